This is an optimization exercise on Yosys and OpenROAD, whose aim is small area and a short achievable clock period, not a production implementation. At most, simulation tests tie the RTL to the original design; equivalence was not proved. Order is by start time. A run may have started before the one above it ended, and the first run may already hold edits. Not every run is shown, and edits may drop behaviour that the tests do not exercise. Function not checked in runs 1, 11, 15 and 16: the RTL went through the layout flow alone. No driver is modelled on the clock port, so clocking that relies on it looks cheaper here than on a real chip. No activity file was given, so power comes from the tool's default toggle rates.

`flow/config.mk`:
```
export PLATFORM = sky130hd
export DESIGN_NAME = sram_controller
export DESIGN_NICKNAME = sram_controller
export VERILOG_FILES = /design/flow/design.v
export SDC_FILE = /design/flow/constraint.sdc
export NUM_CORES = 4
export LEC_CHECK = 0
export CAP_MARGIN = 20
export CORE_MARGIN = 2
export CORE_UTILIZATION = 40
export PLACE_DENSITY = 0.6
export SLEW_MARGIN = 20
```
`flow/constraint.sdc`:
```
create_clock -name core_clock -period 10.0 [get_ports {hclk}]
set_input_delay 2.0000 -clock core_clock [delete_from_list [all_inputs] [get_ports {hclk}]]
set_output_delay 2.0000 -clock core_clock [all_outputs]
set_load 0.01 [all_outputs]
```
`flow/design.v`:
```
`default_nettype none
module sram_controller_pmu_sync (
    input  logic clk_pmu,               
    input  logic clk_ctrl,              
    input  logic reset_n,
    input  logic pwr_save_req,           
    input  logic pwr_restore_req,        
    output logic pwr_save_req_sync,      
    output logic pwr_restore_req_sync     
);
    (* ASYNC_REG = "TRUE" *)
    logic pwr_save_req_meta;
    (* ASYNC_REG = "TRUE" *)
    logic pwr_save_req_sync1;
    (* ASYNC_REG = "TRUE" *)
    logic pwr_save_req_sync2;
    always_ff @(posedge clk_ctrl or negedge reset_n) begin
        if (!reset_n) begin
            pwr_save_req_meta  <= 1'b0;
            pwr_save_req_sync1 <= 1'b0;
            pwr_save_req_sync2 <= 1'b0;
        end else begin
            pwr_save_req_meta  <= pwr_save_req;       
            pwr_save_req_sync1 <= pwr_save_req_meta;  
            pwr_save_req_sync2 <= pwr_save_req_sync1;  
        end
    end
    assign pwr_save_req_sync = pwr_save_req_sync2;
    (* ASYNC_REG = "TRUE" *)
    logic pwr_restore_req_meta;
    (* ASYNC_REG = "TRUE" *)
    logic pwr_restore_req_sync1;
    (* ASYNC_REG = "TRUE" *)
    logic pwr_restore_req_sync2;
    always_ff @(posedge clk_ctrl or negedge reset_n) begin
        if (!reset_n) begin
            pwr_restore_req_meta  <= 1'b0;
            pwr_restore_req_sync1 <= 1'b0;
            pwr_restore_req_sync2 <= 1'b0;
        end else begin
            pwr_restore_req_meta  <= pwr_restore_req;
            pwr_restore_req_sync1 <= pwr_restore_req_meta;
            pwr_restore_req_sync2 <= pwr_restore_req_sync1;
        end
    end
    assign pwr_restore_req_sync = pwr_restore_req_sync2;
endmodule
`default_nettype wire
`default_nettype none
module sram_controller_wakeup_timer (
    input  logic        clk,
    input  logic        reset_n,
    input  logic        enable,            
    output logic        timer_done,        
    output logic [1:0]  timer_count        
);
    logic [1:0] count;
    logic       done;
    logic       safety_lock;   
    always_ff @(posedge clk or negedge reset_n) begin
        if (!reset_n) begin
            count       <= 2'b00;
            done        <= 1'b0;
            safety_lock <= 1'b0;
        end else if (enable) begin
            if (count == 2'b11) begin
                count       <= 2'b11;   
                safety_lock <= 1'b1;    
                done        <= 1'b1;     
            end else begin
                count       <= count + 1'b1;
                done        <= 1'b0;
                safety_lock <= 1'b0;
            end
        end else begin
            count       <= 2'b00;        
            done        <= 1'b0;
            safety_lock <= 1'b0;
        end
    end
    assign timer_done  = done && safety_lock;
    assign timer_count = count;
endmodule
`default_nettype wire
`default_nettype none
module sram_controller_fsm (
    input  logic        clk,
    input  logic        reset_n,
    input  logic        pwr_save_req_sync,       
    input  logic        pwr_restore_req_sync,    
    input  logic        timer_done,              
    output logic [1:0]  fsm_state,                
    output logic        isolation_en,            
    output logic        power_gate_en,           
    output logic        hready_gate,             
    output logic        timer_enable             
);
    typedef enum logic [1:0] {
        ACTIVE = 2'b00,
        SLEEP  = 2'b01,
        WAKEUP = 2'b10
    } fsm_state_t;
    fsm_state_t current_state, next_state;
    always_ff @(posedge clk or negedge reset_n) begin
        if (!reset_n) begin
            current_state <= ACTIVE;   
        end else begin
            current_state <= next_state;
        end
    end
    always_comb begin
        next_state = current_state;   
        case (current_state)
            ACTIVE: begin
                if (pwr_save_req_sync) begin
                    next_state = SLEEP;
                end else begin
                    next_state = ACTIVE;
                end
            end
            SLEEP: begin
                if (pwr_restore_req_sync) begin
                    next_state = WAKEUP;
                end else begin
                    next_state = SLEEP;
                end
            end
            WAKEUP: begin
                if (timer_done) begin
                    next_state = ACTIVE;
                end else begin
                    next_state = WAKEUP;   
                end
            end
            default: begin
                next_state = ACTIVE;
            end
        endcase
    end
    always_comb begin
        isolation_en = 1'b0;
        power_gate_en = 1'b0;
        hready_gate = 1'b1;   
        timer_enable = 1'b0;
        case (current_state)
            ACTIVE: begin
                isolation_en = 1'b0;       
                power_gate_en = 1'b0;      
                hready_gate = 1'b1;        
                timer_enable = 1'b0;       
            end
            SLEEP: begin
                isolation_en = 1'b1;       
                power_gate_en = 1'b1;     
                hready_gate = 1'b0;       
                timer_enable = 1'b0;      
            end
            WAKEUP: begin
                isolation_en = 1'b1;       
                power_gate_en = 1'b0;     
                hready_gate = 1'b0;       
                timer_enable = 1'b1;      
            end
            default: begin
                isolation_en = 1'b1;       
                power_gate_en = 1'b0;     
                hready_gate = 1'b0;       
                timer_enable = 1'b0;
            end
        endcase
    end
    assign fsm_state = current_state;
endmodule
`default_nettype wire
`default_nettype none
module sram_controller_parity (
    input  logic        clk,
    input  logic        reset_n,
    input  logic [31:0] wdata,               
    input  logic        write_enable,        
    input  logic [7:0]  waddr,               
    input  logic [31:0] rdata,               
    input  logic        read_enable,         
    input  logic [7:0]  raddr,               
    output logic        parity_out,          
    input  logic        parity_in,           
    output logic        parity_error         
);
    logic parity_gen;
    assign parity_gen = ^wdata;   
    assign parity_out = !parity_gen;   
    logic parity_check;
    logic parity_mismatch;
    assign parity_check = ^rdata;   
    assign parity_mismatch = (parity_check ^ parity_in) != 1'b1;
    always_ff @(posedge clk or negedge reset_n) begin
        if (!reset_n) begin
            parity_error <= 1'b0;
        end else begin
            if (read_enable) begin
                parity_error <= parity_mismatch;
            end else begin
                parity_error <= 1'b0;
            end
        end
    end
endmodule
`default_nettype wire
`default_nettype none
module sram_controller_parity_storage (
    input  logic        clk,
    input  logic        reset_n,
    input  logic        write_enable,
    input  logic [7:0]  write_addr,
    input  logic        write_parity,
    input  logic [7:0]  read_addr,
    output logic        read_parity
);
    logic [7:0] parity_mem [0:31];   
    always_ff @(posedge clk or negedge reset_n) begin
        if (!reset_n) begin
            for (int i = 0; i < 32; i++) begin
                parity_mem[i] <= 8'h0;
            end
        end else if (write_enable) begin
            parity_mem[write_addr[7:3]][write_addr[2:0]] <= write_parity;
        end
    end
    assign read_parity = parity_mem[read_addr[7:3]][read_addr[2:0]];
endmodule
`default_nettype wire
`default_nettype none
module sram_controller_ahb_lite (
    input  logic        hclk,               
    input  logic        hreset_n,           
    input  logic        hsel,               
    input  logic [7:0]  haddr,              
    input  logic        hwrite,             
    input  logic [1:0]  htrans,             
    input  logic [2:0]  hsize,              
    input  logic [31:0] hwdata,             
    output logic [31:0] hrdata,             
    output logic        hready,             
    output logic        hresp,              
    input  logic        hready_gate,        
    input  logic [1:0]  fsm_state,          
    output logic        sram_clk0,          
    output logic        sram_csb0,          
    output logic        sram_web0,          
    output logic [7:0]  sram_addr0,         
    output logic [31:0] sram_din0,          
    output logic [3:0]  sram_wmask0,        
    input  logic [31:0] sram_dout0,         
    output logic        parity_error        
);
    logic valid_transfer;                   
    logic read_enable;                      
    logic write_enable;                     
    logic [31:0] hrdata_reg;                
    logic [31:0] hrdata_falling;           
    logic parity_out;                       
    logic parity_in;                        
    logic parity_write_en;                  
    logic parity_read_en;                   
    assign sram_addr0 = haddr[7:0];
    assign valid_transfer = hsel && htrans[1];   
    assign read_enable  = valid_transfer && !hwrite;
    assign write_enable = valid_transfer && hwrite;
    assign sram_csb0 = !valid_transfer;    
    assign sram_web0 = !write_enable;      
    assign sram_clk0 = hclk;
    assign sram_din0 = hwdata;
    always_comb begin
        case (hsize)
            3'b000: begin   
                case (haddr[1:0])
                    2'b00: sram_wmask0 = 4'b0001;   
                    2'b01: sram_wmask0 = 4'b0010;   
                    2'b10: sram_wmask0 = 4'b0100;   
                    2'b11: sram_wmask0 = 4'b1000;   
                endcase
            end
            3'b001: begin   
                sram_wmask0 = haddr[1] ? 4'b1100 : 4'b0011;   
            end
            default: begin   
                sram_wmask0 = 4'b1111;   
            end
        endcase
    end
    always_ff @(negedge hclk or negedge hreset_n) begin
        if (!hreset_n) begin
            hrdata_falling <= 32'h0;
        end else begin
            if (read_enable) begin
                hrdata_falling <= sram_dout0;   
            end
        end
    end
    always_ff @(posedge hclk or negedge hreset_n) begin
        if (!hreset_n) begin
            hrdata_reg <= 32'h0;
        end else begin
            hrdata_reg <= hrdata_falling;
        end
    end
    assign hrdata = hrdata_reg;
    always_comb begin
        if (!hready_gate) begin
            hready = 1'b0;
        end else if (valid_transfer) begin
            hready = 1'b1;
        end else begin
            hready = 1'b1;
        end
    end
    assign hresp = 1'b0;   
    assign parity_write_en = write_enable;
    assign parity_read_en = read_enable;
    sram_controller_parity i_parity (
        .clk(hclk),
        .reset_n(hreset_n),
        .wdata(hwdata),                     
        .write_enable(parity_write_en),
        .waddr(haddr),
        .rdata(sram_dout0),                  
        .read_enable(parity_read_en),
        .raddr(haddr),
        .parity_out(parity_out),            
        .parity_in(parity_in),              
        .parity_error(parity_error)         
    );
    sram_controller_parity_storage i_parity_storage (
        .clk(hclk),
        .reset_n(hreset_n),
        .write_enable(parity_write_en),
        .write_addr(haddr),
        .write_parity(parity_out),
        .read_addr(haddr),
        .read_parity(parity_in)
    );
endmodule
`default_nettype wire
`default_nettype none
module sram_controller (
    input  logic        hclk,               
    input  logic        hreset_n,           
    input  logic        hsel,               
    input  logic [7:0]  haddr,              
    input  logic        hwrite,             
    input  logic [1:0]  htrans,             
    input  logic [2:0]  hsize,              
    input  logic [31:0] hwdata,             
    output logic [31:0] hrdata,             
    output logic        hready,             
    output logic        hresp,              
    input  logic        pwr_save_req,       
    input  logic        pwr_restore_req,    
    output logic        sram_csb0,          
    output logic        sram_web0,          
    output logic [7:0]  sram_addr0,         
    output logic [31:0] sram_din0,          
    output logic [3:0]  sram_wmask0,        
    input  logic [31:0] sram_dout0,         
    output logic        parity_error,       
    output logic [1:0]  fsm_state           
);
    logic clk_ctrl;                         
    logic reset_n;                          
    logic pwr_save_req_sync;                
    logic pwr_restore_req_sync;             
    logic [1:0] fsm_state_int;              
    logic isolation_en;                     
    logic power_gate_en;                    
    logic hready_gate;                      
    logic timer_enable;                     
    logic timer_done;                       
    logic [1:0] timer_count;                
    logic parity_error_int;                 
    logic sram_clk0_unused;                 
    assign reset_n = hreset_n;
    assign clk_ctrl = hclk;
    sram_controller_pmu_sync i_pmu_sync (
        .clk_pmu(1'b0),
        .clk_ctrl(clk_ctrl),
        .reset_n(reset_n),
        .pwr_save_req(pwr_save_req),
        .pwr_restore_req(pwr_restore_req),
        .pwr_save_req_sync(pwr_save_req_sync),
        .pwr_restore_req_sync(pwr_restore_req_sync)
    );
    sram_controller_wakeup_timer i_wakeup_timer (
        .clk(clk_ctrl),
        .reset_n(reset_n),
        .enable(timer_enable),
        .timer_done(timer_done),
        .timer_count(timer_count)
    );
    sram_controller_fsm i_fsm (
        .clk(clk_ctrl),
        .reset_n(reset_n),
        .pwr_save_req_sync(pwr_save_req_sync),
        .pwr_restore_req_sync(pwr_restore_req_sync),
        .timer_done(timer_done),
        .fsm_state(fsm_state_int),
        .isolation_en(isolation_en),
        .power_gate_en(power_gate_en),
        .hready_gate(hready_gate),
        .timer_enable(timer_enable)
    );
    sram_controller_ahb_lite i_ahb_lite (
        .hclk(hclk),
        .hreset_n(hreset_n),
        .hsel(hsel),
        .haddr(haddr),
        .hwrite(hwrite),
        .htrans(htrans),
        .hsize(hsize),
        .hwdata(hwdata),
        .hrdata(hrdata),
        .hready(hready),
        .hresp(hresp),
        .hready_gate(hready_gate),
        .fsm_state(fsm_state_int),
        .sram_clk0(sram_clk0_unused),
        .sram_csb0(sram_csb0),
        .sram_web0(sram_web0),
        .sram_addr0(sram_addr0),
        .sram_din0(sram_din0),
        .sram_wmask0(sram_wmask0),
        .sram_dout0(sram_dout0),
        .parity_error(parity_error_int)
    );
    assign parity_error = parity_error_int;
    assign fsm_state = fsm_state_int;
endmodule
`default_nettype wire
```
`flow/run.sh`:
```
#!/bin/bash
# synth_recipe.tcl (not shown) runs the flow's synth.tcl, then flattens the netlist and writes it again
# the make line also repeats each setting of config.mk as NAME=value (left out here)
make -C /OpenROAD-flow-scripts/flow DESIGN_CONFIG=/design/flow/config.mk WORK_HOME=/design/flow/orfs CLKGATE_MAP_FILE= SYNTH_SCRIPT=/design/flow/synth_recipe.tcl finish
```
==> results of run 1 <==
## final cells by class
cell class,count,area (um^2)
Clock inverter,12,143
Sequential cell,332,8310
Inverter,11,41.3
Tap cell,518,648
Clock buffer,55,1100
Multi-Input combinational cell,997,6420
Fill cell,3537,20100
Timing Repair Buffer,190,1860
## worst max path at each step
stage	to	from	slack [ns]
floorplan	i_ahb_lite.hrdata_falling[10]$_DFFE_NN0P_	hsel	1.68
global placement	i_ahb_lite.hrdata_falling[11]$_DFFE_NN0P_	hsel	1.24
detailed placement	i_ahb_lite.hrdata_falling[14]$_DFFE_NN0P_	hsel	1.24
CTS	i_ahb_lite.hrdata_falling[14]$_DFFE_NN0P_	hsel	1.78
global route	i_ahb_lite.hrdata_falling[21]$_DFFE_NN0P_	hsel	1.68
finish	i_ahb_lite.hrdata_falling[14]$_DFFE_NN0P_	hsel	1.78
## power groups by stage
stage	combinational (mW)	sequential, mW	clock [mW]
6_report	0.802	1.49	1.39
5_1_grt	0.857	1.51	1.46
4_1_cts	0.800	1.50	1.40
3_5_place_dp	0.797	1.52	0
3_3_place_gp	0.792	1.52	0
2_1_floorplan	0.457	1.52	0
## placed cells by master, fill, tap and decap left out, types with 21 or more instances in the layout
master and count:
nor2_1 31, and3_1 25, nand3_1 21, o21ai_0 392, dfrtp_1 300, a22oi_1 50, xnor2_1 55, clkbuf_16 37
nand2_1 60, buf_4 25, o31ai_1 129, mux2_2 38, clkdlybuf4s50_1 162, dfrtn_1 32
## cells by family (layout without fill, tap and decap cells)
| family | after synthesis | in the layout | share of synthesized area (%) |
|---|---|---|---|
| and+or+nand+nor | 234 | 234 | 8.27 |
| other | 1 | 1 | 0.0239 |
| AOI/OAI and AO/OA | 639 | 639 | 24.7 |
| xor gates and xnor gates | 64 | 64 | 3.58 |
| DFF | 332 | 332 | 53.0 |
| buffers and inverters | 191 | 268 | 6.16 |
| muxes | 54 | 54 | 3.87 |
| adders and majority gates | 5 | 5 | 0.399 |
## metal layers
layer / GRT usage [%] / part of all wire (%) / vias to the layer above
met2: 38.4 / 45 / 625
met1: 35.2 / 42 / 6258
met5: 0 / 0 / -
met4: 8.51 / 3.6 / 0
met3: 5.76 / 9.4 / 114
li1: - / - / 5693
## stage by stage
| stage | hold WS (ns) | cells | utilization, % | power [mW] | instance area [um^2] |
|---|---|---|---|---|---|
| finish | 0.347 | 2115 | 47.9 | 3.68 | 18500 |
| global route | 0.353 | 2115 | 47.9 | 3.82 | 18500 |
| CTS | 0.350 | 2115 | 47.9 | 3.70 | 18500 |
| detailed placement | 0.337 | 2048 | 44.7 | 2.32 | 17300 |
| global placement | 0.332 | 2048 | 44.7 | 2.31 | 17300 |
| floorplan | 0.331 | 1520 | - | 1.98 | 15700 |
==> qor.txt, run 1 <==
Status: timing/DRC/antenna clean
Layout area overhead: 18.2%
R2R depth: 0
#FFs+latches synth: 332
Root Buffer: clkbuf_16
Core ar.: 0.0386 mm^2
Hold Buf Count CTS: 0
Fin. max-slew vios: 0
Worst path cell trace: clkdlybuf4s50_1 -> nand2_1 -> or2_2 -> mux2_2
Post-CTS sizing: 0
Cell area after synthesis: 0.0157 mm^2
Combinational group share of total power: 21.8%
Slew HR: 23.3%
Internal power: 2.50 mW
WL/cell: 24.3 um
Synth async-reset ratio: 100%
Synth top area cells: dfrtp_1, o21ai_0, o31ai_1
Worst hold start: i_pmu_sync.pwr_restore_req_meta$_DFF_PN0_
I/O Pins: 166
Effective utilization at floorplan: 40.5%
Synth warnings: 7
Post-Synthesis Cells: 1520
CTS sink count: 332
Largest register FFs: 256
Critical path class: input port to flip-flop
Net Sw Frac: 32.3%
Hold Path Class: flip-flop to flip-flop
Sequential power share: 40.6%
Vias: 12690
Max-Cap Viols: 0
Synth unique cells: 70
R2r startpoint: i_ahb_lite.hrdata_falling[14]$_DFFE_NN0P_
# rows: 72
Skew-Pair Late Insertion Delay: 0.53 ns
Pre-CTS WS: 1.24 ns
Fin worst setup slack: 1.78 ns
Slowest cell on crit path: or2_2
Die Wd: 202 um
HPWL Detailed: 33100 um
Family with the most delay on the worst path: simple AND/OR/NAND/NOR gates
R2R setup slack: 4.50 ns
Clock transition at path regs: 0.05 ns
Post-synth EDFFs: 0
Critical Path End Type: flip-flop
CP max stage delay: 0.65 ns
Crit path buf inv count: 1
Endpoint of the worst hold path: i_pmu_sync.pwr_restore_req_sync1$_DFF_PN0_
Commonest cells in the synthesized netlist: o21ai_0, dfrtp_1, o31ai_1, clkbuf_1, nand2_1
Worst R2R End: i_ahb_lite.hrdata_reg[14]$_DFF_PN0_
Die height: 202 um
Worst VDD drop: 0.312 mV
Initial antenna violation count: 0
CTS buffer count: 37
Total GRT Usage: 25.1%
Post-Route WL: 51400 um
Final Skew: 0.0204 ns
Most frequent cell after synthesis: o21ai_0
Drt drc: 0
Antenna diode count: 0
Tightest Pin Transition: 1.12 ns
Antenna Nets Post-Route: 0
Req. time, crit path: 5.38 ns
Vias/cell: 6.00
I/O Buffers: 163
Psw: 1.19 mW
Final setup viols: 0
CP Max Fanout: 34
RSZ-0062 raised after global routing: false
Pleak: 7.55 nW
Most used DFF post-synth: dfrtp_1
CTS max path bufs: 3
Iter 0 DRT Violations: 1427
Clk network pwr share: 37.6%
Largest net degree at the start of global routing: 163
Power per cell area: 199 mW/mm^2
GP Congestion: 0.935
Grt ovf: 0
Hold Crit Depth: 0
Synth top area share: 47.9%
Mapped Avg Cell Area: 10.3 um^2
Final Hold Vio Count: 0
# nets final: 1657
Share of layout cells above drive strength 1: 9.71%
Clock H-tree levels: 2
Total die area: 0.0408 mm^2
Vias in the first global route: 12133
WP data arrival: 3.60 ns
Setup repair bufs after CTS: 0
Sequential share of the synthesized area: 53.0%
First-pass GRT wire length: 77800 um
Cell count along the critical path: 4
Drt first pass iters: 6
Startpoint types: input port
Total negative setup slack: 0 ns
Area leader, netlist: dfrtp_1
CTS tree: done
==> inputs of run 2 (changes only) <==
==> flow/design.v (replaced) <==
`default_nettype none
module sram_controller_pmu_sync (
    input  logic clk,
    input  logic reset_n,
    input  logic pwr_save_req,
    input  logic pwr_restore_req,
    output logic pwr_save_req_sync,
    output logic pwr_restore_req_sync
);
    logic [2:0] save_q;
    logic [2:0] restore_q;
    always_ff @(posedge clk or negedge reset_n) begin
        if (!reset_n) begin
            save_q    <= 3'b000;
            restore_q <= 3'b000;
        end else begin
            save_q    <= {save_q[1:0], pwr_save_req};
            restore_q <= {restore_q[1:0], pwr_restore_req};
        end
    end
    assign pwr_save_req_sync    = save_q[2];
    assign pwr_restore_req_sync = restore_q[2];
endmodule
`default_nettype wire
`default_nettype none
module sram_controller_wakeup_timer (
    input  logic clk,
    input  logic reset_n,
    input  logic enable,
    output logic timer_done
);
    logic [2:0] count;
    always_ff @(posedge clk or negedge reset_n) begin
        if (!reset_n) begin
            count <= 3'd0;
        end else if (enable) begin
            count <= count + 3'd1;
        end else begin
            count <= 3'd0;
        end
    end
    assign timer_done = count[2];
endmodule
`default_nettype wire
`default_nettype none
module sram_controller_fsm (
    input  logic       clk,
    input  logic       reset_n,
    input  logic       pwr_save_req_sync,
    input  logic       pwr_restore_req_sync,
    output logic [1:0] fsm_state,
    output logic       hready
);
    logic [1:0] state;
    logic       timer_done;
    sram_controller_wakeup_timer i_wakeup_timer (
        .clk(clk),
        .reset_n(reset_n),
        .enable(state[1]),
        .timer_done(timer_done)
    );
    always_ff @(posedge clk or negedge reset_n) begin
        if (!reset_n) begin
            state <= 2'b00;
        end else begin
            case (state)
                2'b00:   state <= {1'b0, pwr_save_req_sync};
                2'b01:   state <= pwr_restore_req_sync ? 2'b10 : 2'b01;
                2'b10:   state <= timer_done ? 2'b00 : 2'b10;
                default: state <= 2'b00;
            endcase
        end
    end
    assign fsm_state = state;
    assign hready    = ~(state[1] | state[0]);
endmodule
`default_nettype wire
`default_nettype none
module sram_controller_parity (
    input  logic        clk,
    input  logic        reset_n,
    input  logic [31:0] rdata,
    input  logic        read_enable,
    input  logic        parity_in,
    output logic        parity_error
);
    always_ff @(posedge clk or negedge reset_n) begin
        if (!reset_n) begin
            parity_error <= 1'b0;
        end else begin
            parity_error <= read_enable & ~(^rdata ^ parity_in);
        end
    end
endmodule
`default_nettype wire
`default_nettype none
module sram_controller_parity_storage (
    input  logic       clk,
    input  logic       reset_n,
    input  logic       write_enable,
    input  logic [7:0] addr,
    input  logic       write_parity,
    output logic       read_parity
);
    logic [255:0] bits;
    logic [15:0]  row_sel;
    logic [15:0]  col_sel;
    logic         wdata;
    always_comb begin
        for (int i = 0; i < 16; i++) begin
            row_sel[i] = ~reset_n | (write_enable & (addr[7:4] == i[3:0]));
            col_sel[i] = ~reset_n | (addr[3:0] == i[3:0]);
        end
    end
    assign wdata = write_parity & reset_n;
    always_ff @(posedge clk) begin
        for (int k = 0; k < 256; k++) begin
            if (row_sel[k / 16] & col_sel[k % 16]) begin
                bits[k] <= wdata;
            end
        end
    end
    assign read_parity = bits[addr];
endmodule
`default_nettype wire
`default_nettype none
module sram_controller_ahb_lite (
    input  logic        hclk,
    input  logic        hreset_n,
    input  logic        hsel,
    input  logic [7:0]  haddr,
    input  logic        hwrite,
    input  logic [1:0]  htrans,
    input  logic [2:0]  hsize,
    input  logic [31:0] hwdata,
    output logic [31:0] hrdata,
    output logic        hresp,
    output logic        sram_csb0,
    output logic        sram_web0,
    output logic [7:0]  sram_addr0,
    output logic [31:0] sram_din0,
    output logic [3:0]  sram_wmask0,
    input  logic [31:0] sram_dout0,
    output logic        parity_error
);
    logic valid;
    logic read_enable;
    logic write_enable;
    logic parity_in;
    assign valid        = hsel & htrans[1];
    assign read_enable  = valid & ~hwrite;
    assign write_enable = valid & hwrite;
    assign sram_csb0  = ~valid;
    assign sram_web0  = ~write_enable;
    assign sram_addr0 = haddr;
    assign sram_din0  = hwdata;
    assign hresp      = 1'b0;
    always_comb begin
        case (hsize)
            3'b000:  sram_wmask0 = 4'b0001 << haddr[1:0];
            3'b001:  sram_wmask0 = haddr[1] ? 4'b1100 : 4'b0011;
            default: sram_wmask0 = 4'b1111;
        endcase
    end
    always_ff @(posedge hclk or negedge hreset_n) begin
        if (!hreset_n) begin
            hrdata <= 32'h0;
        end else if (read_enable) begin
            hrdata <= sram_dout0;
        end
    end
    sram_controller_parity_storage i_parity_storage (
        .clk(hclk),
        .reset_n(hreset_n),
        .write_enable(write_enable),
        .addr(haddr),
        .write_parity(~^hwdata),
        .read_parity(parity_in)
    );
    sram_controller_parity i_parity (
        .clk(hclk),
        .reset_n(hreset_n),
        .rdata(sram_dout0),
        .read_enable(read_enable),
        .parity_in(parity_in),
        .parity_error(parity_error)
    );
endmodule
`default_nettype wire
`default_nettype none
module sram_controller (
    input  logic        hclk,
    input  logic        hreset_n,
    input  logic        hsel,
    input  logic [7:0]  haddr,
    input  logic        hwrite,
    input  logic [1:0]  htrans,
    input  logic [2:0]  hsize,
    input  logic [31:0] hwdata,
    output logic [31:0] hrdata,
    output logic        hready,
    output logic        hresp,
    input  logic        pwr_save_req,
    input  logic        pwr_restore_req,
    output logic        sram_csb0,
    output logic        sram_web0,
    output logic [7:0]  sram_addr0,
    output logic [31:0] sram_din0,
    output logic [3:0]  sram_wmask0,
    input  logic [31:0] sram_dout0,
    output logic        parity_error,
    output logic [1:0]  fsm_state
);
    logic pwr_save_req_sync;
    logic pwr_restore_req_sync;
    sram_controller_pmu_sync i_pmu_sync (
        .clk(hclk),
        .reset_n(hreset_n),
        .pwr_save_req(pwr_save_req),
        .pwr_restore_req(pwr_restore_req),
        .pwr_save_req_sync(pwr_save_req_sync),
        .pwr_restore_req_sync(pwr_restore_req_sync)
    );
    sram_controller_fsm i_fsm (
        .clk(hclk),
        .reset_n(hreset_n),
        .pwr_save_req_sync(pwr_save_req_sync),
        .pwr_restore_req_sync(pwr_restore_req_sync),
        .fsm_state(fsm_state),
        .hready(hready)
    );
    sram_controller_ahb_lite i_ahb_lite (
        .hclk(hclk),
        .hreset_n(hreset_n),
        .hsel(hsel),
        .haddr(haddr),
        .hwrite(hwrite),
        .htrans(htrans),
        .hsize(hsize),
        .hwdata(hwdata),
        .hrdata(hrdata),
        .hresp(hresp),
        .sram_csb0(sram_csb0),
        .sram_web0(sram_web0),
        .sram_addr0(sram_addr0),
        .sram_din0(sram_din0),
        .sram_wmask0(sram_wmask0),
        .sram_dout0(sram_dout0),
        .parity_error(parity_error)
    );
endmodule
`default_nettype wire
==> qor.txt, run 2 <==
Synth async-reset ratio: 14.7% (was 100%)
Worst path cell trace: clkdlybuf4s50_1 -> clkdlybuf4s50_1 (was clkdlybuf4s50_1 -> nand2_1 -> or2_2 -> mux2_2)
Most frequent cells in the layout: nor2_1, edfxtp_1, clkdlybuf4s50_1, xnor2_1, dfrtp_1 (was o21ai_0, dfrtp_1, clkdlybuf4s50_1, o31ai_1, nand2_1)
Effective utilization at floorplan: 40.4% (was 40.5%)
Clock H-tree levels: 2 (unchanged)
Worst R2R End: i_ahb_lite.i_parity.parity_error$_DFF_PN0_ (was i_ahb_lite.hrdata_reg[14]$_DFF_PN0_)
Sequential share of the synthesized area: 63.3% (was 53.0%)
Vias in the first global route: 8688 (was 12133)
#FFs+latches synth: 300 (was 332)
Fin util: 49.0% (was 47.9%)
Max-Cap Viols: 0 (unchanged)
Startpoint types: input port (unchanged)
Pleak: 5.81 nW (was 7.55 nW)
Critical Path End Type: primary output (was flip-flop)
Tightest Pin Transition: 1.11 ns (was 1.12 ns)
Die Wd: 190 um (was 202 um)
Core ar.: 0.0344 mm^2 (was 0.0386 mm^2)
Clock transition at path regs: 0.06 ns (was 0.05 ns)
Post-CTS sizing: 0 (unchanged)
I/O Buffers: 163 (unchanged)
Largest net degree at the start of global routing: 257 (was 163)
Biggest register: i_ahb_lite.i_parity_storage.bits
WL/cell: 20.3 um (was 24.3 um)
Critical path class: input port to primary output (was input port to flip-flop)
Commonest non-fill, non-tap cell in the layout: nor2_1 (was o21ai_0)
Mapped Avg Cell Area: 13.2 um^2 (was 10.3 um^2)
Most frequent cell after synthesis: nor2_1 (was o21ai_0)
Multi-input logic area: 0.00451 mm^2 (was 0.00642 mm^2)
Synth warnings: 6 (was 7)
R2R depth: 7 (was 0)
Most frequent CP cell: clkdlybuf4s50_1
Share of layout cells above drive strength 1: 14.9% (was 9.71%)
Total die area: 0.0362 mm^2 (was 0.0408 mm^2)
Most used DFF post-synth: edfxtp_1 (was dfrtp_1)
Tmin final: 5.72 ns
Worst VDD drop: 0.248 mV (was 0.312 mV)
Largest register FFs: 256 (unchanged)
Worst hold start: i_pmu_sync.save_q[0]$_DFF_PN0_ (was i_pmu_sync.pwr_restore_req_meta$_DFF_PN0_)
Req. time, crit path: 8.00 ns (was 5.38 ns)
Fin worst setup slack: 4.28 ns (was 1.78 ns)
R2R setup slack: 7.52 ns (was 4.50 ns)
Grt ovf: 0 (unchanged)
CP Max Fanout: 18 (was 34)
I/O Pins: 166 (unchanged)
Crit path buf inv count: 2 (was 1)
Final Hold Vio Count: 0 (unchanged)
Endpoint of the worst hold path: i_pmu_sync.save_q[1]$_DFF_PN0_ (was i_pmu_sync.pwr_restore_req_sync1$_DFF_PN0_)
Status: timing/DRC/antenna clean (unchanged)
Fin. max-slew vios: 0 (unchanged)
Vias: 8712 (was 12690)
Final critical-path share of the clock period: 57.2%
Hold Crit Depth: 0 (unchanged)
Power per cell area: 246 mW/mm^2 (was 199 mW/mm^2)
Hold Path Class: flip-flop to flip-flop (unchanged)
# rows: 68 (was 72)
Post-Synthesis Cells: 1055 (was 1520)
Hold Buf Count CTS: 0 (unchanged)
Synth top area share: 55.4% (was 47.9%)
Synth unique cells: 43 (was 70)
RSZ-0062 raised after global routing: false (unchanged)
Cell area after synthesis: 0.0139 mm^2 (was 0.0157 mm^2)
Pre-CTS WS: 4.29 ns (was 1.24 ns)
Drt drc: 0 (unchanged)
Slew HR: 26.0% (was 23.3%)
Setup repair bufs after CTS: 0 (unchanged)
Family with the most delay on the worst path: buffers and inverters (was simple AND/OR/NAND/NOR gates)
CTS tree: done (unchanged)
CP max stage delay: 1.03 ns (was 0.65 ns)
WP data arrival: 3.72 ns (was 3.60 ns)
Root Buffer: clkbuf_16 (unchanged)
CTS sink count: 300 (was 332)
HPWL Detailed: 20400 um (was 33100 um)
Final setup viols: 0 (unchanged)
Final Skew: 0.0123 ns (was 0.0204 ns)
Total GRT Usage: 18.4% (was 25.1%)
First-pass GRT wire length: 50400 um (was 77800 um)
Placed Cells: 1587 (was 2048)
Sequential cell area: 0.00879 mm^2 (was 0.00831 mm^2)
# nets final: 1253 (was 1657)
Skew-Pair Late Insertion Delay: 0.51 ns (was 0.53 ns)
Vias/cell: 5.28 (was 6.00)
Die height: 190 um (was 202 um)
Synth top area cells: edfxtp_1, dfrtp_1, nor2_1 (was dfrtp_1, o21ai_0, o31ai_1)
Post-Route WL: 33400 um (was 51400 um)
Antenna Nets Post-Route: 0 (unchanged)
Antenna diode count: 0 (unchanged)
Tot Pwr: 4.14 mW (was 3.68 mW)
Initial antenna violation count: 0 (unchanged)
Fill cells: 3049 (was 3537)
R2r startpoint: i_ahb_lite.i_parity_storage.bits[86]$_DFFE_PP_ (was i_ahb_lite.hrdata_falling[14]$_DFFE_NN0P_)
FMAX: 175 MHz
Total negative setup slack: 0 ns (unchanged)
Area leader, netlist: edfxtp_1 (was dfrtp_1)
CTS max path bufs: 3 (unchanged)
GP Congestion: 0.749 (was 0.935)
Post-synth EDFFs: 256 (was 0)
Slowest cell on crit path: clkdlybuf4s50_1 (was or2_2)
Drt first pass iters: 5 (was 6)
Cell Count, Final, Fillers Out: 1649 (was 2115)
Layout area overhead: 21.2% (was 18.2%)
Commonest cells in the synthesized netlist: nor2_1, edfxtp_1, xnor2_1, buf_4, clkbuf_1 (was o21ai_0, dfrtp_1, o31ai_1, clkbuf_1, nand2_1)
CTS buffer count: 35 (was 37)
Iter 0 DRT Violations: 685 (was 1427)
-- run 2: cells by family after synthesis --
group | share of synthesized area [%]
other cells | 0.0270
fa+ha+maj | 0.0901
mux | 13.1
simple gates | 11.4
compound gates | 3.17
flops | 63.3
xor+xnor | 3.97
buf+inv | 4.96
-- run 2: area by class of cell --
cell class / instances / area share, %
tap: 455 / 3.38
clock inverter: 20 / 0.989
clock buffer: 42 / 5.49
timing repair buffer: 193 / 11.1
multi-input combinational: 635 / 26.8
inverter: 4 / 0.0892
sequential: 300 / 52.2
-- run 2: how the worst max path moves through the flow --
stage | startpoint | end | slack [ns] | cells after the start
2_1_floorplan | hwdata[31] | i_ahb_lite.i_parity_storage.bits[0]$_DFFE_PP_ | 2.74 | 6
5_1_grt | haddr[7] | sram_addr0[7] | 4.28 | 2
6_report | haddr[7] | sram_addr0[7] | 4.28 | 2
3_3_place_gp | haddr[7] | sram_addr0[7] | 4.31 | 2
4_1_cts | haddr[7] | sram_addr0[7] | 4.30 | 2
3_5_place_dp | haddr[7] | sram_addr0[7] | 4.29 | 2
-- run 2: stage by stage --
stage          area, um^2  hold slack [ns]
3_5_place_dp        15700            0.340
5_1_grt             16800            0.359
6_report            16800            0.346
3_3_place_gp        15700            0.332
2_1_floorplan       13900            0.331
4_1_cts             16800            0.352
-- run 2: where the power goes --
part	total, mW	switching [mW]	leakage [nW]	internal, mW
Clock	1.21	0.498	0.542	0.714
Sequential	2.09	0.0914	2.78	2.00
Combinational	0.837	0.501	2.49	0.335
Total	4.14	1.09	5.81	3.05
-- run 2: layer usage --
metal	global-route usage, %	wire length [um]
met5	0	0
met4	6.08	998
met3	2.85	1880
met2	31.2	16700
met1	24.1	13800
==> inputs of run 3 (changes only) <==
--- a/flow/config.mk
+++ b/flow/config.mk
@@ -9,4 +9,5 @@
 export CORE_MARGIN = 2
-export CORE_UTILIZATION = 40
-export PLACE_DENSITY = 0.6
+export CORE_UTILIZATION = 60
+export CTS_BUF_LIST = sky130_fd_sc_hd__clkbuf_2 sky130_fd_sc_hd__clkbuf_4
+export PLACE_DENSITY = 0.7
 export SLEW_MARGIN = 20
==> qor.txt, run 3 <==
Status: timing/DRC/antenna clean (unchanged)
Total die area: 0.0244 mm^2 (was 0.0362 mm^2)
Post-synth EDFFs: 256 (unchanged)
Cell area after synthesis: 0.0139 mm^2 (unchanged)
Startpoint types: input port (unchanged)
Slowest cell on crit path: clkdlybuf4s50_1 (unchanged)
Psw: 1.06 mW (was 1.09 mW)
Layout area overhead: 18.9% (was 21.2%)
CTS tree: done (unchanged)
Area leader, netlist: edfxtp_1 (unchanged)
Sequential power share: 52.6% (was 50.5%)
Fin. max-slew vios: 0 (unchanged)
Synth warnings: 6 (unchanged)
Combinational group share of total power: 20.8% (was 20.2%)
I/O Buffers: 163 (unchanged)
Mapped Avg Cell Area: 13.2 um^2 (unchanged)
Die Wd: 156 um (was 190 um)
FMAX: 175 MHz (about the same)
Pleak: 5.87 nW (was 5.81 nW)
Root Buffer: clkbuf_4 (was clkbuf_16)
Synth async-reset ratio: 14.7% (unchanged)
Vias: 9136 (was 8712)
RSZ-0062 raised after global routing: false (unchanged)
Clock H-tree levels: 3 (was 2)
Largest net degree at the start of global routing: 217 (was 257)
Fin util: 72.7% (was 49.0%)
CP max stage delay: 1.02 ns (was 1.03 ns)
HPWL Detailed: 19900 um (was 20400 um)
Commonest cells in the synthesized netlist: nor2_1, edfxtp_1, xnor2_1, buf_4, clkbuf_1 (unchanged)
Power per cell area: 241 mW/mm^2 (was 246 mW/mm^2)
Vias/cell: 5.89 (was 5.28)
Vias in the first global route: 9023 (was 8688)
Worst VDD drop: 0.295 mV (was 0.248 mV)
Most used DFF post-synth: edfxtp_1 (unchanged)
Setup repair bufs after CTS: 0 (unchanged)
Tmin final: 5.71 ns (was 5.72 ns)
Critical Path End Type: primary output (unchanged)
Multi-input logic area: 0.00447 mm^2 (was 0.00451 mm^2)
Sequential share of the synthesized area: 63.3% (unchanged)
Final Hold Vio Count: 0 (unchanged)
Clock transition at path regs: 0.06 ns (about the same)
Synth top area share: 55.4% (unchanged)
Crit path buf inv count: 2 (unchanged)
CTS buffer count: 77 (was 35)
Final Skew: 0.0436 ns (was 0.0123 ns)
Most frequent CP cell: clkdlybuf4s50_1 (unchanged)
Most frequent cell after synthesis: nor2_1 (unchanged)
Total negative setup slack: 0 ns (unchanged)
Effective utilization at floorplan: 61.1% (was 40.4%)
Req. time, crit path: 8.00 ns (about the same)
Drt first pass iters: 5 (unchanged)
Clk network pwr share: 26.6% (was 29.3%)
Hold Path Class: flip-flop to flip-flop (unchanged)
CTS sink count: 300 (unchanged)
CP Max Fanout: 18 (unchanged)
Internal power: 2.91 mW (was 3.05 mW)
Placed Cells: 1420 (was 1587)
Sequential cell area: 0.00879 mm^2 (unchanged)
Antenna Nets Post-Route: 0 (unchanged)
Worst path cell trace: clkdlybuf4s50_1 -> clkdlybuf4s50_1 (unchanged)
Pre-CTS WS: 4.31 ns (was 4.29 ns)
Total GRT Usage: 26.6% (was 18.4%)
Biggest register: i_ahb_lite.i_parity_storage.bits (unchanged)
Post-Synthesis Cells: 1055 (unchanged)
Max-Cap Viols: 0 (unchanged)
WL/cell: 20.4 um (was 20.3 um)
Synth unique cells: 43 (unchanged)
#FFs+latches synth: 300 (unchanged)
Net Sw Frac: 26.7% (was 26.4%)
Slew HR: 25.6% (was 26.0%)
Hold Buf Count CTS: 0 (unchanged)
Commonest non-fill, non-tap cell in the layout: nor2_1 (unchanged)
CTS max path bufs: 3 (unchanged)
GP Congestion: 0.831 (was 0.749)
Iter 0 DRT Violations: 837 (was 685)
Drt drc: 0 (unchanged)
Cell Count, Final, Fillers Out: 1551 (was 1649)
Initial antenna violation count: 1 (was 0)
I/O Pins: 166 (unchanged)
WP data arrival: 3.71 ns (was 3.72 ns)
Critical path class: input port to primary output (unchanged)
Largest register FFs: 256 (unchanged)
Post-Route WL: 31700 um (was 33400 um)
Family with the most delay on the worst path: buffers and inverters (unchanged)
Most frequent cells in the layout: nor2_1, edfxtp_1, clkdlybuf4s50_1, clkbuf_4, xnor2_1 (was nor2_1, edfxtp_1, clkdlybuf4s50_1, xnor2_1, dfrtp_1)
Die height: 156 um (was 190 um)
# nets final: 1298 (was 1253)
Tot Pwr: 3.98 mW (was 4.14 mW)
Skew-Pair Late Insertion Delay: 0.71 ns (was 0.51 ns)
Synth top area cells: edfxtp_1, dfrtp_1, nor2_1 (unchanged)
Final setup viols: 0 (unchanged)
First-pass GRT wire length: 48700 um (was 50400 um)
Tightest Pin Transition: 1.12 ns (was 1.11 ns)
# rows: 55 (was 68)
Core ar.: 0.0227 mm^2 (was 0.0344 mm^2)
Fin worst setup slack: 4.29 ns (was 4.28 ns)
Share of layout cells above drive strength 1: 19.6% (was 14.9%)
Post-CTS sizing: 0 (unchanged)
Grt ovf: 0 (unchanged)
Final critical-path share of the clock period: 57.1% (was 57.2%)
Fill cells: 1590 (was 3049)
-- run 3: final cells by class --
class,instances,area share (%)
Clock buffer,117,5.32
Timing Repair Buffer,196,11.4
Sequential cell,300,53.3
Inverter,4,0.0910
Multi-Input combinational cell,635,27.1
Clock inverter,13,0.675
Tap cell,285,2.16
Antenna cell,1,0.0152
-- run 3: kinds of logic after synthesis --
kind of cell / count (synthesis) / synth area share, %
AND/OR/NAND/NOR: 383 / 11.4
multiplexers: 118 / 13.1
other: 1 / 0.0270
XOR/XNOR: 63 / 3.97
AO/OA/AOI/OAI: 69 / 3.17
adder cells (fa/ha/maj): 1 / 0.0901
buffers and inverters: 120 / 4.96
flip-flops: 300 / 63.3
-- run 3: per-stage QoR --
step	cell area (um^2)	hold WS, ns
CTS	16500	0.349
detailed placement	15500	0.339
global route	16500	0.353
finish	16500	0.348
global placement	15500	0.335
floorplan	13900	0.331
-- run 3: worst paths after layout --
| kind | start | endpoint | slack [ns] | depth (start not counted) |
|---|---|---|---|---|
| worst max-delay path | haddr[7] | sram_addr0[7] | 4.29 | 2 |
| worst min-delay path | i_pmu_sync.restore_q[0]$_DFF_PN0_ | i_pmu_sync.restore_q[1]$_DFF_PN0_ | 0.35 | 0 |
| worst max register to register | i_ahb_lite.i_parity_storage.bits[86]$_DFFE_PP_ | i_ahb_lite.i_parity.parity_error$_DFF_PN0_ | 7.54 | 7 |
| worst min register to register | i_pmu_sync.restore_q[0]$_DFF_PN0_ | i_pmu_sync.restore_q[1]$_DFF_PN0_ | 0.35 | 0 |
| max in group asynchronous | hreset_n | i_ahb_lite.hrdata[14]$_DFFE_PN0P_ | 8.19 | 2 |
| min in group asynchronous | hreset_n | i_fsm.i_wakeup_timer.count[0]$_DFF_PN0_ | 1.39 | 2 |
-- run 3: metal layers --
metal  vias to the layer above  track usage (%)  share of wire (%)
met3                        72             6.17                9.1
met5                         -                0                  0
li1                       4112                -                  -
met4                         0             10.9                2.5
met2                       455             42.1                 48
met1                      4497             36.3                 41
-- run 3: power by group through the flow --
| stage | logic, mW | registers [mW] | clock network, mW |
|---|---|---|---|
| floorplan | 0.507 | 2.13 | 0 |
| global placement | 0.820 | 2.09 | 0 |
| detailed placement | 0.827 | 2.11 | 0 |
| CTS | 0.830 | 2.09 | 1.08 |
| global route | 0.906 | 2.12 | 1.15 |
| finish | 0.827 | 2.09 | 1.06 |
==> inputs of run 4 (changes only) <==
--- a/flow/config.mk
+++ b/flow/config.mk
@@ -9,5 +9,6 @@
 export CORE_MARGIN = 2
-export CORE_UTILIZATION = 60
-export CTS_BUF_LIST = sky130_fd_sc_hd__clkbuf_2 sky130_fd_sc_hd__clkbuf_4
-export PLACE_DENSITY = 0.7
+export CORE_UTILIZATION = 40
+export CTS_BUF_LIST = sky130_fd_sc_hd__clkbuf_4
+export PLACE_DENSITY = 0.6
+export SETUP_SLACK_MARGIN = 5
 export SLEW_MARGIN = 20
==> qor.txt, run 4 <==
Post-Synthesis Cells: 1055 (unchanged)
Internal power: 2.93 mW (was 2.91 mW)
Post-route cell area: 0.0168 mm^2 (was 0.0165 mm^2)
Cell Count, Final, Fillers Out: 1731 (was 1551)
Worst VDD drop: 0.196 mV (was 0.295 mV)
Combinational group share of total power: 20.6% (was 20.8%)
Endpoint of the worst hold path: i_pmu_sync.restore_q[1]$_DFF_PN0_ (unchanged)
CP max stage delay: 0.60 ns (was 1.02 ns)
CTS tree: done (unchanged)
CP Max Fanout: 12 (was 18)
Hold Crit Depth: 0 (unchanged)
Root Buffer: clkbuf_4 (unchanged)
R2R setup slack: 7.49 ns (was 7.54 ns)
Largest net degree at the start of global routing: 130 (was 217)
Layout area overhead: 21.1% (was 18.9%)
Most used DFF post-synth: edfxtp_1 (unchanged)
Final Hold Vio Count: 0 (unchanged)
Clk network pwr share: 27.3% (was 26.6%)
First-pass GRT wire length: 50800 um (was 48700 um)
Vias in the first global route: 9183 (was 9023)
Final Skew: 0.0374 ns (was 0.0436 ns)
Tmin final: 4.97 ns (was 5.71 ns)
Synth warnings: 6 (unchanged)
Total die area: 0.0362 mm^2 (was 0.0244 mm^2)
Placed Cells: 1591 (was 1420)
Final setup viols: 0 (unchanged)
Critical Path End Type: primary output (unchanged)
Commonest non-fill, non-tap cell in the layout: nor2_1 (unchanged)
Vias: 9014 (was 9136)
Crit path buf inv count: 2 (unchanged)
Iter 0 DRT Violations: 603 (was 837)
Worst R2R End: i_ahb_lite.i_parity.parity_error$_DFF_PN0_ (unchanged)
Post-synth EDFFs: 256 (unchanged)
Drt drc: 0 (unchanged)
Drt first pass iters: 5 (unchanged)
Post-Route WL: 33300 um (was 31700 um)
Sequential cell area: 0.00879 mm^2 (unchanged)
CTS sink count: 300 (unchanged)
Vias/cell: 5.21 (was 5.89)
Die Wd: 190 um (was 156 um)
Clock H-tree levels: 3 (unchanged)
Most Used Layer, Global Route: met2 (unchanged)
Pleak: 6.01 nW (was 5.87 nW)
Hold Path Class: flip-flop to flip-flop (unchanged)
Sequential share of the synthesized area: 63.3% (unchanged)
Die height: 190 um (was 156 um)
Hold Buf Count CTS: 0 (unchanged)
WP data arrival: 2.97 ns (was 3.71 ns)
Total GRT Usage: 18.6% (was 26.6%)
R2r startpoint: i_ahb_lite.i_parity_storage.bits[222]$_DFFE_PP_ (was i_ahb_lite.i_parity_storage.bits[86]$_DFFE_PP_)
Met2 Use GR: 30.2% (was 42.1%)
Most frequent cell after synthesis: nor2_1 (unchanged)
GP Congestion: 0.772 (was 0.831)
M1 GR Usage: 24.1% (was 36.3%)
Synth top area share: 55.4% (unchanged)
Area leader, netlist: edfxtp_1 (unchanged)
Met3 track demand over resource: 4.45% (was 6.17%)
I/O Buffers: 163 (unchanged)
Status: timing/DRC/antenna clean (unchanged)
FMAX: 201 MHz (was 175 MHz)
Placed Area: 0.0157 mm^2 (was 0.0155 mm^2)
Slew HR: 28.6% (was 25.6%)
Share of layout cells above drive strength 1: 21.6% (was 19.6%)
Tightest Pin Transition: 1.07 ns (was 1.12 ns)
Synth unique cells: 43 (unchanged)
RSZ-0062 raised after global routing: false (unchanged)
Final critical-path share of the clock period: 49.7% (was 57.1%)
Initial antenna violation count: 1 (unchanged)
Max-Cap Viols: 0 (unchanged)
Largest register FFs: 256 (unchanged)
Commonest cells in the synthesized netlist: nor2_1, edfxtp_1, xnor2_1, buf_4, clkbuf_1 (unchanged)
Biggest register: i_ahb_lite.i_parity_storage.bits (unchanged)
Total negative setup slack: 0 ns (unchanged)
Psw: 1.07 mW (was 1.06 mW)
Mapped Avg Cell Area: 13.2 um^2 (unchanged)
Most frequent cells in the layout: nor2_1, edfxtp_1, clkbuf_4, clkdlybuf4s50_1, xnor2_1 (was nor2_1, edfxtp_1, clkdlybuf4s50_1, clkbuf_4, xnor2_1)
WL/cell: 19.2 um (was 20.4 um)
Fin. max-slew vios: 0 (unchanged)
Cell area after synthesis: 0.0139 mm^2 (unchanged)
Synth async-reset ratio: 14.7% (unchanged)
HPWL Detailed: 20300 um (was 19900 um)
Clock transition at path regs: 0.06 ns (about the same)
Multi-input logic area: 0.00453 mm^2 (was 0.00447 mm^2)
Worst hold start: i_pmu_sync.restore_q[0]$_DFF_PN0_ (unchanged)
Critical path class: input port to primary output (unchanged)
I/O Pins: 166 (unchanged)
Slowest cell on crit path: clkdlybuf4s50_1 (unchanged)
Req. time, crit path: 8.00 ns (about the same)
#FFs+latches synth: 300 (unchanged)
# nets final: 1305 (was 1298)
CTS buffer count: 80 (was 77)
CTS max path bufs: 3 (unchanged)
Family with the most delay on the worst path: buffers and inverters (unchanged)
Effective utilization at floorplan: 40.4% (was 61.1%)
Fill cells: 3098 (was 1590)
Grt ovf: 0 (unchanged)
# rows: 68 (was 55)
R2R depth: 6 (was 7)
Antenna Nets Post-Route: 0 (unchanged)
Sequential power share: 52.1% (was 52.6%)
Net Sw Frac: 26.8% (was 26.7%)
Startpoint types: input port (unchanged)
Synth top area cells: edfxtp_1, dfrtp_1, nor2_1 (unchanged)
Core ar.: 0.0344 mm^2 (was 0.0227 mm^2)
Worst path cell trace: clkdlybuf4s15_2 -> clkdlybuf4s50_1 (was clkdlybuf4s50_1 -> clkdlybuf4s50_1)
Skew-Pair Late Insertion Delay: 0.73 ns (was 0.71 ns)
Power per cell area: 238 mW/mm^2 (was 241 mW/mm^2)
-- run 4: cell counts after synthesis --
Identical to the previous run, type by type.
-- run 4: layer usage --
layer / routed length [um] / up-vias
met1: 13700 / 4453
met4: 778 / 0
met3: 2420 / 73
met5: 0 / -
met2: 16400 / 345
li1: - / 4143
-- run 4: worst reg2reg max path, cell delays in order, from the launching register on --
cell      delay [ns]
edfxtp_1        0.36
mux4_2          0.48
mux4_2          0.51
nor2b_1         0.15
a211oi_1        0.41
o211ai_1        0.23
a31o_1          0.26
-- run 4: cells by family (layout without fill, tap and decap cells) --
group                      after synthesis  after routing  synth area share [%]
xor gates and xnor gates                63             63                  3.97
DFF                                    300            300                  63.3
buffers and inverters                  120            340                  4.96
adders and majority gates                1              1                0.0901
and+or+nand+nor                        383            383                  11.4
AOI/OAI and AO/OA                       69             69                  3.17
other                                    1              2                0.0270
muxes                                  118            118                  13.1
-- run 4: worst max path at each step --
stage,from,end,slack (ns),cells after the start
CTS,haddr[7],sram_addr0[7],4.85,2
global route,haddr[4],sram_addr0[4],5.00,2
global placement,haddr[7],sram_addr0[7],4.24,2
floorplan,hwdata[31],i_ahb_lite.i_parity_storage.bits[0]$_DFFE_PP_,4.57,6
finish,haddr[4],sram_addr0[4],5.03,2
detailed placement,haddr[7],sram_addr0[7],4.24,2
-- run 4: area by class of cell --
| class | count | area share [%] |
|---|---|---|
| Timing Repair Buffer | 200 | 11.3 |
| Sequential cell | 300 | 52.2 |
| Clock buffer | 122 | 5.44 |
| Tap cell | 455 | 3.38 |
| Antenna cell | 1 | 0.0149 |
| Clock inverter | 14 | 0.647 |
| Inverter | 4 | 0.0893 |
| Multi-Input combinational cell | 635 | 26.9 |
-- run 4: power by group through the flow --
stage	combinational (mW)	clock [mW]	sequential, mW
2_1_floorplan	0.514	0	2.11
3_3_place_gp	0.820	0	2.10
3_5_place_dp	0.832	0	2.12
4_1_cts	0.833	1.13	2.09
5_1_grt	0.906	1.20	2.12
6_report	0.826	1.09	2.08
-- run 4: per-stage QoR --
| step | total power [mW] | hold WS, ns | utilization, % | setup WS [ns] |
|---|---|---|---|---|
| after floorplan | 2.62 | 0.331 | - | 4.57 |
| after global placement | 2.92 | 0.332 | 45.8 | 4.24 |
| after detailed placement | 2.95 | 0.335 | 45.8 | 4.24 |
| after CTS | 4.06 | 0.350 | 48.9 | 4.85 |
| after global routing | 4.23 | 0.364 | 48.9 | 5.00 |
| final | 4.00 | 0.348 | 48.9 | 5.03 |
-- run 4: what timing repair did --
item	4_1_cts	5_1_grt
resized for setup	71	13
cloned	1	0
endpoints found under the setup margin	45	6
buffers inserted	2	0
pin swaps	1	0
==> inputs of run 5 (changes only) <==
==> flow/flow/run.sh (new file) <==
#!/bin/bash
# Own layout flow: the standard ORFS flow (standard.sh: unchanged synthesis,
# floorplan, power grid and tap cells, placement, routing), with hooks that
# change how the port-to-port paths are built:
#  - io_fast.tcl (before the placement resizer): port buffers get fixed cells,
#    and each input buffer drives only the pins that lead to an output port;
#    its loads that only reach registers are moved behind a buffer of their own;
#  - post_cts.tcl: sizes up cells towards a larger setup margin, no buffering;
#  - the clock tree uses larger sink clusters and no dummy loads.
# The make run's full output goes to standard_flow.log in the work folder;
# ORFS's own per-step logs are under orfs/logs/.
set -euo pipefail
cd "$(dirname "${BASH_SOURCE[0]}")/.."
F=$PWD/flow

export IO_FAST_IN_CELL=sky130_fd_sc_hd__buf_2
export IO_FAST_OUT_CELL=sky130_fd_sc_hd__buf_4
export IO_FAST_ISO_CELL=sky130_fd_sc_hd__buf_4
export IO_FAST_SETUP_MARGIN=5.85
export PRE_RESIZE_TCL=$F/io_fast.tcl
export POST_CTS_TCL=$F/post_cts.tcl
export CTS_ARGS="-sink_clustering_enable -repair_clock_nets -buf_list {sky130_fd_sc_hd__clkbuf_16} -sink_clustering_size 25 -sink_clustering_max_diameter 80 -dont_use_dummy_load"

bash standard.sh > standard_flow.log 2>&1
==> flow/flow/io_fast.tcl (new file) <==
# Port-to-port paths: after buffer_ports, let each input buffer drive only the
# pins that lead combinationally to an output port, and move its other loads
# (those that only reach registers) behind a buffer of their own. Port buffers
# are then sized for speed.

proc io_fast_reaches_output { pin } {
  set paths [find_timing_paths -through $pin -to [all_outputs] -group_path_count 1]
  return [expr { [llength $paths] > 0 }]
}

proc io_fast { } {
  set in_cell  $::env(IO_FAST_IN_CELL)
  set out_cell $::env(IO_FAST_OUT_CELL)
  set iso_cell $::env(IO_FAST_ISO_CELL)
  set clk_port [get_full_name [get_property [lindex [all_clocks] 0] sources]]
  set n_iso 0
  foreach port [get_ports -filter "direction==output"] {
    set net [get_nets [get_full_name $port]]
    set drv [get_pins -of_objects $net -filter "direction==output"]
    if { [llength $drv] != 1 } { continue }
    set inst [get_cells -of_objects $drv]
    if { [string match "*__buf_*" [get_property $inst ref_name]] ||
         [string match "*__clkdlybuf*" [get_property $inst ref_name]] ||
         [string match "*__clkbuf_*" [get_property $inst ref_name]] } {
      replace_cell $inst $out_cell
    }
  }
  foreach port [get_ports -filter "direction==input"] {
    set pname [get_full_name $port]
    if { $pname eq $clk_port } { continue }
    set loads [get_pins -of_objects [get_nets $pname] -filter "direction==input"]
    if { [llength $loads] != 1 } { continue }
    set inbuf [get_cells -of_objects $loads]
    set ref [get_property $inbuf ref_name]
    if { ![string match "*buf*" $ref] } { continue }
    replace_cell $inbuf $in_cell
    set xnet [get_nets -of_objects [get_pins -of_objects $inbuf -filter "direction==output"]]
    set keep {}
    set move {}
    foreach s [get_pins -of_objects $xnet -filter "direction==input"] {
      if { [io_fast_reaches_output $s] } {
        lappend keep $s
      } else {
        lappend move $s
      }
    }
    if { [llength $keep] > 0 && [llength $move] > 1 } {
      insert_buffer -buffer_cell $iso_cell -net $xnet -load_pins $move
      incr n_iso
    }
  }
  puts "io_fast: isolated the register loads of $n_iso input ports"
}

io_fast
==> flow/flow/post_cts.tcl (new file) <==
# After clock tree synthesis: size up the cells on the port-to-port paths
# (no new buffers) towards a larger setup margin, then legalise.
log_cmd repair_timing -setup -setup_margin $::env(IO_FAST_SETUP_MARGIN) \
  -sequence "sizeup,swap" -skip_buffering -skip_gate_cloning -skip_last_gasp \
  -skip_pin_swap -verbose
detailed_placement
check_placement -verbose
report_worst_slack -max
==> flow/standard.sh (new file) <==
#!/bin/bash
# synth_recipe.tcl (not shown) runs the flow's synth.tcl, then flattens the netlist and writes it again
# the make line also repeats each setting of config.mk as NAME=value (left out here)
make -C /OpenROAD-flow-scripts/flow DESIGN_CONFIG=/design/flow/config.mk WORK_HOME=/design/flow/orfs CLKGATE_MAP_FILE= SYNTH_SCRIPT=/design/flow/synth_recipe.tcl "${@:-finish}"
--- a/flow/config.mk
+++ b/flow/config.mk
@@ -10,5 +10,4 @@
 export CORE_UTILIZATION = 40
-export CTS_BUF_LIST = sky130_fd_sc_hd__clkbuf_4
+export GPL_TIMING_DRIVEN = 0
 export PLACE_DENSITY = 0.6
-export SETUP_SLACK_MARGIN = 5
 export SLEW_MARGIN = 20
removed: flow/run.sh
==> qor.txt, run 5 <==
I/O Buffers: 160 (was 163)
CP Capture Point: sram_wmask0[3] (was sram_addr0[4])
Fin. max-slew vios: 0 (unchanged)
Area leader, netlist: edfxtp_1 (unchanged)
# rows: 68 (unchanged)
Tmin final: 5.30 ns (was 4.97 ns)
Antenna diode count: 0 (was 1)
Commonest non-fill, non-tap cell in the layout: nor2_1 (unchanged)
Post-route cell area: 0.0168 mm^2 (about the same)
Critical Path End Type: primary output (unchanged)
R2R depth: 7 (was 6)
Layout area overhead: 21.2% (was 21.1%)
CP Max Fanout: 10 (was 12)
Synth async-reset ratio: 14.7% (unchanged)
Synth unique cells: 43 (unchanged)
R2r startpoint: i_ahb_lite.i_parity_storage.bits[214]$_DFFE_PP_ (was i_ahb_lite.i_parity_storage.bits[222]$_DFFE_PP_)
Share of layout cells above drive strength 1: 29.4% (was 21.6%)
CTS sink count: 300 (unchanged)
Largest register FFs: 256 (unchanged)
Total die area: 0.0362 mm^2 (unchanged)
Commonest cells in the synthesized netlist: nor2_1, edfxtp_1, xnor2_1, buf_4, clkbuf_1 (unchanged)
Post-synth EDFFs: 256 (unchanged)
Final Hold Vio Count: 0 (unchanged)
Final Skew: 0.0266 ns (was 0.0374 ns)
Core ar.: 0.0344 mm^2 (unchanged)
# nets final: 1329 (was 1305)
Vias in the first global route: 8993 (was 9183)
Post-Route WL: 35000 um (was 33300 um)
Biggest register: i_ahb_lite.i_parity_storage.bits (unchanged)
Skew-Pair Late Insertion Delay: 0.51 ns (was 0.73 ns)
Grt ovf: 0 (unchanged)
Drt drc: 0 (unchanged)
Mapped Avg Cell Area: 13.2 um^2 (unchanged)
WP data arrival: 3.30 ns (was 2.97 ns)
Vias: 8895 (was 9014)
Most used DFF post-synth: edfxtp_1 (unchanged)
HPWL Detailed: 24400 um (was 20300 um)
Iter 0 DRT Violations: 720 (was 603)
Status: timing/DRC/antenna clean (unchanged)
Worst R2R End: i_ahb_lite.i_parity.parity_error$_DFF_PN0_ (unchanged)
GP Congestion: 0.833 (was 0.772)
Vias/cell: 5.24 (was 5.21)
Hold Path Class: flip-flop to flip-flop (unchanged)
Max-Cap Viols: 0 (unchanged)
Placed Area: 0.0156 mm^2 (was 0.0157 mm^2)
Final setup viols: 0 (unchanged)
CTS tree: done (unchanged)
Final critical-path share of the clock period: 53.0% (was 49.7%)
Cell area after synthesis: 0.0139 mm^2 (unchanged)
Synth top area cells: edfxtp_1, dfrtp_1, nor2_1 (unchanged)
Setup crit start: haddr[0] (was haddr[4])
Die Wd: 190 um (unchanged)
Worst VDD drop: 0.117 mV (was 0.196 mV)
Final hold slack: 0.353 ns (was 0.348 ns)
First-pass GRT wire length: 52700 um (was 50800 um)
Most frequent cells in the layout: nor2_1, edfxtp_1, buf_6, xnor2_1, buf_4 (was nor2_1, edfxtp_1, clkbuf_4, clkdlybuf4s50_1, xnor2_1)
RSZ-0062 raised after global routing: false (unchanged)
I/O Pins: 166 (unchanged)
Power per cell area: 221 mW/mm^2 (was 238 mW/mm^2)
Drt first pass iters: 5 (unchanged)
Slew HR: 22.7% (was 28.6%)
WL/cell: 20.6 um (was 19.2 um)
#FFs+latches synth: 300 (unchanged)
Effective utilization at floorplan: 40.4% (unchanged)
Die height: 190 um (unchanged)
Initial antenna violation count: 0 (was 1)
Post-Synthesis Cells: 1055 (unchanged)
Tightest Pin Transition: 1.15 ns (was 1.07 ns)
Critical path class: input port to primary output (unchanged)
Synth top area share: 55.4% (unchanged)
Synth warnings: 6 (unchanged)
Most frequent cell after synthesis: nor2_1 (unchanged)
Pleak: 6.10 nW (was 6.01 nW)
Total GRT Usage: 19.4% (was 18.6%)
FMAX: 189 MHz (was 201 MHz)
Antenna Nets Post-Route: 0 (unchanged)
Startpoint types: input port (unchanged)
R2R setup slack: 7.50 ns (was 7.49 ns)
Clock transition at path regs: 0.08 ns (was 0.06 ns)
Req. time, crit path: 8.00 ns (about the same)
Largest net degree at the start of global routing: 46 (was 130)
Sequential share of the synthesized area: 63.3% (unchanged)
## run 5: cell counts after synthesis
Identical to the previous run, type by type.
## run 5: how the worst min path moves through the flow
| stage | to | start | slack, ns | cells past startpoint |
|---|---|---|---|---|
| 2_1_floorplan | i_pmu_sync.restore_q[1]$_DFF_PN0_ | i_pmu_sync.restore_q[0]$_DFF_PN0_ | 0.33 | 0 |
| 3_3_place_gp | i_pmu_sync.save_q[1]$_DFF_PN0_ | i_pmu_sync.save_q[0]$_DFF_PN0_ | 0.33 | 0 |
| 3_5_place_dp | i_pmu_sync.restore_q[1]$_DFF_PN0_ | i_pmu_sync.restore_q[0]$_DFF_PN0_ | 0.34 | 0 |
| 5_1_grt | i_pmu_sync.save_q[1]$_DFF_PN0_ | i_pmu_sync.save_q[0]$_DFF_PN0_ | 0.37 | 0 |
| 6_report | i_pmu_sync.save_q[2]$_DFF_PN0_ | i_pmu_sync.save_q[1]$_DFF_PN0_ | 0.35 | 0 |
## run 5: logic make-up (layout without fill, tap and decap cells)
family                     after synthesis  after routing  share of synthesized area [%]
muxes                                  118            118                           13.1
adders and majority gates                1              1                         0.0901
AOI/OAI and AO/OA                       69             69                           3.17
and+or+nand+nor                        383            383                           11.4
other                                    1              1                         0.0270
buffers and inverters                  120            308                           4.96
DFF                                    300            300                           63.3
xor gates and xnor gates                63             63                           3.97
## run 5: layer usage
layer | track usage, % | share of wire (%) | vias to the layer above
met5 | 0 | 0 | -
met4 | 6.05 | 3.1 | 0
met3 | 2.89 | 6.4 | 62
met2 | 33.3 | 50 | 271
met1 | 25.4 | 40 | 4464
li1 | - | - | 4098
## run 5: layout make-up, clock buffers not listed
cell class / instances / area [um^2]
fillers: 3129 / 17500
inverters: 4 / 15.0
well taps: 455 / 569
multi-input cells: 635 / 4520
flip-flops and latches: 300 / 8790
repair buffers: 171 / 1620
plain buffers: 116 / 891
## run 5: worst max-delay path: stages
cell and delay, ns:
buf_12 0.11, buf_12 0.15, buf_16 0.17, buf_12 0.16, buf_12 0.16, buf_8 0.14
nor2_1 0.16, o21ai_1 0.08, buf_4 0.15
## run 5: per-stage QoR
step | worst slack [ns] | TNS [ns] | power [mW] | cells | util (%)
after floorplan | 2.74 | 0 | 2.64 | 1055 | -
after global placement | -2.32 | -592.75 | 3.01 | 1670 | 46.7
after detailed placement | 4.18 | 0 | 3.03 | 1681 | 45.5
after global routing | 4.61 | 0 | 3.89 | 1698 | 49.0
final | 4.70 | 0 | 3.72 | 1698 | 49.0
## run 5: report_power, final
part           total, mW  leakage [nW]  internal (mW)  switching (mW)
Combinational      0.954          3.12          0.410           0.543
Clock              0.692         0.209          0.305           0.387
Sequential          2.07          2.78           1.98          0.0916
==> inputs of run 6 (changes only) <==
--- a/flow/flow/run.sh
+++ b/flow/flow/run.sh
@@ -4,6 +4,9 @@
 # change how the port-to-port paths are built:
-#  - io_fast.tcl (before the placement resizer): port buffers get fixed cells,
-#    and each input buffer drives only the pins that lead to an output port;
-#    its loads that only reach registers are moved behind a buffer of their own;
-#  - post_cts.tcl: sizes up cells towards a larger setup margin, no buffering;
+#  - synthesis buffers are removed at floorplan (REMOVE_ABC_BUFFERS) and the
+#    ports are buffered with buf_2;
+#  - io_fast.tcl (before the placement resizer): each input buffer drives only
+#    the pins that lead to an output port; its loads that only reach registers
+#    are moved behind a buffer of their own;
+#  - post_cts.tcl: one extra timing repair of the paths to the outputs against
+#    a tighter output delay (the SDC's is restored right after);
 #  - the clock tree uses larger sink clusters and no dummy loads.
@@ -15,6 +18,8 @@
 
+export REMOVE_ABC_BUFFERS=1
+export BUFFER_PORTS_ARGS="-buffer_cell sky130_fd_sc_hd__buf_2"
 export IO_FAST_IN_CELL=sky130_fd_sc_hd__buf_2
-export IO_FAST_OUT_CELL=sky130_fd_sc_hd__buf_4
+export IO_FAST_OUT_CELL=sky130_fd_sc_hd__buf_2
 export IO_FAST_ISO_CELL=sky130_fd_sc_hd__buf_4
-export IO_FAST_SETUP_MARGIN=5.85
+export IO_FAST_OUT_DELAY=7.6
 export PRE_RESIZE_TCL=$F/io_fast.tcl
==> flow/flow/post_cts.tcl (replaced) <==
# After clock tree synthesis: repair the paths to the output ports against a
# tighter output delay (IO_FAST_OUT_DELAY instead of the SDC's), so that the
# port-to-port paths are made fast, then restore the SDC's output delay and
# legalise. Only this repair sees the tighter delay; nothing of it is written.
set io_clk [lindex [all_clocks] 0]
set io_sdc_out [expr {$::env(FLOW_PERIOD_NS) * 0.2}]
set_output_delay $::env(IO_FAST_OUT_DELAY) -clock $io_clk [all_outputs]
log_cmd repair_timing -setup -setup_margin 0 -skip_last_gasp -verbose
set_output_delay $io_sdc_out -clock $io_clk [all_outputs]
detailed_placement
check_placement -verbose
estimate_parasitics -placement
report_worst_slack -max
report_checks -to [all_outputs] -group_path_count 5 -format end
==> qor.txt, run 6 <==
Status: timing/DRC/antenna clean (unchanged)
Most frequent cells in the layout: nor2_1, edfxtp_1, buf_2, xnor2_1, dfrtp_1 (was nor2_1, edfxtp_1, buf_6, xnor2_1, buf_4)
Critical path class: input port to flip-flop (was input port to primary output)
Net Sw Frac: 27.1% (was 27.5%)
Layout area overhead: 13.5% (was 21.2%)
Max-Cap Viols: 0 (unchanged)
Critical Path End Type: flip-flop (was primary output)
Worst R2R End: i_ahb_lite.i_parity.parity_error$_DFF_PN0_ (unchanged)
CP Capture Point: i_ahb_lite.i_parity.parity_error$_DFF_PN0_ (was sram_wmask0[3])
Synth top area share: 55.4% (unchanged)
Startpoint types: input port (unchanged)
Fin worst setup slack: 5.31 ns (was 4.70 ns)
Area leader, netlist: edfxtp_1 (unchanged)
Vias in the first global route: 8523 (was 8993)
Final Skew: 0.0355 ns (was 0.0266 ns)
Die Wd: 190 um (unchanged)
Most frequent cell after synthesis: nor2_1 (unchanged)
Synth unique cells: 43 (unchanged)
Mapped Avg Cell Area: 13.2 um^2 (unchanged)
Family with the most delay on the worst path: simple AND/OR/NAND/NOR gates (was buffers and inverters)
FMAX: 213 MHz (was 189 MHz)
CP Max Fanout: 38 (was 10)
First-pass GRT wire length: 48700 um (was 52700 um)
Sequential power share: 56.9% (was 55.7%)
Clock transition at path regs: 0.09 ns (was 0.08 ns)
CTS sink count: 300 (unchanged)
Antenna diode count: 0 (unchanged)
Vias: 8617 (was 8895)
Cell area after synthesis: 0.0139 mm^2 (unchanged)
Cell count along the critical path: 11 (was 9)
Post-Synthesis Cells: 1055 (unchanged)
HPWL Detailed: 20500 um (was 24400 um)
Internal power: 2.65 mW (was 2.70 mW)
#FFs+latches synth: 300 (unchanged)
Drt drc: 0 (unchanged)
Combinational group share of total power: 25.0% (was 25.7%)
Post-Route WL: 31700 um (was 35000 um)
Fin. max-slew vios: 0 (unchanged)
Effective utilization at floorplan: 40.4% (unchanged)
Iter 0 DRT Violations: 703 (was 720)
GP Congestion: 0.787 (was 0.833)
Crit path buf inv count: 3 (was 7)
Fill cells: 3125 (was 3129)
Final setup viols: 0 (unchanged)
Drt first pass iters: 5 (unchanged)
Hold Path Class: flip-flop to flip-flop (unchanged)
Pleak: 5.58 nW (was 6.10 nW)
Core ar.: 0.0344 mm^2 (unchanged)
Psw: 986 uW (was 1.02 mW)
Biggest register: i_ahb_lite.i_parity_storage.bits (unchanged)
Vias/cell: 5.37 (was 5.24)
Grt ovf: 0 (unchanged)
CP max stage delay: 0.87 ns (was 0.17 ns)
Fin util: 45.9% (was 49.0%)
Hold Crit Depth: 0 (unchanged)
Initial antenna violation count: 0 (unchanged)
R2R setup slack: 7.63 ns (was 7.50 ns)
Synth async-reset ratio: 14.7% (unchanged)
Largest net degree at the start of global routing: 67 (was 46)
I/O Pins: 166 (unchanged)
Sequential share of the synthesized area: 63.3% (unchanged)
# rows: 68 (unchanged)
Tightest Pin Transition: 1.13 ns (was 1.15 ns)
RSZ-0062 raised after global routing: false (unchanged)
Tot Pwr: 3.64 mW (was 3.72 mW)
Total GRT Usage: 17.5% (was 19.4%)
Worst VDD drop: 0.143 mV (was 0.117 mV)
Most used DFF post-synth: edfxtp_1 (unchanged)
Worst path cell trace: buf_12 -> buf_4 -> buf_4 -> and2_1 -> nand2_1 -> nand3_1 -> a41oi_1 -> o21ai_0 -> o211ai_1 -> a21oi_1 -> a31o_1 (was buf_12 -> buf_12 -> buf_16 -> buf_12 -> buf_12 -> buf_8 -> nor2_1 -> o21ai_1 -> buf_4)
Skew-Pair Late Insertion Delay: 0.51 ns (about the same)
Antenna Nets Post-Route: 0 (unchanged)
Die height: 190 um (unchanged)
WP data arrival: 5.12 ns (was 3.30 ns)
Slowest cell on crit path: and2_1 (was buf_16)
Pre-CTS WS: 4.81 ns (was 4.18 ns)
Power per cell area: 231 mW/mm^2 (was 221 mW/mm^2)
Multi-input logic area: 0.00468 mm^2 (was 0.00452 mm^2)
Most frequent CP cell: buf_4 (was buf_12)
Synth warnings: 6 (unchanged)
Commonest non-fill, non-tap cell in the layout: nor2_1 (unchanged)
Slew HR: 24.8% (was 22.7%)
Post-synth EDFFs: 256 (unchanged)
Synth top area cells: edfxtp_1, dfrtp_1, nor2_1 (unchanged)
R2r startpoint: i_ahb_lite.i_parity_storage.bits[84]$_DFFE_PP_ (was i_ahb_lite.i_parity_storage.bits[214]$_DFFE_PP_)
WL/cell: 19.8 um (was 20.6 um)
R2R depth: 6 (was 7)
CTS tree: done (unchanged)
Final Hold Vio Count: 0 (unchanged)
# nets final: 1235 (was 1329)
Sequential cell area: 0.00879 mm^2 (unchanged)
Share of layout cells above drive strength 1: 28.4% (was 29.4%)
Final critical-path share of the clock period: 46.9% (was 53.0%)
I/O Buffers: 163 (was 160)
Clk network pwr share: 18.1% (was 18.6%)
Setup crit start: haddr[1] (was haddr[0])
Total die area: 0.0362 mm^2 (unchanged)
Worst hold start: i_pmu_sync.save_q[0]$_DFF_PN0_ (was i_pmu_sync.save_q[1]$_DFF_PN0_)
Commonest cells in the synthesized netlist: nor2_1, edfxtp_1, xnor2_1, buf_4, clkbuf_1 (unchanged)
Req. time, crit path: 10.42 ns (was 8.00 ns)
Tmin final: 4.69 ns (was 5.30 ns)
Final hold slack: 0.356 ns (was 0.353 ns)
Largest register FFs: 256 (unchanged)
## run 6: worst min path at each step
stage,to
3_5_place_dp,i_pmu_sync.save_q[1]$_DFF_PN0_
2_1_floorplan,i_pmu_sync.restore_q[1]$_DFF_PN0_
5_1_grt,i_pmu_sync.restore_q[2]$_DFF_PN0_
3_3_place_gp,i_pmu_sync.restore_q[1]$_DFF_PN0_
6_report,i_pmu_sync.save_q[1]$_DFF_PN0_
## run 6: final cells by class, clock buffers not listed
class                   instances  area share, %
inverters                       4          0.127
well taps                     455           3.61
multi-input cells             635           29.7
flip-flops and latches        300           55.8
repair buffers                194           8.28
## run 6: cell families after synthesis
logic type	count (synthesis)	share of synthesized area (%)
adder cells (fa/ha/maj)	1	0.0901
AO/OA/AOI/OAI	69	3.17
XOR/XNOR	63	3.97
AND/OR/NAND/NOR	383	11.4
buffers and inverters	120	4.96
multiplexers	118	13.1
other	1	0.0270
flip-flops	300	63.3
## run 6: per-stage QoR
step	cells	TNS (ns)	area [um^2]
floorplan	939	-5.66	13200
global placement	1557	-1435.34	14600
detailed placement	1585	0	15300
global route	1604	0	15800
finish	1604	0	15800
## run 6: power by group through the flow
stage | Clock (mW) | Sequential [mW] | Combinational (mW)
floorplan | 0 | 2.18 | 0.462
global placement | 0 | 2.06 | 0.650
detailed placement | 0 | 2.10 | 0.914
global route | 0.720 | 2.11 | 0.991
finish | 0.658 | 2.07 | 0.908
## run 6: per-layer routing
| layer | vias up | global-route usage, % | share of wire [%] |
|---|---|---|---|
| met5 | - | 0 | 0 |
| met3 | 52 | 2.01 | 5.3 |
| li1 | 3911 | - | - |
| met4 | 0 | 4.77 | 2.4 |
| met1 | 4374 | 22.9 | 41 |
| met2 | 280 | 30.9 | 51 |
## run 6: worst reg2reg max path, cell delays in order (launching register included)
cell and delay, ns:
edfxtp_1 0.38, mux4_2 0.47, mux4_2 0.49, nor2b_1 0.15
a211oi_1 0.27, o211ai_1 0.24, a31o_1 0.27
==> inputs of run 7 (changes only) <==
--- a/flow/flow/run.sh
+++ b/flow/flow/run.sh
@@ -3,3 +3,3 @@
 # floorplan, power grid and tap cells, placement, routing), with hooks that
-# change how the port-to-port paths are built:
+# change how the paths from the input ports are built:
 #  - synthesis buffers are removed at floorplan (REMOVE_ABC_BUFFERS) and the
@@ -9,4 +9,4 @@
 #    are moved behind a buffer of their own;
-#  - post_cts.tcl: one extra timing repair of the paths to the outputs against
-#    a tighter output delay (the SDC's is restored right after);
+#  - tighten.tcl (CTS and global route stages): the stage's timing repair runs
+#    against a tighter input delay (the SDC's is restored right after);
 #  - the clock tree uses larger sink clusters and no dummy loads.
@@ -23,5 +23,6 @@
 export IO_FAST_ISO_CELL=sky130_fd_sc_hd__buf_4
-export IO_FAST_OUT_DELAY=7.6
+export IO_FAST_IN_DELAY=${IO_FAST_IN_DELAY:-7.6}
 export PRE_RESIZE_TCL=$F/io_fast.tcl
-export POST_CTS_TCL=$F/post_cts.tcl
+export PRE_CTS_TCL=$F/tighten.tcl
+export PRE_GLOBAL_ROUTE_TCL=$F/tighten.tcl
 export CTS_ARGS="-sink_clustering_enable -repair_clock_nets -buf_list {sky130_fd_sc_hd__clkbuf_16} -sink_clustering_size 25 -sink_clustering_max_diameter 80 -dont_use_dummy_load"
==> flow/flow/tighten.tcl (new file) <==
# Wraps ORFS's repair_timing_helper so that the stage's own timing repair runs
# against a tighter input delay (IO_FAST_IN_DELAY, max only, instead of the
# SDC's), which makes the repair speed up every path from an input port, to
# registers and to output ports alike. The SDC's input delay is restored
# right after the repair, so nothing of it is written to the stage's SDC.
proc io_fast_inputs { } {
  set clk_src [get_full_name [get_property [lindex [all_clocks] 0] sources]]
  set ins {}
  foreach p [all_inputs] {
    if { [get_full_name $p] ne $clk_src } { lappend ins $p }
  }
  return $ins
}

if { [info commands io_fast_orig_repair_timing_helper] eq "" } {
  rename repair_timing_helper io_fast_orig_repair_timing_helper
  proc repair_timing_helper { args } {
    set clk [lindex [all_clocks] 0]
    set ins [io_fast_inputs]
    set_input_delay -max $::env(IO_FAST_IN_DELAY) -clock $clk $ins
    io_fast_orig_repair_timing_helper {*}$args
    set_input_delay -max [expr { $::env(FLOW_PERIOD_NS) * 0.2 }] -clock $clk $ins
    report_worst_slack -max
  }
}
removed: flow/flow/post_cts.tcl
==> qor.txt, run 7 <==
R2R depth: 6 (unchanged)
Critical Path End Type: primary output (was flip-flop)
Fill cells: 3118 (was 3125)
Vias in the first global route: 8537 (was 8523)
CP max stage delay: 0.15 ns (was 0.87 ns)
CP Capture Point: sram_wmask0[3] (was i_ahb_lite.i_parity.parity_error$_DFF_PN0_)
Largest net degree at the start of global routing: 46 (was 67)
Mapped Avg Cell Area: 13.2 um^2 (unchanged)
Drt first pass iters: 5 (unchanged)
WP data arrival: 2.50 ns (was 5.12 ns)
CTS tree: done (unchanged)
Req. time, crit path: 8.00 ns (was 10.42 ns)
# rows: 68 (unchanged)
RSZ-0062 raised after global routing: true (was false)
Biggest register: i_ahb_lite.i_parity_storage.bits (unchanged)
Most frequent cells in the layout: nor2_1, edfxtp_1, buf_2, xnor2_1, dfrtp_1 (unchanged)
Status: timing/DRC/antenna clean (unchanged)
Hold Path Class: flip-flop to flip-flop (unchanged)
Total negative setup slack: 0 ns (unchanged)
Die Wd: 190 um (unchanged)
CTS sink count: 300 (unchanged)
CTS buffer count: 16
Total GRT Usage: 17.6% (was 17.5%)
Largest register FFs: 256 (unchanged)
Synth warnings: 6 (unchanged)
Most used DFF post-synth: edfxtp_1 (unchanged)
Antenna Nets Post-Route: 0 (unchanged)
Power per cell area: 230 mW/mm^2 (was 231 mW/mm^2)
Metal3 WL: 1580 um (was 1670 um)
Cell area after synthesis: 0.0139 mm^2 (unchanged)
Share of layout cells above drive strength 1: 28.7% (was 28.4%)
Final critical-path share of the clock period: 45.0% (was 46.9%)
Sequential share of the synthesized area: 63.3% (unchanged)
Tmin final: 4.50 ns (was 4.69 ns)
Post-route cell area: 0.0158 mm^2 (about the same)
Fin. max-slew vios: 0 (unchanged)
Layout area overhead: 14.1% (was 13.5%)
Drt drc: 0 (unchanged)
Commonest non-fill, non-tap cell in the layout: nor2_1 (unchanged)
Met2 wire length: 16400 um (was 16200 um)
Final Hold Vio Count: 0 (unchanged)
Pleak: 5.62 nW (was 5.58 nW)
Length of routed wiring on met1: 13200 um (was 13100 um)
I/O Buffers: 163 (unchanged)
Setup crit start: haddr[1] (unchanged)
#FFs+latches synth: 300 (unchanged)
Final hold slack: 0.356 ns (about the same)
Most frequent cell after synthesis: nor2_1 (unchanged)
Pre-CTS WS: 4.81 ns (unchanged)
Highest routed layer: met4 (unchanged)
Iter 0 DRT Violations: 739 (was 703)
Slew HR: 26.1% (was 24.8%)
Post-synth EDFFs: 256 (unchanged)
Cell Count, Final, Fillers Out: 1606 (was 1604)
Synth top area share: 55.4% (unchanged)
Fin util: 46.1% (was 45.9%)
Synth top area cells: edfxtp_1, dfrtp_1, nor2_1 (unchanged)
Core ar.: 0.0344 mm^2 (unchanged)
R2R setup slack: 7.63 ns (about the same)
Area leader, netlist: edfxtp_1 (unchanged)
Synth async-reset ratio: 14.7% (unchanged)
Post-Route WL: 31900 um (was 31700 um)
Max-Cap Viols: 0 (unchanged)
Vias: 8618 (was 8617)
Startpoint types: input port (unchanged)
WL/cell: 19.8 um (about the same)
Fin worst setup slack: 5.50 ns (was 5.31 ns)
Tightest Pin Transition: 1.11 ns (was 1.13 ns)
Antenna diode count: 0 (unchanged)
Grt ovf: 0 (unchanged)
CP Max Fanout: 5 (was 38)
R2r startpoint: i_ahb_lite.i_parity_storage.bits[84]$_DFFE_PP_ (unchanged)
Worst R2R End: i_ahb_lite.i_parity.parity_error$_DFF_PN0_ (unchanged)
I/O Pins: 166 (unchanged)
Placed Area: 0.0153 mm^2 (unchanged)
Critical path class: input port to primary output (was input port to flip-flop)
FMAX: 222 MHz (was 213 MHz)
Post-Synthesis Cells: 1055 (unchanged)
Vias/cell: 5.37 (about the same)
Synth unique cells: 43 (unchanged)
Slowest cell on crit path: buf_2 (was and2_1)
Worst VDD drop: 0.144 mV (was 0.143 mV)
Die height: 190 um (unchanged)
Initial antenna violation count: 0 (unchanged)
# nets final: 1237 (was 1235)
Commonest cells in the synthesized netlist: nor2_1, edfxtp_1, xnor2_1, buf_4, clkbuf_1 (unchanged)
Final Skew: 0.0402 ns (was 0.0355 ns)
Clock transition at path regs: 0.09 ns (about the same)
Placed Cells: 1585 (unchanged)
Skew-Pair Late Insertion Delay: 0.52 ns (was 0.51 ns)
HPWL Detailed: 20500 um (unchanged)
GP Congestion: 0.787 (unchanged)
Effective utilization at floorplan: 40.4% (unchanged)
Hold Buf Count CTS: 0
Worst path cell trace: buf_12 -> clkinvlp_4 -> o21ai_2 -> buf_2 (was buf_12 -> buf_4 -> buf_4 -> and2_1 -> nand2_1 -> nand3_1 -> a41oi_1 -> o21ai_0 -> o211ai_1 -> a21oi_1 -> a31o_1)
Final setup viols: 0 (unchanged)
Total die area: 0.0362 mm^2 (unchanged)
Tot Pwr: 3.64 mW (about the same)
First-pass GRT wire length: 48900 um (was 48700 um)
[run 7: worst min path at each step]
stage / from / end / slack, ns / depth (start not counted)
global route: i_pmu_sync.restore_q[1]$_DFF_PN0_ / i_pmu_sync.restore_q[2]$_DFF_PN0_ / 0.36 / 0
detailed placement: i_pmu_sync.save_q[0]$_DFF_PN0_ / i_pmu_sync.save_q[1]$_DFF_PN0_ / 0.34 / 0
global placement: i_pmu_sync.restore_q[0]$_DFF_PN0_ / i_pmu_sync.restore_q[1]$_DFF_PN0_ / 0.33 / 0
finish: i_pmu_sync.save_q[0]$_DFF_PN0_ / i_pmu_sync.save_q[1]$_DFF_PN0_ / 0.36 / 0
floorplan: i_pmu_sync.restore_q[0]$_DFF_PN0_ / i_pmu_sync.restore_q[1]$_DFF_PN0_ / 0.33 / 0
CTS: i_pmu_sync.save_q[0]$_DFF_PN0_ / i_pmu_sync.save_q[1]$_DFF_PN0_ / 0.36 / 0
[run 7: final cells by class, clock buffers not listed]
type / count / area [um^2] / area share [%]
Multi-Input combinational cell: 635 / 4690 / 29.6
Inverter: 4 / 18.8 / 0.118
Tap cell: 455 / 569 / 3.59
Timing Repair Buffer: 196 / 1370 / 8.65
Sequential cell: 300 / 8790 / 55.5
[run 7: cell families (layout without fill, tap and decap cells)]
group / after synthesis / in the layout / synth area share, %
flops: 300 / 300 / 63.3
compound gates: 69 / 69 / 3.17
mux: 118 / 118 / 13.1
xor+xnor: 63 / 63 / 3.97
other cells: 1 / 1 / 0.0270
buf+inv: 120 / 216 / 4.96
fa+ha+maj: 1 / 1 / 0.0901
simple gates: 383 / 383 / 11.4
[run 7: report_power, final]
group	switching, mW	internal [mW]
combinational	0.530	0.385
sequential	0.0895	1.98
clock	0.370	0.288
[run 7: metal layers]
layer / vias to the layer above / track usage, %
met1: 4397 / 23.0
met2: 257 / 31.3
met5: - / 0
met4: 0 / 4.41
li1: 3922 / -
met3: 42 / 1.95
[run 7: worst max-delay path: cells and delay by family]
family / cells / cell delay [ns]
compound gates: 1 / 0.13
buf+inv: 3 / 0.37
[run 7: timing repair]
item                       4_1_cts  5_1_grt
cloned                           1        0
pin swaps                        2        2
setup endpoints to repair      242        5
gates resized for setup         22        3
setup buffers                    1        2
==> inputs of run 8 (changes only) <==
--- a/flow/flow/run.sh
+++ b/flow/flow/run.sh
@@ -5,3 +5,3 @@
 #  - synthesis buffers are removed at floorplan (REMOVE_ABC_BUFFERS) and the
-#    ports are buffered with buf_2;
+#    ports are buffered with buf_1;
 #  - io_fast.tcl (before the placement resizer): each input buffer drives only
@@ -19,5 +19,5 @@
 export REMOVE_ABC_BUFFERS=1
-export BUFFER_PORTS_ARGS="-buffer_cell sky130_fd_sc_hd__buf_2"
-export IO_FAST_IN_CELL=sky130_fd_sc_hd__buf_2
-export IO_FAST_OUT_CELL=sky130_fd_sc_hd__buf_2
+export BUFFER_PORTS_ARGS="-buffer_cell sky130_fd_sc_hd__buf_1"
+export IO_FAST_IN_CELL=sky130_fd_sc_hd__buf_1
+export IO_FAST_OUT_CELL=sky130_fd_sc_hd__buf_1
 export IO_FAST_ISO_CELL=sky130_fd_sc_hd__buf_4
@@ -27,3 +27,3 @@
 export PRE_GLOBAL_ROUTE_TCL=$F/tighten.tcl
-export CTS_ARGS="-sink_clustering_enable -repair_clock_nets -buf_list {sky130_fd_sc_hd__clkbuf_16} -sink_clustering_size 25 -sink_clustering_max_diameter 80 -dont_use_dummy_load"
+export CTS_ARGS="-sink_clustering_enable -repair_clock_nets -buf_list {sky130_fd_sc_hd__clkbuf_8} -sink_clustering_size 16 -sink_clustering_max_diameter 50 -dont_use_dummy_load"
 
==> qor.txt, run 8 <==
Status: timing/DRC/antenna clean (unchanged)
Tmin final: 4.54 ns (was 4.50 ns)
Req. time, crit path: 8.00 ns (about the same)
Die Wd: 190 um (unchanged)
Pleak: 5.21 nW (was 5.62 nW)
Fin. max-slew vios: 0 (unchanged)
CTS buffer count: 27 (was 16)
CTS tree: done (unchanged)
Final hold slack: 0.354 ns (was 0.356 ns)
Fill cells: 3146 (was 3118)
Biggest register: i_ahb_lite.i_parity_storage.bits (unchanged)
GP Congestion: 0.793 (was 0.787)
Layout area overhead: 12.5% (was 14.1%)
Sequential share of the synthesized area: 63.3% (unchanged)
Critical path class: input port to primary output (unchanged)
Largest register FFs: 256 (unchanged)
Post-synth EDFFs: 256 (unchanged)
#FFs+latches synth: 300 (unchanged)
Synth top area cells: edfxtp_1, dfrtp_1, nor2_1 (unchanged)
Final Skew: 0.0248 ns (was 0.0402 ns)
Die height: 190 um (unchanged)
Fin util: 45.4% (was 46.1%)
Tightest Pin Transition: 1.12 ns (was 1.11 ns)
Synth async-reset ratio: 14.7% (unchanged)
First-pass GRT wire length: 48800 um (was 48900 um)
FMAX: 220 MHz (was 222 MHz)
# nets final: 1257 (was 1237)
Placed Area: 0.0150 mm^2 (was 0.0153 mm^2)
Area leader, netlist: edfxtp_1 (unchanged)
Mapped Avg Cell Area: 13.2 um^2 (unchanged)
Grt ovf: 0 (unchanged)
Vias/cell: 5.30 (was 5.37)
R2R depth: 7 (was 6)
Worst VDD drop: 0.137 mV (was 0.144 mV)
Antenna Nets Post-Route: 0 (unchanged)
# rows: 68 (unchanged)
WL/cell: 19.4 um (was 19.8 um)
Largest net degree at the start of global routing: 45 (was 46)
Slew HR: 25.5% (was 26.1%)
Commonest non-fill, non-tap cell in the layout: nor2_1 (unchanged)
Setup crit start: haddr[1] (unchanged)
Final setup viols: 0 (unchanged)
Core ar.: 0.0344 mm^2 (unchanged)
Cell area after synthesis: 0.0139 mm^2 (unchanged)
Skew-Pair Late Insertion Delay: 0.57 ns (was 0.52 ns)
Hold Path Class: flip-flop to flip-flop (unchanged)
Post-Route WL: 31600 um (was 31900 um)
RSZ-0062 raised after global routing: true (unchanged)
Share of layout cells above drive strength 1: 17.3% (was 28.7%)
Worst hold start: i_pmu_sync.restore_q[1]$_DFF_PN0_ (was i_pmu_sync.save_q[0]$_DFF_PN0_)
Most frequent cells in the layout: nor2_1, edfxtp_1, buf_1, xnor2_1, dfrtp_1 (was nor2_1, edfxtp_1, buf_2, xnor2_1, dfrtp_1)
HPWL Detailed: 20300 um (was 20500 um)
Iter 0 DRT Violations: 605 (was 739)
I/O Pins: 166 (unchanged)
Effective utilization at floorplan: 40.4% (unchanged)
Hold Crit Depth: 0 (unchanged)
Clock transition at path regs: 0.09 ns (about the same)
Cell Count, Final, Fillers Out: 1626 (was 1606)
CTS sink count: 300 (unchanged)
Post-Synthesis Cells: 1055 (unchanged)
Antenna diode count: 0 (unchanged)
Final critical-path share of the clock period: 45.4% (was 45.0%)
Endpoint of the worst hold path: i_pmu_sync.restore_q[2]$_DFF_PN0_ (was i_pmu_sync.save_q[1]$_DFF_PN0_)
Synth unique cells: 43 (unchanged)
CP Max Fanout: 5 (unchanged)
Drt drc: 0 (unchanged)
Commonest cells in the synthesized netlist: nor2_1, edfxtp_1, xnor2_1, buf_4, clkbuf_1 (unchanged)
Max-Cap Viols: 0 (unchanged)
Synth top area share: 55.4% (unchanged)
Multi-input logic area: 0.00468 mm^2 (was 0.00469 mm^2)
Most used DFF post-synth: edfxtp_1 (unchanged)
Sequential cell area: 0.00879 mm^2 (unchanged)
Initial antenna violation count: 0 (unchanged)
Drt first pass iters: 5 (unchanged)
Total negative setup slack: 0 ns (unchanged)
R2R setup slack: 7.60 ns (was 7.63 ns)
Worst R2R End: i_ahb_lite.i_parity.parity_error$_DFF_PN0_ (unchanged)
Fin worst setup slack: 5.46 ns (was 5.50 ns)
Vias: 8616 (was 8618)
WP data arrival: 2.54 ns (was 2.50 ns)
Pre-CTS WS: 4.62 ns (was 4.81 ns)
Final Hold Vio Count: 0 (unchanged)
Most frequent cell after synthesis: nor2_1 (unchanged)
Placed Cells: 1583 (was 1585)
I/O Buffers: 163 (unchanged)
Startpoint types: input port (unchanged)
Total die area: 0.0362 mm^2 (unchanged)
Synth warnings: 6 (unchanged)
R2r startpoint: i_ahb_lite.i_parity_storage.bits[84]$_DFFE_PP_ (unchanged)
Vias in the first global route: 8665 (was 8537)
Total GRT Usage: 17.4% (was 17.6%)
Power per cell area: 228 mW/mm^2 (was 230 mW/mm^2)
Tot Pwr: 3.57 mW (was 3.64 mW)
Critical Path End Type: primary output (unchanged)
Post-route cell area: 0.0156 mm^2 (was 0.0158 mm^2)
## run 8: cell families after synthesis
logic type               Yosys count  share of synthesized area (%)
AO/OA/AOI/OAI                     69                           3.17
buffers and inverters            120                           4.96
AND/OR/NAND/NOR                  383                           11.4
XOR/XNOR                          63                           3.97
multiplexers                     118                           13.1
other                              1                         0.0270
flip-flops                       300                           63.3
adder cells (fa/ha/maj)            1                         0.0901
## run 8: cell type report, clock buffers not listed
class	instances	share of cell area (%)
multi-input cells	635	30.0
inverters	4	0.120
flip-flops and latches	300	56.3
repair buffers	205	7.63
well taps	455	3.64
## run 8: worst max path at each step
stage / endpoint / slack (ns) / depth (start not counted)
after floorplan: i_ahb_lite.i_parity_storage.bits[0]$_DFFE_PP_ / -0.02 / 6
after global placement: i_ahb_lite.i_parity_storage.bits[34]$_DFFE_PP_ / -7.19 / 3
after detailed placement: i_ahb_lite.i_parity.parity_error$_DFF_PN0_ / 4.62 / 9
after CTS: sram_wmask0[2] / 5.50 / 4
after global routing: sram_wmask0[2] / 5.46 / 4
final: sram_wmask0[2] / 5.46 / 4
## run 8: where the power goes
part | internal [mW] | switching (mW) | total (mW) | leakage (nW)
Clock | 0.240 | 0.377 | 0.617 | 0.194
Sequential | 1.98 | 0.0924 | 2.07 | 2.78
Combinational | 0.351 | 0.522 | 0.873 | 2.24
## run 8: critical path, cell delays in order
cell        delay [ns]
buf_12            0.10
clkinvlp_4        0.14
o21ai_1           0.15
buf_2             0.14
## run 8: metal layers
metal | share of wire (%) | up-vias | global-route usage [%]
met3 | 4.4 | 60 | 1.71
li1 | - | 3951 | -
met5 | 0 | - | 0
met4 | 2.3 | 0 | 4.80
met2 | 51 | 256 | 30.9
met1 | 42 | 4349 | 22.8
## run 8: what timing repair did
item,4_1_cts,5_1_grt
setup endpoints to repair,8,13
hold buffers,0,0
pin swaps,4,2
cloned,1,0
buffers inserted,14,1
resized for setup,30,6
==> inputs of run 9 (changes only) <==
--- a/flow/flow/run.sh
+++ b/flow/flow/run.sh
@@ -23,3 +23,3 @@
 export IO_FAST_ISO_CELL=sky130_fd_sc_hd__buf_4
-export IO_FAST_IN_DELAY=${IO_FAST_IN_DELAY:-7.6}
+export IO_FAST_IN_DELAY=${IO_FAST_IN_DELAY:-7.85}
 export PRE_RESIZE_TCL=$F/io_fast.tcl
==> qor.txt, run 9 <==
Critical path class: input port to primary output (unchanged)
Clk network pwr share: 17.0% (was 17.3%)
Slew HR: 18.8% (was 25.5%)
Clock transition at path regs: 0.10 ns (was 0.09 ns)
Worst R2R End: i_ahb_lite.i_parity.parity_error$_DFF_PN0_ (unchanged)
Most frequent cell after synthesis: nor2_1 (unchanged)
RSZ-0062 raised after global routing: true (unchanged)
Antenna diode count: 0 (unchanged)
Post-synth EDFFs: 256 (unchanged)
Largest net degree at the start of global routing: 45 (unchanged)
Grt ovf: 0 (unchanged)
FMAX: 219 MHz (was 220 MHz)
CTS tree: done (unchanged)
GP Congestion: 0.793 (unchanged)
Tot Pwr: 3.65 mW (was 3.57 mW)
Psw: 1.03 mW (was 992 uW)
Post-Route WL: 34500 um (was 31600 um)
Initial antenna violation count: 0 (unchanged)
Skew-Pair Late Insertion Delay: 0.57 ns (about the same)
Status: timing/DRC/antenna clean (unchanged)
Synth unique cells: 43 (unchanged)
Worst hold start: i_pmu_sync.restore_q[1]$_DFF_PN0_ (unchanged)
Power per cell area: 216 mW/mm^2 (was 228 mW/mm^2)
Post-Synthesis Cells: 1055 (unchanged)
Drt first pass iters: 5 (unchanged)
R2R depth: 7 (unchanged)
CP Max Fanout: 5 (unchanged)
Max-Cap Viols: 0 (unchanged)
Tmin final: 4.57 ns (was 4.54 ns)
Post-synthesis xor/xnor area fraction: 3.97% (unchanged)
Vias in the first global route: 9024 (was 8665)
Internal power: 2.63 mW (was 2.57 mW)
Worst VDD drop: 0.153 mV (was 0.137 mV)
Area leader, netlist: edfxtp_1 (unchanged)
Synth top area cells: edfxtp_1, dfrtp_1, nor2_1 (unchanged)
Req. time, crit path: 8.00 ns (about the same)
Most used DFF post-synth: edfxtp_1 (unchanged)
CTS sink count: 300 (unchanged)
Simple-gate portion of the synthesized area: 11.4% (unchanged)
Sequential power share: 56.8% (was 58.2%)
Mux contribution to synthesized area: 13.1% (unchanged)
Core ar.: 0.0344 mm^2 (unchanged)
Drt drc: 0 (unchanged)
Sequential share of the synthesized area: 63.3% (unchanged)
R2R setup slack: 7.61 ns (was 7.60 ns)
Iter 0 DRT Violations: 642 (was 605)
Total negative setup slack: 0 ns (unchanged)
CTS buffer count: 27 (unchanged)
R2r startpoint: i_ahb_lite.i_parity_storage.bits[149]$_DFFE_PP_ (was i_ahb_lite.i_parity_storage.bits[84]$_DFFE_PP_)
I/O Pins: 166 (unchanged)
Fin util: 49.1% (was 45.4%)
WP data arrival: 2.57 ns (was 2.54 ns)
HPWL Detailed: 20300 um (unchanged)
Fin. max-slew vios: 0 (unchanged)
Multi-input logic area: 0.00477 mm^2 (was 0.00468 mm^2)
Critical Path End Type: primary output (unchanged)
Hold Crit Depth: 0 (unchanged)
WL/cell: 20.3 um (was 19.4 um)
Total die area: 0.0362 mm^2 (unchanged)
Compound-Gate Fraction of Synth Area: 3.17% (unchanged)
Antenna Nets Post-Route: 0 (unchanged)
Hold Path Class: flip-flop to flip-flop (unchanged)
Total GRT Usage: 18.1% (was 17.4%)
Largest family of logic cells by synthesized area: multiplexers (unchanged)
Post-route cell area: 0.0169 mm^2 (was 0.0156 mm^2)
Biggest register: i_ahb_lite.i_parity_storage.bits (unchanged)
Final Hold Vio Count: 0 (unchanged)
Largest register FFs: 256 (unchanged)
Sequential cell area: 0.00879 mm^2 (unchanged)
Final critical-path share of the clock period: 45.7% (was 45.4%)
Share of layout cells above drive strength 1: 29.0% (was 17.3%)
Die height: 190 um (unchanged)
First-pass GRT wire length: 50800 um (was 48800 um)
Placed Area: 0.0150 mm^2 (unchanged)
Vias: 9051 (was 8616)
# nets final: 1326 (was 1257)
Pleak: 5.94 nW (was 5.21 nW)
Final setup viols: 0 (unchanged)
Net Sw Frac: 28.1% (was 27.8%)
Setup crit start: haddr[1] (unchanged)
Layout area overhead: 21.6% (was 12.5%)
Post-Synth Adder-Cell Area: 0.0901% (unchanged)
Mapped Avg Cell Area: 13.2 um^2 (unchanged)
Most frequent cells in the layout: nor2_1, edfxtp_1, buf_4, buf_1, buf_6 (was nor2_1, edfxtp_1, buf_1, xnor2_1, dfrtp_1)
Synth top area share: 55.4% (unchanged)
Synth warnings: 6 (unchanged)
Commonest cells in the synthesized netlist: nor2_1, edfxtp_1, xnor2_1, buf_4, clkbuf_1 (unchanged)
Hold Buf Count CTS: 0 (unchanged)
Synth async-reset ratio: 14.7% (unchanged)
Cell area after synthesis: 0.0139 mm^2 (unchanged)
Combinational group share of total power: 26.2% (was 24.5%)
Tightest Pin Transition: 1.22 ns (was 1.12 ns)
#FFs+latches synth: 300 (unchanged)
Commonest non-fill, non-tap cell in the layout: nor2_1 (unchanged)
# rows: 68 (unchanged)
Endpoint of the worst hold path: i_pmu_sync.restore_q[2]$_DFF_PN0_ (unchanged)
Die Wd: 190 um (unchanged)
Final Skew: 0.0248 ns (about the same)
Vias/cell: 5.34 (was 5.30)
Startpoint types: input port (unchanged)
Effective utilization at floorplan: 40.4% (unchanged)
I/O Buffers: 163 (unchanged)
Fill cells: 2996 (was 3146)
-- run 9: cell counts after synthesis --
No cell type changed its count.
-- run 9: power by group through the flow --
stage / Sequential [mW] / Combinational (mW) / Clock [mW]
6_report: 2.08 / 0.957 / 0.621
5_1_grt: 2.11 / 1.04 / 0.675
4_1_cts: 2.08 / 0.917 / 0.639
3_5_place_dp: 2.11 / 0.872 / 0
3_3_place_gp: 2.07 / 0.648 / 0
2_1_floorplan: 2.18 / 0.462 / 0
-- run 9: worst max path at each step --
stage	end	cells past startpoint
final	sram_wmask0[2]	4
after global routing	sram_wmask0[2]	4
after CTS	sram_wmask0[2]	4
after detailed placement	i_ahb_lite.i_parity.parity_error$_DFF_PN0_	9
after global placement	i_ahb_lite.i_parity_storage.bits[34]$_DFFE_PP_	3
after floorplan	i_ahb_lite.i_parity_storage.bits[0]$_DFFE_PP_	6
-- run 9: per-stage QoR --
step                      setup slack (ns)  hold WS (ns)  std cells
after floorplan                    -0.0221         0.331        939
after global placement               -7.19         0.333       1557
after detailed placement              4.62         0.336       1583
after CTS                             5.51         0.355       1666
after global routing                  5.43         0.367       1695
final                                 5.43         0.353       1695
-- run 9: cell families after synthesis --
family | count (synthesis)
XOR/XNOR | 63
AO/OA/AOI/OAI | 69
buffers and inverters | 120
adder cells (fa/ha/maj) | 1
multiplexers | 118
AND/OR/NAND/NOR | 383
flip-flops | 300
other | 1
-- run 9: worst max-delay path, stage by stage --
cell	delay, ns
buf_12	0.10
clkinvlp_4	0.14
o21ai_2	0.16
buf_2	0.16
-- run 9: timing repair --
item,in CTS,in global routing
endpoints found under the setup margin,56,143
resized for setup,172,80
gates cloned,1,4
setup buffers,55,26
pin swaps,5,14
-- run 9: layer usage --
metal	GRT usage, %	up-vias	wire [um]	part of all wire (%)
li1	-	4091	-	-
met1	23.5	4597	14000	40
met2	32.1	298	17800	52
met3	2.23	65	1830	5.3
met4	4.89	0	863	2.5
met5	0	-	0	0
-- run 9: final cells by class, clock buffers not listed --
| cell class | count | area share (%) |
|---|---|---|
| inverter | 4 | 0.111 |
| multi-input combinational | 637 | 28.3 |
| sequential | 300 | 52.1 |
| tap | 455 | 3.37 |
| timing repair buffer | 272 | 14.0 |
==> inputs of run 10 (changes only) <==
--- a/flow/design.v
+++ b/flow/design.v
@@ -107,14 +107,16 @@
     logic [15:0]  col_sel;
-    logic         wdata;
     always_comb begin
         for (int i = 0; i < 16; i++) begin
-            row_sel[i] = ~reset_n | (write_enable & (addr[7:4] == i[3:0]));
-            col_sel[i] = ~reset_n | (addr[3:0] == i[3:0]);
-        end
-    end
-    assign wdata = write_parity & reset_n;
-    always_ff @(posedge clk) begin
-        for (int k = 0; k < 256; k++) begin
-            if (row_sel[k / 16] & col_sel[k % 16]) begin
-                bits[k] <= wdata;
+            row_sel[i] = write_enable & (addr[7:4] == i[3:0]);
+            col_sel[i] = (addr[3:0] == i[3:0]);
+        end
+    end
+    always_ff @(posedge clk or negedge reset_n) begin
+        if (!reset_n) begin
+            bits <= 256'b0;
+        end else begin
+            for (int k = 0; k < 256; k++) begin
+                if (row_sel[k / 16] & col_sel[k % 16]) begin
+                    bits[k] <= write_parity;
+                end
             end
--- a/flow/flow/run.sh
+++ b/flow/flow/run.sh
@@ -5,3 +5,3 @@
 #  - synthesis buffers are removed at floorplan (REMOVE_ABC_BUFFERS) and the
-#    ports are buffered with buf_1;
+#    ports are buffered with buf_2;
 #  - io_fast.tcl (before the placement resizer): each input buffer drives only
@@ -19,7 +19,7 @@
 export REMOVE_ABC_BUFFERS=1
-export BUFFER_PORTS_ARGS="-buffer_cell sky130_fd_sc_hd__buf_1"
-export IO_FAST_IN_CELL=sky130_fd_sc_hd__buf_1
-export IO_FAST_OUT_CELL=sky130_fd_sc_hd__buf_1
+export BUFFER_PORTS_ARGS="-buffer_cell sky130_fd_sc_hd__buf_2"
+export IO_FAST_IN_CELL=sky130_fd_sc_hd__buf_2
+export IO_FAST_OUT_CELL=sky130_fd_sc_hd__buf_2
 export IO_FAST_ISO_CELL=sky130_fd_sc_hd__buf_4
-export IO_FAST_IN_DELAY=${IO_FAST_IN_DELAY:-7.85}
+export IO_FAST_IN_DELAY=${IO_FAST_IN_DELAY:-7.6}
 export PRE_RESIZE_TCL=$F/io_fast.tcl
@@ -27,3 +27,3 @@
 export PRE_GLOBAL_ROUTE_TCL=$F/tighten.tcl
-export CTS_ARGS="-sink_clustering_enable -repair_clock_nets -buf_list {sky130_fd_sc_hd__clkbuf_8} -sink_clustering_size 16 -sink_clustering_max_diameter 50 -dont_use_dummy_load"
+export CTS_ARGS="-sink_clustering_enable -repair_clock_nets -buf_list {sky130_fd_sc_hd__clkbuf_16} -sink_clustering_size 25 -sink_clustering_max_diameter 80 -dont_use_dummy_load"
 
==> qor.txt, run 10 <==
Clock transition at path regs: 0.07 ns (was 0.10 ns)
Power per cell area: 189 mW/mm^2 (was 216 mW/mm^2)
Antenna Nets Post-Route: 0 (unchanged)
Cell Count, Final, Fillers Out: 2075 (was 1695)
# nets final: 1649 (was 1326)
Most frequent cell after synthesis: nand2_1 (was nor2_1)
WL/cell: 18.2 um (was 20.3 um)
Compound-Gate Fraction of Synth Area: 16.6% (was 3.17%)
Hold Path Class: flip-flop to flip-flop (unchanged)
Grt ovf: 0 (unchanged)
Endpoint of the worst hold path: i_pmu_sync.save_q[2]$_DFF_PN0_ (was i_pmu_sync.restore_q[2]$_DFF_PN0_)
Placed Area: 0.0162 mm^2 (was 0.0150 mm^2)
Total die area: 0.0392 mm^2 (was 0.0362 mm^2)
Vias/cell: 5.45 (was 5.34)
Commonest non-fill, non-tap cell in the layout: nand2_1 (was nor2_1)
Most frequent cells in the layout: nand2_1, dfrtp_1, o21ai_0, buf_2, o31ai_1 (was nor2_1, edfxtp_1, buf_4, buf_1, buf_6)
Largest family of logic cells by synthesized area: compound AO/OA/AOI/OAI gates (was multiplexers)
GP Congestion: 0.811 (was 0.793)
Hold Buf Count CTS: 0 (unchanged)
Die height: 198 um (was 190 um)
Final setup viols: 0 (unchanged)
R2R setup slack: 7.68 ns (was 7.61 ns)
RSZ-0062 raised after global routing: true (unchanged)
Synth top area cells: dfrtp_1, o21ai_0, nand2_1 (was edfxtp_1, dfrtp_1, nor2_1)
Critical path class: input port to primary output (unchanged)
Vias in the first global route: 10846 (was 9024)
Initial antenna violation count: 1 (was 0)
Final Hold Vio Count: 0 (unchanged)
Post-Route WL: 37800 um (was 34500 um)
Effective utilization at floorplan: 40.2% (was 40.4%)
Iter 0 DRT Violations: 791 (was 642)
Mapped Avg Cell Area: 10.0 um^2 (was 13.2 um^2)
Vias: 11313 (was 9051)
Most used DFF post-synth: dfrtp_1 (was edfxtp_1)
Hold Crit Depth: 0 (unchanged)
I/O Buffers: 163 (unchanged)
Max-Cap Viols: 0 (unchanged)
Mux contribution to synthesized area: 11.9% (was 13.1%)
Final Skew: 0.0203 ns (was 0.0248 ns)
Status: timing/DRC/antenna clean (unchanged)
Worst VDD drop: 0.130 mV (was 0.153 mV)
Biggest register: i_ahb_lite.i_parity_storage.bits (unchanged)
First-pass GRT wire length: 60300 um (was 50800 um)
Tot Pwr: 3.16 mW (was 3.65 mW)
Req. time, crit path: 8.00 ns (about the same)
Tmin final: 4.54 ns (was 4.57 ns)
CP Max Fanout: 4 (was 5)
Post-Synthesis Cells: 1500 (was 1055)
Worst hold start: i_pmu_sync.save_q[1]$_DFF_PN0_ (was i_pmu_sync.restore_q[1]$_DFF_PN0_)
HPWL Detailed: 25200 um (was 20300 um)
Cell area after synthesis: 0.0151 mm^2 (was 0.0139 mm^2)
Startpoint types: input port (unchanged)
I/O Pins: 166 (unchanged)
WP data arrival: 2.54 ns (was 2.57 ns)
Die Wd: 198 um (was 190 um)
Post-synthesis xor/xnor area fraction: 3.67% (was 3.97%)
Skew-Pair Late Insertion Delay: 0.52 ns (was 0.57 ns)
Share of layout cells above drive strength 1: 20.5% (was 29.0%)
Drt first pass iters: 5 (unchanged)
Fin. max-slew vios: 0 (unchanged)
Largest net degree at the start of global routing: 78 (was 45)
CTS buffer count: 16 (was 27)
Simple-gate portion of the synthesized area: 12.0% (was 11.4%)
Post-synth EDFFs: 0 (was 256)
Synth warnings: 6 (unchanged)
Synth unique cells: 37 (was 43)
Met2 Use GR: 32.6% (was 32.1%)
R2r startpoint: i_ahb_lite.i_parity_storage.bits[215]$_DFFE_PN0P_ (was i_ahb_lite.i_parity_storage.bits[149]$_DFFE_PP_)
Area leader, netlist: dfrtp_1 (was edfxtp_1)
Commonest cells in the synthesized netlist: nand2_1, dfrtp_1, o21ai_0, o31ai_1, clkbuf_1 (was nor2_1, edfxtp_1, xnor2_1, buf_4, clkbuf_1)
Placed Cells: 2054 (was 1583)
Pre-CTS WS: 4.76 ns (was 4.62 ns)
Critical Path End Type: primary output (unchanged)
Sequential share of the synthesized area: 49.9% (was 63.3%)
Post-route cell area: 0.0167 mm^2 (was 0.0169 mm^2)
Post-Synth Adder-Cell Area: 0.0831% (was 0.0901%)
Met3 track demand over resource: 2.38% (was 2.23%)
Slew HR: 26.7% (was 18.8%)
Worst R2R End: i_ahb_lite.i_parity.parity_error$_DFF_PN0_ (unchanged)
Tightest Pin Transition: 1.10 ns (was 1.22 ns)
CTS tree: done (unchanged)
Largest register FFs: 256 (unchanged)
Most Used Layer, Global Route: met2 (unchanged)
Layout area overhead: 11.2% (was 21.6%)
#FFs+latches synth: 300 (unchanged)
Synth top area share: 49.9% (was 55.4%)
Final critical-path share of the clock period: 45.4% (was 45.7%)
R2R depth: 6 (was 7)
Drt drc: 0 (unchanged)
Pleak: 7.03 nW (was 5.94 nW)
Total GRT Usage: 19.4% (was 18.1%)
FMAX: 220 MHz (was 219 MHz)
M1 GR Usage: 27.4% (was 23.5%)
CTS sink count: 300 (unchanged)
Core ar.: 0.0374 mm^2 (was 0.0344 mm^2)
Fin worst setup slack: 5.46 ns (was 5.43 ns)
Synth async-reset ratio: 100% (was 14.7%)
# rows: 71 (was 68)
Total negative setup slack: 0 ns (unchanged)
[run 10: cell count changes in the layout (fill, tap and decap cells not counted), moves of 27 or more]
cell | previous run | this run
buf_1 | 78 | 0
buf_2 | 12 | 159
buf_4 | 82 | 12
buf_6 | 63 | 20
clkbuf_8 | 27 | 0
dfrtp_1 | 44 | 300
edfxtp_1 | 256 | 0
nand2_1 | 37 | 317
nor2_1 | 260 | 26
o21ai_0 | 4 | 262
o31ai_1 | 1 | 129
[run 10: routing by layer]
layer / part of all wire, % / wire, um / vias up
li1: - / - / 5423
met1: 46 / 17300 / 5460
met2: 47 / 17600 / 389
met3: 6.2 / 2350 / 41
met4: 1.4 / 543 / 0
met5: 0 / 0 / -
[run 10: per-stage QoR]
stage | util [%] | hold slack [ns]
finish | 44.7 | 0.352
global route | 44.7 | 0.370
CTS | 44.6 | 0.355
detailed placement | 43.3 | 0.337
global placement | 41.9 | 0.334
floorplan | - | 0.331
[run 10: kinds of logic (layout without fill, tap and decap cells)]
kind of cell | Yosys count | after routing
compound gates | 422 | 422
xor+xnor | 63 | 63
fa+ha+maj | 1 | 1
buf+inv | 159 | 222
flops | 300 | 300
mux | 118 | 118
other cells | 1 | 2
simple gates | 436 | 436
[run 10: worst max path at each step]
stage                          from                                                end  cells past startpoint
after floorplan           hwdata[7]  i_ahb_lite.i_parity_storage.bits[128]$_DFFE_PN0P_                      6
after global placement    hwdata[3]  i_ahb_lite.i_parity_storage.bits[236]$_DFFE_PN0P_                      7
after detailed placement   haddr[0]         i_ahb_lite.i_parity.parity_error$_DFF_PN0_                     10
after CTS                  haddr[1]                                     sram_wmask0[3]                      4
after global routing       haddr[1]                                     sram_wmask0[3]                      4
final                      haddr[0]                                     sram_wmask0[0]                      4
[run 10: cell type report, clock buffers not listed]
type | instances | area [um^2]
Tap cell | 511 | 639
Multi-Input combinational cell | 1041 | 6780
Sequential cell | 300 | 7510
Fill cell | 3540 | 20700
Inverter | 3 | 15.0
Timing Repair Buffer | 203 | 1390
Antenna cell | 1 | 2.50
[run 10: worst max-delay path, cell delays in order]
cell,delay [ns]
buf_12,0.12
nor2b_1,0.13
o21ai_0,0.13
buf_2,0.15
[run 10: what timing repair did]
item                                    4_1_cts  5_1_grt
cloned                                        1        0
pin swaps                                     2        3
endpoints found under the setup margin        8        6
resized for setup                            17        3
endpoints found under the hold margin         0        0
buffers inserted                              1        2
[run 10: report_power, final]
part,internal [mW],switching (mW)
sequential,1.30,0.0442
combinational,0.408,0.735
clock,0.288,0.385
==> inputs of run 11 (changes only) <==
--- a/flow/design.v
+++ b/flow/design.v
@@ -96,2 +96,35 @@
 `default_nettype none
+module sram_controller_parity_bit (
+    input  logic clk,
+    input  logic row,
+    input  logic col_set,
+    input  logic col_clr,
+    output logic q
+);
+    always_ff @(posedge clk) begin
+        q <= (q & ~(row & col_clr)) | (row & col_set);
+    end
+endmodule
+module sram_controller_parity_sel4 (
+    input  logic [3:0] bits,
+    input  logic [3:0] sel,
+    output logic       out
+);
+    assign out = |(bits & sel);
+endmodule
+module sram_controller_parity_sel16 (
+    input  logic [15:0] bits,
+    input  logic [15:0] sel,
+    output logic        out
+);
+    logic [3:0] part;
+    for (genvar g = 0; g < 4; g++) begin : g_part
+        sram_controller_parity_sel4 u_sel (
+            .bits(bits[g * 4 +: 4]),
+            .sel(sel[g * 4 +: 4]),
+            .out(part[g])
+        );
+    end
+    assign out = |part;
+endmodule
 module sram_controller_parity_storage (
@@ -106,21 +139,37 @@
     logic [15:0]  row_sel;
-    logic [15:0]  col_sel;
+    logic [15:0]  col_set;
+    logic [15:0]  col_clr;
+    logic [15:0]  row_hit;
+    logic [15:0]  col_hit;
+    logic [15:0]  row_val;
     always_comb begin
         for (int i = 0; i < 16; i++) begin
-            row_sel[i] = write_enable & (addr[7:4] == i[3:0]);
-            col_sel[i] = (addr[3:0] == i[3:0]);
-        end
-    end
-    always_ff @(posedge clk or negedge reset_n) begin
-        if (!reset_n) begin
-            bits <= 256'b0;
-        end else begin
-            for (int k = 0; k < 256; k++) begin
-                if (row_sel[k / 16] & col_sel[k % 16]) begin
-                    bits[k] <= write_parity;
-                end
-            end
-        end
-    end
-    assign read_parity = bits[addr];
+            row_hit[i] = (addr[7:4] == i[3:0]);
+            col_hit[i] = (addr[3:0] == i[3:0]);
+            row_sel[i] = ~reset_n | (write_enable & (addr[7:4] == i[3:0]));
+            col_set[i] = reset_n & write_parity & (addr[3:0] == i[3:0]);
+            col_clr[i] = ~reset_n | (~write_parity & (addr[3:0] == i[3:0]));
+        end
+    end
+    for (genvar k = 0; k < 256; k++) begin : g_bit
+        sram_controller_parity_bit u_bit (
+            .clk(clk),
+            .row(row_sel[k / 16]),
+            .col_set(col_set[k % 16]),
+            .col_clr(col_clr[k % 16]),
+            .q(bits[k])
+        );
+    end
+    for (genvar i = 0; i < 16; i++) begin : g_row
+        sram_controller_parity_sel16 u_row (
+            .bits(bits[i * 16 +: 16]),
+            .sel(col_hit),
+            .out(row_val[i])
+        );
+    end
+    sram_controller_parity_sel16 u_col (
+        .bits(row_val),
+        .sel(row_hit),
+        .out(read_parity)
+    );
 endmodule
--- a/flow/flow/run.sh
+++ b/flow/flow/run.sh
@@ -5,3 +5,3 @@
 #  - synthesis buffers are removed at floorplan (REMOVE_ABC_BUFFERS) and the
-#    ports are buffered with buf_2;
+#    ports are buffered with buf_1;
 #  - io_fast.tcl (before the placement resizer): each input buffer drives only
@@ -19,5 +19,5 @@
 export REMOVE_ABC_BUFFERS=1
-export BUFFER_PORTS_ARGS="-buffer_cell sky130_fd_sc_hd__buf_2"
-export IO_FAST_IN_CELL=sky130_fd_sc_hd__buf_2
-export IO_FAST_OUT_CELL=sky130_fd_sc_hd__buf_2
+export BUFFER_PORTS_ARGS="-buffer_cell sky130_fd_sc_hd__buf_1"
+export IO_FAST_IN_CELL=sky130_fd_sc_hd__buf_1
+export IO_FAST_OUT_CELL=sky130_fd_sc_hd__buf_1
 export IO_FAST_ISO_CELL=sky130_fd_sc_hd__buf_4
@@ -27,3 +27,3 @@
 export PRE_GLOBAL_ROUTE_TCL=$F/tighten.tcl
-export CTS_ARGS="-sink_clustering_enable -repair_clock_nets -buf_list {sky130_fd_sc_hd__clkbuf_16} -sink_clustering_size 25 -sink_clustering_max_diameter 80 -dont_use_dummy_load"
+export CTS_ARGS="-sink_clustering_enable -repair_clock_nets -buf_list {sky130_fd_sc_hd__clkbuf_8} -sink_clustering_size 16 -sink_clustering_max_diameter 50 -dont_use_dummy_load"
 
--- a/flow/config.mk
+++ b/flow/config.mk
@@ -13 +13,3 @@
 export SLEW_MARGIN = 20
+export SYNTH_HIERARCHICAL = 1
+export SYNTH_MINIMUM_KEEP_SIZE = 0
==> qor.txt, run 11 <==
Most frequent cell after synthesis: nand2_1 (unchanged)
Area leader, netlist: dfxtp_1 (was dfrtp_1)
Status: timing/DRC/antenna clean (unchanged)
Commonest non-fill, non-tap cell in the layout: nand2_1 (unchanged)
Critical path class: input port to flip-flop (was input port to primary output)
Synth warnings: 13 (was 6)
Most used DFF post-synth: dfxtp_1 (was dfrtp_1)
Multi-input logic area: 0.00711 mm^2 (was 0.00678 mm^2)
Commonest cells in the synthesized netlist: nand2_1, a22o_1, dfxtp_1, a22oi_1, xnor2_1 (was nand2_1, dfrtp_1, o21ai_0, o31ai_1, clkbuf_1)
Skew-Pair Late Insertion Delay: 0.58 ns (was 0.52 ns)
FMAX: 204 MHz (was 220 MHz)
R2R depth: 11 (was 6)
I/O Buffers: 163 (unchanged)
Tmin final: 4.91 ns (was 4.54 ns)
Cell area after synthesis: 0.0128 mm^2 (was 0.0151 mm^2)
Tightest Pin Transition: 0.932 ns (was 1.10 ns)
Combinational group share of total power: 23.0% (was 36.2%)
Placed Cells: 1864 (was 2054)
Final critical-path share of the clock period: 49.1% (was 45.4%)
Core ar.: 0.0316 mm^2 (was 0.0374 mm^2)
Synth unique cells: 38 (was 37)
Largest net degree at the start of global routing: 33 (was 78)
Met2 Use GR: 37.9% (was 32.6%)
Most frequent cells in the layout: nand2_1, a22o_1, dfxtp_1, buf_1, a22oi_1 (was nand2_1, dfrtp_1, o21ai_0, buf_2, o31ai_1)
Synth top area cells: dfxtp_1, a22o_1, nand2_1 (was dfrtp_1, o21ai_0, nand2_1)
Power per cell area: 171 mW/mm^2 (was 189 mW/mm^2)
Fill cells: 2823 (was 3540)
Cell Count, Final, Fillers Out: 1941 (was 2075)
Most Used Layer, Global Route: met2 (unchanged)
Internal power: 1.89 mW (was 2.00 mW)
Psw: 847 uW (was 1.16 mW)
Final Skew: 0.0396 ns (was 0.0203 ns)
Critical Path End Type: flip-flop (was primary output)
GP Congestion: 0.836 (was 0.811)
Worst VDD drop: 0.132 mV (was 0.130 mV)
Sequential share of the synthesized area: 48.6% (was 49.9%)
Synth top area share: 40.0% (was 49.9%)
#FFs+latches synth: 300 (unchanged)
Iter 0 DRT Violations: 1084 (was 791)
Req. time, crit path: 10.47 ns (was 8.00 ns)
Die height: 183 um (was 198 um)
Post-Route WL: 40900 um (was 37800 um)
Net Sw Frac: 30.9% (was 36.8%)
WL/cell: 21.1 um (was 18.2 um)
Final setup viols: 0 (unchanged)
Drt first pass iters: 5 (unchanged)
R2r startpoint: i_ahb_lite.i_parity_storage.g_bit[208].u_bit.q$_DFF_P_ (was i_ahb_lite.i_parity_storage.bits[215]$_DFFE_PN0P_)
Vias/cell: 5.85 (was 5.45)
Vias in the first global route: 10522 (was 10846)
Total die area: 0.0335 mm^2 (was 0.0392 mm^2)
Post-Synthesis Cells: 1316 (was 1500)
CTS buffer count: 29 (was 16)
Post-synth EDFFs: 0 (unchanged)
Final Hold Vio Count: 0 (unchanged)
Antenna Nets Post-Route: 0 (unchanged)
Met3 track demand over resource: 3.12% (was 2.38%)
Max-Cap Viols: 0 (unchanged)
Clock transition at path regs: 0.08 ns (was 0.07 ns)
CTS tree: done (unchanged)
CTS sink count: 300 (unchanged)
WP data arrival: 5.38 ns (was 2.54 ns)
HPWL Detailed: 26700 um (was 25200 um)
Setup crit start: haddr[2] (was haddr[0])
RSZ-0062 raised after global routing: true (unchanged)
Total GRT Usage: 23.5% (was 19.4%)
Startpoint types: input port (unchanged)
Drt drc: 0 (unchanged)
Sequential cell area: 0.00623 mm^2 (was 0.00751 mm^2)
Die Wd: 183 um (was 198 um)
Clk network pwr share: 23.8% (was 21.3%)
Synth async-reset ratio: 14.7% (was 100%)
Share of layout cells above drive strength 1: 20.9% (was 20.5%)
Effective utilization at floorplan: 40.6% (was 40.2%)
I/O Pins: 166 (unchanged)
Hold Path Class: flip-flop to flip-flop (unchanged)
Biggest register: i_ahb_lite.i_parity_storage.g_bit.u_bit.q (was i_ahb_lite.i_parity_storage.bits)
Worst hold start: i_pmu_sync.restore_q[0]$_DFF_PN0_ (was i_pmu_sync.save_q[1]$_DFF_PN0_)
First-pass GRT wire length: 61200 um (was 60300 um)
Initial antenna violation count: 1 (unchanged)
M1 GR Usage: 32.3% (was 27.4%)
Sequential power share: 53.2% (was 42.5%)
Mapped Avg Cell Area: 9.74 um^2 (was 10.0 um^2)
Antenna diode count: 0 (was 1)
# nets final: 1625 (was 1649)
Pleak: 6.37 nW (was 7.03 nW)
Total negative setup slack: 0 ns (unchanged)
Largest register FFs: 256 (unchanged)
Slew HR: 37.8% (was 26.7%)
Fin. max-slew vios: 0 (unchanged)
Grt ovf: 0 (unchanged)
Vias: 11352 (was 11313)
Layout area overhead: 25.3% (was 11.2%)
# rows: 65 (was 71)
Hold Crit Depth: 0 (unchanged)
CP Max Fanout: 6 (was 4)
run 11: power groups by stage:
| stage | clock network [mW] | logic [mW] | registers [mW] |
|---|---|---|---|
| 2_1_floorplan | 0 | 0.345 | 1.47 |
| 5_1_grt | 0.721 | 0.682 | 1.48 |
| 6_report | 0.652 | 0.630 | 1.46 |
| 4_1_cts | 0.670 | 0.607 | 1.45 |
| 3_5_place_dp | 0 | 0.575 | 1.47 |
| 3_3_place_gp | 0 | 0.527 | 1.47 |
run 11: worst max-delay path, stage by stage:
cell      delay, ns
buf_6          0.11
buf_6          0.21
nand2b_4       0.23
buf_4          0.14
nor2_2         0.07
buf_4          0.14
a22oi_2        0.19
nand2_1        0.14
or4_1          0.46
a22oi_1        0.20
nand2_1        0.08
or4_4          0.53
xnor2_2        0.16
xnor2_1        0.18
xnor2_1        0.15
xnor3_1        0.24
mux2i_1        0.13
run 11: worst paths after layout:
kind / end / slack [ns]
min in group asynchronous: i_ahb_lite.hrdata[11]$_DFFE_PN0P_ / 1.35
worst max register to register: i_ahb_lite.i_parity.parity_error$_DFF_PN0_ / 6.83
max in group asynchronous: i_pmu_sync.save_q[0]$_DFF_PN0_ / 8.07
worst max-delay path: i_ahb_lite.i_parity.parity_error$_DFF_PN0_ / 5.09
worst min register to register: i_pmu_sync.restore_q[1]$_DFF_PN0_ / 0.31
worst min-delay path: i_pmu_sync.restore_q[1]$_DFF_PN0_ / 0.31
run 11: per-stage QoR:
step / utilization, % / power, mW / setup WS, ns / cell area (um^2) / hold WS [ns]
after CTS: 49.8 / 2.73 / 5.25 / 15700 / 0.313
after global routing: 50.9 / 2.88 / 5.01 / 16100 / 0.319
after global placement: 42.9 / 1.99 / 0.365 / 13500 / 0.332
after detailed placement: 46.0 / 2.05 / 3.38 / 14500 / 0.335
final: 50.9 / 2.74 / 5.09 / 16100 / 0.314
after floorplan: - / 1.81 / 4.85 / 12400 / 0.331
run 11: routing by layer:
layer | wire length, um | part of all wire (%)
met5 | 0 | 0
met4 | 1550 | 3.8
met3 | 3440 | 8.4
met2 | 18200 | 44
met1 | 17700 | 43
run 11: cell families after synthesis:
group           count (synthesis)  share of synthesized area [%]
compound gates                430                           27.0
xor+xnor                       61                           4.38
fa+ha+maj                       1                         0.0976
buf+inv                        59                           3.08
flops                         300                           48.6
mux                            33                           2.89
other cells                     1                         0.0293
simple gates                  431                           14.0
run 11: area by class of cell, clock buffers not listed:
cell class / count / share of cell area, %
multi-input combinational: 960 / 44.3
sequential: 300 / 38.8
timing repair buffer: 248 / 11.3
tap: 402 / 3.13
inverter: 2 / 0.0467
run 11: what timing repair did:
action / in CTS / in global routing
setup endpoints to repair: 180 / 34
hold buffers: 0 / 0
pin swaps: 27 / 30
resized for setup: 131 / 51
buffers inserted: 26 / 18
cloned: 4 / 1
run 11: per-module statistics from Yosys (local to each module, per instance), excerpt:
module,cells inside,area (um^2),copies in the design,flops+latches
sram_controller_ahb_lite,152,1820,1,32
sram_controller_parity_storage,119,588,1,0
sram_controller_parity,33,327,1,1
sram_controller_pmu_sync,6,150,1,6
sram_controller_wakeup_timer,8,115,1,3
sram_controller_fsm,9,92.6,1,2
sram_controller_parity_bit,3,32.5,256,1
sram_controller_parity_sel4,3,18.8,68,0
sram_controller_parity_sel16,1,7.51,17,0
==> inputs of run 12 (changes only) <==
--- a/flow/design.v
+++ b/flow/design.v
@@ -78,2 +78,8 @@
 `default_nettype none
+module sram_controller_parity_xor32 (
+    input  logic [31:0] data,
+    output logic        parity
+);
+    assign parity = ^data;
+endmodule
 module sram_controller_parity (
@@ -86,2 +92,7 @@
 );
+    logic rdata_parity;
+    sram_controller_parity_xor32 i_rdata_parity (
+        .data(rdata),
+        .parity(rdata_parity)
+    );
     always_ff @(posedge clk or negedge reset_n) begin
@@ -90,3 +101,3 @@
         end else begin
-            parity_error <= read_enable & ~(^rdata ^ parity_in);
+            parity_error <= read_enable & ~(rdata_parity ^ parity_in);
         end
@@ -107,5 +118,5 @@
 endmodule
-module sram_controller_parity_sel4 (
-    input  logic [3:0] bits,
-    input  logic [3:0] sel,
+module sram_controller_parity_sel8 (
+    input  logic [7:0] bits,
+    input  logic [7:0] sel,
     output logic       out
@@ -119,7 +130,7 @@
 );
-    logic [3:0] part;
-    for (genvar g = 0; g < 4; g++) begin : g_part
-        sram_controller_parity_sel4 u_sel (
-            .bits(bits[g * 4 +: 4]),
-            .sel(sel[g * 4 +: 4]),
+    logic [1:0] part;
+    for (genvar g = 0; g < 2; g++) begin : g_part
+        sram_controller_parity_sel8 u_sel (
+            .bits(bits[g * 8 +: 8]),
+            .sel(sel[g * 8 +: 8]),
             .out(part[g])
--- a/flow/flow/run.sh
+++ b/flow/flow/run.sh
@@ -23,3 +23,3 @@
 export IO_FAST_ISO_CELL=sky130_fd_sc_hd__buf_4
-export IO_FAST_IN_DELAY=${IO_FAST_IN_DELAY:-7.6}
+export IO_FAST_IN_DELAY=${IO_FAST_IN_DELAY:-7.4}
 export PRE_RESIZE_TCL=$F/io_fast.tcl
==> qor.txt, run 12 <==
Post-Route WL: 37800 um (was 40900 um)
Fin. max-slew vios: 0 (unchanged)
Worst path cell trace: buf_2 -> nor2b_1 -> o21ai_0 -> buf_1 (was buf_6 -> buf_6 -> nand2b_4 -> buf_4 -> nor2_2 -> buf_4 -> a22oi_2 -> nand2_1 -> or4_1 -> a22oi_1 -> nand2_1 -> or4_4 -> xnor2_2 -> xnor2_1 -> xnor2_1 -> xnor3_1 -> mux2i_1)
Synth unique cells: 36 (was 38)
Skew-Pair Late Insertion Delay: 0.53 ns (was 0.58 ns)
Share of layout cells above drive strength 1: 12.5% (was 20.9%)
Startpoint types: input port (unchanged)
I/O Buffers: 163 (unchanged)
Total die area: 0.0333 mm^2 (was 0.0335 mm^2)
Die Wd: 182 um (was 183 um)
Worst VDD drop: 0.0970 mV (was 0.132 mV)
CP max stage delay: 0.16 ns (was 0.53 ns)
Total GRT Usage: 22.5% (was 23.5%)
CTS sink count: 300 (unchanged)
Largest register FFs: 256 (unchanged)
Drt first pass iters: 6 (was 5)
Antenna Nets Post-Route: 0 (unchanged)
I/O Pins: 166 (unchanged)
Sequential share of the synthesized area: 48.9% (was 48.6%)
Post-Synthesis Cells: 1283 (was 1316)
Core ar.: 0.0315 mm^2 (was 0.0316 mm^2)
Tmin final: 4.57 ns (was 4.91 ns)
GP Congestion: 0.837 (was 0.836)
Cell area after synthesis: 0.0127 mm^2 (was 0.0128 mm^2)
Met2 Use GR: 36.1% (was 37.9%)
Max-Cap Viols: 0 (unchanged)
Grt ovf: 0 (unchanged)
Layout area overhead: 16.8% (was 25.3%)
Most frequent cell after synthesis: nand2_1 (unchanged)
FMAX: 219 MHz (was 204 MHz)
Slowest cell on crit path: buf_1 (was or4_4)
Synth warnings: 13 (unchanged)
Power per cell area: 184 mW/mm^2 (was 171 mW/mm^2)
Req. time, crit path: 8.00 ns (was 10.47 ns)
Slew HR: 36.4% (was 37.8%)
Largest net degree at the start of global routing: 33 (unchanged)
Commonest non-fill, non-tap cell in the layout: nand2_1 (unchanged)
Vias: 10722 (was 11352)
CTS tree: done (unchanged)
Effective utilization at floorplan: 40.5% (was 40.6%)
Final hold slack: 0.355 ns (was 0.314 ns)
Initial antenna violation count: 1 (unchanged)
#FFs+latches synth: 300 (unchanged)
Synth top area share: 40.2% (was 40.0%)
Final setup viols: 0 (unchanged)
Vias in the first global route: 10230 (was 10522)
Final Hold Vio Count: 0 (unchanged)
WL/cell: 20.3 um (was 21.1 um)
Cell Count, Final, Fillers Out: 1868 (was 1941)
Final critical-path share of the clock period: 45.7% (was 49.1%)
RSZ-0062 raised after global routing: true (unchanged)
# rows: 65 (unchanged)
First-pass GRT wire length: 58900 um (was 61200 um)
Final Skew: 0.0338 ns (was 0.0396 ns)
Hold Path Class: flip-flop to flip-flop (unchanged)
Area leader, netlist: dfxtp_1 (unchanged)
M1 GR Usage: 31.2% (was 32.3%)
Synth top area cells: dfxtp_1, a22o_1, dfrtp_1 (was dfxtp_1, a22o_1, nand2_1)
Total negative setup slack: 0 ns (unchanged)
CP Max Fanout: 4 (was 6)
Commonest cells in the synthesized netlist: nand2_1, a22o_1, dfxtp_1, a22oi_1, xnor2_1 (unchanged)
Vias/cell: 5.74 (was 5.85)
CTS buffer count: 34 (was 29)
Setup repair bufs after CTS: 0 (was 26)
Placed Cells: 1833 (was 1864)
Status: timing/DRC/antenna clean (unchanged)
Synth async-reset ratio: 14.7% (unchanged)
Post-synth EDFFs: 0 (unchanged)
Critical path class: input port to primary output (was input port to flip-flop)
Drt drc: 0 (unchanged)
Met3 track demand over resource: 3.11% (was 3.12%)
Mapped Avg Cell Area: 9.93 um^2 (was 9.74 um^2)
Die height: 182 um (was 183 um)
Antenna diode count: 0 (unchanged)
Biggest register: i_ahb_lite.i_parity_storage.g_bit.u_bit.q (unchanged)
Tightest Pin Transition: 0.953 ns (was 0.932 ns)
# nets final: 1552 (was 1625)
Critical Path End Type: primary output (was flip-flop)
Most used DFF post-synth: dfxtp_1 (unchanged)
Pleak: 5.66 nW (was 6.37 nW)
Iter 0 DRT Violations: 936 (was 1084)
Most Used Layer, Global Route: met2 (unchanged)
Clock transition at path regs: 0.09 ns (was 0.08 ns)
Most frequent cells in the layout: nand2_1, a22o_1, dfxtp_1, buf_1, a22oi_1 (unchanged)
HPWL Detailed: 25900 um (was 26700 um)
WP data arrival: 2.57 ns (was 5.38 ns)
[run 12: changes by cell type in the layout (fill, tap and decap cells not counted), sizes merged, moves of 4 or more]
cell,previous run,this run
nand2,331,262
buf,246,204
nand4,1,35
or2,2,19
or4,17,0
clkbuf,31,36
xnor2,52,56
[run 12: logic make-up (layout without fill, tap and decap cells)]
kind of cell	Yosys count	after routing	share of synthesized area, %
DFF	300	300	48.9
AOI/OAI and AO/OA	430	430	27.1
and+or+nand+nor	396	396	13.5
muxes	32	32	2.83
buffers and inverters	59	242	3.10
xor gates and xnor gates	64	64	4.40
adders and majority gates	1	1	0.0982
other	1	1	0.0294
[run 12: metrics by stage]
stage                     instance area [um^2]  power [mW]  setup slack [ns]  util [%]
final                                    14900        2.74              5.43      47.3
after global routing                     14900        2.88              5.34      47.3
after CTS                                14900        2.76              5.41      47.2
after detailed placement                 14400        2.05              4.77      45.7
after global placement                   13500        1.99             0.829      42.8
after floorplan                          12400        1.82              5.21         -
[run 12: final cells by class, clock buffers not listed]
cell class,count,area (um^2)
Tap cell,402,503
Timing Repair Buffer,206,1220
Fill cell,2921,16600
Inverter,2,7.51
Multi-Input combinational cell,924,6460
Sequential cell,300,6230
[run 12: what timing repair did]
item                                    in CTS  in global routing
pin swaps                                    0                  0
hold buffers                                 0                  0
resized for setup                            3                  4
endpoints found under the setup margin       4                 59
[run 12: layer usage]
metal  vias to the layer above  part of all wire (%)
met5                         -                     0
met3                        76                   5.8
li1                       5141                     -
met2                       341                    46
met1                      5164                    45
met4                         0                   2.9
[run 12: where the power goes]
part | switching (mW) | internal (mW) | total [mW]
registers | 0.0888 | 1.36 | 1.45
logic | 0.331 | 0.248 | 0.579
clock network | 0.407 | 0.304 | 0.712
total | 0.827 | 1.91 | 2.74
[run 12: worst paths after layout]
path	to	startpoint	slack, ns	cells after the start
min in group asynchronous	i_pmu_sync.save_q[2]$_DFF_PN0_	hreset_n	1.36	1
max	sram_wmask0[0]	haddr[0]	5.43	4
max in group asynchronous	i_ahb_lite.hrdata[19]$_DFFE_PN0P_	hreset_n	8.12	2
min reg2reg	i_pmu_sync.restore_q[1]$_DFF_PN0_	i_pmu_sync.restore_q[0]$_DFF_PN0_	0.35	0
max reg2reg	i_ahb_lite.i_parity.parity_error$_DFF_PN0_	i_ahb_lite.i_parity_storage.g_bit[216].u_bit.q$_DFF_P_	7.79	8
min	i_pmu_sync.restore_q[1]$_DFF_PN0_	i_pmu_sync.restore_q[0]$_DFF_PN0_	0.35	0
[run 12: critical path: cells and delay by family]
family | cells | cell delay [ns]
AO/OA/AOI/OAI | 1 | 0.14
buffers and inverters | 2 | 0.29
AND/OR/NAND/NOR | 1 | 0.14
[run 12: per-module statistics from Yosys (local to each module, per instance), excerpt]
module	times used	flip-flops and latches
sram_controller_parity_storage	1	0
sram_controller_parity	1	1
sram_controller_fsm	1	2
sram_controller_parity_sel8	34	0
sram_controller_wakeup_timer	1	3
sram_controller_ahb_lite	1	32
sram_controller_pmu_sync	1	6
sram_controller_parity_bit	256	1
sram_controller_parity_sel16	17	0
==> inputs of run 13 (changes only) <==
--- a/flow/flow/run.sh
+++ b/flow/flow/run.sh
@@ -23,3 +23,3 @@
 export IO_FAST_ISO_CELL=sky130_fd_sc_hd__buf_4
-export IO_FAST_IN_DELAY=${IO_FAST_IN_DELAY:-7.4}
+export IO_FAST_IN_DELAY=${IO_FAST_IN_DELAY:-7.6}
 export PRE_RESIZE_TCL=$F/io_fast.tcl
==> qor.txt, run 13 <==
Pleak: 5.71 nW (was 5.66 nW)
Total die area: 0.0333 mm^2 (unchanged)
Fin. max-slew vios: 0 (unchanged)
Layout area overhead: 17.8% (was 16.8%)
Placed Area: 0.0144 mm^2 (unchanged)
Post-synth EDFFs: 0 (unchanged)
Skew-Pair Late Insertion Delay: 0.53 ns (about the same)
Effective utilization at floorplan: 40.5% (unchanged)
Commonest cells in the synthesized netlist: nand2_1, a22o_1, dfxtp_1, a22oi_1, xnor2_1 (unchanged)
Grt ovf: 0 (unchanged)
CTS sink count: 300 (unchanged)
Critical path class: input port to primary output (unchanged)
CP Capture Point: sram_wmask0[0] (unchanged)
First-pass GRT wire length: 59100 um (was 58900 um)
Largest register FFs: 256 (unchanged)
Total GRT Usage: 22.5% (about the same)
Post-synthesis xor/xnor area fraction: 4.40% (unchanged)
Synth top area share: 40.2% (unchanged)
Tightest Pin Transition: 0.956 ns (was 0.953 ns)
Worst R2R End: i_ahb_lite.i_parity.parity_error$_DFF_PN0_ (unchanged)
Pre-CTS WS: 4.77 ns (unchanged)
Startpoint types: input port (unchanged)
Hold Path Class: flip-flop to flip-flop (unchanged)
Placed Cells: 1833 (unchanged)
Area leader, netlist: dfxtp_1 (unchanged)
Worst VDD drop: 0.0972 mV (was 0.0970 mV)
Most frequent cells in the layout: nand2_1, a22o_1, dfxtp_1, buf_1, a22oi_1 (unchanged)
Vias: 10720 (was 10722)
Final critical-path share of the clock period: 44.9% (was 45.7%)
Vias in the first global route: 10259 (was 10230)
Final Hold Vio Count: 0 (unchanged)
CP Max Fanout: 4 (unchanged)
Most frequent cell after synthesis: nand2_1 (unchanged)
Share of layout cells above drive strength 1: 13.5% (was 12.5%)
Post-Route WL: 37900 um (was 37800 um)
# nets final: 1552 (unchanged)
Simple-gate portion of the synthesized area: 13.5% (unchanged)
Iter 0 DRT Violations: 904 (was 936)
Total negative setup slack: 0 ns (unchanged)
Compound-Gate Fraction of Synth Area: 27.1% (unchanged)
Core ar.: 0.0315 mm^2 (unchanged)
Most used DFF post-synth: dfxtp_1 (unchanged)
Vias/cell: 5.74 (about the same)
Fin worst setup slack: 5.51 ns (was 5.43 ns)
Biggest register: i_ahb_lite.i_parity_storage.g_bit.u_bit.q (unchanged)
FMAX: 223 MHz (was 219 MHz)
Hold Buf Count CTS: 0 (unchanged)
WL/cell: 20.3 um (about the same)
RSZ-0062 raised after global routing: true (unchanged)
#FFs+latches synth: 300 (unchanged)
Largest family of logic cells by synthesized area: compound AO/OA/AOI/OAI gates (unchanged)
Post-Synth Adder-Cell Area: 0.0982% (unchanged)
Initial antenna violation count: 1 (unchanged)
WP data arrival: 2.49 ns (was 2.57 ns)
Power per cell area: 183 mW/mm^2 (was 184 mW/mm^2)
Synth unique cells: 36 (unchanged)
Tmin final: 4.49 ns (was 4.57 ns)
Max-Cap Viols: 0 (unchanged)
GP Congestion: 0.837 (unchanged)
Slew HR: 36.2% (was 36.4%)
Drt first pass iters: 5 (was 6)
Final setup viols: 0 (unchanged)
Req. time, crit path: 8.00 ns (about the same)
Cell area after synthesis: 0.0127 mm^2 (unchanged)
Sequential share of the synthesized area: 48.9% (unchanged)
Cell Count, Final, Fillers Out: 1868 (unchanged)
CTS buffer count: 34 (unchanged)
Commonest non-fill, non-tap cell in the layout: nand2_1 (unchanged)
Antenna Nets Post-Route: 0 (unchanged)
Post-route cell area: 0.0150 mm^2 (was 0.0149 mm^2)
CTS tree: done (unchanged)
Setup crit start: haddr[0] (unchanged)
Largest net degree at the start of global routing: 33 (unchanged)
Synth warnings: 13 (unchanged)
R2R setup slack: 7.74 ns (was 7.79 ns)
R2r startpoint: i_ahb_lite.i_parity_storage.g_bit[216].u_bit.q$_DFF_P_ (unchanged)
Final hold slack: 0.355 ns (unchanged)
I/O Pins: 166 (unchanged)
Post-Synthesis Cells: 1283 (unchanged)
Drt drc: 0 (unchanged)
Die height: 182 um (unchanged)
Status: timing/DRC/antenna clean (unchanged)
Critical Path End Type: primary output (unchanged)
Mapped Avg Cell Area: 9.93 um^2 (unchanged)
I/O Buffers: 163 (unchanged)
Antenna diode count: 0 (unchanged)
Final Skew: 0.0357 ns (was 0.0338 ns)
Synth async-reset ratio: 14.7% (unchanged)
HPWL Detailed: 25900 um (unchanged)
# rows: 65 (unchanged)
Clock transition at path regs: 0.09 ns (about the same)
Synth top area cells: dfxtp_1, a22o_1, dfrtp_1 (unchanged)
Die Wd: 182 um (unchanged)
Mux contribution to synthesized area: 2.83% (unchanged)
R2R depth: 8 (unchanged)
==> run 13: changes by cell type in the layout (fill, tap and decap cells not counted), moves of 2 or more <==
cell / previous run / this run
nor2_1: 16 / 14
nor2_4: 1 / 7
o21ai_4: 16 / 20
o21ai_1: 1 / 4
o21ai_0: 3 / 0
buf_2: 3 / 7
clkbuf_2: 2 / 4
buf_1: 158 / 150
o21ai_2: 16 / 12
nand2_2: 0 / 2
nor2_2: 27 / 23
nand2_1: 262 / 260
==> run 13: logic make-up (layout without fill, tap and decap cells) <==
family,after synthesis,after routing
simple gates,396,396
mux,32,32
compound gates,430,430
flops,300,300
other cells,1,1
fa+ha+maj,1,1
xor+xnor,64,64
buf+inv,59,242
==> run 13: final cells by class, clock buffers not listed <==
cell class	count	area [um^2]
inverter	2	7.51
multi-input combinational	924	6550
timing repair buffer	206	1250
fill	2907	16500
tap	402	503
sequential	300	6230
==> run 13: modules after synthesis (local to each module, per instance), a selection <==
module	flops+latches	copies in the design	area, um^2	cells inside
sram_controller_parity_sel16	0	17	6.26	1
sram_controller_parity_bit	1	256	32.5	3
sram_controller_parity_sel8	0	34	36.3	5
sram_controller_fsm	2	1	92.6	9
sram_controller_pmu_sync	6	1	150	6
sram_controller_parity_storage	0	1	588	119
sram_controller_wakeup_timer	3	1	115	8
sram_controller_parity	1	1	40.0	3
sram_controller_ahb_lite	32	1	1820	152
sram_controller_parity_xor32	0	1	272	31
==> run 13: timing repair <==
action | 4_1_cts | 5_1_grt
pin swaps | 1 | 2
gates resized for setup | 27 | 19
endpoints found under the setup margin | 64 | 233
setup buffers | 0 | 0
gates cloned | 0 | 0
==> run 13: worst min-delay path by stage <==
stage | start | end | depth (start not counted)
floorplan | i_pmu_sync.restore_q[0]$_DFF_PN0_ | i_pmu_sync.restore_q[1]$_DFF_PN0_ | 0
global placement | i_pmu_sync.restore_q[0]$_DFF_PN0_ | i_pmu_sync.restore_q[1]$_DFF_PN0_ | 0
detailed placement | i_pmu_sync.restore_q[0]$_DFF_PN0_ | i_pmu_sync.restore_q[1]$_DFF_PN0_ | 0
CTS | i_pmu_sync.restore_q[0]$_DFF_PN0_ | i_pmu_sync.restore_q[1]$_DFF_PN0_ | 0
global route | i_pmu_sync.restore_q[0]$_DFF_PN0_ | i_pmu_sync.restore_q[1]$_DFF_PN0_ | 0
finish | i_pmu_sync.restore_q[0]$_DFF_PN0_ | i_pmu_sync.restore_q[1]$_DFF_PN0_ | 0
==> run 13: per-stage QoR <==
step / total power, mW / util (%)
floorplan: 1.82 / -
finish: 2.75 / 47.7
global placement: 1.99 / 42.8
detailed placement: 2.05 / 45.7
CTS: 2.76 / 47.4
global route: 2.90 / 47.7
==> run 13: layer usage <==
| layer | global-route usage (%) | vias to the layer above | routed length [um] |
|---|---|---|---|
| li1 | - | 5142 | - |
| met1 | 31.3 | 5171 | 16900 |
| met2 | 36.2 | 340 | 17700 |
| met3 | 3.09 | 67 | 2300 |
| met4 | 7.23 | 0 | 983 |
| met5 | 0 | - | 0 |
==> run 13: report_power, final <==
part	internal [mW]	switching, mW
clock	0.304	0.406
combinational	0.255	0.339
sequential	1.36	0.0887
==> run 13: critical path, cell delays in order <==
cell	delay, ns
buf_8	0.10
nor2b_4	0.12
o21ai_1	0.12
buf_2	0.14
==> inputs of run 14 (changes only) <==
--- a/flow/flow/run.sh
+++ b/flow/flow/run.sh
@@ -27,3 +27,3 @@
 export PRE_GLOBAL_ROUTE_TCL=$F/tighten.tcl
-export CTS_ARGS="-sink_clustering_enable -repair_clock_nets -buf_list {sky130_fd_sc_hd__clkbuf_8} -sink_clustering_size 16 -sink_clustering_max_diameter 50 -dont_use_dummy_load"
+export CTS_ARGS="-sink_clustering_enable -repair_clock_nets -buf_list {sky130_fd_sc_hd__clkbuf_16} -sink_clustering_size 25 -sink_clustering_max_diameter 60 -dont_use_dummy_load"
 
--- a/flow/config.mk
+++ b/flow/config.mk
@@ -9,5 +9,5 @@
 export CORE_MARGIN = 2
-export CORE_UTILIZATION = 40
+export CORE_UTILIZATION = 60
 export GPL_TIMING_DRIVEN = 0
-export PLACE_DENSITY = 0.6
+export PLACE_DENSITY = 0.7
 export SLEW_MARGIN = 20
==> qor.txt, run 14 <==
Layout area overhead: 17.1% (was 17.8%)
Endpoint of the worst hold path: i_pmu_sync.restore_q[2]$_DFF_PN0_ (was i_pmu_sync.restore_q[1]$_DFF_PN0_)
Fin util: 71.2% (was 47.7%)
Tightest Pin Transition: 0.890 ns (was 0.956 ns)
Family with the most delay on the worst path: buffers and inverters (unchanged)
# rows: 53 (was 65)
Synth top area share: 40.2% (unchanged)
Effective utilization at floorplan: 60.8% (was 40.5%)
Largest family of logic cells by synthesized area: compound AO/OA/AOI/OAI gates (unchanged)
WP data arrival: 2.49 ns (about the same)
Placed Area: 0.0142 mm^2 (was 0.0144 mm^2)
Status: timing/DRC/antenna clean (unchanged)
Power per cell area: 190 mW/mm^2 (was 183 mW/mm^2)
R2R setup slack: 7.87 ns (was 7.74 ns)
Met2 Use GR: 53.7% (was 36.2%)
First-pass GRT wire length: 56700 um (was 59100 um)
Biggest register: i_ahb_lite.i_parity_storage.g_bit.u_bit.q (unchanged)
Initial antenna violation count: 0 (was 1)
Post-Route WL: 37700 um (was 37900 um)
Slowest cell on crit path: buf_2 (unchanged)
Total GRT Usage: 32.6% (was 22.5%)
I/O Pins: 166 (unchanged)
Most frequent cells in the layout: nand2_1, a22o_1, dfxtp_1, buf_1, a22oi_1 (unchanged)
Post-Synth Adder-Cell Area: 0.0982% (unchanged)
Die Wd: 150 um (was 182 um)
Simple-gate portion of the synthesized area: 13.5% (unchanged)
Total negative setup slack: 0 ns (unchanged)
Drt first pass iters: 6 (was 5)
Crit path buf inv count: 2 (unchanged)
Worst VDD drop: 0.132 mV (was 0.0972 mV)
M1 GR Usage: 43.2% (was 31.3%)
Cell Count, Final, Fillers Out: 1726 (was 1868)
Critical Path End Type: primary output (unchanged)
#FFs+latches synth: 300 (unchanged)
Skew-Pair Late Insertion Delay: 0.51 ns (was 0.53 ns)
# nets final: 1537 (was 1552)
Mapped Avg Cell Area: 9.93 um^2 (unchanged)
Critical path class: input port to primary output (unchanged)
Final critical-path share of the clock period: 44.9% (about the same)
Most frequent cell after synthesis: nand2_1 (unchanged)
Synth async-reset ratio: 14.7% (unchanged)
Worst hold start: i_pmu_sync.restore_q[1]$_DFF_PN0_ (was i_pmu_sync.restore_q[0]$_DFF_PN0_)
Startpoint types: input port (unchanged)
Fin. max-slew vios: 0 (unchanged)
Post-synthesis xor/xnor area fraction: 4.40% (unchanged)
Cell count along the critical path: 4 (unchanged)
Total die area: 0.0224 mm^2 (was 0.0333 mm^2)
Vias in the first global route: 10043 (was 10259)
CTS tree: done (unchanged)
Iter 0 DRT Violations: 1177 (was 904)
Antenna Nets Post-Route: 0 (unchanged)
RSZ-0062 raised after global routing: true (unchanged)
Commonest non-fill, non-tap cell in the layout: nand2_1 (unchanged)
Final Hold Vio Count: 0 (unchanged)
Final Skew: 0.0234 ns (was 0.0357 ns)
Sequential share of the synthesized area: 48.9% (unchanged)
Area leader, netlist: dfxtp_1 (unchanged)
Synth top area cells: dfxtp_1, a22o_1, dfrtp_1 (unchanged)
Cell area after synthesis: 0.0127 mm^2 (unchanged)
Post-synth EDFFs: 0 (unchanged)
R2R depth: 8 (unchanged)
Worst path cell trace: buf_8 -> nor2b_4 -> o21ai_1 -> buf_2 (unchanged)
Commonest cells in the synthesized netlist: nand2_1, a22o_1, dfxtp_1, a22oi_1, xnor2_1 (unchanged)
Vias: 10971 (was 10720)
R2r startpoint: i_ahb_lite.i_parity_storage.g_bit[139].u_bit.q$_DFF_P_ (was i_ahb_lite.i_parity_storage.g_bit[216].u_bit.q$_DFF_P_)
Largest register FFs: 256 (unchanged)
Largest net degree at the start of global routing: 29 (was 33)
Slew HR: 40.6% (was 36.2%)
Req. time, crit path: 8.00 ns (about the same)
Mux contribution to synthesized area: 2.83% (unchanged)
I/O Buffers: 163 (unchanged)
Drt drc: 0 (unchanged)
Worst R2R End: i_ahb_lite.i_parity.parity_error$_DFF_PN0_ (unchanged)
Synth unique cells: 36 (unchanged)
CTS buffer count: 22 (was 34)
CP max stage delay: 0.15 ns (was 0.14 ns)
Compound-Gate Fraction of Synth Area: 27.1% (unchanged)
Pleak: 5.72 nW (was 5.71 nW)
Die height: 150 um (was 182 um)
HPWL Detailed: 25700 um (was 25900 um)
CP Max Fanout: 4 (unchanged)
Met3 track demand over resource: 3.99% (was 3.09%)
Synth warnings: 13 (unchanged)
GP Congestion: 0.937 (was 0.837)
Max-Cap Viols: 0 (unchanged)
Clock transition at path regs: 0.09 ns (about the same)
FMAX: 223 MHz (about the same)
Grt ovf: 0 (unchanged)
Core ar.: 0.0210 mm^2 (was 0.0315 mm^2)
Antenna diode count: 0 (unchanged)
Placed Cells: 1702 (was 1833)
Most used DFF post-synth: dfxtp_1 (unchanged)
Hold Path Class: flip-flop to flip-flop (unchanged)
Tot Pwr: 2.83 mW (was 2.75 mW)
Hold Crit Depth: 0 (unchanged)
Most Used Layer, Global Route: met2 (unchanged)
WL/cell: 21.8 um (was 20.3 um)
CTS sink count: 300 (unchanged)
Tmin final: 4.49 ns (about the same)
Post-route cell area: 0.0149 mm^2 (was 0.0150 mm^2)
Vias/cell: 6.36 (was 5.74)
Post-Synthesis Cells: 1283 (unchanged)
Final setup viols: 0 (unchanged)
Share of layout cells above drive strength 1: 12.5% (was 13.5%)
==> run 14: cell families (layout without fill, tap and decap cells) <==
kind of cell,after synthesis,after routing
muxes,32,32
buffers and inverters,59,227
AOI/OAI and AO/OA,430,430
adders and majority gates,1,1
DFF,300,300
and+or+nand+nor,396,396
other,1,1
xor gates and xnor gates,64,64
==> run 14: area by class of cell, clock buffers not listed <==
| cell class | count | area [um^2] |
|---|---|---|
| multi-input combinational | 924 | 6560 |
| inverter | 2 | 7.51 |
| fill | 1558 | 6040 |
| sequential | 300 | 6230 |
| tap | 275 | 344 |
| timing repair buffer | 203 | 1230 |
==> run 14: repair_timing <==
action                     4_1_cts  5_1_grt
setup endpoints to repair      230       57
setup buffers                    0        1
resized for setup               36       15
pin swaps                        2        3
hold buffers                     0        0
==> run 14: worst max path at each step <==
stage,slack (ns),end,start
6_report,5.51,sram_wmask0[2],haddr[0]
5_1_grt,5.48,sram_wmask0[1],hsize[1]
4_1_cts,5.51,i_ahb_lite.i_parity_storage.g_bit[48].u_bit.q$_DFF_P_,hwdata[12]
3_5_place_dp,4.87,i_ahb_lite.i_parity_storage.g_bit[149].u_bit.q$_DFF_P_,hwdata[12]
3_3_place_gp,0.62,i_ahb_lite.i_parity_storage.g_bit[18].u_bit.q$_DFF_P_,hreset_n
2_1_floorplan,5.21,i_ahb_lite.i_parity_storage.g_bit[0].u_bit.q$_DFF_P_,hsel
==> run 14: metrics by stage <==
stage | setup WS, ns | hold WS (ns)
after floorplan | 5.21 | 0.331
final | 5.51 | 0.354
after detailed placement | 4.87 | 0.335
after global placement | 0.622 | 0.333
after global routing | 5.48 | 0.368
after CTS | 5.51 | 0.355
==> run 14: worst register-to-register path, stage by stage, from the launching register on <==
cell	delay, ns
dfxtp_1	0.31
a22oi_1	0.29
nand4_1	0.25
or2_1	0.29
a22oi_1	0.21
nand4_1	0.13
or2_1	0.29
xnor2_1	0.13
and2_1	0.15
==> run 14: per-layer routing <==
metal | routed length (um) | part of all wire [%]
met5 | 0 | 0
met4 | 2000 | 5.3
met3 | 2530 | 6.7
met2 | 17800 | 47
met1 | 15400 | 41
==> run 14: power by group <==
part,switching (mW),internal [mW],total [mW],leakage [nW]
logic,0.344,0.254,0.597,2.85
clock network,0.397,0.389,0.786,0.271
registers,0.0893,1.36,1.45,2.60
==> run 14: Yosys stat by module (local to each module, per instance), excerpt <==
| module | flops+latches | cells | cell area [um^2] |
|---|---|---|---|
| sram_controller_parity_storage | 0 | 119 | 588 |
| sram_controller_fsm | 2 | 9 | 92.6 |
| sram_controller_wakeup_timer | 3 | 8 | 115 |
| sram_controller_parity | 1 | 3 | 40.0 |
| sram_controller_parity_sel8 | 0 | 5 | 36.3 |
| sram_controller_ahb_lite | 32 | 152 | 1820 |
| sram_controller_pmu_sync | 6 | 6 | 150 |
| sram_controller_parity_sel16 | 0 | 1 | 6.26 |
==> inputs of run 15 (changes only) <==
--- a/flow/design.v
+++ b/flow/design.v
@@ -26,18 +26,6 @@
 module sram_controller_wakeup_timer (
-    input  logic clk,
-    input  logic reset_n,
-    input  logic enable,
-    output logic timer_done
+    input  logic [2:0] count,
+    output logic [2:0] count_next
 );
-    logic [2:0] count;
-    always_ff @(posedge clk or negedge reset_n) begin
-        if (!reset_n) begin
-            count <= 3'd0;
-        end else if (enable) begin
-            count <= count + 3'd1;
-        end else begin
-            count <= 3'd0;
-        end
-    end
-    assign timer_done = count[2];
+    assign count_next = (count[2] & count[1]) ? 3'b000 : count + 3'd1;
 endmodule
@@ -53,9 +41,7 @@
 );
-    logic [1:0] state;
-    logic       timer_done;
+    logic [2:0] state;
+    logic [2:0] wakeup_next;
     sram_controller_wakeup_timer i_wakeup_timer (
-        .clk(clk),
-        .reset_n(reset_n),
-        .enable(state[1]),
-        .timer_done(timer_done)
+        .count(state),
+        .count_next(wakeup_next)
     );
@@ -63,9 +49,8 @@
         if (!reset_n) begin
-            state <= 2'b00;
+            state <= 3'b000;
         end else begin
             case (state)
-                2'b00:   state <= {1'b0, pwr_save_req_sync};
-                2'b01:   state <= pwr_restore_req_sync ? 2'b10 : 2'b01;
-                2'b10:   state <= timer_done ? 2'b00 : 2'b10;
-                default: state <= 2'b00;
+                3'b000:  state <= {2'b00, pwr_save_req_sync};
+                3'b001:  state <= pwr_restore_req_sync ? 3'b010 : 3'b001;
+                default: state <= wakeup_next;
             endcase
@@ -73,4 +58,4 @@
     end
-    assign fsm_state = state;
-    assign hready    = ~(state[1] | state[0]);
+    assign fsm_state = {state[2] | state[1], ~state[2] & ~state[1] & state[0]};
+    assign hready    = ~(state[2] | state[1] | state[0]);
 endmodule
--- a/flow/flow/run.sh
+++ b/flow/flow/run.sh
@@ -27,3 +27,3 @@
 export PRE_GLOBAL_ROUTE_TCL=$F/tighten.tcl
-export CTS_ARGS="-sink_clustering_enable -repair_clock_nets -buf_list {sky130_fd_sc_hd__clkbuf_16} -sink_clustering_size 25 -sink_clustering_max_diameter 60 -dont_use_dummy_load"
+export CTS_ARGS="-sink_clustering_enable -repair_clock_nets -buf_list {sky130_fd_sc_hd__clkbuf_4} -sink_clustering_size 12 -sink_clustering_max_diameter 30 -dont_use_dummy_load"
 
--- a/flow/config.mk
+++ b/flow/config.mk
@@ -9,5 +9,5 @@
 export CORE_MARGIN = 2
-export CORE_UTILIZATION = 60
+export CORE_UTILIZATION = 40
 export GPL_TIMING_DRIVEN = 0
-export PLACE_DENSITY = 0.7
+export PLACE_DENSITY = 0.6
 export SLEW_MARGIN = 20
==> qor.txt, run 15 <==
Die Wd: 182 um (was 150 um)
Effective utilization at floorplan: 40.4% (was 60.8%)
Commonest cells in the synthesized netlist: nand2_1, a22o_1, dfxtp_1, a22oi_1, xnor2_1 (unchanged)
Power per cell area: 185 mW/mm^2 (was 190 mW/mm^2)
Total die area: 0.0332 mm^2 (was 0.0224 mm^2)
Final hold slack: 0.349 ns (was 0.354 ns)
RSZ-0062 raised after global routing: true (unchanged)
Crit path buf inv count: 2 (unchanged)
I/O Pins: 166 (unchanged)
Fin. max-slew vios: 0 (unchanged)
Family with the most delay on the worst path: buffers and inverters (unchanged)
HPWL Detailed: 25800 um (was 25700 um)
Worst VDD drop: 0.0988 mV (was 0.132 mV)
Status: timing/DRC/antenna clean (unchanged)
I/O Buffers: 163 (unchanged)
CP Max Fanout: 4 (unchanged)
Final critical-path share of the clock period: 44.7% (was 44.9%)
Tightest Pin Transition: 0.930 ns (was 0.890 ns)
Hold Buf Count CTS: 0 (unchanged)
#FFs+latches synth: 298 (was 300)
Synth unique cells: 41 (was 36)
Most used DFF post-synth: dfxtp_1 (unchanged)
Skew-Pair Late Insertion Delay: 0.69 ns (was 0.51 ns)
Pleak: 5.70 nW (was 5.72 nW)
Mapped Avg Cell Area: 9.89 um^2 (was 9.93 um^2)
Critical Path End Type: primary output (unchanged)
Die height: 182 um (was 150 um)
Tmin final: 4.47 ns (was 4.49 ns)
Fin worst setup slack: 5.53 ns (was 5.51 ns)
Critical path class: input port to primary output (unchanged)
GP Congestion: 0.813 (was 0.937)
WL/cell: 19.8 um (was 21.8 um)
Antenna Nets Post-Route: 0 (unchanged)
Sequential share of the synthesized area: 48.5% (was 48.9%)
Startpoint types: input port (unchanged)
Most frequent cell after synthesis: nand2_1 (unchanged)
Most frequent cells in the layout: nand2_1, a22o_1, dfxtp_1, buf_1, a22oi_1 (unchanged)
Vias/cell: 5.71 (was 6.36)
Total negative setup slack: 0 ns (unchanged)
Post-Synthesis Cells: 1286 (was 1283)
CTS sink count: 298 (was 300)
FMAX: 224 MHz (was 223 MHz)
WP data arrival: 2.47 ns (was 2.49 ns)
CP max stage delay: 0.14 ns (was 0.15 ns)
Commonest non-fill, non-tap cell in the layout: nand2_1 (unchanged)
Fill cells: 2944 (was 1558)
Drt drc: 0 (unchanged)
Slew HR: 38.0% (was 40.6%)
Iter 0 DRT Violations: 820 (was 1177)
Drt first pass iters: 5 (was 6)
Vias in the first global route: 10562 (was 10043)
Vias: 10863 (was 10971)
Total GRT Usage: 22.6% (was 32.6%)
Cell area after synthesis: 0.0127 mm^2 (about the same)
Core ar.: 0.0315 mm^2 (was 0.0210 mm^2)
Worst path cell trace: buf_8 -> nor2b_4 -> o21ai_1 -> buf_2 (unchanged)
Layout area overhead: 17.0% (was 17.1%)
Initial antenna violation count: 2 (was 0)
Req. time, crit path: 8.00 ns (about the same)
# nets final: 1584 (was 1537)
CTS tree: done (unchanged)
CTS buffer count: 66 (was 22)
Largest net degree at the start of global routing: 30 (was 29)
Post-synth EDFFs: 0 (unchanged)
Slowest cell on crit path: buf_2 (unchanged)
Hold Path Class: flip-flop to flip-flop (unchanged)
First-pass GRT wire length: 58400 um (was 56700 um)
Synth top area share: 40.3% (was 40.2%)
Max-Cap Viols: 0 (unchanged)
Share of layout cells above drive strength 1: 15.0% (was 12.5%)
Grt ovf: 0 (unchanged)
# rows: 65 (was 53)
Synth warnings: 12 (was 13)
Biggest register: i_ahb_lite.i_parity_storage.g_bit.u_bit.q (unchanged)
Largest register FFs: 256 (unchanged)
Final Hold Vio Count: 0 (unchanged)
Pre-CTS WS: 4.80 ns (was 4.87 ns)
Synth async-reset ratio: 14.1% (was 14.7%)
Area leader, netlist: dfxtp_1 (unchanged)
Final Skew: 0.0645 ns (was 0.0234 ns)
Clock transition at path regs: 0.06 ns (was 0.09 ns)
Synth top area cells: dfxtp_1, a22o_1, dfrtp_1 (unchanged)
Final setup viols: 0 (unchanged)
Post-Route WL: 37600 um (was 37700 um)
-- run 15: cell count changes in the layout (fill, tap and decap cells not counted), sizes merged, moves of 2 or more --
cell,previous run,this run
buf,199,202
clkbuf,26,67
dfrtp,44,42
o21ai,36,38
-- run 15: area by class of cell, clock buffers not listed --
class	instances	area, um^2	share of cell area [%]
inverter	3	11.3	0.0757
sequential	298	6180	41.5
multi-input combinational	928	6500	43.7
tap	402	503	3.38
antenna	1	2.50	0.0168
timing repair buffer	203	1190	8.00
-- run 15: cell families after synthesis --
logic type               count (synthesis)  synth area share [%]
AO/OA/AOI/OAI                          434                  27.4
multiplexers                            33                  2.91
AND/OR/NAND/NOR                        396                  13.6
adder cells (fa/ha/maj)                  1                0.0983
flip-flops                             298                  48.5
other                                    1                0.0295
XOR/XNOR                                63                  4.34
buffers and inverters                   60                  3.14
-- run 15: layer usage --
metal	track usage, %	share of wire [%]
met5	0	0
met1	29.1	44
met4	11.6	4.4
met3	3.77	4.8
met2	36.5	47
-- run 15: repair_timing --
item	in CTS	in global routing
endpoints found under the setup margin	6	6
pin swaps	1	1
resized for setup	19	4
setup buffers	1	0
-- run 15: final timing paths --
check | from | endpoint | slack, ns | cells past startpoint
min | i_pmu_sync.restore_q[1]$_DFF_PN0_ | i_pmu_sync.restore_q[2]$_DFF_PN0_ | 0.35 | 0
max | haddr[0] | sram_wmask0[0] | 5.53 | 4
max reg2reg | i_ahb_lite.i_parity_storage.g_bit[216].u_bit.q$_DFF_P_ | i_ahb_lite.i_parity.parity_error$_DFF_PN0_ | 7.81 | 8
max in group asynchronous | hreset_n | i_ahb_lite.hrdata[5]$_DFFE_PN0P_ | 8.35 | 2
min reg2reg | i_pmu_sync.restore_q[1]$_DFF_PN0_ | i_pmu_sync.restore_q[2]$_DFF_PN0_ | 0.35 | 0
min in group asynchronous | hreset_n | i_pmu_sync.restore_q[1]$_DFF_PN0_ | 1.18 | 1
-- run 15: modules after synthesis, one instance, submodules excluded, excerpt --
module,cells,copies in the design,flip-flops and latches,area [um^2]
sram_controller_fsm,15,1,3,148
sram_controller_parity_sel16,1,17,0,6.26
sram_controller_parity,3,1,1,40.0
sram_controller_parity_sel8,5,34,0,36.3
sram_controller_wakeup_timer,5,1,0,41.3
sram_controller_parity_bit,3,256,1,32.5
sram_controller_ahb_lite,152,1,32,1820
sram_controller_parity_storage,119,1,0,588
sram_controller_pmu_sync,6,1,6,150
sram_controller_parity_xor32,31,1,0,272
-- run 15: where the power goes --
| part | switching [mW] | internal [mW] | leakage, nW |
|---|---|---|---|
| clock network | 0.423 | 0.301 | 0.304 |
| registers | 0.0887 | 1.35 | 2.57 |
| logic | 0.337 | 0.258 | 2.82 |
-- run 15: stage by stage --
stage	power, mW	util, %	std cells	cell area (um^2)
2_1_floorplan	1.83	-	1229	12300
3_3_place_gp	2.01	42.7	1794	13400
3_5_place_dp	2.05	45.5	1833	14300
4_1_cts	2.79	47.2	1900	14800
5_1_grt	2.92	47.3	1901	14900
6_report	2.76	47.3	1901	14900
==> inputs of run 16 (changes only) <==
--- a/flow/flow/run.sh
+++ b/flow/flow/run.sh
@@ -27,3 +27,3 @@
 export PRE_GLOBAL_ROUTE_TCL=$F/tighten.tcl
-export CTS_ARGS="-sink_clustering_enable -repair_clock_nets -buf_list {sky130_fd_sc_hd__clkbuf_4} -sink_clustering_size 12 -sink_clustering_max_diameter 30 -dont_use_dummy_load"
+export CTS_ARGS="-sink_clustering_enable -repair_clock_nets -buf_list {sky130_fd_sc_hd__clkbuf_8} -sink_clustering_size 24 -sink_clustering_max_diameter 40 -dont_use_dummy_load"
 
==> qor.txt, run 16 <==
GP Congestion: 0.813 (unchanged)
Initial antenna violation count: 1 (was 2)
Sequential share of the synthesized area: 48.5% (unchanged)
Final Skew: 0.0427 ns (was 0.0645 ns)
Max-Cap Viols: 0 (unchanged)
Fin util: 47.6% (was 47.3%)
Worst VDD drop: 0.0978 mV (was 0.0988 mV)
Mapped Avg Cell Area: 9.89 um^2 (unchanged)
Hold Path Class: flip-flop to flip-flop (unchanged)
FMAX: 224 MHz (about the same)
Final Hold Vio Count: 0 (unchanged)
WP data arrival: 2.47 ns (about the same)
Final hold slack: 0.347 ns (was 0.349 ns)
Startpoint types: input port (unchanged)
Drt drc: 0 (unchanged)
Final setup viols: 0 (unchanged)
CTS tree: done (unchanged)
First-pass GRT wire length: 58200 um (was 58400 um)
Post-synth EDFFs: 0 (unchanged)
RSZ-0062 raised after global routing: true (unchanged)
Pre-CTS WS: 4.80 ns (unchanged)
Status: timing/DRC/antenna clean (unchanged)
WL/cell: 20.0 um (was 19.8 um)
Post-Synthesis Cells: 1286 (unchanged)
Share of layout cells above drive strength 1: 13.6% (was 15.0%)
Skew-Pair Late Insertion Delay: 0.54 ns (was 0.69 ns)
Fin. max-slew vios: 0 (unchanged)
Biggest register: i_ahb_lite.i_parity_storage.g_bit.u_bit.q (unchanged)
# nets final: 1558 (was 1584)
Power per cell area: 188 mW/mm^2 (was 185 mW/mm^2)
Cell area after synthesis: 0.0127 mm^2 (unchanged)
Critical path class: input port to primary output (unchanged)
Synth top area share: 40.3% (unchanged)
# rows: 65 (unchanged)
HPWL Detailed: 25800 um (unchanged)
CTS sink count: 298 (unchanged)
Antenna Nets Post-Route: 0 (unchanged)
Clock transition at path regs: 0.06 ns (about the same)
Synth top area cells: dfxtp_1, a22o_1, dfrtp_1 (unchanged)
Vias: 10697 (was 10863)
Slew HR: 37.0% (was 38.0%)
CTS buffer count: 40 (was 66)
Hold Buf Count CTS: 0 (unchanged)
Layout area overhead: 17.7% (was 17.0%)
I/O Pins: 166 (unchanged)
#FFs+latches synth: 298 (unchanged)
Final critical-path share of the clock period: 44.7% (about the same)
Most frequent cells in the layout: nand2_1, a22o_1, dfxtp_1, buf_1, a22oi_1 (unchanged)
Pleak: 5.68 nW (was 5.70 nW)
Core ar.: 0.0315 mm^2 (unchanged)
Synth unique cells: 41 (unchanged)
Total GRT Usage: 22.3% (was 22.6%)
Vias/cell: 5.71 (about the same)
Total negative setup slack: 0 ns (unchanged)
Fin worst setup slack: 5.53 ns (about the same)
Grt ovf: 0 (unchanged)
Critical Path End Type: primary output (unchanged)
Commonest non-fill, non-tap cell in the layout: nand2_1 (unchanged)
Req. time, crit path: 8.00 ns (about the same)
Most used DFF post-synth: dfxtp_1 (unchanged)
Antenna diode count: 0 (was 1)
Synth warnings: 12 (unchanged)
Die Wd: 182 um (unchanged)
Most frequent cell after synthesis: nand2_1 (unchanged)
Drt first pass iters: 5 (unchanged)
Post-Route WL: 37500 um (was 37600 um)
Commonest cells in the synthesized netlist: nand2_1, a22o_1, dfxtp_1, a22oi_1, xnor2_1 (unchanged)
Largest register FFs: 256 (unchanged)
I/O Buffers: 163 (unchanged)
Iter 0 DRT Violations: 739 (was 820)
Vias in the first global route: 10355 (was 10562)
Area leader, netlist: dfxtp_1 (unchanged)
Die height: 182 um (unchanged)
Tightest Pin Transition: 0.944 ns (was 0.930 ns)
Largest net degree at the start of global routing: 30 (unchanged)
Tmin final: 4.47 ns (about the same)
Synth async-reset ratio: 14.1% (unchanged)
CP Max Fanout: 4 (unchanged)
Total die area: 0.0332 mm^2 (unchanged)
Effective utilization at floorplan: 40.4% (unchanged)
run 16: what timing repair did:
item | CTS | global route
setup buffers | 1 | 0
gates resized for setup | 33 | 10
hold endpoints to repair | 0 | 0
pin swaps | 2 | 3
endpoints found under the setup margin | 66 | 131
run 16: modules after synthesis, one instance, submodules excluded, a selection:
module                          area, um^2  copies in the design  cells  flip-flops and latches
sram_controller_ahb_lite              1820                     1    152                      32
sram_controller_fsm                    148                     1     15                       3
sram_controller_parity                40.0                     1      3                       1
sram_controller_parity_bit            32.5                   256      3                       1
sram_controller_parity_sel16          6.26                    17      1                       0
sram_controller_parity_sel8           36.3                    34      5                       0
sram_controller_parity_storage         588                     1    119                       0
sram_controller_parity_xor32           272                     1     31                       0
sram_controller_pmu_sync               150                     1      6                       6
sram_controller_wakeup_timer          41.3                     1      5                       0
run 16: cells by family after synthesis:
family | count (synthesis) | share of synthesized area (%)
compound gates | 434 | 27.4
xor+xnor | 63 | 4.34
fa+ha+maj | 1 | 0.0983
buf+inv | 60 | 3.14
flops | 298 | 48.5
mux | 33 | 2.91
other cells | 1 | 0.0295
simple gates | 396 | 13.6
run 16: final timing paths:
path                                                         endpoint  slack [ns]  depth (start not counted)                                                   start
max reg2reg                i_ahb_lite.i_parity.parity_error$_DFF_PN0_        7.74                          8  i_ahb_lite.i_parity_storage.g_bit[104].u_bit.q$_DFF_P_
min reg2reg                         i_pmu_sync.restore_q[2]$_DFF_PN0_        0.35                          0                       i_pmu_sync.restore_q[1]$_DFF_PN0_
min                                 i_pmu_sync.restore_q[2]$_DFF_PN0_        0.35                          0                       i_pmu_sync.restore_q[1]$_DFF_PN0_
min in group asynchronous                    i_fsm.state[1]$_DFF_PN0_        1.31                          1                                                hreset_n
max                                                    sram_wmask0[0]        5.53                          4                                                haddr[0]
max in group asynchronous           i_ahb_lite.hrdata[24]$_DFFE_PN0P_        8.20                          2                                                hreset_n
run 16: where the power goes:
group / internal [mW] / switching (mW) / total [mW]
Clock: 0.354 / 0.415 / 0.769
Combinational: 0.258 / 0.340 / 0.599
Sequential: 1.35 / 0.0886 / 1.44
Total: 1.96 / 0.844 / 2.81
run 16: cell type report, clock buffers not listed:
cell class              instances  area [um^2]
fillers                      2911        16500
inverters                       3         11.3
multi-input cells             928         6550
flip-flops and latches        298         6180
well taps                     402          503
repair buffers                203         1190
run 16: worst max-delay path, cell delays in order:
cell and delay [ns]:
buf_8 0.10, nor2b_4 0.12, o21ai_1 0.11, buf_2 0.14
run 16: metrics by stage:
step | cells | instance area (um^2) | total power [mW]
after floorplan | 1229 | 12300 | 1.83
after global placement | 1794 | 13400 | 2.01
after detailed placement | 1833 | 14300 | 2.05
after CTS | 1874 | 14900 | 2.83
after global routing | 1874 | 15000 | 2.96
final | 1874 | 15000 | 2.81
run 16: routing by layer:
layer	part of all wire, %	global-route usage, %	up-vias
met1	43	29.3	5161
li1	-	-	5165
met2	48	37.1	297
met5	0	0	-
met4	3.6	8.61	0
met3	5.4	3.47	74
==> inputs of run 17 (changes only) <==
--- a/flow/design.v
+++ b/flow/design.v
@@ -173,2 +173,18 @@
 `default_nettype none
+module sram_controller_hrdata_bit (
+    input  logic clk,
+    input  logic reset_n,
+    input  logic load,
+    input  logic hold,
+    input  logic d,
+    output logic q
+);
+    always_ff @(posedge clk or negedge reset_n) begin
+        if (!reset_n) begin
+            q <= 1'b0;
+        end else begin
+            q <= (load & d) | (hold & q);
+        end
+    end
+endmodule
 module sram_controller_ahb_lite (
@@ -211,8 +227,11 @@
     end
-    always_ff @(posedge hclk or negedge hreset_n) begin
-        if (!hreset_n) begin
-            hrdata <= 32'h0;
-        end else if (read_enable) begin
-            hrdata <= sram_dout0;
-        end
+    for (genvar i = 0; i < 32; i++) begin : g_hrdata
+        sram_controller_hrdata_bit u_bit (
+            .clk(hclk),
+            .reset_n(hreset_n),
+            .load(read_enable),
+            .hold(~read_enable),
+            .d(sram_dout0[i]),
+            .q(hrdata[i])
+        );
     end
--- a/flow/flow/run.sh
+++ b/flow/flow/run.sh
@@ -11,3 +11,3 @@
 #    against a tighter input delay (the SDC's is restored right after);
-#  - the clock tree uses larger sink clusters and no dummy loads.
+#  - the clock tree uses its own buffer list and sink clustering, and no dummy loads.
 # The make run's full output goes to standard_flow.log in the work folder;
@@ -27,3 +27,3 @@
 export PRE_GLOBAL_ROUTE_TCL=$F/tighten.tcl
-export CTS_ARGS="-sink_clustering_enable -repair_clock_nets -buf_list {sky130_fd_sc_hd__clkbuf_8} -sink_clustering_size 24 -sink_clustering_max_diameter 40 -dont_use_dummy_load"
+export CTS_ARGS="-sink_clustering_enable -repair_clock_nets -buf_list {sky130_fd_sc_hd__clkbuf_16} -sink_clustering_size 30 -sink_clustering_max_diameter 90 -dont_use_dummy_load"
 
==> qor.txt, run 17 <==
Status: timing/DRC/antenna clean (unchanged)
Most frequent cells in the layout: a22o_1, nand2_1, dfxtp_1, buf_1, a22oi_1 (was nand2_1, a22o_1, dfxtp_1, buf_1, a22oi_1)
Grt ovf: 0 (unchanged)
Mapped Avg Cell Area: 9.84 um^2 (was 9.89 um^2)
Pleak: 5.68 nW (about the same)
Setup crit start: haddr[0] (unchanged)
Power per cell area: 180 mW/mm^2 (was 188 mW/mm^2)
Tightest Pin Transition: 1.05 ns (was 0.944 ns)
Total negative setup slack: 0 ns (unchanged)
Post-route cell area: 0.0148 mm^2 (was 0.0150 mm^2)
Commonest cells in the synthesized netlist: a22o_1, nand2_1, dfxtp_1, a22oi_1, xnor2_1 (was nand2_1, a22o_1, dfxtp_1, a22oi_1, xnor2_1)
Antenna diode count: 0 (unchanged)
Cell area after synthesis: 0.0126 mm^2 (was 0.0127 mm^2)
Area leader, netlist: dfxtp_1 (unchanged)
Layout area overhead: 17.3% (was 17.7%)
Total die area: 0.0330 mm^2 (was 0.0332 mm^2)
Post-Route WL: 38000 um (was 37500 um)
Core ar.: 0.0313 mm^2 (was 0.0315 mm^2)
RSZ-0062 raised after global routing: true (unchanged)
Synth warnings: 13 (was 12)
Worst hold start: i_pmu_sync.save_q[1]$_DFF_PN0_ (was i_pmu_sync.restore_q[1]$_DFF_PN0_)
Vias in the first global route: 9877 (was 10355)
HPWL Detailed: 26000 um (was 25800 um)
Initial antenna violation count: 0 (was 1)
Fill cells: 2881 (was 2911)
# nets final: 1538 (was 1558)
I/O Pins: 166 (unchanged)
Most frequent cell after synthesis: a22o_1 (was nand2_1)
Die Wd: 182 um (about the same)
CP max stage delay: 0.14 ns (about the same)
Commonest non-fill, non-tap cell in the layout: a22o_1 (was nand2_1)
CTS buffer count: 14 (was 40)
Largest register FFs: 256 (unchanged)
Metal3 WL: 1840 um (was 2020 um)
Crit path buf inv count: 2 (unchanged)
Sequential share of the synthesized area: 48.9% (was 48.5%)
Post-Synthesis Cells: 1284 (was 1286)
First-pass GRT wire length: 58300 um (was 58200 um)
Largest net degree at the start of global routing: 34 (was 30)
Clock transition at path regs: 0.10 ns (was 0.06 ns)
Worst path cell trace: buf_8 -> nor2b_4 -> o21ai_1 -> buf_2 (unchanged)
R2r startpoint: i_ahb_lite.i_parity_storage.g_bit[168].u_bit.q$_DFF_P_ (was i_ahb_lite.i_parity_storage.g_bit[104].u_bit.q$_DFF_P_)
Effective utilization at floorplan: 40.3% (was 40.4%)
Antenna Nets Post-Route: 0 (unchanged)
CTS sink count: 298 (unchanged)
Skew-Pair Late Insertion Delay: 0.52 ns (was 0.54 ns)
Slowest cell on crit path: buf_2 (unchanged)
Pre-CTS WS: 4.87 ns (was 4.80 ns)
Final setup viols: 0 (unchanged)
Placed Area: 0.0142 mm^2 (was 0.0143 mm^2)
Biggest register: i_ahb_lite.i_parity_storage.g_bit.u_bit.q (unchanged)
Tmin final: 4.48 ns (was 4.47 ns)
# rows: 65 (unchanged)
Critical path class: input port to primary output (unchanged)
Final Skew: 0.0384 ns (was 0.0427 ns)
Synth async-reset ratio: 14.1% (unchanged)
WP data arrival: 2.48 ns (was 2.47 ns)
Synth unique cells: 40 (was 41)
Synth top area share: 40.6% (was 40.3%)
Family with the most delay on the worst path: buffers and inverters (unchanged)
I/O Buffers: 163 (unchanged)
Highest routed layer: met4 (unchanged)
Final critical-path share of the clock period: 44.8% (was 44.7%)
Share of layout cells above drive strength 1: 10.1% (was 13.6%)
Worst VDD drop: 0.121 mV (was 0.0978 mV)
Post-synth EDFFs: 0 (unchanged)
Length of routed wiring on met1: 16700 um (was 16200 um)
Hold Buf Count CTS: 0 (unchanged)
Req. time, crit path: 8.00 ns (about the same)
FMAX: 223 MHz (was 224 MHz)
Drt first pass iters: 5 (unchanged)
WL/cell: 20.5 um (was 20.0 um)
Critical Path End Type: primary output (unchanged)
Final Hold Vio Count: 0 (unchanged)
Fin worst setup slack: 5.52 ns (was 5.53 ns)
Slew HR: 29.9% (was 37.0%)
Met2 wire length: 18100 um (was 17900 um)
Hold Path Class: flip-flop to flip-flop (unchanged)
CP Max Fanout: 4 (unchanged)
Drt drc: 0 (unchanged)
Most used DFF post-synth: dfxtp_1 (unchanged)
Synth top area cells: dfxtp_1, a22o_1, dfrtp_1 (unchanged)
Max-Cap Viols: 0 (unchanged)
Vias/cell: 5.79 (was 5.71)
Iter 0 DRT Violations: 904 (was 739)
#FFs+latches synth: 298 (unchanged)
Total GRT Usage: 22.4% (was 22.3%)
Die height: 182 um (about the same)
Vias: 10727 (was 10697)
Fin. max-slew vios: 0 (unchanged)
Startpoint types: input port (unchanged)
GP Congestion: 0.866 (was 0.813)
CTS tree: done (unchanged)
==> run 17: kinds of logic after synthesis <==
kind of cell / Yosys count / share of synthesized area [%]
DFF: 298 / 48.9
adders and majority gates: 1 / 0.0990
muxes: 1 / 0.0793
and+or+nand+nor: 396 / 13.7
buffers and inverters: 58 / 3.07
xor gates and xnor gates: 63 / 4.37
other: 1 / 0.0297
AOI/OAI and AO/OA: 466 / 29.8
==> run 17: worst register-to-register path, cell delays in order (launching register included) <==
cell	delay, ns
dfxtp_1	0.33
a22oi_1	0.28
nand4_1	0.28
or2_1	0.32
a22oi_1	0.19
nand4_1	0.16
or2_1	0.28
xnor2_1	0.12
and2_1	0.14
==> run 17: cell type report, clock buffers not listed <==
cell class / count / area, um^2 / share of cell area (%)
inverter: 4 / 15.0 / 0.101
multi-input combinational: 928 / 6520 / 44.0
sequential: 298 / 6180 / 41.7
tap: 402 / 503 / 3.39
timing repair buffer: 208 / 1250 / 8.44
==> run 17: metrics by stage <==
stage / hold WS [ns] / cells / power [mW] / utilization, %
CTS: 0.359 / 1850 / 2.67 / 46.8
finish: 0.356 / 1854 / 2.67 / 47.3
detailed placement: 0.335 / 1836 / 2.04 / 45.5
global placement: 0.334 / 1795 / 1.99 / 42.7
global route: 0.361 / 1854 / 2.80 / 47.3
floorplan: 0.331 / 1230 / 1.81 / -
==> run 17: modules after synthesis, one instance, submodules excluded, a selection <==
| module | area, um^2 | flops+latches |
|---|---|---|
| sram_controller_ahb_lite | 643 | 0 |
| sram_controller_fsm | 148 | 3 |
| sram_controller_hrdata_bit | 33.8 | 1 |
| sram_controller_parity_bit | 32.5 | 1 |
| sram_controller_parity_sel16 | 6.26 | 0 |
| sram_controller_parity_sel8 | 36.3 | 0 |
| sram_controller_parity_xor32 | 272 | 0 |
| sram_controller_pmu_sync | 150 | 6 |
==> run 17: layer usage <==
metal / up-vias / global-route usage (%)
li1: 5157 / -
met1: 5219 / 30.5
met2: 286 / 37.0
met3: 65 / 2.63
met4: 0 / 7.45
met5: - / 0
==> run 17: final timing paths <==
path	endpoint	slack (ns)	depth (start not counted)
max	sram_wmask0[0]	5.52	4
min	i_pmu_sync.save_q[2]$_DFF_PN0_	0.36	0
max reg2reg	i_ahb_lite.i_parity.parity_error$_DFF_PN0_	7.78	8
min reg2reg	i_pmu_sync.save_q[2]$_DFF_PN0_	0.36	0
max in group asynchronous	i_ahb_lite.i_parity.parity_error$_DFF_PN0_	7.87	3
min in group asynchronous	i_ahb_lite.g_hrdata[4].u_bit.q$_DFF_PN0_	1.41	1
==> run 17: report_power, final <==
part / leakage (nW) / switching [mW] / total, mW / internal, mW
Sequential: 2.59 / 0.0883 / 1.43 / 1.35
Clock: 0.173 / 0.372 / 0.627 / 0.254
Combinational: 2.91 / 0.347 / 0.609 / 0.262
Total: 5.68 / 0.807 / 2.67 / 1.86
==> run 17: timing repair <==
item / 4_1_cts / 5_1_grt
pin swaps: 2 / 4
setup endpoints to repair: 70 / 256
resized for setup: 27 / 21
buffers inserted: 0 / 4
cloned: 0 / 0
==> inputs of run 18 (changes only) <==
--- a/flow/flow/run.sh
+++ b/flow/flow/run.sh
@@ -27,3 +27,3 @@
 export PRE_GLOBAL_ROUTE_TCL=$F/tighten.tcl
-export CTS_ARGS="-sink_clustering_enable -repair_clock_nets -buf_list {sky130_fd_sc_hd__clkbuf_16} -sink_clustering_size 30 -sink_clustering_max_diameter 90 -dont_use_dummy_load"
+export CTS_ARGS="-sink_clustering_enable -repair_clock_nets -buf_list {sky130_fd_sc_hd__clkbuf_4} -sink_clustering_size 12 -sink_clustering_max_diameter 30 -dont_use_dummy_load"
 
==> qor.txt, run 18 <==
Commonest cells in the synthesized netlist: a22o_1, nand2_1, dfxtp_1, a22oi_1, xnor2_1 (unchanged)
Total GRT Usage: 23.0% (was 22.4%)
#FFs+latches synth: 298 (unchanged)
Placed Area: 0.0142 mm^2 (unchanged)
Tot Pwr: 2.72 mW (was 2.67 mW)
CP Max Fanout: 2 (was 4)
Largest net degree at the start of global routing: 34 (unchanged)
Compound-Gate Fraction of Synth Area: 29.8% (unchanged)
Setup crit start: hsize[0] (was haddr[0])
Pre-CTS WS: 4.87 ns (unchanged)
CTS buffer count: 60 (was 14)
I/O Pins: 166 (unchanged)
CP Capture Point: sram_wmask0[3] (was sram_wmask0[0])
Mux contribution to synthesized area: 0.0792% (unchanged)
Post-synth EDFFs: 0 (unchanged)
WP data arrival: 2.47 ns (was 2.48 ns)
Startpoint types: input port (unchanged)
Slew HR: 30.4% (was 29.9%)
Fin. max-slew vios: 0 (unchanged)
Total negative setup slack: 0 ns (unchanged)
Final hold slack: 0.350 ns (was 0.356 ns)
Core ar.: 0.0313 mm^2 (unchanged)
Commonest non-fill, non-tap cell in the layout: a22o_1 (unchanged)
Status: timing/DRC/antenna clean (unchanged)
First-pass GRT wire length: 59600 um (was 58300 um)
Skew-Pair Late Insertion Delay: 0.75 ns (was 0.52 ns)
Post-Route WL: 38600 um (was 38000 um)
Cell count along the critical path: 4 (unchanged)
Synth warnings: 13 (unchanged)
I/O Buffers: 163 (unchanged)
Worst VDD drop: 0.0914 mV (was 0.121 mV)
Most used DFF post-synth: dfxtp_1 (unchanged)
RSZ-0062 raised after global routing: true (unchanged)
Total die area: 0.0330 mm^2 (unchanged)
Post-Synthesis Cells: 1284 (unchanged)
Area leader, netlist: dfxtp_1 (unchanged)
Final setup viols: 0 (unchanged)
Grt ovf: 0 (unchanged)
Drt drc: 0 (unchanged)
Clock transition at path regs: 0.07 ns (was 0.10 ns)
Cell area after synthesis: 0.0126 mm^2 (unchanged)
Power per cell area: 183 mW/mm^2 (was 180 mW/mm^2)
Cell Count, Final, Fillers Out: 1899 (was 1854)
Vias in the first global route: 10312 (was 9877)
Crit path buf inv count: 2 (unchanged)
Fin util: 47.3% (about the same)
# nets final: 1582 (was 1538)
Most frequent CP cell: buf_2
Placed Cells: 1836 (unchanged)
Iter 0 DRT Violations: 903 (was 904)
Die height: 182 um (unchanged)
Worst R2R End: i_ahb_lite.i_parity.parity_error$_DFF_PN0_ (unchanged)
R2R depth: 8 (unchanged)
Die Wd: 182 um (unchanged)
Initial antenna violation count: 1 (was 0)
Synth top area cells: dfxtp_1, a22o_1, dfrtp_1 (unchanged)
Final Hold Vio Count: 0 (unchanged)
Synth unique cells: 40 (unchanged)
Final critical-path share of the clock period: 44.7% (was 44.8%)
GP Congestion: 0.866 (unchanged)
Sequential share of the synthesized area: 48.9% (unchanged)
WL/cell: 20.3 um (was 20.5 um)
R2r startpoint: i_ahb_lite.i_parity_storage.g_bit[168].u_bit.q$_DFF_P_ (unchanged)
Hold Path Class: flip-flop to flip-flop (unchanged)
Tmin final: 4.47 ns (was 4.48 ns)
Drt first pass iters: 5 (unchanged)
Post-Synth Adder-Cell Area: 0.0991% (unchanged)
Simple-gate portion of the synthesized area: 13.7% (unchanged)
Max-Cap Viols: 0 (unchanged)
Antenna Nets Post-Route: 0 (unchanged)
Mapped Avg Cell Area: 9.84 um^2 (unchanged)
Post-synthesis xor/xnor area fraction: 4.37% (unchanged)
Synth async-reset ratio: 14.1% (unchanged)
Critical Path End Type: primary output (unchanged)
Worst path cell trace: buf_2 -> nor2_1 -> o21ai_1 -> buf_2 (was buf_8 -> nor2b_4 -> o21ai_1 -> buf_2)
Vias: 10958 (was 10727)
Final Skew: 0.0506 ns (was 0.0384 ns)
FMAX: 224 MHz (was 223 MHz)
Pleak: 5.74 nW (was 5.68 nW)
Most frequent cell after synthesis: a22o_1 (unchanged)
Fin worst setup slack: 5.53 ns (was 5.52 ns)
HPWL Detailed: 26000 um (unchanged)
Most frequent cells in the layout: a22o_1, nand2_1, dfxtp_1, buf_1, a22oi_1 (unchanged)
R2R setup slack: 7.79 ns (was 7.78 ns)
CTS tree: done (unchanged)
Layout area overhead: 17.2% (was 17.3%)
Share of layout cells above drive strength 1: 12.6% (was 10.1%)
CTS sink count: 298 (unchanged)
CP max stage delay: 0.14 ns (about the same)
Biggest register: i_ahb_lite.i_parity_storage.g_bit.u_bit.q (unchanged)
Post-route cell area: 0.0148 mm^2 (about the same)
Req. time, crit path: 8.00 ns (about the same)
Vias/cell: 5.77 (was 5.79)
Largest register FFs: 256 (unchanged)
Effective utilization at floorplan: 40.3% (unchanged)
Synth top area share: 40.6% (unchanged)
Tightest Pin Transition: 1.04 ns (was 1.05 ns)
Slowest cell on crit path: nor2_1 (was buf_2)
Family with the most delay on the worst path: buffers and inverters (unchanged)
Critical path class: input port to primary output (unchanged)
# rows: 65 (unchanged)
Largest family of logic cells by synthesized area: compound AO/OA/AOI/OAI gates (unchanged)
## run 18: cell types whose count changed in the layout (fill, tap and decap cells not counted), sizes merged
| cell | previous run | this run |
|---|---|---|
| buf | 207 | 205 |
| clkbuf | 15 | 61 |
| diode | 0 | 1 |
## run 18: area by class of cell, clock buffers not listed
type	count	area (um^2)
Sequential cell	298	6180
Antenna cell	1	2.50
Fill cell	2928	16500
Multi-Input combinational cell	928	6450
Timing Repair Buffer	206	1210
Tap cell	402	503
Inverter	4	15.0
## run 18: per-layer routing
layer / GRT usage, % / up-vias / routed length [um]
li1: - / 5262 / -
met1: 30.5 / 5259 / 16900
met2: 36.6 / 342 / 18000
met3: 4.23 / 95 / 2040
met4: 10.6 / 0 / 1580
met5: 0 / - / 0
## run 18: cells by family after synthesis
group           count (synthesis)
compound gates                466
xor+xnor                       63
fa+ha+maj                       1
buf+inv                        58
flops                         298
mux                             1
other cells                     1
simple gates                  396
## run 18: repair_timing
item / CTS / global route
pin swaps: 3 / 2
resized for setup: 17 / 12
setup endpoints to repair: 5 / 11
buffers inserted: 1 / 1
hold buffers: 0 / 0
## run 18: worst min path at each step
stage / cells past startpoint / end / slack, ns / startpoint
detailed placement: 0 / i_pmu_sync.save_q[2]$_DFF_PN0_ / 0.33 / i_pmu_sync.save_q[1]$_DFF_PN0_
floorplan: 0 / i_pmu_sync.restore_q[1]$_DFF_PN0_ / 0.33 / i_pmu_sync.restore_q[0]$_DFF_PN0_
global placement: 0 / i_pmu_sync.save_q[2]$_DFF_PN0_ / 0.33 / i_pmu_sync.save_q[1]$_DFF_PN0_
finish: 0 / i_pmu_sync.restore_q[2]$_DFF_PN0_ / 0.35 / i_pmu_sync.restore_q[1]$_DFF_PN0_
CTS: 0 / i_pmu_sync.restore_q[2]$_DFF_PN0_ / 0.36 / i_pmu_sync.restore_q[1]$_DFF_PN0_
global route: 0 / i_pmu_sync.save_q[1]$_DFF_PN0_ / 0.36 / i_pmu_sync.save_q[0]$_DFF_PN0_
## run 18: report_power, final
part	total, mW	switching, mW	internal, mW	leakage, nW
Combinational	0.592	0.339	0.253	2.88
Sequential	1.44	0.0884	1.35	2.59
Clock	0.688	0.417	0.271	0.276
## run 18: Yosys stat by module, one instance, submodules excluded, excerpt
module	flip-flops and latches	times used	cells	area (um^2)
sram_controller_parity_bit	1	256	3	32.5
sram_controller_wakeup_timer	0	1	5	41.3
sram_controller_parity_sel16	0	17	1	6.26
sram_controller_parity_xor32	0	1	31	272
sram_controller_hrdata_bit	1	32	2	33.8
sram_controller_fsm	3	1	15	148
sram_controller_parity	1	1	3	40.0
==> inputs of run 19 (changes only) <==
--- a/flow/flow/run.sh
+++ b/flow/flow/run.sh
@@ -10,3 +10,5 @@
 #  - tighten.tcl (CTS and global route stages): the stage's timing repair runs
-#    against a tighter input delay (the SDC's is restored right after);
+#    against a tighter input delay (the SDC's is restored right after),
+#    followed by a power-recovery pass that sizes cells back down where that
+#    tighter delay leaves slack;
 #  - the clock tree uses its own buffer list and sink clustering, and no dummy loads.
@@ -24,2 +26,3 @@
 export IO_FAST_IN_DELAY=${IO_FAST_IN_DELAY:-7.6}
+export IO_FAST_RECOVER=100
 export PRE_RESIZE_TCL=$F/io_fast.tcl
--- a/flow/flow/tighten.tcl
+++ b/flow/flow/tighten.tcl
@@ -5,2 +5,4 @@
 # right after the repair, so nothing of it is written to the stage's SDC.
+# With IO_FAST_RECOVER set, a power-recovery pass (which sizes cells down
+# where there is slack) follows the repair, against the same tighter delay.
 proc io_fast_inputs { } {
@@ -21,2 +23,6 @@
     io_fast_orig_repair_timing_helper {*}$args
+    if { [info exists ::env(IO_FAST_RECOVER)] && $::env(IO_FAST_RECOVER) > 0 } {
+      # Size cells back down where the tighter input delay leaves slack.
+      log_cmd repair_timing -recover_power $::env(IO_FAST_RECOVER) -setup_margin 0 -verbose
+    }
     set_input_delay -max [expr { $::env(FLOW_PERIOD_NS) * 0.2 }] -clock $clk $ins
==> qor.txt, run 19 <==
Status: timing/DRC/antenna clean (unchanged)
Tot Pwr: 2.71 mW (was 2.72 mW)
Share of layout cells above drive strength 1: 12.1% (was 12.6%)
First-pass GRT wire length: 59600 um (about the same)
Commonest non-fill, non-tap cell in the layout: a22o_1 (unchanged)
WP data arrival: 2.47 ns (about the same)
Startpoint types: input port (unchanged)
FMAX: 224 MHz (about the same)
Layout area overhead: 16.8% (was 17.2%)
# rows: 65 (unchanged)
Slew HR: 18.0% (was 30.4%)
Vias in the first global route: 10304 (was 10312)
Pleak: 5.72 nW (was 5.74 nW)
Antenna Nets Post-Route: 0 (unchanged)
Req. time, crit path: 8.00 ns (about the same)
Hold Crit Depth: 0 (unchanged)
Total die area: 0.0330 mm^2 (unchanged)
R2r startpoint: i_ahb_lite.i_parity_storage.g_bit[220].u_bit.q$_DFF_P_ (was i_ahb_lite.i_parity_storage.g_bit[168].u_bit.q$_DFF_P_)
Effective utilization at floorplan: 40.3% (unchanged)
Iter 0 DRT Violations: 850 (was 903)
Total GRT Usage: 23.0% (about the same)
GP Congestion: 0.866 (unchanged)
Synth warnings: 13 (unchanged)
Crit path buf inv count: 2 (unchanged)
Critical Path End Type: primary output (unchanged)
Hold Path Class: flip-flop to flip-flop (unchanged)
Most used DFF post-synth: dfxtp_1 (unchanged)
I/O Buffers: 163 (unchanged)
Hold Buf Count CTS: 0 (unchanged)
Tmin final: 4.47 ns (about the same)
WL/cell: 20.3 um (about the same)
Post-route cell area: 0.0148 mm^2 (about the same)
Worst hold start: i_pmu_sync.restore_q[1]$_DFF_PN0_ (unchanged)
Largest register FFs: 256 (unchanged)
Highest routed layer: met4 (unchanged)
Biggest register: i_ahb_lite.i_parity_storage.g_bit.u_bit.q (unchanged)
Placed Area: 0.0142 mm^2 (unchanged)
Final Skew: 0.0519 ns (was 0.0506 ns)
Worst path cell trace: buf_2 -> nor2_1 -> o21ai_1 -> buf_2 (unchanged)
CP max stage delay: 0.14 ns (about the same)
Drt first pass iters: 5 (unchanged)
Power per cell area: 184 mW/mm^2 (was 183 mW/mm^2)
Most frequent CP cell: buf_2 (unchanged)
Area leader, netlist: dfxtp_1 (unchanged)
Core ar.: 0.0313 mm^2 (unchanged)
CTS sink count: 298 (unchanged)
Synth top area share: 40.6% (unchanged)
Sequential share of the synthesized area: 48.9% (unchanged)
R2R depth: 8 (unchanged)
Mapped Avg Cell Area: 9.84 um^2 (unchanged)
Largest net degree at the start of global routing: 34 (unchanged)
Family with the most delay on the worst path: buffers and inverters (unchanged)
Final setup viols: 0 (unchanged)
Sequential cell area: 0.00618 mm^2 (unchanged)
Slowest cell on crit path: nor2_1 (unchanged)
Grt ovf: 0 (unchanged)
Post-synth EDFFs: 0 (unchanged)
Vias: 10987 (was 10958)
Critical path class: input port to primary output (unchanged)
CP Max Fanout: 2 (unchanged)
Most frequent cells in the layout: a22o_1, nand2_1, dfxtp_1, buf_1, a22oi_1 (unchanged)
Worst VDD drop: 0.0917 mV (was 0.0914 mV)
Synth top area cells: dfxtp_1, a22o_1, dfrtp_1 (unchanged)
Length of routed wiring on met1: 16700 um (was 16900 um)
Final Hold Vio Count: 0 (unchanged)
Post-Synthesis Cells: 1284 (unchanged)
Commonest cells in the synthesized netlist: a22o_1, nand2_1, dfxtp_1, a22oi_1, xnor2_1 (unchanged)
R2R setup slack: 7.77 ns (was 7.79 ns)
Die height: 182 um (unchanged)
Post-Route WL: 38400 um (was 38600 um)
Synth async-reset ratio: 14.1% (unchanged)
#FFs+latches synth: 298 (unchanged)
Endpoint of the worst hold path: i_pmu_sync.restore_q[2]$_DFF_PN0_ (unchanged)
Clock transition at path regs: 0.07 ns (about the same)
Met2 wire length: 18000 um (about the same)
I/O Pins: 166 (unchanged)
# nets final: 1581 (was 1582)
CTS tree: done (unchanged)
Tightest Pin Transition: 1.23 ns (was 1.04 ns)
RSZ-0062 raised after global routing: true (unchanged)
Cell area after synthesis: 0.0126 mm^2 (unchanged)
Max-Cap Viols: 0 (unchanged)
Die Wd: 182 um (unchanged)
Multi-input logic area: 0.00641 mm^2 (was 0.00645 mm^2)
Fill cells: 2933 (was 2928)
Final critical-path share of the clock period: 44.7% (about the same)
CTS buffer count: 60 (unchanged)
Drt drc: 0 (unchanged)
Worst R2R End: i_ahb_lite.i_parity.parity_error$_DFF_PN0_ (unchanged)
Initial antenna violation count: 1 (unchanged)
Total negative setup slack: 0 ns (unchanged)
Vias/cell: 5.79 (was 5.77)
Metal3 WL: 2230 um (was 2040 um)
Fin. max-slew vios: 0 (unchanged)
HPWL Detailed: 26000 um (unchanged)
Synth unique cells: 40 (unchanged)
Most frequent cell after synthesis: a22o_1 (unchanged)
Skew-Pair Late Insertion Delay: 0.75 ns (about the same)
[run 19: cell counts after synthesis]
No cell type changed its count.
[run 19: Yosys stat by module (local to each module, per instance), excerpt]
module                          flops+latches  times used
sram_controller_parity_xor32                0           1
sram_controller_ahb_lite                    0           1
sram_controller_parity_sel16                0          17
sram_controller_parity_bit                  1         256
sram_controller_parity_sel8                 0          34
sram_controller_wakeup_timer                0           1
sram_controller_parity_storage              0           1
[run 19: metrics by stage]
| stage | worst slack, ns | instances | hold slack, ns | util [%] |
|---|---|---|---|---|
| finish | 5.53 | 1898 | 0.350 | 47.1 |
| global route | 5.49 | 1898 | 0.360 | 47.1 |
| CTS | 5.53 | 1897 | 0.355 | 47.0 |
| detailed placement | 4.87 | 1836 | 0.335 | 45.5 |
| global placement | 0.942 | 1795 | 0.334 | 42.7 |
| floorplan | 5.21 | 1230 | 0.331 | - |
[run 19: per-layer routing]
layer / vias to the layer above / GRT usage [%]
met5: - / 0
met4: 0 / 10.4
met3: 91 / 4.23
met2: 346 / 36.7
met1: 5283 / 30.5
li1: 5267 / -
[run 19: cell families after synthesis]
family	count (synthesis)	synth area share (%)
flops	298	48.9
buf+inv	58	3.07
simple gates	396	13.7
mux	1	0.0793
other cells	1	0.0297
compound gates	466	29.8
fa+ha+maj	1	0.0990
xor+xnor	63	4.37
[run 19: area by class of cell, clock buffers not listed]
type / count / area share (%)
multi-input cells: 928 / 43.5
repair buffers: 205 / 8.09
flip-flops and latches: 298 / 41.9
diodes: 1 / 0.0170
inverters: 4 / 0.102
well taps: 402 / 3.41
[run 19: worst reg2reg max path, cell delays in order (launching register included)]
cell	delay (ns)
dfxtp_1	0.32
a22oi_1	0.26
nand4_1	0.28
or2_1	0.30
a22oi_1	0.19
nand4_1	0.18
or2_0	0.29
xnor2_1	0.13
and2_1	0.15
[run 19: power breakdown]
group	total, mW	internal (mW)	switching [mW]
Clock	0.688	0.271	0.417
Sequential	1.44	1.35	0.0879
Combinational	0.591	0.254	0.337
[run 19: how the worst max path moves through the flow]
stage	depth (start not counted)	slack (ns)	to	startpoint
finish	4	5.53	sram_wmask0[3]	hsize[0]
global route	4	5.49	sram_wmask0[0]	haddr[0]
CTS	4	5.53	sram_wmask0[0]	haddr[0]
detailed placement	12	4.87	i_ahb_lite.i_parity.parity_error$_DFF_PN0_	haddr[0]
global placement	3	0.94	i_ahb_lite.i_parity_storage.g_bit[62].u_bit.q$_DFF_P_	hreset_n
floorplan	6	5.21	i_ahb_lite.i_parity_storage.g_bit[0].u_bit.q$_DFF_P_	hsel
[run 19: timing repair]
item                                    4_1_cts  5_1_grt
gates cloned                                  0        0
setup buffers                                 1        0
endpoints found under the setup margin        5       21
hold endpoints to repair                      0        0
pin swaps                                     3        2
gates resized for setup                      17        7
==> inputs of run 20 (changes only) <==
--- a/flow/flow/run.sh
+++ b/flow/flow/run.sh
@@ -10,4 +10,4 @@
 #  - tighten.tcl (CTS and global route stages): the stage's timing repair runs
-#    against a tighter input delay (the SDC's is restored right after),
-#    followed by a power-recovery pass that sizes cells back down where that
+#    against tighter input and output delays (the SDC's are restored right
+#    after), followed by a power-recovery pass that sizes cells back down where that
 #    tighter delay leaves slack;
@@ -27,2 +27,3 @@
 export IO_FAST_RECOVER=100
+export IO_FAST_OUT_DELAY=2.15
 export PRE_RESIZE_TCL=$F/io_fast.tcl
--- a/flow/flow/tighten.tcl
+++ b/flow/flow/tighten.tcl
@@ -3,4 +3,6 @@
 # SDC's), which makes the repair speed up every path from an input port, to
-# registers and to output ports alike. The SDC's input delay is restored
-# right after the repair, so nothing of it is written to the stage's SDC.
+# registers and to output ports alike, and a slightly tighter output delay
+# (IO_FAST_OUT_DELAY), which asks a little more of the port-to-port paths.
+# The SDC's input and output delays are restored right after the repair,
+# so nothing of it is written to the stage's SDC.
 # With IO_FAST_RECOVER set, a power-recovery pass (which sizes cells down
@@ -22,2 +24,3 @@
     set_input_delay -max $::env(IO_FAST_IN_DELAY) -clock $clk $ins
+    set_output_delay -max $::env(IO_FAST_OUT_DELAY) -clock $clk [all_outputs]
     io_fast_orig_repair_timing_helper {*}$args
@@ -28,2 +31,3 @@
     set_input_delay -max [expr { $::env(FLOW_PERIOD_NS) * 0.2 }] -clock $clk $ins
+    set_output_delay -max [expr { $::env(FLOW_PERIOD_NS) * 0.2 }] -clock $clk [all_outputs]
     report_worst_slack -max
==> qor.txt, run 20 <==
Status: timing/DRC/antenna clean (unchanged)
R2R depth: 8 (unchanged)
HPWL Detailed: 26000 um (unchanged)
Layout area overhead: 19.2% (was 16.8%)
Drt drc: 0 (unchanged)
Post-Synthesis Cells: 1284 (unchanged)
Commonest non-fill, non-tap cell in the layout: a22o_1 (unchanged)
Cell Count, Final, Fillers Out: 1899 (was 1898)
Vias/cell: 5.82 (was 5.79)
CP Max Fanout: 2 (unchanged)
I/O Buffers: 163 (unchanged)
First-pass GRT wire length: 59900 um (was 59600 um)
Vias: 11045 (was 10987)
Synth warnings: 13 (unchanged)
Req. time, crit path: 8.00 ns (about the same)
Total negative setup slack: 0 ns (unchanged)
Skew-Pair Late Insertion Delay: 0.75 ns (about the same)
Max-Cap Viols: 0 (unchanged)
Slew HR: 23.7% (was 18.0%)
Power per cell area: 181 mW/mm^2 (was 184 mW/mm^2)
# nets final: 1582 (was 1581)
Hold Path Class: flip-flop to flip-flop (unchanged)
Total die area: 0.0330 mm^2 (unchanged)
Final critical-path share of the clock period: 44.7% (unchanged)
Setup crit start: hsize[0] (unchanged)
Area leader, netlist: dfxtp_1 (unchanged)
Cell area after synthesis: 0.0126 mm^2 (unchanged)
Pre-CTS WS: 4.87 ns (unchanged)
Die height: 182 um (unchanged)
Tmin final: 4.47 ns (unchanged)
Vias in the first global route: 10413 (was 10304)
Share of layout cells above drive strength 1: 17.6% (was 12.1%)
Worst VDD drop: 0.0916 mV (was 0.0917 mV)
Startpoint types: input port (unchanged)
Grt ovf: 0 (unchanged)
WP data arrival: 2.47 ns (about the same)
CTS sink count: 298 (unchanged)
Synth top area cells: dfxtp_1, a22o_1, dfrtp_1 (unchanged)
Post-route cell area: 0.0151 mm^2 (was 0.0148 mm^2)
Die Wd: 182 um (unchanged)
Fin. max-slew vios: 0 (unchanged)
Most frequent cells in the layout: a22o_1, nand2_1, dfxtp_1, a22oi_1, buf_1 (was a22o_1, nand2_1, dfxtp_1, buf_1, a22oi_1)
Placed Cells: 1836 (unchanged)
Iter 0 DRT Violations: 857 (was 850)
Effective utilization at floorplan: 40.3% (unchanged)
Pleak: 5.99 nW (was 5.72 nW)
RSZ-0062 raised after global routing: true (unchanged)
Most used DFF post-synth: dfxtp_1 (unchanged)
Worst R2R End: i_ahb_lite.i_parity.parity_error$_DFF_PN0_ (unchanged)
#FFs+latches synth: 298 (unchanged)
Post-synth EDFFs: 0 (unchanged)
Slowest cell on crit path: buf_2 (was nor2_1)
GP Congestion: 0.866 (unchanged)
Antenna Nets Post-Route: 0 (unchanged)
Commonest cells in the synthesized netlist: a22o_1, nand2_1, dfxtp_1, a22oi_1, xnor2_1 (unchanged)
Placed Area: 0.0142 mm^2 (unchanged)
Tightest Pin Transition: 1.14 ns (was 1.23 ns)
Synth unique cells: 40 (unchanged)
Sequential share of the synthesized area: 48.9% (unchanged)
Worst path cell trace: buf_2 -> nor2_1 -> o21ai_1 -> buf_2 (unchanged)
R2R setup slack: 7.78 ns (was 7.77 ns)
Synth top area share: 40.6% (unchanged)
WL/cell: 20.5 um (was 20.3 um)
Initial antenna violation count: 1 (unchanged)
Fin worst setup slack: 5.53 ns (unchanged)
Clock transition at path regs: 0.07 ns (about the same)
Final Hold Vio Count: 0 (unchanged)
CP max stage delay: 0.14 ns (about the same)
CTS tree: done (unchanged)
FMAX: 224 MHz (about the same)
Core ar.: 0.0313 mm^2 (unchanged)
Biggest register: i_ahb_lite.i_parity_storage.g_bit.u_bit.q (unchanged)
Largest register FFs: 256 (unchanged)
Tot Pwr: 2.73 mW (was 2.71 mW)
Critical path class: input port to primary output (unchanged)
Critical Path End Type: primary output (unchanged)
Most frequent cell after synthesis: a22o_1 (unchanged)
Most frequent CP cell: buf_2 (unchanged)
Final hold slack: 0.350 ns (about the same)
R2r startpoint: i_ahb_lite.i_parity_storage.g_bit[220].u_bit.q$_DFF_P_ (unchanged)
CTS buffer count: 60 (unchanged)
Largest net degree at the start of global routing: 34 (unchanged)
Mapped Avg Cell Area: 9.84 um^2 (unchanged)
# rows: 65 (unchanged)
Total GRT Usage: 23.2% (was 23.0%)
Drt first pass iters: 7 (was 5)
Synth async-reset ratio: 14.1% (unchanged)
Final Skew: 0.0558 ns (was 0.0519 ns)
Post-Route WL: 39000 um (was 38400 um)
I/O Pins: 166 (unchanged)
Fin util: 48.1% (was 47.1%)
Final setup viols: 0 (unchanged)
CP Capture Point: sram_wmask0[1] (was sram_wmask0[3])
[run 20: changes by cell type in the layout (fill, tap and decap cells not counted), sizes merged]
cell,delta
buf,-27
clkbuf,+28
[run 20: Yosys stat by module, one instance, submodules excluded, excerpt]
module                          area [um^2]  flops+latches  times used
sram_controller_wakeup_timer           41.3              0           1
sram_controller_parity_xor32            272              0           1
sram_controller_fsm                     148              3           1
sram_controller_parity                 40.0              1           1
sram_controller_parity_sel16           6.26              0          17
sram_controller_ahb_lite                643              0           1
sram_controller_hrdata_bit             33.8              1          32
sram_controller_pmu_sync                150              6           1
sram_controller_parity_storage          588              0           1
sram_controller_parity_sel8            36.3              0          34
sram_controller_parity_bit             32.5              1         256
[run 20: how the worst min path moves through the flow]
stage	from	to	slack (ns)	depth (start not counted)
detailed placement	i_pmu_sync.save_q[1]$_DFF_PN0_	i_pmu_sync.save_q[2]$_DFF_PN0_	0.33	0
global route	i_pmu_sync.save_q[0]$_DFF_PN0_	i_pmu_sync.save_q[1]$_DFF_PN0_	0.36	0
floorplan	i_pmu_sync.restore_q[0]$_DFF_PN0_	i_pmu_sync.restore_q[1]$_DFF_PN0_	0.33	0
CTS	i_pmu_sync.restore_q[1]$_DFF_PN0_	i_pmu_sync.restore_q[2]$_DFF_PN0_	0.36	0
finish	i_pmu_sync.restore_q[1]$_DFF_PN0_	i_pmu_sync.restore_q[2]$_DFF_PN0_	0.35	0
global placement	i_pmu_sync.save_q[1]$_DFF_PN0_	i_pmu_sync.save_q[2]$_DFF_PN0_	0.33	0
[run 20: critical path: cells and delay by family]
| family | cells | cell delay (ns) |
|---|---|---|
| buf+inv | 2 | 0.26 |
| simple gates | 1 | 0.13 |
| compound gates | 1 | 0.07 |
[run 20: cell type report, clock buffers not listed]
cell class,instances,area [um^2]
Timing Repair Buffer,206,1440
Tap cell,402,503
Multi-Input combinational cell,928,6470
Sequential cell,298,6180
Inverter,4,15.0
Fill cell,2901,16300
Antenna cell,1,2.50
[run 20: timing repair]
item                       in CTS  in global routing
pin swaps                       4                  3
buffers inserted                2                  0
hold buffers                    0                  0
setup endpoints to repair      46                 52
gates resized for setup        90                 54
[run 20: cells by family (layout without fill, tap and decap cells)]
kind of cell / count (synthesis) / count (layout) / synth area share, %
other: 1 / 2 / 0.0297
DFF: 298 / 298 / 48.9
adders and majority gates: 1 / 1 / 0.0990
buffers and inverters: 58 / 270 / 3.07
AOI/OAI and AO/OA: 466 / 466 / 29.8
muxes: 1 / 1 / 0.0793
xor gates and xnor gates: 63 / 63 / 4.37
and+or+nand+nor: 396 / 396 / 13.7
[run 20: report_power, final]
group / switching (mW) / internal [mW] / total [mW]
registers: 0.0881 / 1.35 / 1.44
logic: 0.342 / 0.261 / 0.603
clock network: 0.418 / 0.271 / 0.689
[run 20: layer usage]
metal / global-route usage (%) / share of wire (%) / vias up
met5: 0 / 0 / -
met4: 10.4 / 3.9 / 0
met3: 4.27 / 6.0 / 93
met2: 37.1 / 47 / 362
met1: 30.5 / 43 / 5321
li1: - / - / 5269
==> inputs of run 21 (changes only) <==
--- a/flow/design.v
+++ b/flow/design.v
@@ -103,8 +103,8 @@
 endmodule
-module sram_controller_parity_sel8 (
-    input  logic [7:0] bits,
-    input  logic [7:0] sel,
+module sram_controller_parity_sel4 (
+    input  logic [3:0] bits,
+    input  logic [3:0] sel_n,
     output logic       out
 );
-    assign out = |(bits & sel);
+    assign out = &(bits | sel_n);
 endmodule
@@ -112,10 +112,10 @@
     input  logic [15:0] bits,
-    input  logic [15:0] sel,
+    input  logic [15:0] sel_n,
     output logic        out
 );
-    logic [1:0] part;
-    for (genvar g = 0; g < 2; g++) begin : g_part
-        sram_controller_parity_sel8 u_sel (
-            .bits(bits[g * 8 +: 8]),
-            .sel(sel[g * 8 +: 8]),
+    logic [3:0] part;
+    for (genvar g = 0; g < 4; g++) begin : g_part
+        sram_controller_parity_sel4 u_sel (
+            .bits(bits[g * 4 +: 4]),
+            .sel_n(sel_n[g * 4 +: 4]),
             .out(part[g])
@@ -123,3 +123,3 @@
     end
-    assign out = |part;
+    assign out = &part;
 endmodule
@@ -139,2 +139,4 @@
     logic [15:0]  col_hit;
+    logic [15:0]  row_hit_n;
+    logic [15:0]  col_hit_n;
     logic [15:0]  row_val;
@@ -144,2 +146,4 @@
             col_hit[i] = (addr[3:0] == i[3:0]);
+            row_hit_n[i] = ~row_hit[i];
+            col_hit_n[i] = ~col_hit[i];
             row_sel[i] = ~reset_n | (write_enable & (addr[7:4] == i[3:0]));
@@ -161,3 +165,3 @@
             .bits(bits[i * 16 +: 16]),
-            .sel(col_hit),
+            .sel_n(col_hit_n),
             .out(row_val[i])
@@ -167,3 +171,3 @@
         .bits(row_val),
-        .sel(row_hit),
+        .sel_n(row_hit_n),
         .out(read_parity)
--- a/flow/flow/run.sh
+++ b/flow/flow/run.sh
@@ -10,4 +10,4 @@
 #  - tighten.tcl (CTS and global route stages): the stage's timing repair runs
-#    against tighter input and output delays (the SDC's are restored right
-#    after), followed by a power-recovery pass that sizes cells back down where that
+#    against a tighter input delay (the SDC's is restored right after),
+#    followed by a power-recovery pass that sizes cells back down where that
 #    tighter delay leaves slack;
@@ -27,3 +27,2 @@
 export IO_FAST_RECOVER=100
-export IO_FAST_OUT_DELAY=2.15
 export PRE_RESIZE_TCL=$F/io_fast.tcl
--- a/flow/flow/tighten.tcl
+++ b/flow/flow/tighten.tcl
@@ -3,6 +3,4 @@
 # SDC's), which makes the repair speed up every path from an input port, to
-# registers and to output ports alike, and a slightly tighter output delay
-# (IO_FAST_OUT_DELAY), which asks a little more of the port-to-port paths.
-# The SDC's input and output delays are restored right after the repair,
-# so nothing of it is written to the stage's SDC.
+# registers and to output ports alike. The SDC's input delay is restored
+# right after the repair, so nothing of it is written to the stage's SDC.
 # With IO_FAST_RECOVER set, a power-recovery pass (which sizes cells down
@@ -24,3 +22,2 @@
     set_input_delay -max $::env(IO_FAST_IN_DELAY) -clock $clk $ins
-    set_output_delay -max $::env(IO_FAST_OUT_DELAY) -clock $clk [all_outputs]
     io_fast_orig_repair_timing_helper {*}$args
@@ -31,3 +28,2 @@
     set_input_delay -max [expr { $::env(FLOW_PERIOD_NS) * 0.2 }] -clock $clk $ins
-    set_output_delay -max [expr { $::env(FLOW_PERIOD_NS) * 0.2 }] -clock $clk [all_outputs]
     report_worst_slack -max
==> qor.txt, run 21 <==
# nets final: 1608 (was 1582)
CTS buffer count: 60 (unchanged)
Psw: 882 uW (was 848 uW)
Setup repair bufs after CTS: 0 (was 2)
Synth async-reset ratio: 14.1% (unchanged)
Power per cell area: 189 mW/mm^2 (was 181 mW/mm^2)
# rows: 64 (was 65)
R2R setup slack: 8.20 ns (was 7.78 ns)
Tmin final: 4.51 ns (was 4.47 ns)
Internal power: 1.89 mW (was 1.88 mW)
Post-synth EDFFs: 0 (unchanged)
Grt ovf: 0 (unchanged)
Commonest non-fill, non-tap cell in the layout: a22o_1 (unchanged)
Final Hold Vio Count: 0 (unchanged)
Die Wd: 181 um (was 182 um)
Slew HR: 24.2% (was 23.7%)
Clock transition at path regs: 0.10 ns (was 0.07 ns)
Initial antenna violation count: 4 (was 1)
Antenna Nets Post-Route: 0 (unchanged)
Mapped Avg Cell Area: 9.50 um^2 (was 9.84 um^2)
Sequential power share: 51.8% (was 52.6%)
I/O Buffers: 163 (unchanged)
Critical path class: input port to primary output (unchanged)
Final Skew: 0.0787 ns (was 0.0558 ns)
Req. time, crit path: 8.00 ns (about the same)
Slowest cell on crit path: buf_2 (unchanged)
Max-Cap Viols: 0 (unchanged)
Effective utilization at floorplan: 40.9% (was 40.3%)
Total die area: 0.0329 mm^2 (was 0.0330 mm^2)
CTS sink count: 298 (unchanged)
Fin util: 47.7% (was 48.1%)
Vias in the first global route: 10333 (was 10413)
Synth top area cells: dfxtp_1, a22o_1, dfrtp_1 (unchanged)
#FFs+latches synth: 298 (unchanged)
HPWL Detailed: 27000 um (was 26000 um)
Drt drc: 0 (unchanged)
Most used DFF post-synth: dfxtp_1 (unchanged)
First-pass GRT wire length: 61000 um (was 59900 um)
Startpoint types: input port (unchanged)
Tightest Pin Transition: 1.14 ns (about the same)
Iter 0 DRT Violations: 1059 (was 857)
Total negative setup slack: 0 ns (unchanged)
WL/cell: 20.9 um (was 20.5 um)
Synth warnings: 13 (unchanged)
Layout area overhead: 16.4% (was 19.2%)
Synth top area share: 40.7% (was 40.6%)
GP Congestion: 0.904 (was 0.866)
Clk network pwr share: 24.8% (was 25.3%)
Post-Synthesis Cells: 1324 (was 1284)
Vias/cell: 5.84 (was 5.82)
Combinational group share of total power: 23.5% (was 22.1%)
Area leader, netlist: dfxtp_1 (unchanged)
Synth unique cells: 40 (unchanged)
RSZ-0062 raised after global routing: true (unchanged)
CP max stage delay: 0.14 ns (about the same)
Most frequent cells in the layout: a22o_1, nand2_1, dfxtp_1, buf_1, o22ai_1 (was a22o_1, nand2_1, dfxtp_1, a22oi_1, buf_1)
Largest net degree at the start of global routing: 34 (unchanged)
WP data arrival: 2.51 ns (was 2.47 ns)
Share of layout cells above drive strength 1: 10.2% (was 17.6%)
Largest register FFs: 256 (unchanged)
Fin. max-slew vios: 0 (unchanged)
Vias: 11225 (was 11045)
Final critical-path share of the clock period: 45.1% (was 44.7%)
Worst path cell trace: buf_12 -> nor2b_4 -> o21ai_1 -> buf_2 (was buf_2 -> nor2_1 -> o21ai_1 -> buf_2)
CTS tree: done (unchanged)
Final setup viols: 0 (unchanged)
Family with the most delay on the worst path: buffers and inverters (unchanged)
I/O Pins: 166 (unchanged)
Total GRT Usage: 23.9% (was 23.2%)
Worst VDD drop: 0.149 mV (was 0.0916 mV)
Biggest register: i_ahb_lite.i_parity_storage.g_bit.u_bit.q (unchanged)
Post-Route WL: 40300 um (was 39000 um)
Skew-Pair Late Insertion Delay: 0.73 ns (was 0.75 ns)
Pleak: 5.85 nW (was 5.99 nW)
Critical Path End Type: primary output (unchanged)
Core ar.: 0.0307 mm^2 (was 0.0313 mm^2)
Die height: 181 um (was 182 um)
Sequential share of the synthesized area: 49.1% (was 48.9%)
Status: timing/DRC/antenna clean (unchanged)
CP Max Fanout: 4 (was 2)
Cell area after synthesis: 0.0126 mm^2 (about the same)
FMAX: 221 MHz (was 224 MHz)
Most frequent cell after synthesis: a22o_1 (unchanged)
Commonest cells in the synthesized netlist: a22o_1, nand2_1, dfxtp_1, o22ai_1, nor2_1 (was a22o_1, nand2_1, dfxtp_1, a22oi_1, xnor2_1)
Net Sw Frac: 31.8% (was 31.1%)
Drt first pass iters: 5 (was 7)
Hold Path Class: flip-flop to flip-flop (unchanged)
Crit path buf inv count: 2 (unchanged)
## run 21: cell count changes after synthesis, moves of 12 or more
cell	before	now
o22ai_1	0	136
nor2_1	43	91
nand3_1	2	14
a22oi_1	136	0
or2_1	17	2
nand2_1	262	278
nand4_1	35	3
and4_1	0	17
## run 21: logic make-up after synthesis
family / Yosys count / share of synthesized area [%]
AO/OA/AOI/OAI: 466 / 28.5
AND/OR/NAND/NOR: 436 / 14.7
flip-flops: 298 / 49.1
XOR/XNOR: 63 / 4.38
buffers and inverters: 58 / 3.04
adder cells (fa/ha/maj): 1 / 0.0994
other: 1 / 0.0298
multiplexers: 1 / 0.0795
## run 21: per-module statistics from Yosys, one instance, submodules excluded, excerpt
module | times used | cell area [um^2] | flip-flops and latches
sram_controller_parity_bit | 256 | 32.5 | 1
sram_controller_fsm | 1 | 148 | 3
sram_controller_parity_xor32 | 1 | 272 | 0
sram_controller_hrdata_bit | 32 | 33.8 | 1
sram_controller_parity | 1 | 40.0 | 1
sram_controller_parity_storage | 1 | 627 | 0
sram_controller_ahb_lite | 1 | 643 | 0
sram_controller_parity_sel16 | 17 | 8.76 | 0
sram_controller_parity_sel4 | 68 | 16.3 | 0
sram_controller_pmu_sync | 1 | 150 | 6
sram_controller_wakeup_timer | 1 | 41.3 | 0
## run 21: worst register-to-register path: cells and delay by family, from the launching register on
kind            cells  cell delay, ns
xor+xnor            1            0.09
compound gates      2            0.20
flops               1            0.33
simple gates        5            1.09
## run 21: layout make-up, clock buffers not listed
class / count / area [um^2]
Fill cell: 2917 / 16100
Multi-Input combinational cell: 968 / 6350
Sequential cell: 298 / 6180
Timing Repair Buffer: 192 / 1160
Tap cell: 396 / 495
Inverter: 4 / 15.0
Antenna cell: 4 / 10.0
## run 21: what timing repair did
action | 4_1_cts | 5_1_grt
pin swaps | 2 | 4
endpoints found under the setup margin | 70 | 257
hold buffers | 0 | 0
gates resized for setup | 25 | 13
## run 21: path summary, 6_finish.rpt
path,endpoint,from,depth (start not counted)
hold / removal,i_pmu_sync.restore_q[1]$_DFF_PN0_,i_pmu_sync.restore_q[0]$_DFF_PN0_,0
min in group asynchronous,i_ahb_lite.g_hrdata[10].u_bit.q$_DFF_PN0_,hreset_n,1
hold reg to reg,i_pmu_sync.restore_q[1]$_DFF_PN0_,i_pmu_sync.restore_q[0]$_DFF_PN0_,0
max in group asynchronous,i_ahb_lite.g_hrdata[18].u_bit.q$_DFF_PN0_,hreset_n,3
setup reg to reg,i_ahb_lite.i_parity.parity_error$_DFF_PN0_,i_ahb_lite.i_parity_storage.g_bit[34].u_bit.q$_DFF_P_,8
setup / recovery,sram_wmask0[0],haddr[0],4
## run 21: metal layers
layer	global-route usage [%]	wire [um]
met1	32.1	17300
met2	37.2	18400
met3	4.97	2980
met4	10.1	1590
met5	0	0
## run 21: stage by stage
step	hold WS, ns	cell area [um^2]	total power [mW]	worst slack, ns	instances
after floorplan	0.331	12200	1.84	5.21	1270
after global placement	0.333	13300	2.05	0.721	1829
after detailed placement	0.340	14100	2.10	4.70	1858
after CTS	0.320	14600	2.79	5.50	1918
after global routing	0.314	14600	2.93	5.48	1920
final	0.321	14700	2.77	5.49	1922
## run 21: power groups by stage
stage	Clock (mW)	Combinational, mW	Sequential, mW
final	0.687	0.651	1.44
after global routing	0.763	0.707	1.45
after CTS	0.711	0.640	1.43
after detailed placement	0	0.639	1.46
after global placement	0	0.596	1.45
after floorplan	0	0.393	1.45
==> inputs of run 22 (changes only) <==
--- a/flow/config.mk
+++ b/flow/config.mk
@@ -9,5 +9,5 @@
 export CORE_MARGIN = 2
-export CORE_UTILIZATION = 40
+export CORE_UTILIZATION = 50
 export GPL_TIMING_DRIVEN = 0
-export PLACE_DENSITY = 0.6
+export PLACE_DENSITY = 0.8
 export SLEW_MARGIN = 20
==> qor.txt, run 22 <==
R2R depth: 8 (unchanged)
Iter 0 DRT Violations: 1187 (was 1059)
Pleak: 5.84 nW (was 5.85 nW)
Final Hold Vio Count: 0 (unchanged)
Effective utilization at floorplan: 50.4% (was 40.9%)
Commonest cells in the synthesized netlist: a22o_1, nand2_1, dfxtp_1, o22ai_1, nor2_1 (unchanged)
Area leader, netlist: dfxtp_1 (unchanged)
I/O Buffers: 163 (unchanged)
Psw: 862 uW (was 882 uW)
Hold Path Class: flip-flop to flip-flop (unchanged)
Synth async-reset ratio: 14.1% (unchanged)
Critical Path End Type: primary output (unchanged)
Biggest register: i_ahb_lite.i_parity_storage.g_bit.u_bit.q (unchanged)
Total GRT Usage: 28.4% (was 23.9%)
Total negative setup slack: 0 ns (unchanged)
CTS tree: done (unchanged)
Clk network pwr share: 23.3% (was 24.8%)
Fill cells: 2147 (was 2917)
Synth top area share: 40.7% (unchanged)
Max-Cap Viols: 0 (unchanged)
Antenna Nets Post-Route: 0 (unchanged)
Tmin final: 4.49 ns (was 4.51 ns)
Clock transition at path regs: 0.06 ns (was 0.10 ns)
Skew-Pair Late Insertion Delay: 0.71 ns (was 0.73 ns)
Most frequent cells in the layout: a22o_1, nand2_1, dfxtp_1, buf_1, o22ai_1 (unchanged)
Post-Route WL: 38300 um (was 40300 um)
Status: timing/DRC/antenna clean (unchanged)
Worst VDD drop: 0.149 mV (about the same)
Slew HR: 26.3% (was 24.2%)
Die Wd: 163 um (was 181 um)
HPWL Detailed: 26000 um (was 27000 um)
Vias in the first global route: 10777 (was 10333)
Startpoint types: input port (unchanged)
Final hold slack: 0.351 ns (was 0.321 ns)
# nets final: 1605 (was 1608)
Most used DFF post-synth: dfxtp_1 (unchanged)
Endpoint of the worst hold path: i_pmu_sync.restore_q[2]$_DFF_PN0_ (was i_pmu_sync.restore_q[1]$_DFF_PN0_)
Hold Crit Depth: 0 (unchanged)
FMAX: 223 MHz (was 221 MHz)
GP Congestion: 0.907 (was 0.904)
R2R setup slack: 8.12 ns (was 8.20 ns)
Most frequent cell after synthesis: a22o_1 (unchanged)
Drt drc: 0 (unchanged)
Cell area after synthesis: 0.0126 mm^2 (unchanged)
Final Skew: 0.0685 ns (was 0.0787 ns)
# rows: 58 (was 64)
Sequential share of the synthesized area: 49.1% (unchanged)
Critical path class: input port to primary output (unchanged)
Fin. max-slew vios: 0 (unchanged)
Worst R2R End: i_ahb_lite.i_parity.parity_error$_DFF_PN0_ (unchanged)
Post-synth EDFFs: 0 (unchanged)
RSZ-0062 raised after global routing: true (unchanged)
Vias/cell: 6.30 (was 5.84)
Initial antenna violation count: 3 (was 4)
Req. time, crit path: 8.00 ns (about the same)
Largest register FFs: 256 (unchanged)
Grt ovf: 0 (unchanged)
Internal power: 1.86 mW (was 1.89 mW)
Synth top area cells: dfxtp_1, a22o_1, dfrtp_1 (unchanged)
Tot Pwr: 2.72 mW (was 2.77 mW)
CTS sink count: 298 (unchanged)
Synth warnings: 13 (unchanged)
Vias: 11663 (was 11225)
CP Max Fanout: 3 (was 4)
Drt first pass iters: 5 (unchanged)
Sequential power share: 52.9% (was 51.8%)
CTS buffer count: 53 (was 60)
Synth unique cells: 40 (unchanged)
Total die area: 0.0265 mm^2 (was 0.0329 mm^2)
WL/cell: 20.7 um (was 20.9 um)
Die height: 163 um (was 181 um)
Power per cell area: 188 mW/mm^2 (was 189 mW/mm^2)
Share of layout cells above drive strength 1: 10.0% (was 10.2%)
Tightest Pin Transition: 1.11 ns (was 1.14 ns)
Core ar.: 0.0250 mm^2 (was 0.0307 mm^2)
Combinational group share of total power: 23.8% (was 23.5%)
Layout area overhead: 15.3% (was 16.4%)
#FFs+latches synth: 298 (unchanged)
Hold Buf Count CTS: 0 (unchanged)
First-pass GRT wire length: 58900 um (was 61000 um)
R2r startpoint: i_ahb_lite.i_parity_storage.g_bit[204].u_bit.q$_DFF_P_ (was i_ahb_lite.i_parity_storage.g_bit[34].u_bit.q$_DFF_P_)
Final setup viols: 0 (unchanged)
Mapped Avg Cell Area: 9.50 um^2 (unchanged)
Cell Count, Final, Fillers Out: 1850 (was 1922)
I/O Pins: 166 (unchanged)
Worst hold start: i_pmu_sync.restore_q[1]$_DFF_PN0_ (was i_pmu_sync.restore_q[0]$_DFF_PN0_)
Commonest non-fill, non-tap cell in the layout: a22o_1 (unchanged)
Placed Cells: 1795 (was 1858)
Post-Synthesis Cells: 1324 (unchanged)
Final critical-path share of the clock period: 44.9% (was 45.1%)
Net Sw Frac: 31.7% (was 31.8%)
WP data arrival: 2.49 ns (was 2.51 ns)
Largest net degree at the start of global routing: 34 (unchanged)
==> run 22: cell counts after synthesis <==
Identical to the previous run, type by type.
==> run 22: how the worst max path moves through the flow <==
stage               depth (start not counted)  slack (ns)  startpoint                                                endpoint
CTS                                         9        5.43  hwdata[14]  i_ahb_lite.i_parity_storage.g_bit[140].u_bit.q$_DFF_P_
global placement                            3        1.04    hreset_n  i_ahb_lite.i_parity_storage.g_bit[223].u_bit.q$_DFF_P_
floorplan                                   6        5.21        hsel    i_ahb_lite.i_parity_storage.g_bit[0].u_bit.q$_DFF_P_
detailed placement                          9        4.73  hwdata[14]  i_ahb_lite.i_parity_storage.g_bit[191].u_bit.q$_DFF_P_
finish                                      4        5.51    haddr[0]                                          sram_wmask0[0]
global route                                4        5.51    haddr[0]                                          sram_wmask0[0]
==> run 22: per-module statistics from Yosys, one instance, submodules excluded, excerpt <==
module | times used | cells inside | flip-flops and latches
sram_controller_ahb_lite | 1 | 86 | 0
sram_controller_parity_sel4 | 68 | 3 | 0
sram_controller_fsm | 1 | 15 | 3
sram_controller_parity_storage | 1 | 125 | 0
sram_controller_hrdata_bit | 32 | 2 | 1
sram_controller_pmu_sync | 1 | 6 | 6
sram_controller_wakeup_timer | 1 | 5 | 0
sram_controller_parity_bit | 256 | 3 | 1
sram_controller_parity | 1 | 3 | 1
sram_controller_parity_sel16 | 17 | 1 | 0
sram_controller_parity_xor32 | 1 | 31 | 0
==> run 22: cell families after synthesis <==
family,after synthesis,share of synthesized area [%]
multiplexers,1,0.0795
AO/OA/AOI/OAI,466,28.5
AND/OR/NAND/NOR,436,14.7
flip-flops,298,49.1
other,1,0.0298
buffers and inverters,58,3.04
adder cells (fa/ha/maj),1,0.0994
XOR/XNOR,63,4.38
==> run 22: layout make-up, clock buffers not listed <==
type | instances | area (um^2) | share of cell area, %
diodes | 1 | 2.50 | 0.0172
inverters | 4 | 15.0 | 0.103
multi-input cells | 968 | 6340 | 43.7
flip-flops and latches | 298 | 6180 | 42.6
well taps | 330 | 413 | 2.85
repair buffers | 196 | 1170 | 8.05
==> run 22: critical path, cell delays in order <==
cell	delay, ns
buf_8	0.10
nor2b_4	0.12
o21ai_1	0.12
buf_2	0.14
==> run 22: per-stage QoR <==
step / util, % / cell area [um^2] / setup WS (ns)
2_1_floorplan: - / 12200 / 5.21
3_3_place_gp: 53.0 / 13200 / 1.04
3_5_place_dp: 56.2 / 14000 / 4.73
4_1_cts: 57.9 / 14500 / 5.43
5_1_grt: 58.1 / 14500 / 5.51
6_report: 58.1 / 14500 / 5.51
==> run 22: layer usage <==
layer / vias up / part of all wire, % / wire length, um / global-route usage [%]
li1: 5331 / - / - / -
met1: 5519 / 39 / 15100 / 37.7
met2: 660 / 45 / 17100 / 44.3
met3: 153 / 10 / 3870 / 5.91
met4: 0 / 5.7 / 2200 / 13.8
met5: - / 0 / 0 / 0
==> run 22: timing repair <==
| action | CTS | global route |
|---|---|---|
| setup buffers | 1 | 0 |
| pin swaps | 3 | 2 |
| endpoints found under the hold margin | 0 | 0 |
| endpoints found under the setup margin | 194 | 251 |
| resized for setup | 31 | 19 |
==> run 22: power by group through the flow <==
stage / Sequential, mW / Combinational [mW] / Clock [mW]
floorplan: 1.45 / 0.393 / 0
global placement: 1.45 / 0.577 / 0
detailed placement: 1.46 / 0.627 / 0
CTS: 1.44 / 0.628 / 0.649
global route: 1.46 / 0.697 / 0.704
finish: 1.44 / 0.648 / 0.635
==> inputs of run 23 (changes only) <==
--- a/flow/flow/run.sh
+++ b/flow/flow/run.sh
@@ -25,3 +25,3 @@
 export IO_FAST_ISO_CELL=sky130_fd_sc_hd__buf_4
-export IO_FAST_IN_DELAY=${IO_FAST_IN_DELAY:-7.6}
+export IO_FAST_IN_DELAY=${IO_FAST_IN_DELAY:-7.5}
 export IO_FAST_RECOVER=100
--- a/flow/config.mk
+++ b/flow/config.mk
@@ -9,5 +9,5 @@
 export CORE_MARGIN = 2
-export CORE_UTILIZATION = 50
+export CORE_UTILIZATION = 40
 export GPL_TIMING_DRIVEN = 0
-export PLACE_DENSITY = 0.8
+export PLACE_DENSITY = 0.6
 export SLEW_MARGIN = 20
==> qor.txt, run 23 <==
Post-Route WL: 40300 um (was 38300 um)
RSZ-0062 raised after global routing: true (unchanged)
Commonest cells in the synthesized netlist: a22o_1, nand2_1, dfxtp_1, o22ai_1, nor2_1 (unchanged)
Most used DFF post-synth: dfxtp_1 (unchanged)
Total negative setup slack: 0 ns (unchanged)
Post-Synth Adder-Cell Area: 0.0994% (unchanged)
Final setup viols: 0 (unchanged)
# nets final: 1608 (was 1605)
I/O Buffers: 163 (unchanged)
Hold Crit Depth: 0 (unchanged)
Commonest non-fill, non-tap cell in the layout: a22o_1 (unchanged)
Largest family of logic cells by synthesized area: compound AO/OA/AOI/OAI gates (unchanged)
Fill cells: 2925 (was 2147)
Grt ovf: 0 (unchanged)
Final critical-path share of the clock period: 45.0% (was 44.9%)
Cell area after synthesis: 0.0126 mm^2 (unchanged)
#FFs+latches synth: 298 (unchanged)
Drt drc: 0 (unchanged)
Largest net degree at the start of global routing: 34 (unchanged)
Effective utilization at floorplan: 40.9% (was 50.4%)
Post-synthesis xor/xnor area fraction: 4.38% (unchanged)
Slowest cell on crit path: buf_2 (unchanged)
Sequential share of the synthesized area: 49.1% (unchanged)
Largest register FFs: 256 (unchanged)
Post-Synthesis Cells: 1324 (unchanged)
# rows: 64 (was 58)
Tot Pwr: 2.77 mW (was 2.72 mW)
Worst hold start: i_pmu_sync.restore_q[0]$_DFF_PN0_ (was i_pmu_sync.restore_q[1]$_DFF_PN0_)
Slew HR: 24.3% (was 26.3%)
Synth async-reset ratio: 14.1% (unchanged)
Share of layout cells above drive strength 1: 9.86% (was 10.0%)
Internal power: 1.89 mW (was 1.86 mW)
Power per cell area: 190 mW/mm^2 (was 188 mW/mm^2)
Total die area: 0.0329 mm^2 (was 0.0265 mm^2)
Mapped Avg Cell Area: 9.50 um^2 (unchanged)
GP Congestion: 0.904 (was 0.907)
Simple-gate portion of the synthesized area: 14.7% (unchanged)
Worst path cell trace: buf_12 -> nor2b_4 -> o21ai_1 -> buf_2 (was buf_8 -> nor2b_4 -> o21ai_1 -> buf_2)
Hold Buf Count CTS: 0 (unchanged)
Sequential power share: 51.8% (was 52.9%)
Setup repair bufs after CTS: 0 (was 1)
Pre-CTS WS: 4.70 ns (was 4.73 ns)
Combinational group share of total power: 23.4% (was 23.8%)
Tightest Pin Transition: 1.14 ns (was 1.11 ns)
Core ar.: 0.0307 mm^2 (was 0.0250 mm^2)
Biggest register: i_ahb_lite.i_parity_storage.g_bit.u_bit.q (unchanged)
Endpoint of the worst hold path: i_pmu_sync.restore_q[1]$_DFF_PN0_ (was i_pmu_sync.restore_q[2]$_DFF_PN0_)
Post-synth EDFFs: 0 (unchanged)
CTS buffer count: 60 (was 53)
Initial antenna violation count: 2 (was 3)
Die height: 181 um (was 163 um)
CTS sink count: 298 (unchanged)
Status: timing/DRC/antenna clean (unchanged)
Worst VDD drop: 0.147 mV (was 0.149 mV)
Vias: 11239 (was 11663)
R2R depth: 8 (unchanged)
Critical path class: input port to primary output (unchanged)
Die Wd: 181 um (was 163 um)
WP data arrival: 2.50 ns (was 2.49 ns)
HPWL Detailed: 27000 um (was 26000 um)
Vias/cell: 5.85 (was 6.30)
Synth unique cells: 40 (unchanged)
Clock transition at path regs: 0.10 ns (was 0.06 ns)
Req. time, crit path: 8.00 ns (about the same)
Synth top area cells: dfxtp_1, a22o_1, dfrtp_1 (unchanged)
Hold Path Class: flip-flop to flip-flop (unchanged)
Synth top area share: 40.7% (unchanged)
Iter 0 DRT Violations: 997 (was 1187)
Final Hold Vio Count: 0 (unchanged)
CP Max Fanout: 4 (was 3)
Final Skew: 0.0753 ns (was 0.0685 ns)
Most frequent cell after synthesis: a22o_1 (unchanged)
Skew-Pair Late Insertion Delay: 0.72 ns (was 0.71 ns)
Antenna Nets Post-Route: 0 (unchanged)
Startpoint types: input port (unchanged)
Compound-Gate Fraction of Synth Area: 28.5% (unchanged)
R2r startpoint: i_ahb_lite.i_parity_storage.g_bit[12].u_bit.q$_DFF_P_ (was i_ahb_lite.i_parity_storage.g_bit[204].u_bit.q$_DFF_P_)
Mux contribution to synthesized area: 0.0795% (unchanged)
R2R setup slack: 8.17 ns (was 8.12 ns)
Fin worst setup slack: 5.50 ns (was 5.51 ns)
Net Sw Frac: 31.8% (was 31.7%)
CP max stage delay: 0.14 ns (about the same)
Most frequent cells in the layout: a22o_1, nand2_1, dfxtp_1, buf_1, o22ai_1 (unchanged)
Fin. max-slew vios: 0 (unchanged)
Layout area overhead: 16.2% (was 15.3%)
Clk network pwr share: 24.8% (was 23.3%)
FMAX: 222 MHz (was 223 MHz)
WL/cell: 21.0 um (was 20.7 um)
First-pass GRT wire length: 61100 um (was 58900 um)
CTS tree: done (unchanged)
Vias in the first global route: 10331 (was 10777)
Area leader, netlist: dfxtp_1 (unchanged)
Pleak: 5.84 nW (about the same)
Synth warnings: 13 (unchanged)
Drt first pass iters: 5 (unchanged)
Critical Path End Type: primary output (unchanged)
I/O Pins: 166 (unchanged)
Psw: 882 uW (was 862 uW)
Max-Cap Viols: 0 (unchanged)
Tmin final: 4.50 ns (was 4.49 ns)
Worst R2R End: i_ahb_lite.i_parity.parity_error$_DFF_PN0_ (unchanged)
Total GRT Usage: 23.8% (was 28.4%)
-- run 23: per-layer routing --
layer  GRT usage [%]  routed length (um)  up-vias
met5               0                   0        -
met4            9.33                1240        0
met3            4.69                2880       93
met2            37.5               18700      476
met1            32.3               17500     5323
li1                -                   -     5347
-- run 23: metrics by stage --
step	instances	util (%)	hold slack (ns)	area (um^2)
5_1_grt	1919	47.6	0.314	14600
4_1_cts	1918	47.4	0.320	14600
3_3_place_gp	1829	43.3	0.333	13300
3_5_place_dp	1858	45.9	0.340	14100
6_report	1920	47.6	0.321	14600
2_1_floorplan	1270	-	0.331	12200
-- run 23: power by group through the flow --
| stage | sequential (mW) | combinational, mW | clock (mW) |
|---|---|---|---|
| 6_report | 1.44 | 0.650 | 0.687 |
| 3_3_place_gp | 1.45 | 0.596 | 0 |
| 2_1_floorplan | 1.45 | 0.393 | 0 |
| 3_5_place_dp | 1.46 | 0.639 | 0 |
| 5_1_grt | 1.45 | 0.706 | 0.764 |
| 4_1_cts | 1.43 | 0.639 | 0.711 |
-- run 23: cell type report, clock buffers not listed --
class / instances / area [um^2] / share of cell area (%)
Tap cell: 396 / 495 / 3.39
Antenna cell: 2 / 5.00 / 0.0342
Inverter: 4 / 15.0 / 0.103
Timing Repair Buffer: 192 / 1150 / 7.88
Sequential cell: 298 / 6180 / 42.2
Multi-Input combinational cell: 968 / 6330 / 43.3
-- run 23: per-module statistics from Yosys (local to each module, per instance), excerpt --
| module | cell area, um^2 | copies in the design | flip-flops and latches |
|---|---|---|---|
| sram_controller_parity_storage | 627 | 1 | 0 |
| sram_controller_ahb_lite | 643 | 1 | 0 |
| sram_controller_parity_sel4 | 16.3 | 68 | 0 |
| sram_controller_parity | 40.0 | 1 | 1 |
| sram_controller_parity_sel16 | 8.76 | 17 | 0 |
| sram_controller_wakeup_timer | 41.3 | 1 | 0 |
| sram_controller_parity_bit | 32.5 | 256 | 1 |
| sram_controller_hrdata_bit | 33.8 | 32 | 1 |
| sram_controller_parity_xor32 | 272 | 1 | 0 |
| sram_controller_pmu_sync | 150 | 1 | 6 |
| sram_controller_fsm | 148 | 1 | 3 |
-- run 23: worst max path at each step --
stage	startpoint	to	cells past startpoint
3_3_place_gp	hreset_n	i_ahb_lite.i_parity_storage.g_bit[183].u_bit.q$_DFF_P_	3
3_5_place_dp	hwdata[7]	i_ahb_lite.i_parity_storage.g_bit[148].u_bit.q$_DFF_P_	9
4_1_cts	haddr[0]	sram_wmask0[0]	4
2_1_floorplan	hsel	i_ahb_lite.i_parity_storage.g_bit[0].u_bit.q$_DFF_P_	6
5_1_grt	haddr[0]	sram_wmask0[2]	4
6_report	haddr[0]	sram_wmask0[0]	4
-- run 23: critical path, delay by kind of cell --
kind            cells  cell delay, ns
buf+inv             2            0.26
compound gates      1            0.11
simple gates        1            0.12
-- run 23: logic make-up (layout without fill, tap and decap cells) --
group	after synthesis	in the layout
compound gates	466	466
fa+ha+maj	1	1
buf+inv	58	256
xor+xnor	63	63
flops	298	298
simple gates	436	436
other cells	1	3
mux	1	1
-- run 23: what timing repair did --
item / in CTS / in global routing
pin swaps: 1 / 3
resized for setup: 16 / 10
endpoints found under the setup margin: 18 / 50
hold endpoints to repair: 0 / 0
==> inputs of run 24 (changes only) <==
--- a/flow/flow/run.sh
+++ b/flow/flow/run.sh
@@ -25,3 +25,3 @@
 export IO_FAST_ISO_CELL=sky130_fd_sc_hd__buf_4
-export IO_FAST_IN_DELAY=${IO_FAST_IN_DELAY:-7.5}
+export IO_FAST_IN_DELAY=${IO_FAST_IN_DELAY:-7.6}
 export IO_FAST_RECOVER=100
--- a/flow/config.mk
+++ b/flow/config.mk
@@ -7,3 +7,3 @@
 export LEC_CHECK = 0
-export CAP_MARGIN = 20
+export CAP_MARGIN = 0
 export CORE_MARGIN = 2
@@ -12,3 +12,3 @@
 export PLACE_DENSITY = 0.6
-export SLEW_MARGIN = 20
+export SLEW_MARGIN = 0
 export SYNTH_HIERARCHICAL = 1
==> qor.txt, run 24 <==
Critical path class: input port to primary output (unchanged)
Clock transition at path regs: 0.09 ns (was 0.10 ns)
Synth top area cells: dfxtp_1, a22o_1, dfrtp_1 (unchanged)
Total die area: 0.0329 mm^2 (unchanged)
Worst R2R End: i_ahb_lite.i_parity.parity_error$_DFF_PN0_ (unchanged)
Drt drc: 0 (unchanged)
Largest net degree at the start of global routing: 38 (was 34)
Startpoint types: input port (unchanged)
Total GRT Usage: 23.6% (was 23.8%)
Final Hold Vio Count: 0 (unchanged)
GP Congestion: 0.904 (unchanged)
Fin util: 46.9% (was 47.6%)
R2R depth: 8 (unchanged)
Antenna Nets Post-Route: 0 (unchanged)
Tightest Pin Transition: 1.04 ns (was 1.14 ns)
Drt first pass iters: 5 (unchanged)
R2R setup slack: 8.16 ns (was 8.17 ns)
WP data arrival: 2.50 ns (about the same)
#FFs+latches synth: 298 (unchanged)
Pleak: 5.76 nW (was 5.84 nW)
Post-synth EDFFs: 0 (unchanged)
First-pass GRT wire length: 60800 um (was 61100 um)
Fin. max-slew vios: 0 (unchanged)
Die Wd: 181 um (unchanged)
Sequential share of the synthesized area: 49.1% (unchanged)
Slew HR: 30.2% (was 24.3%)
Hold Crit Depth: 0 (unchanged)
Hold Path Class: flip-flop to flip-flop (unchanged)
WL/cell: 20.9 um (was 21.0 um)
# nets final: 1602 (was 1608)
Most frequent cell after synthesis: a22o_1 (unchanged)
Worst VDD drop: 0.109 mV (was 0.147 mV)
Synth top area share: 40.7% (unchanged)
Core ar.: 0.0307 mm^2 (unchanged)
Pre-CTS WS: 4.64 ns (was 4.70 ns)
Commonest cells in the synthesized netlist: a22o_1, nand2_1, dfxtp_1, o22ai_1, nor2_1 (unchanged)
Skew-Pair Late Insertion Delay: 0.74 ns (was 0.72 ns)
Post-Route WL: 39900 um (was 40300 um)
Fin worst setup slack: 5.50 ns (about the same)
Synth unique cells: 40 (unchanged)
# rows: 64 (unchanged)
Total negative setup slack: 0 ns (unchanged)
Hold Buf Count CTS: 0 (unchanged)
Most frequent cells in the layout: a22o_1, nand2_1, dfxtp_1, buf_1, o22ai_1 (unchanged)
Mapped Avg Cell Area: 9.50 um^2 (unchanged)
CTS tree: done (unchanged)
Vias/cell: 5.85 (about the same)
I/O Pins: 166 (unchanged)
HPWL Detailed: 26000 um (was 27000 um)
CTS sink count: 298 (unchanged)
CTS buffer count: 58 (was 60)
CP Max Fanout: 3 (was 4)
Die height: 181 um (unchanged)
Final critical-path share of the clock period: 45.0% (about the same)
Cell area after synthesis: 0.0126 mm^2 (unchanged)
Area leader, netlist: dfxtp_1 (unchanged)
Req. time, crit path: 8.00 ns (about the same)
Layout area overhead: 14.6% (was 16.2%)
Max-Cap Viols: 0 (unchanged)
Post-Synthesis Cells: 1324 (unchanged)
Largest register FFs: 256 (unchanged)
Commonest non-fill, non-tap cell in the layout: a22o_1 (unchanged)
Endpoint of the worst hold path: i_pmu_sync.save_q[1]$_DFF_PN0_ (was i_pmu_sync.restore_q[1]$_DFF_PN0_)
Status: timing/DRC/antenna clean (unchanged)
Worst hold start: i_pmu_sync.save_q[0]$_DFF_PN0_ (was i_pmu_sync.restore_q[0]$_DFF_PN0_)
Synth async-reset ratio: 14.1% (unchanged)
Tot Pwr: 2.75 mW (was 2.77 mW)
Final hold slack: 0.322 ns (was 0.321 ns)
Fill cells: 2925 (unchanged)
Final setup viols: 0 (unchanged)
Critical Path End Type: primary output (unchanged)
Initial antenna violation count: 1 (was 2)
Share of layout cells above drive strength 1: 9.96% (was 9.86%)
Vias: 11195 (was 11239)
I/O Buffers: 163 (unchanged)
Effective utilization at floorplan: 40.9% (unchanged)
Grt ovf: 0 (unchanged)
Most used DFF post-synth: dfxtp_1 (unchanged)
Biggest register: i_ahb_lite.i_parity_storage.g_bit.u_bit.q (unchanged)
Iter 0 DRT Violations: 1114 (was 997)
Vias in the first global route: 10197 (was 10331)
FMAX: 222 MHz (about the same)
Synth warnings: 13 (unchanged)
R2r startpoint: i_ahb_lite.i_parity_storage.g_bit[34].u_bit.q$_DFF_P_ (was i_ahb_lite.i_parity_storage.g_bit[12].u_bit.q$_DFF_P_)
Final Skew: 0.0574 ns (was 0.0753 ns)
Power per cell area: 190 mW/mm^2 (about the same)
Tmin final: 4.50 ns (about the same)
RSZ-0062 raised after global routing: true (unchanged)
[run 24: cell count changes in the layout (fill, tap and decap cells not counted), moves of 4 or more]
cell      before  now
nand3_2        0    5
clkbuf_2       0    4
o21ai_4       16    9
buf_16        10    4
nand3_1       14    9
o21ai_2       16   20
[run 24: kinds of logic after synthesis]
family | share of synthesized area, %
AND/OR/NAND/NOR | 14.7
adder cells (fa/ha/maj) | 0.0994
XOR/XNOR | 4.38
other | 0.0298
flip-flops | 49.1
AO/OA/AOI/OAI | 28.5
multiplexers | 0.0795
buffers and inverters | 3.04
[run 24: layout make-up, clock buffers not listed]
class	count	area [um^2]	area share, %
flip-flops and latches	298	6180	42.8
multi-input cells	968	6310	43.8
repair buffers	188	985	6.83
inverters	4	15.0	0.104
diodes	1	2.50	0.0174
well taps	396	495	3.44
[run 24: metrics by stage]
stage          cells  cell area (um^2)
6_report        1913             14400
5_1_grt         1913             14400
4_1_cts         1910             14300
3_5_place_dp    1851             13800
3_3_place_gp    1829             13300
2_1_floorplan   1270             12200
[run 24: worst max-delay path by stage]
stage / start / endpoint / slack (ns) / cells after the start
finish: haddr[0] / sram_wmask0[1] / 5.50 / 5
global route: haddr[0] / sram_wmask0[3] / 5.46 / 5
CTS: hwdata[7] / i_ahb_lite.i_parity_storage.g_bit[13].u_bit.q$_DFF_P_ / 5.43 / 9
detailed placement: hwdata[7] / i_ahb_lite.i_parity_storage.g_bit[89].u_bit.q$_DFF_P_ / 4.64 / 9
global placement: hreset_n / i_ahb_lite.i_parity_storage.g_bit[183].u_bit.q$_DFF_P_ / 0.72 / 3
floorplan: hsel / i_ahb_lite.i_parity_storage.g_bit[0].u_bit.q$_DFF_P_ / 5.21 / 6
[run 24: per-module statistics from Yosys (local to each module, per instance), excerpt]
module,area [um^2],times used
sram_controller_ahb_lite,643,1
sram_controller_parity_storage,627,1
sram_controller_parity_xor32,272,1
sram_controller_pmu_sync,150,1
sram_controller_fsm,148,1
sram_controller_wakeup_timer,41.3,1
sram_controller_parity,40.0,1
sram_controller_hrdata_bit,33.8,32
sram_controller_parity_bit,32.5,256
sram_controller_parity_sel4,16.3,68
sram_controller_parity_sel16,8.76,17
[run 24: critical path: stages]
cell and delay, ns:
buf_12 0.11, buf_6 0.11, nor2_4 0.08, o21ai_1 0.07, buf_2 0.14
[run 24: what timing repair did]
action,in CTS,in global routing
resized for setup,41,29
setup buffers,1,1
pin swaps,2,5
endpoints found under the setup margin,250,263
[run 24: power by group]
| group | internal (mW) | switching (mW) | leakage (nW) |
|---|---|---|---|
| clock network | 0.263 | 0.408 | 0.267 |
| logic | 0.266 | 0.373 | 2.91 |
| registers | 1.35 | 0.0888 | 2.59 |
[run 24: layer usage]
metal | up-vias | wire [um] | global-route usage [%]
met3 | 91 | 2890 | 4.15
met1 | 5312 | 17400 | 32.1
met2 | 474 | 18200 | 37.2
li1 | 5318 | - | -
met5 | - | 0 | 0
met4 | 0 | 1500 | 9.66
==> inputs of run 25 (changes only) <==
--- a/flow/flow/run.sh
+++ b/flow/flow/run.sh
@@ -30,3 +30,3 @@
 export PRE_GLOBAL_ROUTE_TCL=$F/tighten.tcl
-export CTS_ARGS="-sink_clustering_enable -repair_clock_nets -buf_list {sky130_fd_sc_hd__clkbuf_4} -sink_clustering_size 12 -sink_clustering_max_diameter 30 -dont_use_dummy_load"
+export CTS_ARGS="-sink_clustering_enable -repair_clock_nets -buf_list {sky130_fd_sc_hd__clkbuf_8} -tree_buf sky130_fd_sc_hd__clkbuf_4 -sink_clustering_size 20 -sink_clustering_max_diameter 40 -dont_use_dummy_load"
 
==> qor.txt, run 25 <==
Most frequent cells in the layout: a22o_1, nand2_1, dfxtp_1, buf_1, o22ai_1 (unchanged)
Post-synth EDFFs: 0 (unchanged)
Largest net degree at the start of global routing: 38 (unchanged)
WL/cell: 21.1 um (was 20.9 um)
Hold Crit Depth: 0 (unchanged)
Total negative setup slack: 0 ns (unchanged)
Share of layout cells above drive strength 1: 8.84% (was 9.96%)
HPWL Detailed: 26000 um (unchanged)
Final setup viols: 0 (unchanged)
Met2 Use GR: 37.1% (was 37.2%)
Power per cell area: 195 mW/mm^2 (was 190 mW/mm^2)
Clock transition at path regs: 0.08 ns (was 0.09 ns)
Worst VDD drop: 0.119 mV (was 0.109 mV)
Synth top area share: 40.7% (unchanged)
#FFs+latches synth: 298 (unchanged)
Die height: 181 um (unchanged)
Core ar.: 0.0307 mm^2 (unchanged)
Sequential share of the synthesized area: 49.1% (unchanged)
Internal power: 1.96 mW (was 1.88 mW)
Iter 0 DRT Violations: 1139 (was 1114)
Fin worst setup slack: 5.40 ns (was 5.50 ns)
Drt first pass iters: 5 (unchanged)
Post-route cell area: 0.0145 mm^2 (was 0.0144 mm^2)
Total die area: 0.0329 mm^2 (unchanged)
Cell area after synthesis: 0.0126 mm^2 (unchanged)
Vias/cell: 5.89 (was 5.85)
M1 GR Usage: 32.2% (was 32.1%)
# nets final: 1580 (was 1602)
I/O Pins: 166 (unchanged)
Initial antenna violation count: 0 (was 1)
Max-Cap Viols: 0 (unchanged)
Synth top area cells: dfxtp_1, a22o_1, dfrtp_1 (unchanged)
Tot Pwr: 2.84 mW (was 2.75 mW)
# rows: 64 (unchanged)
Combinational group share of total power: 22.7% (was 23.3%)
Grt ovf: 0 (unchanged)
CP Max Fanout: 4 (was 3)
Tightest Pin Transition: 1.30 ns (was 1.04 ns)
I/O Buffers: 163 (unchanged)
Final hold slack: 0.320 ns (was 0.322 ns)
Die Wd: 181 um (unchanged)
Synth warnings: 13 (unchanged)
Placed Area: 0.0138 mm^2 (unchanged)
Commonest cells in the synthesized netlist: a22o_1, nand2_1, dfxtp_1, o22ai_1, nor2_1 (unchanged)
Pre-CTS WS: 4.64 ns (unchanged)
Effective utilization at floorplan: 40.9% (unchanged)
Met3 track demand over resource: 3.49% (was 4.15%)
Critical path class: input port to primary output (unchanged)
Mapped Avg Cell Area: 9.50 um^2 (unchanged)
Status: timing/DRC/antenna clean (unchanged)
Vias: 11133 (was 11195)
Antenna diode count: 0 (was 1)
FMAX: 217 MHz (was 222 MHz)
Vias in the first global route: 9978 (was 10197)
Placed Cells: 1851 (unchanged)
Fin util: 47.3% (was 46.9%)
First-pass GRT wire length: 60200 um (was 60800 um)
Final critical-path share of the clock period: 46.0% (was 45.0%)
Fin. max-slew vios: 0 (unchanged)
Biggest register: i_ahb_lite.i_parity_storage.g_bit.u_bit.q (unchanged)
Most Used Layer, Global Route: met2 (unchanged)
Startpoint types: input port (unchanged)
CTS tree: done (unchanged)
Final Skew: 0.0359 ns (was 0.0574 ns)
CTS buffer count: 39 (was 58)
Post-Route WL: 39900 um (about the same)
Critical Path End Type: primary output (unchanged)
Pleak: 5.77 nW (was 5.76 nW)
CTS sink count: 298 (unchanged)
WP data arrival: 2.60 ns (was 2.50 ns)
Largest register FFs: 256 (unchanged)
Hold Path Class: flip-flop to flip-flop (unchanged)
Cell Count, Final, Fillers Out: 1890 (was 1913)
Req. time, crit path: 8.00 ns (about the same)
Most used DFF post-synth: dfxtp_1 (unchanged)
Layout area overhead: 15.6% (was 14.6%)
Slew HR: 12.9% (was 30.2%)
R2R depth: 8 (unchanged)
Final Hold Vio Count: 0 (unchanged)
Antenna Nets Post-Route: 0 (unchanged)
Psw: 884 uW (was 871 uW)
Skew-Pair Late Insertion Delay: 0.54 ns (was 0.74 ns)
Drt drc: 0 (unchanged)
Tmin final: 4.60 ns (was 4.50 ns)
Sequential power share: 50.5% (was 52.3%)
Synth async-reset ratio: 14.1% (unchanged)
Clk network pwr share: 26.8% (was 24.4%)
Setup repair bufs after CTS: 0 (was 1)
Total GRT Usage: 23.4% (was 23.6%)
GP Congestion: 0.904 (unchanged)
RSZ-0062 raised after global routing: true (unchanged)
Most frequent cell after synthesis: a22o_1 (unchanged)
Post-Synthesis Cells: 1324 (unchanged)
Area leader, netlist: dfxtp_1 (unchanged)
Net Sw Frac: 31.1% (was 31.7%)
Synth unique cells: 40 (unchanged)
Commonest non-fill, non-tap cell in the layout: a22o_1 (unchanged)
## run 25: cell counts after synthesis
Identical to the previous run, type by type.
## run 25: power groups by stage
stage | clock network, mW | logic, mW | registers, mW
CTS | 0.778 | 0.629 | 1.44
global placement | 0 | 0.596 | 1.45
floorplan | 0 | 0.393 | 1.45
finish | 0.762 | 0.644 | 1.44
global route | 0.822 | 0.695 | 1.46
detailed placement | 0 | 0.619 | 1.46
## run 25: area by class of cell, clock buffers not listed
type	instances	area (um^2)
Fill cell	2887	16200
Inverter	4	15.0
Multi-Input combinational cell	968	6370
Sequential cell	298	6180
Tap cell	396	495
Timing Repair Buffer	185	948
## run 25: path summary, 6_finish.rpt
kind	startpoint	endpoint	slack, ns
setup reg to reg	i_ahb_lite.i_parity_storage.g_bit[206].u_bit.q$_DFF_P_	i_ahb_lite.i_parity.parity_error$_DFF_PN0_	8.17
setup / recovery	haddr[0]	sram_wmask0[0]	5.40
min in group asynchronous	hreset_n	i_fsm.state[0]$_DFF_PN0_	1.33
max in group asynchronous	hreset_n	i_ahb_lite.g_hrdata[19].u_bit.q$_DFF_PN0_	8.08
hold / removal	i_pmu_sync.save_q[1]$_DFF_PN0_	i_pmu_sync.save_q[2]$_DFF_PN0_	0.32
hold reg to reg	i_pmu_sync.save_q[1]$_DFF_PN0_	i_pmu_sync.save_q[2]$_DFF_PN0_	0.32
## run 25: cell families (layout without fill, tap and decap cells)
family	after synthesis	count (layout)	synth area share (%)
flip-flops	298	298	49.1
AND/OR/NAND/NOR	436	436	14.7
other	1	1	0.0298
AO/OA/AOI/OAI	466	466	28.5
multiplexers	1	1	0.0795
buffers and inverters	58	228	3.04
adder cells (fa/ha/maj)	1	1	0.0994
XOR/XNOR	63	63	4.38
## run 25: Yosys stat by module (local to each module, per instance), a selection
module | copies in the design | area (um^2) | cells | flip-flops and latches
sram_controller_parity_storage | 1 | 627 | 125 | 0
sram_controller_parity_sel4 | 68 | 16.3 | 3 | 0
sram_controller_wakeup_timer | 1 | 41.3 | 5 | 0
sram_controller_pmu_sync | 1 | 150 | 6 | 6
sram_controller_parity_bit | 256 | 32.5 | 3 | 1
sram_controller_fsm | 1 | 148 | 15 | 3
sram_controller_ahb_lite | 1 | 643 | 86 | 0
sram_controller_parity_xor32 | 1 | 272 | 31 | 0
## run 25: worst max-delay path, stage by stage
cell	delay, ns
buf_2	0.20
nor2b_4	0.20
o21ai_1	0.06
buf_2	0.14
## run 25: what timing repair did
action | 4_1_cts | 5_1_grt
resized for setup | 38 | 44
hold buffers | 0 | 0
setup endpoints to repair | 263 | 220
pin swaps | 2 | 4
## run 25: metal layers
layer  part of all wire [%]  up-vias
met2                     46      459
met4                    3.5        0
li1                       -     5264
met1                     43     5317
met5                      0        -
met3                    7.1       93
==> inputs of run 26 (changes only) <==
--- a/flow/flow/run.sh
+++ b/flow/flow/run.sh
@@ -30,3 +30,3 @@
 export PRE_GLOBAL_ROUTE_TCL=$F/tighten.tcl
-export CTS_ARGS="-sink_clustering_enable -repair_clock_nets -buf_list {sky130_fd_sc_hd__clkbuf_8} -tree_buf sky130_fd_sc_hd__clkbuf_4 -sink_clustering_size 20 -sink_clustering_max_diameter 40 -dont_use_dummy_load"
+export CTS_ARGS="-sink_clustering_enable -repair_clock_nets -buf_list {sky130_fd_sc_hd__clkbuf_4} -sink_clustering_size 14 -sink_clustering_max_diameter 34 -dont_use_dummy_load"
 
==> qor.txt, run 26 <==
HPWL Detailed: 26000 um (unchanged)
Fin. max-slew vios: 0 (unchanged)
Tightest Pin Transition: 1.05 ns (was 1.30 ns)
Total GRT Usage: 23.5% (was 23.4%)
Slew HR: 29.7% (was 12.9%)
Iter 0 DRT Violations: 1098 (was 1139)
Synth top area share: 40.7% (unchanged)
GP Congestion: 0.904 (unchanged)
Mapped Avg Cell Area: 9.50 um^2 (unchanged)
Vias: 11151 (was 11133)
Die Wd: 181 um (unchanged)
Area leader, netlist: dfxtp_1 (unchanged)
Power per cell area: 188 mW/mm^2 (was 195 mW/mm^2)
Skew-Pair Late Insertion Delay: 0.67 ns (was 0.54 ns)
Post-Route WL: 40000 um (was 39900 um)
WL/cell: 21.0 um (was 21.1 um)
Grt ovf: 0 (unchanged)
Tmin final: 4.49 ns (was 4.60 ns)
Most frequent cells in the layout: a22o_1, nand2_1, dfxtp_1, buf_1, o22ai_1 (unchanged)
Synth warnings: 13 (unchanged)
Vias in the first global route: 10103 (was 9978)
Core ar.: 0.0307 mm^2 (unchanged)
Critical path class: input port to primary output (unchanged)
Cell area after synthesis: 0.0126 mm^2 (unchanged)
Synth unique cells: 40 (unchanged)
Vias/cell: 5.86 (was 5.89)
Antenna Nets Post-Route: 0 (unchanged)
Largest register FFs: 256 (unchanged)
CP max stage delay: 0.14 ns (was 0.20 ns)
Commonest cells in the synthesized netlist: a22o_1, nand2_1, dfxtp_1, o22ai_1, nor2_1 (unchanged)
# rows: 64 (unchanged)
Die height: 181 um (unchanged)
Initial antenna violation count: 1 (was 0)
Commonest non-fill, non-tap cell in the layout: a22o_1 (unchanged)
Most frequent cell after synthesis: a22o_1 (unchanged)
RSZ-0062 raised after global routing: true (unchanged)
Final hold slack: 0.325 ns (was 0.320 ns)
Synth async-reset ratio: 14.1% (unchanged)
Worst VDD drop: 0.108 mV (was 0.119 mV)
Final Hold Vio Count: 0 (unchanged)
WP data arrival: 2.49 ns (was 2.60 ns)
Drt first pass iters: 8 (was 5)
Simple-gate portion of the synthesized area: 14.7% (unchanged)
Post-synthesis xor/xnor area fraction: 4.38% (unchanged)
R2R depth: 8 (unchanged)
CTS buffer count: 50 (was 39)
Post-synth EDFFs: 0 (unchanged)
Pleak: 5.72 nW (was 5.77 nW)
Final Skew: 0.0567 ns (was 0.0359 ns)
Synth top area cells: dfxtp_1, a22o_1, dfrtp_1 (unchanged)
Hold Path Class: flip-flop to flip-flop (unchanged)
CP Max Fanout: 3 (was 4)
Clock transition at path regs: 0.10 ns (was 0.08 ns)
Post-Synthesis Cells: 1324 (unchanged)
Mux contribution to synthesized area: 0.0795% (unchanged)
Hold Crit Depth: 0 (unchanged)
Max-Cap Viols: 0 (unchanged)
Final critical-path share of the clock period: 44.9% (was 46.0%)
Status: timing/DRC/antenna clean (unchanged)
Effective utilization at floorplan: 40.9% (unchanged)
#FFs+latches synth: 298 (unchanged)
Total negative setup slack: 0 ns (unchanged)
I/O Buffers: 163 (unchanged)
Largest net degree at the start of global routing: 38 (unchanged)
Post-Synth Adder-Cell Area: 0.0994% (unchanged)
Critical Path End Type: primary output (unchanged)
Share of layout cells above drive strength 1: 9.56% (was 8.84%)
CTS sink count: 298 (unchanged)
Crit path buf inv count: 2 (unchanged)
Cell count along the critical path: 4 (unchanged)
Sequential share of the synthesized area: 49.1% (unchanged)
Final setup viols: 0 (unchanged)
Family with the most delay on the worst path: buffers and inverters (unchanged)
First-pass GRT wire length: 60500 um (was 60200 um)
Total die area: 0.0329 mm^2 (unchanged)
FMAX: 223 MHz (was 217 MHz)
Layout area overhead: 14.0% (was 15.6%)
Startpoint types: input port (unchanged)
Hold Buf Count CTS: 0 (unchanged)
Compound-Gate Fraction of Synth Area: 28.5% (unchanged)
# nets final: 1593 (was 1580)
Largest family of logic cells by synthesized area: compound AO/OA/AOI/OAI gates (unchanged)
Drt drc: 0 (unchanged)
Slowest cell on crit path: buf_2 (unchanged)
Worst path cell trace: buf_12 -> nor2b_4 -> o21ai_2 -> buf_2 (was buf_2 -> nor2b_4 -> o21ai_1 -> buf_2)
Most used DFF post-synth: dfxtp_1 (unchanged)
Req. time, crit path: 8.00 ns (about the same)
Biggest register: i_ahb_lite.i_parity_storage.g_bit.u_bit.q (unchanged)
I/O Pins: 166 (unchanged)
CTS tree: done (unchanged)
## run 26: cell counts after synthesis
No cell type changed its count.
## run 26: worst paths after layout
path | startpoint | end | slack, ns
max in group asynchronous | hreset_n | i_ahb_lite.g_hrdata[24].u_bit.q$_DFF_PN0_ | 8.17
hold / removal | i_pmu_sync.save_q[1]$_DFF_PN0_ | i_pmu_sync.save_q[2]$_DFF_PN0_ | 0.33
hold reg to reg | i_pmu_sync.save_q[1]$_DFF_PN0_ | i_pmu_sync.save_q[2]$_DFF_PN0_ | 0.33
min in group asynchronous | hreset_n | i_fsm.state[0]$_DFF_PN0_ | 1.19
setup / recovery | haddr[0] | sram_wmask0[2] | 5.51
setup reg to reg | i_ahb_lite.i_parity_storage.g_bit[206].u_bit.q$_DFF_P_ | i_ahb_lite.i_parity.parity_error$_DFF_PN0_ | 8.16
## run 26: Yosys stat by module, one instance, submodules excluded, a selection
module | flip-flops and latches | copies in the design | cell area (um^2)
sram_controller_parity_sel16 | 0 | 17 | 8.76
sram_controller_wakeup_timer | 0 | 1 | 41.3
sram_controller_fsm | 3 | 1 | 148
sram_controller_ahb_lite | 0 | 1 | 643
sram_controller_parity_xor32 | 0 | 1 | 272
sram_controller_parity | 1 | 1 | 40.0
sram_controller_parity_sel4 | 0 | 68 | 16.3
sram_controller_parity_bit | 1 | 256 | 32.5
## run 26: cell type report, clock buffers not listed
class,instances,area (um^2)
antenna,1,2.50
timing repair buffer,187,981
multi-input combinational,968,6300
fill,2917,16400
inverter,4,15.0
tap,396,495
sequential,298,6180
## run 26: power breakdown
group / total (mW) / internal [mW] / switching, mW
combinational: 0.637 / 0.265 / 0.372
clock: 0.628 / 0.228 / 0.400
sequential: 1.44 / 1.35 / 0.0889
total: 2.70 / 1.84 / 0.861
## run 26: per-stage QoR
stage	std cells	power, mW	util [%]	cell area, um^2	setup WS (ns)
6_report	1904	2.70	46.6	14300	5.51
5_1_grt	1904	2.84	46.6	14300	5.47
4_1_cts	1902	2.71	46.2	14200	5.41
3_5_place_dp	1851	2.08	44.8	13800	4.64
3_3_place_gp	1829	2.05	43.3	13300	0.721
2_1_floorplan	1270	1.84	-	12200	5.21
## run 26: per-layer routing
metal	vias up	wire (um)	track usage, %
li1	5304	-	-
met1	5270	17300	31.9
met2	489	18500	37.6
met3	88	2900	3.99
met4	0	1280	8.78
met5	-	0	0
## run 26: kinds of logic after synthesis
kind of cell,Yosys count
buffers and inverters,58
adder cells (fa/ha/maj),1
XOR/XNOR,63
flip-flops,298
AO/OA/AOI/OAI,466
multiplexers,1
other,1
AND/OR/NAND/NOR,436
## run 26: what timing repair did
| item | in CTS | in global routing |
|---|---|---|
| pin swaps | 2 | 3 |
| gates resized for setup | 36 | 36 |
| setup endpoints to repair | 256 | 253 |
| hold endpoints to repair | 0 | 0 |
| setup buffers | 1 | 0 |
==> inputs of run 27 (changes only) <==
--- a/flow/flow/io_fast.tcl
+++ b/flow/flow/io_fast.tcl
@@ -3,3 +3,3 @@
 # (those that only reach registers) behind a buffer of their own. Port buffers
-# are then sized for speed.
+# are set to the cells the flow names.
 
==> qor.txt, run 27 <==
Status: timing/DRC/antenna clean (unchanged)
Fin worst setup slack: 5.51 ns (unchanged)
Post-Route WL: 40000 um (unchanged)
Drt first pass iters: 8 (unchanged)
Worst VDD drop: 0.108 mV (unchanged)
Die height: 181 um (unchanged)
Synth async-reset ratio: 14.1% (unchanged)
Effective utilization at floorplan: 40.9% (unchanged)
Most frequent cell after synthesis: a22o_1 (unchanged)
I/O Buffers: 163 (unchanged)
Req. time, crit path: 8.00 ns (about the same)
CTS tree: done (unchanged)
Startpoint types: input port (unchanged)
Clock transition at path regs: 0.10 ns (about the same)
Post-Synth Adder-Cell Area: 0.0994% (unchanged)
Die Wd: 181 um (unchanged)
Area leader, netlist: dfxtp_1 (unchanged)
Skew-Pair Late Insertion Delay: 0.67 ns (about the same)
Mapped Avg Cell Area: 9.50 um^2 (unchanged)
Drt drc: 0 (unchanged)
Final setup viols: 0 (unchanged)
Share of layout cells above drive strength 1: 9.56% (unchanged)
#FFs+latches synth: 298 (unchanged)
Slew HR: 29.7% (unchanged)
First-pass GRT wire length: 60500 um (unchanged)
RSZ-0062 raised after global routing: true (unchanged)
WL/cell: 21.0 um (unchanged)
Tightest Pin Transition: 1.05 ns (unchanged)
Iter 0 DRT Violations: 1098 (unchanged)
# nets final: 1593 (unchanged)
CTS sink count: 298 (unchanged)
WP data arrival: 2.49 ns (about the same)
Total die area: 0.0329 mm^2 (unchanged)
CTS buffer count: 50 (unchanged)
Synth top area share: 40.7% (unchanged)
HPWL Detailed: 26000 um (unchanged)
# rows: 64 (unchanged)
Sequential share of the synthesized area: 49.1% (unchanged)
Max-Cap Viols: 0 (unchanged)
FMAX: 223 MHz (unchanged)
Final Hold Vio Count: 0 (unchanged)
Simple-gate portion of the synthesized area: 14.7% (unchanged)
Total negative setup slack: 0 ns (unchanged)
Tot Pwr: 2.70 mW (unchanged)
Vias: 11151 (unchanged)
Most frequent cells in the layout: a22o_1, nand2_1, dfxtp_1, buf_1, o22ai_1 (unchanged)
CP Max Fanout: 3 (unchanged)
Largest register FFs: 256 (unchanged)
Pleak: 5.72 nW (unchanged)
Antenna Nets Post-Route: 0 (unchanged)
Largest net degree at the start of global routing: 38 (unchanged)
Power per cell area: 188 mW/mm^2 (unchanged)
Post-Synthesis Cells: 1324 (unchanged)
Multi-input logic area: 0.00630 mm^2 (unchanged)
Mux contribution to synthesized area: 0.0795% (unchanged)
Initial antenna violation count: 1 (unchanged)
Tmin final: 4.49 ns (unchanged)
Commonest cells in the synthesized netlist: a22o_1, nand2_1, dfxtp_1, o22ai_1, nor2_1 (unchanged)
Hold Buf Count CTS: 0 (unchanged)
Pre-CTS WS: 4.64 ns (unchanged)
Fin. max-slew vios: 0 (unchanged)
Critical path class: input port to primary output (unchanged)
Layout area overhead: 14.0% (unchanged)
Most used DFF post-synth: dfxtp_1 (unchanged)
Final Skew: 0.0567 ns (unchanged)
GP Congestion: 0.904 (unchanged)
Compound-Gate Fraction of Synth Area: 28.5% (unchanged)
Total GRT Usage: 23.5% (unchanged)
Grt ovf: 0 (unchanged)
Hold Path Class: flip-flop to flip-flop (unchanged)
Largest family of logic cells by synthesized area: compound AO/OA/AOI/OAI gates (unchanged)
Synth warnings: 13 (unchanged)
I/O Pins: 166 (unchanged)
Vias/cell: 5.86 (unchanged)
Post-synthesis xor/xnor area fraction: 4.38% (unchanged)
Synth unique cells: 40 (unchanged)
Fin util: 46.6% (unchanged)
Sequential cell area: 0.00618 mm^2 (unchanged)
Post-synth EDFFs: 0 (unchanged)
Critical Path End Type: primary output (unchanged)
Synth top area cells: dfxtp_1, a22o_1, dfrtp_1 (unchanged)
Fill cells: 2917 (unchanged)
Biggest register: i_ahb_lite.i_parity_storage.g_bit.u_bit.q (unchanged)
Final critical-path share of the clock period: 44.9% (unchanged)
Cell area after synthesis: 0.0126 mm^2 (unchanged)
Vias in the first global route: 10103 (unchanged)
Commonest non-fill, non-tap cell in the layout: a22o_1 (unchanged)
Core ar.: 0.0307 mm^2 (unchanged)
-- run 27: cell counts after synthesis --
Identical to the previous run, type by type.
-- run 27: worst paths after layout --
path,slack (ns),end,depth (start not counted),startpoint
setup reg to reg,8.16,i_ahb_lite.i_parity.parity_error$_DFF_PN0_,8,i_ahb_lite.i_parity_storage.g_bit[206].u_bit.q$_DFF_P_
max in group asynchronous,8.17,i_ahb_lite.g_hrdata[24].u_bit.q$_DFF_PN0_,2,hreset_n
setup / recovery,5.51,sram_wmask0[2],4,haddr[0]
hold reg to reg,0.33,i_pmu_sync.save_q[2]$_DFF_PN0_,0,i_pmu_sync.save_q[1]$_DFF_PN0_
hold / removal,0.33,i_pmu_sync.save_q[2]$_DFF_PN0_,0,i_pmu_sync.save_q[1]$_DFF_PN0_
min in group asynchronous,1.19,i_fsm.state[0]$_DFF_PN0_,1,hreset_n
-- run 27: layout make-up, clock buffers not listed --
| class | instances | share of cell area [%] |
|---|---|---|
| antenna | 1 | 0.0174 |
| inverter | 4 | 0.105 |
| multi-input combinational | 968 | 43.9 |
| sequential | 298 | 43.1 |
| tap | 396 | 3.45 |
| timing repair buffer | 187 | 6.84 |
-- run 27: Yosys stat by module, one instance, submodules excluded, a selection --
module | area (um^2) | cells inside | copies in the design
sram_controller_ahb_lite | 643 | 86 | 1
sram_controller_parity_xor32 | 272 | 31 | 1
sram_controller_wakeup_timer | 41.3 | 5 | 1
sram_controller_parity_sel16 | 8.76 | 1 | 17
sram_controller_hrdata_bit | 33.8 | 2 | 32
sram_controller_parity_bit | 32.5 | 3 | 256
sram_controller_pmu_sync | 150 | 6 | 1
sram_controller_parity_storage | 627 | 125 | 1
sram_controller_fsm | 148 | 15 | 1
sram_controller_parity | 40.0 | 3 | 1
sram_controller_parity_sel4 | 16.3 | 3 | 68
-- run 27: layer usage --
layer / wire length, um / vias up / GRT usage (%)
met1: 17300 / 5270 / 31.9
met4: 1280 / 0 / 8.78
met2: 18500 / 489 / 37.6
met3: 2900 / 88 / 3.99
met5: 0 / - / 0
li1: - / 5304 / -
-- run 27: per-stage QoR --
step,std cells,hold WS (ns),instance area (um^2)
3_3_place_gp,1829,0.333,13300
3_5_place_dp,1851,0.335,13800
2_1_floorplan,1270,0.331,12200
5_1_grt,1904,0.348,14300
4_1_cts,1902,0.324,14200
6_report,1904,0.325,14300
-- run 27: cell families after synthesis --
family                     Yosys count
other                                1
AOI/OAI and AO/OA                  466
xor gates and xnor gates            63
and+or+nand+nor                    436
buffers and inverters               58
adders and majority gates            1
DFF                                298
muxes                                1
-- run 27: critical path, stage by stage --
cell and delay (ns):
buf_12 0.11, nor2b_4 0.12, o21ai_2 0.12, buf_2 0.14
-- run 27: what timing repair did --
action / 4_1_cts / 5_1_grt
cloned: 0 / 0
buffers inserted: 1 / 0
resized for setup: 36 / 36
endpoints found under the setup margin: 256 / 253
pin swaps: 2 / 3
-- run 27: power breakdown --
| group | switching [mW] | internal, mW | total, mW |
|---|---|---|---|
| Clock | 0.400 | 0.228 | 0.628 |
| Sequential | 0.0889 | 1.35 | 1.44 |
| Combinational | 0.372 | 0.265 | 0.637 |
| Total | 0.861 | 1.84 | 2.70 |
==> inputs of run 28 (changes only) <==
--- a/flow/flow/run.sh
+++ b/flow/flow/run.sh
@@ -24,3 +24,3 @@
 export IO_FAST_OUT_CELL=sky130_fd_sc_hd__buf_1
-export IO_FAST_ISO_CELL=sky130_fd_sc_hd__buf_4
+export IO_FAST_ISO_CELL=sky130_fd_sc_hd__buf_2
 export IO_FAST_IN_DELAY=${IO_FAST_IN_DELAY:-7.6}
==> qor.txt, run 28 <==
Status: timing/DRC/antenna clean (unchanged)
Share of layout cells above drive strength 1: 9.23% (was 9.56%)
Synth top area cells: dfxtp_1, a22o_1, dfrtp_1 (unchanged)
Power per cell area: 188 mW/mm^2 (about the same)
Largest register FFs: 256 (unchanged)
Vias/cell: 5.84 (was 5.86)
Pleak: 5.70 nW (was 5.72 nW)
M1 GR Usage: 31.6% (was 31.9%)
Final Skew: 0.0607 ns (was 0.0567 ns)
Cell area after synthesis: 0.0126 mm^2 (unchanged)
Sequential share of the synthesized area: 49.1% (unchanged)
Final critical-path share of the clock period: 45.0% (was 44.9%)
Die Wd: 181 um (unchanged)
Hold Path Class: flip-flop to flip-flop (unchanged)
Layout area overhead: 13.6% (was 14.0%)
Most used DFF post-synth: dfxtp_1 (unchanged)
Biggest register: i_ahb_lite.i_parity_storage.g_bit.u_bit.q (unchanged)
Max-Cap Viols: 0 (unchanged)
R2R depth: 8 (unchanged)
First-pass GRT wire length: 60300 um (was 60500 um)
CTS buffer count: 48 (was 50)
Iter 0 DRT Violations: 937 (was 1098)
Post-Route WL: 39900 um (was 40000 um)
Commonest cells in the synthesized netlist: a22o_1, nand2_1, dfxtp_1, o22ai_1, nor2_1 (unchanged)
Most frequent cell after synthesis: a22o_1 (unchanged)
Most frequent cells in the layout: a22o_1, nand2_1, dfxtp_1, buf_1, o22ai_1 (unchanged)
Synth async-reset ratio: 14.1% (unchanged)
Total die area: 0.0329 mm^2 (unchanged)
Post-synthesis xor/xnor area fraction: 4.38% (unchanged)
RSZ-0062 raised after global routing: true (unchanged)
Slew HR: 30.1% (was 29.7%)
Die height: 181 um (unchanged)
WL/cell: 20.9 um (was 21.0 um)
Area leader, netlist: dfxtp_1 (unchanged)
Clock transition at path regs: 0.10 ns (about the same)
#FFs+latches synth: 298 (unchanged)
Post-synth EDFFs: 0 (unchanged)
Largest family of logic cells by synthesized area: compound AO/OA/AOI/OAI gates (unchanged)
Final setup viols: 0 (unchanged)
Drt first pass iters: 5 (was 8)
# nets final: 1592 (was 1593)
Critical Path End Type: primary output (unchanged)
Commonest non-fill, non-tap cell in the layout: a22o_1 (unchanged)
Vias: 11125 (was 11151)
WP data arrival: 2.50 ns (was 2.49 ns)
Hold Crit Depth: 0 (unchanged)
Mapped Avg Cell Area: 9.50 um^2 (unchanged)
Pre-CTS WS: 4.59 ns (was 4.64 ns)
I/O Buffers: 163 (unchanged)
Most Used Layer, Global Route: met2 (unchanged)
Effective utilization at floorplan: 40.9% (unchanged)
FMAX: 222 MHz (was 223 MHz)
Largest net degree at the start of global routing: 38 (unchanged)
Fin. max-slew vios: 0 (unchanged)
Worst VDD drop: 0.0996 mV (was 0.108 mV)
HPWL Detailed: 26000 um (about the same)
Total negative setup slack: 0 ns (unchanged)
Startpoint types: input port (unchanged)
Final hold slack: 0.325 ns (about the same)
Tmin final: 4.50 ns (was 4.49 ns)
Placed Cells: 1851 (unchanged)
Fin worst setup slack: 5.50 ns (was 5.51 ns)
GP Congestion: 0.904 (unchanged)
Req. time, crit path: 8.00 ns (about the same)
I/O Pins: 166 (unchanged)
CP Max Fanout: 3 (unchanged)
Fill cells: 2965 (was 2917)
R2R setup slack: 8.21 ns (was 8.16 ns)
Synth top area share: 40.7% (unchanged)
Critical path class: input port to primary output (unchanged)
Met2 Use GR: 37.8% (was 37.6%)
Tightest Pin Transition: 1.04 ns (was 1.05 ns)
Post-Synth Adder-Cell Area: 0.0994% (unchanged)
Fin util: 46.5% (was 46.6%)
Total GRT Usage: 23.5% (about the same)
Met3 track demand over resource: 3.91% (was 3.99%)
Synth warnings: 13 (unchanged)
Synth unique cells: 40 (unchanged)
Hold Buf Count CTS: 0 (unchanged)
Simple-gate portion of the synthesized area: 14.7% (unchanged)
Vias in the first global route: 10124 (was 10103)
Cell Count, Final, Fillers Out: 1904 (unchanged)
CTS sink count: 298 (unchanged)
Drt drc: 0 (unchanged)
Mux contribution to synthesized area: 0.0795% (unchanged)
Antenna Nets Post-Route: 0 (unchanged)
Compound-Gate Fraction of Synth Area: 28.5% (unchanged)
Skew-Pair Late Insertion Delay: 0.70 ns (was 0.67 ns)
Grt ovf: 0 (unchanged)
# rows: 64 (unchanged)
Initial antenna violation count: 1 (unchanged)
Post-Synthesis Cells: 1324 (unchanged)
CTS tree: done (unchanged)
Final Hold Vio Count: 0 (unchanged)
Core ar.: 0.0307 mm^2 (unchanged)
run 28: Yosys stat by module, one instance, submodules excluded, excerpt:
module / cell area, um^2 / times used / flops+latches
sram_controller_wakeup_timer: 41.3 / 1 / 0
sram_controller_parity_bit: 32.5 / 256 / 1
sram_controller_parity_sel4: 16.3 / 68 / 0
sram_controller_fsm: 148 / 1 / 3
sram_controller_parity_storage: 627 / 1 / 0
sram_controller_hrdata_bit: 33.8 / 32 / 1
sram_controller_parity: 40.0 / 1 / 1
sram_controller_ahb_lite: 643 / 1 / 0
sram_controller_parity_xor32: 272 / 1 / 0
run 28: area by class of cell, clock buffers not listed:
| type | instances | area [um^2] | share of cell area (%) |
|---|---|---|---|
| Antenna cell | 2 | 5.00 | 0.0350 |
| Inverter | 4 | 15.0 | 0.105 |
| Multi-Input combinational cell | 968 | 6290 | 44.0 |
| Sequential cell | 298 | 6180 | 43.2 |
| Tap cell | 396 | 495 | 3.47 |
| Timing Repair Buffer | 188 | 947 | 6.63 |
run 28: path summary, 6_finish.rpt:
check / startpoint / endpoint
hold reg to reg: i_pmu_sync.save_q[1]$_DFF_PN0_ / i_pmu_sync.save_q[2]$_DFF_PN0_
min in group asynchronous: hreset_n / i_fsm.state[0]$_DFF_PN0_
setup reg to reg: i_ahb_lite.i_parity_storage.g_bit[154].u_bit.q$_DFF_P_ / i_ahb_lite.i_parity.parity_error$_DFF_PN0_
setup / recovery: haddr[0] / sram_wmask0[0]
hold / removal: i_pmu_sync.save_q[1]$_DFF_PN0_ / i_pmu_sync.save_q[2]$_DFF_PN0_
max in group asynchronous: hreset_n / i_ahb_lite.g_hrdata[24].u_bit.q$_DFF_PN0_
run 28: routing by layer:
layer | vias to the layer above | part of all wire, %
met4 | 0 | 3.3
met5 | - | 0
li1 | 5302 | -
met1 | 5254 | 43
met2 | 483 | 46
met3 | 86 | 7.4
run 28: where the power goes:
part	switching, mW	internal [mW]
logic	0.372	0.264
registers	0.0888	1.35
clock network	0.403	0.220
run 28: timing repair:
| item | in CTS | in global routing |
|---|---|---|
| setup buffers | 1 | 0 |
| pin swaps | 1 | 0 |
| resized for setup | 33 | 33 |
| endpoints found under the setup margin | 263 | 237 |
run 28: cell families (layout without fill, tap and decap cells):
family	after synthesis	count (layout)
buffers and inverters	58	240
AND/OR/NAND/NOR	436	436
other	1	3
XOR/XNOR	63	63
adder cells (fa/ha/maj)	1	1
multiplexers	1	1
AO/OA/AOI/OAI	466	466
flip-flops	298	298
run 28: per-stage QoR:
step           power [mW]  cell area, um^2
2_1_floorplan        1.84            12200
6_report             2.69            14300
3_3_place_gp         2.05            13300
3_5_place_dp         2.08            13700
4_1_cts              2.70            14200
5_1_grt              2.83            14300
run 28: worst max-delay path: stages:
cell	delay [ns]
buf_12	0.11
nor2b_4	0.12
o21ai_1	0.12
buf_2	0.14
==> inputs of run 29 (changes only) <==
--- a/flow/flow/run.sh
+++ b/flow/flow/run.sh
@@ -24,3 +24,3 @@
 export IO_FAST_OUT_CELL=sky130_fd_sc_hd__buf_1
-export IO_FAST_ISO_CELL=sky130_fd_sc_hd__buf_2
+export IO_FAST_ISO_CELL=sky130_fd_sc_hd__buf_4
 export IO_FAST_IN_DELAY=${IO_FAST_IN_DELAY:-7.6}
--- a/flow/config.mk
+++ b/flow/config.mk
@@ -9,5 +9,5 @@
 export CORE_MARGIN = 2
-export CORE_UTILIZATION = 40
+export CORE_UTILIZATION = 45
 export GPL_TIMING_DRIVEN = 0
-export PLACE_DENSITY = 0.6
+export PLACE_DENSITY = 0.65
 export SLEW_MARGIN = 0
==> qor.txt, run 29 <==
Status: timing/DRC/antenna clean (unchanged)
Die Wd: 171 um (was 181 um)
Most used DFF post-synth: dfxtp_1 (unchanged)
RSZ-0062 raised after global routing: true (unchanged)
GP Congestion: 0.911 (was 0.904)
Req. time, crit path: 8.00 ns (about the same)
Worst hold start: i_pmu_sync.save_q[1]$_DFF_PN0_ (unchanged)
Sequential power share: 53.0% (was 53.3%)
Area leader, netlist: dfxtp_1 (unchanged)
Biggest register: i_ahb_lite.i_parity_storage.g_bit.u_bit.q (unchanged)
Max-Cap Viols: 0 (unchanged)
Drt drc: 0 (unchanged)
Hold Path Class: flip-flop to flip-flop (unchanged)
R2r startpoint: i_ahb_lite.i_parity_storage.g_bit[40].u_bit.q$_DFF_P_ (was i_ahb_lite.i_parity_storage.g_bit[154].u_bit.q$_DFF_P_)
Post-synth EDFFs: 0 (unchanged)
Tot Pwr: 2.71 mW (was 2.69 mW)
I/O Buffers: 163 (unchanged)
Post-Synthesis Cells: 1324 (unchanged)
Drt first pass iters: 7 (was 5)
Total negative setup slack: 0 ns (unchanged)
Sequential cell area: 0.00618 mm^2 (unchanged)
CP Max Fanout: 3 (unchanged)
Critical path class: input port to primary output (unchanged)
Internal power: 1.85 mW (was 1.83 mW)
Initial antenna violation count: 1 (unchanged)
Total die area: 0.0293 mm^2 (was 0.0329 mm^2)
Combinational group share of total power: 23.3% (was 23.6%)
Tmin final: 4.47 ns (was 4.50 ns)
Net Sw Frac: 31.6% (was 32.1%)
Pleak: 5.77 nW (was 5.70 nW)
Clk network pwr share: 23.8% (was 23.1%)
Mapped Avg Cell Area: 9.50 um^2 (unchanged)
Fill cells: 2558 (was 2965)
Most frequent cells in the layout: a22o_1, nand2_1, dfxtp_1, buf_1, o22ai_1 (unchanged)
Cell Count, Final, Fillers Out: 1895 (was 1904)
CTS tree: done (unchanged)
Commonest non-fill, non-tap cell in the layout: a22o_1 (unchanged)
Vias/cell: 5.89 (was 5.84)
HPWL Detailed: 25800 um (was 26000 um)
FMAX: 224 MHz (was 222 MHz)
Slew HR: 30.7% (was 30.1%)
Tightest Pin Transition: 1.04 ns (about the same)
Multi-input logic area: 0.00622 mm^2 (was 0.00629 mm^2)
Post-Route WL: 38800 um (was 39900 um)
# rows: 61 (was 64)
Setup crit start: haddr[0] (unchanged)
Largest register FFs: 256 (unchanged)
Iter 0 DRT Violations: 1034 (was 937)
Power per cell area: 189 mW/mm^2 (was 188 mW/mm^2)
R2R setup slack: 8.12 ns (was 8.21 ns)
WP data arrival: 2.47 ns (was 2.50 ns)
Final Skew: 0.0622 ns (was 0.0607 ns)
Commonest cells in the synthesized netlist: a22o_1, nand2_1, dfxtp_1, o22ai_1, nor2_1 (unchanged)
Synth async-reset ratio: 14.1% (unchanged)
Fin. max-slew vios: 0 (unchanged)
Antenna Nets Post-Route: 0 (unchanged)
I/O Pins: 166 (unchanged)
Synth top area cells: dfxtp_1, a22o_1, dfrtp_1 (unchanged)
Most frequent cell after synthesis: a22o_1 (unchanged)
WL/cell: 20.5 um (was 20.9 um)
First-pass GRT wire length: 59100 um (was 60300 um)
Effective utilization at floorplan: 45.5% (was 40.9%)
Largest net degree at the start of global routing: 44 (was 38)
Vias: 11165 (was 11125)
Sequential share of the synthesized area: 49.1% (unchanged)
Final Hold Vio Count: 0 (unchanged)
Hold Buf Count CTS: 0 (unchanged)
CTS buffer count: 53 (was 48)
Psw: 858 uW (was 863 uW)
Critical Path End Type: primary output (unchanged)
Total GRT Usage: 26.0% (was 23.5%)
Core ar.: 0.0276 mm^2 (was 0.0307 mm^2)
Clock transition at path regs: 0.11 ns (was 0.10 ns)
Startpoint types: input port (unchanged)
#FFs+latches synth: 298 (unchanged)
Synth warnings: 13 (unchanged)
Layout area overhead: 14.0% (was 13.6%)
Cell area after synthesis: 0.0126 mm^2 (unchanged)
Final critical-path share of the clock period: 44.7% (was 45.0%)
Die height: 171 um (was 181 um)
Final setup viols: 0 (unchanged)
Vias in the first global route: 10067 (was 10124)
Fin util: 51.9% (was 46.5%)
CTS sink count: 298 (unchanged)
Synth unique cells: 40 (unchanged)
Synth top area share: 40.7% (unchanged)
Share of layout cells above drive strength 1: 9.76% (was 9.23%)
# nets final: 1602 (was 1592)
Placed Cells: 1839 (was 1851)
Skew-Pair Late Insertion Delay: 0.69 ns (was 0.70 ns)
Grt ovf: 0 (unchanged)
Worst VDD drop: 0.118 mV (was 0.0996 mV)
[run 29: cell counts after synthesis]
Identical to the previous run, type by type.
[run 29: path summary, 6_finish.rpt]
kind,end,cells past startpoint
worst max register to register,i_ahb_lite.i_parity.parity_error$_DFF_PN0_,8
worst min register to register,i_pmu_sync.save_q[2]$_DFF_PN0_,0
min in group asynchronous,i_ahb_lite.g_hrdata[4].u_bit.q$_DFF_PN0_,1
max in group asynchronous,i_ahb_lite.g_hrdata[19].u_bit.q$_DFF_PN0_,2
worst min-delay path,i_pmu_sync.save_q[2]$_DFF_PN0_,0
worst max-delay path,sram_wmask0[2],4
[run 29: timing repair]
action                     CTS  global route
resized for setup           47            25
setup endpoints to repair  222           242
setup buffers                1             0
pin swaps                    3             1
[run 29: kinds of logic after synthesis]
group / count (synthesis) / share of synthesized area [%]
AO/OA/AOI/OAI: 466 / 28.5
AND/OR/NAND/NOR: 436 / 14.7
flip-flops: 298 / 49.1
other: 1 / 0.0298
buffers and inverters: 58 / 3.04
XOR/XNOR: 63 / 4.38
adder cells (fa/ha/maj): 1 / 0.0994
multiplexers: 1 / 0.0795
[run 29: layout make-up, clock buffers not listed]
cell class,count,share of cell area (%)
diodes,1,0.0174
flip-flops and latches,298,43.1
inverters,4,0.105
well taps,378,3.30
repair buffers,193,7.35
multi-input cells,968,43.4
[run 29: modules after synthesis (local to each module, per instance), excerpt]
module,flops+latches,copies in the design,cells inside
sram_controller_parity_sel4,0,68,3
sram_controller_parity_xor32,0,1,31
sram_controller_parity_sel16,0,17,1
sram_controller_parity_storage,0,1,125
sram_controller_fsm,3,1,15
sram_controller_wakeup_timer,0,1,5
sram_controller_hrdata_bit,1,32,2
[run 29: critical path: stages]
cell and delay [ns]:
buf_12 0.11, nor2b_4 0.12, o21ai_1 0.10, buf_2 0.14
[run 29: metrics by stage]
stage,hold slack [ns],setup slack (ns),area (um^2)
5_1_grt,0.379,5.49,14300
6_report,0.362,5.53,14300
3_3_place_gp,0.332,0.898,13300
4_1_cts,0.367,5.42,14300
2_1_floorplan,0.331,5.21,12200
3_5_place_dp,0.341,4.71,13800
[run 29: power by group through the flow]
stage / sequential [mW] / combinational (mW) / clock [mW]
3_5_place_dp: 1.46 / 0.613 / 0
4_1_cts: 1.44 / 0.618 / 0.663
5_1_grt: 1.46 / 0.691 / 0.711
6_report: 1.44 / 0.631 / 0.644
2_1_floorplan: 1.45 / 0.393 / 0
3_3_place_gp: 1.45 / 0.587 / 0
[run 29: metal layers]
| metal | up-vias | routed length [um] | GRT usage, % |
|---|---|---|---|
| met3 | 84 | 3060 | 4.83 |
| met1 | 5292 | 16800 | 36.6 |
| met4 | 0 | 1170 | 8.92 |
| li1 | 5334 | - | - |
| met5 | - | 0 | 0 |
| met2 | 455 | 17800 | 40.3 |
==> inputs of run 30 (changes only) <==
--- a/flow/design.v
+++ b/flow/design.v
@@ -94,2 +94,3 @@
     input  logic clk,
+    input  logic reset_n,
     input  logic row,
@@ -99,4 +100,8 @@
 );
-    always_ff @(posedge clk) begin
-        q <= (q & ~(row & col_clr)) | (row & col_set);
+    always_ff @(posedge clk or negedge reset_n) begin
+        if (!reset_n) begin
+            q <= 1'b0;
+        end else begin
+            q <= (q & ~(row & col_clr)) | (row & col_set);
+        end
     end
@@ -148,5 +153,5 @@
             col_hit_n[i] = ~col_hit[i];
-            row_sel[i] = ~reset_n | (write_enable & (addr[7:4] == i[3:0]));
-            col_set[i] = reset_n & write_parity & (addr[3:0] == i[3:0]);
-            col_clr[i] = ~reset_n | (~write_parity & (addr[3:0] == i[3:0]));
+            row_sel[i] = write_enable & (addr[7:4] == i[3:0]);
+            col_set[i] = write_parity & (addr[3:0] == i[3:0]);
+            col_clr[i] = ~write_parity & (addr[3:0] == i[3:0]);
         end
@@ -156,2 +161,3 @@
             .clk(clk),
+            .reset_n(reset_n),
             .row(row_sel[k / 16]),
--- a/flow/config.mk
+++ b/flow/config.mk
@@ -9,5 +9,5 @@
 export CORE_MARGIN = 2
-export CORE_UTILIZATION = 45
+export CORE_UTILIZATION = 40
 export GPL_TIMING_DRIVEN = 0
-export PLACE_DENSITY = 0.65
+export PLACE_DENSITY = 0.6
 export SLEW_MARGIN = 0
==> qor.txt, run 30 <==
GP Congestion: 0.928 (was 0.911)
Sequential power share: 51.2% (was 53.0%)
Final setup viols: 0 (unchanged)
Fin. max-slew vios: 111 (was 0)
Die Wd: 190 um (was 171 um)
Psw: 839 uW (was 858 uW)
Largest net degree at the start of global routing: 39 (was 44)
Final Hold Vio Count: 0 (unchanged)
RSZ-0062 raised after global routing: true (unchanged)
Pleak: 6.73 nW (was 5.77 nW)
Effective utilization at floorplan: 40.4% (was 45.5%)
Post-synthesis xor/xnor area fraction: 3.98% (was 4.38%)
Most frequent cells in the layout: dfrtp_1, a22o_1, nand2_1, buf_1, o22ai_1 (was a22o_1, nand2_1, dfxtp_1, buf_1, o22ai_1)
Simple-gate portion of the synthesized area: 14.4% (was 14.7%)
I/O Buffers: 163 (unchanged)
WP data arrival: 2.56 ns (was 2.47 ns)
Worst path cell trace: clkbuf_2 -> nor2b_4 -> o21ai_1 -> buf_2 (was buf_12 -> nor2b_4 -> o21ai_1 -> buf_2)
#FFs+latches synth: 298 (unchanged)
Synth async-reset ratio: 100% (was 14.1%)
# rows: 68 (was 61)
Placed Area: 0.0152 mm^2 (was 0.0138 mm^2)
Vias/cell: 5.86 (was 5.89)
Mapped Avg Cell Area: 10.5 um^2 (was 9.50 um^2)
Commonest cells in the synthesized netlist: dfrtp_1, a22o_1, nand2_1, o22ai_1, nor2_1 (was a22o_1, nand2_1, dfxtp_1, o22ai_1, nor2_1)
# nets final: 1619 (was 1602)
Die height: 190 um (was 171 um)
Post-synth EDFFs: 0 (unchanged)
Hold Path Class: flip-flop to flip-flop (unchanged)
Initial antenna violation count: 2 (was 1)
Vias: 11677 (was 11165)
HPWL Detailed: 28400 um (was 25800 um)
Synth unique cells: 39 (was 40)
Critical path class: input port to primary output (unchanged)
I/O Pins: 166 (unchanged)
Clk network pwr share: 28.1% (was 23.8%)
Worst VDD drop: 0.201 mV (was 0.118 mV)
Post-Synth Adder-Cell Area: 0.0903% (was 0.0994%)
First-pass GRT wire length: 66000 um (was 59100 um)
Slew HR: -39.7% (was 30.7%)
Synth top area share: 53.8% (was 40.7%)
Core ar.: 0.0343 mm^2 (was 0.0276 mm^2)
Tightest Pin Transition: 2.10 ns (was 1.04 ns)
Setup repair bufs after CTS: 0 (was 1)
Skew-Pair Late Insertion Delay: 0.72 ns (was 0.69 ns)
Drt drc: 0 (unchanged)
Synth top area cells: dfrtp_1, a22o_1, nand2_1 (was dfxtp_1, a22o_1, dfrtp_1)
Critical Path End Type: primary output (unchanged)
Grt ovf: 0 (unchanged)
Internal power: 1.78 mW (was 1.85 mW)
Drt first pass iters: 7 (unchanged)
FMAX: 219 MHz (was 224 MHz)
Post-Route WL: 43300 um (was 38800 um)
Most used DFF post-synth: dfrtp_1 (was dfxtp_1)
Vias in the first global route: 11145 (was 10067)
Commonest non-fill, non-tap cell in the layout: dfrtp_1 (was a22o_1)
Layout check fault list: max-capacitance violations, max-slew violations
Net Sw Frac: 32.0% (was 31.6%)
CTS tree: done (unchanged)
Antenna Nets Post-Route: 0 (unchanged)
CTS buffer count: 66 (was 53)
Total die area: 0.0361 mm^2 (was 0.0293 mm^2)
Tmin final: 4.56 ns (was 4.47 ns)
Cell area after synthesis: 0.0139 mm^2 (was 0.0126 mm^2)
Power per cell area: 166 mW/mm^2 (was 189 mW/mm^2)
Largest register FFs: 256 (unchanged)
Mux contribution to synthesized area: 0.0723% (was 0.0795%)
Area leader, netlist: dfrtp_1 (was dfxtp_1)
Startpoint types: input port (unchanged)
CP Max Fanout: 4 (was 3)
WL/cell: 21.8 um (was 20.5 um)
Largest family of logic cells by synthesized area: compound AO/OA/AOI/OAI gates (unchanged)
Post-Synthesis Cells: 1322 (was 1324)
Synth warnings: 13 (unchanged)
Final hold slack: 0.315 ns (was 0.362 ns)
Share of layout cells above drive strength 1: 10.8% (was 9.76%)
Tot Pwr: 2.62 mW (was 2.71 mW)
Sequential share of the synthesized area: 53.8% (was 49.1%)
Slowest cell on crit path: nor2b_4 (was buf_2)
Final critical-path share of the clock period: 45.6% (was 44.7%)
Max-Cap Viols: 3 (was 0)
Compound-Gate Fraction of Synth Area: 24.8% (was 28.5%)
Layout area overhead: 14.0% (about the same)
Req. time, crit path: 8.00 ns (about the same)
Clock transition at path regs: 0.08 ns (was 0.11 ns)
Most frequent cell after synthesis: dfrtp_1 (was a22o_1)
Status: complete, but fails checks (was timing/DRC/antenna clean)
Post-route cell area: 0.0158 mm^2 (was 0.0143 mm^2)
CTS sink count: 298 (unchanged)
Final Skew: 0.0897 ns (was 0.0622 ns)
Total GRT Usage: 23.9% (was 26.0%)
Combinational group share of total power: 20.8% (was 23.3%)
CP max stage delay: 0.18 ns (was 0.14 ns)
Biggest register: i_ahb_lite.i_parity_storage.g_bit.u_bit.q (unchanged)
Iter 0 DRT Violations: 1118 (was 1034)
run 30: changes by cell type in the layout (fill, tap and decap cells not counted), sizes merged, moves of 2 or more:
| cell | previous run | this run |
|---|---|---|
| buf | 187 | 183 |
| clkbuf | 59 | 81 |
| dfrtp | 42 | 298 |
| dfxtp | 256 | 0 |
| diode | 1 | 3 |
| nand4b | 2 | 0 |
| nor2 | 92 | 116 |
| nor3 | 0 | 8 |
| o21ai | 38 | 6 |
run 30: cell type report, clock buffers not listed:
cell class | instances | area (um^2)
antenna | 3 | 7.51
fill | 3227 | 18500
inverter | 4 | 15.0
multi-input combinational | 967 | 6200
sequential | 298 | 7460
tap | 455 | 569
timing repair buffer | 198 | 1050
run 30: power groups by stage:
stage                     registers, mW  logic [mW]  clock network (mW)
after floorplan                    1.36       0.303                   0
after global placement             1.36       0.502                   0
after detailed placement           1.36       0.532                   0
after CTS                          1.34       0.536               0.758
after global routing               1.35       0.587               0.827
final                              1.34       0.544               0.735
run 30: logic make-up (layout without fill, tap and decap cells):
| family | count (synthesis) | count (layout) |
|---|---|---|
| buffers and inverters | 57 | 268 |
| adder cells (fa/ha/maj) | 1 | 1 |
| XOR/XNOR | 63 | 63 |
| multiplexers | 1 | 1 |
| AO/OA/AOI/OAI | 434 | 434 |
| AND/OR/NAND/NOR | 467 | 467 |
| flip-flops | 298 | 298 |
| other | 1 | 4 |
run 30: what timing repair did:
action / 4_1_cts / 5_1_grt
endpoints found under the setup margin: 263 / 201
resized for setup: 29 / 35
hold buffers: 0 / 0
hold endpoints to repair: 0 / 0
pin swaps: 2 / 2
run 30: worst max-delay path, delay by kind of cell:
family / cells / cell delay, ns
buffers and inverters: 2 / 0.31
and+or+nand+nor: 1 / 0.18
AOI/OAI and AO/OA: 1 / 0.06
run 30: path summary, 6_finish.rpt:
check | start | to | slack (ns) | cells past startpoint
setup / recovery | haddr[0] | sram_wmask0[2] | 5.44 | 4
hold / removal | i_pmu_sync.restore_q[0]$_DFF_PN0_ | i_pmu_sync.restore_q[1]$_DFF_PN0_ | 0.31 | 0
setup reg to reg | i_ahb_lite.i_parity_storage.g_bit[148].u_bit.q$_DFF_PN0_ | i_ahb_lite.i_parity.parity_error$_DFF_PN0_ | 8.13 | 8
hold reg to reg | i_pmu_sync.restore_q[0]$_DFF_PN0_ | i_pmu_sync.restore_q[1]$_DFF_PN0_ | 0.31 | 0
max in group asynchronous | hreset_n | i_ahb_lite.i_parity_storage.g_bit[193].u_bit.q$_DFF_PN0_ | 5.98 | 6
min in group asynchronous | hreset_n | i_ahb_lite.i_parity.parity_error$_DFF_PN0_ | 1.29 | 1
run 30: per-module statistics from Yosys (local to each module, per instance), excerpt:
module,copies in the design,flip-flops and latches,cells
sram_controller_parity_storage,1,0,123
sram_controller_hrdata_bit,32,1,2
sram_controller_parity_xor32,1,0,31
sram_controller_wakeup_timer,1,0,5
sram_controller_fsm,1,3,15
sram_controller_parity_sel4,68,0,3
sram_controller_parity_bit,256,1,3
sram_controller_parity_sel16,17,0,1
sram_controller_parity,1,1,3
sram_controller_pmu_sync,1,6,6
sram_controller_ahb_lite,1,0,86
run 30: metal layers:
metal / vias up / routed length, um / GRT usage [%]
met5: - / 0 / 0
met4: 0 / 1390 / 9.69
met3: 92 / 3060 / 4.32
met2: 530 / 20200 / 36.8
met1: 5718 / 18700 / 33.5
li1: 5337 / - / -
run 30: stage by stage:
| stage | cells | setup TNS, ns | setup WS, ns | utilization, % |
|---|---|---|---|---|
| CTS | 1985 | 0 | 5.44 | 45.8 |
| floorplan | 1269 | 0 | 5.52 | - |
| global placement | 1887 | -2523.26 | -8.50 | 42.7 |
| global route | 1991 | 0 | 5.33 | 46.1 |
| detailed placement | 1919 | 0 | 4.26 | 44.4 |
| finish | 1991 | 0 | 5.44 | 46.1 |
==> inputs of run 31 (changes only) <==
--- a/flow/flow/run.sh
+++ b/flow/flow/run.sh
@@ -30,3 +30,3 @@
 export PRE_GLOBAL_ROUTE_TCL=$F/tighten.tcl
-export CTS_ARGS="-sink_clustering_enable -repair_clock_nets -buf_list {sky130_fd_sc_hd__clkbuf_4} -sink_clustering_size 14 -sink_clustering_max_diameter 34 -dont_use_dummy_load"
+export CTS_ARGS="-sink_clustering_enable -repair_clock_nets -buf_list {sky130_fd_sc_hd__clkbuf_4} -sink_clustering_size 12 -sink_clustering_max_diameter 30 -dont_use_dummy_load"
 
--- a/flow/flow/io_fast.tcl
+++ b/flow/flow/io_fast.tcl
@@ -2,3 +2,4 @@
 # pins that lead combinationally to an output port, and move its other loads
-# (those that only reach registers) behind a buffer of their own. Port buffers
+# (those that only reach registers, asynchronous resets included) behind a
+# buffer of their own. Port buffers
 # are set to the cells the flow names.
@@ -6,2 +7,7 @@
 proc io_fast_reaches_output { pin } {
+  # A register's asynchronous set or reset pin reaches the outputs only
+  # through the register, so it is left off the input buffer too.
+  if { [regexp {/(RESET_B|SET_B)$} [get_full_name $pin]] } {
+    return 0
+  }
   set paths [find_timing_paths -through $pin -to [all_outputs] -group_path_count 1]
--- a/flow/config.mk
+++ b/flow/config.mk
@@ -7,3 +7,3 @@
 export LEC_CHECK = 0
-export CAP_MARGIN = 0
+export CAP_MARGIN = 20
 export CORE_MARGIN = 2
@@ -12,3 +12,3 @@
 export PLACE_DENSITY = 0.6
-export SLEW_MARGIN = 0
+export SLEW_MARGIN = 20
 export SYNTH_HIERARCHICAL = 1
==> qor.txt, run 31 <==
Pleak: 6.85 nW (was 6.73 nW)
# rows: 68 (unchanged)
Final Hold Vio Count: 0 (unchanged)
Tightest Pin Transition: 1.52 ns (was 2.10 ns)
Synth warnings: 13 (unchanged)
Cell area after synthesis: 0.0139 mm^2 (unchanged)
Total die area: 0.0361 mm^2 (unchanged)
Die height: 190 um (unchanged)
Synth async-reset ratio: 100% (unchanged)
Pre-CTS WS: 4.70 ns (was 4.26 ns)
I/O Pins: 166 (unchanged)
Commonest cells in the synthesized netlist: dfrtp_1, a22o_1, nand2_1, o22ai_1, nor2_1 (unchanged)
Post-synth EDFFs: 0 (unchanged)
Net Sw Frac: 31.9% (was 32.0%)
Final setup viols: 0 (unchanged)
Final critical-path share of the clock period: 44.7% (was 45.6%)
Critical path class: input port to primary output (unchanged)
Crit path buf inv count: 2 (unchanged)
FMAX: 224 MHz (was 219 MHz)
Most used DFF post-synth: dfrtp_1 (unchanged)
Synth top area share: 53.8% (unchanged)
CTS buffer count: 71 (was 66)
I/O Buffers: 163 (unchanged)
Largest net degree at the start of global routing: 34 (was 39)
Combinational group share of total power: 21.0% (was 20.8%)
Drt drc: 0 (unchanged)
Tmin final: 4.47 ns (was 4.56 ns)
Synth top area cells: dfrtp_1, a22o_1, nand2_1 (unchanged)
First-pass GRT wire length: 65900 um (was 66000 um)
Post-Synthesis Cells: 1322 (unchanged)
Layout area overhead: 15.8% (was 14.0%)
Fin. max-slew vios: 29 (was 111)
Worst path cell trace: buf_8 -> nor2b_4 -> o21ai_1 -> buf_2 (was clkbuf_2 -> nor2b_4 -> o21ai_1 -> buf_2)
Largest register FFs: 256 (unchanged)
Vias/cell: 5.86 (about the same)
Biggest register: i_ahb_lite.i_parity_storage.g_bit.u_bit.q (unchanged)
# nets final: 1635 (was 1619)
Vias: 11762 (was 11677)
Antenna Nets Post-Route: 0 (unchanged)
Worst VDD drop: 0.172 mV (was 0.201 mV)
Power per cell area: 166 mW/mm^2 (about the same)
Most frequent cell after synthesis: dfrtp_1 (unchanged)
Skew-Pair Late Insertion Delay: 0.70 ns (was 0.72 ns)
WL/cell: 21.7 um (was 21.8 um)
HPWL Detailed: 29500 um (was 28400 um)
Clock transition at path regs: 0.06 ns (was 0.08 ns)
Die Wd: 190 um (unchanged)
Initial antenna violation count: 3 (was 2)
Sequential share of the synthesized area: 53.8% (unchanged)
Psw: 849 uW (was 839 uW)
Fill cells: 3158 (was 3227)
Final Skew: 0.0502 ns (was 0.0897 ns)
Max-Cap Viols: 1 (was 3)
CTS tree: done (unchanged)
RSZ-0062 raised after global routing: true (unchanged)
Internal power: 1.81 mW (was 1.78 mW)
CP Max Fanout: 4 (unchanged)
WP data arrival: 2.47 ns (was 2.56 ns)
Post-Route WL: 43500 um (was 43300 um)
Commonest non-fill, non-tap cell in the layout: dfrtp_1 (unchanged)
Startpoint types: input port (unchanged)
Total negative setup slack: 0 ns (unchanged)
Synth unique cells: 39 (unchanged)
Hold Path Class: flip-flop to flip-flop (unchanged)
Critical Path End Type: primary output (unchanged)
GP Congestion: 0.928 (unchanged)
Effective utilization at floorplan: 40.4% (unchanged)
Slowest cell on crit path: buf_2 (was nor2b_4)
Drt first pass iters: 5 (was 7)
CP max stage delay: 0.14 ns (was 0.18 ns)
Vias in the first global route: 11228 (was 11145)
Layout check fault list: max-capacitance violations, max-slew violations (unchanged)
Clk network pwr share: 28.6% (was 28.1%)
Mapped Avg Cell Area: 10.5 um^2 (unchanged)
Sequential power share: 50.4% (was 51.2%)
Req. time, crit path: 8.00 ns (about the same)
Iter 0 DRT Violations: 1102 (was 1118)
Fin util: 46.8% (was 46.1%)
Fin worst setup slack: 5.53 ns (was 5.44 ns)
CTS sink count: 298 (unchanged)
Family with the most delay on the worst path: buffers and inverters (unchanged)
Core ar.: 0.0343 mm^2 (unchanged)
Area leader, netlist: dfrtp_1 (unchanged)
Share of layout cells above drive strength 1: 12.5% (was 10.8%)
#FFs+latches synth: 298 (unchanged)
Status: complete, but fails checks (unchanged)
Slew HR: -1.17% (was -39.7%)
Total GRT Usage: 24.0% (was 23.9%)
Grt ovf: 0 (unchanged)
Most frequent cells in the layout: dfrtp_1, a22o_1, nand2_1, buf_1, o22ai_1 (unchanged)
run 31: cell count changes in the layout (fill, tap and decap cells not counted), sizes merged:
| cell | change |
|---|---|
| clkbuf | +11 |
| clkinv | +1 |
| buf | +5 |
| inv | -1 |
| diode | -1 |
run 31: power by group through the flow:
stage	sequential (mW)	combinational [mW]	clock [mW]
after global placement	1.36	0.502	0
after detailed placement	1.36	0.548	0
after floorplan	1.36	0.303	0
final	1.34	0.559	0.760
after global routing	1.35	0.603	0.846
after CTS	1.34	0.541	0.790
run 31: layer usage:
metal	routed length [um]	share of wire, %	global-route usage (%)	up-vias
met5	13	0.030	0	-
met4	1490	3.4	10.6	2
met3	3440	7.9	5.15	95
met2	20500	47	37.5	544
met1	18000	41	32.2	5748
li1	-	-	-	5373
run 31: logic make-up (layout without fill, tap and decap cells):
kind of cell    after synthesis  count (layout)  share of synthesized area, %
compound gates              434             434                          24.8
other cells                   1               3                        0.0271
buf+inv                      57             284                          2.85
fa+ha+maj                     1               1                        0.0903
simple gates                467             467                          14.4
flops                       298             298                          53.8
mux                           1               1                        0.0723
xor+xnor                     63              63                          3.98
run 31: path summary, 6_finish.rpt:
| check | depth (start not counted) | from | slack (ns) | to |
|---|---|---|---|---|
| min in group asynchronous | 1 | hreset_n | 1.41 | i_ahb_lite.i_parity_storage.g_bit[153].u_bit.q$_DFF_PN0_ |
| worst max-delay path | 4 | haddr[0] | 5.53 | sram_wmask0[2] |
| max in group asynchronous | 5 | hreset_n | 6.00 | i_ahb_lite.i_parity_storage.g_bit[192].u_bit.q$_DFF_PN0_ |
| worst min register to register | 0 | i_pmu_sync.restore_q[0]$_DFF_PN0_ | 0.33 | i_pmu_sync.restore_q[1]$_DFF_PN0_ |
| worst max register to register | 8 | i_ahb_lite.i_parity_storage.g_bit[134].u_bit.q$_DFF_PN0_ | 8.10 | i_ahb_lite.i_parity.parity_error$_DFF_PN0_ |
| worst min-delay path | 0 | i_pmu_sync.restore_q[0]$_DFF_PN0_ | 0.33 | i_pmu_sync.restore_q[1]$_DFF_PN0_ |
run 31: per-module statistics from Yosys, one instance, submodules excluded, excerpt:
module                          area, um^2  flops+latches
sram_controller_parity_bit            37.5              1
sram_controller_parity_sel16          8.76              0
sram_controller_parity                40.0              1
sram_controller_hrdata_bit            33.8              1
sram_controller_parity_xor32           272              0
sram_controller_ahb_lite               643              0
sram_controller_fsm                    148              3
sram_controller_pmu_sync               150              6
sram_controller_parity_sel4           16.3              0
sram_controller_parity_storage         614              0
sram_controller_wakeup_timer          41.3              0
run 31: timing repair:
action | in CTS | in global routing
setup endpoints to repair | 39 | 48
hold buffers | 0 | 0
pin swaps | 2 | 2
resized for setup | 24 | 28
buffers inserted | 1 | 0
run 31: through the flow:
stage	cell area (um^2)	hold WS [ns]	std cells	power [mW]
6_report	16000	0.326	2006	2.66
5_1_grt	16000	0.340	2006	2.80
4_1_cts	15900	0.329	2003	2.67
3_5_place_dp	15500	0.335	1931	1.91
3_3_place_gp	14700	0.331	1887	1.86
2_1_floorplan	13500	0.331	1269	1.67
run 31: cell type report, clock buffers not listed:
cell class / instances / area [um^2] / share of cell area (%)
well taps: 455 / 569 / 3.55
inverters: 4 / 15.0 / 0.0936
diodes: 2 / 5.00 / 0.0312
repair buffers: 209 / 1190 / 7.40
flip-flops and latches: 298 / 7460 / 46.5
multi-input cells: 967 / 6270 / 39.1
==> inputs of run 32 (changes only) <==
--- a/flow/design.v
+++ b/flow/design.v
@@ -94,3 +94,2 @@
     input  logic clk,
-    input  logic reset_n,
     input  logic row,
@@ -100,8 +99,4 @@
 );
-    always_ff @(posedge clk or negedge reset_n) begin
-        if (!reset_n) begin
-            q <= 1'b0;
-        end else begin
-            q <= (q & ~(row & col_clr)) | (row & col_set);
-        end
+    always_ff @(posedge clk) begin
+        q <= (q & ~(row & col_clr)) | (row & col_set);
     end
@@ -153,5 +148,5 @@
             col_hit_n[i] = ~col_hit[i];
-            row_sel[i] = write_enable & (addr[7:4] == i[3:0]);
-            col_set[i] = write_parity & (addr[3:0] == i[3:0]);
-            col_clr[i] = ~write_parity & (addr[3:0] == i[3:0]);
+            row_sel[i] = ~reset_n | (write_enable & (addr[7:4] == i[3:0]));
+            col_set[i] = reset_n & write_parity & (addr[3:0] == i[3:0]);
+            col_clr[i] = ~reset_n | (~write_parity & (addr[3:0] == i[3:0]));
         end
@@ -161,3 +156,2 @@
             .clk(clk),
-            .reset_n(reset_n),
             .row(row_sel[k / 16]),
--- a/flow/flow/run.sh
+++ b/flow/flow/run.sh
@@ -30,3 +30,3 @@
 export PRE_GLOBAL_ROUTE_TCL=$F/tighten.tcl
-export CTS_ARGS="-sink_clustering_enable -repair_clock_nets -buf_list {sky130_fd_sc_hd__clkbuf_4} -sink_clustering_size 12 -sink_clustering_max_diameter 30 -dont_use_dummy_load"
+export CTS_ARGS="-sink_clustering_enable -repair_clock_nets -buf_list {sky130_fd_sc_hd__clkbuf_4} -sink_clustering_size 14 -sink_clustering_max_diameter 34 -dont_use_dummy_load"
 
--- a/flow/flow/io_fast.tcl
+++ b/flow/flow/io_fast.tcl
@@ -3,4 +3,3 @@
 # (those that only reach registers, asynchronous resets included) behind a
-# buffer of their own. Port buffers
-# are set to the cells the flow names.
+# buffer of their own. Port buffers are set to the cells the flow names.
 
--- a/flow/config.mk
+++ b/flow/config.mk
@@ -7,3 +7,3 @@
 export LEC_CHECK = 0
-export CAP_MARGIN = 20
+export CAP_MARGIN = 0
 export CORE_MARGIN = 2
@@ -12,3 +12,3 @@
 export PLACE_DENSITY = 0.6
-export SLEW_MARGIN = 20
+export SLEW_MARGIN = 0
 export SYNTH_HIERARCHICAL = 1
==> qor.txt, run 32 <==
Die Wd: 181 um (was 190 um)
Simple-gate portion of the synthesized area: 14.7% (was 14.4%)
Met3 track demand over resource: 3.99% (was 5.15%)
Final setup viols: 0 (unchanged)
R2R setup slack: 8.16 ns (was 8.10 ns)
R2R depth: 8 (unchanged)
# nets final: 1593 (was 1635)
First-pass GRT wire length: 60500 um (was 65900 um)
Critical Path End Type: primary output (unchanged)
Fin util: 46.6% (was 46.8%)
Tmin final: 4.49 ns (was 4.47 ns)
Drt drc: 0 (unchanged)
Sequential power share: 53.1% (was 50.4%)
Post-synthesis xor/xnor area fraction: 4.38% (was 3.98%)
Fill cells: 2917 (was 3158)
Largest net degree at the start of global routing: 38 (was 34)
Sequential share of the synthesized area: 49.1% (was 53.8%)
CTS sink count: 298 (unchanged)
Final critical-path share of the clock period: 44.9% (was 44.7%)
Status: timing/DRC/antenna clean (was complete, but fails checks)
GP Congestion: 0.904 (was 0.928)
Net Sw Frac: 31.9% (about the same)
Worst R2R End: i_ahb_lite.i_parity.parity_error$_DFF_PN0_ (unchanged)
Clock transition at path regs: 0.10 ns (was 0.06 ns)
Vias in the first global route: 10103 (was 11228)
Initial antenna violation count: 1 (was 3)
Power per cell area: 188 mW/mm^2 (was 166 mW/mm^2)
Endpoint of the worst hold path: i_pmu_sync.save_q[2]$_DFF_PN0_ (was i_pmu_sync.restore_q[1]$_DFF_PN0_)
Max-Cap Viols: 0 (was 1)
Vias: 11151 (was 11762)
Synth async-reset ratio: 14.1% (was 100%)
I/O Pins: 166 (unchanged)
Die height: 181 um (was 190 um)
Psw: 861 uW (was 849 uW)
Final hold slack: 0.325 ns (was 0.326 ns)
Synth warnings: 13 (unchanged)
Largest register FFs: 256 (unchanged)
Post-Synth Adder-Cell Area: 0.0994% (was 0.0903%)
Antenna Nets Post-Route: 0 (unchanged)
# rows: 64 (was 68)
Pre-CTS WS: 4.64 ns (was 4.70 ns)
M1 GR Usage: 31.9% (was 32.2%)
Total negative setup slack: 0 ns (unchanged)
Clk network pwr share: 23.3% (was 28.6%)
Post-Synthesis Cells: 1324 (was 1322)
Tightest Pin Transition: 1.05 ns (was 1.52 ns)
Internal power: 1.84 mW (was 1.81 mW)
Synth unique cells: 40 (was 39)
R2r startpoint: i_ahb_lite.i_parity_storage.g_bit[206].u_bit.q$_DFF_P_ (was i_ahb_lite.i_parity_storage.g_bit[134].u_bit.q$_DFF_PN0_)
CTS buffer count: 50 (was 71)
Grt ovf: 0 (unchanged)
Post-synth EDFFs: 0 (unchanged)
Req. time, crit path: 8.00 ns (about the same)
Share of layout cells above drive strength 1: 9.56% (was 12.5%)
FMAX: 223 MHz (was 224 MHz)
Pleak: 5.72 nW (was 6.85 nW)
Placed Cells: 1851 (was 1931)
Hold Crit Depth: 0 (unchanged)
Biggest register: i_ahb_lite.i_parity_storage.g_bit.u_bit.q (unchanged)
Hold Buf Count CTS: 0 (unchanged)
Cell area after synthesis: 0.0126 mm^2 (was 0.0139 mm^2)
CP Max Fanout: 3 (was 4)
Cell Count, Final, Fillers Out: 1904 (was 2006)
Commonest cells in the synthesized netlist: a22o_1, nand2_1, dfxtp_1, o22ai_1, nor2_1 (was dfrtp_1, a22o_1, nand2_1, o22ai_1, nor2_1)
Total GRT Usage: 23.5% (was 24.0%)
Post-Route WL: 40000 um (was 43500 um)
Worst path cell trace: buf_12 -> nor2b_4 -> o21ai_2 -> buf_2 (was buf_8 -> nor2b_4 -> o21ai_1 -> buf_2)
Combinational group share of total power: 23.6% (was 21.0%)
Worst VDD drop: 0.108 mV (was 0.172 mV)
Drt first pass iters: 8 (was 5)
Most Used Layer, Global Route: met2 (unchanged)
Worst hold start: i_pmu_sync.save_q[1]$_DFF_PN0_ (was i_pmu_sync.restore_q[0]$_DFF_PN0_)
Most frequent cells in the layout: a22o_1, nand2_1, dfxtp_1, buf_1, o22ai_1 (was dfrtp_1, a22o_1, nand2_1, buf_1, o22ai_1)
Final Skew: 0.0567 ns (was 0.0502 ns)
Tot Pwr: 2.70 mW (was 2.66 mW)
Met2 Use GR: 37.6% (was 37.5%)
Vias/cell: 5.86 (about the same)
Skew-Pair Late Insertion Delay: 0.67 ns (was 0.70 ns)
Commonest non-fill, non-tap cell in the layout: a22o_1 (was dfrtp_1)
Fin. max-slew vios: 0 (was 29)
Largest family of logic cells by synthesized area: compound AO/OA/AOI/OAI gates (unchanged)
Area leader, netlist: dfxtp_1 (was dfrtp_1)
Post-route cell area: 0.0143 mm^2 (was 0.0160 mm^2)
CTS tree: done (unchanged)
Most frequent cell after synthesis: a22o_1 (was dfrtp_1)
Layout area overhead: 14.0% (was 15.8%)
WP data arrival: 2.49 ns (was 2.47 ns)
Final Hold Vio Count: 0 (unchanged)
Mapped Avg Cell Area: 9.50 um^2 (was 10.5 um^2)
Startpoint types: input port (unchanged)
Placed Area: 0.0138 mm^2 (was 0.0155 mm^2)
Synth top area share: 40.7% (was 53.8%)
Hold Path Class: flip-flop to flip-flop (unchanged)
Synth top area cells: dfxtp_1, a22o_1, dfrtp_1 (was dfrtp_1, a22o_1, nand2_1)
Critical path class: input port to primary output (unchanged)
CP max stage delay: 0.14 ns (about the same)
RSZ-0062 raised after global routing: true (unchanged)
Most used DFF post-synth: dfxtp_1 (was dfrtp_1)
Fin worst setup slack: 5.51 ns (was 5.53 ns)
Core ar.: 0.0307 mm^2 (was 0.0343 mm^2)
WL/cell: 21.0 um (was 21.7 um)
Compound-Gate Fraction of Synth Area: 28.5% (was 24.8%)
Effective utilization at floorplan: 40.9% (was 40.4%)
HPWL Detailed: 26000 um (was 29500 um)
#FFs+latches synth: 298 (unchanged)
Slowest cell on crit path: buf_2 (unchanged)
I/O Buffers: 163 (unchanged)
Total die area: 0.0329 mm^2 (was 0.0361 mm^2)
Slew HR: 29.7% (was -1.17%)
Iter 0 DRT Violations: 1098 (was 1102)
Mux contribution to synthesized area: 0.0795% (was 0.0723%)
run 32: cell count changes after synthesis, moves of 3 or more:
cell      previous run  this run
clkbuf_1             0         4
dfrtp_1            298        42
dfxtp_1              0       256
nor2_1             115        91
nor3_1               5         0
nor3_2               3         0
o21ai_0              5        25
o21ai_1              1        13
run 32: logic make-up after synthesis:
family                   Yosys count
multiplexers                       1
flip-flops                       298
AO/OA/AOI/OAI                    466
AND/OR/NAND/NOR                  436
adder cells (fa/ha/maj)            1
XOR/XNOR                          63
buffers and inverters             58
other                              1
run 32: worst max path at each step:
| stage | end | slack (ns) | startpoint | cells after the start |
|---|---|---|---|---|
| final | sram_wmask0[2] | 5.51 | haddr[0] | 4 |
| after global routing | sram_wmask0[2] | 5.47 | haddr[0] | 4 |
| after CTS | i_ahb_lite.i_parity_storage.g_bit[200].u_bit.q$_DFF_P_ | 5.41 | hwdata[7] | 10 |
| after detailed placement | i_ahb_lite.i_parity_storage.g_bit[89].u_bit.q$_DFF_P_ | 4.64 | hwdata[7] | 9 |
| after global placement | i_ahb_lite.i_parity_storage.g_bit[183].u_bit.q$_DFF_P_ | 0.72 | hreset_n | 3 |
| after floorplan | i_ahb_lite.i_parity_storage.g_bit[0].u_bit.q$_DFF_P_ | 5.21 | hsel | 6 |
run 32: final cells by class, clock buffers not listed:
class | instances | area [um^2] | share of cell area [%]
multi-input cells | 968 | 6300 | 43.9
flip-flops and latches | 298 | 6180 | 43.1
repair buffers | 187 | 981 | 6.84
well taps | 396 | 495 | 3.45
inverters | 4 | 15.0 | 0.105
diodes | 1 | 2.50 | 0.0174
run 32: critical path: cells and delay by family:
| kind | cells | cell delay [ns] |
|---|---|---|
| and+or+nand+nor | 1 | 0.12 |
| AOI/OAI and AO/OA | 1 | 0.12 |
| buffers and inverters | 2 | 0.25 |
run 32: Yosys stat by module (local to each module, per instance), excerpt:
module                          flops+latches  area [um^2]
sram_controller_parity_xor32                0          272
sram_controller_fsm                         3          148
sram_controller_parity_sel16                0         8.76
sram_controller_wakeup_timer                0         41.3
sram_controller_parity_storage              0          627
sram_controller_parity_sel4                 0         16.3
sram_controller_pmu_sync                    6          150
sram_controller_parity                      1         40.0
sram_controller_parity_bit                  1         32.5
sram_controller_ahb_lite                    0          643
run 32: power groups by stage:
| stage | clock network (mW) | registers, mW | logic (mW) |
|---|---|---|---|
| after floorplan | 0 | 1.45 | 0.393 |
| after global placement | 0 | 1.45 | 0.596 |
| after detailed placement | 0 | 1.46 | 0.619 |
| after CTS | 0.650 | 1.43 | 0.623 |
| after global routing | 0.696 | 1.46 | 0.689 |
| final | 0.628 | 1.44 | 0.637 |
run 32: layer usage:
metal,up-vias,share of wire (%)
met3,88,7.2
met1,5270,43
li1,5304,-
met5,-,0
met4,0,3.2
met2,489,46
run 32: what timing repair did:
item | in CTS | in global routing
resized for setup | 36 | 36
setup endpoints to repair | 256 | 253
buffers inserted | 1 | 0
pin swaps | 2 | 3
==> inputs of run 33 (changes only) <==
--- a/flow/design.v
+++ b/flow/design.v
@@ -94,2 +94,3 @@
     input  logic clk,
+    input  logic reset_n,
     input  logic row,
@@ -99,4 +100,8 @@
 );
-    always_ff @(posedge clk) begin
-        q <= (q & ~(row & col_clr)) | (row & col_set);
+    always_ff @(posedge clk or negedge reset_n) begin
+        if (!reset_n) begin
+            q <= 1'b0;
+        end else begin
+            q <= (q & ~(row & col_clr)) | (row & col_set);
+        end
     end
@@ -148,5 +153,5 @@
             col_hit_n[i] = ~col_hit[i];
-            row_sel[i] = ~reset_n | (write_enable & (addr[7:4] == i[3:0]));
-            col_set[i] = reset_n & write_parity & (addr[3:0] == i[3:0]);
-            col_clr[i] = ~reset_n | (~write_parity & (addr[3:0] == i[3:0]));
+            row_sel[i] = write_enable & (addr[7:4] == i[3:0]);
+            col_set[i] = write_parity & (addr[3:0] == i[3:0]);
+            col_clr[i] = ~write_parity & (addr[3:0] == i[3:0]);
         end
@@ -156,2 +161,3 @@
             .clk(clk),
+            .reset_n(reset_n),
             .row(row_sel[k / 16]),
--- a/flow/flow/run.sh
+++ b/flow/flow/run.sh
@@ -30,3 +30,3 @@
 export PRE_GLOBAL_ROUTE_TCL=$F/tighten.tcl
-export CTS_ARGS="-sink_clustering_enable -repair_clock_nets -buf_list {sky130_fd_sc_hd__clkbuf_4} -sink_clustering_size 14 -sink_clustering_max_diameter 34 -dont_use_dummy_load"
+export CTS_ARGS="-sink_clustering_enable -repair_clock_nets -buf_list {sky130_fd_sc_hd__clkbuf_4} -sink_clustering_size 12 -sink_clustering_max_diameter 30 -dont_use_dummy_load"
 
--- a/flow/config.mk
+++ b/flow/config.mk
@@ -7,3 +7,3 @@
 export LEC_CHECK = 0
-export CAP_MARGIN = 0
+export CAP_MARGIN = 40
 export CORE_MARGIN = 2
@@ -12,3 +12,3 @@
 export PLACE_DENSITY = 0.6
-export SLEW_MARGIN = 0
+export SLEW_MARGIN = 40
 export SYNTH_HIERARCHICAL = 1
==> qor.txt, run 33 <==
Status: timing/DRC/antenna clean (unchanged)
Final critical-path share of the clock period: 45.8% (was 44.9%)
Commonest cells in the synthesized netlist: dfrtp_1, a22o_1, nand2_1, o22ai_1, nor2_1 (was a22o_1, nand2_1, dfxtp_1, o22ai_1, nor2_1)
Vias/cell: 5.87 (was 5.86)
Drt drc: 0 (unchanged)
# nets final: 1648 (was 1593)
Effective utilization at floorplan: 40.4% (was 40.9%)
Cell area after synthesis: 0.0139 mm^2 (was 0.0126 mm^2)
Slowest cell on crit path: nor2_2 (was buf_2)
Pre-CTS WS: 4.69 ns (was 4.64 ns)
CP max stage delay: 0.70 ns (was 0.14 ns)
Compound-Gate Fraction of Synth Area: 24.8% (was 28.5%)
Placed Cells: 1938 (was 1851)
Max-Cap Viols: 0 (unchanged)
I/O Buffers: 163 (unchanged)
Crit path buf inv count: 2 (unchanged)
Startpoint types: input port (unchanged)
Tightest Pin Transition: 1.33 ns (was 1.05 ns)
Layout area overhead: 16.3% (was 14.0%)
Post-synth EDFFs: 0 (unchanged)
Most frequent cell after synthesis: dfrtp_1 (was a22o_1)
Post-synthesis xor/xnor area fraction: 3.98% (was 4.38%)
Core ar.: 0.0343 mm^2 (was 0.0307 mm^2)
Cell count along the critical path: 10 (was 4)
Placed Area: 0.0157 mm^2 (was 0.0138 mm^2)
Commonest non-fill, non-tap cell in the layout: dfrtp_1 (was a22o_1)
Grt ovf: 0 (unchanged)
# rows: 68 (was 64)
Sequential share of the synthesized area: 53.8% (was 49.1%)
Hold Crit Depth: 0 (unchanged)
WP data arrival: 5.19 ns (was 2.49 ns)
Post-Route WL: 43200 um (was 40000 um)
R2r startpoint: i_ahb_lite.i_parity_storage.g_bit[208].u_bit.q$_DFF_PN0_ (was i_ahb_lite.i_parity_storage.g_bit[206].u_bit.q$_DFF_P_)
Total die area: 0.0361 mm^2 (was 0.0329 mm^2)
Fin. max-slew vios: 0 (unchanged)
Skew-Pair Late Insertion Delay: 0.69 ns (was 0.67 ns)
FMAX: 218 MHz (was 223 MHz)
Iter 0 DRT Violations: 924 (was 1098)
Pleak: 6.90 nW (was 5.72 nW)
Synth warnings: 13 (unchanged)
Largest register FFs: 256 (unchanged)
Biggest register: i_ahb_lite.i_parity_storage.g_bit.u_bit.q (unchanged)
Fin util: 47.0% (was 46.6%)
Initial antenna violation count: 2 (was 1)
CTS sink count: 298 (unchanged)
Post-Synth Adder-Cell Area: 0.0903% (was 0.0994%)
RSZ-0062 raised after global routing: true (unchanged)
Die height: 190 um (was 181 um)
Tmin final: 4.58 ns (was 4.49 ns)
Worst hold start: i_pmu_sync.save_q[0]$_DFF_PN0_ (was i_pmu_sync.save_q[1]$_DFF_PN0_)
Area leader, netlist: dfrtp_1 (was dfxtp_1)
HPWL Detailed: 29600 um (was 26000 um)
Synth top area cells: dfrtp_1, a22o_1, nand2_1 (was dfxtp_1, a22o_1, dfrtp_1)
Req. time, crit path: 10.61 ns (was 8.00 ns)
Critical Path End Type: flip-flop (was primary output)
Antenna Nets Post-Route: 0 (unchanged)
Worst VDD drop: 0.114 mV (was 0.108 mV)
Critical path class: input port to flip-flop (was input port to primary output)
Share of layout cells above drive strength 1: 12.7% (was 9.56%)
Vias in the first global route: 11375 (was 10103)
Power per cell area: 165 mW/mm^2 (was 188 mW/mm^2)
Total negative setup slack: 0 ns (unchanged)
Hold Buf Count CTS: 0 (unchanged)
Post-route cell area: 0.0161 mm^2 (was 0.0143 mm^2)
First-pass GRT wire length: 66700 um (was 60500 um)
CTS tree: done (unchanged)
Fin worst setup slack: 5.42 ns (was 5.51 ns)
Hold Path Class: flip-flop to flip-flop (unchanged)
Post-Synthesis Cells: 1322 (was 1324)
I/O Pins: 166 (unchanged)
Worst R2R End: i_ahb_lite.i_parity.parity_error$_DFF_PN0_ (unchanged)
Final Skew: 0.0491 ns (was 0.0567 ns)
Simple-gate portion of the synthesized area: 14.4% (was 14.7%)
Total GRT Usage: 24.1% (was 23.5%)
Drt first pass iters: 5 (was 8)
Final setup viols: 0 (unchanged)
Clock transition at path regs: 0.07 ns (was 0.10 ns)
Die Wd: 190 um (was 181 um)
Largest net degree at the start of global routing: 34 (was 38)
Vias: 11836 (was 11151)
Mux contribution to synthesized area: 0.0723% (was 0.0795%)
Mapped Avg Cell Area: 10.5 um^2 (was 9.50 um^2)
Most frequent CP cell: xnor2_1
Synth top area share: 53.8% (was 40.7%)
Slew HR: 11.6% (was 29.7%)
#FFs+latches synth: 298 (unchanged)
Most used DFF post-synth: dfrtp_1 (was dfxtp_1)
Largest family of logic cells by synthesized area: compound AO/OA/AOI/OAI gates (unchanged)
Final Hold Vio Count: 0 (unchanged)
R2R setup slack: 8.05 ns (was 8.16 ns)
GP Congestion: 0.928 (was 0.904)
Worst path cell trace: buf_1 -> xor2_1 -> xnor2_1 -> xnor2_1 -> xnor2_1 -> xnor2_1 -> clkbuf_1 -> nand3b_1 -> nor2_2 -> a22o_1 (was buf_12 -> nor2b_4 -> o21ai_2 -> buf_2)
Synth unique cells: 39 (was 40)
Family with the most delay on the worst path: XOR/XNOR gates (was buffers and inverters)
R2R depth: 8 (unchanged)
Endpoint of the worst hold path: i_pmu_sync.save_q[1]$_DFF_PN0_ (was i_pmu_sync.save_q[2]$_DFF_PN0_)
Cell Count, Final, Fillers Out: 2018 (was 1904)
CP Max Fanout: 16 (was 3)
Synth async-reset ratio: 100% (was 14.1%)
WL/cell: 21.4 um (was 21.0 um)
Most frequent cells in the layout: dfrtp_1, a22o_1, nand2_1, buf_1, o22ai_1 (was a22o_1, nand2_1, dfxtp_1, buf_1, o22ai_1)
CTS buffer count: 73 (was 50)
[run 33: cell families after synthesis]
family / count (synthesis)
AO/OA/AOI/OAI: 434
other: 1
multiplexers: 1
AND/OR/NAND/NOR: 467
flip-flops: 298
XOR/XNOR: 63
adder cells (fa/ha/maj): 1
buffers and inverters: 57
[run 33: cell type report, clock buffers not listed]
cell class / count / area, um^2
tap: 455 / 569
timing repair buffer: 220 / 1250
multi-input combinational: 967 / 6260
fill: 3198 / 18200
sequential: 298 / 7460
antenna: 1 / 2.50
inverter: 4 / 15.0
[run 33: how the worst max path moves through the flow]
stage                from                                                  endpoint  slack, ns
2_1_floorplan        hsel  i_ahb_lite.i_parity_storage.g_bit[128].u_bit.q$_DFF_PN0_       5.52
3_3_place_gp     hreset_n   i_ahb_lite.i_parity_storage.g_bit[49].u_bit.q$_DFF_PN0_      -8.50
3_5_place_dp     haddr[0]                i_ahb_lite.i_parity.parity_error$_DFF_PN0_       4.69
4_1_cts          haddr[0]                                            sram_wmask0[0]       5.51
5_1_grt        hwdata[30]   i_ahb_lite.i_parity_storage.g_bit[58].u_bit.q$_DFF_PN0_       5.38
6_report       hwdata[23]  i_ahb_lite.i_parity_storage.g_bit[202].u_bit.q$_DFF_PN0_       5.42
[run 33: through the flow]
| stage | power [mW] | hold slack (ns) |
|---|---|---|
| finish | 2.66 | 0.333 |
| global route | 2.81 | 0.361 |
| CTS | 2.69 | 0.334 |
| detailed placement | 1.94 | 0.335 |
| global placement | 1.86 | 0.331 |
| floorplan | 1.67 | 0.331 |
[run 33: layer usage]
| metal | share of wire, % | wire length, um | global-route usage, % |
|---|---|---|---|
| met1 | 42 | 18200 | 32.9 |
| met2 | 47 | 20100 | 37.3 |
| met3 | 7.6 | 3310 | 4.69 |
| met4 | 3.8 | 1630 | 10.9 |
| met5 | 0 | 0 | 0 |
[run 33: Yosys stat by module (local to each module, per instance), a selection]
| module | cells inside | cell area (um^2) | flops+latches |
|---|---|---|---|
| sram_controller_fsm | 15 | 148 | 3 |
| sram_controller_parity_xor32 | 31 | 272 | 0 |
| sram_controller_parity | 3 | 40.0 | 1 |
| sram_controller_hrdata_bit | 2 | 33.8 | 1 |
| sram_controller_parity_sel4 | 3 | 16.3 | 0 |
| sram_controller_wakeup_timer | 5 | 41.3 | 0 |
[run 33: what timing repair did]
action / CTS / global route
buffers inserted: 1 / 0
pin swaps: 1 / 3
gates resized for setup: 21 / 22
setup endpoints to repair: 8 / 135
[run 33: power by group]
group	internal, mW	switching [mW]	leakage (nW)
sequential	1.29	0.0524	4.09
combinational	0.194	0.360	2.48
clock	0.332	0.437	0.336
total	1.82	0.849	6.90
==> inputs of run 34 (changes only) <==
--- a/flow/design.v
+++ b/flow/design.v
@@ -94,3 +94,2 @@
     input  logic clk,
-    input  logic reset_n,
     input  logic row,
@@ -100,8 +99,4 @@
 );
-    always_ff @(posedge clk or negedge reset_n) begin
-        if (!reset_n) begin
-            q <= 1'b0;
-        end else begin
-            q <= (q & ~(row & col_clr)) | (row & col_set);
-        end
+    always_ff @(posedge clk) begin
+        q <= (q & ~(row & col_clr)) | (row & col_set);
     end
@@ -153,5 +148,5 @@
             col_hit_n[i] = ~col_hit[i];
-            row_sel[i] = write_enable & (addr[7:4] == i[3:0]);
-            col_set[i] = write_parity & (addr[3:0] == i[3:0]);
-            col_clr[i] = ~write_parity & (addr[3:0] == i[3:0]);
+            row_sel[i] = ~reset_n | (write_enable & (addr[7:4] == i[3:0]));
+            col_set[i] = reset_n & write_parity & (addr[3:0] == i[3:0]);
+            col_clr[i] = ~reset_n | (~write_parity & (addr[3:0] == i[3:0]));
         end
@@ -161,3 +156,2 @@
             .clk(clk),
-            .reset_n(reset_n),
             .row(row_sel[k / 16]),
--- a/flow/flow/run.sh
+++ b/flow/flow/run.sh
@@ -6,2 +6,4 @@
 #    ports are buffered with buf_1;
+#  - io_pins.tcl (pin placement): the address and write-mask ports are kept
+#    together on one edge;
 #  - io_fast.tcl (before the placement resizer): each input buffer drives only
@@ -27,2 +29,3 @@
 export IO_FAST_RECOVER=100
+export PRE_IO_PLACEMENT_TCL=$F/io_pins.tcl
 export PRE_RESIZE_TCL=$F/io_fast.tcl
@@ -30,3 +33,3 @@
 export PRE_GLOBAL_ROUTE_TCL=$F/tighten.tcl
-export CTS_ARGS="-sink_clustering_enable -repair_clock_nets -buf_list {sky130_fd_sc_hd__clkbuf_4} -sink_clustering_size 12 -sink_clustering_max_diameter 30 -dont_use_dummy_load"
+export CTS_ARGS="-sink_clustering_enable -repair_clock_nets -buf_list {sky130_fd_sc_hd__clkbuf_4} -sink_clustering_size 14 -sink_clustering_max_diameter 34 -dont_use_dummy_load"
 
--- a/flow/flow/io_fast.tcl
+++ b/flow/flow/io_fast.tcl
@@ -2,11 +2,6 @@
 # pins that lead combinationally to an output port, and move its other loads
-# (those that only reach registers, asynchronous resets included) behind a
-# buffer of their own. Port buffers are set to the cells the flow names.
+# (those that only reach registers) behind a buffer of their own. Port buffers
+# are set to the cells the flow names.
 
 proc io_fast_reaches_output { pin } {
-  # A register's asynchronous set or reset pin reaches the outputs only
-  # through the register, so it is left off the input buffer too.
-  if { [regexp {/(RESET_B|SET_B)$} [get_full_name $pin]] } {
-    return 0
-  }
   set paths [find_timing_paths -through $pin -to [all_outputs] -group_path_count 1]
==> flow/flow/io_pins.tcl (new file) <==
# Pin placement: keep the address and write-mask ports together on one
# edge: haddr, its pass-through sram_addr0, hsize and sram_wmask0, which
# hsize and the low address bits drive. place_pins still places every pin.
set io_addr_group {}
foreach n {hsize[2] hsize[1] hsize[0]
           sram_wmask0[3] sram_wmask0[2] sram_wmask0[1] sram_wmask0[0]} {
  lappend io_addr_group $n
}
for {set i 0} {$i < 8} {incr i} {
  lappend io_addr_group "haddr\[$i\]" "sram_addr0\[$i\]"
}
set_io_pin_constraint -group -order -pin_names $io_addr_group
--- a/flow/config.mk
+++ b/flow/config.mk
@@ -7,3 +7,3 @@
 export LEC_CHECK = 0
-export CAP_MARGIN = 40
+export CAP_MARGIN = 0
 export CORE_MARGIN = 2
@@ -12,3 +12,3 @@
 export PLACE_DENSITY = 0.6
-export SLEW_MARGIN = 40
+export SLEW_MARGIN = 0
 export SYNTH_HIERARCHICAL = 1
==> qor.txt, run 34 <==
Status: timing/DRC/antenna clean (unchanged)
Final Skew: 0.0510 ns (was 0.0491 ns)
Setup crit start: haddr[0] (was hwdata[23])
Core ar.: 0.0307 mm^2 (was 0.0343 mm^2)
I/O Buffers: 163 (unchanged)
Vias: 11138 (was 11836)
#FFs+latches synth: 298 (unchanged)
Slowest cell on crit path: buf_2 (was nor2_2)
# nets final: 1596 (was 1648)
Antenna Nets Post-Route: 0 (unchanged)
Post-Synthesis Cells: 1324 (was 1322)
FMAX: 223 MHz (was 218 MHz)
Final Hold Vio Count: 0 (unchanged)
WP data arrival: 2.49 ns (was 5.19 ns)
Commonest cells in the synthesized netlist: a22o_1, nand2_1, dfxtp_1, o22ai_1, nor2_1 (was dfrtp_1, a22o_1, nand2_1, o22ai_1, nor2_1)
Skew-Pair Late Insertion Delay: 0.70 ns (was 0.69 ns)
Clk network pwr share: 23.4% (was 28.8%)
I/O Pins: 166 (unchanged)
Synth async-reset ratio: 14.1% (was 100%)
CP max stage delay: 0.15 ns (was 0.70 ns)
Most frequent cell after synthesis: a22o_1 (was dfrtp_1)
Power per cell area: 188 mW/mm^2 (was 165 mW/mm^2)
Fin. max-slew vios: 0 (unchanged)
HPWL Detailed: 26000 um (was 29600 um)
Largest net degree at the start of global routing: 39 (was 34)
Hold Path Class: flip-flop to flip-flop (unchanged)
Effective utilization at floorplan: 40.9% (was 40.4%)
Synth top area share: 40.7% (was 53.8%)
Final hold slack: 0.339 ns (was 0.333 ns)
Layout area overhead: 14.0% (was 16.3%)
Vias/cell: 5.83 (was 5.87)
Sequential power share: 53.1% (was 50.4%)
Combinational group share of total power: 23.5% (was 20.8%)
Cell Count, Final, Fillers Out: 1909 (was 2018)
Share of layout cells above drive strength 1: 9.74% (was 12.7%)
Sequential share of the synthesized area: 49.1% (was 53.8%)
Crit path buf inv count: 2 (unchanged)
Final critical-path share of the clock period: 44.9% (was 45.8%)
Worst VDD drop: 0.125 mV (was 0.114 mV)
Total negative setup slack: 0 ns (unchanged)
Slew HR: 28.3% (was 11.6%)
Area leader, netlist: dfxtp_1 (was dfrtp_1)
Req. time, crit path: 8.00 ns (was 10.61 ns)
Critical Path End Type: primary output (was flip-flop)
Max-Cap Viols: 0 (unchanged)
Grt ovf: 0 (unchanged)
Pleak: 5.73 nW (was 6.90 nW)
Post-Route WL: 39300 um (was 43200 um)
Final setup viols: 0 (unchanged)
Most frequent cells in the layout: a22o_1, nand2_1, dfxtp_1, buf_1, o22ai_1 (was dfrtp_1, a22o_1, nand2_1, buf_1, o22ai_1)
Tmin final: 4.49 ns (was 4.58 ns)
Startpoint types: input port (unchanged)
# rows: 64 (was 68)
Synth top area cells: dfxtp_1, a22o_1, dfrtp_1 (was dfrtp_1, a22o_1, nand2_1)
Largest register FFs: 256 (unchanged)
Hold Buf Count CTS: 0 (unchanged)
Worst path cell trace: buf_8 -> nor2b_4 -> o21ai_2 -> buf_2 (was buf_1 -> xor2_1 -> xnor2_1 -> xnor2_1 -> xnor2_1 -> xnor2_1 -> clkbuf_1 -> nand3b_1 -> nor2_2 -> a22o_1)
Psw: 861 uW (was 849 uW)
WL/cell: 20.6 um (was 21.4 um)
Placed Cells: 1854 (was 1938)
Iter 0 DRT Violations: 1045 (was 924)
Worst hold start: i_pmu_sync.save_q[0]$_DFF_PN0_ (unchanged)
Net Sw Frac: 31.9% (about the same)
Vias in the first global route: 10112 (was 11375)
Synth warnings: 13 (unchanged)
Biggest register: i_ahb_lite.i_parity_storage.g_bit.u_bit.q (unchanged)
Total GRT Usage: 23.0% (was 24.1%)
RSZ-0062 raised after global routing: true (unchanged)
Family with the most delay on the worst path: buffers and inverters (was XOR/XNOR gates)
Synth unique cells: 40 (was 39)
First-pass GRT wire length: 59300 um (was 66700 um)
Post-synth EDFFs: 0 (unchanged)
Mapped Avg Cell Area: 9.50 um^2 (was 10.5 um^2)
Drt first pass iters: 7 (was 5)
Tightest Pin Transition: 1.08 ns (was 1.33 ns)
Total die area: 0.0329 mm^2 (was 0.0361 mm^2)
Initial antenna violation count: 3 (was 2)
Commonest non-fill, non-tap cell in the layout: a22o_1 (was dfrtp_1)
GP Congestion: 0.898 (was 0.928)
CP Max Fanout: 4 (was 16)
Die Wd: 181 um (was 190 um)
Clock transition at path regs: 0.09 ns (was 0.07 ns)
Cell area after synthesis: 0.0126 mm^2 (was 0.0139 mm^2)
Most used DFF post-synth: dfxtp_1 (was dfrtp_1)
CTS sink count: 298 (unchanged)
CTS buffer count: 50 (was 73)
R2r startpoint: i_ahb_lite.i_parity_storage.g_bit[44].u_bit.q$_DFF_P_ (was i_ahb_lite.i_parity_storage.g_bit[208].u_bit.q$_DFF_PN0_)
Die height: 181 um (was 190 um)
Critical path class: input port to primary output (was input port to flip-flop)
Drt drc: 0 (unchanged)
CTS tree: done (unchanged)
Internal power: 1.84 mW (was 1.82 mW)
[run 34: routing by layer]
metal  up-vias  track usage, %  share of wire, %
li1       5317               -                 -
met1      5324            32.0                45
met2       406            36.0                45
met3        89            4.21               7.1
met4         2            8.00               3.0
met5         -               0             0.028
[run 34: cell families (layout without fill, tap and decap cells)]
group	count (synthesis)	in the layout	share of synthesized area, %
other	1	4	0.0298
AND/OR/NAND/NOR	436	436	14.7
AO/OA/AOI/OAI	466	466	28.5
multiplexers	1	1	0.0795
XOR/XNOR	63	63	4.38
buffers and inverters	58	244	3.04
flip-flops	298	298	49.1
adder cells (fa/ha/maj)	1	1	0.0994
[run 34: area by class of cell, clock buffers not listed]
class | instances | area [um^2]
Antenna cell | 3 | 7.51
Fill cell | 2988 | 16400
Inverter | 4 | 15.0
Multi-Input combinational cell | 968 | 6280
Sequential cell | 298 | 6180
Tap cell | 396 | 495
Timing Repair Buffer | 190 | 995
[run 34: power groups by stage]
stage,Sequential (mW),Combinational [mW],Clock (mW)
final,1.44,0.634,0.631
after global placement,1.46,0.594,0
after global routing,1.46,0.689,0.699
after detailed placement,1.46,0.618,0
after floorplan,1.45,0.393,0
after CTS,1.43,0.622,0.651
[run 34: final timing paths]
| path | end | slack, ns | cells past startpoint |
|---|---|---|---|
| max in group asynchronous | i_ahb_lite.g_hrdata[17].u_bit.q$_DFF_PN0_ | 7.62 | 3 |
| hold reg to reg | i_pmu_sync.save_q[1]$_DFF_PN0_ | 0.34 | 0 |
| hold / removal | i_pmu_sync.save_q[1]$_DFF_PN0_ | 0.34 | 0 |
| min in group asynchronous | i_pmu_sync.save_q[2]$_DFF_PN0_ | 1.40 | 1 |
| setup reg to reg | i_ahb_lite.i_parity.parity_error$_DFF_PN0_ | 8.17 | 8 |
| setup / recovery | sram_wmask0[0] | 5.51 | 4 |
[run 34: timing repair]
item                       in CTS  in global routing
resized for setup              33                 40
buffers inserted                1                  0
pin swaps                       4                  2
setup endpoints to repair     261                224
[run 34: worst register-to-register path, stage by stage (launching register included)]
cell     delay, ns
dfxtp_1       0.33
o22ai_1       0.09
nor2_1        0.35
and4_1        0.24
o22ai_1       0.07
nor2_1        0.10
and4_1        0.28
xnor2_1       0.09
and2_1        0.15
[run 34: stage by stage]
step                total power, mW  util [%]  area, um^2  worst slack, ns
global route                   2.84      46.6       14300             5.49
global placement               2.05      43.3       13300            0.651
CTS                            2.71      46.3       14200             5.39
floorplan                      1.84         -       12200             5.21
finish                         2.70      46.6       14300             5.51
detailed placement             2.08      44.8       13800             4.67
[run 34: modules after synthesis (local to each module, per instance), a selection]
| module | cells | copies in the design | flip-flops and latches |
|---|---|---|---|
| sram_controller_ahb_lite | 86 | 1 | 0 |
| sram_controller_parity_storage | 125 | 1 | 0 |
| sram_controller_parity_xor32 | 31 | 1 | 0 |
| sram_controller_pmu_sync | 6 | 1 | 6 |
| sram_controller_fsm | 15 | 1 | 3 |
| sram_controller_wakeup_timer | 5 | 1 | 0 |
| sram_controller_parity | 3 | 1 | 1 |
| sram_controller_parity_bit | 3 | 256 | 1 |
| sram_controller_parity_sel4 | 3 | 68 | 0 |
| sram_controller_parity_sel16 | 1 | 17 | 0 |

## static timing again, ports no longer ideal
No port has a modelled driver above. Below, the same layouts with a new extraction and two added sets of constraints.
Step 1 assumes that a clkbuf_16 drives the clock port and a buf_2 every other input.
Step 2 also shifts input and output timing later by t, the mid clock arrival at the registers, as if the neighbouring blocks saw the same clock.
a / b / c = ideal / step 1 / step 2; a / b = the first two.
| run | shift t [ns] | setup slack, ns | worst setup path after step 2 | worst register clock-pin slew, ns | cell pins on the clock port's net |
|---|---|---|---|---|---|
| run 2 | 0.560 | 4.285 / 4.260 / 4.260 | input to output | 0.06 / 0.06 | 1 |
| run 3 | 0.726 | 4.292 / 4.271 / 4.271 | input to output | 0.07 / 0.07 | 1 |
| run 4 | 0.744 | 5.029 / 5.005 / 4.575 | input to register | 0.07 / 0.07 | 1 |
| run 5 | 0.547 | 4.700 / 4.621 / 4.621 | input to output | 0.10 / 0.10 | 1 |
| run 6 | 0.545 | 5.309 / 5.300 / 4.755 | input to register | 0.10 / 0.10 | 1 |
| run 7 | 0.547 | 5.503 / 5.440 / 5.136 | input to register | 0.10 / 0.10 | 1 |
| run 8 | 0.604 | 5.462 / 5.393 / 5.079 | input to register | 0.10 / 0.10 | 1 |
| run 9 | 0.606 | 5.431 / 5.361 / 4.993 | input to register | 0.10 / 0.10 | 1 |
| run 10 | 0.551 | 5.459 / 5.405 / 5.125 | input to register | 0.10 / 0.10 | 1 |
| run 11 | 0.618 | 5.088 / 5.093 / 4.475 | input to register | 0.10 / 0.10 | 1 |
| run 12 | 0.562 | 5.432 / 5.406 / 5.004 | input to register | 0.10 / 0.10 | 1 |
| run 13 | 0.562 | 5.514 / 5.471 / 5.136 | input to register | 0.10 / 0.10 | 1 |
| run 14 | 0.549 | 5.513 / 5.471 / 5.087 | input to register | 0.09 / 0.09 | 1 |
| run 15 | 0.708 | 5.533 / 5.490 / 5.131 | input to register | 0.11 / 0.11 | 1 |
| run 16 | 0.575 | 5.528 / 5.484 / 5.083 | input to register | 0.10 / 0.10 | 1 |
| run 17 | 0.545 | 5.524 / 5.481 / 5.171 | input to register | 0.12 / 0.12 | 1 |
| run 18 | 0.760 | 5.534 / 5.492 / 5.023 | input to register | 0.10 / 0.10 | 1 |
| run 19 | 0.753 | 5.533 / 5.492 / 4.948 | input to register | 0.11 / 0.11 | 1 |
| run 20 | 0.760 | 5.533 / 5.494 / 4.962 | input to register | 0.11 / 0.11 | 1 |
| run 21 | 0.744 | 5.485 / 5.438 / 4.852 | input to register | 0.10 / 0.10 | 1 |
| run 22 | 0.713 | 5.513 / 5.468 / 5.025 | input to register | 0.12 / 0.12 | 1 |
| run 23 | 0.738 | 5.503 / 5.456 / 4.825 | input to register | 0.10 / 0.10 | 1 |
| run 24 | 0.737 | 5.496 / 5.449 / 4.844 | input to register | 0.10 / 0.10 | 1 |
| run 25 | 0.587 | 5.397 / 5.375 / 4.919 | input to register | 0.09 / 0.09 | 1 |
| run 26 | 0.713 | 5.509 / 5.462 / 4.939 | input to register | 0.11 / 0.11 | 1 |
| run 27 | 0.713 | 5.509 / 5.462 / 4.939 | input to register | 0.11 / 0.11 | 1 |
| run 28 | 0.731 | 5.504 / 5.457 / 4.894 | input to register | 0.12 / 0.12 | 1 |
| run 29 | 0.724 | 5.527 / 5.482 / 4.985 | input to register | 0.12 / 0.12 | 1 |
| run 30 | 0.744 | 5.444 / 5.417 / 4.759 | input to register | 0.12 / 0.12 | 1 |
| run 31 | 0.744 | 5.532 / 5.492 / 4.842 | input to register | 0.12 / 0.12 | 1 |
| run 32 | 0.713 | 5.509 / 5.462 / 4.939 | input to register | 0.11 / 0.11 | 1 |
| run 33 | 0.738 | 5.423 / 5.446 / 4.714 | input to register | 0.09 / 0.09 | 1 |
| run 34 | 0.710 | 5.511 / 5.470 / 4.971 | input to register | 0.10 / 0.10 | 1 |
The setup slack of run 33, which loses most, moves by +0.023 ns with the drivers and by -0.709 ns with both steps.
